From an optimization exercise on the open Yosys and OpenROAD flow, aimed at small area, a short achievable clock period and few clock cycles per item; shortcuts taken in it are not production practice. At most, simulation tests tie the RTL to the original design; equivalence was not proved. The runs stand in the order in which they began. Some may have run side by side, so a run need not build on the results above it, and the first need not be the original design. The series may have gaps, and a smaller design here may also do less where the tests do not look. The RTL of runs 2 to 4 was laid out without a check of its function.

$ cat flow/constraint.sdc
create_clock -name core_clock -period 8.5 [get_ports {clock}]
set_input_delay 1.7000 -clock core_clock [delete_from_list [all_inputs] [get_ports {clock}]]
set_output_delay 1.7000 -clock core_clock [all_outputs]
set_load 0.01 [all_outputs]
$ cat flow/config.mk
export PLATFORM = sky130hd
export DESIGN_NAME = gemm_array
export DESIGN_NICKNAME = gemm_array
export VERILOG_FILES = /design/flow/design.v
export SDC_FILE = /design/flow/constraint.sdc
export NUM_CORES = 4
export LEC_CHECK = 0
export CAP_MARGIN = 20
export CORE_MARGIN = 2
export CORE_UTILIZATION = 45
export SLEW_MARGIN = 20
$ cat flow/run.sh
#!/bin/bash
# synth_recipe.tcl (not shown) runs the flow's synth.tcl, then flattens the netlist and writes it again
# the make line also repeats each setting of config.mk as NAME=value (left out here)
make -C /OpenROAD-flow-scripts/flow DESIGN_CONFIG=/design/flow/config.mk WORK_HOME=/design/flow/orfs CLKGATE_MAP_FILE= SYNTH_SCRIPT=/design/flow/synth_recipe.tcl finish
$ cat flow/design.v
module delaychain
#(
  parameter C_DATA_WIDTH = 32,
  parameter C_LENGTH = 1
)
(
  input                      clock,
  input  [C_DATA_WIDTH-1: 0] in,
  output [C_DATA_WIDTH-1: 0] out
);
integer i;
reg [C_DATA_WIDTH-1: 0] r_delay [C_LENGTH-1: 0];
generate
if (C_LENGTH == 0)
  assign out = in;
else if (C_LENGTH == 1)
begin
  always @(posedge clock)
    r_delay[0] <= in;
  assign out = r_delay[0];
end
else
begin
  always @(posedge clock)
  begin
    for (i = C_LENGTH-1; i >0; i = i - 1)
      r_delay[i] <= r_delay[i-1];
    r_delay[0] <= in;
  end
  assign out = r_delay[C_LENGTH-1];
end
endgenerate
endmodule
module sdp_ram
#(
  parameter C_DATA_WIDTH = 32,
  parameter C_DEPTH = 4,
  parameter C_IN_DELAY = 0,
  parameter C_OUT_DELAY = 1,
  parameter C_RAM_STYLE = 0
)
(
  input                       clock,
  input [$clog2(C_DEPTH)-1:0] raddr,
  input                       ren,
  output [C_DATA_WIDTH-1: 0]  rdata,
  output                      rdata_vld,
  input [$clog2(C_DEPTH)-1:0] waddr,
  input                       wen,
  input [C_DATA_WIDTH-1: 0]   wdata
);
reg [$clog2(C_DEPTH)-1: 0] r_idx;
wire [C_DATA_WIDTH-1: 0] w_wdata;
wire                     w_wen;
wire [$clog2(C_DEPTH)-1: 0] w_raddr;
wire [$clog2(C_DEPTH)-1: 0] w_waddr;
wire [C_DATA_WIDTH-1: 0] w_rdata;
delaychain
#(
  .C_DATA_WIDTH($clog2(C_DEPTH)),
  .C_LENGTH(C_IN_DELAY)
) waddr_dly (
  .clock(clock),
  .in(waddr),
  .out(w_waddr)
);
delaychain
#(
  .C_DATA_WIDTH(C_DATA_WIDTH),
  .C_LENGTH(C_IN_DELAY)
) wdata_dly (
  .clock(clock),
  .in(wdata),
  .out(w_wdata)
);
delaychain
#(
  .C_DATA_WIDTH(1),
  .C_LENGTH(C_IN_DELAY)
) wen_dly (
  .clock(clock),
  .in(wen),
  .out(w_wen)
);
generate
if (C_RAM_STYLE == 1)
begin : bram_mem
  (* ram_style = "block" *) reg [C_DATA_WIDTH-1: 0] m_ram [C_DEPTH-1:0];
  always @(posedge clock)
  begin
    if (w_wen)
      m_ram[w_waddr] <= w_wdata;
  end
  assign w_rdata = m_ram[w_raddr];
end
else if (C_RAM_STYLE == 2)
begin : dist_mem
  (* ram_style = "distributed" *) reg [C_DATA_WIDTH-1: 0] m_ram [C_DEPTH-1:0];
  always @(posedge clock)
  begin
    if (w_wen)
      m_ram[w_waddr] <= w_wdata;
  end
  assign w_rdata = m_ram[w_raddr];
end
else
begin : auto_mem
  reg [C_DATA_WIDTH-1: 0] m_ram [C_DEPTH-1:0];
  always @(posedge clock)
  begin
    if (w_wen)
      m_ram[w_waddr] <= w_wdata;
  end
  assign w_rdata = m_ram[w_raddr];
end
endgenerate
delaychain
#(
  .C_DATA_WIDTH($clog2(C_DEPTH)),
  .C_LENGTH(C_IN_DELAY)
) raddr_dly (
  .clock(clock),
  .in(raddr),
  .out(w_raddr)
);
delaychain
#(
  .C_DATA_WIDTH(C_DATA_WIDTH),
  .C_LENGTH(C_OUT_DELAY)
) rdata_dly (
  .clock(clock),
  .in(w_rdata),
  .out(rdata)
);
delaychain
#(
  .C_DATA_WIDTH(1),
  .C_LENGTH(C_IN_DELAY+C_OUT_DELAY)
) ren_dly (
  .clock(clock),
  .in(ren),
  .out(rdata_vld)
);
endmodule
module gemm_mac
#(
  parameter C_DATA_WIDTH = 32,
  parameter C_DELAY = 0
)
(
  input clock,
  input [C_DATA_WIDTH-1: 0] A,
  input [C_DATA_WIDTH-1: 0] B,
  input [C_DATA_WIDTH-1: 0] Cin,
  input in_valid,
  output [C_DATA_WIDTH-1: 0] Cout,
  output out_valid
);
reg [C_DATA_WIDTH-1: 0] r_AB;
reg [C_DATA_WIDTH-1: 0] r_Cin;
reg [C_DATA_WIDTH-1: 0] r_Cout;
delaychain
#(
  .C_DATA_WIDTH(1),
  .C_LENGTH(C_DELAY)
) vld_dly (
  .clock(clock),
  .in(in_valid),
  .out(out_valid)
);
generate
if (C_DELAY == 0)
begin
  assign Cout = A*B + Cin;
end
else if (C_DELAY == 1)
begin
  always @(posedge clock)
  begin
    r_AB <= A*B;
    r_Cin <= Cin;
  end
  assign Cout = r_AB + r_Cin;
end
else if (C_DELAY == 2)
begin
  always @(posedge clock)
  begin
    r_AB <= A*B;
    r_Cin <= Cin;
    r_Cout <= r_AB + r_Cin;
  end
  assign Cout = r_Cout;
end
endgenerate
endmodule
module gemm_ctrl_alt
#(
  parameter C_DATA_WIDTH = 32,
  parameter C_DIM = 4,
  parameter C_LAST_PE = 0,
  parameter C_BRAM_DELAY = 1,
  parameter C_MAC_DELAY = 1
)
(
  input                       clock,
  input                       i_reset,
  output                      o_reset,
  input [C_DATA_WIDTH-1: 0]   Ain_data,
  input [C_DATA_WIDTH-1: 0]   Bin_data,
  input                       Ain_valid,
  input                       Bin_valid,
  output [C_DATA_WIDTH-1: 0]  Aout_data,
  output [C_DATA_WIDTH-1: 0]  Bout_data,
  output                      Aout_valid,
  output                      Bout_valid,
  input                       i_rd_output,
  output                      o_rd_output,
  output                      mac_in_valid,
  output [C_DATA_WIDTH-1: 0]  mac_Ain,
  output [C_DATA_WIDTH-1: 0]  mac_Bin,
  output [C_DATA_WIDTH-1: 0]  mac_Cin,
  input [C_DATA_WIDTH-1: 0]   mac_Cout,
  input                       mac_out_valid,
  output [$clog2(C_DIM)-1:0]    ram_raddr,
  output                        ram_ren,
  input  [C_DATA_WIDTH-1: 0]    ram_rdata,
  input                         ram_rdata_vld,
  output [$clog2(C_DIM)-1:0]    ram_waddr,
  output                        ram_wen,
  output [C_DATA_WIDTH-1: 0]    ram_wdata
);
reg [C_DATA_WIDTH-1: 0] r_Ain_data;
reg [C_DATA_WIDTH-1: 0] r_Bin_data;
reg                     r_Ain_valid;
reg                     r_Bin_valid;
reg                     r_reset;
reg                     r_rd_output;
reg                     r_first_valid;
reg                     B_sav_idx;       
reg [C_DATA_WIDTH-1: 0] B_saved [1:0];
reg [$clog2(C_DIM): 0]  r_bvalid_cnt;
reg                     B_wrk_idx;       
reg [$clog2(2*C_DIM*C_DIM + C_DIM): 0] r_valid_cnt;  
reg [$clog2(C_DIM*C_DIM): 0] r_comp_cnt;   
wire [C_DATA_WIDTH-1: 0]  dly_Ain_data;
wire [C_DATA_WIDTH-1: 0]  dly_Bin_data;
wire                      dly_in_valid;
wire [C_DATA_WIDTH-1: 0]  w_mac_out;
wire                      w_mac_out_vld;
localparam WR_RESET = 2'b00,
           WR_COMPUTE = 2'b01,
           WR_CLEAR = 2'b10;
reg [1: 0] c_wr_state;
reg [1: 0] r_wr_state;
reg                       c_wen;
reg [C_DATA_WIDTH-1: 0]   c_wdata;
reg [$clog2(C_DIM)-1: 0]  r_write_addr;
localparam RD_PRELOAD = 2'b00,
           RD_COMPUTE = 2'b01,
           RD_WAIT = 2'b10,
           RD_OUTPUT = 2'b11;
reg [1: 0] c_rd_state;
reg [1: 0] r_rd_state;
reg c_ren;
reg [$clog2(C_DIM)-1: 0]  r_read_addr;
reg [$clog2(C_DIM)-1: 0]  r_rdata_vld;
wire [C_DATA_WIDTH-1: 0]  w_rdata;
assign ram_raddr = r_read_addr;
assign ram_ren = c_ren;
assign w_rdata = ram_rdata;
assign w_rdata_vld = ram_rdata_vld;
assign ram_waddr = r_write_addr;
assign ram_wen = c_wen;
assign ram_wdata = c_wdata;
always @(posedge clock)
begin
  if (r_reset)
    r_write_addr <= 'd0;
  else if (c_wen)
  begin
    if (r_write_addr == C_DIM-1)
      r_write_addr <= 'd0;
    else
      r_write_addr <= r_write_addr + 'd1;
  end
end
always @(*)
begin
  c_wen = 1'b0;
  c_wdata = 'd0;
  case (r_wr_state)
    WR_RESET:
    begin
      c_wen = 1'b1;
      c_wdata = 'd0;
    end
    WR_COMPUTE:
    begin
      c_wen = w_mac_out_vld;
      c_wdata = w_mac_out;
    end
    WR_CLEAR:
    begin
      c_wen = c_ren;
      c_wdata = 'd0;
    end
  endcase
end
always @(posedge clock)
begin
  if (r_reset)  r_wr_state <= WR_RESET;
  else          r_wr_state <= c_wr_state;
end
always @(*)
begin
  c_wr_state = WR_COMPUTE;
  case (r_wr_state)
    WR_RESET:
      c_wr_state = (r_write_addr == C_DIM-1) ? WR_COMPUTE : WR_RESET;
    WR_COMPUTE:
      c_wr_state = (r_comp_cnt == C_DIM*C_DIM-1) ? WR_CLEAR : WR_COMPUTE;
    WR_CLEAR:
      c_wr_state = (r_read_addr == C_DIM-1) ? WR_COMPUTE : WR_CLEAR;
  endcase
end
always @(posedge clock)
begin
  if (r_reset | o_rd_output)
    r_comp_cnt <= 'd0;
  else if (w_mac_out_vld && r_wr_state == WR_COMPUTE)
    r_comp_cnt <= r_comp_cnt + 'd1;
end
always @(posedge clock)
begin
  if (r_reset | o_rd_output)
    r_valid_cnt <= 'd0;
  else if ((r_rd_state != RD_WAIT && r_Ain_valid == 1'b1) || 
           (r_rd_state == RD_WAIT && r_comp_cnt == C_DIM*C_DIM))
    r_valid_cnt <= r_valid_cnt + 'd1;
end
always @(posedge clock)
begin
  if (r_rd_state != RD_OUTPUT)
    r_rdata_vld <= 'd0;
  else if (w_rdata_vld)
    r_rdata_vld <= r_rdata_vld + 'd1;
end
always @(posedge clock)
begin
  if (r_reset | o_rd_output)
  begin
    r_read_addr <= 'd0;
    B_wrk_idx <= 1'b0;
  end
  else if (c_ren)
  begin
    if (r_read_addr == C_DIM-1)
    begin
      r_read_addr <= 'd0;
      B_wrk_idx <= ~B_wrk_idx;
    end
    else
      r_read_addr <= r_read_addr + 'd1;
  end
end
always @(*)
begin
  c_ren = 1'b0;
  case (r_rd_state)
    RD_COMPUTE:
    begin
      c_ren = r_Ain_valid;
    end
    RD_OUTPUT:
      c_ren = 1'b1;
  endcase
end
always @(posedge clock)
begin
  if (r_reset)  r_rd_state <= RD_PRELOAD;
  else          r_rd_state <= c_rd_state;
end
always @(*)
begin
  c_rd_state = RD_PRELOAD;
  case (r_rd_state)
    RD_PRELOAD:
      c_rd_state = (r_valid_cnt == C_DIM-1) ? RD_COMPUTE : RD_PRELOAD;
    RD_COMPUTE:
      c_rd_state = (r_valid_cnt == C_DIM*(C_DIM+1)-1) ? RD_WAIT : RD_COMPUTE;
    RD_WAIT:
      c_rd_state = (r_comp_cnt == C_DIM*C_DIM &&
                    r_rd_output == 1'b1)
                    ? RD_OUTPUT : RD_WAIT;
    RD_OUTPUT:  
      c_rd_state = (r_rdata_vld == C_DIM-1) ? RD_PRELOAD : RD_OUTPUT;
  endcase
end
delaychain
#(
  .C_DATA_WIDTH(C_DATA_WIDTH),
  .C_LENGTH(C_BRAM_DELAY)
) ain_dly (
  .clock(clock),
  .in(r_Ain_data),
  .out(dly_Ain_data)
);
delaychain
#(
  .C_DATA_WIDTH(C_DATA_WIDTH),
  .C_LENGTH(C_BRAM_DELAY)
) bin_dly (
  .clock(clock),
  .in(B_saved[B_wrk_idx]),
  .out(dly_Bin_data)
);
delaychain
#(
  .C_DATA_WIDTH(1),
  .C_LENGTH(C_BRAM_DELAY)
) in_valid_dly (
  .clock(clock),
  .in(r_Ain_valid == 1'b1 & r_rd_state == RD_COMPUTE),
  .out(dly_in_valid)
);
assign mac_in_valid = dly_in_valid;
assign mac_Ain = dly_Ain_data;
assign mac_Bin = dly_Bin_data;
assign mac_Cin = w_rdata;
assign w_mac_out = mac_Cout;
assign w_mac_out_vld = mac_out_valid;
always @(posedge clock)
begin
  r_Ain_data <= Ain_data;
  r_Ain_valid <= Ain_valid;
  r_Bin_data <= Bin_data;
  r_Bin_valid <= Bin_valid;
  r_reset <= i_reset;
  r_rd_output <= i_rd_output;
end
assign o_reset = r_reset;
assign Bout_data = r_Bin_data;
assign o_rd_output = (r_rd_state == RD_OUTPUT &&
                      r_rdata_vld == C_DIM-1) ? 1'b1 : 1'b0;
generate
if (C_LAST_PE == 1)
  assign Aout_valid = (r_rd_state == RD_OUTPUT ? w_rdata_vld | r_Ain_valid
                      : (r_rd_state == RD_WAIT ? r_Ain_valid : 1'b0));
else
  assign Aout_valid = (r_rd_state == RD_OUTPUT ? w_rdata_vld | r_Ain_valid : r_Ain_valid);
endgenerate
assign Aout_data = (r_rd_state == RD_OUTPUT && w_rdata_vld ? 
                    w_rdata : r_Ain_data);
assign Bout_valid = r_Bin_valid & ~r_first_valid;
always @(posedge clock)
begin
  if (r_reset | o_rd_output)
  begin
    r_bvalid_cnt <= 0;
    r_first_valid <= 1'b1;
    B_sav_idx  <= 0;
  end
  else
  begin
    if (r_Bin_valid)
    begin
      if (r_first_valid)
      begin
        r_first_valid <= 1'b0;
      end
      if (r_bvalid_cnt == 'd0)
      begin
        B_saved[B_sav_idx] <= r_Bin_data;
        B_sav_idx <= ~B_sav_idx;
        r_bvalid_cnt <= C_DIM-1;
      end
      else
        r_bvalid_cnt <= r_bvalid_cnt - 'd1;
    end
  end
end
endmodule
module gemm_pe
#(
  parameter C_DATA_WIDTH = 32,
  parameter C_DIM = 4,
  parameter C_LAST_PE = 0,
  parameter C_RAM_IN_DELAY = 1,
  parameter C_RAM_OUT_DELAY = 1,
  parameter C_MAC_DELAY = 1,
  parameter C_RAM_STYLE = 1
)
(
  input                       clock,
  input                       i_reset,
  output                      o_reset,
  input [C_DATA_WIDTH-1: 0]   Ain_data,
  input [C_DATA_WIDTH-1: 0]   Bin_data,
  input                       Ain_valid,
  input                       Bin_valid,
  output [C_DATA_WIDTH-1: 0]  Aout_data,
  output [C_DATA_WIDTH-1: 0]  Bout_data,
  output                      Aout_valid,
  output                      Bout_valid,
  input                       i_rd_output,
  output                      o_rd_output
);
wire                        mac_in_valid;
wire [C_DATA_WIDTH-1: 0]    mac_Ain;
wire [C_DATA_WIDTH-1: 0]    mac_Bin;
wire [C_DATA_WIDTH-1: 0]    mac_Cin;
wire [C_DATA_WIDTH-1: 0]    mac_Cout;
wire                        mac_out_valid;
wire [$clog2(C_DIM)-1:0]    ram_raddr;
wire                        ram_ren;
wire [C_DATA_WIDTH-1: 0]    ram_rdata;
wire                        ram_rdata_vld;
wire [$clog2(C_DIM)-1:0]    ram_waddr;
wire                        ram_wen;
wire [C_DATA_WIDTH-1: 0]    ram_wdata;
gemm_ctrl_alt
#(
  .C_DATA_WIDTH(C_DATA_WIDTH),
  .C_DIM(C_DIM),
  .C_LAST_PE(C_LAST_PE),
  .C_BRAM_DELAY(C_RAM_IN_DELAY+C_RAM_OUT_DELAY),
  .C_MAC_DELAY(C_MAC_DELAY)
) ctrl_i (
  .clock(clock),
  .i_reset(i_reset),
  .o_reset(o_reset),
  .Ain_data(Ain_data),
  .Bin_data(Bin_data),
  .Ain_valid(Ain_valid),
  .Bin_valid(Bin_valid),
  .Aout_data(Aout_data),
  .Bout_data(Bout_data),
  .Aout_valid(Aout_valid),
  .Bout_valid(Bout_valid),
  .i_rd_output(i_rd_output),
  .o_rd_output(o_rd_output),
  .mac_in_valid(mac_in_valid),
  .mac_Ain(mac_Ain),
  .mac_Bin(mac_Bin),
  .mac_Cin(mac_Cin),
  .mac_Cout(mac_Cout),
  .mac_out_valid(mac_out_valid),
  .ram_raddr(ram_raddr),
  .ram_ren(ram_ren),
  .ram_rdata(ram_rdata),
  .ram_rdata_vld(ram_rdata_vld),
  .ram_waddr(ram_waddr),
  .ram_wen(ram_wen),
  .ram_wdata(ram_wdata)
);
gemm_mac
#(
  .C_DATA_WIDTH(C_DATA_WIDTH),
  .C_DELAY(C_MAC_DELAY)
) mac_i
(
  .clock(clock),
  .A(mac_Ain),
  .B(mac_Bin),
  .Cin(mac_Cin),
  .Cout(mac_Cout),
  .in_valid(mac_in_valid),
  .out_valid(mac_out_valid)
);
sdp_ram
#(
  .C_DATA_WIDTH(C_DATA_WIDTH),
  .C_DEPTH(C_DIM),
  .C_IN_DELAY(C_RAM_IN_DELAY),
  .C_OUT_DELAY(C_RAM_OUT_DELAY),
  .C_RAM_STYLE(C_RAM_STYLE)
) ram_i
(
  .clock(clock),
  .raddr(ram_raddr),
  .ren(ram_ren),
  .rdata(ram_rdata),
  .rdata_vld(ram_rdata_vld),
  .waddr(ram_waddr),
  .wen(ram_wen),
  .wdata(ram_wdata)
);
endmodule
module gemm_array
#(
  parameter C_DATA_WIDTH = 32,
  parameter C_DIM = 4,
  parameter C_NUM_PE = 4,
  parameter C_RAM_IN_DELAY = 1,
  parameter C_RAM_OUT_DELAY = 1,
  parameter C_MAC_DELAY = 1,
  parameter C_RAM_STYLE = 1
)
(
  input                       clock,
  input                       i_reset,
  input [C_DATA_WIDTH-1: 0]   Ain_data,
  input [C_DATA_WIDTH-1: 0]   Bin_data,
  input                       Ain_valid,
  input                       Bin_valid,
  output [C_DATA_WIDTH-1: 0]  Aout_data,
  output [C_DATA_WIDTH-1: 0]  Bout_data,
  output                      Aout_valid,
  output                      Bout_valid,
  input                       i_rd_output,
  output                      o_rd_output
);
genvar i;
wire [C_DATA_WIDTH-1: 0] reset [C_NUM_PE: 0];
wire [C_DATA_WIDTH-1: 0] A_data [C_NUM_PE: 0];
wire [C_DATA_WIDTH-1: 0] B_data [C_NUM_PE: 0];
wire [C_DATA_WIDTH-1: 0] A_valid [C_NUM_PE: 0];
wire [C_DATA_WIDTH-1: 0] B_valid [C_NUM_PE: 0];
wire [C_DATA_WIDTH-1: 0] rd_output [C_NUM_PE: 0];
assign reset[0] = i_reset;
assign A_data[0] = Ain_data; 
assign B_data[0] = Bin_data; 
assign A_valid[0] = Ain_valid; 
assign B_valid[0] = Bin_valid; 
assign rd_output[0] = i_rd_output;
assign Aout_data = A_data[C_NUM_PE];
assign Bout_data = B_data[C_NUM_PE];
assign Aout_valid = A_valid[C_NUM_PE];
assign Bout_valid = B_valid[C_NUM_PE];
assign o_rd_output = rd_output[C_NUM_PE];
generate
for (i = 0; i < C_NUM_PE; i = i + 1)
begin : n_1_gemm_pes
  gemm_pe #(
    .C_DATA_WIDTH(C_DATA_WIDTH),
    .C_DIM(C_DIM),
    .C_LAST_PE(i == C_NUM_PE-1 ? 1 : 0),
    .C_RAM_IN_DELAY(C_RAM_IN_DELAY),
    .C_RAM_OUT_DELAY(C_RAM_IN_DELAY),
    .C_MAC_DELAY(C_RAM_IN_DELAY),
    .C_RAM_STYLE(C_RAM_IN_DELAY)
  ) n1pe (
    .clock(clock),
    .i_reset(reset[i]),
    .o_reset(reset[i+1]),
    .Ain_data(A_data[i]),
    .Bin_data(B_data[i]),
    .Ain_valid(A_valid[i]),
    .Bin_valid(B_valid[i]),
    .Aout_data(A_data[i+1]),
    .Bout_data(B_data[i+1]),
    .Aout_valid(A_valid[i+1]),
    .Bout_valid(B_valid[i+1]),
    .i_rd_output(rd_output[i]),
    .o_rd_output(rd_output[i+1])
  );
end
endgenerate
endmodule
==> run summary, run 1 <==
status=complete, no violations; ys flop type=dfxtp_1; Worst R2R Setup Slack=around 1 ns; hold_sp=n_1_gemm_pes[3].n1pe.ctrl_i.bin_dly.r_delay[0][26]; Final period util=88.39%; met3 wire length=17,460 µm; multiplexer area fraction after synthesis=4.622%; core area=287,700 µm²; skew final=0.1209 ns; cells after synthesis=between 10k and 15k; Post-Synth XOR/XNOR Area=3.201%; Final GP Congestion=about 0.9; crit path time final=7.513 ns; maximum clock path buffer count=4; CP max FO=26; dpl ws=0.9607 ns; critical path required time=9.26 ns; Yosys cell types=71; Boundary Pins=136; worst hold endpoint=n_1_gemm_pes[3].n1pe.ctrl_i.bin_dly.r_delay[1][26]; CTS sink count=2,216; Seq/Total Area, Yosys=40.04%; setup ws final=approximately 1 ns; row cnt=197; Via Count=77.45k; post-CTS setup repair buffer count=0; endpoints failing setup=0; Yosys reg bits=approximately 2.2k; wire length on met2=162,000 µm; grt total ovfl=0; gr usage total=around a quarter; cts repair resizes=0; DIE HEIGHT=roughly 540 µm; wire per inst=22.46 µm; Avg Cell Area, Syn=approximately 12 µm²; clk latency of the worst-skew pair=0.94 ns; M1 WL=152,200 µm; Post-Synth Simple-Gate Area=11.13%; DRT antenna net count=0; worst-margin pin slew=1.143 ns; worst min path class=reg2reg; final WL=340,400 µm; Final Core Density=50.01%; crit path DAT=about 8.3 ns; # hold bufs at CTS=0; fraction of layout instances using a drive strength above 1=a little under 9%; CTS clock-pin slew for the worst setup and hold paths=0.06 ns; final HPWL from detailed placement=265,400 µm; nets=13.52k; fmax=133.1 MHz; warnings from Yosys=19; unrepaired setup endpoints after global routing=no; max_slew headroom=23.52%; Final Slew Violations=0; crit path kind=reg2reg; most common cell after layout, fill and taps aside=inv_1; Post-Synthesis Cell Area=about 130,000 µm²; ys async rst share=0%; DR iter-0 viols=~4.9k; Hold Crit Depth=0; H-tree depth=4; First-pass DRT Iterations=5; endpoint of the worst-slack reg-to-reg timing path=n_1_gemm_pes[1].n1pe.mac_i.r_AB[31]; largest net degree at the start of global routing=34; DIE AREA=293,200 µm²; first-pass GRT wire length=approximately 530,000 µm; DR top layer=met5; Syn Nets=13.43k; drt via density=5.112; post-route setup TNS=0 ns; worst reg2reg path depth=22; largest family of logic cells by synthesized area=adder cells; Startpoint Class=flip-flop; vias in the first global route=84.26k; Initial Utilization=a little under half; synth-to-layout area growth=10.68%; Max Cap Violations=0; Die W=541.5 µm; CTS Root Cell=clkbuf_16; initial antenna violation count=35; most frequent cells in the layout=inv_1 (1,662), fa_1 (1,636), dfxtp_1 (1,435), and2_1 (1,176), nand2_1 (1,096); CTS Buf Count=231; adder-cell share of the synthesized area=31.51%; Reg-to-Reg Start=n_1_gemm_pes[1].n1pe.ctrl_i.bin_dly.r_delay[1][6]; CP Capture Type=flip-flop; Post-route DRC=0; Synth Area in Compound Gates=~3.4%; number of enable flip-flop cells after synthesis=768; Port Buf Inserts=135; Final Hold Fails=0; CTS tree=done
## cell usage after synthesis, drive strengths merged, types with 7 or more instances
master | count | area share [%]
xnor2 | 328 | 2.2
o211ai | 21 | 0.12
ha | 656 | 6.3
nand3 | 56 | 0.22
o21bai | 28 | 0.16
o31a | 7 | 0.047
dfxtp | 1448 | 22
a211o | 9 | 0.061
nor3 | 59 | 0.23
buf | 19 | 0.055
nor2b | 27 | 0.13
xor2 | 147 | 0.99
mux2 | 258 | 2.2
a31o | 11 | 0.074
or2 | 17 | 0.082
o31ai | 9 | 0.056
inv | 1662 | 4.8
or3 | 18 | 0.087
edfxtp | 768 | 18
nand2b | 27 | 0.13
mux2i | 22 | 0.17
o21a | 35 | 0.20
fa | 1636 | 25
o21ai | 122 | 0.47
a211oi | 42 | 0.24
clkbuf | 414 | 1.2
a31oi | 34 | 0.17
nor3b | 17 | 0.098
a21oi | 214 | 0.82
and3 | 32 | 0.15
nand4 | 14 | 0.067
and2 | 1176 | 5.7
a21o | 98 | 0.57
a21boi | 11 | 0.064
nor2 | 315 | 0.91
mux4 | 128 | 2.2
nand2 | 1096 | 3.2
nor4 | 10 | 0.048
## state kept, by name (all words and copies together) (netlist names), 12 cells and up
signal / cells
n_1_gemm_pes.n1pe.ctrl_i.bin_dly.r_delay: 256
n_1_gemm_pes.n1pe.ctrl_i.r_valid_cnt: 28
n_1_gemm_pes.n1pe.mac_i.r_Cin: 128
n_1_gemm_pes.n1pe.ctrl_i.r_Ain_data: 128
n_1_gemm_pes.n1pe.ctrl_i.r_comp_cnt: 20
n_1_gemm_pes.n1pe.ctrl_i.r_bvalid_cnt: 12
n_1_gemm_pes.n1pe.ctrl_i.B_saved: 256
n_1_gemm_pes.n1pe.ram_i.bram_mem.m_ram: 512
n_1_gemm_pes.n1pe.mac_i.r_AB: 128
n_1_gemm_pes.n1pe.ram_i.rdata_dly.r_delay: 128
n_1_gemm_pes.n1pe.ram_i.wdata_dly.r_delay: 128
n_1_gemm_pes.n1pe.ctrl_i.r_Bin_data: 128
n_1_gemm_pes.n1pe.ctrl_i.ain_dly.r_delay: 256
## cell families (layout without fill, tap and decap cells)
logic type / Yosys count / count (layout)
AOI/OAI and AO/OA: 695 / 695
and+or+nand+nor: 2888 / 2888
other: 0 / 10
buffers and inverters: 2095 / 2386
xor gates and xnor gates: 475 / 475
adders and majority gates: 2292 / 2292
muxes: 408 / 408
DFF: 2216 / 2216
## worst max-delay path by stage
stage                                                            from                                   to  slack (ns)
CTS                 n_1_gemm_pes[1].n1pe.ctrl_i.bin_dly.r_delay[1][2]  n_1_gemm_pes[1].n1pe.mac_i.r_AB[31]        0.91
global route        n_1_gemm_pes[1].n1pe.ctrl_i.bin_dly.r_delay[1][6]  n_1_gemm_pes[1].n1pe.mac_i.r_AB[31]        0.55
floorplan           n_1_gemm_pes[1].n1pe.ctrl_i.bin_dly.r_delay[1][4]  n_1_gemm_pes[1].n1pe.mac_i.r_AB[31]        1.81
global placement    n_1_gemm_pes[1].n1pe.ctrl_i.bin_dly.r_delay[1][2]  n_1_gemm_pes[1].n1pe.mac_i.r_AB[31]        1.01
detailed placement  n_1_gemm_pes[1].n1pe.ctrl_i.bin_dly.r_delay[1][2]  n_1_gemm_pes[1].n1pe.mac_i.r_AB[31]        0.96
finish              n_1_gemm_pes[1].n1pe.ctrl_i.bin_dly.r_delay[1][6]  n_1_gemm_pes[1].n1pe.mac_i.r_AB[31]        0.99
## stage by stage
stage,hold slack [ns],area (µm²),cells
finish,0.2757,143900,15150
global route,0.2861,143800,15140
CTS,0.2884,143800,15140
detailed placement,0.3121,135700,14700
global placement,0.3101,135700,14700
floorplan,0.3096,130000,11070
## worst max-delay path: stages, from the launching register on
cell	delay, ns
dfxtp_1	0.97
and2_1	0.27
fa_1	0.45
fa_1	0.51
fa_1	0.54
inv_1	0.06
fa_1	0.48
inv_1	0.06
fa_1	0.51
inv_1	0.06
fa_1	0.54
inv_1	0.05
fa_1	0.49
fa_1	0.43
ha_1	0.38
a21o_1	0.19
a221oi_1	0.38
nor2_1	0.10
a21oi_1	0.13
o31ai_1	0.10
o41ai_1	0.44
o21a_1	0.22
xnor2_1	0.06
## routing by layer
| layer | track usage (%) | vias to the layer above |
|---|---|---|
| met3 | 3.139 | 411 |
| met5 | 0 | - |
| met4 | 6.083 | 2 |
| li1 | - | 35000 |
| met1 | 33.15 | 40220 |
| met2 | 39.13 | 1818 |
## final cells by class
type	count	area [µm²]
sequential	2216	52070
clock inverter	148	1743
antenna	10	25.02
fill	25330	143800
inverter	1662	6238
multi-input combinational	6758	70160
tap	3781	4731
clock buffer	289	6391
timing repair buffer	287	2512
Testbench counts, summed over its fixed seeds: cycles 13,056, matrices 256.
Power of run 1 is not shown: the default activity estimate is doubtful for this run.
==> run 2, diff against run 1 <==
==> flow/design.v (replaced) <==
module gemm_mac (
  input             clock,
  input  [10:0]     neg,
  input  [10:0]     m1,
  input  [10:0]     m2,
  input  [10:0]     m3,
  input  [10:0]     m4,
  input  [31:0]     b,
  input  [31:0]     b3,
  input             clr,
  output reg [31:0] r1
);
reg [31:0] r2;
reg [31:0] r3;
wire [31:0] acc = r3;
reg [120:0] cut;
wire pp1;
wire pp2;
wire pp3;
wire pp4;
wire pp5;
wire pp6;
wire pp7;
wire pp8;
wire pp9;
wire pp10;
wire pp11;
wire pp12;
wire pp13;
wire pp14;
wire pp15;
wire pp16;
wire pp17;
wire pp18;
wire pp19;
wire pp20;
wire pp21;
wire pp22;
wire pp23;
wire pp24;
wire pp25;
wire pp26;
wire pp27;
wire pp28;
wire pp29;
wire pp30;
wire pp31;
wire pp32;
wire pp33;
wire pp34;
wire pp35;
wire pp36;
wire pp37;
wire pp38;
wire pp39;
wire pp40;
wire pp41;
wire pp42;
wire pp43;
wire pp44;
wire pp45;
wire pp46;
wire pp47;
wire pp48;
wire pp49;
wire pp50;
wire pp51;
wire pp52;
wire pp53;
wire pp54;
wire pp55;
wire pp56;
wire pp57;
wire pp58;
wire pp59;
wire pp60;
wire pp61;
wire pp62;
wire pp63;
wire pp64;
wire pp65;
wire pp66;
wire pp67;
wire pp68;
wire pp69;
wire pp70;
wire pp71;
wire pp72;
wire pp73;
wire pp74;
wire pp75;
wire pp76;
wire pp77;
wire pp78;
wire pp79;
wire pp80;
wire pp81;
wire pp82;
wire pp83;
wire pp84;
wire pp85;
wire pp86;
wire pp87;
wire pp88;
wire pp89;
wire pp90;
wire pp91;
wire pp92;
wire pp93;
wire pp94;
wire pp95;
wire pp96;
wire pp97;
wire pp98;
wire pp99;
wire pp100;
wire pp101;
wire pp102;
wire pp103;
wire pp104;
wire pp105;
wire pp106;
wire pp107;
wire pp108;
wire pp109;
wire pp110;
wire pp111;
wire pp112;
wire pp113;
wire pp114;
wire pp115;
wire pp116;
wire pp117;
wire pp118;
wire pp119;
wire pp120;
wire pp121;
wire pp122;
wire pp123;
wire pp124;
wire pp125;
wire pp126;
wire pp127;
wire pp128;
wire pp129;
wire pp130;
wire pp131;
wire pp132;
wire pp133;
wire pp134;
wire pp135;
wire pp136;
wire pp137;
wire pp138;
wire pp139;
wire pp140;
wire pp141;
wire pp142;
wire pp143;
wire pp144;
wire pp145;
wire pp146;
wire pp147;
wire pp148;
wire pp149;
wire pp150;
wire pp151;
wire pp152;
wire pp153;
wire pp154;
wire pp155;
wire pp156;
wire pp157;
wire pp158;
wire pp159;
wire pp160;
wire pp161;
wire pp162;
wire pp163;
wire pp164;
wire pp165;
wire pp166;
wire pp167;
wire pp168;
wire pp169;
wire pp170;
wire pp171;
wire pp172;
wire pp173;
wire pp174;
wire pp175;
wire pp176;
wire pp177;
wire pp178;
wire pp179;
wire pp180;
wire pp181;
wire pp182;
wire pp183;
wire pp184;
wire pp185;
wire pp186;
wire pp187;
wire xs188;
wire xc189;
wire xs190;
wire xc191;
wire xs192;
wire xc193;
wire xs194;
wire xc195;
wire xs196;
wire xc197;
wire xs198;
wire xc199;
wire xs200;
wire xc201;
wire xs202;
wire xc203;
wire xs204;
wire xc205;
wire xs206;
wire xc207;
wire xs208;
wire xc209;
wire xs210;
wire xc211;
wire xs212;
wire xc213;
wire xs214;
wire xc215;
wire xs216;
wire xc217;
wire xs218;
wire xc219;
wire xs220;
wire xc221;
wire xs222;
wire xc223;
wire xs224;
wire xc225;
wire xs226;
wire xc227;
wire xs228;
wire xc229;
wire xs230;
wire xc231;
wire xs232;
wire xs233;
wire xs234;
wire xs235;
wire xs236;
wire xc237;
wire xs238;
wire xc239;
wire xs240;
wire xc241;
wire xs242;
wire xc243;
wire xs244;
wire xc245;
wire xs246;
wire xc247;
wire xs248;
wire xc249;
wire xs250;
wire xc251;
wire xs252;
wire xc253;
wire xs254;
wire xc255;
wire xs256;
wire xc257;
wire xs258;
wire xc259;
wire xs260;
wire xc261;
wire xs262;
wire xc263;
wire xs264;
wire xc265;
wire xs266;
wire xc267;
wire xs268;
wire xc269;
wire xs270;
wire xc271;
wire xs272;
wire xc273;
wire xs274;
wire xc275;
wire xs276;
wire xc277;
wire xs278;
wire xc279;
wire xs280;
wire xc281;
wire xs282;
wire xc283;
wire xs284;
wire xc285;
wire xs286;
wire xc287;
wire xs288;
wire xc289;
wire xs290;
wire xc291;
wire xs292;
wire xc293;
wire xs294;
wire xc295;
wire xs296;
wire xc297;
wire xs298;
wire xc299;
wire xs300;
wire xc301;
wire xs302;
wire xc303;
wire xs304;
wire xc305;
wire xs306;
wire xc307;
wire xs308;
wire xc309;
wire xs310;
wire xc311;
wire xs312;
wire xc313;
wire xs314;
wire xc315;
wire xs316;
wire xc317;
wire xs318;
wire xc319;
wire xs320;
wire xc321;
wire xs322;
wire xc323;
wire xs324;
wire xc325;
wire xs326;
wire xc327;
wire xs328;
wire xc329;
wire xs330;
wire xc331;
wire xs332;
wire xs333;
wire xs334;
wire xs335;
wire xc336;
wire xs337;
wire xc338;
wire xs339;
wire xc340;
wire xs341;
wire xc342;
wire xs343;
wire xc344;
wire xs345;
wire xc346;
wire xs347;
wire xc348;
wire xs349;
wire xc350;
wire xs351;
wire xc352;
wire xs353;
wire xc354;
wire xs355;
wire xc356;
wire xs357;
wire xc358;
wire xs359;
wire xc360;
wire xs361;
wire xc362;
wire xs363;
wire xc364;
wire xs365;
wire xc366;
wire xs367;
wire xc368;
wire xs369;
wire xc370;
wire xs371;
wire xc372;
wire xs373;
wire xc374;
wire xs375;
wire xc376;
wire xs377;
wire xc378;
wire xs379;
wire xc380;
wire xs381;
wire xc382;
wire xs383;
wire xc384;
wire xs385;
wire xc386;
wire xs387;
wire xc388;
wire xs389;
wire xc390;
wire xs391;
wire xc392;
wire xs393;
wire xc394;
wire xs395;
wire xc396;
wire xs397;
wire xc398;
wire xs399;
wire xc400;
wire xs401;
wire xc402;
wire xs403;
wire xc404;
wire xs405;
wire xc406;
wire xs407;
wire xc408;
wire xs409;
wire xc410;
wire xs411;
wire xc412;
wire xs413;
wire xc414;
wire xs415;
wire xc416;
wire xs417;
wire xc418;
wire xs419;
wire xc420;
wire xs421;
wire xc422;
wire xs423;
wire xc424;
wire xs425;
wire xc426;
wire xs427;
wire xc428;
wire xs429;
wire xs430;
wire ys431;
wire yc432;
wire ys433;
wire yc434;
wire ys435;
wire yc436;
wire ys437;
wire yc438;
wire ys439;
wire yc440;
wire ys441;
wire yc442;
wire ys443;
wire yc444;
wire ys445;
wire yc446;
wire ys447;
wire yc448;
wire ys449;
wire yc450;
wire ys451;
wire yc452;
wire ys453;
wire yc454;
wire ys455;
wire yc456;
wire ys457;
wire yc458;
wire ys459;
wire yc460;
wire ys461;
wire yc462;
wire ys463;
wire yc464;
wire ys465;
wire yc466;
wire ys467;
wire yc468;
wire ys469;
wire yc470;
wire ys471;
wire yc472;
wire ys473;
wire yc474;
wire ys475;
wire yc476;
wire ys477;
wire yc478;
wire ys479;
wire yc480;
wire ys481;
wire yc482;
wire ys483;
wire yc484;
wire ys485;
wire yc486;
wire ys487;
wire ys488;
wire yc489;
wire ys490;
wire yc491;
wire ys492;
wire yc493;
wire ys494;
wire yc495;
wire ys496;
wire yc497;
wire ys498;
wire yc499;
wire ys500;
wire yc501;
wire ys502;
wire yc503;
wire ys504;
wire yc505;
wire ys506;
wire yc507;
wire ys508;
wire yc509;
wire ys510;
wire yc511;
wire ys512;
wire yc513;
wire ys514;
wire yc515;
wire ys516;
wire yc517;
wire ys518;
wire yc519;
wire ys520;
wire yc521;
wire ys522;
wire yc523;
wire ys524;
wire yc525;
wire ys526;
wire yc527;
wire ys528;
wire yc529;
wire ys530;
wire yc531;
wire ys532;
wire yc533;
wire ys534;
wire yc535;
wire ys536;
wire yc537;
wire ys538;
wire yc539;
wire ys540;
wire yc541;
wire ys542;
wire yc543;
wire ys544;
wire yc545;
wire ys546;
wire yc547;
wire ys548;
wire yc549;
wire ys550;
wire [31:0] opa, opb;
assign pp1 = neg[0] ^ ((m1[0] & b[0]) | (m3[0] & b3[0]));
assign pp2 = neg[0] ^ ((m1[0] & b[1]) | (m3[0] & b3[1]) | (m2[0] & b[0]));
assign pp3 = neg[0] ^ ((m1[0] & b[2]) | (m3[0] & b3[2]) | (m2[0] & b[1]) | (m4[0] & b[0]));
assign pp4 = neg[0] ^ ((m1[0] & b[3]) | (m3[0] & b3[3]) | (m2[0] & b[2]) | (m4[0] & b[1]));
assign pp5 = neg[0] ^ ((m1[0] & b[4]) | (m3[0] & b3[4]) | (m2[0] & b[3]) | (m4[0] & b[2]));
assign pp6 = neg[0] ^ ((m1[0] & b[5]) | (m3[0] & b3[5]) | (m2[0] & b[4]) | (m4[0] & b[3]));
assign pp7 = neg[0] ^ ((m1[0] & b[6]) | (m3[0] & b3[6]) | (m2[0] & b[5]) | (m4[0] & b[4]));
assign pp8 = neg[0] ^ ((m1[0] & b[7]) | (m3[0] & b3[7]) | (m2[0] & b[6]) | (m4[0] & b[5]));
assign pp9 = neg[0] ^ ((m1[0] & b[8]) | (m3[0] & b3[8]) | (m2[0] & b[7]) | (m4[0] & b[6]));
assign pp10 = neg[0] ^ ((m1[0] & b[9]) | (m3[0] & b3[9]) | (m2[0] & b[8]) | (m4[0] & b[7]));
assign pp11 = neg[0] ^ ((m1[0] & b[10]) | (m3[0] & b3[10]) | (m2[0] & b[9]) | (m4[0] & b[8]));
assign pp12 = neg[0] ^ ((m1[0] & b[11]) | (m3[0] & b3[11]) | (m2[0] & b[10]) | (m4[0] & b[9]));
assign pp13 = neg[0] ^ ((m1[0] & b[12]) | (m3[0] & b3[12]) | (m2[0] & b[11]) | (m4[0] & b[10]));
assign pp14 = neg[0] ^ ((m1[0] & b[13]) | (m3[0] & b3[13]) | (m2[0] & b[12]) | (m4[0] & b[11]));
assign pp15 = neg[0] ^ ((m1[0] & b[14]) | (m3[0] & b3[14]) | (m2[0] & b[13]) | (m4[0] & b[12]));
assign pp16 = neg[0] ^ ((m1[0] & b[15]) | (m3[0] & b3[15]) | (m2[0] & b[14]) | (m4[0] & b[13]));
assign pp17 = neg[0] ^ ((m1[0] & b[16]) | (m3[0] & b3[16]) | (m2[0] & b[15]) | (m4[0] & b[14]));
assign pp18 = neg[0] ^ ((m1[0] & b[17]) | (m3[0] & b3[17]) | (m2[0] & b[16]) | (m4[0] & b[15]));
assign pp19 = neg[0] ^ ((m1[0] & b[18]) | (m3[0] & b3[18]) | (m2[0] & b[17]) | (m4[0] & b[16]));
assign pp20 = neg[0] ^ ((m1[0] & b[19]) | (m3[0] & b3[19]) | (m2[0] & b[18]) | (m4[0] & b[17]));
assign pp21 = neg[0] ^ ((m1[0] & b[20]) | (m3[0] & b3[20]) | (m2[0] & b[19]) | (m4[0] & b[18]));
assign pp22 = neg[0] ^ ((m1[0] & b[21]) | (m3[0] & b3[21]) | (m2[0] & b[20]) | (m4[0] & b[19]));
assign pp23 = neg[0] ^ ((m1[0] & b[22]) | (m3[0] & b3[22]) | (m2[0] & b[21]) | (m4[0] & b[20]));
assign pp24 = neg[0] ^ ((m1[0] & b[23]) | (m3[0] & b3[23]) | (m2[0] & b[22]) | (m4[0] & b[21]));
assign pp25 = neg[0] ^ ((m1[0] & b[24]) | (m3[0] & b3[24]) | (m2[0] & b[23]) | (m4[0] & b[22]));
assign pp26 = neg[0] ^ ((m1[0] & b[25]) | (m3[0] & b3[25]) | (m2[0] & b[24]) | (m4[0] & b[23]));
assign pp27 = neg[0] ^ ((m1[0] & b[26]) | (m3[0] & b3[26]) | (m2[0] & b[25]) | (m4[0] & b[24]));
assign pp28 = neg[0] ^ ((m1[0] & b[27]) | (m3[0] & b3[27]) | (m2[0] & b[26]) | (m4[0] & b[25]));
assign pp29 = neg[0] ^ ((m1[0] & b[28]) | (m3[0] & b3[28]) | (m2[0] & b[27]) | (m4[0] & b[26]));
assign pp30 = neg[0] ^ ((m1[0] & b[29]) | (m3[0] & b3[29]) | (m2[0] & b[28]) | (m4[0] & b[27]));
assign pp31 = neg[0] ^ ((m1[0] & b[30]) | (m3[0] & b3[30]) | (m2[0] & b[29]) | (m4[0] & b[28]));
assign pp32 = neg[0] ^ ((m1[0] & b[31]) | (m3[0] & b3[31]) | (m2[0] & b[30]) | (m4[0] & b[29]));
assign pp33 = neg[1] ^ ((m1[1] & b[0]) | (m3[1] & b3[0]));
assign pp34 = neg[1] ^ ((m1[1] & b[1]) | (m3[1] & b3[1]) | (m2[1] & b[0]));
assign pp35 = neg[1] ^ ((m1[1] & b[2]) | (m3[1] & b3[2]) | (m2[1] & b[1]) | (m4[1] & b[0]));
assign pp36 = neg[1] ^ ((m1[1] & b[3]) | (m3[1] & b3[3]) | (m2[1] & b[2]) | (m4[1] & b[1]));
assign pp37 = neg[1] ^ ((m1[1] & b[4]) | (m3[1] & b3[4]) | (m2[1] & b[3]) | (m4[1] & b[2]));
assign pp38 = neg[1] ^ ((m1[1] & b[5]) | (m3[1] & b3[5]) | (m2[1] & b[4]) | (m4[1] & b[3]));
assign pp39 = neg[1] ^ ((m1[1] & b[6]) | (m3[1] & b3[6]) | (m2[1] & b[5]) | (m4[1] & b[4]));
assign pp40 = neg[1] ^ ((m1[1] & b[7]) | (m3[1] & b3[7]) | (m2[1] & b[6]) | (m4[1] & b[5]));
assign pp41 = neg[1] ^ ((m1[1] & b[8]) | (m3[1] & b3[8]) | (m2[1] & b[7]) | (m4[1] & b[6]));
assign pp42 = neg[1] ^ ((m1[1] & b[9]) | (m3[1] & b3[9]) | (m2[1] & b[8]) | (m4[1] & b[7]));
assign pp43 = neg[1] ^ ((m1[1] & b[10]) | (m3[1] & b3[10]) | (m2[1] & b[9]) | (m4[1] & b[8]));
assign pp44 = neg[1] ^ ((m1[1] & b[11]) | (m3[1] & b3[11]) | (m2[1] & b[10]) | (m4[1] & b[9]));
assign pp45 = neg[1] ^ ((m1[1] & b[12]) | (m3[1] & b3[12]) | (m2[1] & b[11]) | (m4[1] & b[10]));
assign pp46 = neg[1] ^ ((m1[1] & b[13]) | (m3[1] & b3[13]) | (m2[1] & b[12]) | (m4[1] & b[11]));
assign pp47 = neg[1] ^ ((m1[1] & b[14]) | (m3[1] & b3[14]) | (m2[1] & b[13]) | (m4[1] & b[12]));
assign pp48 = neg[1] ^ ((m1[1] & b[15]) | (m3[1] & b3[15]) | (m2[1] & b[14]) | (m4[1] & b[13]));
assign pp49 = neg[1] ^ ((m1[1] & b[16]) | (m3[1] & b3[16]) | (m2[1] & b[15]) | (m4[1] & b[14]));
assign pp50 = neg[1] ^ ((m1[1] & b[17]) | (m3[1] & b3[17]) | (m2[1] & b[16]) | (m4[1] & b[15]));
assign pp51 = neg[1] ^ ((m1[1] & b[18]) | (m3[1] & b3[18]) | (m2[1] & b[17]) | (m4[1] & b[16]));
assign pp52 = neg[1] ^ ((m1[1] & b[19]) | (m3[1] & b3[19]) | (m2[1] & b[18]) | (m4[1] & b[17]));
assign pp53 = neg[1] ^ ((m1[1] & b[20]) | (m3[1] & b3[20]) | (m2[1] & b[19]) | (m4[1] & b[18]));
assign pp54 = neg[1] ^ ((m1[1] & b[21]) | (m3[1] & b3[21]) | (m2[1] & b[20]) | (m4[1] & b[19]));
assign pp55 = neg[1] ^ ((m1[1] & b[22]) | (m3[1] & b3[22]) | (m2[1] & b[21]) | (m4[1] & b[20]));
assign pp56 = neg[1] ^ ((m1[1] & b[23]) | (m3[1] & b3[23]) | (m2[1] & b[22]) | (m4[1] & b[21]));
assign pp57 = neg[1] ^ ((m1[1] & b[24]) | (m3[1] & b3[24]) | (m2[1] & b[23]) | (m4[1] & b[22]));
assign pp58 = neg[1] ^ ((m1[1] & b[25]) | (m3[1] & b3[25]) | (m2[1] & b[24]) | (m4[1] & b[23]));
assign pp59 = neg[1] ^ ((m1[1] & b[26]) | (m3[1] & b3[26]) | (m2[1] & b[25]) | (m4[1] & b[24]));
assign pp60 = neg[1] ^ ((m1[1] & b[27]) | (m3[1] & b3[27]) | (m2[1] & b[26]) | (m4[1] & b[25]));
assign pp61 = neg[1] ^ ((m1[1] & b[28]) | (m3[1] & b3[28]) | (m2[1] & b[27]) | (m4[1] & b[26]));
assign pp62 = neg[2] ^ ((m1[2] & b[0]) | (m3[2] & b3[0]));
assign pp63 = neg[2] ^ ((m1[2] & b[1]) | (m3[2] & b3[1]) | (m2[2] & b[0]));
assign pp64 = neg[2] ^ ((m1[2] & b[2]) | (m3[2] & b3[2]) | (m2[2] & b[1]) | (m4[2] & b[0]));
assign pp65 = neg[2] ^ ((m1[2] & b[3]) | (m3[2] & b3[3]) | (m2[2] & b[2]) | (m4[2] & b[1]));
assign pp66 = neg[2] ^ ((m1[2] & b[4]) | (m3[2] & b3[4]) | (m2[2] & b[3]) | (m4[2] & b[2]));
assign pp67 = neg[2] ^ ((m1[2] & b[5]) | (m3[2] & b3[5]) | (m2[2] & b[4]) | (m4[2] & b[3]));
assign pp68 = neg[2] ^ ((m1[2] & b[6]) | (m3[2] & b3[6]) | (m2[2] & b[5]) | (m4[2] & b[4]));
assign pp69 = neg[2] ^ ((m1[2] & b[7]) | (m3[2] & b3[7]) | (m2[2] & b[6]) | (m4[2] & b[5]));
assign pp70 = neg[2] ^ ((m1[2] & b[8]) | (m3[2] & b3[8]) | (m2[2] & b[7]) | (m4[2] & b[6]));
assign pp71 = neg[2] ^ ((m1[2] & b[9]) | (m3[2] & b3[9]) | (m2[2] & b[8]) | (m4[2] & b[7]));
assign pp72 = neg[2] ^ ((m1[2] & b[10]) | (m3[2] & b3[10]) | (m2[2] & b[9]) | (m4[2] & b[8]));
assign pp73 = neg[2] ^ ((m1[2] & b[11]) | (m3[2] & b3[11]) | (m2[2] & b[10]) | (m4[2] & b[9]));
assign pp74 = neg[2] ^ ((m1[2] & b[12]) | (m3[2] & b3[12]) | (m2[2] & b[11]) | (m4[2] & b[10]));
assign pp75 = neg[2] ^ ((m1[2] & b[13]) | (m3[2] & b3[13]) | (m2[2] & b[12]) | (m4[2] & b[11]));
assign pp76 = neg[2] ^ ((m1[2] & b[14]) | (m3[2] & b3[14]) | (m2[2] & b[13]) | (m4[2] & b[12]));
assign pp77 = neg[2] ^ ((m1[2] & b[15]) | (m3[2] & b3[15]) | (m2[2] & b[14]) | (m4[2] & b[13]));
assign pp78 = neg[2] ^ ((m1[2] & b[16]) | (m3[2] & b3[16]) | (m2[2] & b[15]) | (m4[2] & b[14]));
assign pp79 = neg[2] ^ ((m1[2] & b[17]) | (m3[2] & b3[17]) | (m2[2] & b[16]) | (m4[2] & b[15]));
assign pp80 = neg[2] ^ ((m1[2] & b[18]) | (m3[2] & b3[18]) | (m2[2] & b[17]) | (m4[2] & b[16]));
assign pp81 = neg[2] ^ ((m1[2] & b[19]) | (m3[2] & b3[19]) | (m2[2] & b[18]) | (m4[2] & b[17]));
assign pp82 = neg[2] ^ ((m1[2] & b[20]) | (m3[2] & b3[20]) | (m2[2] & b[19]) | (m4[2] & b[18]));
assign pp83 = neg[2] ^ ((m1[2] & b[21]) | (m3[2] & b3[21]) | (m2[2] & b[20]) | (m4[2] & b[19]));
assign pp84 = neg[2] ^ ((m1[2] & b[22]) | (m3[2] & b3[22]) | (m2[2] & b[21]) | (m4[2] & b[20]));
assign pp85 = neg[2] ^ ((m1[2] & b[23]) | (m3[2] & b3[23]) | (m2[2] & b[22]) | (m4[2] & b[21]));
assign pp86 = neg[2] ^ ((m1[2] & b[24]) | (m3[2] & b3[24]) | (m2[2] & b[23]) | (m4[2] & b[22]));
assign pp87 = neg[2] ^ ((m1[2] & b[25]) | (m3[2] & b3[25]) | (m2[2] & b[24]) | (m4[2] & b[23]));
assign pp88 = neg[3] ^ ((m1[3] & b[0]) | (m3[3] & b3[0]));
assign pp89 = neg[3] ^ ((m1[3] & b[1]) | (m3[3] & b3[1]) | (m2[3] & b[0]));
assign pp90 = neg[3] ^ ((m1[3] & b[2]) | (m3[3] & b3[2]) | (m2[3] & b[1]) | (m4[3] & b[0]));
assign pp91 = neg[3] ^ ((m1[3] & b[3]) | (m3[3] & b3[3]) | (m2[3] & b[2]) | (m4[3] & b[1]));
assign pp92 = neg[3] ^ ((m1[3] & b[4]) | (m3[3] & b3[4]) | (m2[3] & b[3]) | (m4[3] & b[2]));
assign pp93 = neg[3] ^ ((m1[3] & b[5]) | (m3[3] & b3[5]) | (m2[3] & b[4]) | (m4[3] & b[3]));
assign pp94 = neg[3] ^ ((m1[3] & b[6]) | (m3[3] & b3[6]) | (m2[3] & b[5]) | (m4[3] & b[4]));
assign pp95 = neg[3] ^ ((m1[3] & b[7]) | (m3[3] & b3[7]) | (m2[3] & b[6]) | (m4[3] & b[5]));
assign pp96 = neg[3] ^ ((m1[3] & b[8]) | (m3[3] & b3[8]) | (m2[3] & b[7]) | (m4[3] & b[6]));
assign pp97 = neg[3] ^ ((m1[3] & b[9]) | (m3[3] & b3[9]) | (m2[3] & b[8]) | (m4[3] & b[7]));
assign pp98 = neg[3] ^ ((m1[3] & b[10]) | (m3[3] & b3[10]) | (m2[3] & b[9]) | (m4[3] & b[8]));
assign pp99 = neg[3] ^ ((m1[3] & b[11]) | (m3[3] & b3[11]) | (m2[3] & b[10]) | (m4[3] & b[9]));
assign pp100 = neg[3] ^ ((m1[3] & b[12]) | (m3[3] & b3[12]) | (m2[3] & b[11]) | (m4[3] & b[10]));
assign pp101 = neg[3] ^ ((m1[3] & b[13]) | (m3[3] & b3[13]) | (m2[3] & b[12]) | (m4[3] & b[11]));
assign pp102 = neg[3] ^ ((m1[3] & b[14]) | (m3[3] & b3[14]) | (m2[3] & b[13]) | (m4[3] & b[12]));
assign pp103 = neg[3] ^ ((m1[3] & b[15]) | (m3[3] & b3[15]) | (m2[3] & b[14]) | (m4[3] & b[13]));
assign pp104 = neg[3] ^ ((m1[3] & b[16]) | (m3[3] & b3[16]) | (m2[3] & b[15]) | (m4[3] & b[14]));
assign pp105 = neg[3] ^ ((m1[3] & b[17]) | (m3[3] & b3[17]) | (m2[3] & b[16]) | (m4[3] & b[15]));
assign pp106 = neg[3] ^ ((m1[3] & b[18]) | (m3[3] & b3[18]) | (m2[3] & b[17]) | (m4[3] & b[16]));
assign pp107 = neg[3] ^ ((m1[3] & b[19]) | (m3[3] & b3[19]) | (m2[3] & b[18]) | (m4[3] & b[17]));
assign pp108 = neg[3] ^ ((m1[3] & b[20]) | (m3[3] & b3[20]) | (m2[3] & b[19]) | (m4[3] & b[18]));
assign pp109 = neg[3] ^ ((m1[3] & b[21]) | (m3[3] & b3[21]) | (m2[3] & b[20]) | (m4[3] & b[19]));
assign pp110 = neg[3] ^ ((m1[3] & b[22]) | (m3[3] & b3[22]) | (m2[3] & b[21]) | (m4[3] & b[20]));
assign pp111 = neg[4] ^ ((m1[4] & b[0]) | (m3[4] & b3[0]));
assign pp112 = neg[4] ^ ((m1[4] & b[1]) | (m3[4] & b3[1]) | (m2[4] & b[0]));
assign pp113 = neg[4] ^ ((m1[4] & b[2]) | (m3[4] & b3[2]) | (m2[4] & b[1]) | (m4[4] & b[0]));
assign pp114 = neg[4] ^ ((m1[4] & b[3]) | (m3[4] & b3[3]) | (m2[4] & b[2]) | (m4[4] & b[1]));
assign pp115 = neg[4] ^ ((m1[4] & b[4]) | (m3[4] & b3[4]) | (m2[4] & b[3]) | (m4[4] & b[2]));
assign pp116 = neg[4] ^ ((m1[4] & b[5]) | (m3[4] & b3[5]) | (m2[4] & b[4]) | (m4[4] & b[3]));
assign pp117 = neg[4] ^ ((m1[4] & b[6]) | (m3[4] & b3[6]) | (m2[4] & b[5]) | (m4[4] & b[4]));
assign pp118 = neg[4] ^ ((m1[4] & b[7]) | (m3[4] & b3[7]) | (m2[4] & b[6]) | (m4[4] & b[5]));
assign pp119 = neg[4] ^ ((m1[4] & b[8]) | (m3[4] & b3[8]) | (m2[4] & b[7]) | (m4[4] & b[6]));
assign pp120 = neg[4] ^ ((m1[4] & b[9]) | (m3[4] & b3[9]) | (m2[4] & b[8]) | (m4[4] & b[7]));
assign pp121 = neg[4] ^ ((m1[4] & b[10]) | (m3[4] & b3[10]) | (m2[4] & b[9]) | (m4[4] & b[8]));
assign pp122 = neg[4] ^ ((m1[4] & b[11]) | (m3[4] & b3[11]) | (m2[4] & b[10]) | (m4[4] & b[9]));
assign pp123 = neg[4] ^ ((m1[4] & b[12]) | (m3[4] & b3[12]) | (m2[4] & b[11]) | (m4[4] & b[10]));
assign pp124 = neg[4] ^ ((m1[4] & b[13]) | (m3[4] & b3[13]) | (m2[4] & b[12]) | (m4[4] & b[11]));
assign pp125 = neg[4] ^ ((m1[4] & b[14]) | (m3[4] & b3[14]) | (m2[4] & b[13]) | (m4[4] & b[12]));
assign pp126 = neg[4] ^ ((m1[4] & b[15]) | (m3[4] & b3[15]) | (m2[4] & b[14]) | (m4[4] & b[13]));
assign pp127 = neg[4] ^ ((m1[4] & b[16]) | (m3[4] & b3[16]) | (m2[4] & b[15]) | (m4[4] & b[14]));
assign pp128 = neg[4] ^ ((m1[4] & b[17]) | (m3[4] & b3[17]) | (m2[4] & b[16]) | (m4[4] & b[15]));
assign pp129 = neg[4] ^ ((m1[4] & b[18]) | (m3[4] & b3[18]) | (m2[4] & b[17]) | (m4[4] & b[16]));
assign pp130 = neg[4] ^ ((m1[4] & b[19]) | (m3[4] & b3[19]) | (m2[4] & b[18]) | (m4[4] & b[17]));
assign pp131 = neg[5] ^ ((m1[5] & b[0]) | (m3[5] & b3[0]));
assign pp132 = neg[5] ^ ((m1[5] & b[1]) | (m3[5] & b3[1]) | (m2[5] & b[0]));
assign pp133 = neg[5] ^ ((m1[5] & b[2]) | (m3[5] & b3[2]) | (m2[5] & b[1]) | (m4[5] & b[0]));
assign pp134 = neg[5] ^ ((m1[5] & b[3]) | (m3[5] & b3[3]) | (m2[5] & b[2]) | (m4[5] & b[1]));
assign pp135 = neg[5] ^ ((m1[5] & b[4]) | (m3[5] & b3[4]) | (m2[5] & b[3]) | (m4[5] & b[2]));
assign pp136 = neg[5] ^ ((m1[5] & b[5]) | (m3[5] & b3[5]) | (m2[5] & b[4]) | (m4[5] & b[3]));
assign pp137 = neg[5] ^ ((m1[5] & b[6]) | (m3[5] & b3[6]) | (m2[5] & b[5]) | (m4[5] & b[4]));
assign pp138 = neg[5] ^ ((m1[5] & b[7]) | (m3[5] & b3[7]) | (m2[5] & b[6]) | (m4[5] & b[5]));
assign pp139 = neg[5] ^ ((m1[5] & b[8]) | (m3[5] & b3[8]) | (m2[5] & b[7]) | (m4[5] & b[6]));
assign pp140 = neg[5] ^ ((m1[5] & b[9]) | (m3[5] & b3[9]) | (m2[5] & b[8]) | (m4[5] & b[7]));
assign pp141 = neg[5] ^ ((m1[5] & b[10]) | (m3[5] & b3[10]) | (m2[5] & b[9]) | (m4[5] & b[8]));
assign pp142 = neg[5] ^ ((m1[5] & b[11]) | (m3[5] & b3[11]) | (m2[5] & b[10]) | (m4[5] & b[9]));
assign pp143 = neg[5] ^ ((m1[5] & b[12]) | (m3[5] & b3[12]) | (m2[5] & b[11]) | (m4[5] & b[10]));
assign pp144 = neg[5] ^ ((m1[5] & b[13]) | (m3[5] & b3[13]) | (m2[5] & b[12]) | (m4[5] & b[11]));
assign pp145 = neg[5] ^ ((m1[5] & b[14]) | (m3[5] & b3[14]) | (m2[5] & b[13]) | (m4[5] & b[12]));
assign pp146 = neg[5] ^ ((m1[5] & b[15]) | (m3[5] & b3[15]) | (m2[5] & b[14]) | (m4[5] & b[13]));
assign pp147 = neg[5] ^ ((m1[5] & b[16]) | (m3[5] & b3[16]) | (m2[5] & b[15]) | (m4[5] & b[14]));
assign pp148 = neg[6] ^ ((m1[6] & b[0]) | (m3[6] & b3[0]));
assign pp149 = neg[6] ^ ((m1[6] & b[1]) | (m3[6] & b3[1]) | (m2[6] & b[0]));
assign pp150 = neg[6] ^ ((m1[6] & b[2]) | (m3[6] & b3[2]) | (m2[6] & b[1]) | (m4[6] & b[0]));
assign pp151 = neg[6] ^ ((m1[6] & b[3]) | (m3[6] & b3[3]) | (m2[6] & b[2]) | (m4[6] & b[1]));
assign pp152 = neg[6] ^ ((m1[6] & b[4]) | (m3[6] & b3[4]) | (m2[6] & b[3]) | (m4[6] & b[2]));
assign pp153 = neg[6] ^ ((m1[6] & b[5]) | (m3[6] & b3[5]) | (m2[6] & b[4]) | (m4[6] & b[3]));
assign pp154 = neg[6] ^ ((m1[6] & b[6]) | (m3[6] & b3[6]) | (m2[6] & b[5]) | (m4[6] & b[4]));
assign pp155 = neg[6] ^ ((m1[6] & b[7]) | (m3[6] & b3[7]) | (m2[6] & b[6]) | (m4[6] & b[5]));
assign pp156 = neg[6] ^ ((m1[6] & b[8]) | (m3[6] & b3[8]) | (m2[6] & b[7]) | (m4[6] & b[6]));
assign pp157 = neg[6] ^ ((m1[6] & b[9]) | (m3[6] & b3[9]) | (m2[6] & b[8]) | (m4[6] & b[7]));
assign pp158 = neg[6] ^ ((m1[6] & b[10]) | (m3[6] & b3[10]) | (m2[6] & b[9]) | (m4[6] & b[8]));
assign pp159 = neg[6] ^ ((m1[6] & b[11]) | (m3[6] & b3[11]) | (m2[6] & b[10]) | (m4[6] & b[9]));
assign pp160 = neg[6] ^ ((m1[6] & b[12]) | (m3[6] & b3[12]) | (m2[6] & b[11]) | (m4[6] & b[10]));
assign pp161 = neg[6] ^ ((m1[6] & b[13]) | (m3[6] & b3[13]) | (m2[6] & b[12]) | (m4[6] & b[11]));
assign pp162 = neg[7] ^ ((m1[7] & b[0]) | (m3[7] & b3[0]));
assign pp163 = neg[7] ^ ((m1[7] & b[1]) | (m3[7] & b3[1]) | (m2[7] & b[0]));
assign pp164 = neg[7] ^ ((m1[7] & b[2]) | (m3[7] & b3[2]) | (m2[7] & b[1]) | (m4[7] & b[0]));
assign pp165 = neg[7] ^ ((m1[7] & b[3]) | (m3[7] & b3[3]) | (m2[7] & b[2]) | (m4[7] & b[1]));
assign pp166 = neg[7] ^ ((m1[7] & b[4]) | (m3[7] & b3[4]) | (m2[7] & b[3]) | (m4[7] & b[2]));
assign pp167 = neg[7] ^ ((m1[7] & b[5]) | (m3[7] & b3[5]) | (m2[7] & b[4]) | (m4[7] & b[3]));
assign pp168 = neg[7] ^ ((m1[7] & b[6]) | (m3[7] & b3[6]) | (m2[7] & b[5]) | (m4[7] & b[4]));
assign pp169 = neg[7] ^ ((m1[7] & b[7]) | (m3[7] & b3[7]) | (m2[7] & b[6]) | (m4[7] & b[5]));
assign pp170 = neg[7] ^ ((m1[7] & b[8]) | (m3[7] & b3[8]) | (m2[7] & b[7]) | (m4[7] & b[6]));
assign pp171 = neg[7] ^ ((m1[7] & b[9]) | (m3[7] & b3[9]) | (m2[7] & b[8]) | (m4[7] & b[7]));
assign pp172 = neg[7] ^ ((m1[7] & b[10]) | (m3[7] & b3[10]) | (m2[7] & b[9]) | (m4[7] & b[8]));
assign pp173 = neg[8] ^ ((m1[8] & b[0]) | (m3[8] & b3[0]));
assign pp174 = neg[8] ^ ((m1[8] & b[1]) | (m3[8] & b3[1]) | (m2[8] & b[0]));
assign pp175 = neg[8] ^ ((m1[8] & b[2]) | (m3[8] & b3[2]) | (m2[8] & b[1]) | (m4[8] & b[0]));
assign pp176 = neg[8] ^ ((m1[8] & b[3]) | (m3[8] & b3[3]) | (m2[8] & b[2]) | (m4[8] & b[1]));
assign pp177 = neg[8] ^ ((m1[8] & b[4]) | (m3[8] & b3[4]) | (m2[8] & b[3]) | (m4[8] & b[2]));
assign pp178 = neg[8] ^ ((m1[8] & b[5]) | (m3[8] & b3[5]) | (m2[8] & b[4]) | (m4[8] & b[3]));
assign pp179 = neg[8] ^ ((m1[8] & b[6]) | (m3[8] & b3[6]) | (m2[8] & b[5]) | (m4[8] & b[4]));
assign pp180 = neg[8] ^ ((m1[8] & b[7]) | (m3[8] & b3[7]) | (m2[8] & b[6]) | (m4[8] & b[5]));
assign pp181 = neg[9] ^ ((m1[9] & b[0]) | (m3[9] & b3[0]));
assign pp182 = neg[9] ^ ((m1[9] & b[1]) | (m3[9] & b3[1]) | (m2[9] & b[0]));
assign pp183 = neg[9] ^ ((m1[9] & b[2]) | (m3[9] & b3[2]) | (m2[9] & b[1]) | (m4[9] & b[0]));
assign pp184 = neg[9] ^ ((m1[9] & b[3]) | (m3[9] & b3[3]) | (m2[9] & b[2]) | (m4[9] & b[1]));
assign pp185 = neg[9] ^ ((m1[9] & b[4]) | (m3[9] & b3[4]) | (m2[9] & b[3]) | (m4[9] & b[2]));
assign pp186 = neg[10] ^ ((m1[10] & b[0]) | (m3[10] & b3[0]));
assign pp187 = neg[10] ^ ((m1[10] & b[1]) | (m3[10] & b3[1]) | (m2[10] & b[0]));
assign xs188 = acc[21] ^ pp22;
assign xc189 = acc[21] & pp22;
assign xs190 = acc[22] ^ pp23;
assign xc191 = acc[22] & pp23;
assign xs192 = acc[23] ^ pp24;
assign xc193 = acc[23] & pp24;
assign xs194 = acc[24] ^ pp25 ^ pp54;
assign xc195 = (acc[24] & pp25) | (acc[24] & pp54) | (pp25 & pp54);
assign xs196 = pp80 ^ pp103;
assign xc197 = pp80 & pp103;
assign xs198 = acc[25] ^ pp26 ^ pp55;
assign xc199 = (acc[25] & pp26) | (acc[25] & pp55) | (pp26 & pp55);
assign xs200 = pp81 ^ pp104;
assign xc201 = pp81 & pp104;
assign xs202 = acc[26] ^ pp27 ^ pp56;
assign xc203 = (acc[26] & pp27) | (acc[26] & pp56) | (pp27 & pp56);
assign xs204 = pp82 ^ pp105;
assign xc205 = pp82 & pp105;
assign xs206 = acc[27] ^ pp28 ^ pp57;
assign xc207 = (acc[27] & pp28) | (acc[27] & pp57) | (pp28 & pp57);
assign xs208 = pp83 ^ pp106 ^ pp126;
assign xc209 = (pp83 & pp106) | (pp83 & pp126) | (pp106 & pp126);
assign xs210 = pp143 ^ pp157;
assign xc211 = pp143 & pp157;
assign xs212 = acc[28] ^ pp29 ^ pp58;
assign xc213 = (acc[28] & pp29) | (acc[28] & pp58) | (pp29 & pp58);
assign xs214 = pp84 ^ pp107 ^ pp127;
assign xc215 = (pp84 & pp107) | (pp84 & pp127) | (pp107 & pp127);
assign xs216 = pp144 ^ pp158;
assign xc217 = pp144 & pp158;
assign xs218 = acc[29] ^ pp30 ^ pp59;
assign xc219 = (acc[29] & pp30) | (acc[29] & pp59) | (pp30 & pp59);
assign xs220 = pp85 ^ pp108 ^ pp128;
assign xc221 = (pp85 & pp108) | (pp85 & pp128) | (pp108 & pp128);
assign xs222 = pp145 ^ pp159;
assign xc223 = pp145 & pp159;
assign xs224 = acc[30] ^ pp31 ^ pp60;
assign xc225 = (acc[30] & pp31) | (acc[30] & pp60) | (pp31 & pp60);
assign xs226 = pp86 ^ pp109 ^ pp129;
assign xc227 = (pp86 & pp109) | (pp86 & pp129) | (pp109 & pp129);
assign xs228 = pp146 ^ pp160 ^ pp171;
assign xc229 = (pp146 & pp160) | (pp146 & pp171) | (pp160 & pp171);
assign xs230 = pp179 ^ pp184;
assign xc231 = pp179 & pp184;
assign xs232 = acc[31] ^ pp32 ^ pp61;
assign xs233 = pp87 ^ pp110 ^ pp130;
assign xs234 = pp147 ^ pp161 ^ pp172;
assign xs235 = pp180 ^ pp185;
assign xs236 = acc[12] ^ pp13;
assign xc237 = acc[12] & pp13;
assign xs238 = acc[13] ^ pp14;
assign xc239 = acc[13] & pp14;
assign xs240 = acc[14] ^ pp15;
assign xc241 = acc[14] & pp15;
assign xs242 = acc[15] ^ pp16 ^ pp45;
assign xc243 = (acc[15] & pp16) | (acc[15] & pp45) | (pp16 & pp45);
assign xs244 = pp71 ^ pp94;
assign xc245 = pp71 & pp94;
assign xs246 = acc[16] ^ pp17 ^ pp46;
assign xc247 = (acc[16] & pp17) | (acc[16] & pp46) | (pp17 & pp46);
assign xs248 = pp72 ^ pp95;
assign xc249 = pp72 & pp95;
assign xs250 = acc[17] ^ pp18 ^ pp47;
assign xc251 = (acc[17] & pp18) | (acc[17] & pp47) | (pp18 & pp47);
assign xs252 = pp73 ^ pp96;
assign xc253 = pp73 & pp96;
assign xs254 = acc[18] ^ pp19 ^ pp48;
assign xc255 = (acc[18] & pp19) | (acc[18] & pp48) | (pp19 & pp48);
assign xs256 = pp74 ^ pp97 ^ pp117;
assign xc257 = (pp74 & pp97) | (pp74 & pp117) | (pp97 & pp117);
assign xs258 = pp134 ^ neg[6];
assign xc259 = pp134 & neg[6];
assign xs260 = acc[19] ^ pp20 ^ pp49;
assign xc261 = (acc[19] & pp20) | (acc[19] & pp49) | (pp20 & pp49);
assign xs262 = pp75 ^ pp98 ^ pp118;
assign xc263 = (pp75 & pp98) | (pp75 & pp118) | (pp98 & pp118);
assign xs264 = pp135 ^ pp149;
assign xc265 = pp135 & pp149;
assign xs266 = acc[20] ^ pp21 ^ pp50;
assign xc267 = (acc[20] & pp21) | (acc[20] & pp50) | (pp21 & pp50);
assign xs268 = pp76 ^ pp99 ^ pp119;
assign xc269 = (pp76 & pp99) | (pp76 & pp119) | (pp99 & pp119);
assign xs270 = pp136 ^ pp150;
assign xc271 = pp136 & pp150;
assign xs272 = pp51 ^ pp77 ^ pp100;
assign xc273 = (pp51 & pp77) | (pp51 & pp100) | (pp77 & pp100);
assign xs274 = pp120 ^ pp137 ^ pp151;
assign xc275 = (pp120 & pp137) | (pp120 & pp151) | (pp137 & pp151);
assign xs276 = neg[7] ^ pp162 ^ xs188;
assign xc277 = (neg[7] & pp162) | (neg[7] & xs188) | (pp162 & xs188);
assign xs278 = pp52 ^ pp78 ^ pp101;
assign xc279 = (pp52 & pp78) | (pp52 & pp101) | (pp78 & pp101);
assign xs280 = pp121 ^ pp138 ^ pp152;
assign xc281 = (pp121 & pp138) | (pp121 & pp152) | (pp138 & pp152);
assign xs282 = pp163 ^ xs190 ^ xc189;
assign xc283 = (pp163 & xs190) | (pp163 & xc189) | (xs190 & xc189);
assign xs284 = pp53 ^ pp79 ^ pp102;
assign xc285 = (pp53 & pp79) | (pp53 & pp102) | (pp79 & pp102);
assign xs286 = pp122 ^ pp139 ^ pp153;
assign xc287 = (pp122 & pp139) | (pp122 & pp153) | (pp139 & pp153);
assign xs288 = pp164 ^ xs192 ^ xc191;
assign xc289 = (pp164 & xs192) | (pp164 & xc191) | (xs192 & xc191);
assign xs290 = pp123 ^ pp140 ^ pp154;
assign xc291 = (pp123 & pp140) | (pp123 & pp154) | (pp140 & pp154);
assign xs292 = pp165 ^ neg[8] ^ pp173;
assign xc293 = (pp165 & neg[8]) | (pp165 & pp173) | (neg[8] & pp173);
assign xs294 = xs194 ^ xs196 ^ xc193;
assign xc295 = (xs194 & xs196) | (xs194 & xc193) | (xs196 & xc193);
assign xs296 = pp124 ^ pp141 ^ pp155;
assign xc297 = (pp124 & pp141) | (pp124 & pp155) | (pp141 & pp155);
assign xs298 = pp166 ^ pp174 ^ xs198;
assign xc299 = (pp166 & pp174) | (pp166 & xs198) | (pp174 & xs198);
assign xs300 = xs200 ^ xc195 ^ xc197;
assign xc301 = (xs200 & xc195) | (xs200 & xc197) | (xc195 & xc197);
assign xs302 = pp125 ^ pp142 ^ pp156;
assign xc303 = (pp125 & pp142) | (pp125 & pp156) | (pp142 & pp156);
assign xs304 = pp167 ^ pp175 ^ xs202;
assign xc305 = (pp167 & pp175) | (pp167 & xs202) | (pp175 & xs202);
assign xs306 = xs204 ^ xc199 ^ xc201;
assign xc307 = (xs204 & xc199) | (xs204 & xc201) | (xc199 & xc201);
assign xs308 = pp168 ^ pp176 ^ neg[9];
assign xc309 = (pp168 & pp176) | (pp168 & neg[9]) | (pp176 & neg[9]);
assign xs310 = pp181 ^ xs206 ^ xs208;
assign xc311 = (pp181 & xs206) | (pp181 & xs208) | (xs206 & xs208);
assign xs312 = xs210 ^ xc203 ^ xc205;
assign xc313 = (xs210 & xc203) | (xs210 & xc205) | (xc203 & xc205);
assign xs314 = pp169 ^ pp177 ^ pp182;
assign xc315 = (pp169 & pp177) | (pp169 & pp182) | (pp177 & pp182);
assign xs316 = xs212 ^ xs214 ^ xs216;
assign xc317 = (xs212 & xs214) | (xs212 & xs216) | (xs214 & xs216);
assign xs318 = xc207 ^ xc209 ^ xc211;
assign xc319 = (xc207 & xc209) | (xc207 & xc211) | (xc209 & xc211);
assign xs320 = pp170 ^ pp178 ^ pp183;
assign xc321 = (pp170 & pp178) | (pp170 & pp183) | (pp178 & pp183);
assign xs322 = xs218 ^ xs220 ^ xs222;
assign xc323 = (xs218 & xs220) | (xs218 & xs222) | (xs220 & xs222);
assign xs324 = xc213 ^ xc215 ^ xc217;
assign xc325 = (xc213 & xc215) | (xc213 & xc217) | (xc215 & xc217);
assign xs326 = neg[10] ^ pp186 ^ xs224;
assign xc327 = (neg[10] & pp186) | (neg[10] & xs224) | (pp186 & xs224);
assign xs328 = xs226 ^ xs228 ^ xs230;
assign xc329 = (xs226 & xs228) | (xs226 & xs230) | (xs228 & xs230);
assign xs330 = xc219 ^ xc221 ^ xc223;
assign xc331 = (xc219 & xc221) | (xc219 & xc223) | (xc221 & xc223);
assign xs332 = pp187 ^ xs232 ^ xs233;
assign xs333 = xs234 ^ xs235 ^ xc225;
assign xs334 = xc227 ^ xc229 ^ xc231;
assign xs335 = acc[6] ^ pp7;
assign xc336 = acc[6] & pp7;
assign xs337 = acc[7] ^ pp8;
assign xc338 = acc[7] & pp8;
assign xs339 = acc[8] ^ pp9;
assign xc340 = acc[8] & pp9;
assign xs341 = acc[9] ^ pp10 ^ pp39;
assign xc342 = (acc[9] & pp10) | (acc[9] & pp39) | (pp10 & pp39);
assign xs343 = pp65 ^ neg[3];
assign xc344 = pp65 & neg[3];
assign xs345 = acc[10] ^ pp11 ^ pp40;
assign xc346 = (acc[10] & pp11) | (acc[10] & pp40) | (pp11 & pp40);
assign xs347 = pp66 ^ pp89;
assign xc348 = pp66 & pp89;
assign xs349 = acc[11] ^ pp12 ^ pp41;
assign xc350 = (acc[11] & pp12) | (acc[11] & pp41) | (pp12 & pp41);
assign xs351 = pp67 ^ pp90;
assign xc352 = pp67 & pp90;
assign xs353 = pp42 ^ pp68 ^ pp91;
assign xc354 = (pp42 & pp68) | (pp42 & pp91) | (pp68 & pp91);
assign xs355 = neg[4] ^ pp111 ^ xs236;
assign xc356 = (neg[4] & pp111) | (neg[4] & xs236) | (pp111 & xs236);
assign xs357 = pp43 ^ pp69 ^ pp92;
assign xc358 = (pp43 & pp69) | (pp43 & pp92) | (pp69 & pp92);
assign xs359 = pp112 ^ xs238 ^ xc237;
assign xc360 = (pp112 & xs238) | (pp112 & xc237) | (xs238 & xc237);
assign xs361 = pp44 ^ pp70 ^ pp93;
assign xc362 = (pp44 & pp70) | (pp44 & pp93) | (pp70 & pp93);
assign xs363 = pp113 ^ xs240 ^ xc239;
assign xc364 = (pp113 & xs240) | (pp113 & xc239) | (xs240 & xc239);
assign xs365 = pp114 ^ neg[5] ^ pp131;
assign xc366 = (pp114 & neg[5]) | (pp114 & pp131) | (neg[5] & pp131);
assign xs367 = xs242 ^ xs244 ^ xc241;
assign xc368 = (xs242 & xs244) | (xs242 & xc241) | (xs244 & xc241);
assign xs369 = pp115 ^ pp132 ^ xs246;
assign xc370 = (pp115 & pp132) | (pp115 & xs246) | (pp132 & xs246);
assign xs371 = xs248 ^ xc243 ^ xc245;
assign xc372 = (xs248 & xc243) | (xs248 & xc245) | (xc243 & xc245);
assign xs373 = pp116 ^ pp133 ^ xs250;
assign xc374 = (pp116 & pp133) | (pp116 & xs250) | (pp133 & xs250);
assign xs375 = xs252 ^ xc247 ^ xc249;
assign xc376 = (xs252 & xc247) | (xs252 & xc249) | (xc247 & xc249);
assign xs377 = pp148 ^ xs254 ^ xs256;
assign xc378 = (pp148 & xs254) | (pp148 & xs256) | (xs254 & xs256);
assign xs379 = xs258 ^ xc251 ^ xc253;
assign xc380 = (xs258 & xc251) | (xs258 & xc253) | (xc251 & xc253);
assign xs381 = xs260 ^ xs262 ^ xs264;
assign xc382 = (xs260 & xs262) | (xs260 & xs264) | (xs262 & xs264);
assign xs383 = xc255 ^ xc257 ^ xc259;
assign xc384 = (xc255 & xc257) | (xc255 & xc259) | (xc257 & xc259);
assign xs385 = xs266 ^ xs268 ^ xs270;
assign xc386 = (xs266 & xs268) | (xs266 & xs270) | (xs268 & xs270);
assign xs387 = xc261 ^ xc263 ^ xc265;
assign xc388 = (xc261 & xc263) | (xc261 & xc265) | (xc263 & xc265);
assign xs389 = xs272 ^ xs274 ^ xs276;
assign xc390 = (xs272 & xs274) | (xs272 & xs276) | (xs274 & xs276);
assign xs391 = xc267 ^ xc269 ^ xc271;
assign xc392 = (xc267 & xc269) | (xc267 & xc271) | (xc269 & xc271);
assign xs393 = xs278 ^ xs280 ^ xs282;
assign xc394 = (xs278 & xs280) | (xs278 & xs282) | (xs280 & xs282);
assign xs395 = xc273 ^ xc275 ^ xc277;
assign xc396 = (xc273 & xc275) | (xc273 & xc277) | (xc275 & xc277);
assign xs397 = xs284 ^ xs286 ^ xs288;
assign xc398 = (xs284 & xs286) | (xs284 & xs288) | (xs286 & xs288);
assign xs399 = xc279 ^ xc281 ^ xc283;
assign xc400 = (xc279 & xc281) | (xc279 & xc283) | (xc281 & xc283);
assign xs401 = xs290 ^ xs292 ^ xs294;
assign xc402 = (xs290 & xs292) | (xs290 & xs294) | (xs292 & xs294);
assign xs403 = xc285 ^ xc287 ^ xc289;
assign xc404 = (xc285 & xc287) | (xc285 & xc289) | (xc287 & xc289);
assign xs405 = xs296 ^ xs298 ^ xs300;
assign xc406 = (xs296 & xs298) | (xs296 & xs300) | (xs298 & xs300);
assign xs407 = xc291 ^ xc293 ^ xc295;
assign xc408 = (xc291 & xc293) | (xc291 & xc295) | (xc293 & xc295);
assign xs409 = xs302 ^ xs304 ^ xs306;
assign xc410 = (xs302 & xs304) | (xs302 & xs306) | (xs304 & xs306);
assign xs411 = xc297 ^ xc299 ^ xc301;
assign xc412 = (xc297 & xc299) | (xc297 & xc301) | (xc299 & xc301);
assign xs413 = xs308 ^ xs310 ^ xs312;
assign xc414 = (xs308 & xs310) | (xs308 & xs312) | (xs310 & xs312);
assign xs415 = xc303 ^ xc305 ^ xc307;
assign xc416 = (xc303 & xc305) | (xc303 & xc307) | (xc305 & xc307);
assign xs417 = xs314 ^ xs316 ^ xs318;
assign xc418 = (xs314 & xs316) | (xs314 & xs318) | (xs316 & xs318);
assign xs419 = xc309 ^ xc311 ^ xc313;
assign xc420 = (xc309 & xc311) | (xc309 & xc313) | (xc311 & xc313);
assign xs421 = xs320 ^ xs322 ^ xs324;
assign xc422 = (xs320 & xs322) | (xs320 & xs324) | (xs322 & xs324);
assign xs423 = xc315 ^ xc317 ^ xc319;
assign xc424 = (xc315 & xc317) | (xc315 & xc319) | (xc317 & xc319);
assign xs425 = xs326 ^ xs328 ^ xs330;
assign xc426 = (xs326 & xs328) | (xs326 & xs330) | (xs328 & xs330);
assign xs427 = xc321 ^ xc323 ^ xc325;
assign xc428 = (xc321 & xc323) | (xc321 & xc325) | (xc323 & xc325);
assign xs429 = xs332 ^ xs333 ^ xs334;
assign xs430 = xc327 ^ xc329 ^ xc331;
assign ys431 = cut[7] ^ cut[8];
assign yc432 = cut[7] & cut[8];
assign ys433 = cut[11] ^ cut[12];
assign yc434 = cut[11] & cut[12];
assign ys435 = cut[14] ^ cut[15];
assign yc436 = cut[14] & cut[15];
assign ys437 = cut[17] ^ cut[18] ^ cut[19];
assign yc438 = (cut[17] & cut[18]) | (cut[17] & cut[19]) | (cut[18] & cut[19]);
assign ys439 = cut[21] ^ cut[22] ^ cut[23];
assign yc440 = (cut[21] & cut[22]) | (cut[21] & cut[23]) | (cut[22] & cut[23]);
assign ys441 = cut[25] ^ cut[26] ^ cut[27];
assign yc442 = (cut[25] & cut[26]) | (cut[25] & cut[27]) | (cut[26] & cut[27]);
assign ys443 = cut[29] ^ cut[30] ^ cut[31];
assign yc444 = (cut[29] & cut[30]) | (cut[29] & cut[31]) | (cut[30] & cut[31]);
assign ys445 = cut[33] ^ cut[34] ^ cut[35];
assign yc446 = (cut[33] & cut[34]) | (cut[33] & cut[35]) | (cut[34] & cut[35]);
assign ys447 = cut[37] ^ cut[38] ^ cut[39];
assign yc448 = (cut[37] & cut[38]) | (cut[37] & cut[39]) | (cut[38] & cut[39]);
assign ys449 = cut[41] ^ cut[42] ^ cut[43];
assign yc450 = (cut[41] & cut[42]) | (cut[41] & cut[43]) | (cut[42] & cut[43]);
assign ys451 = cut[45] ^ cut[46] ^ cut[47];
assign yc452 = (cut[45] & cut[46]) | (cut[45] & cut[47]) | (cut[46] & cut[47]);
assign ys453 = cut[49] ^ cut[50] ^ cut[51];
assign yc454 = (cut[49] & cut[50]) | (cut[49] & cut[51]) | (cut[50] & cut[51]);
assign ys455 = cut[53] ^ cut[54] ^ cut[55];
assign yc456 = (cut[53] & cut[54]) | (cut[53] & cut[55]) | (cut[54] & cut[55]);
assign ys457 = cut[57] ^ cut[58] ^ cut[59];
assign yc458 = (cut[57] & cut[58]) | (cut[57] & cut[59]) | (cut[58] & cut[59]);
assign ys459 = cut[61] ^ cut[62] ^ cut[63];
assign yc460 = (cut[61] & cut[62]) | (cut[61] & cut[63]) | (cut[62] & cut[63]);
assign ys461 = cut[65] ^ cut[66] ^ cut[67];
assign yc462 = (cut[65] & cut[66]) | (cut[65] & cut[67]) | (cut[66] & cut[67]);
assign ys463 = cut[69] ^ cut[70] ^ cut[71];
assign yc464 = (cut[69] & cut[70]) | (cut[69] & cut[71]) | (cut[70] & cut[71]);
assign ys465 = cut[73] ^ cut[74] ^ cut[75];
assign yc466 = (cut[73] & cut[74]) | (cut[73] & cut[75]) | (cut[74] & cut[75]);
assign ys467 = cut[77] ^ cut[78] ^ cut[79];
assign yc468 = (cut[77] & cut[78]) | (cut[77] & cut[79]) | (cut[78] & cut[79]);
assign ys469 = cut[81] ^ cut[82] ^ cut[83];
assign yc470 = (cut[81] & cut[82]) | (cut[81] & cut[83]) | (cut[82] & cut[83]);
assign ys471 = cut[85] ^ cut[86] ^ cut[87];
assign yc472 = (cut[85] & cut[86]) | (cut[85] & cut[87]) | (cut[86] & cut[87]);
assign ys473 = cut[89] ^ cut[90] ^ cut[91];
assign yc474 = (cut[89] & cut[90]) | (cut[89] & cut[91]) | (cut[90] & cut[91]);
assign ys475 = cut[93] ^ cut[94] ^ cut[95];
assign yc476 = (cut[93] & cut[94]) | (cut[93] & cut[95]) | (cut[94] & cut[95]);
assign ys477 = cut[97] ^ cut[98] ^ cut[99];
assign yc478 = (cut[97] & cut[98]) | (cut[97] & cut[99]) | (cut[98] & cut[99]);
assign ys479 = cut[101] ^ cut[102] ^ cut[103];
assign yc480 = (cut[101] & cut[102]) | (cut[101] & cut[103]) | (cut[102] & cut[103]);
assign ys481 = cut[105] ^ cut[106] ^ cut[107];
assign yc482 = (cut[105] & cut[106]) | (cut[105] & cut[107]) | (cut[106] & cut[107]);
assign ys483 = cut[109] ^ cut[110] ^ cut[111];
assign yc484 = (cut[109] & cut[110]) | (cut[109] & cut[111]) | (cut[110] & cut[111]);
assign ys485 = cut[113] ^ cut[114] ^ cut[115];
assign yc486 = (cut[113] & cut[114]) | (cut[113] & cut[115]) | (cut[114] & cut[115]);
assign ys487 = cut[117] ^ cut[118] ^ cut[119];
assign ys488 = cut[0] ^ cut[1];
assign yc489 = cut[0] & cut[1];
assign ys490 = cut[3] ^ cut[4];
assign yc491 = cut[3] & cut[4];
assign ys492 = cut[5] ^ cut[6];
assign yc493 = cut[5] & cut[6];
assign ys494 = cut[9] ^ cut[10] ^ ys431;
assign yc495 = (cut[9] & cut[10]) | (cut[9] & ys431) | (cut[10] & ys431);
assign ys496 = cut[13] ^ ys433 ^ yc432;
assign yc497 = (cut[13] & ys433) | (cut[13] & yc432) | (ys433 & yc432);
assign ys498 = cut[16] ^ ys435 ^ yc434;
assign yc499 = (cut[16] & ys435) | (cut[16] & yc434) | (ys435 & yc434);
assign ys500 = cut[20] ^ ys437 ^ yc436;
assign yc501 = (cut[20] & ys437) | (cut[20] & yc436) | (ys437 & yc436);
assign ys502 = cut[24] ^ ys439 ^ yc438;
assign yc503 = (cut[24] & ys439) | (cut[24] & yc438) | (ys439 & yc438);
assign ys504 = cut[28] ^ ys441 ^ yc440;
assign yc505 = (cut[28] & ys441) | (cut[28] & yc440) | (ys441 & yc440);
assign ys506 = cut[32] ^ ys443 ^ yc442;
assign yc507 = (cut[32] & ys443) | (cut[32] & yc442) | (ys443 & yc442);
assign ys508 = cut[36] ^ ys445 ^ yc444;
assign yc509 = (cut[36] & ys445) | (cut[36] & yc444) | (ys445 & yc444);
assign ys510 = cut[40] ^ ys447 ^ yc446;
assign yc511 = (cut[40] & ys447) | (cut[40] & yc446) | (ys447 & yc446);
assign ys512 = cut[44] ^ ys449 ^ yc448;
assign yc513 = (cut[44] & ys449) | (cut[44] & yc448) | (ys449 & yc448);
assign ys514 = cut[48] ^ ys451 ^ yc450;
assign yc515 = (cut[48] & ys451) | (cut[48] & yc450) | (ys451 & yc450);
assign ys516 = cut[52] ^ ys453 ^ yc452;
assign yc517 = (cut[52] & ys453) | (cut[52] & yc452) | (ys453 & yc452);
assign ys518 = cut[56] ^ ys455 ^ yc454;
assign yc519 = (cut[56] & ys455) | (cut[56] & yc454) | (ys455 & yc454);
assign ys520 = cut[60] ^ ys457 ^ yc456;
assign yc521 = (cut[60] & ys457) | (cut[60] & yc456) | (ys457 & yc456);
assign ys522 = cut[64] ^ ys459 ^ yc458;
assign yc523 = (cut[64] & ys459) | (cut[64] & yc458) | (ys459 & yc458);
assign ys524 = cut[68] ^ ys461 ^ yc460;
assign yc525 = (cut[68] & ys461) | (cut[68] & yc460) | (ys461 & yc460);
assign ys526 = cut[72] ^ ys463 ^ yc462;
assign yc527 = (cut[72] & ys463) | (cut[72] & yc462) | (ys463 & yc462);
assign ys528 = cut[76] ^ ys465 ^ yc464;
assign yc529 = (cut[76] & ys465) | (cut[76] & yc464) | (ys465 & yc464);
assign ys530 = cut[80] ^ ys467 ^ yc466;
assign yc531 = (cut[80] & ys467) | (cut[80] & yc466) | (ys467 & yc466);
assign ys532 = cut[84] ^ ys469 ^ yc468;
assign yc533 = (cut[84] & ys469) | (cut[84] & yc468) | (ys469 & yc468);
assign ys534 = cut[88] ^ ys471 ^ yc470;
assign yc535 = (cut[88] & ys471) | (cut[88] & yc470) | (ys471 & yc470);
assign ys536 = cut[92] ^ ys473 ^ yc472;
assign yc537 = (cut[92] & ys473) | (cut[92] & yc472) | (ys473 & yc472);
assign ys538 = cut[96] ^ ys475 ^ yc474;
assign yc539 = (cut[96] & ys475) | (cut[96] & yc474) | (ys475 & yc474);
assign ys540 = cut[100] ^ ys477 ^ yc476;
assign yc541 = (cut[100] & ys477) | (cut[100] & yc476) | (ys477 & yc476);
assign ys542 = cut[104] ^ ys479 ^ yc478;
assign yc543 = (cut[104] & ys479) | (cut[104] & yc478) | (ys479 & yc478);
assign ys544 = cut[108] ^ ys481 ^ yc480;
assign yc545 = (cut[108] & ys481) | (cut[108] & yc480) | (ys481 & yc480);
assign ys546 = cut[112] ^ ys483 ^ yc482;
assign yc547 = (cut[112] & ys483) | (cut[112] & yc482) | (ys483 & yc482);
assign ys548 = cut[116] ^ ys485 ^ yc484;
assign yc549 = (cut[116] & ys485) | (cut[116] & yc484) | (ys485 & yc484);
assign ys550 = cut[120] ^ ys487 ^ yc486;
assign opa = {ys550, ys548, ys546, ys544, ys542, ys540, ys538, ys536, ys534, ys532, ys530, ys528, ys526, ys524, ys522, ys520, ys518, ys516, ys514, ys512, ys510, ys508, ys506, ys504, ys502, ys500, ys498, ys496, ys494, ys492, ys490, cut[2]};
assign opb = {yc549, yc547, yc545, yc543, yc541, yc539, yc537, yc535, yc533, yc531, yc529, yc527, yc525, yc523, yc521, yc519, yc517, yc515, yc513, yc511, yc509, yc507, yc505, yc503, yc501, yc499, yc497, yc495, yc493, yc491, yc489, ys488};
always @(posedge clock) begin
    cut[0] <= acc[0];
    cut[1] <= neg[0];
    cut[2] <= pp1;
    cut[3] <= acc[1];
    cut[4] <= pp2;
    cut[5] <= acc[2];
    cut[6] <= pp3;
    cut[7] <= acc[3];
    cut[8] <= pp4;
    cut[9] <= neg[1];
    cut[10] <= pp33;
    cut[11] <= acc[4];
    cut[12] <= pp5;
    cut[13] <= pp34;
    cut[14] <= acc[5];
    cut[15] <= pp6;
    cut[16] <= pp35;
    cut[17] <= pp36;
    cut[18] <= neg[2];
    cut[19] <= pp62;
    cut[20] <= xs335;
    cut[21] <= pp37;
    cut[22] <= pp63;
    cut[23] <= xs337;
    cut[24] <= xc336;
    cut[25] <= pp38;
    cut[26] <= pp64;
    cut[27] <= xs339;
    cut[28] <= xc338;
    cut[29] <= pp88;
    cut[30] <= xs341;
    cut[31] <= xs343;
    cut[32] <= xc340;
    cut[33] <= xs345;
    cut[34] <= xs347;
    cut[35] <= xc342;
    cut[36] <= xc344;
    cut[37] <= xs349;
    cut[38] <= xs351;
    cut[39] <= xc346;
    cut[40] <= xc348;
    cut[41] <= xs353;
    cut[42] <= xs355;
    cut[43] <= xc350;
    cut[44] <= xc352;
    cut[45] <= xs357;
    cut[46] <= xs359;
    cut[47] <= xc354;
    cut[48] <= xc356;
    cut[49] <= xs361;
    cut[50] <= xs363;
    cut[51] <= xc358;
    cut[52] <= xc360;
    cut[53] <= xs365;
    cut[54] <= xs367;
    cut[55] <= xc362;
    cut[56] <= xc364;
    cut[57] <= xs369;
    cut[58] <= xs371;
    cut[59] <= xc366;
    cut[60] <= xc368;
    cut[61] <= xs373;
    cut[62] <= xs375;
    cut[63] <= xc370;
    cut[64] <= xc372;
    cut[65] <= xs377;
    cut[66] <= xs379;
    cut[67] <= xc374;
    cut[68] <= xc376;
    cut[69] <= xs381;
    cut[70] <= xs383;
    cut[71] <= xc378;
    cut[72] <= xc380;
    cut[73] <= xs385;
    cut[74] <= xs387;
    cut[75] <= xc382;
    cut[76] <= xc384;
    cut[77] <= xs389;
    cut[78] <= xs391;
    cut[79] <= xc386;
    cut[80] <= xc388;
    cut[81] <= xs393;
    cut[82] <= xs395;
    cut[83] <= xc390;
    cut[84] <= xc392;
    cut[85] <= xs397;
    cut[86] <= xs399;
    cut[87] <= xc394;
    cut[88] <= xc396;
    cut[89] <= xs401;
    cut[90] <= xs403;
    cut[91] <= xc398;
    cut[92] <= xc400;
    cut[93] <= xs405;
    cut[94] <= xs407;
    cut[95] <= xc402;
    cut[96] <= xc404;
    cut[97] <= xs409;
    cut[98] <= xs411;
    cut[99] <= xc406;
    cut[100] <= xc408;
    cut[101] <= xs413;
    cut[102] <= xs415;
    cut[103] <= xc410;
    cut[104] <= xc412;
    cut[105] <= xs417;
    cut[106] <= xs419;
    cut[107] <= xc414;
    cut[108] <= xc416;
    cut[109] <= xs421;
    cut[110] <= xs423;
    cut[111] <= xc418;
    cut[112] <= xc420;
    cut[113] <= xs425;
    cut[114] <= xs427;
    cut[115] <= xc422;
    cut[116] <= xc424;
    cut[117] <= xs429;
    cut[118] <= xs430;
    cut[119] <= xc426;
    cut[120] <= xc428;
    r1 <= opa + opb;
    r2 <= r1;
    r3 <= clr ? 32'd0 : r2;
end
endmodule
module gemm_array
#(
  parameter C_DATA_WIDTH = 32,
  parameter C_DIM = 4,
  parameter C_NUM_PE = 4,
  parameter C_RAM_IN_DELAY = 1,
  parameter C_RAM_OUT_DELAY = 1,
  parameter C_MAC_DELAY = 1,
  parameter C_RAM_STYLE = 1
)
(
  input                       clock,
  input                       i_reset,
  input [C_DATA_WIDTH-1: 0]   Ain_data,
  input [C_DATA_WIDTH-1: 0]   Bin_data,
  input                       Ain_valid,
  input                       Bin_valid,
  output [C_DATA_WIDTH-1: 0]  Aout_data,
  output [C_DATA_WIDTH-1: 0]  Bout_data,
  output                      Aout_valid,
  output                      Bout_valid,
  input                       i_rd_output,
  output                      o_rd_output
);
genvar j;
reg        r_reset;
reg        r_vld;        
reg        r_bvld;       
reg        r_rd;
reg [31:0] b1, b2, b3, b4;    
reg        bp2, bp3, bp4;     
wire [33:0] ax = {Ain_data[31], Ain_data, 1'b0};
reg  [10:0] a_neg, a_m1, a_m2, a_m3, a_m4;
genvar r;
generate
for (r = 0; r < 11; r = r + 1)
begin : aenc
  wire [2:0] y = ax[3*r +: 3] ^ {3{ax[3*r+3]}};
  always @(posedge clock)
  begin
    a_neg[r] <= ax[3*r+3];
    a_m1[r]  <= ~y[2] & (y[1] ^ y[0]);
    a_m2[r]  <= (~y[2] & y[1] & y[0]) | (y[2] & ~y[1] & ~y[0]);
    a_m3[r]  <= y[2] & (y[1] ^ y[0]);
    a_m4[r]  <= y[2] & y[1] & y[0];
  end
end
endgenerate
always @(posedge clock)
begin
  r_reset <= i_reset;
  r_vld   <= Ain_valid;
  r_bvld  <= Bin_valid;
  r_rd    <= i_rd_output;
  b1 <= Bin_data;
  b2 <= b1;
  b3 <= b2;
  b4 <= b3;
end
reg [4:0] tcnt;
always @(posedge clock)
begin
  if (r_reset)
    tcnt <= 5'd0;
  else if (r_vld)
    tcnt <= (tcnt == 5'd19) ? 5'd0 : tcnt + 5'd1;
end
always @(posedge clock)
begin
  if (r_reset)
  begin
    bp2 <= 1'b0;
    bp3 <= 1'b0;
    bp4 <= 1'b0;
  end
  else
  begin
    bp2 <= r_bvld & (tcnt >= 5'd4);
    bp3 <= bp2;
    bp4 <= bp3;
  end
end
assign Bout_data  = b4;
assign Bout_valid = bp4;
wire b_load = r_vld & (tcnt[1:0] == 2'd3);
wire b_zero = r_reset | (r_vld & (tcnt == 5'd19));
wire [31:0] b_tap [0:3];
assign b_tap[0] = b4;
assign b_tap[1] = b3;
assign b_tap[2] = b2;
assign b_tap[3] = b1;
wire acc_clr = r_vld & (tcnt >= 5'd3) & (tcnt <= 5'd6);
wire [31:0] col_r1 [0:3];
generate
for (j = 0; j < 4; j = j + 1)
begin : col
  reg [31:0] bj;
  reg [31:0] b3j;
  always @(posedge clock)
  begin
    if (b_zero)
    begin
      bj  <= 32'd0;
      b3j <= 32'd0;
    end
    else if (b_load)
    begin
      bj  <= b_tap[j];
      b3j <= b_tap[j] + {b_tap[j][30:0], 1'b0};
    end
  end
  gemm_mac mac (
    .clock(clock),
    .neg(a_neg),
    .m1(a_m1),
    .m2(a_m2),
    .m3(a_m3),
    .m4(a_m4),
    .b(bj),
    .b3(b3j),
    .clr(acc_clr),
    .r1(col_r1[j])
  );
end
endgenerate
reg [1:0]  ph;
reg        ready;       
reg        active;      
reg        rd_ok;       
reg [3:0]  on;          
reg [31:0] r_out;
reg        r_out_vld;
reg        r_out_last;
wire deliver = ready & rd_ok & (ph == on[1:0]);
always @(posedge clock)
begin
  ph <= (r_vld && tcnt == 5'd0) ? 2'd3 : ph + 2'd1;
  r_out <= col_r1[on[3:2]];
end
always @(posedge clock)
begin
  if (r_reset)
  begin
    ready <= 1'b0;
    active <= 1'b0;
    rd_ok <= 1'b0;
    on <= 4'd0;
    r_out_vld <= 1'b0;
    r_out_last <= 1'b0;
  end
  else
  begin
    r_out_vld <= deliver;
    r_out_last <= deliver & (on == 4'd15);
    if (deliver)
      on <= on + 4'd1;
    if (deliver && on == 4'd15)
    begin
      ready <= 1'b0;
      active <= 1'b0;
      rd_ok <= 1'b0;
    end
    else
    begin
      if (r_vld && tcnt == 5'd17)
        ready <= 1'b1;
      if (r_vld)
        active <= 1'b1;
      if (r_rd && (active || r_vld))
        rd_ok <= 1'b1;
    end
  end
end
assign Aout_data   = r_out;
assign Aout_valid  = r_out_vld;
assign o_rd_output = r_out_last;
endmodule
--- a/flow/config.mk
+++ b/flow/config.mk
@@ -5,7 +5,9 @@
 export SDC_FILE = /design/flow/constraint.sdc
 export NUM_CORES = 4
 export LEC_CHECK = 0
+export ABC_CLOCK_PERIOD_IN_PS = 2500
 export CAP_MARGIN = 20
 export CORE_MARGIN = 2
-export CORE_UTILIZATION = 45
+export CORE_UTILIZATION = 50
+export SETUP_SLACK_MARGIN = 5
 export SLEW_MARGIN = 20
==> run 2 against run 1 <==
Against the previous run:
- area after synthesis down 37%
- critical endpoint is now col[1].mac.r1[31]
- critical path depth down 7
- die area down 43%
- cell count down 31%
- setup slack better by 3.7 ns
- core utilization up 6.5 points
- critical path type unchanged
==> run summary, run 2 <==
CTS Buf Count=about 150; Via Count=67.90k; wire per inst=30.31 µm; fraction of layout instances using a drive strength above 1=9.621%; ys flop type=dfxtp_1; Final Slew Violations=0; skew final=0.02725 ns; nets=9,131; ys async rst share=0%; Port Buf Inserts=between 100 and 150; Post-synth top cells=dfxtp_1 (1,347), inv_1 (864), xnor2_1 (781); count leader, synth=dfxtp_1; most common cell after layout, fill and taps aside=dfxtp_1; Die W=409.0 µm; Startpoint Class=flip-flop; Post-route DRC=0; DRT antenna net count=0; worst-margin pin slew=approximately 1.2 ns; Avg Cell Area, Syn=9.755 µm²; Seq/Total Area, Yosys=32.89%; worst min path class=reg2reg; Max Cap Violations=0; cells after synthesis=8,406; final HPWL from detailed placement=201,300 µm; status=complete, no violations; Initial Utilization=50.38%; core area=162,800 µm²; drt via density=approximately 6.5; DR iter-0 viols=9,286; vias in the first global route=66.10k; number of flip-flops under the largest register name=475; first-pass GRT wire length=453,900 µm; initial antenna violation count=13; Final period util=44.28%; DIE AREA=roughly 170,000 µm²; share of the synthesized area in the top cell type=about a third; gr usage total=36.61%; First-pass DRT Iterations=8; CP bufs+invs=2; Yosys cell types=72; crit path kind=reg2reg; crit path time final=3.764 ns; Crit path max-delay family=compound AO/OA/AOI/OAI gates; CTS Root Cell=clkbuf_16; CTS tree=done; max incr delay on CP=0.58 ns; CTS clock-pin slew for the worst setup and hold paths=0.06 ns; Post-Synthesis Cell Area=between 80,000 and 90,000 µm²; number of enable flip-flop cells after synthesis=0; Most flops, register=col.mac.cut; endpoints failing setup=0; # hold bufs at CTS=0; clk latency of the worst-skew pair=0.83 ns; CTS sink count=1,347; max_slew headroom=just under 20%; Yosys reg bits=1,347; row cnt=between 100 and 150; CP Cell Sequence=inv_1, fa_1, fa_1, inv_2, ha_4, a21o_1, a41oi_2, o21ai_2, a21oi_2, o31ai_4, a211oi_4, o211ai_2, and3_4, a311o_1, xnor2_1; CP Capture Type=flip-flop; final WL=315,800 µm; unrepaired setup endpoints after global routing=yes; largest net degree at the start of global routing=173; Synth area leaders=dfxtp_1 (33%), fa_1 (14%), xnor2_1 (8.3%), a221oi_1 (7.1%), a22o_1 (7.0%); top cell type by total area after synthesis=dfxtp_1; Syn Nets=9,416; synth-to-layout area growth=12.26%; grt total ovfl=0; warnings from Yosys=2; CP max stage cell=fa_1; crit-path most repeated cell=fa_1; post-route setup TNS=0 ns; Final GP Congestion=0.9731; critical path required time=between 9 and 10 ns; Final Hold Fails=0; CP max FO=2; DIE HEIGHT=409.0 µm; Boundary Pins=136; H-tree depth=4; fmax=265.7 MHz; most frequent cells in the layout=dfxtp_1 (1,257), inv_1 (847), xnor2_1 (779), a221oi_1 (663), a22o_1 (660); maximum clock path buffer count=3; crit path DAT=4.48 ns
## run 2: cell count changes after synthesis, moves of 178 or more
cell	delta
xnor2_1	+453
a21oi_1	+178
and2_1	-1031
a221oi_1	+662
a22o_1	+659
edfxtp_1	-768
inv_1	-798
ha_1	-283
clkbuf_1	+231
mux2_2	-242
nand2_1	-586
fa_1	-1068
## run 2: kinds of logic after synthesis
group	share of synthesized area, %
compound gates	21.49
xor+xnor	11.12
fa+ha+maj	19.56
buf+inv	7.526
flops	32.89
mux	1.209
simple gates	6.210
## run 2: per-stage QoR
stage	hold slack [ns]	area (µm²)	setup slack [ns]	util (%)	instances
6_report	0.3157	92050	4.736	56.55	10420
2_1_floorplan	0.3096	82090	4.911	-	8406
5_1_grt	0.3324	92040	4.600	56.55	10420
3_3_place_gp	0.3118	84310	4.359	51.79	10050
4_1_cts	0.3152	91150	4.757	56.00	10380
3_5_place_dp	0.3121	84310	4.314	51.79	10050
## run 2: timing repair
item                       CTS  global route
resized for setup          249           149
pin swaps                   81            78
buffers inserted            54            36
setup endpoints to repair  257           126
## run 2: cell type report
cell class	instances	area (µm²)
inverter	864	3254
clock buffer	213	4395
clock inverter	62	944.7
timing repair buffer	341	3436
sequential	1347	27160
fill	14260	70720
antenna	3	7.507
tap	2175	2721
multi-input combinational	5415	50130
## run 2: final timing paths
path,startpoint,end,slack (ns),cells after the start
hold reg to reg,col[0].mac.r3[4],col[0].mac.cut[11],0.32,0
setup / recovery,col[1].mac.cut[35],col[1].mac.r1[31],4.74,15
setup reg to reg,col[1].mac.cut[35],col[1].mac.r1[31],4.74,15
hold / removal,col[0].mac.r3[4],col[0].mac.cut[11],0.32,0
## run 2: per-layer routing
layer | part of all wire (%) | global-route usage [%] | vias up
met4 | 7.1 | 20.46 | 8
met1 | 40 | 48.55 | 33200
met2 | 40 | 51.58 | 4824
met3 | 13 | 12.88 | 1195
met5 | 0.047 | 0.5747 | -
li1 | - | - | 28670
Power of run 2 is not shown: the default activity estimate is doubtful for this run.
==> run 3, diff against run 2 <==
--- a/flow/design.v
+++ b/flow/design.v
@@ -8,12 +8,14 @@
   input  [31:0]     b,
   input  [31:0]     b3,
   input             clr,
-  output reg [31:0] r1
+  output [31:0]     sum
 );
+reg [31:0] r1;
 reg [31:0] r2;
-reg [31:0] r3;
-wire [31:0] acc = r3;
-reg [120:0] cut;
+reg [31:0] sa;
+reg [31:0] sb;
+wire [31:0] acc = r2;
+reg [165:0] cut;
 wire pp1;
 wire pp2;
 wire pp3;
@@ -348,102 +350,102 @@
 wire xs332;
 wire xs333;
 wire xs334;
-wire xs335;
-wire xc336;
-wire xs337;
-wire xc338;
-wire xs339;
-wire xc340;
-wire xs341;
-wire xc342;
-wire xs343;
-wire xc344;
-wire xs345;
-wire xc346;
-wire xs347;
-wire xc348;
-wire xs349;
-wire xc350;
-wire xs351;
-wire xc352;
-wire xs353;
-wire xc354;
-wire xs355;
-wire xc356;
-wire xs357;
-wire xc358;
-wire xs359;
-wire xc360;
-wire xs361;
-wire xc362;
-wire xs363;
-wire xc364;
-wire xs365;
-wire xc366;
-wire xs367;
-wire xc368;
-wire xs369;
-wire xc370;
-wire xs371;
-wire xc372;
-wire xs373;
-wire xc374;
-wire xs375;
-wire xc376;
-wire xs377;
-wire xc378;
-wire xs379;
-wire xc380;
-wire xs381;
-wire xc382;
-wire xs383;
-wire xc384;
-wire xs385;
-wire xc386;
-wire xs387;
-wire xc388;
-wire xs389;
-wire xc390;
-wire xs391;
-wire xc392;
-wire xs393;
-wire xc394;
-wire xs395;
-wire xc396;
-wire xs397;
-wire xc398;
-wire xs399;
-wire xc400;
-wire xs401;
-wire xc402;
-wire xs403;
-wire xc404;
-wire xs405;
-wire xc406;
-wire xs407;
-wire xc408;
-wire xs409;
-wire xc410;
-wire xs411;
-wire xc412;
-wire xs413;
-wire xc414;
-wire xs415;
-wire xc416;
-wire xs417;
-wire xc418;
-wire xs419;
-wire xc420;
-wire xs421;
-wire xc422;
-wire xs423;
-wire xc424;
-wire xs425;
-wire xc426;
-wire xs427;
-wire xc428;
-wire xs429;
-wire xs430;
+wire ys335;
+wire yc336;
+wire ys337;
+wire yc338;
+wire ys339;
+wire yc340;
+wire ys341;
+wire yc342;
+wire ys343;
+wire yc344;
+wire ys345;
+wire yc346;
+wire ys347;
+wire yc348;
+wire ys349;
+wire yc350;
+wire ys351;
+wire yc352;
+wire ys353;
+wire yc354;
+wire ys355;
+wire yc356;
+wire ys357;
+wire yc358;
+wire ys359;
+wire yc360;
+wire ys361;
+wire yc362;
+wire ys363;
+wire yc364;
+wire ys365;
+wire yc366;
+wire ys367;
+wire yc368;
+wire ys369;
+wire yc370;
+wire ys371;
+wire yc372;
+wire ys373;
+wire yc374;
+wire ys375;
+wire yc376;
+wire ys377;
+wire yc378;
+wire ys379;
+wire yc380;
+wire ys381;
+wire yc382;
+wire ys383;
+wire yc384;
+wire ys385;
+wire yc386;
+wire ys387;
+wire yc388;
+wire ys389;
+wire yc390;
+wire ys391;
+wire yc392;
+wire ys393;
+wire yc394;
+wire ys395;
+wire yc396;
+wire ys397;
+wire yc398;
+wire ys399;
+wire yc400;
+wire ys401;
+wire yc402;
+wire ys403;
+wire yc404;
+wire ys405;
+wire yc406;
+wire ys407;
+wire yc408;
+wire ys409;
+wire yc410;
+wire ys411;
+wire yc412;
+wire ys413;
+wire yc414;
+wire ys415;
+wire yc416;
+wire ys417;
+wire yc418;
+wire ys419;
+wire yc420;
+wire ys421;
+wire yc422;
+wire ys423;
+wire yc424;
+wire ys425;
+wire yc426;
+wire ys427;
+wire yc428;
+wire ys429;
+wire ys430;
 wire ys431;
 wire yc432;
 wire ys433;
@@ -899,159 +901,159 @@
 assign xs332 = pp187 ^ xs232 ^ xs233;
 assign xs333 = xs234 ^ xs235 ^ xc225;
 assign xs334 = xc227 ^ xc229 ^ xc231;
-assign xs335 = acc[6] ^ pp7;
-assign xc336 = acc[6] & pp7;
-assign xs337 = acc[7] ^ pp8;
-assign xc338 = acc[7] & pp8;
-assign xs339 = acc[8] ^ pp9;
-assign xc340 = acc[8] & pp9;
-assign xs341 = acc[9] ^ pp10 ^ pp39;
-assign xc342 = (acc[9] & pp10) | (acc[9] & pp39) | (pp10 & pp39);
-assign xs343 = pp65 ^ neg[3];
-assign xc344 = pp65 & neg[3];
-assign xs345 = acc[10] ^ pp11 ^ pp40;
-assign xc346 = (acc[10] & pp11) | (acc[10] & pp40) | (pp11 & pp40);
-assign xs347 = pp66 ^ pp89;
-assign xc348 = pp66 & pp89;
-assign xs349 = acc[11] ^ pp12 ^ pp41;
-assign xc350 = (acc[11] & pp12) | (acc[11] & pp41) | (pp12 & pp41);
-assign xs351 = pp67 ^ pp90;
-assign xc352 = pp67 & pp90;
-assign xs353 = pp42 ^ pp68 ^ pp91;
-assign xc354 = (pp42 & pp68) | (pp42 & pp91) | (pp68 & pp91);
-assign xs355 = neg[4] ^ pp111 ^ xs236;
-assign xc356 = (neg[4] & pp111) | (neg[4] & xs236) | (pp111 & xs236);
-assign xs357 = pp43 ^ pp69 ^ pp92;
-assign xc358 = (pp43 & pp69) | (pp43 & pp92) | (pp69 & pp92);
-assign xs359 = pp112 ^ xs238 ^ xc237;
-assign xc360 = (pp112 & xs238) | (pp112 & xc237) | (xs238 & xc237);
-assign xs361 = pp44 ^ pp70 ^ pp93;
-assign xc362 = (pp44 & pp70) | (pp44 & pp93) | (pp70 & pp93);
-assign xs363 = pp113 ^ xs240 ^ xc239;
-assign xc364 = (pp113 & xs240) | (pp113 & xc239) | (xs240 & xc239);
-assign xs365 = pp114 ^ neg[5] ^ pp131;
-assign xc366 = (pp114 & neg[5]) | (pp114 & pp131) | (neg[5] & pp131);
-assign xs367 = xs242 ^ xs244 ^ xc241;
-assign xc368 = (xs242 & xs244) | (xs242 & xc241) | (xs244 & xc241);
-assign xs369 = pp115 ^ pp132 ^ xs246;
-assign xc370 = (pp115 & pp132) | (pp115 & xs246) | (pp132 & xs246);
-assign xs371 = xs248 ^ xc243 ^ xc245;
-assign xc372 = (xs248 & xc243) | (xs248 & xc245) | (xc243 & xc245);
-assign xs373 = pp116 ^ pp133 ^ xs250;
-assign xc374 = (pp116 & pp133) | (pp116 & xs250) | (pp133 & xs250);
-assign xs375 = xs252 ^ xc247 ^ xc249;
-assign xc376 = (xs252 & xc247) | (xs252 & xc249) | (xc247 & xc249);
-assign xs377 = pp148 ^ xs254 ^ xs256;
-assign xc378 = (pp148 & xs254) | (pp148 & xs256) | (xs254 & xs256);
-assign xs379 = xs258 ^ xc251 ^ xc253;
-assign xc380 = (xs258 & xc251) | (xs258 & xc253) | (xc251 & xc253);
-assign xs381 = xs260 ^ xs262 ^ xs264;
-assign xc382 = (xs260 & xs262) | (xs260 & xs264) | (xs262 & xs264);
-assign xs383 = xc255 ^ xc257 ^ xc259;
-assign xc384 = (xc255 & xc257) | (xc255 & xc259) | (xc257 & xc259);
-assign xs385 = xs266 ^ xs268 ^ xs270;
-assign xc386 = (xs266 & xs268) | (xs266 & xs270) | (xs268 & xs270);
-assign xs387 = xc261 ^ xc263 ^ xc265;
-assign xc388 = (xc261 & xc263) | (xc261 & xc265) | (xc263 & xc265);
-assign xs389 = xs272 ^ xs274 ^ xs276;
-assign xc390 = (xs272 & xs274) | (xs272 & xs276) | (xs274 & xs276);
-assign xs391 = xc267 ^ xc269 ^ xc271;
-assign xc392 = (xc267 & xc269) | (xc267 & xc271) | (xc269 & xc271);
-assign xs393 = xs278 ^ xs280 ^ xs282;
-assign xc394 = (xs278 & xs280) | (xs278 & xs282) | (xs280 & xs282);
-assign xs395 = xc273 ^ xc275 ^ xc277;
-assign xc396 = (xc273 & xc275) | (xc273 & xc277) | (xc275 & xc277);
-assign xs397 = xs284 ^ xs286 ^ xs288;
-assign xc398 = (xs284 & xs286) | (xs284 & xs288) | (xs286 & xs288);
-assign xs399 = xc279 ^ xc281 ^ xc283;
-assign xc400 = (xc279 & xc281) | (xc279 & xc283) | (xc281 & xc283);
-assign xs401 = xs290 ^ xs292 ^ xs294;
-assign xc402 = (xs290 & xs292) | (xs290 & xs294) | (xs292 & xs294);
-assign xs403 = xc285 ^ xc287 ^ xc289;
-assign xc404 = (xc285 & xc287) | (xc285 & xc289) | (xc287 & xc289);
-assign xs405 = xs296 ^ xs298 ^ xs300;
-assign xc406 = (xs296 & xs298) | (xs296 & xs300) | (xs298 & xs300);
-assign xs407 = xc291 ^ xc293 ^ xc295;
-assign xc408 = (xc291 & xc293) | (xc291 & xc295) | (xc293 & xc295);
-assign xs409 = xs302 ^ xs304 ^ xs306;
-assign xc410 = (xs302 & xs304) | (xs302 & xs306) | (xs304 & xs306);
-assign xs411 = xc297 ^ xc299 ^ xc301;
-assign xc412 = (xc297 & xc299) | (xc297 & xc301) | (xc299 & xc301);
-assign xs413 = xs308 ^ xs310 ^ xs312;
-assign xc414 = (xs308 & xs310) | (xs308 & xs312) | (xs310 & xs312);
-assign xs415 = xc303 ^ xc305 ^ xc307;
-assign xc416 = (xc303 & xc305) | (xc303 & xc307) | (xc305 & xc307);
-assign xs417 = xs314 ^ xs316 ^ xs318;
-assign xc418 = (xs314 & xs316) | (xs314 & xs318) | (xs316 & xs318);
-assign xs419 = xc309 ^ xc311 ^ xc313;
-assign xc420 = (xc309 & xc311) | (xc309 & xc313) | (xc311 & xc313);
-assign xs421 = xs320 ^ xs322 ^ xs324;
-assign xc422 = (xs320 & xs322) | (xs320 & xs324) | (xs322 & xs324);
-assign xs423 = xc315 ^ xc317 ^ xc319;
-assign xc424 = (xc315 & xc317) | (xc315 & xc319) | (xc317 & xc319);
-assign xs425 = xs326 ^ xs328 ^ xs330;
-assign xc426 = (xs326 & xs328) | (xs326 & xs330) | (xs328 & xs330);
-assign xs427 = xc321 ^ xc323 ^ xc325;
-assign xc428 = (xc321 & xc323) | (xc321 & xc325) | (xc323 & xc325);
-assign xs429 = xs332 ^ xs333 ^ xs334;
-assign xs430 = xc327 ^ xc329 ^ xc331;
+assign ys335 = cut[17] ^ cut[18];
+assign yc336 = cut[17] & cut[18];
+assign ys337 = cut[22] ^ cut[23];
+assign yc338 = cut[22] & cut[23];
+assign ys339 = cut[26] ^ cut[27];
+assign yc340 = cut[26] & cut[27];
+assign ys341 = cut[30] ^ cut[31] ^ cut[32];
+assign yc342 = (cut[30] & cut[31]) | (cut[30] & cut[32]) | (cut[31] & cut[32]);
+assign ys343 = cut[33] ^ cut[34];
+assign yc344 = cut[33] & cut[34];
+assign ys345 = cut[36] ^ cut[37] ^ cut[38];
+assign yc346 = (cut[36] & cut[37]) | (cut[36] & cut[38]) | (cut[37] & cut[38]);
+assign ys347 = cut[39] ^ cut[40];
+assign yc348 = cut[39] & cut[40];
+assign ys349 = cut[41] ^ cut[42] ^ cut[43];
+assign yc350 = (cut[41] & cut[42]) | (cut[41] & cut[43]) | (cut[42] & cut[43]);
+assign ys351 = cut[44] ^ cut[45];
+assign yc352 = cut[44] & cut[45];
+assign ys353 = cut[46] ^ cut[47] ^ cut[48];
+assign yc354 = (cut[46] & cut[47]) | (cut[46] & cut[48]) | (cut[47] & cut[48]);
+assign ys355 = cut[49] ^ cut[50] ^ cut[51];
+assign yc356 = (cut[49] & cut[50]) | (cut[49] & cut[51]) | (cut[50] & cut[51]);
+assign ys357 = cut[52] ^ cut[53] ^ cut[54];
+assign yc358 = (cut[52] & cut[53]) | (cut[52] & cut[54]) | (cut[53] & cut[54]);
+assign ys359 = cut[55] ^ cut[56] ^ cut[57];
+assign yc360 = (cut[55] & cut[56]) | (cut[55] & cut[57]) | (cut[56] & cut[57]);
+assign ys361 = cut[58] ^ cut[59] ^ cut[60];
+assign yc362 = (cut[58] & cut[59]) | (cut[58] & cut[60]) | (cut[59] & cut[60]);
+assign ys363 = cut[61] ^ cut[62] ^ cut[63];
+assign yc364 = (cut[61] & cut[62]) | (cut[61] & cut[63]) | (cut[62] & cut[63]);
+assign ys365 = cut[64] ^ cut[65] ^ cut[66];
+assign yc366 = (cut[64] & cut[65]) | (cut[64] & cut[66]) | (cut[65] & cut[66]);
+assign ys367 = cut[67] ^ cut[68] ^ cut[69];
+assign yc368 = (cut[67] & cut[68]) | (cut[67] & cut[69]) | (cut[68] & cut[69]);
+assign ys369 = cut[70] ^ cut[71] ^ cut[72];
+assign yc370 = (cut[70] & cut[71]) | (cut[70] & cut[72]) | (cut[71] & cut[72]);
+assign ys371 = cut[73] ^ cut[74] ^ cut[75];
+assign yc372 = (cut[73] & cut[74]) | (cut[73] & cut[75]) | (cut[74] & cut[75]);
+assign ys373 = cut[76] ^ cut[77] ^ cut[78];
+assign yc374 = (cut[76] & cut[77]) | (cut[76] & cut[78]) | (cut[77] & cut[78]);
+assign ys375 = cut[79] ^ cut[80] ^ cut[81];
+assign yc376 = (cut[79] & cut[80]) | (cut[79] & cut[81]) | (cut[80] & cut[81]);
+assign ys377 = cut[82] ^ cut[83] ^ cut[84];
+assign yc378 = (cut[82] & cut[83]) | (cut[82] & cut[84]) | (cut[83] & cut[84]);
+assign ys379 = cut[85] ^ cut[86] ^ cut[87];
+assign yc380 = (cut[85] & cut[86]) | (cut[85] & cut[87]) | (cut[86] & cut[87]);
+assign ys381 = cut[88] ^ cut[89] ^ cut[90];
+assign yc382 = (cut[88] & cut[89]) | (cut[88] & cut[90]) | (cut[89] & cut[90]);
+assign ys383 = cut[91] ^ cut[92] ^ cut[93];
+assign yc384 = (cut[91] & cut[92]) | (cut[91] & cut[93]) | (cut[92] & cut[93]);
+assign ys385 = cut[94] ^ cut[95] ^ cut[96];
+assign yc386 = (cut[94] & cut[95]) | (cut[94] & cut[96]) | (cut[95] & cut[96]);
+assign ys387 = cut[97] ^ cut[98] ^ cut[99];
+assign yc388 = (cut[97] & cut[98]) | (cut[97] & cut[99]) | (cut[98] & cut[99]);
+assign ys389 = cut[100] ^ cut[101] ^ cut[102];
+assign yc390 = (cut[100] & cut[101]) | (cut[100] & cut[102]) | (cut[101] & cut[102]);
+assign ys391 = cut[103] ^ cut[104] ^ cut[105];
+assign yc392 = (cut[103] & cut[104]) | (cut[103] & cut[105]) | (cut[104] & cut[105]);
+assign ys393 = cut[106] ^ cut[107] ^ cut[108];
+assign yc394 = (cut[106] & cut[107]) | (cut[106] & cut[108]) | (cut[107] & cut[108]);
+assign ys395 = cut[109] ^ cut[110] ^ cut[111];
+assign yc396 = (cut[109] & cut[110]) | (cut[109] & cut[111]) | (cut[110] & cut[111]);
+assign ys397 = cut[112] ^ cut[113] ^ cut[114];
+assign yc398 = (cut[112] & cut[113]) | (cut[112] & cut[114]) | (cut[113] & cut[114]);
+assign ys399 = cut[115] ^ cut[116] ^ cut[117];
+assign yc400 = (cut[115] & cut[116]) | (cut[115] & cut[117]) | (cut[116] & cut[117]);
+assign ys401 = cut[118] ^ cut[119] ^ cut[120];
+assign yc402 = (cut[118] & cut[119]) | (cut[118] & cut[120]) | (cut[119] & cut[120]);
+assign ys403 = cut[121] ^ cut[122] ^ cut[123];
+assign yc404 = (cut[121] & cut[122]) | (cut[121] & cut[123]) | (cut[122] & cut[123]);
+assign ys405 = cut[124] ^ cut[125] ^ cut[126];
+assign yc406 = (cut[124] & cut[125]) | (cut[124] & cut[126]) | (cut[125] & cut[126]);
+assign ys407 = cut[127] ^ cut[128] ^ cut[129];
+assign yc408 = (cut[127] & cut[128]) | (cut[127] & cut[129]) | (cut[128] & cut[129]);
+assign ys409 = cut[130] ^ cut[131] ^ cut[132];
+assign yc410 = (cut[130] & cut[131]) | (cut[130] & cut[132]) | (cut[131] & cut[132]);
+assign ys411 = cut[133] ^ cut[134] ^ cut[135];
+assign yc412 = (cut[133] & cut[134]) | (cut[133] & cut[135]) | (cut[134] & cut[135]);
+assign ys413 = cut[136] ^ cut[137] ^ cut[138];
+assign yc414 = (cut[136] & cut[137]) | (cut[136] & cut[138]) | (cut[137] & cut[138]);
+assign ys415 = cut[139] ^ cut[140] ^ cut[141];
+assign yc416 = (cut[139] & cut[140]) | (cut[139] & cut[141]) | (cut[140] & cut[141]);
+assign ys417 = cut[142] ^ cut[143] ^ cut[144];
+assign yc418 = (cut[142] & cut[143]) | (cut[142] & cut[144]) | (cut[143] & cut[144]);
+assign ys419 = cut[145] ^ cut[146] ^ cut[147];
+assign yc420 = (cut[145] & cut[146]) | (cut[145] & cut[147]) | (cut[146] & cut[147]);
+assign ys421 = cut[148] ^ cut[149] ^ cut[150];
+assign yc422 = (cut[148] & cut[149]) | (cut[148] & cut[150]) | (cut[149] & cut[150]);
+assign ys423 = cut[151] ^ cut[152] ^ cut[153];
+assign yc424 = (cut[151] & cut[152]) | (cut[151] & cut[153]) | (cut[152] & cut[153]);
+assign ys425 = cut[154] ^ cut[155] ^ cut[156];
+assign yc426 = (cut[154] & cut[155]) | (cut[154] & cut[156]) | (cut[155] & cut[156]);
+assign ys427 = cut[157] ^ cut[158] ^ cut[159];
+assign yc428 = (cut[157] & cut[158]) | (cut[157] & cut[159]) | (cut[158] & cut[159]);
+assign ys429 = cut[160] ^ cut[161] ^ cut[162];
+assign ys430 = cut[163] ^ cut[164] ^ cut[165];
 assign ys431 = cut[7] ^ cut[8];
 assign yc432 = cut[7] & cut[8];
 assign ys433 = cut[11] ^ cut[12];
 assign yc434 = cut[11] & cut[12];
 assign ys435 = cut[14] ^ cut[15];
 assign yc436 = cut[14] & cut[15];
-assign ys437 = cut[17] ^ cut[18] ^ cut[19];
-assign yc438 = (cut[17] & cut[18]) | (cut[17] & cut[19]) | (cut[18] & cut[19]);
-assign ys439 = cut[21] ^ cut[22] ^ cut[23];
-assign yc440 = (cut[21] & cut[22]) | (cut[21] & cut[23]) | (cut[22] & cut[23]);
-assign ys441 = cut[25] ^ cut[26] ^ cut[27];
-assign yc442 = (cut[25] & cut[26]) | (cut[25] & cut[27]) | (cut[26] & cut[27]);
-assign ys443 = cut[29] ^ cut[30] ^ cut[31];
-assign yc444 = (cut[29] & cut[30]) | (cut[29] & cut[31]) | (cut[30] & cut[31]);
-assign ys445 = cut[33] ^ cut[34] ^ cut[35];
-assign yc446 = (cut[33] & cut[34]) | (cut[33] & cut[35]) | (cut[34] & cut[35]);
-assign ys447 = cut[37] ^ cut[38] ^ cut[39];
-assign yc448 = (cut[37] & cut[38]) | (cut[37] & cut[39]) | (cut[38] & cut[39]);
-assign ys449 = cut[41] ^ cut[42] ^ cut[43];
-assign yc450 = (cut[41] & cut[42]) | (cut[41] & cut[43]) | (cut[42] & cut[43]);
-assign ys451 = cut[45] ^ cut[46] ^ cut[47];
-assign yc452 = (cut[45] & cut[46]) | (cut[45] & cut[47]) | (cut[46] & cut[47]);
-assign ys453 = cut[49] ^ cut[50] ^ cut[51];
-assign yc454 = (cut[49] & cut[50]) | (cut[49] & cut[51]) | (cut[50] & cut[51]);
-assign ys455 = cut[53] ^ cut[54] ^ cut[55];
-assign yc456 = (cut[53] & cut[54]) | (cut[53] & cut[55]) | (cut[54] & cut[55]);
-assign ys457 = cut[57] ^ cut[58] ^ cut[59];
-assign yc458 = (cut[57] & cut[58]) | (cut[57] & cut[59]) | (cut[58] & cut[59]);
-assign ys459 = cut[61] ^ cut[62] ^ cut[63];
-assign yc460 = (cut[61] & cut[62]) | (cut[61] & cut[63]) | (cut[62] & cut[63]);
-assign ys461 = cut[65] ^ cut[66] ^ cut[67];
-assign yc462 = (cut[65] & cut[66]) | (cut[65] & cut[67]) | (cut[66] & cut[67]);
-assign ys463 = cut[69] ^ cut[70] ^ cut[71];
-assign yc464 = (cut[69] & cut[70]) | (cut[69] & cut[71]) | (cut[70] & cut[71]);
-assign ys465 = cut[73] ^ cut[74] ^ cut[75];
-assign yc466 = (cut[73] & cut[74]) | (cut[73] & cut[75]) | (cut[74] & cut[75]);
-assign ys467 = cut[77] ^ cut[78] ^ cut[79];
-assign yc468 = (cut[77] & cut[78]) | (cut[77] & cut[79]) | (cut[78] & cut[79]);
-assign ys469 = cut[81] ^ cut[82] ^ cut[83];
-assign yc470 = (cut[81] & cut[82]) | (cut[81] & cut[83]) | (cut[82] & cut[83]);
-assign ys471 = cut[85] ^ cut[86] ^ cut[87];
-assign yc472 = (cut[85] & cut[86]) | (cut[85] & cut[87]) | (cut[86] & cut[87]);
-assign ys473 = cut[89] ^ cut[90] ^ cut[91];
-assign yc474 = (cut[89] & cut[90]) | (cut[89] & cut[91]) | (cut[90] & cut[91]);
-assign ys475 = cut[93] ^ cut[94] ^ cut[95];
-assign yc476 = (cut[93] & cut[94]) | (cut[93] & cut[95]) | (cut[94] & cut[95]);
-assign ys477 = cut[97] ^ cut[98] ^ cut[99];
-assign yc478 = (cut[97] & cut[98]) | (cut[97] & cut[99]) | (cut[98] & cut[99]);
-assign ys479 = cut[101] ^ cut[102] ^ cut[103];
-assign yc480 = (cut[101] & cut[102]) | (cut[101] & cut[103]) | (cut[102] & cut[103]);
-assign ys481 = cut[105] ^ cut[106] ^ cut[107];
-assign yc482 = (cut[105] & cut[106]) | (cut[105] & cut[107]) | (cut[106] & cut[107]);
-assign ys483 = cut[109] ^ cut[110] ^ cut[111];
-assign yc484 = (cut[109] & cut[110]) | (cut[109] & cut[111]) | (cut[110] & cut[111]);
-assign ys485 = cut[113] ^ cut[114] ^ cut[115];
-assign yc486 = (cut[113] & cut[114]) | (cut[113] & cut[115]) | (cut[114] & cut[115]);
-assign ys487 = cut[117] ^ cut[118] ^ cut[119];
+assign ys437 = cut[19] ^ cut[20] ^ cut[21];
+assign yc438 = (cut[19] & cut[20]) | (cut[19] & cut[21]) | (cut[20] & cut[21]);
+assign ys439 = cut[24] ^ cut[25] ^ ys337;
+assign yc440 = (cut[24] & cut[25]) | (cut[24] & ys337) | (cut[25] & ys337);
+assign ys441 = cut[28] ^ cut[29] ^ ys339;
+assign yc442 = (cut[28] & cut[29]) | (cut[28] & ys339) | (cut[29] & ys339);
+assign ys443 = cut[35] ^ ys341 ^ ys343;
+assign yc444 = (cut[35] & ys341) | (cut[35] & ys343) | (ys341 & ys343);
+assign ys445 = ys345 ^ ys347 ^ yc342;
+assign yc446 = (ys345 & ys347) | (ys345 & yc342) | (ys347 & yc342);
+assign ys447 = ys349 ^ ys351 ^ yc346;
+assign yc448 = (ys349 & ys351) | (ys349 & yc346) | (ys351 & yc346);
+assign ys449 = ys353 ^ ys355 ^ yc350;
+assign yc450 = (ys353 & ys355) | (ys353 & yc350) | (ys355 & yc350);
+assign ys451 = ys357 ^ ys359 ^ yc354;
+assign yc452 = (ys357 & ys359) | (ys357 & yc354) | (ys359 & yc354);
+assign ys453 = ys361 ^ ys363 ^ yc358;
+assign yc454 = (ys361 & ys363) | (ys361 & yc358) | (ys363 & yc358);
+assign ys455 = ys365 ^ ys367 ^ yc362;
+assign yc456 = (ys365 & ys367) | (ys365 & yc362) | (ys367 & yc362);
+assign ys457 = ys369 ^ ys371 ^ yc366;
+assign yc458 = (ys369 & ys371) | (ys369 & yc366) | (ys371 & yc366);
+assign ys459 = ys373 ^ ys375 ^ yc370;
+assign yc460 = (ys373 & ys375) | (ys373 & yc370) | (ys375 & yc370);
+assign ys461 = ys377 ^ ys379 ^ yc374;
+assign yc462 = (ys377 & ys379) | (ys377 & yc374) | (ys379 & yc374);
+assign ys463 = ys381 ^ ys383 ^ yc378;
+assign yc464 = (ys381 & ys383) | (ys381 & yc378) | (ys383 & yc378);
+assign ys465 = ys385 ^ ys387 ^ yc382;
+assign yc466 = (ys385 & ys387) | (ys385 & yc382) | (ys387 & yc382);
+assign ys467 = ys389 ^ ys391 ^ yc386;
+assign yc468 = (ys389 & ys391) | (ys389 & yc386) | (ys391 & yc386);
+assign ys469 = ys393 ^ ys395 ^ yc390;
+assign yc470 = (ys393 & ys395) | (ys393 & yc390) | (ys395 & yc390);
+assign ys471 = ys397 ^ ys399 ^ yc394;
+assign yc472 = (ys397 & ys399) | (ys397 & yc394) | (ys399 & yc394);
+assign ys473 = ys401 ^ ys403 ^ yc398;
+assign yc474 = (ys401 & ys403) | (ys401 & yc398) | (ys403 & yc398);
+assign ys475 = ys405 ^ ys407 ^ yc402;
+assign yc476 = (ys405 & ys407) | (ys405 & yc402) | (ys407 & yc402);
+assign ys477 = ys409 ^ ys411 ^ yc406;
+assign yc478 = (ys409 & ys411) | (ys409 & yc406) | (ys411 & yc406);
+assign ys479 = ys413 ^ ys415 ^ yc410;
+assign yc480 = (ys413 & ys415) | (ys413 & yc410) | (ys415 & yc410);
+assign ys481 = ys417 ^ ys419 ^ yc414;
+assign yc482 = (ys417 & ys419) | (ys417 & yc414) | (ys419 & yc414);
+assign ys483 = ys421 ^ ys423 ^ yc418;
+assign yc484 = (ys421 & ys423) | (ys421 & yc418) | (ys423 & yc418);
+assign ys485 = ys425 ^ ys427 ^ yc422;
+assign yc486 = (ys425 & ys427) | (ys425 & yc422) | (ys427 & yc422);
+assign ys487 = ys429 ^ ys430 ^ yc426;
 assign ys488 = cut[0] ^ cut[1];
 assign yc489 = cut[0] & cut[1];
 assign ys490 = cut[3] ^ cut[4];
@@ -1064,59 +1066,60 @@
 assign yc497 = (cut[13] & ys433) | (cut[13] & yc432) | (ys433 & yc432);
 assign ys498 = cut[16] ^ ys435 ^ yc434;
 assign yc499 = (cut[16] & ys435) | (cut[16] & yc434) | (ys435 & yc434);
-assign ys500 = cut[20] ^ ys437 ^ yc436;
-assign yc501 = (cut[20] & ys437) | (cut[20] & yc436) | (ys437 & yc436);
-assign ys502 = cut[24] ^ ys439 ^ yc438;
-assign yc503 = (cut[24] & ys439) | (cut[24] & yc438) | (ys439 & yc438);
-assign ys504 = cut[28] ^ ys441 ^ yc440;
-assign yc505 = (cut[28] & ys441) | (cut[28] & yc440) | (ys441 & yc440);
-assign ys506 = cut[32] ^ ys443 ^ yc442;
-assign yc507 = (cut[32] & ys443) | (cut[32] & yc442) | (ys443 & yc442);
-assign ys508 = cut[36] ^ ys445 ^ yc444;
-assign yc509 = (cut[36] & ys445) | (cut[36] & yc444) | (ys445 & yc444);
-assign ys510 = cut[40] ^ ys447 ^ yc446;
-assign yc511 = (cut[40] & ys447) | (cut[40] & yc446) | (ys447 & yc446);
-assign ys512 = cut[44] ^ ys449 ^ yc448;
-assign yc513 = (cut[44] & ys449) | (cut[44] & yc448) | (ys449 & yc448);
-assign ys514 = cut[48] ^ ys451 ^ yc450;
-assign yc515 = (cut[48] & ys451) | (cut[48] & yc450) | (ys451 & yc450);
-assign ys516 = cut[52] ^ ys453 ^ yc452;
-assign yc517 = (cut[52] & ys453) | (cut[52] & yc452) | (ys453 & yc452);
-assign ys518 = cut[56] ^ ys455 ^ yc454;
-assign yc519 = (cut[56] & ys455) | (cut[56] & yc454) | (ys455 & yc454);
-assign ys520 = cut[60] ^ ys457 ^ yc456;
-assign yc521 = (cut[60] & ys457) | (cut[60] & yc456) | (ys457 & yc456);
-assign ys522 = cut[64] ^ ys459 ^ yc458;
-assign yc523 = (cut[64] & ys459) | (cut[64] & yc458) | (ys459 & yc458);
-assign ys524 = cut[68] ^ ys461 ^ yc460;
-assign yc525 = (cut[68] & ys461) | (cut[68] & yc460) | (ys461 & yc460);
-assign ys526 = cut[72] ^ ys463 ^ yc462;
-assign yc527 = (cut[72] & ys463) | (cut[72] & yc462) | (ys463 & yc462);
-assign ys528 = cut[76] ^ ys465 ^ yc464;
-assign yc529 = (cut[76] & ys465) | (cut[76] & yc464) | (ys465 & yc464);
-assign ys530 = cut[80] ^ ys467 ^ yc466;
-assign yc531 = (cut[80] & ys467) | (cut[80] & yc466) | (ys467 & yc466);
-assign ys532 = cut[84] ^ ys469 ^ yc468;
-assign yc533 = (cut[84] & ys469) | (cut[84] & yc468) | (ys469 & yc468);
-assign ys534 = cut[88] ^ ys471 ^ yc470;
-assign yc535 = (cut[88] & ys471) | (cut[88] & yc470) | (ys471 & yc470);
-assign ys536 = cut[92] ^ ys473 ^ yc472;
-assign yc537 = (cut[92] & ys473) | (cut[92] & yc472) | (ys473 & yc472);
-assign ys538 = cut[96] ^ ys475 ^ yc474;
-assign yc539 = (cut[96] & ys475) | (cut[96] & yc474) | (ys475 & yc474);
-assign ys540 = cut[100] ^ ys477 ^ yc476;
-assign yc541 = (cut[100] & ys477) | (cut[100] & yc476) | (ys477 & yc476);
-assign ys542 = cut[104] ^ ys479 ^ yc478;
-assign yc543 = (cut[104] & ys479) | (cut[104] & yc478) | (ys479 & yc478);
-assign ys544 = cut[108] ^ ys481 ^ yc480;
-assign yc545 = (cut[108] & ys481) | (cut[108] & yc480) | (ys481 & yc480);
-assign ys546 = cut[112] ^ ys483 ^ yc482;
-assign yc547 = (cut[112] & ys483) | (cut[112] & yc482) | (ys483 & yc482);
-assign ys548 = cut[116] ^ ys485 ^ yc484;
-assign yc549 = (cut[116] & ys485) | (cut[116] & yc484) | (ys485 & yc484);
-assign ys550 = cut[120] ^ ys487 ^ yc486;
+assign ys500 = ys335 ^ ys437 ^ yc436;
+assign yc501 = (ys335 & ys437) | (ys335 & yc436) | (ys437 & yc436);
+assign ys502 = yc336 ^ ys439 ^ yc438;
+assign yc503 = (yc336 & ys439) | (yc336 & yc438) | (ys439 & yc438);
+assign ys504 = yc338 ^ ys441 ^ yc440;
+assign yc505 = (yc338 & ys441) | (yc338 & yc440) | (ys441 & yc440);
+assign ys506 = yc340 ^ ys443 ^ yc442;
+assign yc507 = (yc340 & ys443) | (yc340 & yc442) | (ys443 & yc442);
+assign ys508 = yc344 ^ ys445 ^ yc444;
+assign yc509 = (yc344 & ys445) | (yc344 & yc444) | (ys445 & yc444);
+assign ys510 = yc348 ^ ys447 ^ yc446;
+assign yc511 = (yc348 & ys447) | (yc348 & yc446) | (ys447 & yc446);
+assign ys512 = yc352 ^ ys449 ^ yc448;
+assign yc513 = (yc352 & ys449) | (yc352 & yc448) | (ys449 & yc448);
+assign ys514 = yc356 ^ ys451 ^ yc450;
+assign yc515 = (yc356 & ys451) | (yc356 & yc450) | (ys451 & yc450);
+assign ys516 = yc360 ^ ys453 ^ yc452;
+assign yc517 = (yc360 & ys453) | (yc360 & yc452) | (ys453 & yc452);
+assign ys518 = yc364 ^ ys455 ^ yc454;
+assign yc519 = (yc364 & ys455) | (yc364 & yc454) | (ys455 & yc454);
+assign ys520 = yc368 ^ ys457 ^ yc456;
+assign yc521 = (yc368 & ys457) | (yc368 & yc456) | (ys457 & yc456);
+assign ys522 = yc372 ^ ys459 ^ yc458;
+assign yc523 = (yc372 & ys459) | (yc372 & yc458) | (ys459 & yc458);
+assign ys524 = yc376 ^ ys461 ^ yc460;
+assign yc525 = (yc376 & ys461) | (yc376 & yc460) | (ys461 & yc460);
+assign ys526 = yc380 ^ ys463 ^ yc462;
+assign yc527 = (yc380 & ys463) | (yc380 & yc462) | (ys463 & yc462);
+assign ys528 = yc384 ^ ys465 ^ yc464;
+assign yc529 = (yc384 & ys465) | (yc384 & yc464) | (ys465 & yc464);
+assign ys530 = yc388 ^ ys467 ^ yc466;
+assign yc531 = (yc388 & ys467) | (yc388 & yc466) | (ys467 & yc466);
+assign ys532 = yc392 ^ ys469 ^ yc468;
+assign yc533 = (yc392 & ys469) | (yc392 & yc468) | (ys469 & yc468);
+assign ys534 = yc396 ^ ys471 ^ yc470;
+assign yc535 = (yc396 & ys471) | (yc396 & yc470) | (ys471 & yc470);
+assign ys536 = yc400 ^ ys473 ^ yc472;
+assign yc537 = (yc400 & ys473) | (yc400 & yc472) | (ys473 & yc472);
+assign ys538 = yc404 ^ ys475 ^ yc474;
+assign yc539 = (yc404 & ys475) | (yc404 & yc474) | (ys475 & yc474);
+assign ys540 = yc408 ^ ys477 ^ yc476;
+assign yc541 = (yc408 & ys477) | (yc408 & yc476) | (ys477 & yc476);
+assign ys542 = yc412 ^ ys479 ^ yc478;
+assign yc543 = (yc412 & ys479) | (yc412 & yc478) | (ys479 & yc478);
+assign ys544 = yc416 ^ ys481 ^ yc480;
+assign yc545 = (yc416 & ys481) | (yc416 & yc480) | (ys481 & yc480);
+assign ys546 = yc420 ^ ys483 ^ yc482;
+assign yc547 = (yc420 & ys483) | (yc420 & yc482) | (ys483 & yc482);
+assign ys548 = yc424 ^ ys485 ^ yc484;
+assign yc549 = (yc424 & ys485) | (yc424 & yc484) | (ys485 & yc484);
+assign ys550 = yc428 ^ ys487 ^ yc486;
 assign opa = {ys550, ys548, ys546, ys544, ys542, ys540, ys538, ys536, ys534, ys532, ys530, ys528, ys526, ys524, ys522, ys520, ys518, ys516, ys514, ys512, ys510, ys508, ys506, ys504, ys502, ys500, ys498, ys496, ys494, ys492, ys490, cut[2]};
 assign opb = {yc549, yc547, yc545, yc543, yc541, yc539, yc537, yc535, yc533, yc531, yc529, yc527, yc525, yc523, yc521, yc519, yc517, yc515, yc513, yc511, yc509, yc507, yc505, yc503, yc501, yc499, yc497, yc495, yc493, yc491, yc489, ys488};
+assign sum = sa + sb;
 always @(posedge clock) begin
     cut[0] <= acc[0];
     cut[1] <= neg[0];
@@ -1135,113 +1138,159 @@
     cut[14] <= acc[5];
     cut[15] <= pp6;
     cut[16] <= pp35;
-    cut[17] <= pp36;
-    cut[18] <= neg[2];
-    cut[19] <= pp62;
-    cut[20] <= xs335;
-    cut[21] <= pp37;
-    cut[22] <= pp63;
-    cut[23] <= xs337;
-    cut[24] <= xc336;
-    cut[25] <= pp38;
-    cut[26] <= pp64;
-    cut[27] <= xs339;
-    cut[28] <= xc338;
-    cut[29] <= pp88;
-    cut[30] <= xs341;
-    cut[31] <= xs343;
-    cut[32] <= xc340;
-    cut[33] <= xs345;
-    cut[34] <= xs347;
-    cut[35] <= xc342;
-    cut[36] <= xc344;
-    cut[37] <= xs349;
-    cut[38] <= xs351;
-    cut[39] <= xc346;
-    cut[40] <= xc348;
-    cut[41] <= xs353;
-    cut[42] <= xs355;
-    cut[43] <= xc350;
-    cut[44] <= xc352;
-    cut[45] <= xs357;
-    cut[46] <= xs359;
-    cut[47] <= xc354;
-    cut[48] <= xc356;
-    cut[49] <= xs361;
-    cut[50] <= xs363;
-    cut[51] <= xc358;
-    cut[52] <= xc360;
-    cut[53] <= xs365;
-    cut[54] <= xs367;
-    cut[55] <= xc362;
-    cut[56] <= xc364;
-    cut[57] <= xs369;
-    cut[58] <= xs371;
-    cut[59] <= xc366;
-    cut[60] <= xc368;
-    cut[61] <= xs373;
-    cut[62] <= xs375;
-    cut[63] <= xc370;
-    cut[64] <= xc372;
-    cut[65] <= xs377;
-    cut[66] <= xs379;
-    cut[67] <= xc374;
-    cut[68] <= xc376;
-    cut[69] <= xs381;
-    cut[70] <= xs383;
-    cut[71] <= xc378;
-    cut[72] <= xc380;
-    cut[73] <= xs385;
-    cut[74] <= xs387;
-    cut[75] <= xc382;
-    cut[76] <= xc384;
-    cut[77] <= xs389;
-    cut[78] <= xs391;
-    cut[79] <= xc386;
-    cut[80] <= xc388;
-    cut[81] <= xs393;
-    cut[82] <= xs395;
-    cut[83] <= xc390;
-    cut[84] <= xc392;
-    cut[85] <= xs397;
-    cut[86] <= xs399;
-    cut[87] <= xc394;
-    cut[88] <= xc396;
-    cut[89] <= xs401;
-    cut[90] <= xs403;
-    cut[91] <= xc398;
-    cut[92] <= xc400;
-    cut[93] <= xs405;
-    cut[94] <= xs407;
-    cut[95] <= xc402;
-    cut[96] <= xc404;
-    cut[97] <= xs409;
-    cut[98] <= xs411;
-    cut[99] <= xc406;
-    cut[100] <= xc408;
-    cut[101] <= xs413;
-    cut[102] <= xs415;
-    cut[103] <= xc410;
-    cut[104] <= xc412;
-    cut[105] <= xs417;
-    cut[106] <= xs419;
-    cut[107] <= xc414;
-    cut[108] <= xc416;
-    cut[109] <= xs421;
-    cut[110] <= xs423;
-    cut[111] <= xc418;
-    cut[112] <= xc420;
-    cut[113] <= xs425;
-    cut[114] <= xs427;
-    cut[115] <= xc422;
-    cut[116] <= xc424;
-    cut[117] <= xs429;
-    cut[118] <= xs430;
-    cut[119] <= xc426;
-    cut[120] <= xc428;
-    r1 <= opa + opb;
-    r2 <= r1;
-    r3 <= clr ? 32'd0 : r2;
+    cut[17] <= acc[6];
+    cut[18] <= pp7;
+    cut[19] <= pp36;
+    cut[20] <= neg[2];
+    cut[21] <= pp62;
+    cut[22] <= acc[7];
+    cut[23] <= pp8;
+    cut[24] <= pp37;
+    cut[25] <= pp63;
+    cut[26] <= acc[8];
+    cut[27] <= pp9;
+    cut[28] <= pp38;
+    cut[29] <= pp64;
+    cut[30] <= acc[9];
+    cut[31] <= pp10;
+    cut[32] <= pp39;
+    cut[33] <= pp65;
+    cut[34] <= neg[3];
+    cut[35] <= pp88;
+    cut[36] <= acc[10];
+    cut[37] <= pp11;
+    cut[38] <= pp40;
+    cut[39] <= pp66;
+    cut[40] <= pp89;
+    cut[41] <= acc[11];
+    cut[42] <= pp12;
+    cut[43] <= pp41;
+    cut[44] <= pp67;
+    cut[45] <= pp90;
+    cut[46] <= pp42;
+    cut[47] <= pp68;
+    cut[48] <= pp91;
+    cut[49] <= neg[4];
+    cut[50] <= pp111;
+    cut[51] <= xs236;
+    cut[52] <= pp43;
+    cut[53] <= pp69;
+    cut[54] <= pp92;
+    cut[55] <= pp112;
+    cut[56] <= xs238;
+    cut[57] <= xc237;
+    cut[58] <= pp44;
+    cut[59] <= pp70;
+    cut[60] <= pp93;
+    cut[61] <= pp113;
+    cut[62] <= xs240;
+    cut[63] <= xc239;
+    cut[64] <= pp114;
+    cut[65] <= neg[5];
+    cut[66] <= pp131;
+    cut[67] <= xs242;
+    cut[68] <= xs244;
+    cut[69] <= xc241;
+    cut[70] <= pp115;
+    cut[71] <= pp132;
+    cut[72] <= xs246;
+    cut[73] <= xs248;
+    cut[74] <= xc243;
+    cut[75] <= xc245;
+    cut[76] <= pp116;
+    cut[77] <= pp133;
+    cut[78] <= xs250;
+    cut[79] <= xs252;
+    cut[80] <= xc247;
+    cut[81] <= xc249;
+    cut[82] <= pp148;
+    cut[83] <= xs254;
+    cut[84] <= xs256;
+    cut[85] <= xs258;
+    cut[86] <= xc251;
+    cut[87] <= xc253;
+    cut[88] <= xs260;
+    cut[89] <= xs262;
+    cut[90] <= xs264;
+    cut[91] <= xc255;
+    cut[92] <= xc257;
+    cut[93] <= xc259;
+    cut[94] <= xs266;
+    cut[95] <= xs268;
+    cut[96] <= xs270;
+    cut[97] <= xc261;
+    cut[98] <= xc263;
+    cut[99] <= xc265;
+    cut[100] <= xs272;
+    cut[101] <= xs274;
+    cut[102] <= xs276;
+    cut[103] <= xc267;
+    cut[104] <= xc269;
+    cut[105] <= xc271;
+    cut[106] <= xs278;
+    cut[107] <= xs280;
+    cut[108] <= xs282;
+    cut[109] <= xc273;
+    cut[110] <= xc275;
+    cut[111] <= xc277;
+    cut[112] <= xs284;
+    cut[113] <= xs286;
+    cut[114] <= xs288;
+    cut[115] <= xc279;
+    cut[116] <= xc281;
+    cut[117] <= xc283;
+    cut[118] <= xs290;
+    cut[119] <= xs292;
+    cut[120] <= xs294;
+    cut[121] <= xc285;
+    cut[122] <= xc287;
+    cut[123] <= xc289;
+    cut[124] <= xs296;
+    cut[125] <= xs298;
+    cut[126] <= xs300;
+    cut[127] <= xc291;
+    cut[128] <= xc293;
+    cut[129] <= xc295;
+    cut[130] <= xs302;
+    cut[131] <= xs304;
+    cut[132] <= xs306;
+    cut[133] <= xc297;
+    cut[134] <= xc299;
+    cut[135] <= xc301;
+    cut[136] <= xs308;
+    cut[137] <= xs310;
+    cut[138] <= xs312;
+    cut[139] <= xc303;
+    cut[140] <= xc305;
+    cut[141] <= xc307;
+    cut[142] <= xs314;
+    cut[143] <= xs316;
+    cut[144] <= xs318;
+    cut[145] <= xc309;
+    cut[146] <= xc311;
+    cut[147] <= xc313;
+    cut[148] <= xs320;
+    cut[149] <= xs322;
+    cut[150] <= xs324;
+    cut[151] <= xc315;
+    cut[152] <= xc317;
+    cut[153] <= xc319;
+    cut[154] <= xs326;
+    cut[155] <= xs328;
+    cut[156] <= xs330;
+    cut[157] <= xc321;
+    cut[158] <= xc323;
+    cut[159] <= xc325;
+    cut[160] <= xs332;
+    cut[161] <= xs333;
+    cut[162] <= xs334;
+    cut[163] <= xc327;
+    cut[164] <= xc329;
+    cut[165] <= xc331;
+    sa <= opa;
+    sb <= opb;
+    r1 <= sum;
+    r2 <= clr ? 32'd0 : r1;
 end
 endmodule
 module gemm_array
@@ -1336,7 +1385,7 @@
 assign b_tap[2] = b2;
 assign b_tap[3] = b1;
 wire acc_clr = r_vld & (tcnt >= 5'd3) & (tcnt <= 5'd6);
-wire [31:0] col_r1 [0:3];
+wire [31:0] col_sum [0:3];
 generate
 for (j = 0; j < 4; j = j + 1)
 begin : col
@@ -1365,7 +1414,7 @@
     .b(bj),
     .b3(b3j),
     .clr(acc_clr),
-    .r1(col_r1[j])
+    .sum(col_sum[j])
   );
 end
 endgenerate
@@ -1381,7 +1430,7 @@
 always @(posedge clock)
 begin
   ph <= (r_vld && tcnt == 5'd0) ? 2'd3 : ph + 2'd1;
-  r_out <= col_r1[on[3:2]];
+  r_out <= col_sum[on[3:2]];
 end
 always @(posedge clock)
 begin
--- a/flow/config.mk
+++ b/flow/config.mk
@@ -5,7 +5,7 @@
 export SDC_FILE = /design/flow/constraint.sdc
 export NUM_CORES = 4
 export LEC_CHECK = 0
-export ABC_CLOCK_PERIOD_IN_PS = 2500
+export ABC_CLOCK_PERIOD_IN_PS = 2000
 export CAP_MARGIN = 20
 export CORE_MARGIN = 2
 export CORE_UTILIZATION = 50
==> run 3 against run 2 <==
Against the previous run:
- still clean
- synthesized cell count rose by 4.3%
- maximum frequency rose by 5.5%
- sequential share of layout area rose by 4.4 points
- first-iteration DRC count fell by 5.9%
- critical path depth fell by 9
- final area rose by 6.2%
- cell count rose by 4.8%
- via count rose by 2.0%
- core utilization fell by 1.0 points
- count of clock-buffer cells in the layout rose by 38
- global-route usage fell by 3.0 points
- highest routed layer unchanged
==> run summary, run 3 <==
number of enable flip-flop cells after synthesis=0; First-pass DRT Iterations=9; drt via density=6.337; top cell type by total area after synthesis=dfxtp_1; most common cell after layout, fill and taps aside=dfxtp_1; worst reg2reg path depth=6; Yosys cell types=84; endpoint of the worst-slack reg-to-reg timing path=col[3].mac.cut[155]; setup ws final=4.932 ns; Final Hold Fails=0; max_slew headroom=11.78%; largest net degree at the start of global routing=115; gr usage total=33.59%; final WL=309,900 µm; DIE AREA=180,300 µm²; Final Slew Violations=0; crit path DAT=4.30 ns; cells after synthesis=8,766; CTS tree=done; CTS sink count=approximately 1.6k; Hold Crit Depth=0; CP max FO=35; wire per inst=28.36 µm; worst-margin pin slew=between 1 and 1.5 ns; unrepaired setup endpoints after global routing=yes; CP Launch Point=a_m1[5]; Yosys reg bits=1,646; CTS Root Cell=clkbuf_16; DIE HEIGHT=424.6 µm; most frequent cells in the layout=dfxtp_1 (1,551), xnor2_1 (902), inv_1 (790), a22o_1 (663), a221oi_1 (662); Post-Synthesis Cell Area=88,460 µm²; CTS clock-pin slew for the worst setup and hold paths=0.06 ns; worst min path class=reg2reg; DR iter-0 viols=8,737; post-route cell area=97,730 µm²; Reg-to-Reg Start=a_m1[5]; initial antenna violation count=9; Syn Nets=just under 10k; share of the synthesized area in the top cell type=37.25%; warnings from Yosys=2; Post-DP Area=90,790 µm²; CP Capture Type=flip-flop; # hold bufs at CTS=0; Post-synth top cells=dfxtp_1 (1,646), xnor2_1 (905), inv_1 (791); endpoints failing setup=0; count leader, synth=dfxtp_1; Seq/Total Area, Yosys=37.25%; skew final=0.02847 ns; vias in the first global route=67.99k; maximum clock path buffer count=3; hold_sp=col[0].mac.r2[2]; dpl ws=4.582 ns; Die W=424.6 µm; DRT antenna net count=0; core area=between 150,000 and 200,000 µm²; Initial Utilization=between 50% and 60%; H-tree depth=4; Final period util=41.98%; Final GP Congestion=0.9380; Max Cap Violations=0; # fillers=15.48k; clk latency of the worst-skew pair=0.85 ns; final HPWL from detailed placement=204,300 µm; crit path time final=3.568 ns; Worst R2R Setup Slack=4.93 ns; Synth area leaders=dfxtp_1 (37%), fa_1 (13%), xnor2_1 (9.0%), a22o_1 (6.6%), a221oi_1 (6.6%); ys async rst share=0%; Via Count=between 60k and 70k; CTS Buf Count=around 180; status=complete, no violations; ys flop type=dfxtp_1; fraction of layout instances using a drive strength above 1=7.748%; Avg Cell Area, Syn=10.09 µm²; Boundary Pins=136; grt total ovfl=0; nets=around 9.4k; fmax=about 280 MHz; Startpoint Class=flip-flop; row cnt=154; worst hold endpoint=col[0].mac.cut[5]; crit path kind=reg2reg; Post-route DRC=0; Most flops, register=col.mac.cut; first-pass GRT wire length=451,000 µm; number of flip-flops under the largest register name=646; critical path required time=9.23 ns; synth-to-layout area growth=10.48%; Port Buf Inserts=roughly 140; post-route setup TNS=0 ns
[run 3: layout make-up]
cell class,count,area (µm²),area share [%]
Clock buffer,251,5224,5.345
Tap cell,2340,2928,2.996
Antenna cell,2,5.005,0.005121
Timing Repair Buffer,271,2419,2.475
Inverter,792,2973,3.042
Sequential cell,1646,33160,33.92
Multi-Input combinational cell,5536,49910,51.07
Clock inverter,87,1120,1.146
[run 3: critical path: stages, from the launching register on]
cell and delay (ns):
dfxtp_2 1.11, buf_4 0.71, a221oi_1 0.22, xor2_1 0.22
fa_1 0.60, inv_1 0.06, fa_1 0.45
[run 3: how the worst max path moves through the flow]
stage | endpoint | slack, ns
after floorplan | r_out[26] | 5.38
after global placement | r_out[31] | 4.58
after detailed placement | r_out[31] | 4.58
after CTS | r_out[31] | 4.81
after global routing | r_out[26] | 4.90
final | col[3].mac.cut[155] | 4.93
[run 3: routing by layer]
metal  share of wire, %  vias up  global-route usage, %
li1                   -    29810                      -
met1                 41    33870                  45.45
met2                 41     4562                  47.99
met3                 12      981                  10.52
met4                5.9       10                  17.31
met5              0.033        -                 0.1852
[run 3: logic make-up (layout without fill, tap and decap cells)]
group / Yosys count / after routing / share of synthesized area [%]
AND/OR/NAND/NOR: 1181 / 1181 / 6.304
other: 0 / 2 / 0
multiplexers: 47 / 47 / 0.8897
AO/OA/AOI/OAI: 2313 / 2313 / 20.17
adder cells (fa/ha/maj): 949 / 949 / 18.31
buffers and inverters: 1584 / 1401 / 6.724
flip-flops: 1646 / 1646 / 37.25
XOR/XNOR: 1046 / 1046 / 10.36
[run 3: timing repair]
item,in CTS,in global routing
buffers inserted,4,17
resized for setup,110,71
setup endpoints to repair,75,80
pin swaps,8,27
[run 3: stage by stage]
stage	cells	hold slack [ns]	utilization [%]
detailed placement	10560	0.3132	51.61
CTS	10910	0.3256	55.28
floorplan	8766	0.3096	-
finish	10930	0.3217	55.56
global placement	10560	0.3116	51.61
global route	10920	0.3317	55.55
Power of run 3 is not shown: the default activity estimate is doubtful for this run.
==> run 4, diff against run 3 <==
==> flow/flow/run.sh (new file) <==
#!/bin/bash
set -euo pipefail
bash standard.sh SETUP_SLACK_MARGIN=6 finish > make_standard.log 2>&1
==> flow/standard.sh (new file) <==
#!/bin/bash
# synth_recipe.tcl (not shown) runs the flow's synth.tcl, then flattens the netlist and writes it again
# the make line also repeats each setting of config.mk as NAME=value (left out here)
make -C /OpenROAD-flow-scripts/flow DESIGN_CONFIG=/design/flow/config.mk WORK_HOME=/design/flow/orfs CLKGATE_MAP_FILE= SYNTH_SCRIPT=/design/flow/synth_recipe.tcl "${@:-finish}"
--- a/flow/config.mk
+++ b/flow/config.mk
@@ -8,6 +8,5 @@
 export ABC_CLOCK_PERIOD_IN_PS = 2000
 export CAP_MARGIN = 20
 export CORE_MARGIN = 2
-export CORE_UTILIZATION = 50
-export SETUP_SLACK_MARGIN = 5
+export CORE_UTILIZATION = 45
 export SLEW_MARGIN = 20
removed: flow/run.sh
==> run 4 against run 3 <==
Against the previous run:
- synthesized cell count stayed put
- area after synthesis stayed put
- worst hold slack worse by 0.00091 ns
- die area is 11% higher
- largest cell class unchanged
==> run summary, run 4 <==
H-tree depth=4; CTS Buf Count=180; Synth area leaders=dfxtp_1 (37%), fa_1 (13%), xnor2_1 (9.0%), a22o_1 (6.6%), a221oi_1 (6.6%); most common cell after layout, fill and taps aside=dfxtp_1; First-pass DRT Iterations=9; ys async rst share=0%; Final period util=39.31%; final HPWL from detailed placement=~210,000 µm; final WL=346,800 µm; maximum clock path buffer count=3; crit path time final=3.341 ns; critical path required time=9.21 ns; post-route setup TNS=0 ns; number of enable flip-flop cells after synthesis=0; Via Count=around 72k; top cell type by total area after synthesis=dfxtp_1; Post-DP Area=91,660 µm²; row cnt=162; Post-route DRC=0; synth-to-layout area growth=20.27%; wire per inst=29.98 µm; ys flop type=dfxtp_1; Boundary Pins=between 100 and 150; Post-synth top cells=dfxtp_1 (1,646), xnor2_1 (905), inv_1 (791); count leader, synth=dfxtp_1; # hold bufs at CTS=0; core area=195,200 µm²; DIE AREA=200,100 µm²; largest net degree at the start of global routing=between 90 and 100; crit path kind=reg2reg; Port Buf Inserts=135; gr usage total=33.32%; CP max FO=4; grt total ovfl=0; CTS tree=done; Final Hold Fails=0; Avg Cell Area, Syn=~10 µm²; nets=9,803; Most flops, register=col.mac.cut; Initial Utilization=45.32%; Max Cap Violations=0; # fillers=16.68k; Syn Nets=~9.8k; CTS sink count=1,646; crit path DAT=4.05 ns; initial antenna violation count=17; Seq/Total Area, Yosys=37.25%; Final GP Congestion=0.9504; worst-margin pin slew=1.114 ns; max_slew headroom=25.67%; worst min path class=reg2reg; CTS Root Cell=clkbuf_16; Yosys reg bits=about 1.6k; number of flip-flops under the largest register name=646; Post-Synthesis Cell Area=between 80,000 and 90,000 µm²; unrepaired setup endpoints after global routing=yes; Die W=447.4 µm; warnings from Yosys=2; Startpoint Class=flip-flop; DIE HEIGHT=447.4 µm; skew final=0.05408 ns; fmax=299.3 MHz; post-route cell area=106,400 µm²; share of the synthesized area in the top cell type=37.25%; most frequent cells in the layout=dfxtp_1 (1,439), xnor2_1 (860), inv_1 (781), a22o_1 (663), a221oi_1 (599); drt via density=between 6 and 7; first-pass GRT wire length=488,000 µm; cells after synthesis=8,766; vias in the first global route=roughly 71k; CP Capture Type=flip-flop; fraction of layout instances using a drive strength above 1=a little under a fifth; Yosys cell types=84; DR iter-0 viols=10.24k; clk latency of the worst-skew pair=0.88 ns; Final Slew Violations=0; CTS clock-pin slew for the worst setup and hold paths=roughly 0.06 ns; DRT antenna net count=0; endpoints failing setup=0; status=complete, no violations
## run 4: cell counts after synthesis
Identical to the previous run, type by type.
## run 4: cells by family (layout without fill, tap and decap cells)
kind of cell,Yosys count,in the layout,share of synthesized area [%]
DFF,1646,1646,37.25
other,0,4,0
adders and majority gates,949,949,18.31
AOI/OAI and AO/OA,2313,2313,20.17
muxes,47,47,0.8897
and+or+nand+nor,1181,1184,6.304
buffers and inverters,1584,1753,6.724
xor gates and xnor gates,1046,1046,10.36
## run 4: layout make-up
class | count | area [µm²] | share of cell area (%)
Inverter | 792 | 2977 | 2.798
Tap cell | 2624 | 3283 | 3.086
Sequential cell | 1646 | 33480 | 31.46
Multi-Input combinational cell | 5539 | 53230 | 50.03
Clock buffer | 259 | 5295 | 4.977
Timing Repair Buffer | 626 | 7201 | 6.768
Clock inverter | 76 | 924.6 | 0.8690
Antenna cell | 4 | 10.01 | 0.009408
## run 4: repair_timing
| item | CTS | global route |
|---|---|---|
| endpoints found under the setup margin | 768 | 446 |
| resized for setup | 932 | 369 |
| pin swaps | 221 | 254 |
| gates cloned | 9 | 11 |
| buffers inserted | 214 | 149 |
| endpoints found under the hold margin | 0 | 0 |
## run 4: critical path: stages (launching register included)
cell and delay [ns]:
dfxtp_2 0.33, ha_4 0.16, fa_2 0.37, a211oi_4 0.25, o21ai_2 0.12, a211o_1 0.39, o21ai_4 0.20, a21boi_4 0.11
a2111oi_4 0.47, o31ai_2 0.13, xor2_1 0.19, mux4_2 0.48
## run 4: metal layers
| layer | vias to the layer above | global-route usage (%) | routed length (µm) |
|---|---|---|---|
| met5 | - | 0.9524 | 532 |
| met4 | 20 | 20.33 | 27310 |
| met3 | 1397 | 12.46 | 47040 |
| met2 | 5210 | 46.65 | 138300 |
| met1 | 35300 | 43.22 | 133600 |
| li1 | 30500 | - | - |
## run 4: final timing paths
check | startpoint | endpoint | slack, ns | cells after the start
hold / removal | col[0].mac.r2[9] | col[0].mac.cut[30] | 0.32 | 0
setup reg to reg | col[1].mac.sb[0] | r_out[26] | 5.16 | 11
hold reg to reg | col[0].mac.r2[9] | col[0].mac.cut[30] | 0.32 | 0
setup / recovery | col[1].mac.sb[0] | r_out[26] | 5.16 | 11
## run 4: stage by stage
stage | setup WS (ns) | std cells | hold WS (ns) | util (%)
after floorplan | 5.489 | 8766 | 0.3096 | -
after global placement | 4.864 | 10840 | 0.3122 | 46.96
after detailed placement | 4.830 | 10840 | 0.3121 | 46.96
after CTS | 5.210 | 11400 | 0.3217 | 52.80
after global routing | 5.022 | 11560 | 0.3306 | 54.51
final | 5.159 | 11570 | 0.3208 | 54.51
Power of run 4 is not shown: the default activity estimate is doubtful for this run.
==> run 5: too many edits to list; what changed since run 4 <==
flow/design.v: 1472 -> 1894 lines; modules unchanged: 0
  gemm_mac: edited, 1295 -> 1716 lines, shown in part
  gemm_array: edited, 177 -> 178 lines
==> module gemm_mac, changes in run 5, first 125 of 1761 lines <==
@@ -5,17 +5,15 @@
   input  [10:0]     m2,
   input  [10:0]     m3,
   input  [10:0]     m4,
-  input  [31:0]     b,
-  input  [31:0]     b3,
+  input  [31:0]     a,
+  input  [31:0]     a3,
   input             clr,
-  output [31:0]     sum
+  output reg [31:0] r1
 );
-reg [31:0] r1;
 reg [31:0] r2;
-reg [31:0] sa;
-reg [31:0] sb;
-wire [31:0] acc = r2;
-reg [165:0] cut;
+reg [31:0] r3;
+wire [31:0] acc = r3;
+reg [120:0] cut;
 wire pp1;
 wire pp2;
 wire pp3;
@@ -350,102 +348,102 @@
 wire xs332;
 wire xs333;
 wire xs334;
-wire ys335;
-wire yc336;
-wire ys337;
-wire yc338;
-wire ys339;
-wire yc340;
-wire ys341;
-wire yc342;
-wire ys343;
-wire yc344;
-wire ys345;
-wire yc346;
-wire ys347;
-wire yc348;
-wire ys349;
-wire yc350;
-wire ys351;
-wire yc352;
-wire ys353;
-wire yc354;
-wire ys355;
-wire yc356;
-wire ys357;
-wire yc358;
-wire ys359;
-wire yc360;
-wire ys361;
-wire yc362;
-wire ys363;
-wire yc364;
-wire ys365;
-wire yc366;
-wire ys367;
-wire yc368;
-wire ys369;
-wire yc370;
-wire ys371;
-wire yc372;
-wire ys373;
-wire yc374;
-wire ys375;
-wire yc376;
-wire ys377;
-wire yc378;
-wire ys379;
-wire yc380;
-wire ys381;
-wire yc382;
-wire ys383;
-wire yc384;
-wire ys385;
-wire yc386;
-wire ys387;
-wire yc388;
-wire ys389;
-wire yc390;
-wire ys391;
-wire yc392;
-wire ys393;
-wire yc394;
-wire ys395;
-wire yc396;
-wire ys397;
-wire yc398;
-wire ys399;
-wire yc400;
-wire ys401;
-wire yc402;
-wire ys403;
-wire yc404;
-wire ys405;
-wire yc406;
-wire ys407;
-wire yc408;
-wire ys409;
-wire yc410;
-wire ys411;
-wire yc412;
-wire ys413;
-wire yc414;
-wire ys415;
-wire yc416;
-wire ys417;
-wire yc418;
-wire ys419;
-wire yc420;
-wire ys421;
-wire yc422;
-wire ys423;
-wire yc424;
-wire ys425;
-wire yc426;
-wire ys427;
-wire yc428;
-wire ys429;
-wire ys430;
+wire xs335;
==> module gemm_array, changes in run 5 <==
@@ -29,23 +29,13 @@
 reg        r_rd;
 reg [31:0] b1, b2, b3, b4;    
 reg        bp2, bp3, bp4;     
-wire [33:0] ax = {Ain_data[31], Ain_data, 1'b0};
-reg  [10:0] a_neg, a_m1, a_m2, a_m3, a_m4;
-genvar r;
-generate
-for (r = 0; r < 11; r = r + 1)
-begin : aenc
-  wire [2:0] y = ax[3*r +: 3] ^ {3{ax[3*r+3]}};
-  always @(posedge clock)
-  begin
-    a_neg[r] <= ax[3*r+3];
-    a_m1[r]  <= ~y[2] & (y[1] ^ y[0]);
-    a_m2[r]  <= (~y[2] & y[1] & y[0]) | (y[2] & ~y[1] & ~y[0]);
-    a_m3[r]  <= y[2] & (y[1] ^ y[0]);
-    a_m4[r]  <= y[2] & y[1] & y[0];
-  end
+reg [31:0] r_a;
+reg [31:0] r_a3;
+always @(posedge clock)
+begin
+  r_a  <= Ain_data;
+  r_a3 <= Ain_data + {Ain_data[30:0], 1'b0};
 end
-endgenerate
 always @(posedge clock)
 begin
   r_reset <= i_reset;
@@ -90,36 +80,47 @@
 assign b_tap[2] = b2;
 assign b_tap[3] = b1;
 wire acc_clr = r_vld & (tcnt >= 5'd3) & (tcnt <= 5'd6);
-wire [31:0] col_sum [0:3];
+wire [31:0] col_r1 [0:3];
 generate
 for (j = 0; j < 4; j = j + 1)
 begin : col
-  reg [31:0] bj;
-  reg [31:0] b3j;
-  always @(posedge clock)
-  begin
-    if (b_zero)
+  wire [33:0] bx = {b_tap[j][31], b_tap[j], 1'b0};
+  reg  [10:0] d_neg, d_m1, d_m2, d_m3, d_m4;
+  genvar r;
+  for (r = 0; r < 11; r = r + 1)
+  begin : benc
+    wire [2:0] y = bx[3*r +: 3] ^ {3{bx[3*r+3]}};
+    always @(posedge clock)
     begin
-      bj  <= 32'd0;
-      b3j <= 32'd0;
-    end
-    else if (b_load)
-    begin
-      bj  <= b_tap[j];
-      b3j <= b_tap[j] + {b_tap[j][30:0], 1'b0};
+      if (b_zero)
+      begin
+        d_neg[r] <= 1'b0;
+        d_m1[r]  <= 1'b0;
+        d_m2[r]  <= 1'b0;
+        d_m3[r]  <= 1'b0;
+        d_m4[r]  <= 1'b0;
+      end
+      else if (b_load)
+      begin
+        d_neg[r] <= bx[3*r+3];
+        d_m1[r]  <= ~y[2] & (y[1] ^ y[0]);
+        d_m2[r]  <= (~y[2] & y[1] & y[0]) | (y[2] & ~y[1] & ~y[0]);
+        d_m3[r]  <= y[2] & (y[1] ^ y[0]);
+        d_m4[r]  <= y[2] & y[1] & y[0];
+      end
     end
   end
   gemm_mac mac (
     .clock(clock),
-    .neg(a_neg),
-    .m1(a_m1),
-    .m2(a_m2),
-    .m3(a_m3),
-    .m4(a_m4),
-    .b(bj),
-    .b3(b3j),
+    .neg(d_neg),
+    .m1(d_m1),
+    .m2(d_m2),
+    .m3(d_m3),
+    .m4(d_m4),
+    .a(r_a),
+    .a3(r_a3),
     .clr(acc_clr),
-    .sum(col_sum[j])
+    .r1(col_r1[j])
   );
 end
 endgenerate
@@ -135,7 +136,7 @@
 always @(posedge clock)
 begin
   ph <= (r_vld && tcnt == 5'd0) ? 2'd3 : ph + 2'd1;
-  r_out <= col_sum[on[3:2]];
+  r_out <= col_r1[on[3:2]];
 end
 always @(posedge clock)
 begin
==> flow/flow/run.sh (replaced) <==
#!/bin/bash
set -euo pipefail
bash standard.sh SETUP_SLACK_MARGIN=5.6 finish > make_standard.log 2>&1
--- a/flow/config.mk
+++ b/flow/config.mk
@@ -5,7 +5,6 @@
 export SDC_FILE = /design/flow/constraint.sdc
 export NUM_CORES = 4
 export LEC_CHECK = 0
-export ABC_CLOCK_PERIOD_IN_PS = 2000
 export CAP_MARGIN = 20
 export CORE_MARGIN = 2
 export CORE_UTILIZATION = 45
==> run 5 against run 4 <==
Against the previous run:
- critical path type unchanged
- sequential share of layout area down 2.1 points
- worst hold slack better by 0.0059 ns
- global-route usage up 0.46 points
- routed wire length down 8.4%
- synthesized cell count down 15%
- still clean
- core utilization down 0.52 points
- cell count down 16%
- clock skew up 0.020 ns
- area after synthesis down 13%
==> run summary, run 5 <==
nets=8,267; Initial Utilization=between 40% and 50%; CP Cell Sequence=fa_1, fa_1, ha_4, a21o_1, a211o_1, a31oi_4, o31a_1, o31a_1, o221a_4, o21ai_4, or4_1, nand4_1; ys async rst share=0%; skew final=0.07382 ns; max incr delay on CP=0.57 ns; drt via density=6.655; Worst R2R Setup Slack=4.78 ns; Most flops, register=col.mac.cut; # hold bufs at CTS=0; Die W=418.2 µm; Final GP Congestion=0.9590; Post-Synthesis Cell Area=77,190 µm²; number of flip-flops under the largest register name=484; Post-synth top cells=dfxtp_1 (1,326), xnor2_1 (793), clkbuf_1 (676); CTS Root Cell=clkbuf_16; Crit path max-delay family=compound AO/OA/AOI/OAI gates; critical path required time=9.29 ns; Final Slew Violations=0; count leader, synth=dfxtp_1; status=complete, no violations; hold_sp=col[1].mac.r3[2]; fraction of layout instances using a drive strength above 1=19.87%; first-pass GRT wire length=433,900 µm; Yosys reg bits=about 1.3k; CP max stage cell=fa_1; vias in the first global route=61.53k; cells after synthesis=7,472; final HPWL from detailed placement=179,100 µm; synth-to-layout area growth=19.59%; CP bufs+invs=0; CP max FO=5; CP Launch Point=col[1].mac.cut[25]; wire per inst=32.69 µm; Port Buf Inserts=between 100 and 150; unrepaired setup endpoints after global routing=yes; DRT antenna net count=0; CTS tree=done; most frequent cells in the layout=dfxtp_1 (1,114), xnor2_1 (771), a22o_1 (658), fa_1 (538), a221oi_1 (524); share of the synthesized area in the top cell type=34.39%; Boundary Pins=136; CTS clock-pin slew for the worst setup and hold paths=0.06 ns; warnings from Yosys=2; clk latency of the worst-skew pair=0.86 ns; final WL=317,500 µm; Yosys cell types=slightly below 80; First-pass DRT Iterations=11; worst min path class=reg2reg; Final period util=a little over two fifths; number of enable flip-flop cells after synthesis=0; Via Count=around 65k; Post-route DRC=0; Crit. path cell count=12; crit path kind=reg2reg; DIE AREA=174,900 µm²; most common cell after layout, fill and taps aside=dfxtp_1; H-tree depth=4; Seq/Total Area, Yosys=about a third; post-route setup TNS=0 ns; Final Hold Fails=0; max_slew headroom=21.43%; initial antenna violation count=9; Avg Cell Area, Syn=10.33 µm²; Startpoint Class=flip-flop; Syn Nets=~8.4k; Reg-to-Reg Start=col[1].mac.cut[25]; endpoints failing setup=0; CTS sink count=1,326; DR iter-0 viols=9,176; row cnt=152; endpoint of the worst-slack reg-to-reg timing path=col[1].mac.r1[29]; crit path DAT=4.51 ns; CP Capture Type=flip-flop; ys flop type=dfxtp_1; worst reg2reg path depth=12; largest net degree at the start of global routing=220; top cell type by total area after synthesis=dfxtp_1; fmax=268.9 MHz; core area=171,000 µm²; Synth area leaders=dfxtp_1 (34%), fa_1 (15%), xnor2_1 (9.0%), a221oi_1 (7.5%), a22o_1 (7.5%); DIE HEIGHT=418.2 µm; worst setup path endpoint=col[1].mac.r1[29]; gr usage total=33.77%; Max Cap Violations=0; worst-margin pin slew=1.166 ns; maximum clock path buffer count=3; CTS Buf Count=149; grt total ovfl=0; crit path time final=3.718 ns
## run 5: changes by cell type in the layout (fill, tap and decap cells not counted), sizes merged, moves of 43 or more
cell    change
nand2     -327
inv       -497
a21oi     -155
o21ai      -54
nor2      +150
xnor2     -112
a21o       -58
nor3      +130
clkbuf     -43
xor2      +125
buf        -84
ha         -87
dfxtp     -320
## run 5: how the worst min path moves through the flow
stage / to / depth (start not counted)
2_1_floorplan: col[0].mac.cut[0] / 0
3_3_place_gp: col[1].mac.cut[11] / 0
3_5_place_dp: col[0].mac.cut[14] / 0
4_1_cts: col[1].mac.cut[7] / 0
5_1_grt: col[1].mac.cut[5] / 0
6_report: col[1].mac.cut[5] / 0
## run 5: layout make-up
class	instances	area, µm²
antenna	21	52.55
fill	14590	78660
tap	2233	2794
clock inverter	61	878.3
multi-input combinational	5034	49830
timing repair buffer	543	6369
inverter	293	1107
clock buffer	203	4223
sequential	1326	27060
## run 5: logic make-up after synthesis
logic type / share of synthesized area, %
muxes: 1.298
xor gates and xnor gates: 12.02
and+or+nand+nor: 7.095
buffers and inverters: 5.422
adders and majority gates: 19.29
AOI/OAI and AO/OA: 20.49
DFF: 34.39
## run 5: what timing repair did
action	CTS	global route
resized for setup	920	379
pin swaps	172	204
buffers inserted	152	108
setup endpoints to repair	672	384
gates cloned	15	26
## run 5: layer usage
metal / track usage, % / part of all wire [%] / vias to the layer above
met1: 42.81 / 37 / 31750
met3: 12.13 / 13 / 1386
met2: 47.01 / 40 / 4918
met4: 24.74 / 9.9 / 18
met5: 0.6669 / 0.12 / -
li1: - / - / 26580
## run 5: worst register-to-register path: stages (launching register included)
cell	delay [ns]
dfxtp_1	0.32
fa_1	0.57
fa_1	0.46
ha_4	0.25
a21o_1	0.20
a211o_1	0.34
a31oi_4	0.20
o31a_1	0.25
o31a_1	0.21
o221a_4	0.25
o21ai_4	0.09
or4_1	0.43
nand4_1	0.09
## run 5: stage by stage
step	cell area, µm²	utilization [%]	instances	worst slack, ns	hold slack [ns]
6_report	92310	53.99	9714	4.782	0.3266
5_1_grt	92300	53.98	9708	4.689	0.3326
4_1_cts	89160	52.15	9558	4.831	0.3258
3_5_place_dp	80060	46.82	9127	3.713	0.3147
3_3_place_gp	80050	46.82	9127	3.763	0.3129
2_1_floorplan	78090	-	7472	4.811	0.3096
Testbench counts for the RTL of run 5, summed over its fixed seeds: cycles 8,960, matrices 256.
Power of run 5 is not shown: the default activity estimate is doubtful for this run.
==> run 6, diff against run 5 <==
==> flow/run.sh (new file) <==
#!/bin/bash
# synth_recipe.tcl (not shown) runs the flow's synth.tcl, then flattens the netlist and writes it again
# the make line also repeats each setting of config.mk as NAME=value (left out here)
make -C /OpenROAD-flow-scripts/flow DESIGN_CONFIG=/design/flow/config.mk WORK_HOME=/design/flow/orfs CLKGATE_MAP_FILE= SYNTH_SCRIPT=/design/flow/synth_recipe.tcl finish
--- a/flow/config.mk
+++ b/flow/config.mk
@@ -8,4 +8,5 @@
 export CAP_MARGIN = 20
 export CORE_MARGIN = 2
 export CORE_UTILIZATION = 45
+export SETUP_SLACK_MARGIN = 5
 export SLEW_MARGIN = 20
removed: flow/flow/run.sh
removed: flow/standard.sh
==> run 6 against run 5 <==
Against the previous run:
- global-route usage decreased by 2.7 points
- final area decreased by 6.1%
- die area unchanged
- critical path type unchanged
==> run summary, run 6 <==
worst hold endpoint=col[2].mac.cut[14]; hold_sp=col[2].mac.r3[5]; Final Slew Violations=0; nets=8,039; First-pass DRT Iterations=7; synth-to-layout area growth=12.27%; final std cells w/o fill=9,482; Synth area leaders=dfxtp_1 (34%), fa_1 (15%), xnor2_1 (9.0%), a221oi_1 (7.5%), a22o_1 (7.5%); grt total ovfl=0; Syn Nets=8,392; worst reg2reg path depth=12; # fillers=15.17k; core area=171,000 µm²; number of enable flip-flop cells after synthesis=0; CTS tree=done; worst-margin pin slew=about 1.3 ns; DR iter-0 viols=7,706; Port Buf Inserts=135; drt via density=between 6 and 7; Seq/Total Area, Yosys=34.39%; fmax=271.8 MHz; share of the synthesized area in the top cell type=34.39%; vias in the first global route=60.36k; CP Capture Type=flip-flop; maximum clock path buffer count=3; Final period util=43.29%; largest net degree at the start of global routing=207; Initial Utilization=45.15%; crit path DAT=4.45 ns; Final GP Congestion=0.9299; Final Hold Fails=0; crit path time final=about 3.7 ns; Yosys reg bits=1,326; crit path kind=reg2reg; Hold Crit Depth=0; Avg Cell Area, Syn=10.33 µm²; gr usage total=a little under a third; Post-route DRC=0; Post-Synthesis Cell Area=between 70,000 and 80,000 µm²; initial antenna violation count=15; status=complete, no violations; Max Cap Violations=0; Reg-to-Reg Start=col[1].mac.cut[27]; Via Count=about 60k; Die W=roughly 420 µm; endpoints failing setup=0; DIE AREA=between 150,000 and 200,000 µm²; CP max FO=6; worst min path class=reg2reg; most frequent cells in the layout=dfxtp_1 (1,229), xnor2_1 (792), a22o_1 (660), a221oi_1 (660), fa_1 (563); final WL=279,800 µm; Post-synth top cells=dfxtp_1 (1,326), xnor2_1 (793), clkbuf_1 (676); Startpoint Class=flip-flop; skew final=0.05180 ns; post-route setup TNS=0 ns; Most flops, register=col.mac.cut; Boundary Pins=136; # hold bufs at CTS=0; cells after synthesis=7,472; max_slew headroom=14.85%; critical path required time=9.27 ns; Yosys cell types=approximately 80; CTS clock-pin slew for the worst setup and hold paths=0.06 ns; count leader, synth=dfxtp_1; ys async rst share=0%; Hold WS=around 0.33 ns; Placed Instances=9,130; clk latency of the worst-skew pair=between 0.8 and 0.9 ns; endpoint of the worst-slack reg-to-reg timing path=col[1].mac.r1[29]; row cnt=152; number of flip-flops under the largest register name=a little under 500; DRT antenna net count=0; wire per inst=29.51 µm; CTS Buf Count=151; first-pass GRT wire length=a little over 400,000 µm; final HPWL from detailed placement=approximately 180,000 µm; H-tree depth=4; warnings from Yosys=2; DIE HEIGHT=418.2 µm; CTS sink count=~1.3k; CTS Root Cell=clkbuf_16; Worst R2R Setup Slack=4.82 ns; most common cell after layout, fill and taps aside=dfxtp_1; unrepaired setup endpoints after global routing=yes; ys flop type=dfxtp_1; fraction of layout instances using a drive strength above 1=10.62%; top cell type by total area after synthesis=dfxtp_1
run 6: changes by cell type in the layout (fill, tap and decap cells not counted), sizes merged, moves of 5 or more:
cell | previous run | this run
buf | 456 | 181
clkdlybuf4s50 | 45 | 96
dlygate4sd2 | 3 | 29
clkbuf | 227 | 208
diode | 21 | 11
bufbuf | 8 | 0
clkdlybuf4s15 | 5 | 0
dlymetal6s2s | 2 | 7
run 6: how the worst max path moves through the flow:
stage | start | slack (ns) | endpoint | cells past startpoint
floorplan | Ain_data[0] | 4.81 | r_a3[23] | 12
global placement | Ain_data[1] | 3.86 | r_a3[17] | 13
detailed placement | Ain_data[1] | 3.83 | r_a3[17] | 13
CTS | col[1].mac.cut[19] | 4.74 | col[1].mac.r1[31] | 14
global route | col[1].mac.cut[27] | 4.71 | col[1].mac.r1[29] | 12
finish | col[1].mac.cut[27] | 4.82 | col[1].mac.r1[29] | 12
run 6: metal layers:
layer  global-route usage [%]  routed length (µm)
met1                    41.00              110800
met2                    44.04              114900
met3                    9.548               33900
met4                    19.86               20210
met5                        0                  55
run 6: final cells by class:
cell class	instances	area [µm²]	area share, %
inverter	293	1100	1.269
clock buffer	205	4345	5.014
tap	2233	2794	3.224
multi-input combinational	5031	47720	55.07
clock inverter	67	924.6	1.067
timing repair buffer	316	2974	3.432
sequential	1326	26770	30.90
antenna	11	27.53	0.03176
run 6: timing repair:
item,in CTS,in global routing
pin swaps,100,67
endpoints found under the setup margin,149,169
buffers inserted,44,25
resized for setup,234,97
run 6: metrics by stage:
step                util (%)  area (µm²)  setup WS (ns)
floorplan                  -       77390          4.811
finish                 50.69       86660          4.820
detailed placement     46.47       79460          3.830
global route           50.67       86630          4.705
CTS                    50.28       85970          4.735
global placement       46.47       79450          3.857
run 6: cell families after synthesis:
group / after synthesis / share of synthesized area (%)
AO/OA/AOI/OAI: 1980 / 20.49
flip-flops: 1326 / 34.39
buffers and inverters: 1115 / 5.422
AND/OR/NAND/NOR: 1083 / 7.095
XOR/XNOR: 1059 / 12.02
adder cells (fa/ha/maj): 851 / 19.29
multiplexers: 58 / 1.298
run 6: worst max-delay path, cell delays in order (launching register included):
cell     delay (ns)
dfxtp_1        0.31
fa_1           0.55
fa_1           0.46
ha_4           0.29
a21o_1         0.21
a211o_1        0.33
a31oi_4        0.18
o31a_1         0.21
o31a_1         0.22
o221a_4        0.24
o21ai_4        0.10
or4_1          0.42
nand4_1        0.11
Power of run 6 is not shown: the default activity estimate is doubtful for this run.
==> run 7: too many edits to list; what changed since run 6 <==
flow/design.v: 1894 -> 2004 lines; modules unchanged: 0
  gemm_mac: edited, 1716 -> 1809 lines, shown in part
  gemm_array: edited, 178 -> 195 lines
==> module gemm_mac, changes in run 7, first 121 of 1458 lines <==
@@ -5,15 +5,17 @@
   input  [10:0]     m2,
   input  [10:0]     m3,
   input  [10:0]     m4,
-  input  [31:0]     a,
-  input  [31:0]     a3,
+  input  [31:0]     b,
+  input  [31:0]     b3,
   input             clr,
-  output reg [31:0] r1
+  output [31:0]     sum
 );
+reg [31:0] r1;
 reg [31:0] r2;
-reg [31:0] r3;
-wire [31:0] acc = r3;
+wire [31:0] acc = r2;
 reg [120:0] cut;
+reg [31:0] kx;
+reg [30:0] kg;
 wire pp1;
 wire pp2;
 wire pp3;
@@ -564,412 +566,442 @@
 wire ys548;
 wire yc549;
 wire ys550;
-wire kg1_1;
-wire kg1_2;
-wire kp1_2;
-wire kg1_3;
-wire kp1_3;
-wire kg1_4;
-wire kp1_4;
-wire kg1_5;
-wire kp1_5;
-wire kg1_6;
-wire kp1_6;
-wire kg1_7;
-wire kp1_7;
-wire kg1_8;
-wire kp1_8;
-wire kg1_9;
-wire kp1_9;
-wire kg1_10;
-wire kp1_10;
-wire kg1_11;
-wire kp1_11;
-wire kg1_12;
-wire kp1_12;
-wire kg1_13;
-wire kp1_13;
-wire kg1_14;
-wire kp1_14;
-wire kg1_15;
-wire kp1_15;
-wire kg1_16;
-wire kp1_16;
-wire kg1_17;
-wire kp1_17;
-wire kg1_18;
-wire kp1_18;
-wire kg1_19;
-wire kp1_19;
-wire kg1_20;
-wire kp1_20;
-wire kg1_21;
-wire kp1_21;
-wire kg1_22;
-wire kp1_22;
-wire kg1_23;
-wire kp1_23;
-wire kg1_24;
-wire kp1_24;
-wire kg1_25;
-wire kp1_25;
-wire kg1_26;
-wire kp1_26;
-wire kg1_27;
-wire kp1_27;
-wire kg1_28;
-wire kp1_28;
-wire kg1_29;
-wire kp1_29;
-wire kg1_30;
-wire kp1_30;
-wire kg2_2;
-wire kg2_3;
-wire kg2_4;
-wire kp2_4;
-wire kg2_5;
-wire kp2_5;
-wire kg2_6;
-wire kp2_6;
-wire kg2_7;
-wire kp2_7;
-wire kg2_8;
-wire kp2_8;
-wire kg2_9;
-wire kp2_9;
-wire kg2_10;
-wire kp2_10;
-wire kg2_11;
-wire kp2_11;
-wire kg2_12;
-wire kp2_12;
-wire kg2_13;
-wire kp2_13;
-wire kg2_14;
-wire kp2_14;
-wire kg2_15;
-wire kp2_15;
-wire kg2_16;
-wire kp2_16;
-wire kg2_17;
-wire kp2_17;
-wire kg2_18;
-wire kp2_18;
-wire kg2_19;
-wire kp2_19;
-wire kg2_20;
==> module gemm_array as of run 7 <==
module gemm_array
#(
  parameter C_DATA_WIDTH = 32,
  parameter C_DIM = 4,
  parameter C_NUM_PE = 4,
  parameter C_RAM_IN_DELAY = 1,
  parameter C_RAM_OUT_DELAY = 1,
  parameter C_MAC_DELAY = 1,
  parameter C_RAM_STYLE = 1
)
(
  input                       clock,
  input                       i_reset,
  input [C_DATA_WIDTH-1: 0]   Ain_data,
  input [C_DATA_WIDTH-1: 0]   Bin_data,
  input                       Ain_valid,
  input                       Bin_valid,
  output [C_DATA_WIDTH-1: 0]  Aout_data,
  output [C_DATA_WIDTH-1: 0]  Bout_data,
  output                      Aout_valid,
  output                      Bout_valid,
  input                       i_rd_output,
  output                      o_rd_output
);
genvar j;
reg        r_reset;
reg        r_vld;        
reg        r_bvld;       
reg        r_rd;
reg [31:0] b1, b2, b3, b4;    
reg        bp2, bp3, bp4;     
wire [33:0] ax = {Ain_data[31], Ain_data, 1'b0};
reg  [10:0] a_neg, a_m1, a_m2, a_m3, a_m4;
reg  [4:0] icnt;
wire       a_use = Ain_valid & (icnt >= 5'd4);
always @(posedge clock)
begin
  if (r_reset)
    icnt <= 5'd0;
  else if (Ain_valid)
    icnt <= (icnt == 5'd19) ? 5'd0 : icnt + 5'd1;
end
genvar r;
generate
for (r = 0; r < 11; r = r + 1)
begin : aenc
  wire [2:0] y = ax[3*r +: 3] ^ {3{ax[3*r+3]}};
  always @(posedge clock)
  begin
    a_neg[r] <= a_use & ax[3*r+3];
    a_m1[r]  <= a_use & ~y[2] & (y[1] ^ y[0]);
    a_m2[r]  <= a_use & ((~y[2] & y[1] & y[0]) | (y[2] & ~y[1] & ~y[0]));
    a_m3[r]  <= a_use & y[2] & (y[1] ^ y[0]);
    a_m4[r]  <= a_use & y[2] & y[1] & y[0];
  end
end
endgenerate
always @(posedge clock)
begin
  r_reset <= i_reset;
  r_vld   <= Ain_valid;
  r_bvld  <= Bin_valid;
  r_rd    <= i_rd_output;
  b1 <= Bin_data;
  b2 <= b1;
  b3 <= b2;
  b4 <= b3;
end
reg [4:0] tcnt;
always @(posedge clock)
begin
  if (r_reset)
    tcnt <= 5'd0;
  else if (r_vld)
    tcnt <= (tcnt == 5'd19) ? 5'd0 : tcnt + 5'd1;
end
always @(posedge clock)
begin
  if (r_reset)
  begin
    bp2 <= 1'b0;
    bp3 <= 1'b0;
    bp4 <= 1'b0;
  end
  else
  begin
    bp2 <= r_bvld & (tcnt >= 5'd4);
    bp3 <= bp2;
    bp4 <= bp3;
  end
end
assign Bout_data  = b4;
assign Bout_valid = bp4;
reg  [16:0] t1;
reg  [31:0] y2, y3, y4;
wire [31:0] y1 = {b1[31:16] + {b1[30:16], b1[15]} + {15'd0, t1[16]}, t1[15:0]};
always @(posedge clock)
begin
  t1 <= {1'b0, Bin_data[15:0]} + {1'b0, Bin_data[14:0], 1'b0};
  y2 <= y1;
  y3 <= y2;
  y4 <= y3;
end
wire b_load = r_vld & (tcnt[1:0] == 2'd3);
wire [31:0] b_tap [0:3];
assign b_tap[0] = b4;
assign b_tap[1] = b3;
assign b_tap[2] = b2;
assign b_tap[3] = b1;
wire [31:0] y_tap [0:3];
assign y_tap[0] = y4;
assign y_tap[1] = y3;
assign y_tap[2] = y2;
assign y_tap[3] = y1;
wire acc_clr = r_vld & (tcnt >= 5'd3) & (tcnt <= 5'd6);
wire [31:0] col_sum [0:3];
generate
for (j = 0; j < 4; j = j + 1)
begin : col
  reg [31:0] bj;
  reg [31:0] b3j;
  always @(posedge clock)
  begin
    if (b_load)
    begin
      bj  <= b_tap[j];
      b3j <= y_tap[j];
    end
  end
  gemm_mac mac (
    .clock(clock),
    .neg(a_neg),
    .m1(a_m1),
    .m2(a_m2),
    .m3(a_m3),
    .m4(a_m4),
    .b(bj),
    .b3(b3j),
    .clr(acc_clr),
    .sum(col_sum[j])
  );
end
endgenerate
reg [1:0]  ph;
reg        ready;       
reg        active;      
reg        rd_ok;       
reg [3:0]  on;          
reg [31:0] r_out;
reg        r_out_vld;
reg        r_out_last;
wire deliver = ready & rd_ok & (ph == on[1:0]);
always @(posedge clock)
begin
  ph <= (r_vld && tcnt == 5'd0) ? 2'd3 : ph + 2'd1;
  r_out <= col_sum[on[3:2]];
end
always @(posedge clock)
begin
  if (r_reset)
  begin
    ready <= 1'b0;
    active <= 1'b0;
    rd_ok <= 1'b0;
    on <= 4'd0;
    r_out_vld <= 1'b0;
    r_out_last <= 1'b0;
  end
  else
  begin
    r_out_vld <= deliver;
    r_out_last <= deliver & (on == 4'd15);
    if (deliver)
      on <= on + 4'd1;
    if (deliver && on == 4'd15)
    begin
      ready <= 1'b0;
      active <= 1'b0;
      rd_ok <= 1'b0;
    end
    else
    begin
      if (r_vld && tcnt == 5'd17)
        ready <= 1'b1;
      if (r_vld)
        active <= 1'b1;
      if (r_rd && (active || r_vld))
        rd_ok <= 1'b1;
    end
  end
end
assign Aout_data   = r_out;
assign Aout_valid  = r_out_vld;
assign o_rd_output = r_out_last;
endmodule
removed: flow/run.sh
==> flow/flow/run.sh (new file) <==
#!/bin/bash
set -euo pipefail
bash standard.sh SETUP_SLACK_MARGIN=5.6 finish > make_standard.log 2>&1
==> flow/standard.sh (new file) <==
#!/bin/bash
# synth_recipe.tcl (not shown) runs the flow's synth.tcl, then flattens the netlist and writes it again
# the make line also repeats each setting of config.mk as NAME=value (left out here)
make -C /OpenROAD-flow-scripts/flow DESIGN_CONFIG=/design/flow/config.mk WORK_HOME=/design/flow/orfs CLKGATE_MAP_FILE= SYNTH_SCRIPT=/design/flow/synth_recipe.tcl "${@:-finish}"
--- a/flow/config.mk
+++ b/flow/config.mk
@@ -7,6 +7,7 @@
 export LEC_CHECK = 0
 export CAP_MARGIN = 20
 export CORE_MARGIN = 2
-export CORE_UTILIZATION = 45
-export SETUP_SLACK_MARGIN = 5
+export CORE_UTILIZATION = 40
+export CTS_CLUSTER_DIAMETER = 60
+export CTS_CLUSTER_SIZE = 30
 export SLEW_MARGIN = 20
==> run 7 against run 6 <==
Against the previous run:
- non-clock buffer count is 433 higher
- core utilization is 0.98 points lower
- maximum frequency is 17% higher
- synthesized cell count is 7.1% lower
- routed wire length is 20% higher
- via count is 3.5% higher
- critical endpoint is now col[1].mac.cut[113]
- worst hold slack hardly changed
- area after synthesis is 4.6% higher
- die area is 17% higher
- still clean on timing, DRC and antenna
==> run summary, run 7 <==
first-pass GRT wire length=roughly 460,000 µm; H-tree depth=4; Seq/Total Area, Yosys=42.43%; Startpoint Class=flip-flop; CP max FO=36; synth-to-layout area growth=23.21%; top cell type by total area after synthesis=dfxtp_1; ys flop type=dfxtp_1; clk latency of the worst-skew pair=0.87 ns; CP Capture Type=flip-flop; gr usage total=31.79%; CTS Buf Count=130; Post-synth top cells=dfxtp_1 (1,333), xnor2_1 (719), a221oi_1 (666); Most flops, register=col.mac.cut; final WL=335,900 µm; Final GP Congestion=1.015; # fillers=~17k; # hold bufs at CTS=0; worst-margin pin slew=1.235 ns; Final Slew Violations=0; Final Hold Fails=0; Yosys reg bits=between 1.5k and 2k; grt total ovfl=0; critical path required time=9.31 ns; max_slew headroom=17.09%; DR iter-0 viols=9,449; DIE HEIGHT=around 450 µm; DRT antenna net count=0; fmax=approximately 320 MHz; initial antenna violation count=46; CTS sink count=1,585; fraction of layout instances using a drive strength above 1=a little under a quarter; Port Buf Inserts=135; crit path DAT=3.96 ns; post-route setup TNS=0 ns; CTS tree=done; number of flip-flops under the largest register name=roughly 480; share of the synthesized area in the top cell type=33.06%; Post-Synthesis Cell Area=80,720 µm²; crit path time final=between 3 and 4 ns; drt via density=6.422; Avg Cell Area, Syn=11.62 µm²; Synth area leaders=dfxtp_1 (33%), fa_1 (14%), edfxtp_1 (9.4%), xnor2_1 (7.8%), a221oi_1 (7.2%); CTS Root Cell=clkbuf_16; vias in the first global route=62.40k; Final period util=37.10%; maximum clock path buffer count=3; largest net degree at the start of global routing=130; Die W=approximately 450 µm; First-pass DRT Iterations=14; warnings from Yosys=2; nets=8,065; count leader, synth=dfxtp_1; most common cell after layout, fill and taps aside=dfxtp_1; core area=~200,000 µm²; Post-route DRC=0; skew final=around 0.054 ns; Boundary Pins=136; Syn Nets=7,865; endpoints failing setup=0; DIE AREA=205,400 µm²; status=complete, no violations; number of enable flip-flop cells after synthesis=252; wire per inst=approximately 34 µm; most frequent cells in the layout=dfxtp_1 (1,207), a22o_1 (660), xnor2_1 (659), fa_1 (482), a221oi_1 (470); worst min path class=reg2reg; Max Cap Violations=0; Via Count=63.90k; unrepaired setup endpoints after global routing=yes; row cnt=approximately 160; Initial Utilization=~40%; ys async rst share=0%; CTS clock-pin slew for the worst setup and hold paths=0.09 ns; cells after synthesis=roughly 6.9k; crit path kind=reg2reg; Yosys cell types=85; final HPWL from detailed placement=between 150,000 and 200,000 µm
[run 7: cell count changes after synthesis, moves of 38 or more]
cell,previous run,this run
a211oi_1,53,15
a21oi_1,257,142
clkbuf_1,676,553
edfxtp_1,0,252
inv_1,293,423
nand2_1,229,81
nor2_1,316,105
nor3_1,169,25
xnor2_1,793,719
[run 7: critical path: stages, from the launching register on]
cell,delay [ns]
dfxtp_1,0.31
buf_6,0.20
a22o_1,0.30
a221oi_2,0.20
xor2_1,0.27
fa_2,0.61
fa_1,0.59
inv_1,0.07
fa_2,0.51
[run 7: cell families (layout without fill, tap and decap cells)]
group | count (synthesis) | count (layout) | share of synthesized area, %
xor gates and xnor gates | 977 | 977 | 10.60
adders and majority gates | 851 | 851 | 18.43
other | 0 | 41 | 0
DFF | 1585 | 1585 | 42.43
and+or+nand+nor | 523 | 525 | 3.578
AOI/OAI and AO/OA | 1847 | 1847 | 18.70
muxes | 54 | 54 | 1.099
buffers and inverters | 1108 | 1414 | 5.157
[run 7: stage by stage]
stage                     area, µm²  setup WS (ns)  util [%]  hold WS (ns)  std cells
after floorplan               81790          3.744         -        0.3096       6945
after global placement        84540          3.883     42.25        0.3105       9189
after detailed placement      84540          4.056     42.26        0.3121       9189
after CTS                     96910          5.343     48.44        0.3270       9819
after global routing          99370          5.278     49.67        0.3311       9915
final                         99450          5.347     49.71        0.3256       9950
[run 7: final cells by class]
type | instances | area [µm²] | share of cell area [%]
Timing Repair Buffer | 749 | 9010 | 9.059
Tap cell | 2656 | 3323 | 3.341
Multi-Input combinational cell | 4254 | 45920 | 46.17
Antenna cell | 41 | 102.6 | 0.1032
Sequential cell | 1585 | 34570 | 34.76
Clock buffer | 139 | 3368 | 3.387
Clock inverter | 101 | 1555 | 1.564
Inverter | 425 | 1600 | 1.609
[run 7: per-layer routing]
layer	global-route usage, %	wire length [µm]	vias up
li1	-	-	25470
met1	38.62	120900	31450
met2	45.34	136400	5234
met3	13.01	47780	1725
met4	22.63	30230	24
met5	0.5830	634	-
[run 7: timing repair]
action	4_1_cts	5_1_grt
cloned	42	9
resized for setup	983	348
setup endpoints to repair	433	467
setup buffers	348	80
pin swaps	208	221
[run 7: worst paths after layout]
kind | from | endpoint | slack (ns) | cells past startpoint
worst max-delay path | a_m4[7] | col[1].mac.cut[113] | 5.35 | 8
worst max register to register | a_m4[7] | col[1].mac.cut[113] | 5.35 | 8
worst min-delay path | col[3].mac.r2[2] | col[3].mac.cut[5] | 0.33 | 0
worst min register to register | col[3].mac.r2[2] | col[3].mac.cut[5] | 0.33 | 0
Testbench counts for the RTL of run 7, summed over its fixed seeds: cycles 8,960, matrices 256.
Power of run 7 is not shown: the default activity estimate is doubtful for this run.
==> run 8, diff against run 7 <==
--- a/flow/design.v
+++ b/flow/design.v
@@ -13,7 +13,7 @@
 reg [31:0] r1;
 reg [31:0] r2;
 wire [31:0] acc = r2;
-reg [120:0] cut;
+reg [86:0] cut;
 reg [31:0] kx;
 reg [30:0] kg;
 wire pp1;
@@ -248,9 +248,9 @@
 wire xs230;
 wire xc231;
 wire xs232;
-wire xs233;
+wire xc233;
 wire xs234;
-wire xs235;
+wire xc235;
 wire xs236;
 wire xc237;
 wire xs238;
@@ -328,9 +328,9 @@
 wire xs310;
 wire xc311;
 wire xs312;
-wire xc313;
+wire xs313;
 wire xs314;
-wire xc315;
+wire xs315;
 wire xs316;
 wire xc317;
 wire xs318;
@@ -348,136 +348,136 @@
 wire xs330;
 wire xc331;
 wire xs332;
-wire xs333;
+wire xc333;
 wire xs334;
-wire xs335;
-wire xc336;
-wire xs337;
-wire xc338;
-wire xs339;
-wire xc340;
-wire xs341;
-wire xc342;
-wire xs343;
-wire xc344;
-wire xs345;
-wire xc346;
-wire xs347;
-wire xc348;
-wire xs349;
-wire xc350;
-wire xs351;
-wire xc352;
-wire xs353;
-wire xc354;
-wire xs355;
-wire xc356;
-wire xs357;
-wire xc358;
-wire xs359;
-wire xc360;
-wire xs361;
-wire xc362;
-wire xs363;
-wire xc364;
-wire xs365;
-wire xc366;
-wire xs367;
-wire xc368;
-wire xs369;
-wire xc370;
-wire xs371;
-wire xc372;
-wire xs373;
-wire xc374;
-wire xs375;
-wire xc376;
-wire xs377;
-wire xc378;
-wire xs379;
-wire xc380;
-wire xs381;
-wire xc382;
-wire xs383;
-wire xc384;
-wire xs385;
-wire xc386;
-wire xs387;
-wire xc388;
-wire xs389;
-wire xc390;
-wire xs391;
-wire xc392;
-wire xs393;
-wire xc394;
-wire xs395;
-wire xc396;
+wire xc335;
+wire xs336;
+wire xc337;
+wire xs338;
+wire xc339;
+wire xs340;
+wire xc341;
+wire xs342;
+wire xc343;
+wire xs344;
+wire xc345;
+wire xs346;
+wire xc347;
+wire xs348;
+wire xc349;
+wire xs350;
+wire xc351;
+wire xs352;
+wire xc353;
+wire xs354;
+wire xc355;
+wire xs356;
+wire xc357;
+wire xs358;
+wire xc359;
+wire xs360;
+wire xc361;
+wire xs362;
+wire xc363;
+wire xs364;
+wire xc365;
+wire xs366;
+wire xc367;
+wire xs368;
+wire xc369;
+wire xs370;
+wire xc371;
+wire xs372;
+wire xc373;
+wire xs374;
+wire xc375;
+wire xs376;
+wire xc377;
+wire xs378;
+wire xc379;
+wire xs380;
+wire xc381;
+wire xs382;
+wire xc383;
+wire xs384;
+wire xc385;
+wire xs386;
+wire xc387;
+wire xs388;
+wire xc389;
+wire xs390;
+wire xc391;
+wire xs392;
+wire xc393;
+wire xs394;
+wire xc395;
+wire xs396;
 wire xs397;
-wire xc398;
-wire xs399;
-wire xc400;
-wire xs401;
-wire xc402;
-wire xs403;
-wire xc404;
-wire xs405;
-wire xc406;
-wire xs407;
-wire xc408;
-wire xs409;
-wire xc410;
-wire xs411;
-wire xc412;
-wire xs413;
-wire xc414;
-wire xs415;
-wire xc416;
-wire xs417;
-wire xc418;
-wire xs419;
-wire xc420;
-wire xs421;
-wire xc422;
-wire xs423;
-wire xc424;
-wire xs425;
-wire xc426;
-wire xs427;
-wire xc428;
-wire xs429;
+wire xs398;
+wire xc399;
+wire xs400;
+wire xc401;
+wire xs402;
+wire xc403;
+wire xs404;
+wire xc405;
+wire xs406;
+wire xc407;
+wire xs408;
+wire xc409;
+wire xs410;
+wire xc411;
+wire xs412;
+wire xc413;
+wire xs414;
+wire xc415;
+wire xs416;
+wire xc417;
+wire xs418;
+wire xc419;
+wire xs420;
+wire xc421;
+wire xs422;
+wire xc423;
+wire xs424;
+wire xc425;
+wire xs426;
+wire xc427;
+wire xs428;
+wire xc429;
 wire xs430;
-wire ys431;
-wire yc432;
-wire ys433;
-wire yc434;
-wire ys435;
-wire yc436;
-wire ys437;
-wire yc438;
-wire ys439;
-wire yc440;
-wire ys441;
-wire yc442;
-wire ys443;
-wire yc444;
-wire ys445;
-wire yc446;
-wire ys447;
-wire yc448;
-wire ys449;
-wire yc450;
-wire ys451;
-wire yc452;
-wire ys453;
-wire yc454;
-wire ys455;
-wire yc456;
-wire ys457;
-wire yc458;
-wire ys459;
-wire yc460;
-wire ys461;
-wire yc462;
+wire xc431;
+wire xs432;
+wire xc433;
+wire xs434;
+wire xc435;
+wire xs436;
+wire xc437;
+wire xs438;
+wire xc439;
+wire xs440;
+wire xc441;
+wire xs442;
+wire xc443;
+wire xs444;
+wire xc445;
+wire xs446;
+wire xc447;
+wire xs448;
+wire xs449;
+wire ys450;
+wire yc451;
+wire ys452;
+wire yc453;
+wire ys454;
+wire yc455;
+wire ys456;
+wire yc457;
+wire ys458;
+wire yc459;
+wire ys460;
+wire yc461;
+wire ys462;
 wire ys463;
 wire yc464;
 wire ys465;
@@ -503,12 +503,12 @@
 wire ys485;
 wire yc486;
 wire ys487;
-wire ys488;
-wire yc489;
-wire ys490;
-wire yc491;
-wire ys492;
-wire yc493;
+wire yc488;
+wire ys489;
+wire yc490;
+wire ys491;
+wire yc492;
+wire ys493;
 wire ys494;
 wire yc495;
 wire ys496;
@@ -1002,371 +1002,371 @@
 assign pp185 = neg[9] ^ ((m1[9] & b[4]) | (m3[9] & b3[4]) | (m2[9] & b[3]) | (m4[9] & b[2]));
 assign pp186 = neg[10] ^ ((m1[10] & b[0]) | (m3[10] & b3[0]));
 assign pp187 = neg[10] ^ ((m1[10] & b[1]) | (m3[10] & b3[1]) | (m2[10] & b[0]));
-assign xs188 = acc[21] ^ pp22;
-assign xc189 = acc[21] & pp22;
-assign xs190 = acc[22] ^ pp23;
-assign xc191 = acc[22] & pp23;
-assign xs192 = acc[23] ^ pp24;
-assign xc193 = acc[23] & pp24;
-assign xs194 = acc[24] ^ pp25 ^ pp54;
-assign xc195 = (acc[24] & pp25) | (acc[24] & pp54) | (pp25 & pp54);
-assign xs196 = pp80 ^ pp103;
-assign xc197 = pp80 & pp103;
-assign xs198 = acc[25] ^ pp26 ^ pp55;
-assign xc199 = (acc[25] & pp26) | (acc[25] & pp55) | (pp26 & pp55);
-assign xs200 = pp81 ^ pp104;
-assign xc201 = pp81 & pp104;
-assign xs202 = acc[26] ^ pp27 ^ pp56;
-assign xc203 = (acc[26] & pp27) | (acc[26] & pp56) | (pp27 & pp56);
-assign xs204 = pp82 ^ pp105;
-assign xc205 = pp82 & pp105;
-assign xs206 = acc[27] ^ pp28 ^ pp57;
-assign xc207 = (acc[27] & pp28) | (acc[27] & pp57) | (pp28 & pp57);
-assign xs208 = pp83 ^ pp106 ^ pp126;
-assign xc209 = (pp83 & pp106) | (pp83 & pp126) | (pp106 & pp126);
-assign xs210 = pp143 ^ pp157;
-assign xc211 = pp143 & pp157;
-assign xs212 = acc[28] ^ pp29 ^ pp58;
-assign xc213 = (acc[28] & pp29) | (acc[28] & pp58) | (pp29 & pp58);
-assign xs214 = pp84 ^ pp107 ^ pp127;
-assign xc215 = (pp84 & pp107) | (pp84 & pp127) | (pp107 & pp127);
-assign xs216 = pp144 ^ pp158;
-assign xc217 = pp144 & pp158;
-assign xs218 = acc[29] ^ pp30 ^ pp59;
-assign xc219 = (acc[29] & pp30) | (acc[29] & pp59) | (pp30 & pp59);
-assign xs220 = pp85 ^ pp108 ^ pp128;
-assign xc221 = (pp85 & pp108) | (pp85 & pp128) | (pp108 & pp128);
-assign xs222 = pp145 ^ pp159;
-assign xc223 = pp145 & pp159;
-assign xs224 = acc[30] ^ pp31 ^ pp60;
-assign xc225 = (acc[30] & pp31) | (acc[30] & pp60) | (pp31 & pp60);
-assign xs226 = pp86 ^ pp109 ^ pp129;
-assign xc227 = (pp86 & pp109) | (pp86 & pp129) | (pp109 & pp129);
-assign xs228 = pp146 ^ pp160 ^ pp171;
-assign xc229 = (pp146 & pp160) | (pp146 & pp171) | (pp160 & pp171);
-assign xs230 = pp179 ^ pp184;
-assign xc231 = pp179 & pp184;
-assign xs232 = acc[31] ^ pp32 ^ pp61;
-assign xs233 = pp87 ^ pp110 ^ pp130;
-assign xs234 = pp147 ^ pp161 ^ pp172;
-assign xs235 = pp180 ^ pp185;
-assign xs236 = acc[12] ^ pp13;
-assign xc237 = acc[12] & pp13;
-assign xs238 = acc[13] ^ pp14;
-assign xc239 = acc[13] & pp14;
-assign xs240 = acc[14] ^ pp15;
-assign xc241 = acc[14] & pp15;
-assign xs242 = acc[15] ^ pp16 ^ pp45;
-assign xc243 = (acc[15] & pp16) | (acc[15] & pp45) | (pp16 & pp45);
-assign xs244 = pp71 ^ pp94;
-assign xc245 = pp71 & pp94;
-assign xs246 = acc[16] ^ pp17 ^ pp46;
-assign xc247 = (acc[16] & pp17) | (acc[16] & pp46) | (pp17 & pp46);
-assign xs248 = pp72 ^ pp95;
-assign xc249 = pp72 & pp95;
-assign xs250 = acc[17] ^ pp18 ^ pp47;
-assign xc251 = (acc[17] & pp18) | (acc[17] & pp47) | (pp18 & pp47);
-assign xs252 = pp73 ^ pp96;
-assign xc253 = pp73 & pp96;
-assign xs254 = acc[18] ^ pp19 ^ pp48;
-assign xc255 = (acc[18] & pp19) | (acc[18] & pp48) | (pp19 & pp48);
-assign xs256 = pp74 ^ pp97 ^ pp117;
-assign xc257 = (pp74 & pp97) | (pp74 & pp117) | (pp97 & pp117);
-assign xs258 = pp134 ^ neg[6];
-assign xc259 = pp134 & neg[6];
-assign xs260 = acc[19] ^ pp20 ^ pp49;
-assign xc261 = (acc[19] & pp20) | (acc[19] & pp49) | (pp20 & pp49);
-assign xs262 = pp75 ^ pp98 ^ pp118;
-assign xc263 = (pp75 & pp98) | (pp75 & pp118) | (pp98 & pp118);
-assign xs264 = pp135 ^ pp149;
-assign xc265 = pp135 & pp149;
-assign xs266 = acc[20] ^ pp21 ^ pp50;
-assign xc267 = (acc[20] & pp21) | (acc[20] & pp50) | (pp21 & pp50);
-assign xs268 = pp76 ^ pp99 ^ pp119;
-assign xc269 = (pp76 & pp99) | (pp76 & pp119) | (pp99 & pp119);
-assign xs270 = pp136 ^ pp150;
-assign xc271 = pp136 & pp150;
-assign xs272 = pp51 ^ pp77 ^ pp100;
-assign xc273 = (pp51 & pp77) | (pp51 & pp100) | (pp77 & pp100);
-assign xs274 = pp120 ^ pp137 ^ pp151;
-assign xc275 = (pp120 & pp137) | (pp120 & pp151) | (pp137 & pp151);
-assign xs276 = neg[7] ^ pp162 ^ xs188;
-assign xc277 = (neg[7] & pp162) | (neg[7] & xs188) | (pp162 & xs188);
-assign xs278 = pp52 ^ pp78 ^ pp101;
-assign xc279 = (pp52 & pp78) | (pp52 & pp101) | (pp78 & pp101);
-assign xs280 = pp121 ^ pp138 ^ pp152;
-assign xc281 = (pp121 & pp138) | (pp121 & pp152) | (pp138 & pp152);
-assign xs282 = pp163 ^ xs190 ^ xc189;
-assign xc283 = (pp163 & xs190) | (pp163 & xc189) | (xs190 & xc189);
-assign xs284 = pp53 ^ pp79 ^ pp102;
-assign xc285 = (pp53 & pp79) | (pp53 & pp102) | (pp79 & pp102);
-assign xs286 = pp122 ^ pp139 ^ pp153;
-assign xc287 = (pp122 & pp139) | (pp122 & pp153) | (pp139 & pp153);
-assign xs288 = pp164 ^ xs192 ^ xc191;
-assign xc289 = (pp164 & xs192) | (pp164 & xc191) | (xs192 & xc191);
-assign xs290 = pp123 ^ pp140 ^ pp154;
-assign xc291 = (pp123 & pp140) | (pp123 & pp154) | (pp140 & pp154);
-assign xs292 = pp165 ^ neg[8] ^ pp173;
-assign xc293 = (pp165 & neg[8]) | (pp165 & pp173) | (neg[8] & pp173);
-assign xs294 = xs194 ^ xs196 ^ xc193;
-assign xc295 = (xs194 & xs196) | (xs194 & xc193) | (xs196 & xc193);
-assign xs296 = pp124 ^ pp141 ^ pp155;
-assign xc297 = (pp124 & pp141) | (pp124 & pp155) | (pp141 & pp155);
-assign xs298 = pp166 ^ pp174 ^ xs198;
-assign xc299 = (pp166 & pp174) | (pp166 & xs198) | (pp174 & xs198);
-assign xs300 = xs200 ^ xc195 ^ xc197;
-assign xc301 = (xs200 & xc195) | (xs200 & xc197) | (xc195 & xc197);
-assign xs302 = pp125 ^ pp142 ^ pp156;
-assign xc303 = (pp125 & pp142) | (pp125 & pp156) | (pp142 & pp156);
-assign xs304 = pp167 ^ pp175 ^ xs202;
-assign xc305 = (pp167 & pp175) | (pp167 & xs202) | (pp175 & xs202);
-assign xs306 = xs204 ^ xc199 ^ xc201;
-assign xc307 = (xs204 & xc199) | (xs204 & xc201) | (xc199 & xc201);
-assign xs308 = pp168 ^ pp176 ^ neg[9];
-assign xc309 = (pp168 & pp176) | (pp168 & neg[9]) | (pp176 & neg[9]);
-assign xs310 = pp181 ^ xs206 ^ xs208;
-assign xc311 = (pp181 & xs206) | (pp181 & xs208) | (xs206 & xs208);
-assign xs312 = xs210 ^ xc203 ^ xc205;
-assign xc313 = (xs210 & xc203) | (xs210 & xc205) | (xc203 & xc205);
-assign xs314 = pp169 ^ pp177 ^ pp182;
-assign xc315 = (pp169 & pp177) | (pp169 & pp182) | (pp177 & pp182);
-assign xs316 = xs212 ^ xs214 ^ xs216;
-assign xc317 = (xs212 & xs214) | (xs212 & xs216) | (xs214 & xs216);
-assign xs318 = xc207 ^ xc209 ^ xc211;
-assign xc319 = (xc207 & xc209) | (xc207 & xc211) | (xc209 & xc211);
-assign xs320 = pp170 ^ pp178 ^ pp183;
-assign xc321 = (pp170 & pp178) | (pp170 & pp183) | (pp178 & pp183);
-assign xs322 = xs218 ^ xs220 ^ xs222;
-assign xc323 = (xs218 & xs220) | (xs218 & xs222) | (xs220 & xs222);
-assign xs324 = xc213 ^ xc215 ^ xc217;
-assign xc325 = (xc213 & xc215) | (xc213 & xc217) | (xc215 & xc217);
-assign xs326 = neg[10] ^ pp186 ^ xs224;
-assign xc327 = (neg[10] & pp186) | (neg[10] & xs224) | (pp186 & xs224);
-assign xs328 = xs226 ^ xs228 ^ xs230;
-assign xc329 = (xs226 & xs228) | (xs226 & xs230) | (xs228 & xs230);
-assign xs330 = xc219 ^ xc221 ^ xc223;
-assign xc331 = (xc219 & xc221) | (xc219 & xc223) | (xc221 & xc223);
-assign xs332 = pp187 ^ xs232 ^ xs233;
-assign xs333 = xs234 ^ xs235 ^ xc225;
-assign xs334 = xc227 ^ xc229 ^ xc231;
-assign xs335 = acc[6] ^ pp7;
-assign xc336 = acc[6] & pp7;
-assign xs337 = acc[7] ^ pp8;
-assign xc338 = acc[7] & pp8;
-assign xs339 = acc[8] ^ pp9;
-assign xc340 = acc[8] & pp9;
-assign xs341 = acc[9] ^ pp10 ^ pp39;
-assign xc342 = (acc[9] & pp10) | (acc[9] & pp39) | (pp10 & pp39);
-assign xs343 = pp65 ^ neg[3];
-assign xc344 = pp65 & neg[3];
-assign xs345 = acc[10] ^ pp11 ^ pp40;
-assign xc346 = (acc[10] & pp11) | (acc[10] & pp40) | (pp11 & pp40);
-assign xs347 = pp66 ^ pp89;
-assign xc348 = pp66 & pp89;
-assign xs349 = acc[11] ^ pp12 ^ pp41;
-assign xc350 = (acc[11] & pp12) | (acc[11] & pp41) | (pp12 & pp41);
-assign xs351 = pp67 ^ pp90;
-assign xc352 = pp67 & pp90;
-assign xs353 = pp42 ^ pp68 ^ pp91;
-assign xc354 = (pp42 & pp68) | (pp42 & pp91) | (pp68 & pp91);
-assign xs355 = neg[4] ^ pp111 ^ xs236;
-assign xc356 = (neg[4] & pp111) | (neg[4] & xs236) | (pp111 & xs236);
-assign xs357 = pp43 ^ pp69 ^ pp92;
-assign xc358 = (pp43 & pp69) | (pp43 & pp92) | (pp69 & pp92);
-assign xs359 = pp112 ^ xs238 ^ xc237;
-assign xc360 = (pp112 & xs238) | (pp112 & xc237) | (xs238 & xc237);
-assign xs361 = pp44 ^ pp70 ^ pp93;
-assign xc362 = (pp44 & pp70) | (pp44 & pp93) | (pp70 & pp93);
-assign xs363 = pp113 ^ xs240 ^ xc239;
-assign xc364 = (pp113 & xs240) | (pp113 & xc239) | (xs240 & xc239);
-assign xs365 = pp114 ^ neg[5] ^ pp131;
-assign xc366 = (pp114 & neg[5]) | (pp114 & pp131) | (neg[5] & pp131);
-assign xs367 = xs242 ^ xs244 ^ xc241;
-assign xc368 = (xs242 & xs244) | (xs242 & xc241) | (xs244 & xc241);
-assign xs369 = pp115 ^ pp132 ^ xs246;
-assign xc370 = (pp115 & pp132) | (pp115 & xs246) | (pp132 & xs246);
-assign xs371 = xs248 ^ xc243 ^ xc245;
-assign xc372 = (xs248 & xc243) | (xs248 & xc245) | (xc243 & xc245);
-assign xs373 = pp116 ^ pp133 ^ xs250;
-assign xc374 = (pp116 & pp133) | (pp116 & xs250) | (pp133 & xs250);
-assign xs375 = xs252 ^ xc247 ^ xc249;
-assign xc376 = (xs252 & xc247) | (xs252 & xc249) | (xc247 & xc249);
-assign xs377 = pp148 ^ xs254 ^ xs256;
-assign xc378 = (pp148 & xs254) | (pp148 & xs256) | (xs254 & xs256);
-assign xs379 = xs258 ^ xc251 ^ xc253;
-assign xc380 = (xs258 & xc251) | (xs258 & xc253) | (xc251 & xc253);
-assign xs381 = xs260 ^ xs262 ^ xs264;
-assign xc382 = (xs260 & xs262) | (xs260 & xs264) | (xs262 & xs264);
-assign xs383 = xc255 ^ xc257 ^ xc259;
-assign xc384 = (xc255 & xc257) | (xc255 & xc259) | (xc257 & xc259);
-assign xs385 = xs266 ^ xs268 ^ xs270;
-assign xc386 = (xs266 & xs268) | (xs266 & xs270) | (xs268 & xs270);
-assign xs387 = xc261 ^ xc263 ^ xc265;
-assign xc388 = (xc261 & xc263) | (xc261 & xc265) | (xc263 & xc265);
-assign xs389 = xs272 ^ xs274 ^ xs276;
-assign xc390 = (xs272 & xs274) | (xs272 & xs276) | (xs274 & xs276);
-assign xs391 = xc267 ^ xc269 ^ xc271;
-assign xc392 = (xc267 & xc269) | (xc267 & xc271) | (xc269 & xc271);
-assign xs393 = xs278 ^ xs280 ^ xs282;
-assign xc394 = (xs278 & xs280) | (xs278 & xs282) | (xs280 & xs282);
-assign xs395 = xc273 ^ xc275 ^ xc277;
-assign xc396 = (xc273 & xc275) | (xc273 & xc277) | (xc275 & xc277);
-assign xs397 = xs284 ^ xs286 ^ xs288;
-assign xc398 = (xs284 & xs286) | (xs284 & xs288) | (xs286 & xs288);
-assign xs399 = xc279 ^ xc281 ^ xc283;
-assign xc400 = (xc279 & xc281) | (xc279 & xc283) | (xc281 & xc283);
-assign xs401 = xs290 ^ xs292 ^ xs294;
-assign xc402 = (xs290 & xs292) | (xs290 & xs294) | (xs292 & xs294);
-assign xs403 = xc285 ^ xc287 ^ xc289;
-assign xc404 = (xc285 & xc287) | (xc285 & xc289) | (xc287 & xc289);
-assign xs405 = xs296 ^ xs298 ^ xs300;
-assign xc406 = (xs296 & xs298) | (xs296 & xs300) | (xs298 & xs300);
-assign xs407 = xc291 ^ xc293 ^ xc295;
-assign xc408 = (xc291 & xc293) | (xc291 & xc295) | (xc293 & xc295);
-assign xs409 = xs302 ^ xs304 ^ xs306;
-assign xc410 = (xs302 & xs304) | (xs302 & xs306) | (xs304 & xs306);
-assign xs411 = xc297 ^ xc299 ^ xc301;
-assign xc412 = (xc297 & xc299) | (xc297 & xc301) | (xc299 & xc301);
-assign xs413 = xs308 ^ xs310 ^ xs312;
-assign xc414 = (xs308 & xs310) | (xs308 & xs312) | (xs310 & xs312);
-assign xs415 = xc303 ^ xc305 ^ xc307;
-assign xc416 = (xc303 & xc305) | (xc303 & xc307) | (xc305 & xc307);
-assign xs417 = xs314 ^ xs316 ^ xs318;
-assign xc418 = (xs314 & xs316) | (xs314 & xs318) | (xs316 & xs318);
-assign xs419 = xc309 ^ xc311 ^ xc313;
-assign xc420 = (xc309 & xc311) | (xc309 & xc313) | (xc311 & xc313);
-assign xs421 = xs320 ^ xs322 ^ xs324;
-assign xc422 = (xs320 & xs322) | (xs320 & xs324) | (xs322 & xs324);
-assign xs423 = xc315 ^ xc317 ^ xc319;
-assign xc424 = (xc315 & xc317) | (xc315 & xc319) | (xc317 & xc319);
-assign xs425 = xs326 ^ xs328 ^ xs330;
-assign xc426 = (xs326 & xs328) | (xs326 & xs330) | (xs328 & xs330);
-assign xs427 = xc321 ^ xc323 ^ xc325;
-assign xc428 = (xc321 & xc323) | (xc321 & xc325) | (xc323 & xc325);
-assign xs429 = xs332 ^ xs333 ^ xs334;
-assign xs430 = xc327 ^ xc329 ^ xc331;
-assign ys431 = cut[7] ^ cut[8];
-assign yc432 = cut[7] & cut[8];
-assign ys433 = cut[11] ^ cut[12];
-assign yc434 = cut[11] & cut[12];
-assign ys435 = cut[14] ^ cut[15];
-assign yc436 = cut[14] & cut[15];
-assign ys437 = cut[17] ^ cut[18] ^ cut[19];
-assign yc438 = (cut[17] & cut[18]) | (cut[17] & cut[19]) | (cut[18] & cut[19]);
-assign ys439 = cut[21] ^ cut[22] ^ cut[23];
-assign yc440 = (cut[21] & cut[22]) | (cut[21] & cut[23]) | (cut[22] & cut[23]);
-assign ys441 = cut[25] ^ cut[26] ^ cut[27];
-assign yc442 = (cut[25] & cut[26]) | (cut[25] & cut[27]) | (cut[26] & cut[27]);
-assign ys443 = cut[29] ^ cut[30] ^ cut[31];
-assign yc444 = (cut[29] & cut[30]) | (cut[29] & cut[31]) | (cut[30] & cut[31]);
-assign ys445 = cut[33] ^ cut[34] ^ cut[35];
-assign yc446 = (cut[33] & cut[34]) | (cut[33] & cut[35]) | (cut[34] & cut[35]);
-assign ys447 = cut[37] ^ cut[38] ^ cut[39];
-assign yc448 = (cut[37] & cut[38]) | (cut[37] & cut[39]) | (cut[38] & cut[39]);
-assign ys449 = cut[41] ^ cut[42] ^ cut[43];
-assign yc450 = (cut[41] & cut[42]) | (cut[41] & cut[43]) | (cut[42] & cut[43]);
-assign ys451 = cut[45] ^ cut[46] ^ cut[47];
-assign yc452 = (cut[45] & cut[46]) | (cut[45] & cut[47]) | (cut[46] & cut[47]);
-assign ys453 = cut[49] ^ cut[50] ^ cut[51];
-assign yc454 = (cut[49] & cut[50]) | (cut[49] & cut[51]) | (cut[50] & cut[51]);
-assign ys455 = cut[53] ^ cut[54] ^ cut[55];
-assign yc456 = (cut[53] & cut[54]) | (cut[53] & cut[55]) | (cut[54] & cut[55]);
-assign ys457 = cut[57] ^ cut[58] ^ cut[59];
-assign yc458 = (cut[57] & cut[58]) | (cut[57] & cut[59]) | (cut[58] & cut[59]);
-assign ys459 = cut[61] ^ cut[62] ^ cut[63];
-assign yc460 = (cut[61] & cut[62]) | (cut[61] & cut[63]) | (cut[62] & cut[63]);
-assign ys461 = cut[65] ^ cut[66] ^ cut[67];
-assign yc462 = (cut[65] & cut[66]) | (cut[65] & cut[67]) | (cut[66] & cut[67]);
-assign ys463 = cut[69] ^ cut[70] ^ cut[71];
-assign yc464 = (cut[69] & cut[70]) | (cut[69] & cut[71]) | (cut[70] & cut[71]);
-assign ys465 = cut[73] ^ cut[74] ^ cut[75];
-assign yc466 = (cut[73] & cut[74]) | (cut[73] & cut[75]) | (cut[74] & cut[75]);
-assign ys467 = cut[77] ^ cut[78] ^ cut[79];
-assign yc468 = (cut[77] & cut[78]) | (cut[77] & cut[79]) | (cut[78] & cut[79]);
-assign ys469 = cut[81] ^ cut[82] ^ cut[83];
-assign yc470 = (cut[81] & cut[82]) | (cut[81] & cut[83]) | (cut[82] & cut[83]);
-assign ys471 = cut[85] ^ cut[86] ^ cut[87];
-assign yc472 = (cut[85] & cut[86]) | (cut[85] & cut[87]) | (cut[86] & cut[87]);
-assign ys473 = cut[89] ^ cut[90] ^ cut[91];
-assign yc474 = (cut[89] & cut[90]) | (cut[89] & cut[91]) | (cut[90] & cut[91]);
-assign ys475 = cut[93] ^ cut[94] ^ cut[95];
-assign yc476 = (cut[93] & cut[94]) | (cut[93] & cut[95]) | (cut[94] & cut[95]);
-assign ys477 = cut[97] ^ cut[98] ^ cut[99];
-assign yc478 = (cut[97] & cut[98]) | (cut[97] & cut[99]) | (cut[98] & cut[99]);
-assign ys479 = cut[101] ^ cut[102] ^ cut[103];
-assign yc480 = (cut[101] & cut[102]) | (cut[101] & cut[103]) | (cut[102] & cut[103]);
-assign ys481 = cut[105] ^ cut[106] ^ cut[107];
-assign yc482 = (cut[105] & cut[106]) | (cut[105] & cut[107]) | (cut[106] & cut[107]);
-assign ys483 = cut[109] ^ cut[110] ^ cut[111];
-assign yc484 = (cut[109] & cut[110]) | (cut[109] & cut[111]) | (cut[110] & cut[111]);
-assign ys485 = cut[113] ^ cut[114] ^ cut[115];
-assign yc486 = (cut[113] & cut[114]) | (cut[113] & cut[115]) | (cut[114] & cut[115]);
-assign ys487 = cut[117] ^ cut[118] ^ cut[119];
-assign ys488 = cut[0] ^ cut[1];
-assign yc489 = cut[0] & cut[1];
-assign ys490 = cut[3] ^ cut[4];
-assign yc491 = cut[3] & cut[4];
-assign ys492 = cut[5] ^ cut[6];
-assign yc493 = cut[5] & cut[6];
-assign ys494 = cut[9] ^ cut[10] ^ ys431;
-assign yc495 = (cut[9] & cut[10]) | (cut[9] & ys431) | (cut[10] & ys431);
-assign ys496 = cut[13] ^ ys433 ^ yc432;
-assign yc497 = (cut[13] & ys433) | (cut[13] & yc432) | (ys433 & yc432);
-assign ys498 = cut[16] ^ ys435 ^ yc434;
-assign yc499 = (cut[16] & ys435) | (cut[16] & yc434) | (ys435 & yc434);
-assign ys500 = cut[20] ^ ys437 ^ yc436;
-assign yc501 = (cut[20] & ys437) | (cut[20] & yc436) | (ys437 & yc436);
-assign ys502 = cut[24] ^ ys439 ^ yc438;
-assign yc503 = (cut[24] & ys439) | (cut[24] & yc438) | (ys439 & yc438);
-assign ys504 = cut[28] ^ ys441 ^ yc440;
-assign yc505 = (cut[28] & ys441) | (cut[28] & yc440) | (ys441 & yc440);
-assign ys506 = cut[32] ^ ys443 ^ yc442;
-assign yc507 = (cut[32] & ys443) | (cut[32] & yc442) | (ys443 & yc442);
-assign ys508 = cut[36] ^ ys445 ^ yc444;
-assign yc509 = (cut[36] & ys445) | (cut[36] & yc444) | (ys445 & yc444);
-assign ys510 = cut[40] ^ ys447 ^ yc446;
-assign yc511 = (cut[40] & ys447) | (cut[40] & yc446) | (ys447 & yc446);
-assign ys512 = cut[44] ^ ys449 ^ yc448;
-assign yc513 = (cut[44] & ys449) | (cut[44] & yc448) | (ys449 & yc448);
-assign ys514 = cut[48] ^ ys451 ^ yc450;
-assign yc515 = (cut[48] & ys451) | (cut[48] & yc450) | (ys451 & yc450);
-assign ys516 = cut[52] ^ ys453 ^ yc452;
-assign yc517 = (cut[52] & ys453) | (cut[52] & yc452) | (ys453 & yc452);
-assign ys518 = cut[56] ^ ys455 ^ yc454;
-assign yc519 = (cut[56] & ys455) | (cut[56] & yc454) | (ys455 & yc454);
-assign ys520 = cut[60] ^ ys457 ^ yc456;
-assign yc521 = (cut[60] & ys457) | (cut[60] & yc456) | (ys457 & yc456);
-assign ys522 = cut[64] ^ ys459 ^ yc458;
-assign yc523 = (cut[64] & ys459) | (cut[64] & yc458) | (ys459 & yc458);
-assign ys524 = cut[68] ^ ys461 ^ yc460;
-assign yc525 = (cut[68] & ys461) | (cut[68] & yc460) | (ys461 & yc460);
-assign ys526 = cut[72] ^ ys463 ^ yc462;
-assign yc527 = (cut[72] & ys463) | (cut[72] & yc462) | (ys463 & yc462);
-assign ys528 = cut[76] ^ ys465 ^ yc464;
-assign yc529 = (cut[76] & ys465) | (cut[76] & yc464) | (ys465 & yc464);
-assign ys530 = cut[80] ^ ys467 ^ yc466;
-assign yc531 = (cut[80] & ys467) | (cut[80] & yc466) | (ys467 & yc466);
-assign ys532 = cut[84] ^ ys469 ^ yc468;
-assign yc533 = (cut[84] & ys469) | (cut[84] & yc468) | (ys469 & yc468);
-assign ys534 = cut[88] ^ ys471 ^ yc470;
-assign yc535 = (cut[88] & ys471) | (cut[88] & yc470) | (ys471 & yc470);
-assign ys536 = cut[92] ^ ys473 ^ yc472;
-assign yc537 = (cut[92] & ys473) | (cut[92] & yc472) | (ys473 & yc472);
-assign ys538 = cut[96] ^ ys475 ^ yc474;
-assign yc539 = (cut[96] & ys475) | (cut[96] & yc474) | (ys475 & yc474);
-assign ys540 = cut[100] ^ ys477 ^ yc476;
-assign yc541 = (cut[100] & ys477) | (cut[100] & yc476) | (ys477 & yc476);
-assign ys542 = cut[104] ^ ys479 ^ yc478;
-assign yc543 = (cut[104] & ys479) | (cut[104] & yc478) | (ys479 & yc478);
-assign ys544 = cut[108] ^ ys481 ^ yc480;
-assign yc545 = (cut[108] & ys481) | (cut[108] & yc480) | (ys481 & yc480);
-assign ys546 = cut[112] ^ ys483 ^ yc482;
-assign yc547 = (cut[112] & ys483) | (cut[112] & yc482) | (ys483 & yc482);
-assign ys548 = cut[116] ^ ys485 ^ yc484;
-assign yc549 = (cut[116] & ys485) | (cut[116] & yc484) | (ys485 & yc484);
-assign ys550 = cut[120] ^ ys487 ^ yc486;
-assign opa = {ys550, ys548, ys546, ys544, ys542, ys540, ys538, ys536, ys534, ys532, ys530, ys528, ys526, ys524, ys522, ys520, ys518, ys516, ys514, ys512, ys510, ys508, ys506, ys504, ys502, ys500, ys498, ys496, ys494, ys492, ys490, cut[2]};
-assign opb = {yc549, yc547, yc545, yc543, yc541, yc539, yc537, yc535, yc533, yc531, yc529, yc527, yc525, yc523, yc521, yc519, yc517, yc515, yc513, yc511, yc509, yc507, yc505, yc503, yc501, yc499, yc497, yc495, yc493, yc491, yc489, ys488};
+assign xs188 = acc[0] ^ neg[0] ^ pp1;
+assign xc189 = (acc[0] & neg[0]) | (acc[0] & pp1) | (neg[0] & pp1);
+assign xs190 = acc[3] ^ pp4 ^ neg[1];
+assign xc191 = (acc[3] & pp4) | (acc[3] & neg[1]) | (pp4 & neg[1]);
+assign xs192 = acc[4] ^ pp5 ^ pp34;
+assign xc193 = (acc[4] & pp5) | (acc[4] & pp34) | (pp5 & pp34);
+assign xs194 = acc[5] ^ pp6 ^ pp35;
+assign xc195 = (acc[5] & pp6) | (acc[5] & pp35) | (pp6 & pp35);
+assign xs196 = acc[6] ^ pp7 ^ pp36;
+assign xc197 = (acc[6] & pp7) | (acc[6] & pp36) | (pp7 & pp36);
+assign xs198 = acc[7] ^ pp8 ^ pp37;
+assign xc199 = (acc[7] & pp8) | (acc[7] & pp37) | (pp8 & pp37);
+assign xs200 = acc[8] ^ pp9 ^ pp38;
+assign xc201 = (acc[8] & pp9) | (acc[8] & pp38) | (pp9 & pp38);
+assign xs202 = acc[9] ^ pp10 ^ pp39;
+assign xc203 = (acc[9] & pp10) | (acc[9] & pp39) | (pp10 & pp39);
+assign xs204 = pp65 ^ neg[3] ^ pp88;
+assign xc205 = (pp65 & neg[3]) | (pp65 & pp88) | (neg[3] & pp88);
+assign xs206 = acc[10] ^ pp11 ^ pp40;
+assign xc207 = (acc[10] & pp11) | (acc[10] & pp40) | (pp11 & pp40);
+assign xs208 = acc[11] ^ pp12 ^ pp41;
+assign xc209 = (acc[11] & pp12) | (acc[11] & pp41) | (pp12 & pp41);
+assign xs210 = acc[12] ^ pp13 ^ pp42;
+assign xc211 = (acc[12] & pp13) | (acc[12] & pp42) | (pp13 & pp42);
+assign xs212 = pp68 ^ pp91 ^ neg[4];
+assign xc213 = (pp68 & pp91) | (pp68 & neg[4]) | (pp91 & neg[4]);
+assign xs214 = acc[13] ^ pp14 ^ pp43;
+assign xc215 = (acc[13] & pp14) | (acc[13] & pp43) | (pp14 & pp43);
+assign xs216 = pp69 ^ pp92 ^ pp112;
+assign xc217 = (pp69 & pp92) | (pp69 & pp112) | (pp92 & pp112);
+assign xs218 = acc[14] ^ pp15 ^ pp44;
+assign xc219 = (acc[14] & pp15) | (acc[14] & pp44) | (pp15 & pp44);
+assign xs220 = pp70 ^ pp93 ^ pp113;
+assign xc221 = (pp70 & pp93) | (pp70 & pp113) | (pp93 & pp113);
+assign xs222 = acc[15] ^ pp16 ^ pp45;
+assign xc223 = (acc[15] & pp16) | (acc[15] & pp45) | (pp16 & pp45);
+assign xs224 = pp71 ^ pp94 ^ pp114;
+assign xc225 = (pp71 & pp94) | (pp71 & pp114) | (pp94 & pp114);
+assign xs226 = acc[16] ^ pp17 ^ pp46;
+assign xc227 = (acc[16] & pp17) | (acc[16] & pp46) | (pp17 & pp46);
+assign xs228 = pp72 ^ pp95 ^ pp115;
+assign xc229 = (pp72 & pp95) | (pp72 & pp115) | (pp95 & pp115);
+assign xs230 = acc[17] ^ pp18 ^ pp47;
+assign xc231 = (acc[17] & pp18) | (acc[17] & pp47) | (pp18 & pp47);
+assign xs232 = pp73 ^ pp96 ^ pp116;
+assign xc233 = (pp73 & pp96) | (pp73 & pp116) | (pp96 & pp116);
+assign xs234 = acc[18] ^ pp19 ^ pp48;
+assign xc235 = (acc[18] & pp19) | (acc[18] & pp48) | (pp19 & pp48);
+assign xs236 = pp74 ^ pp97 ^ pp117;
+assign xc237 = (pp74 & pp97) | (pp74 & pp117) | (pp97 & pp117);
+assign xs238 = pp134 ^ neg[6] ^ pp148;
+assign xc239 = (pp134 & neg[6]) | (pp134 & pp148) | (neg[6] & pp148);
+assign xs240 = acc[19] ^ pp20 ^ pp49;
+assign xc241 = (acc[19] & pp20) | (acc[19] & pp49) | (pp20 & pp49);
+assign xs242 = pp75 ^ pp98 ^ pp118;
+assign xc243 = (pp75 & pp98) | (pp75 & pp118) | (pp98 & pp118);
+assign xs244 = acc[20] ^ pp21 ^ pp50;
+assign xc245 = (acc[20] & pp21) | (acc[20] & pp50) | (pp21 & pp50);
+assign xs246 = pp76 ^ pp99 ^ pp119;
+assign xc247 = (pp76 & pp99) | (pp76 & pp119) | (pp99 & pp119);
+assign xs248 = acc[21] ^ pp22 ^ pp51;
+assign xc249 = (acc[21] & pp22) | (acc[21] & pp51) | (pp22 & pp51);
+assign xs250 = pp77 ^ pp100 ^ pp120;
+assign xc251 = (pp77 & pp100) | (pp77 & pp120) | (pp100 & pp120);
+assign xs252 = pp137 ^ pp151 ^ neg[7];
+assign xc253 = (pp137 & pp151) | (pp137 & neg[7]) | (pp151 & neg[7]);
+assign xs254 = acc[22] ^ pp23 ^ pp52;
+assign xc255 = (acc[22] & pp23) | (acc[22] & pp52) | (pp23 & pp52);
+assign xs256 = pp78 ^ pp101 ^ pp121;
+assign xc257 = (pp78 & pp101) | (pp78 & pp121) | (pp101 & pp121);
+assign xs258 = pp138 ^ pp152 ^ pp163;
+assign xc259 = (pp138 & pp152) | (pp138 & pp163) | (pp152 & pp163);
+assign xs260 = acc[23] ^ pp24 ^ pp53;
+assign xc261 = (acc[23] & pp24) | (acc[23] & pp53) | (pp24 & pp53);
+assign xs262 = pp79 ^ pp102 ^ pp122;
+assign xc263 = (pp79 & pp102) | (pp79 & pp122) | (pp102 & pp122);
+assign xs264 = pp139 ^ pp153 ^ pp164;
+assign xc265 = (pp139 & pp153) | (pp139 & pp164) | (pp153 & pp164);
+assign xs266 = acc[24] ^ pp25 ^ pp54;
+assign xc267 = (acc[24] & pp25) | (acc[24] & pp54) | (pp25 & pp54);
+assign xs268 = pp80 ^ pp103 ^ pp123;
+assign xc269 = (pp80 & pp103) | (pp80 & pp123) | (pp103 & pp123);
+assign xs270 = pp140 ^ pp154 ^ pp165;
+assign xc271 = (pp140 & pp154) | (pp140 & pp165) | (pp154 & pp165);
+assign xs272 = acc[25] ^ pp26 ^ pp55;
+assign xc273 = (acc[25] & pp26) | (acc[25] & pp55) | (pp26 & pp55);
+assign xs274 = pp81 ^ pp104 ^ pp124;
+assign xc275 = (pp81 & pp104) | (pp81 & pp124) | (pp104 & pp124);
+assign xs276 = pp141 ^ pp155 ^ pp166;
+assign xc277 = (pp141 & pp155) | (pp141 & pp166) | (pp155 & pp166);
+assign xs278 = acc[26] ^ pp27 ^ pp56;
+assign xc279 = (acc[26] & pp27) | (acc[26] & pp56) | (pp27 & pp56);
+assign xs280 = pp82 ^ pp105 ^ pp125;
+assign xc281 = (pp82 & pp105) | (pp82 & pp125) | (pp105 & pp125);
+assign xs282 = pp142 ^ pp156 ^ pp167;
+assign xc283 = (pp142 & pp156) | (pp142 & pp167) | (pp156 & pp167);
+assign xs284 = acc[27] ^ pp28 ^ pp57;
+assign xc285 = (acc[27] & pp28) | (acc[27] & pp57) | (pp28 & pp57);
+assign xs286 = pp83 ^ pp106 ^ pp126;
+assign xc287 = (pp83 & pp106) | (pp83 & pp126) | (pp106 & pp126);
+assign xs288 = pp143 ^ pp157 ^ pp168;
+assign xc289 = (pp143 & pp157) | (pp143 & pp168) | (pp157 & pp168);
+assign xs290 = pp176 ^ neg[9] ^ pp181;
+assign xc291 = (pp176 & neg[9]) | (pp176 & pp181) | (neg[9] & pp181);
+assign xs292 = acc[28] ^ pp29 ^ pp58;
+assign xc293 = (acc[28] & pp29) | (acc[28] & pp58) | (pp29 & pp58);
+assign xs294 = pp84 ^ pp107 ^ pp127;
+assign xc295 = (pp84 & pp107) | (pp84 & pp127) | (pp107 & pp127);
+assign xs296 = pp144 ^ pp158 ^ pp169;
+assign xc297 = (pp144 & pp158) | (pp144 & pp169) | (pp158 & pp169);
+assign xs298 = acc[29] ^ pp30 ^ pp59;
+assign xc299 = (acc[29] & pp30) | (acc[29] & pp59) | (pp30 & pp59);
+assign xs300 = pp85 ^ pp108 ^ pp128;
+assign xc301 = (pp85 & pp108) | (pp85 & pp128) | (pp108 & pp128);
+assign xs302 = pp145 ^ pp159 ^ pp170;
+assign xc303 = (pp145 & pp159) | (pp145 & pp170) | (pp159 & pp170);
+assign xs304 = acc[30] ^ pp31 ^ pp60;
+assign xc305 = (acc[30] & pp31) | (acc[30] & pp60) | (pp31 & pp60);
+assign xs306 = pp86 ^ pp109 ^ pp129;
+assign xc307 = (pp86 & pp109) | (pp86 & pp129) | (pp109 & pp129);
+assign xs308 = pp146 ^ pp160 ^ pp171;
+assign xc309 = (pp146 & pp160) | (pp146 & pp171) | (pp160 & pp171);
+assign xs310 = pp179 ^ pp184 ^ neg[10];
+assign xc311 = (pp179 & pp184) | (pp179 & neg[10]) | (pp184 & neg[10]);
+assign xs312 = acc[31] ^ pp32 ^ pp61;
+assign xs313 = pp87 ^ pp110 ^ pp130;
+assign xs314 = pp147 ^ pp161 ^ pp172;
+assign xs315 = pp180 ^ pp185 ^ pp187;
+assign xs316 = acc[1] ^ pp2 ^ xc189;
+assign xc317 = (acc[1] & pp2) | (acc[1] & xc189) | (pp2 & xc189);
+assign xs318 = neg[2] ^ pp62 ^ xs196;
+assign xc319 = (neg[2] & pp62) | (neg[2] & xs196) | (pp62 & xs196);
+assign xs320 = pp63 ^ xs198 ^ xc197;
+assign xc321 = (pp63 & xs198) | (pp63 & xc197) | (xs198 & xc197);
+assign xs322 = pp64 ^ xs200 ^ xc199;
+assign xc323 = (pp64 & xs200) | (pp64 & xc199) | (xs200 & xc199);
+assign xs324 = xs202 ^ xs204 ^ xc201;
+assign xc325 = (xs202 & xs204) | (xs202 & xc201) | (xs204 & xc201);
+assign xs326 = pp66 ^ pp89 ^ xs206;
+assign xc327 = (pp66 & pp89) | (pp66 & xs206) | (pp89 & xs206);
+assign xs328 = pp67 ^ pp90 ^ xs208;
+assign xc329 = (pp67 & pp90) | (pp67 & xs208) | (pp90 & xs208);
+assign xs330 = pp111 ^ xs210 ^ xs212;
+assign xc331 = (pp111 & xs210) | (pp111 & xs212) | (xs210 & xs212);
+assign xs332 = xs214 ^ xs216 ^ xc211;
+assign xc333 = (xs214 & xs216) | (xs214 & xc211) | (xs216 & xc211);
+assign xs334 = xs218 ^ xs220 ^ xc215;
+assign xc335 = (xs218 & xs220) | (xs218 & xc215) | (xs220 & xc215);
+assign xs336 = neg[5] ^ pp131 ^ xs222;
+assign xc337 = (neg[5] & pp131) | (neg[5] & xs222) | (pp131 & xs222);
+assign xs338 = xs224 ^ xc219 ^ xc221;
+assign xc339 = (xs224 & xc219) | (xs224 & xc221) | (xc219 & xc221);
+assign xs340 = pp132 ^ xs226 ^ xs228;
+assign xc341 = (pp132 & xs226) | (pp132 & xs228) | (xs226 & xs228);
+assign xs342 = pp133 ^ xs230 ^ xs232;
+assign xc343 = (pp133 & xs230) | (pp133 & xs232) | (xs230 & xs232);
+assign xs344 = xs234 ^ xs236 ^ xs238;
+assign xc345 = (xs234 & xs236) | (xs234 & xs238) | (xs236 & xs238);
+assign xs346 = pp135 ^ pp149 ^ xs240;
+assign xc347 = (pp135 & pp149) | (pp135 & xs240) | (pp149 & xs240);
+assign xs348 = xs242 ^ xc235 ^ xc237;
+assign xc349 = (xs242 & xc235) | (xs242 & xc237) | (xc235 & xc237);
+assign xs350 = pp136 ^ pp150 ^ xs244;
+assign xc351 = (pp136 & pp150) | (pp136 & xs244) | (pp150 & xs244);
+assign xs352 = xs246 ^ xc241 ^ xc243;
+assign xc353 = (xs246 & xc241) | (xs246 & xc243) | (xc241 & xc243);
+assign xs354 = pp162 ^ xs248 ^ xs250;
+assign xc355 = (pp162 & xs248) | (pp162 & xs250) | (xs248 & xs250);
+assign xs356 = xs252 ^ xc245 ^ xc247;
+assign xc357 = (xs252 & xc245) | (xs252 & xc247) | (xc245 & xc247);
+assign xs358 = xs254 ^ xs256 ^ xs258;
+assign xc359 = (xs254 & xs256) | (xs254 & xs258) | (xs256 & xs258);
+assign xs360 = xc249 ^ xc251 ^ xc253;
+assign xc361 = (xc249 & xc251) | (xc249 & xc253) | (xc251 & xc253);
+assign xs362 = xs260 ^ xs262 ^ xs264;
+assign xc363 = (xs260 & xs262) | (xs260 & xs264) | (xs262 & xs264);
+assign xs364 = xc255 ^ xc257 ^ xc259;
+assign xc365 = (xc255 & xc257) | (xc255 & xc259) | (xc257 & xc259);
+assign xs366 = neg[8] ^ pp173 ^ xs266;
+assign xc367 = (neg[8] & pp173) | (neg[8] & xs266) | (pp173 & xs266);
+assign xs368 = xs268 ^ xs270 ^ xc261;
+assign xc369 = (xs268 & xs270) | (xs268 & xc261) | (xs270 & xc261);
+assign xs370 = pp174 ^ xs272 ^ xs274;
+assign xc371 = (pp174 & xs272) | (pp174 & xs274) | (xs272 & xs274);
+assign xs372 = xs276 ^ xc267 ^ xc269;
+assign xc373 = (xs276 & xc267) | (xs276 & xc269) | (xc267 & xc269);
+assign xs374 = pp175 ^ xs278 ^ xs280;
+assign xc375 = (pp175 & xs278) | (pp175 & xs280) | (xs278 & xs280);
+assign xs376 = xs282 ^ xc273 ^ xc275;
+assign xc377 = (xs282 & xc273) | (xs282 & xc275) | (xc273 & xc275);
+assign xs378 = xs284 ^ xs286 ^ xs288;
+assign xc379 = (xs284 & xs286) | (xs284 & xs288) | (xs286 & xs288);
+assign xs380 = xs290 ^ xc279 ^ xc281;
+assign xc381 = (xs290 & xc279) | (xs290 & xc281) | (xc279 & xc281);
+assign xs382 = pp177 ^ pp182 ^ xs292;
+assign xc383 = (pp177 & pp182) | (pp177 & xs292) | (pp182 & xs292);
+assign xs384 = xs294 ^ xs296 ^ xc285;
+assign xc385 = (xs294 & xs296) | (xs294 & xc285) | (xs296 & xc285);
+assign xs386 = xc287 ^ xc289 ^ xc291;
+assign xc387 = (xc287 & xc289) | (xc287 & xc291) | (xc289 & xc291);
+assign xs388 = pp178 ^ pp183 ^ xs298;
+assign xc389 = (pp178 & pp183) | (pp178 & xs298) | (pp183 & xs298);
+assign xs390 = xs300 ^ xs302 ^ xc293;
+assign xc391 = (xs300 & xs302) | (xs300 & xc293) | (xs302 & xc293);
+assign xs392 = pp186 ^ xs304 ^ xs306;
+assign xc393 = (pp186 & xs304) | (pp186 & xs306) | (xs304 & xs306);
+assign xs394 = xs308 ^ xs310 ^ xc299;
+assign xc395 = (xs308 & xs310) | (xs308 & xc299) | (xs310 & xc299);
+assign xs396 = xs312 ^ xs313 ^ xs314;
+assign xs397 = xs315 ^ xc305 ^ xc307;
+assign xs398 = acc[2] ^ pp3 ^ xc317;
+assign xc399 = (acc[2] & pp3) | (acc[2] & xc317) | (pp3 & xc317);
+assign xs400 = xc203 ^ xc205 ^ xs326;
+assign xc401 = (xc203 & xc205) | (xc203 & xs326) | (xc205 & xs326);
+assign xs402 = xc207 ^ xs328 ^ xc327;
+assign xc403 = (xc207 & xs328) | (xc207 & xc327) | (xs328 & xc327);
+assign xs404 = xc209 ^ xs330 ^ xc329;
+assign xc405 = (xc209 & xs330) | (xc209 & xc329) | (xs330 & xc329);
+assign xs406 = xc213 ^ xs332 ^ xc331;
+assign xc407 = (xc213 & xs332) | (xc213 & xc331) | (xs332 & xc331);
+assign xs408 = xc217 ^ xs334 ^ xc333;
+assign xc409 = (xc217 & xs334) | (xc217 & xc333) | (xs334 & xc333);
+assign xs410 = xs336 ^ xs338 ^ xc335;
+assign xc411 = (xs336 & xs338) | (xs336 & xc335) | (xs338 & xc335);
+assign xs412 = xc223 ^ xc225 ^ xs340;
+assign xc413 = (xc223 & xc225) | (xc223 & xs340) | (xc225 & xs340);
+assign xs414 = xc227 ^ xc229 ^ xs342;
+assign xc415 = (xc227 & xc229) | (xc227 & xs342) | (xc229 & xs342);
+assign xs416 = xc231 ^ xc233 ^ xs344;
+assign xc417 = (xc231 & xc233) | (xc231 & xs344) | (xc233 & xs344);
+assign xs418 = xc239 ^ xs346 ^ xs348;
+assign xc419 = (xc239 & xs346) | (xc239 & xs348) | (xs346 & xs348);
+assign xs420 = xs350 ^ xs352 ^ xc347;
+assign xc421 = (xs350 & xs352) | (xs350 & xc347) | (xs352 & xc347);
+assign xs422 = xs354 ^ xs356 ^ xc351;
+assign xc423 = (xs354 & xs356) | (xs354 & xc351) | (xs356 & xc351);
+assign xs424 = xs358 ^ xs360 ^ xc355;
+assign xc425 = (xs358 & xs360) | (xs358 & xc355) | (xs360 & xc355);
+assign xs426 = xs362 ^ xs364 ^ xc359;
+assign xc427 = (xs362 & xs364) | (xs362 & xc359) | (xs364 & xc359);
+assign xs428 = xc263 ^ xc265 ^ xs366;
+assign xc429 = (xc263 & xc265) | (xc263 & xs366) | (xc265 & xs366);
+assign xs430 = xs368 ^ xc363 ^ xc365;
+assign xc431 = (xs368 & xc363) | (xs368 & xc365) | (xc363 & xc365);
+assign xs432 = xc271 ^ xs370 ^ xs372;
+assign xc433 = (xc271 & xs370) | (xc271 & xs372) | (xs370 & xs372);
+assign xs434 = xc277 ^ xs374 ^ xs376;
+assign xc435 = (xc277 & xs374) | (xc277 & xs376) | (xs374 & xs376);
+assign xs436 = xc283 ^ xs378 ^ xs380;
+assign xc437 = (xc283 & xs378) | (xc283 & xs380) | (xs378 & xs380);
+assign xs438 = xs382 ^ xs384 ^ xs386;
+assign xc439 = (xs382 & xs384) | (xs382 & xs386) | (xs384 & xs386);
+assign xs440 = xc295 ^ xc297 ^ xs388;
+assign xc441 = (xc295 & xc297) | (xc295 & xs388) | (xc297 & xs388);
+assign xs442 = xs390 ^ xc383 ^ xc385;
+assign xc443 = (xs390 & xc383) | (xs390 & xc385) | (xc383 & xc385);
+assign xs444 = xc301 ^ xc303 ^ xs392;
+assign xc445 = (xc301 & xc303) | (xc301 & xs392) | (xc303 & xs392);
+assign xs446 = xs394 ^ xc389 ^ xc391;
+assign xc447 = (xs394 & xc389) | (xs394 & xc391) | (xc389 & xc391);
+assign xs448 = xc309 ^ xc311 ^ xs396;
+assign xs449 = xs397 ^ xc393 ^ xc395;
+assign ys450 = cut[58] ^ cut[59];
+assign yc451 = cut[58] & cut[59];
+assign ys452 = cut[63] ^ cut[64];
+assign yc453 = cut[63] & cut[64];
+assign ys454 = cut[67] ^ cut[68];
+assign yc455 = cut[67] & cut[68];
+assign ys456 = cut[71] ^ cut[72];
+assign yc457 = cut[71] & cut[72];
+assign ys458 = cut[75] ^ cut[76];
+assign yc459 = cut[75] & cut[76];
+assign ys460 = cut[79] ^ cut[80];
+assign yc461 = cut[79] & cut[80];
+assign ys462 = cut[83] ^ cut[84];
+assign ys463 = cut[30] ^ cut[31];
+assign yc464 = cut[30] & cut[31];
+assign ys465 = cut[34] ^ cut[35];
+assign yc466 = cut[34] & cut[35];
+assign ys467 = cut[37] ^ cut[38];
+assign yc468 = cut[37] & cut[38];
+assign ys469 = cut[40] ^ cut[41];
+assign yc470 = cut[40] & cut[41];
+assign ys471 = cut[43] ^ cut[44];
+assign yc472 = cut[43] & cut[44];
+assign ys473 = cut[46] ^ cut[47];
+assign yc474 = cut[46] & cut[47];
+assign ys475 = cut[49] ^ cut[50];
+assign yc476 = cut[49] & cut[50];
+assign ys477 = cut[52] ^ cut[53];
+assign yc478 = cut[52] & cut[53];
+assign ys479 = cut[55] ^ cut[56];
+assign yc480 = cut[55] & cut[56];
+assign ys481 = cut[60] ^ cut[61] ^ cut[62];
+assign yc482 = (cut[60] & cut[61]) | (cut[60] & cut[62]) | (cut[61] & cut[62]);
+assign ys483 = cut[65] ^ cut[66] ^ ys452;
+assign yc484 = (cut[65] & cut[66]) | (cut[65] & ys452) | (cut[66] & ys452);
+assign ys485 = cut[69] ^ cut[70] ^ ys454;
+assign yc486 = (cut[69] & cut[70]) | (cut[69] & ys454) | (cut[70] & ys454);
+assign ys487 = cut[73] ^ cut[74] ^ ys456;
+assign yc488 = (cut[73] & cut[74]) | (cut[73] & ys456) | (cut[74] & ys456);
+assign ys489 = cut[77] ^ cut[78] ^ ys458;
+assign yc490 = (cut[77] & cut[78]) | (cut[77] & ys458) | (cut[78] & ys458);
+assign ys491 = cut[81] ^ cut[82] ^ ys460;
+assign yc492 = (cut[81] & cut[82]) | (cut[81] & ys460) | (cut[82] & ys460);
+assign ys493 = cut[85] ^ cut[86] ^ ys462;
+assign ys494 = cut[3] ^ cut[4];
+assign yc495 = cut[3] & cut[4];
+assign ys496 = cut[6] ^ cut[7];
+assign yc497 = cut[6] & cut[7];
+assign ys498 = cut[8] ^ cut[9];
+assign yc499 = cut[8] & cut[9];
+assign ys500 = cut[10] ^ cut[11];
+assign yc501 = cut[10] & cut[11];
+assign ys502 = cut[12] ^ cut[13];
+assign yc503 = cut[12] & cut[13];
+assign ys504 = cut[14] ^ cut[15];
+assign yc505 = cut[14] & cut[15];
+assign ys506 = cut[16] ^ cut[17];
+assign yc507 = cut[16] & cut[17];
+assign ys508 = cut[18] ^ cut[19];
+assign yc509 = cut[18] & cut[19];
+assign ys510 = cut[20] ^ cut[21];
+assign yc511 = cut[20] & cut[21];
+assign ys512 = cut[22] ^ cut[23];
+assign yc513 = cut[22] & cut[23];
+assign ys514 = cut[24] ^ cut[25];
+assign yc515 = cut[24] & cut[25];
+assign ys516 = cut[26] ^ cut[27];
+assign yc517 = cut[26] & cut[27];
+assign ys518 = cut[28] ^ cut[29];
+assign yc519 = cut[28] & cut[29];
+assign ys520 = cut[32] ^ cut[33] ^ ys463;
+assign yc521 = (cut[32] & cut[33]) | (cut[32] & ys463) | (cut[33] & ys463);
+assign ys522 = cut[36] ^ ys465 ^ yc464;
+assign yc523 = (cut[36] & ys465) | (cut[36] & yc464) | (ys465 & yc464);
+assign ys524 = cut[39] ^ ys467 ^ yc466;
+assign yc525 = (cut[39] & ys467) | (cut[39] & yc466) | (ys467 & yc466);
+assign ys526 = cut[42] ^ ys469 ^ yc468;
+assign yc527 = (cut[42] & ys469) | (cut[42] & yc468) | (ys469 & yc468);
+assign ys528 = cut[45] ^ ys471 ^ yc470;
+assign yc529 = (cut[45] & ys471) | (cut[45] & yc470) | (ys471 & yc470);
+assign ys530 = cut[48] ^ ys473 ^ yc472;
+assign yc531 = (cut[48] & ys473) | (cut[48] & yc472) | (ys473 & yc472);
+assign ys532 = cut[51] ^ ys475 ^ yc474;
+assign yc533 = (cut[51] & ys475) | (cut[51] & yc474) | (ys475 & yc474);
+assign ys534 = cut[54] ^ ys477 ^ yc476;
+assign yc535 = (cut[54] & ys477) | (cut[54] & yc476) | (ys477 & yc476);
+assign ys536 = cut[57] ^ ys479 ^ yc478;
+assign yc537 = (cut[57] & ys479) | (cut[57] & yc478) | (ys479 & yc478);
+assign ys538 = ys450 ^ ys481 ^ yc480;
+assign yc539 = (ys450 & ys481) | (ys450 & yc480) | (ys481 & yc480);
+assign ys540 = yc451 ^ ys483 ^ yc482;
+assign yc541 = (yc451 & ys483) | (yc451 & yc482) | (ys483 & yc482);
+assign ys542 = yc453 ^ ys485 ^ yc484;
+assign yc543 = (yc453 & ys485) | (yc453 & yc484) | (ys485 & yc484);
+assign ys544 = yc455 ^ ys487 ^ yc486;
+assign yc545 = (yc455 & ys487) | (yc455 & yc486) | (ys487 & yc486);
+assign ys546 = yc457 ^ ys489 ^ yc488;
+assign yc547 = (yc457 & ys489) | (yc457 & yc488) | (ys489 & yc488);
+assign ys548 = yc459 ^ ys491 ^ yc490;
+assign yc549 = (yc459 & ys491) | (yc459 & yc490) | (ys491 & yc490);
+assign ys550 = yc461 ^ ys493 ^ yc492;
+assign opa = {ys550, ys548, ys546, ys544, ys542, ys540, ys538, ys536, ys534, ys532, ys530, ys528, ys526, ys524, ys522, ys520, ys518, ys516, ys514, ys512, ys510, ys508, ys506, ys504, ys502, ys500, ys498, ys496, cut[5], cut[2], cut[1], cut[0]};
+assign opb = {yc549, yc547, yc545, yc543, yc541, yc539, yc537, yc535, yc533, yc531, yc529, yc527, yc525, yc523, yc521, yc519, yc517, yc515, yc513, yc511, yc509, yc507, yc505, yc503, yc501, yc499, yc497, yc495, ys494, 1'b0, 1'b0, 1'b0};
 assign p0 = opa ^ opb;
 assign g0 = opa & opb;
 assign g1_1 = kg[1] | (kx[1] & kg[0]);
@@ -1650,127 +1650,93 @@
 assign sum[30] = kx[30] ^ g5_29;
 assign sum[31] = kx[31] ^ g5_30;
 always @(posedge clock) begin
-    cut[0] <= acc[0];
-    cut[1] <= neg[0];
-    cut[2] <= pp1;
-    cut[3] <= acc[1];
-    cut[4] <= pp2;
-    cut[5] <= acc[2];
-    cut[6] <= pp3;
-    cut[7] <= acc[3];
-    cut[8] <= pp4;
-    cut[9] <= neg[1];
-    cut[10] <= pp33;
-    cut[11] <= acc[4];
-    cut[12] <= pp5;
-    cut[13] <= pp34;
-    cut[14] <= acc[5];
-    cut[15] <= pp6;
-    cut[16] <= pp35;
-    cut[17] <= pp36;
-    cut[18] <= neg[2];
-    cut[19] <= pp62;
-    cut[20] <= xs335;
-    cut[21] <= pp37;
-    cut[22] <= pp63;
-    cut[23] <= xs337;
-    cut[24] <= xc336;
-    cut[25] <= pp38;
-    cut[26] <= pp64;
-    cut[27] <= xs339;
-    cut[28] <= xc338;
-    cut[29] <= pp88;
-    cut[30] <= xs341;
-    cut[31] <= xs343;
-    cut[32] <= xc340;
-    cut[33] <= xs345;
-    cut[34] <= xs347;
-    cut[35] <= xc342;
-    cut[36] <= xc344;
-    cut[37] <= xs349;
-    cut[38] <= xs351;
-    cut[39] <= xc346;
-    cut[40] <= xc348;
-    cut[41] <= xs353;
-    cut[42] <= xs355;
-    cut[43] <= xc350;
-    cut[44] <= xc352;
-    cut[45] <= xs357;
-    cut[46] <= xs359;
-    cut[47] <= xc354;
-    cut[48] <= xc356;
-    cut[49] <= xs361;
-    cut[50] <= xs363;
-    cut[51] <= xc358;
-    cut[52] <= xc360;
-    cut[53] <= xs365;
-    cut[54] <= xs367;
-    cut[55] <= xc362;
-    cut[56] <= xc364;
-    cut[57] <= xs369;
-    cut[58] <= xs371;
-    cut[59] <= xc366;
-    cut[60] <= xc368;
-    cut[61] <= xs373;
-    cut[62] <= xs375;
-    cut[63] <= xc370;
-    cut[64] <= xc372;
-    cut[65] <= xs377;
-    cut[66] <= xs379;
-    cut[67] <= xc374;
-    cut[68] <= xc376;
-    cut[69] <= xs381;
-    cut[70] <= xs383;
-    cut[71] <= xc378;
-    cut[72] <= xc380;
-    cut[73] <= xs385;
-    cut[74] <= xs387;
-    cut[75] <= xc382;
-    cut[76] <= xc384;
-    cut[77] <= xs389;
-    cut[78] <= xs391;
-    cut[79] <= xc386;
-    cut[80] <= xc388;
-    cut[81] <= xs393;
-    cut[82] <= xs395;
-    cut[83] <= xc390;
-    cut[84] <= xc392;
-    cut[85] <= xs397;
-    cut[86] <= xs399;
-    cut[87] <= xc394;
-    cut[88] <= xc396;
-    cut[89] <= xs401;
-    cut[90] <= xs403;
-    cut[91] <= xc398;
-    cut[92] <= xc400;
-    cut[93] <= xs405;
-    cut[94] <= xs407;
-    cut[95] <= xc402;
-    cut[96] <= xc404;
-    cut[97] <= xs409;
-    cut[98] <= xs411;
-    cut[99] <= xc406;
-    cut[100] <= xc408;
-    cut[101] <= xs413;
-    cut[102] <= xs415;
-    cut[103] <= xc410;
-    cut[104] <= xc412;
-    cut[105] <= xs417;
-    cut[106] <= xs419;
-    cut[107] <= xc414;
-    cut[108] <= xc416;
-    cut[109] <= xs421;
-    cut[110] <= xs423;
-    cut[111] <= xc418;
-    cut[112] <= xc420;
-    cut[113] <= xs425;
-    cut[114] <= xs427;
-    cut[115] <= xc422;
-    cut[116] <= xc424;
-    cut[117] <= xs429;
-    cut[118] <= xs430;
-    cut[119] <= xc426;
-    cut[120] <= xc428;
+    cut[0] <= xs188;
+    cut[1] <= xs316;
+    cut[2] <= xs398;
+    cut[3] <= pp33;
+    cut[4] <= xs190;
+    cut[5] <= xc399;
+    cut[6] <= xs192;
+    cut[7] <= xc191;
+    cut[8] <= xs194;
+    cut[9] <= xc193;
+    cut[10] <= xc195;
+    cut[11] <= xs318;
+    cut[12] <= xs320;
+    cut[13] <= xc319;
+    cut[14] <= xs322;
+    cut[15] <= xc321;
+    cut[16] <= xs324;
+    cut[17] <= xc323;
+    cut[18] <= xc325;
+    cut[19] <= xs400;
+    cut[20] <= xs402;
+    cut[21] <= xc401;
+    cut[22] <= xs404;
+    cut[23] <= xc403;
+    cut[24] <= xs406;
+    cut[25] <= xc405;
+    cut[26] <= xs408;
+    cut[27] <= xc407;
+    cut[28] <= xs410;
+    cut[29] <= xc409;
+    cut[30] <= xc337;
+    cut[31] <= xc339;
+    cut[32] <= xs412;
+    cut[33] <= xc411;
+    cut[34] <= xc341;
+    cut[35] <= xs414;
+    cut[36] <= xc413;
+    cut[37] <= xc343;
+    cut[38] <= xs416;
+    cut[39] <= xc415;
+    cut[40] <= xc345;
+    cut[41] <= xs418;
+    cut[42] <= xc417;
+    cut[43] <= xc349;
+    cut[44] <= xs420;
+    cut[45] <= xc419;
+    cut[46] <= xc353;
+    cut[47] <= xs422;
+    cut[48] <= xc421;
+    cut[49] <= xc357;
+    cut[50] <= xs424;
+    cut[51] <= xc423;
+    cut[52] <= xc361;
+    cut[53] <= xs426;
+    cut[54] <= xc425;
+    cut[55] <= xs428;
+    cut[56] <= xs430;
+    cut[57] <= xc427;
+    cut[58] <= xc367;
+    cut[59] <= xc369;
+    cut[60] <= xs432;
+    cut[61] <= xc429;
+    cut[62] <= xc431;
+    cut[63] <= xc371;
+    cut[64] <= xc373;
+    cut[65] <= xs434;
+    cut[66] <= xc433;
+    cut[67] <= xc375;
+    cut[68] <= xc377;
+    cut[69] <= xs436;
+    cut[70] <= xc435;
+    cut[71] <= xc379;
+    cut[72] <= xc381;
+    cut[73] <= xs438;
+    cut[74] <= xc437;
+    cut[75] <= xc387;
+    cut[76] <= xs440;
+    cut[77] <= xs442;
+    cut[78] <= xc439;
+    cut[79] <= xs444;
+    cut[80] <= xs446;
+    cut[81] <= xc441;
+    cut[82] <= xc443;
+    cut[83] <= xs448;
+    cut[84] <= xs449;
+    cut[85] <= xc445;
+    cut[86] <= xc447;
     kx <= p0;
     kg[0] <= g0[0];
     kg[1] <= g0[1];
@@ -1840,15 +1806,6 @@
 reg        bp2, bp3, bp4;     
 wire [33:0] ax = {Ain_data[31], Ain_data, 1'b0};
 reg  [10:0] a_neg, a_m1, a_m2, a_m3, a_m4;
-reg  [4:0] icnt;
-wire       a_use = Ain_valid & (icnt >= 5'd4);
-always @(posedge clock)
-begin
-  if (r_reset)
-    icnt <= 5'd0;
-  else if (Ain_valid)
-    icnt <= (icnt == 5'd19) ? 5'd0 : icnt + 5'd1;
-end
 genvar r;
 generate
 for (r = 0; r < 11; r = r + 1)
@@ -1856,11 +1813,11 @@
   wire [2:0] y = ax[3*r +: 3] ^ {3{ax[3*r+3]}};
   always @(posedge clock)
   begin
-    a_neg[r] <= a_use & ax[3*r+3];
-    a_m1[r]  <= a_use & ~y[2] & (y[1] ^ y[0]);
-    a_m2[r]  <= a_use & ((~y[2] & y[1] & y[0]) | (y[2] & ~y[1] & ~y[0]));
-    a_m3[r]  <= a_use & y[2] & (y[1] ^ y[0]);
-    a_m4[r]  <= a_use & y[2] & y[1] & y[0];
+    a_neg[r] <= ax[3*r+3];
+    a_m1[r]  <= ~y[2] & (y[1] ^ y[0]);
+    a_m2[r]  <= (~y[2] & y[1] & y[0]) | (y[2] & ~y[1] & ~y[0]);
+    a_m3[r]  <= y[2] & (y[1] ^ y[0]);
+    a_m4[r]  <= y[2] & y[1] & y[0];
   end
 end
 endgenerate
@@ -1900,17 +1857,18 @@
 end
 assign Bout_data  = b4;
 assign Bout_valid = bp4;
-reg  [16:0] t1;
+reg  [8:0]  t1;
 reg  [31:0] y2, y3, y4;
-wire [31:0] y1 = {b1[31:16] + {b1[30:16], b1[15]} + {15'd0, t1[16]}, t1[15:0]};
+wire [31:0] y1 = {b1[31:8] + {b1[30:8], b1[7]} + {23'd0, t1[8]}, t1[7:0]};
 always @(posedge clock)
 begin
-  t1 <= {1'b0, Bin_data[15:0]} + {1'b0, Bin_data[14:0], 1'b0};
+  t1 <= {1'b0, Bin_data[7:0]} + {1'b0, Bin_data[6:0], 1'b0};
   y2 <= y1;
   y3 <= y2;
   y4 <= y3;
 end
 wire b_load = r_vld & (tcnt[1:0] == 2'd3);
+wire b_zero = r_reset | (r_vld & (tcnt == 5'd19));
 wire [31:0] b_tap [0:3];
 assign b_tap[0] = b4;
 assign b_tap[1] = b3;
@@ -1930,7 +1888,12 @@
   reg [31:0] b3j;
   always @(posedge clock)
   begin
-    if (b_load)
+    if (b_zero)
+    begin
+      bj  <= 32'd0;
+      b3j <= 32'd0;
+    end
+    else if (b_load)
     begin
       bj  <= b_tap[j];
       b3j <= y_tap[j];
==> run 8 against run 7 <==
Against the previous run:
- die area is 1.9% lower
- first-iteration DRC count is 9.5% higher
- critical path depth is 1 lower
- global-route usage is 0.35 points higher
- register-to-register slack worse by 0.15 ns
- sequential share of layout area is 4.9 points lower
- setup slack worse by 0.15 ns
- non-clock buffer count is 218 lower
- routed wire length is 4.0% higher
- synthesized cell count is 14% higher
- worst hold slack better by 0.0087 ns
==> run summary, run 8 <==
status=complete, no violations; crit path kind=reg2reg; final HPWL from detailed placement=roughly 200,000 µm; nets=approximately 8.6k; vias in the first global route=63.94k; Worst R2R Setup Slack=~5.2 ns; CTS clock-pin slew for the worst setup and hold paths=about 0.090 ns; Final GP Congestion=0.9212; CP Cell Sequence=buf_16, a221oi_2, xor2_1, fa_1, fa_1, inv_2, fa_2; final std cells w/o fill=10.52k; max_slew headroom=21.37%; Yosys reg bits=~1.4k; final WL=~350,000 µm; Avg Cell Area, Syn=10.04 µm²; Yosys cell types=79; CTS Root Cell=clkbuf_16; initial antenna violation count=26; Seq/Total Area, Yosys=36.22%; Most flops, register=col.mac.cut; # hold bufs at CTS=0; Via Count=67.80k; Post-Synthesis Cell Area=79,210 µm²; First-pass DRT Iterations=10; share of the synthesized area in the top cell type=36.22%; Post-DP Area=83,710 µm²; Port Buf Inserts=135; ys async rst share=0%; Placed Instances=around 10k; crit path DAT=4.05 ns; unrepaired setup endpoints after global routing=yes; CTS tree=done; post-route setup TNS=0 ns; fmax=303.1 MHz; drt via density=6.445; Syn Nets=8,787; Final Slew Violations=0; CTS Buf Count=117; critical path required time=9.25 ns; DIE AREA=201,600 µm²; warnings from Yosys=2; CP max FO=49; Initial Utilization=40.21%; crit-path most repeated cell=fa_1; Hold WS=0.3344 ns; CTS sink count=~1.4k; Final Hold Fails=0; Die W=449.0 µm; Post-route DRC=0; most frequent cells in the layout=dfxtp_1 (1,246), a22o_1 (649), inv_1 (635), nand2_1 (593), xnor2_1 (503); post-route cell area=97,230 µm²; cells after synthesis=7,889; DR iter-0 viols=10.34k; skew final=0.06343 ns; number of enable flip-flop cells after synthesis=0; most common cell after layout, fill and taps aside=dfxtp_1; gr usage total=32.14%; CP max stage cell=a221oi_2; clk latency of the worst-skew pair=0.85 ns; first-pass GRT wire length=approximately 470,000 µm; number of flip-flops under the largest register name=348; maximum clock path buffer count=3; Startpoint Class=flip-flop; Post-synth top cells=dfxtp_1 (1,433), inv_1 (735), a221oi_1 (663); DRT antenna net count=0; grt total ovfl=0; Max Cap Violations=0; largest net degree at the start of global routing=204; Final period util=38.82%; max incr delay on CP=0.53 ns; ys flop type=dfxtp_1; synth-to-layout area growth=22.75%; crit path time final=3.299 ns; Boundary Pins=between 100 and 150; top cell type by total area after synthesis=dfxtp_1; core area=between 150,000 and 200,000 µm²; worst min path class=reg2reg; worst-margin pin slew=1.179 ns; count leader, synth=dfxtp_1; row cnt=163; CP Capture Type=flip-flop; Synth area leaders=dfxtp_1 (36%), fa_1 (14%), a221oi_1 (7.3%), a22o_1 (7.3%), xnor2_1 (6.3%); endpoints failing setup=0; wire per inst=33.22 µm; DIE HEIGHT=449.0 µm; fraction of layout instances using a drive strength above 1=a little under a quarter; H-tree depth=3
run 8: layout make-up:
cell class / count / area [µm²]
Antenna cell: 28 / 70.07
Clock buffer: 130 / 3080
Clock inverter: 93 / 1438
Fill cell: 17680 / 99780
Inverter: 737 / 2774
Multi-Input combinational cell: 4929 / 49820
Sequential cell: 1433 / 29080
Tap cell: 2640 / 3303
Timing Repair Buffer: 531 / 7670
run 8: routing by layer:
layer / global-route usage [%] / up-vias / wire, µm
li1: - / 27170 / -
met1: 39.59 / 33030 / 125400
met2: 43.93 / 5709 / 135700
met3: 13.07 / 1862 / 50670
met4: 25.53 / 39 / 36690
met5: 1.184 / - / 963
run 8: worst max-delay path, delay by kind of cell (launching register included):
kind,cells,cell delay [ns]
flip-flops,1,0.41
buffers and inverters,2,0.28
adder cells (fa/ha/maj),3,1.53
XOR/XNOR,1,0.24
AO/OA/AOI/OAI,1,0.53
run 8: cell families after synthesis:
kind of cell | Yosys count | share of synthesized area, %
compound gates | 2020 | 20.11
buf+inv | 1527 | 7.246
flops | 1433 | 36.22
simple gates | 1051 | 6.039
xor+xnor | 961 | 10.63
fa+ha+maj | 829 | 18.47
mux | 68 | 1.297
run 8: per-stage QoR:
step,setup WS (ns),utilization (%)
final,5.201,49.35
after global routing,5.240,49.32
after CTS,5.364,47.81
after detailed placement,4.200,42.49
after global placement,4.229,42.48
after floorplan,5.556,-
run 8: path summary, 6_finish.rpt:
| kind | to | cells past startpoint | start |
|---|---|---|---|
| max | col[3].mac.cut[41] | 7 | a_m1[0] |
| min | col[3].mac.kx[1] | 0 | col[3].mac.cut[1] |
| max reg2reg | col[3].mac.cut[41] | 7 | a_m1[0] |
| min reg2reg | col[3].mac.kx[1] | 0 | col[3].mac.cut[1] |
run 8: timing repair:
item / CTS / global route
pin swaps: 283 / 345
buffers inserted: 154 / 47
resized for setup: 1050 / 410
endpoints found under the setup margin: 671 / 399
cloned: 40 / 27
Testbench counts for the RTL of run 8, summed over its fixed seeds: cycles 8,960, matrices 256.
Power of run 8 is not shown: the default activity estimate is doubtful for this run.
==> run 9, diff against run 8 <==
==> flow/run.sh (new file) <==
#!/bin/bash
# synth_recipe.tcl (not shown) runs the flow's synth.tcl, then flattens the netlist and writes it again
# the make line also repeats each setting of config.mk as NAME=value (left out here)
make -C /OpenROAD-flow-scripts/flow DESIGN_CONFIG=/design/flow/config.mk WORK_HOME=/design/flow/orfs CLKGATE_MAP_FILE= SYNTH_SCRIPT=/design/flow/synth_recipe.tcl finish
--- a/flow/config.mk
+++ b/flow/config.mk
@@ -10,4 +10,5 @@
 export CORE_UTILIZATION = 40
 export CTS_CLUSTER_DIAMETER = 60
 export CTS_CLUSTER_SIZE = 30
+export SETUP_SLACK_MARGIN = 5
 export SLEW_MARGIN = 20
removed: flow/flow/run.sh
removed: flow/standard.sh
==> run 9 against run 8 <==
Against the previous run:
- routed wire length down 11%
- sequential share of layout area rose by 2.9 points
- area after synthesis unchanged
- first-iteration DRC count fell by 8.0%
- core utilization decreased by 4.7 points
- sequential cell count unchanged
- highest routed layer unchanged
- still clean on timing, DRC and antenna
==> run summary, run 9 <==
DIE HEIGHT=449.0 µm; vias in the first global route=63.10k; # hold bufs at CTS=0; clk latency of the worst-skew pair=between 0.8 and 0.9 ns; Die W=roughly 450 µm; synth-to-layout area growth=11.18%; CP Cell Sequence=a22o_1, a221oi_1, xnor2_1, fa_1, inv_1, fa_1, inv_1, fa_1; DIE AREA=just over 200,000 µm²; gr usage total=29.62%; Final period util=between 40% and 50%; Via Count=about 64k; # fillers=18.64k; Synth area leaders=dfxtp_1 (36%), fa_1 (14%), a221oi_1 (7.3%), a22o_1 (7.3%), xnor2_1 (6.3%); First-pass DRT Iterations=13; DRT antenna net count=0; H-tree depth=3; CTS tree=done; CP max FO=19; nets=roughly 8.4k; critical path required time=between 9 and 10 ns; top cell type by total area after synthesis=dfxtp_1; number of enable flip-flop cells after synthesis=0; crit-path most repeated cell=fa_1; worst-margin pin slew=between 1 and 1.5 ns; CP Capture Type=flip-flop; Boundary Pins=136; final HPWL from detailed placement=about 200,000 µm; Startpoint Class=flip-flop; Yosys reg bits=1,433; cells after synthesis=7,889; DR iter-0 viols=roughly 9.5k; CP max stage cell=dfxtp_1; Seq/Total Area, Yosys=36.22%; Worst R2R Setup Slack=4.95 ns; row cnt=163; crit path DAT=approximately 4.2 ns; skew final=0.05139 ns; drt via density=6.253; Crit path max-delay family=adder cells; count leader, synth=dfxtp_1; most frequent cells in the layout=dfxtp_1 (1,366), inv_1 (734), a22o_1 (661), a221oi_1 (642), nand2_1 (594); CTS Root Cell=clkbuf_16; Syn Nets=8,787; Initial Utilization=about two fifths; crit path kind=reg2reg; status=complete, no violations; wire per inst=30.36 µm; Reg area=28,850 µm²; most common cell after layout, fill and taps aside=dfxtp_1; ys async rst share=0%; max incr delay on CP=1.08 ns; Avg Cell Area, Syn=10.04 µm²; ys flop type=dfxtp_1; maximum clock path buffer count=3; first-pass GRT wire length=441,200 µm; post-route setup TNS=0 ns; max_slew headroom=17.11%; warnings from Yosys=2; CTS clock-pin slew for the worst setup and hold paths=0.10 ns; Post-route DRC=0; crit path time final=around 3.6 ns; Post-Synthesis Cell Area=between 70,000 and 80,000 µm²; area occupied by multi-input gates=around 45,000 µm²; fmax=281.7 MHz; number of flip-flops under the largest register name=348; Yosys cell types=79; CTS sink count=about 1.4k; Final GP Congestion=0.9444; Max Cap Violations=0; largest net degree at the start of global routing=between 90 and 100; Final Hold Fails=0; endpoints failing setup=0; Final Slew Violations=0; CTS Buf Count=approximately 110; core area=197,000 µm²; initial antenna violation count=12; Most flops, register=col.mac.cut; share of the synthesized area in the top cell type=36.22%; Post-synth top cells=dfxtp_1 (1,433), inv_1 (735), a221oi_1 (663); Port Buf Inserts=about 140; worst min path class=reg2reg; CP bufs+invs=2; unrepaired setup endpoints after global routing=yes; final WL=312,000 µm; fraction of layout instances using a drive strength above 1=7.762%; grt total ovfl=0; Hold WS=0.3350 ns
[run 9: cell counts after synthesis]
No cell type changed its count.
[run 9: final timing paths]
| kind | startpoint | endpoint | cells past startpoint |
|---|---|---|---|
| setup / recovery | col[0].bj[14] | col[0].mac.cut[32] | 8 |
| hold reg to reg | col[1].mac.cut[2] | col[1].mac.kx[2] | 0 |
| setup reg to reg | col[0].bj[14] | col[0].mac.cut[32] | 8 |
| hold / removal | col[1].mac.cut[2] | col[1].mac.kx[2] | 0 |
[run 9: per-layer routing]
metal  global-route usage [%]  share of wire, %  up-vias  routed length, µm
li1                         -                 -    26580                  -
met1                    36.95                37    31360             115900
met2                    41.91                40     4980             125000
met3                    10.40                13     1333              41360
met4                    22.17               9.5       10              29610
met5                   0.1657             0.034        -                105
[run 9: cells by family (layout without fill, tap and decap cells)]
logic type,after synthesis,in the layout,synth area share (%)
buffers and inverters,1527,1263,7.246
XOR/XNOR,961,961,10.63
AO/OA/AOI/OAI,2020,2021,20.11
adder cells (fa/ha/maj),829,829,18.47
AND/OR/NAND/NOR,1051,1052,6.039
other,0,9,0
flip-flops,1433,1433,36.22
multiplexers,68,68,1.297
[run 9: timing repair]
item / 4_1_cts / 5_1_grt
buffers inserted: 21 / 23
pin swaps: 2 / 2
resized for setup: 107 / 66
cloned: 3 / 0
endpoints found under the setup margin: 380 / 169
[run 9: final cells by class]
type	instances	share of cell area, %
multi-input cells	4931	51.24
flip-flops and latches	1433	32.77
repair buffers	311	3.856
well taps	2640	3.751
clock buffers	120	3.347
inverters	737	3.144
clock inverters	95	1.868
diodes	9	0.02557
[run 9: worst register-to-register path, stage by stage, from the launching register on]
cell,delay (ns)
dfxtp_1,1.08
a22o_1,0.28
a221oi_1,0.07
xnor2_1,0.52
fa_1,0.49
inv_1,0.09
fa_1,0.41
inv_1,0.07
fa_1,0.41
[run 9: metrics by stage]
step	cells	util [%]	cell area, µm²	worst slack, ns
global placement	10010	41.64	82030	4.307
detailed placement	10010	41.64	82040	4.266
CTS	10240	44.36	87400	4.965
finish	10280	44.70	88060	4.950
floorplan	7889	-	79210	5.182
global route	10270	44.69	88040	4.965
Power of run 9 is not shown: the default activity estimate is doubtful for this run.
==> run 10, diff against run 9 <==
--- a/flow/design.v
+++ b/flow/design.v
@@ -13,9 +13,9 @@
 reg [31:0] r1;
 reg [31:0] r2;
 wire [31:0] acc = r2;
-reg [86:0] cut;
-reg [31:0] kx;
-reg [30:0] kg;
+reg [115:0] cut;
+reg [31:0] sa;
+reg [31:0] sb;
 wire pp1;
 wire pp2;
 wire pp3;
@@ -413,71 +413,71 @@
 wire xc395;
 wire xs396;
 wire xs397;
-wire xs398;
-wire xc399;
-wire xs400;
-wire xc401;
-wire xs402;
-wire xc403;
-wire xs404;
-wire xc405;
-wire xs406;
-wire xc407;
-wire xs408;
-wire xc409;
-wire xs410;
-wire xc411;
-wire xs412;
-wire xc413;
-wire xs414;
-wire xc415;
-wire xs416;
-wire xc417;
-wire xs418;
-wire xc419;
-wire xs420;
-wire xc421;
-wire xs422;
-wire xc423;
-wire xs424;
-wire xc425;
-wire xs426;
-wire xc427;
-wire xs428;
-wire xc429;
-wire xs430;
-wire xc431;
-wire xs432;
-wire xc433;
-wire xs434;
-wire xc435;
-wire xs436;
-wire xc437;
-wire xs438;
-wire xc439;
-wire xs440;
-wire xc441;
-wire xs442;
-wire xc443;
-wire xs444;
-wire xc445;
-wire xs446;
-wire xc447;
-wire xs448;
-wire xs449;
-wire ys450;
-wire yc451;
-wire ys452;
-wire yc453;
-wire ys454;
-wire yc455;
-wire ys456;
-wire yc457;
-wire ys458;
-wire yc459;
-wire ys460;
-wire yc461;
-wire ys462;
+wire ys398;
+wire yc399;
+wire ys400;
+wire yc401;
+wire ys402;
+wire yc403;
+wire ys404;
+wire yc405;
+wire ys406;
+wire yc407;
+wire ys408;
+wire yc409;
+wire ys410;
+wire yc411;
+wire ys412;
+wire yc413;
+wire ys414;
+wire yc415;
+wire ys416;
+wire ys417;
+wire ys418;
+wire yc419;
+wire ys420;
+wire yc421;
+wire ys422;
+wire yc423;
+wire ys424;
+wire yc425;
+wire ys426;
+wire yc427;
+wire ys428;
+wire yc429;
+wire ys430;
+wire yc431;
+wire ys432;
+wire yc433;
+wire ys434;
+wire yc435;
+wire ys436;
+wire yc437;
+wire ys438;
+wire yc439;
+wire ys440;
+wire yc441;
+wire ys442;
+wire yc443;
+wire ys444;
+wire yc445;
+wire ys446;
+wire yc447;
+wire ys448;
+wire ys449;
+wire yc450;
+wire ys451;
+wire yc452;
+wire ys453;
+wire yc454;
+wire ys455;
+wire yc456;
+wire ys457;
+wire yc458;
+wire ys459;
+wire yc460;
+wire ys461;
+wire yc462;
 wire ys463;
 wire yc464;
 wire ys465;
@@ -507,8 +507,8 @@
 wire ys489;
 wire yc490;
 wire ys491;
-wire yc492;
-wire ys493;
+wire ys492;
+wire yc493;
 wire ys494;
 wire yc495;
 wire ys496;
@@ -1212,225 +1212,225 @@
 assign xc395 = (xs308 & xs310) | (xs308 & xc299) | (xs310 & xc299);
 assign xs396 = xs312 ^ xs313 ^ xs314;
 assign xs397 = xs315 ^ xc305 ^ xc307;
-assign xs398 = acc[2] ^ pp3 ^ xc317;
-assign xc399 = (acc[2] & pp3) | (acc[2] & xc317) | (pp3 & xc317);
-assign xs400 = xc203 ^ xc205 ^ xs326;
-assign xc401 = (xc203 & xc205) | (xc203 & xs326) | (xc205 & xs326);
-assign xs402 = xc207 ^ xs328 ^ xc327;
-assign xc403 = (xc207 & xs328) | (xc207 & xc327) | (xs328 & xc327);
-assign xs404 = xc209 ^ xs330 ^ xc329;
-assign xc405 = (xc209 & xs330) | (xc209 & xc329) | (xs330 & xc329);
-assign xs406 = xc213 ^ xs332 ^ xc331;
-assign xc407 = (xc213 & xs332) | (xc213 & xc331) | (xs332 & xc331);
-assign xs408 = xc217 ^ xs334 ^ xc333;
-assign xc409 = (xc217 & xs334) | (xc217 & xc333) | (xs334 & xc333);
-assign xs410 = xs336 ^ xs338 ^ xc335;
-assign xc411 = (xs336 & xs338) | (xs336 & xc335) | (xs338 & xc335);
-assign xs412 = xc223 ^ xc225 ^ xs340;
-assign xc413 = (xc223 & xc225) | (xc223 & xs340) | (xc225 & xs340);
-assign xs414 = xc227 ^ xc229 ^ xs342;
-assign xc415 = (xc227 & xc229) | (xc227 & xs342) | (xc229 & xs342);
-assign xs416 = xc231 ^ xc233 ^ xs344;
-assign xc417 = (xc231 & xc233) | (xc231 & xs344) | (xc233 & xs344);
-assign xs418 = xc239 ^ xs346 ^ xs348;
-assign xc419 = (xc239 & xs346) | (xc239 & xs348) | (xs346 & xs348);
-assign xs420 = xs350 ^ xs352 ^ xc347;
-assign xc421 = (xs350 & xs352) | (xs350 & xc347) | (xs352 & xc347);
-assign xs422 = xs354 ^ xs356 ^ xc351;
-assign xc423 = (xs354 & xs356) | (xs354 & xc351) | (xs356 & xc351);
-assign xs424 = xs358 ^ xs360 ^ xc355;
-assign xc425 = (xs358 & xs360) | (xs358 & xc355) | (xs360 & xc355);
-assign xs426 = xs362 ^ xs364 ^ xc359;
-assign xc427 = (xs362 & xs364) | (xs362 & xc359) | (xs364 & xc359);
-assign xs428 = xc263 ^ xc265 ^ xs366;
-assign xc429 = (xc263 & xc265) | (xc263 & xs366) | (xc265 & xs366);
-assign xs430 = xs368 ^ xc363 ^ xc365;
-assign xc431 = (xs368 & xc363) | (xs368 & xc365) | (xc363 & xc365);
-assign xs432 = xc271 ^ xs370 ^ xs372;
-assign xc433 = (xc271 & xs370) | (xc271 & xs372) | (xs370 & xs372);
-assign xs434 = xc277 ^ xs374 ^ xs376;
-assign xc435 = (xc277 & xs374) | (xc277 & xs376) | (xs374 & xs376);
-assign xs436 = xc283 ^ xs378 ^ xs380;
-assign xc437 = (xc283 & xs378) | (xc283 & xs380) | (xs378 & xs380);
-assign xs438 = xs382 ^ xs384 ^ xs386;
-assign xc439 = (xs382 & xs384) | (xs382 & xs386) | (xs384 & xs386);
-assign xs440 = xc295 ^ xc297 ^ xs388;
-assign xc441 = (xc295 & xc297) | (xc295 & xs388) | (xc297 & xs388);
-assign xs442 = xs390 ^ xc383 ^ xc385;
-assign xc443 = (xs390 & xc383) | (xs390 & xc385) | (xc383 & xc385);
-assign xs444 = xc301 ^ xc303 ^ xs392;
-assign xc445 = (xc301 & xc303) | (xc301 & xs392) | (xc303 & xs392);
-assign xs446 = xs394 ^ xc389 ^ xc391;
-assign xc447 = (xs394 & xc389) | (xs394 & xc391) | (xc389 & xc391);
-assign xs448 = xc309 ^ xc311 ^ xs396;
-assign xs449 = xs397 ^ xc393 ^ xc395;
-assign ys450 = cut[58] ^ cut[59];
-assign yc451 = cut[58] & cut[59];
-assign ys452 = cut[63] ^ cut[64];
-assign yc453 = cut[63] & cut[64];
-assign ys454 = cut[67] ^ cut[68];
-assign yc455 = cut[67] & cut[68];
-assign ys456 = cut[71] ^ cut[72];
-assign yc457 = cut[71] & cut[72];
-assign ys458 = cut[75] ^ cut[76];
-assign yc459 = cut[75] & cut[76];
-assign ys460 = cut[79] ^ cut[80];
-assign yc461 = cut[79] & cut[80];
-assign ys462 = cut[83] ^ cut[84];
-assign ys463 = cut[30] ^ cut[31];
-assign yc464 = cut[30] & cut[31];
-assign ys465 = cut[34] ^ cut[35];
-assign yc466 = cut[34] & cut[35];
-assign ys467 = cut[37] ^ cut[38];
-assign yc468 = cut[37] & cut[38];
-assign ys469 = cut[40] ^ cut[41];
-assign yc470 = cut[40] & cut[41];
-assign ys471 = cut[43] ^ cut[44];
-assign yc472 = cut[43] & cut[44];
-assign ys473 = cut[46] ^ cut[47];
-assign yc474 = cut[46] & cut[47];
-assign ys475 = cut[49] ^ cut[50];
-assign yc476 = cut[49] & cut[50];
-assign ys477 = cut[52] ^ cut[53];
-assign yc478 = cut[52] & cut[53];
-assign ys479 = cut[55] ^ cut[56];
-assign yc480 = cut[55] & cut[56];
-assign ys481 = cut[60] ^ cut[61] ^ cut[62];
-assign yc482 = (cut[60] & cut[61]) | (cut[60] & cut[62]) | (cut[61] & cut[62]);
-assign ys483 = cut[65] ^ cut[66] ^ ys452;
-assign yc484 = (cut[65] & cut[66]) | (cut[65] & ys452) | (cut[66] & ys452);
-assign ys485 = cut[69] ^ cut[70] ^ ys454;
-assign yc486 = (cut[69] & cut[70]) | (cut[69] & ys454) | (cut[70] & ys454);
-assign ys487 = cut[73] ^ cut[74] ^ ys456;
-assign yc488 = (cut[73] & cut[74]) | (cut[73] & ys456) | (cut[74] & ys456);
-assign ys489 = cut[77] ^ cut[78] ^ ys458;
-assign yc490 = (cut[77] & cut[78]) | (cut[77] & ys458) | (cut[78] & ys458);
-assign ys491 = cut[81] ^ cut[82] ^ ys460;
-assign yc492 = (cut[81] & cut[82]) | (cut[81] & ys460) | (cut[82] & ys460);
-assign ys493 = cut[85] ^ cut[86] ^ ys462;
-assign ys494 = cut[3] ^ cut[4];
-assign yc495 = cut[3] & cut[4];
-assign ys496 = cut[6] ^ cut[7];
-assign yc497 = cut[6] & cut[7];
-assign ys498 = cut[8] ^ cut[9];
-assign yc499 = cut[8] & cut[9];
-assign ys500 = cut[10] ^ cut[11];
-assign yc501 = cut[10] & cut[11];
-assign ys502 = cut[12] ^ cut[13];
-assign yc503 = cut[12] & cut[13];
-assign ys504 = cut[14] ^ cut[15];
-assign yc505 = cut[14] & cut[15];
-assign ys506 = cut[16] ^ cut[17];
-assign yc507 = cut[16] & cut[17];
-assign ys508 = cut[18] ^ cut[19];
-assign yc509 = cut[18] & cut[19];
-assign ys510 = cut[20] ^ cut[21];
-assign yc511 = cut[20] & cut[21];
-assign ys512 = cut[22] ^ cut[23];
-assign yc513 = cut[22] & cut[23];
-assign ys514 = cut[24] ^ cut[25];
-assign yc515 = cut[24] & cut[25];
-assign ys516 = cut[26] ^ cut[27];
-assign yc517 = cut[26] & cut[27];
-assign ys518 = cut[28] ^ cut[29];
-assign yc519 = cut[28] & cut[29];
-assign ys520 = cut[32] ^ cut[33] ^ ys463;
-assign yc521 = (cut[32] & cut[33]) | (cut[32] & ys463) | (cut[33] & ys463);
-assign ys522 = cut[36] ^ ys465 ^ yc464;
-assign yc523 = (cut[36] & ys465) | (cut[36] & yc464) | (ys465 & yc464);
-assign ys524 = cut[39] ^ ys467 ^ yc466;
-assign yc525 = (cut[39] & ys467) | (cut[39] & yc466) | (ys467 & yc466);
-assign ys526 = cut[42] ^ ys469 ^ yc468;
-assign yc527 = (cut[42] & ys469) | (cut[42] & yc468) | (ys469 & yc468);
-assign ys528 = cut[45] ^ ys471 ^ yc470;
-assign yc529 = (cut[45] & ys471) | (cut[45] & yc470) | (ys471 & yc470);
-assign ys530 = cut[48] ^ ys473 ^ yc472;
-assign yc531 = (cut[48] & ys473) | (cut[48] & yc472) | (ys473 & yc472);
-assign ys532 = cut[51] ^ ys475 ^ yc474;
-assign yc533 = (cut[51] & ys475) | (cut[51] & yc474) | (ys475 & yc474);
-assign ys534 = cut[54] ^ ys477 ^ yc476;
-assign yc535 = (cut[54] & ys477) | (cut[54] & yc476) | (ys477 & yc476);
-assign ys536 = cut[57] ^ ys479 ^ yc478;
-assign yc537 = (cut[57] & ys479) | (cut[57] & yc478) | (ys479 & yc478);
-assign ys538 = ys450 ^ ys481 ^ yc480;
-assign yc539 = (ys450 & ys481) | (ys450 & yc480) | (ys481 & yc480);
-assign ys540 = yc451 ^ ys483 ^ yc482;
-assign yc541 = (yc451 & ys483) | (yc451 & yc482) | (ys483 & yc482);
-assign ys542 = yc453 ^ ys485 ^ yc484;
-assign yc543 = (yc453 & ys485) | (yc453 & yc484) | (ys485 & yc484);
-assign ys544 = yc455 ^ ys487 ^ yc486;
-assign yc545 = (yc455 & ys487) | (yc455 & yc486) | (ys487 & yc486);
-assign ys546 = yc457 ^ ys489 ^ yc488;
-assign yc547 = (yc457 & ys489) | (yc457 & yc488) | (ys489 & yc488);
-assign ys548 = yc459 ^ ys491 ^ yc490;
-assign yc549 = (yc459 & ys491) | (yc459 & yc490) | (ys491 & yc490);
-assign ys550 = yc461 ^ ys493 ^ yc492;
-assign opa = {ys550, ys548, ys546, ys544, ys542, ys540, ys538, ys536, ys534, ys532, ys530, ys528, ys526, ys524, ys522, ys520, ys518, ys516, ys514, ys512, ys510, ys508, ys506, ys504, ys502, ys500, ys498, ys496, cut[5], cut[2], cut[1], cut[0]};
-assign opb = {yc549, yc547, yc545, yc543, yc541, yc539, yc537, yc535, yc533, yc531, yc529, yc527, yc525, yc523, yc521, yc519, yc517, yc515, yc513, yc511, yc509, yc507, yc505, yc503, yc501, yc499, yc497, yc495, ys494, 1'b0, 1'b0, 1'b0};
-assign p0 = opa ^ opb;
-assign g0 = opa & opb;
-assign g1_1 = kg[1] | (kx[1] & kg[0]);
-assign p1_1 = kx[1] & kx[0];
-assign g1_2 = kg[2] | (kx[2] & kg[1]);
-assign p1_2 = kx[2] & kx[1];
-assign g1_3 = kg[3] | (kx[3] & kg[2]);
-assign p1_3 = kx[3] & kx[2];
-assign g1_4 = kg[4] | (kx[4] & kg[3]);
-assign p1_4 = kx[4] & kx[3];
-assign g1_5 = kg[5] | (kx[5] & kg[4]);
-assign p1_5 = kx[5] & kx[4];
-assign g1_6 = kg[6] | (kx[6] & kg[5]);
-assign p1_6 = kx[6] & kx[5];
-assign g1_7 = kg[7] | (kx[7] & kg[6]);
-assign p1_7 = kx[7] & kx[6];
-assign g1_8 = kg[8] | (kx[8] & kg[7]);
-assign p1_8 = kx[8] & kx[7];
-assign g1_9 = kg[9] | (kx[9] & kg[8]);
-assign p1_9 = kx[9] & kx[8];
-assign g1_10 = kg[10] | (kx[10] & kg[9]);
-assign p1_10 = kx[10] & kx[9];
-assign g1_11 = kg[11] | (kx[11] & kg[10]);
-assign p1_11 = kx[11] & kx[10];
-assign g1_12 = kg[12] | (kx[12] & kg[11]);
-assign p1_12 = kx[12] & kx[11];
-assign g1_13 = kg[13] | (kx[13] & kg[12]);
-assign p1_13 = kx[13] & kx[12];
-assign g1_14 = kg[14] | (kx[14] & kg[13]);
-assign p1_14 = kx[14] & kx[13];
-assign g1_15 = kg[15] | (kx[15] & kg[14]);
-assign p1_15 = kx[15] & kx[14];
-assign g1_16 = kg[16] | (kx[16] & kg[15]);
-assign p1_16 = kx[16] & kx[15];
-assign g1_17 = kg[17] | (kx[17] & kg[16]);
-assign p1_17 = kx[17] & kx[16];
-assign g1_18 = kg[18] | (kx[18] & kg[17]);
-assign p1_18 = kx[18] & kx[17];
-assign g1_19 = kg[19] | (kx[19] & kg[18]);
-assign p1_19 = kx[19] & kx[18];
-assign g1_20 = kg[20] | (kx[20] & kg[19]);
-assign p1_20 = kx[20] & kx[19];
-assign g1_21 = kg[21] | (kx[21] & kg[20]);
-assign p1_21 = kx[21] & kx[20];
-assign g1_22 = kg[22] | (kx[22] & kg[21]);
-assign p1_22 = kx[22] & kx[21];
-assign g1_23 = kg[23] | (kx[23] & kg[22]);
-assign p1_23 = kx[23] & kx[22];
-assign g1_24 = kg[24] | (kx[24] & kg[23]);
-assign p1_24 = kx[24] & kx[23];
-assign g1_25 = kg[25] | (kx[25] & kg[24]);
-assign p1_25 = kx[25] & kx[24];
-assign g1_26 = kg[26] | (kx[26] & kg[25]);
-assign p1_26 = kx[26] & kx[25];
-assign g1_27 = kg[27] | (kx[27] & kg[26]);
-assign p1_27 = kx[27] & kx[26];
-assign g1_28 = kg[28] | (kx[28] & kg[27]);
-assign p1_28 = kx[28] & kx[27];
-assign g1_29 = kg[29] | (kx[29] & kg[28]);
-assign p1_29 = kx[29] & kx[28];
-assign g1_30 = kg[30] | (kx[30] & kg[29]);
-assign p1_30 = kx[30] & kx[29];
-assign g2_2 = g1_2 | (p1_2 & kg[0]);
-assign p2_2 = p1_2 & kx[0];
+assign ys398 = cut[71] ^ cut[72];
+assign yc399 = cut[71] & cut[72];
+assign ys400 = cut[77] ^ cut[78];
+assign yc401 = cut[77] & cut[78];
+assign ys402 = cut[82] ^ cut[83];
+assign yc403 = cut[82] & cut[83];
+assign ys404 = cut[87] ^ cut[88];
+assign yc405 = cut[87] & cut[88];
+assign ys406 = cut[92] ^ cut[93];
+assign yc407 = cut[92] & cut[93];
+assign ys408 = cut[97] ^ cut[98] ^ cut[99];
+assign yc409 = (cut[97] & cut[98]) | (cut[97] & cut[99]) | (cut[98] & cut[99]);
+assign ys410 = cut[100] ^ cut[101];
+assign yc411 = cut[100] & cut[101];
+assign ys412 = cut[104] ^ cut[105] ^ cut[106];
+assign yc413 = (cut[104] & cut[105]) | (cut[104] & cut[106]) | (cut[105] & cut[106]);
+assign ys414 = cut[107] ^ cut[108];
+assign yc415 = cut[107] & cut[108];
+assign ys416 = cut[110] ^ cut[111] ^ cut[112];
+assign ys417 = cut[113] ^ cut[114];
+assign ys418 = cut[38] ^ cut[39];
+assign yc419 = cut[38] & cut[39];
+assign ys420 = cut[43] ^ cut[44];
+assign yc421 = cut[43] & cut[44];
+assign ys422 = cut[47] ^ cut[48];
+assign yc423 = cut[47] & cut[48];
+assign ys424 = cut[51] ^ cut[52];
+assign yc425 = cut[51] & cut[52];
+assign ys426 = cut[55] ^ cut[56];
+assign yc427 = cut[55] & cut[56];
+assign ys428 = cut[59] ^ cut[60];
+assign yc429 = cut[59] & cut[60];
+assign ys430 = cut[63] ^ cut[64];
+assign yc431 = cut[63] & cut[64];
+assign ys432 = cut[67] ^ cut[68];
+assign yc433 = cut[67] & cut[68];
+assign ys434 = cut[73] ^ cut[74] ^ cut[75];
+assign yc435 = (cut[73] & cut[74]) | (cut[73] & cut[75]) | (cut[74] & cut[75]);
+assign ys436 = cut[79] ^ cut[80] ^ cut[81];
+assign yc437 = (cut[79] & cut[80]) | (cut[79] & cut[81]) | (cut[80] & cut[81]);
+assign ys438 = cut[84] ^ cut[85] ^ cut[86];
+assign yc439 = (cut[84] & cut[85]) | (cut[84] & cut[86]) | (cut[85] & cut[86]);
+assign ys440 = cut[89] ^ cut[90] ^ cut[91];
+assign yc441 = (cut[89] & cut[90]) | (cut[89] & cut[91]) | (cut[90] & cut[91]);
+assign ys442 = cut[94] ^ cut[95] ^ cut[96];
+assign yc443 = (cut[94] & cut[95]) | (cut[94] & cut[96]) | (cut[95] & cut[96]);
+assign ys444 = cut[102] ^ cut[103] ^ ys408;
+assign yc445 = (cut[102] & cut[103]) | (cut[102] & ys408) | (cut[103] & ys408);
+assign ys446 = cut[109] ^ ys412 ^ ys414;
+assign yc447 = (cut[109] & ys412) | (cut[109] & ys414) | (ys412 & ys414);
+assign ys448 = cut[115] ^ ys416 ^ ys417;
+assign ys449 = cut[19] ^ cut[20];
+assign yc450 = cut[19] & cut[20];
+assign ys451 = cut[23] ^ cut[24];
+assign yc452 = cut[23] & cut[24];
+assign ys453 = cut[26] ^ cut[27];
+assign yc454 = cut[26] & cut[27];
+assign ys455 = cut[29] ^ cut[30];
+assign yc456 = cut[29] & cut[30];
+assign ys457 = cut[32] ^ cut[33];
+assign yc458 = cut[32] & cut[33];
+assign ys459 = cut[35] ^ cut[36];
+assign yc460 = cut[35] & cut[36];
+assign ys461 = cut[40] ^ cut[41] ^ cut[42];
+assign yc462 = (cut[40] & cut[41]) | (cut[40] & cut[42]) | (cut[41] & cut[42]);
+assign ys463 = cut[45] ^ cut[46] ^ ys420;
+assign yc464 = (cut[45] & cut[46]) | (cut[45] & ys420) | (cut[46] & ys420);
+assign ys465 = cut[49] ^ cut[50] ^ ys422;
+assign yc466 = (cut[49] & cut[50]) | (cut[49] & ys422) | (cut[50] & ys422);
+assign ys467 = cut[53] ^ cut[54] ^ ys424;
+assign yc468 = (cut[53] & cut[54]) | (cut[53] & ys424) | (cut[54] & ys424);
+assign ys469 = cut[57] ^ cut[58] ^ ys426;
+assign yc470 = (cut[57] & cut[58]) | (cut[57] & ys426) | (cut[58] & ys426);
+assign ys471 = cut[61] ^ cut[62] ^ ys428;
+assign yc472 = (cut[61] & cut[62]) | (cut[61] & ys428) | (cut[62] & ys428);
+assign ys473 = cut[65] ^ cut[66] ^ ys430;
+assign yc474 = (cut[65] & cut[66]) | (cut[65] & ys430) | (cut[66] & ys430);
+assign ys475 = cut[69] ^ cut[70] ^ ys432;
+assign yc476 = (cut[69] & cut[70]) | (cut[69] & ys432) | (cut[70] & ys432);
+assign ys477 = cut[76] ^ ys398 ^ ys434;
+assign yc478 = (cut[76] & ys398) | (cut[76] & ys434) | (ys398 & ys434);
+assign ys479 = ys400 ^ yc399 ^ ys436;
+assign yc480 = (ys400 & yc399) | (ys400 & ys436) | (yc399 & ys436);
+assign ys481 = ys402 ^ yc401 ^ ys438;
+assign yc482 = (ys402 & yc401) | (ys402 & ys438) | (yc401 & ys438);
+assign ys483 = ys404 ^ yc403 ^ ys440;
+assign yc484 = (ys404 & yc403) | (ys404 & ys440) | (yc403 & ys440);
+assign ys485 = ys406 ^ yc405 ^ ys442;
+assign yc486 = (ys406 & yc405) | (ys406 & ys442) | (yc405 & ys442);
+assign ys487 = ys410 ^ yc407 ^ ys444;
+assign yc488 = (ys410 & yc407) | (ys410 & ys444) | (yc407 & ys444);
+assign ys489 = yc409 ^ yc411 ^ ys446;
+assign yc490 = (yc409 & yc411) | (yc409 & ys446) | (yc411 & ys446);
+assign ys491 = yc413 ^ yc415 ^ ys448;
+assign ys492 = cut[2] ^ cut[3];
+assign yc493 = cut[2] & cut[3];
+assign ys494 = cut[5] ^ cut[6];
+assign yc495 = cut[5] & cut[6];
+assign ys496 = cut[7] ^ cut[8];
+assign yc497 = cut[7] & cut[8];
+assign ys498 = cut[9] ^ cut[10];
+assign yc499 = cut[9] & cut[10];
+assign ys500 = cut[11] ^ cut[12];
+assign yc501 = cut[11] & cut[12];
+assign ys502 = cut[13] ^ cut[14];
+assign yc503 = cut[13] & cut[14];
+assign ys504 = cut[15] ^ cut[16];
+assign yc505 = cut[15] & cut[16];
+assign ys506 = cut[17] ^ cut[18];
+assign yc507 = cut[17] & cut[18];
+assign ys508 = cut[21] ^ cut[22] ^ ys449;
+assign yc509 = (cut[21] & cut[22]) | (cut[21] & ys449) | (cut[22] & ys449);
+assign ys510 = cut[25] ^ ys451 ^ yc450;
+assign yc511 = (cut[25] & ys451) | (cut[25] & yc450) | (ys451 & yc450);
+assign ys512 = cut[28] ^ ys453 ^ yc452;
+assign yc513 = (cut[28] & ys453) | (cut[28] & yc452) | (ys453 & yc452);
+assign ys514 = cut[31] ^ ys455 ^ yc454;
+assign yc515 = (cut[31] & ys455) | (cut[31] & yc454) | (ys455 & yc454);
+assign ys516 = cut[34] ^ ys457 ^ yc456;
+assign yc517 = (cut[34] & ys457) | (cut[34] & yc456) | (ys457 & yc456);
+assign ys518 = cut[37] ^ ys459 ^ yc458;
+assign yc519 = (cut[37] & ys459) | (cut[37] & yc458) | (ys459 & yc458);
+assign ys520 = ys418 ^ ys461 ^ yc460;
+assign yc521 = (ys418 & ys461) | (ys418 & yc460) | (ys461 & yc460);
+assign ys522 = yc419 ^ ys463 ^ yc462;
+assign yc523 = (yc419 & ys463) | (yc419 & yc462) | (ys463 & yc462);
+assign ys524 = yc421 ^ ys465 ^ yc464;
+assign yc525 = (yc421 & ys465) | (yc421 & yc464) | (ys465 & yc464);
+assign ys526 = yc423 ^ ys467 ^ yc466;
+assign yc527 = (yc423 & ys467) | (yc423 & yc466) | (ys467 & yc466);
+assign ys528 = yc425 ^ ys469 ^ yc468;
+assign yc529 = (yc425 & ys469) | (yc425 & yc468) | (ys469 & yc468);
+assign ys530 = yc427 ^ ys471 ^ yc470;
+assign yc531 = (yc427 & ys471) | (yc427 & yc470) | (ys471 & yc470);
+assign ys532 = yc429 ^ ys473 ^ yc472;
+assign yc533 = (yc429 & ys473) | (yc429 & yc472) | (ys473 & yc472);
+assign ys534 = yc431 ^ ys475 ^ yc474;
+assign yc535 = (yc431 & ys475) | (yc431 & yc474) | (ys475 & yc474);
+assign ys536 = yc433 ^ ys477 ^ yc476;
+assign yc537 = (yc433 & ys477) | (yc433 & yc476) | (ys477 & yc476);
+assign ys538 = yc435 ^ ys479 ^ yc478;
+assign yc539 = (yc435 & ys479) | (yc435 & yc478) | (ys479 & yc478);
+assign ys540 = yc437 ^ ys481 ^ yc480;
+assign yc541 = (yc437 & ys481) | (yc437 & yc480) | (ys481 & yc480);
+assign ys542 = yc439 ^ ys483 ^ yc482;
+assign yc543 = (yc439 & ys483) | (yc439 & yc482) | (ys483 & yc482);
+assign ys544 = yc441 ^ ys485 ^ yc484;
+assign yc545 = (yc441 & ys485) | (yc441 & yc484) | (ys485 & yc484);
+assign ys546 = yc443 ^ ys487 ^ yc486;
+assign yc547 = (yc443 & ys487) | (yc443 & yc486) | (ys487 & yc486);
+assign ys548 = yc445 ^ ys489 ^ yc488;
+assign yc549 = (yc445 & ys489) | (yc445 & yc488) | (ys489 & yc488);
+assign ys550 = yc447 ^ ys491 ^ yc490;
+assign opa = {ys550, ys548, ys546, ys544, ys542, ys540, ys538, ys536, ys534, ys532, ys530, ys528, ys526, ys524, ys522, ys520, ys518, ys516, ys514, ys512, ys510, ys508, ys506, ys504, ys502, ys500, ys498, ys496, ys494, cut[4], cut[1], cut[0]};
+assign opb = {yc549, yc547, yc545, yc543, yc541, yc539, yc537, yc535, yc533, yc531, yc529, yc527, yc525, yc523, yc521, yc519, yc517, yc515, yc513, yc511, yc509, yc507, yc505, yc503, yc501, yc499, yc497, yc495, yc493, ys492, 1'b0, 1'b0};
+assign p0 = sa ^ sb;
+assign g0 = sa & sb;
+assign g1_1 = g0[1] | (p0[1] & g0[0]);
+assign p1_1 = p0[1] & p0[0];
+assign g1_2 = g0[2] | (p0[2] & g0[1]);
+assign p1_2 = p0[2] & p0[1];
+assign g1_3 = g0[3] | (p0[3] & g0[2]);
+assign p1_3 = p0[3] & p0[2];
+assign g1_4 = g0[4] | (p0[4] & g0[3]);
+assign p1_4 = p0[4] & p0[3];
+assign g1_5 = g0[5] | (p0[5] & g0[4]);
+assign p1_5 = p0[5] & p0[4];
+assign g1_6 = g0[6] | (p0[6] & g0[5]);
+assign p1_6 = p0[6] & p0[5];
+assign g1_7 = g0[7] | (p0[7] & g0[6]);
+assign p1_7 = p0[7] & p0[6];
+assign g1_8 = g0[8] | (p0[8] & g0[7]);
+assign p1_8 = p0[8] & p0[7];
+assign g1_9 = g0[9] | (p0[9] & g0[8]);
+assign p1_9 = p0[9] & p0[8];
+assign g1_10 = g0[10] | (p0[10] & g0[9]);
+assign p1_10 = p0[10] & p0[9];
+assign g1_11 = g0[11] | (p0[11] & g0[10]);
+assign p1_11 = p0[11] & p0[10];
+assign g1_12 = g0[12] | (p0[12] & g0[11]);
+assign p1_12 = p0[12] & p0[11];
+assign g1_13 = g0[13] | (p0[13] & g0[12]);
+assign p1_13 = p0[13] & p0[12];
+assign g1_14 = g0[14] | (p0[14] & g0[13]);
+assign p1_14 = p0[14] & p0[13];
+assign g1_15 = g0[15] | (p0[15] & g0[14]);
+assign p1_15 = p0[15] & p0[14];
+assign g1_16 = g0[16] | (p0[16] & g0[15]);
+assign p1_16 = p0[16] & p0[15];
+assign g1_17 = g0[17] | (p0[17] & g0[16]);
+assign p1_17 = p0[17] & p0[16];
+assign g1_18 = g0[18] | (p0[18] & g0[17]);
+assign p1_18 = p0[18] & p0[17];
+assign g1_19 = g0[19] | (p0[19] & g0[18]);
+assign p1_19 = p0[19] & p0[18];
+assign g1_20 = g0[20] | (p0[20] & g0[19]);
+assign p1_20 = p0[20] & p0[19];
+assign g1_21 = g0[21] | (p0[21] & g0[20]);
+assign p1_21 = p0[21] & p0[20];
+assign g1_22 = g0[22] | (p0[22] & g0[21]);
+assign p1_22 = p0[22] & p0[21];
+assign g1_23 = g0[23] | (p0[23] & g0[22]);
+assign p1_23 = p0[23] & p0[22];
+assign g1_24 = g0[24] | (p0[24] & g0[23]);
+assign p1_24 = p0[24] & p0[23];
+assign g1_25 = g0[25] | (p0[25] & g0[24]);
+assign p1_25 = p0[25] & p0[24];
+assign g1_26 = g0[26] | (p0[26] & g0[25]);
+assign p1_26 = p0[26] & p0[25];
+assign g1_27 = g0[27] | (p0[27] & g0[26]);
+assign p1_27 = p0[27] & p0[26];
+assign g1_28 = g0[28] | (p0[28] & g0[27]);
+assign p1_28 = p0[28] & p0[27];
+assign g1_29 = g0[29] | (p0[29] & g0[28]);
+assign p1_29 = p0[29] & p0[28];
+assign g1_30 = g0[30] | (p0[30] & g0[29]);
+assign p1_30 = p0[30] & p0[29];
+assign g2_2 = g1_2 | (p1_2 & g0[0]);
+assign p2_2 = p1_2 & p0[0];
 assign g2_3 = g1_3 | (p1_3 & g1_1);
 assign p2_3 = p1_3 & p1_1;
 assign g2_4 = g1_4 | (p1_4 & g1_2);
@@ -1487,8 +1487,8 @@
 assign p2_29 = p1_29 & p1_27;
 assign g2_30 = g1_30 | (p1_30 & g1_28);
 assign p2_30 = p1_30 & p1_28;
-assign g3_4 = g2_4 | (p2_4 & kg[0]);
-assign p3_4 = p2_4 & kx[0];
+assign g3_4 = g2_4 | (p2_4 & g0[0]);
+assign p3_4 = p2_4 & p0[0];
 assign g3_5 = g2_5 | (p2_5 & g1_1);
 assign p3_5 = p2_5 & p1_1;
 assign g3_6 = g2_6 | (p2_6 & g2_2);
@@ -1541,8 +1541,8 @@
 assign p3_29 = p2_29 & p2_25;
 assign g3_30 = g2_30 | (p2_30 & g2_26);
 assign p3_30 = p2_30 & p2_26;
-assign g4_8 = g3_8 | (p3_8 & kg[0]);
-assign p4_8 = p3_8 & kx[0];
+assign g4_8 = g3_8 | (p3_8 & g0[0]);
+assign p4_8 = p3_8 & p0[0];
 assign g4_9 = g3_9 | (p3_9 & g1_1);
 assign p4_9 = p3_9 & p1_1;
 assign g4_10 = g3_10 | (p3_10 & g2_2);
@@ -1587,8 +1587,8 @@
 assign p4_29 = p3_29 & p3_21;
 assign g4_30 = g3_30 | (p3_30 & g3_22);
 assign p4_30 = p3_30 & p3_22;
-assign g5_16 = g4_16 | (p4_16 & kg[0]);
-assign p5_16 = p4_16 & kx[0];
+assign g5_16 = g4_16 | (p4_16 & g0[0]);
+assign p5_16 = p4_16 & p0[0];
 assign g5_17 = g4_17 | (p4_17 & g1_1);
 assign p5_17 = p4_17 & p1_1;
 assign g5_18 = g4_18 | (p4_18 & g2_2);
@@ -1617,158 +1617,157 @@
 assign p5_29 = p4_29 & p4_13;
 assign g5_30 = g4_30 | (p4_30 & g4_14);
 assign p5_30 = p4_30 & p4_14;
-assign sum[0] = kx[0];
-assign sum[1] = kx[1] ^ kg[0];
-assign sum[2] = kx[2] ^ g1_1;
-assign sum[3] = kx[3] ^ g2_2;
-assign sum[4] = kx[4] ^ g2_3;
-assign sum[5] = kx[5] ^ g3_4;
-assign sum[6] = kx[6] ^ g3_5;
-assign sum[7] = kx[7] ^ g3_6;
-assign sum[8] = kx[8] ^ g3_7;
-assign sum[9] = kx[9] ^ g4_8;
-assign sum[10] = kx[10] ^ g4_9;
-assign sum[11] = kx[11] ^ g4_10;
-assign sum[12] = kx[12] ^ g4_11;
-assign sum[13] = kx[13] ^ g4_12;
-assign sum[14] = kx[14] ^ g4_13;
-assign sum[15] = kx[15] ^ g4_14;
-assign sum[16] = kx[16] ^ g4_15;
-assign sum[17] = kx[17] ^ g5_16;
-assign sum[18] = kx[18] ^ g5_17;
-assign sum[19] = kx[19] ^ g5_18;
-assign sum[20] = kx[20] ^ g5_19;
-assign sum[21] = kx[21] ^ g5_20;
-assign sum[22] = kx[22] ^ g5_21;
-assign sum[23] = kx[23] ^ g5_22;
-assign sum[24] = kx[24] ^ g5_23;
-assign sum[25] = kx[25] ^ g5_24;
-assign sum[26] = kx[26] ^ g5_25;
-assign sum[27] = kx[27] ^ g5_26;
-assign sum[28] = kx[28] ^ g5_27;
-assign sum[29] = kx[29] ^ g5_28;
-assign sum[30] = kx[30] ^ g5_29;
-assign sum[31] = kx[31] ^ g5_30;
+assign sum[0] = p0[0];
+assign sum[1] = p0[1] ^ g0[0];
+assign sum[2] = p0[2] ^ g1_1;
+assign sum[3] = p0[3] ^ g2_2;
+assign sum[4] = p0[4] ^ g2_3;
+assign sum[5] = p0[5] ^ g3_4;
+assign sum[6] = p0[6] ^ g3_5;
+assign sum[7] = p0[7] ^ g3_6;
+assign sum[8] = p0[8] ^ g3_7;
+assign sum[9] = p0[9] ^ g4_8;
+assign sum[10] = p0[10] ^ g4_9;
+assign sum[11] = p0[11] ^ g4_10;
+assign sum[12] = p0[12] ^ g4_11;
+assign sum[13] = p0[13] ^ g4_12;
+assign sum[14] = p0[14] ^ g4_13;
+assign sum[15] = p0[15] ^ g4_14;
+assign sum[16] = p0[16] ^ g4_15;
+assign sum[17] = p0[17] ^ g5_16;
+assign sum[18] = p0[18] ^ g5_17;
+assign sum[19] = p0[19] ^ g5_18;
+assign sum[20] = p0[20] ^ g5_19;
+assign sum[21] = p0[21] ^ g5_20;
+assign sum[22] = p0[22] ^ g5_21;
+assign sum[23] = p0[23] ^ g5_22;
+assign sum[24] = p0[24] ^ g5_23;
+assign sum[25] = p0[25] ^ g5_24;
+assign sum[26] = p0[26] ^ g5_25;
+assign sum[27] = p0[27] ^ g5_26;
+assign sum[28] = p0[28] ^ g5_27;
+assign sum[29] = p0[29] ^ g5_28;
+assign sum[30] = p0[30] ^ g5_29;
+assign sum[31] = p0[31] ^ g5_30;
 always @(posedge clock) begin
     cut[0] <= xs188;
     cut[1] <= xs316;
-    cut[2] <= xs398;
-    cut[3] <= pp33;
-    cut[4] <= xs190;
-    cut[5] <= xc399;
-    cut[6] <= xs192;
-    cut[7] <= xc191;
-    cut[8] <= xs194;
-    cut[9] <= xc193;
-    cut[10] <= xc195;
-    cut[11] <= xs318;
-    cut[12] <= xs320;
-    cut[13] <= xc319;
-    cut[14] <= xs322;
-    cut[15] <= xc321;
-    cut[16] <= xs324;
-    cut[17] <= xc323;
-    cut[18] <= xc325;
-    cut[19] <= xs400;
-    cut[20] <= xs402;
-    cut[21] <= xc401;
-    cut[22] <= xs404;
-    cut[23] <= xc403;
-    cut[24] <= xs406;
-    cut[25] <= xc405;
-    cut[26] <= xs408;
-    cut[27] <= xc407;
-    cut[28] <= xs410;
-    cut[29] <= xc409;
-    cut[30] <= xc337;
-    cut[31] <= xc339;
-    cut[32] <= xs412;
-    cut[33] <= xc411;
-    cut[34] <= xc341;
-    cut[35] <= xs414;
-    cut[36] <= xc413;
-    cut[37] <= xc343;
-    cut[38] <= xs416;
-    cut[39] <= xc415;
-    cut[40] <= xc345;
-    cut[41] <= xs418;
-    cut[42] <= xc417;
-    cut[43] <= xc349;
-    cut[44] <= xs420;
-    cut[45] <= xc419;
-    cut[46] <= xc353;
-    cut[47] <= xs422;
-    cut[48] <= xc421;
-    cut[49] <= xc357;
-    cut[50] <= xs424;
-    cut[51] <= xc423;
-    cut[52] <= xc361;
-    cut[53] <= xs426;
-    cut[54] <= xc425;
-    cut[55] <= xs428;
-    cut[56] <= xs430;
-    cut[57] <= xc427;
-    cut[58] <= xc367;
-    cut[59] <= xc369;
-    cut[60] <= xs432;
-    cut[61] <= xc429;
-    cut[62] <= xc431;
-    cut[63] <= xc371;
-    cut[64] <= xc373;
-    cut[65] <= xs434;
-    cut[66] <= xc433;
-    cut[67] <= xc375;
-    cut[68] <= xc377;
-    cut[69] <= xs436;
-    cut[70] <= xc435;
-    cut[71] <= xc379;
-    cut[72] <= xc381;
-    cut[73] <= xs438;
-    cut[74] <= xc437;
-    cut[75] <= xc387;
-    cut[76] <= xs440;
-    cut[77] <= xs442;
-    cut[78] <= xc439;
-    cut[79] <= xs444;
-    cut[80] <= xs446;
-    cut[81] <= xc441;
-    cut[82] <= xc443;
-    cut[83] <= xs448;
-    cut[84] <= xs449;
-    cut[85] <= xc445;
-    cut[86] <= xc447;
-    kx <= p0;
-    kg[0] <= g0[0];
-    kg[1] <= g0[1];
-    kg[2] <= g0[2];
-    kg[3] <= g0[3];
-    kg[4] <= g0[4];
-    kg[5] <= g0[5];
-    kg[6] <= g0[6];
-    kg[7] <= g0[7];
-    kg[8] <= g0[8];
-    kg[9] <= g0[9];
-    kg[10] <= g0[10];
-    kg[11] <= g0[11];
-    kg[12] <= g0[12];
-    kg[13] <= g0[13];
-    kg[14] <= g0[14];
-    kg[15] <= g0[15];
-    kg[16] <= g0[16];
-    kg[17] <= g0[17];
-    kg[18] <= g0[18];
-    kg[19] <= g0[19];
-    kg[20] <= g0[20];
-    kg[21] <= g0[21];
-    kg[22] <= g0[22];
-    kg[23] <= g0[23];
-    kg[24] <= g0[24];
-    kg[25] <= g0[25];
-    kg[26] <= g0[26];
-    kg[27] <= g0[27];
-    kg[28] <= g0[28];
-    kg[29] <= g0[29];
-    kg[30] <= g0[30];
+    cut[2] <= acc[2];
+    cut[3] <= pp3;
+    cut[4] <= xc317;
+    cut[5] <= pp33;
+    cut[6] <= xs190;
+    cut[7] <= xs192;
+    cut[8] <= xc191;
+    cut[9] <= xs194;
+    cut[10] <= xc193;
+    cut[11] <= xc195;
+    cut[12] <= xs318;
+    cut[13] <= xs320;
+    cut[14] <= xc319;
+    cut[15] <= xs322;
+    cut[16] <= xc321;
+    cut[17] <= xs324;
+    cut[18] <= xc323;
+    cut[19] <= xc203;
+    cut[20] <= xc205;
+    cut[21] <= xs326;
+    cut[22] <= xc325;
+    cut[23] <= xc207;
+    cut[24] <= xs328;
+    cut[25] <= xc327;
+    cut[26] <= xc209;
+    cut[27] <= xs330;
+    cut[28] <= xc329;
+    cut[29] <= xc213;
+    cut[30] <= xs332;
+    cut[31] <= xc331;
+    cut[32] <= xc217;
+    cut[33] <= xs334;
+    cut[34] <= xc333;
+    cut[35] <= xs336;
+    cut[36] <= xs338;
+    cut[37] <= xc335;
+    cut[38] <= xc223;
+    cut[39] <= xc225;
+    cut[40] <= xs340;
+    cut[41] <= xc337;
+    cut[42] <= xc339;
+    cut[43] <= xc227;
+    cut[44] <= xc229;
+    cut[45] <= xs342;
+    cut[46] <= xc341;
+    cut[47] <= xc231;
+    cut[48] <= xc233;
+    cut[49] <= xs344;
+    cut[50] <= xc343;
+    cut[51] <= xc239;
+    cut[52] <= xs346;
+    cut[53] <= xs348;
+    cut[54] <= xc345;
+    cut[55] <= xs350;
+    cut[56] <= xs352;
+    cut[57] <= xc347;
+    cut[58] <= xc349;
+    cut[59] <= xs354;
+    cut[60] <= xs356;
+    cut[61] <= xc351;
+    cut[62] <= xc353;
+    cut[63] <= xs358;
+    cut[64] <= xs360;
+    cut[65] <= xc355;
+    cut[66] <= xc357;
+    cut[67] <= xs362;
+    cut[68] <= xs364;
+    cut[69] <= xc359;
+    cut[70] <= xc361;
+    cut[71] <= xc263;
+    cut[72] <= xc265;
+    cut[73] <= xs366;
+    cut[74] <= xs368;
+    cut[75] <= xc363;
+    cut[76] <= xc365;
+    cut[77] <= xc271;
+    cut[78] <= xs370;
+    cut[79] <= xs372;
+    cut[80] <= xc367;
+    cut[81] <= xc369;
+    cut[82] <= xc277;
+    cut[83] <= xs374;
+    cut[84] <= xs376;
+    cut[85] <= xc371;
+    cut[86] <= xc373;
+    cut[87] <= xc283;
+    cut[88] <= xs378;
+    cut[89] <= xs380;
+    cut[90] <= xc375;
+    cut[91] <= xc377;
+    cut[92] <= xs382;
+    cut[93] <= xs384;
+    cut[94] <= xs386;
+    cut[95] <= xc379;
+    cut[96] <= xc381;
+    cut[97] <= xc295;
+    cut[98] <= xc297;
+    cut[99] <= xs388;
+    cut[100] <= xs390;
+    cut[101] <= xc383;
+    cut[102] <= xc385;
+    cut[103] <= xc387;
+    cut[104] <= xc301;
+    cut[105] <= xc303;
+    cut[106] <= xs392;
+    cut[107] <= xs394;
+    cut[108] <= xc389;
+    cut[109] <= xc391;
+    cut[110] <= xc309;
+    cut[111] <= xc311;
+    cut[112] <= xs396;
+    cut[113] <= xs397;
+    cut[114] <= xc393;
+    cut[115] <= xc395;
+    sa <= opa;
+    sb <= opb;
     r1 <= sum;
     r2 <= clr ? 32'd0 : r1;
 end
==> flow/flow/run.sh (new file) <==
#!/bin/bash
set -euo pipefail
bash standard.sh SETUP_SLACK_MARGIN=5.45 finish > make_standard.log 2>&1
==> flow/standard.sh (new file) <==
#!/bin/bash
# synth_recipe.tcl (not shown) runs the flow's synth.tcl, then flattens the netlist and writes it again
# the make line also repeats each setting of config.mk as NAME=value (left out here)
make -C /OpenROAD-flow-scripts/flow DESIGN_CONFIG=/design/flow/config.mk WORK_HOME=/design/flow/orfs CLKGATE_MAP_FILE= SYNTH_SCRIPT=/design/flow/synth_recipe.tcl "${@:-finish}"
--- a/flow/config.mk
+++ b/flow/config.mk
@@ -5,10 +5,10 @@
 export SDC_FILE = /design/flow/constraint.sdc
 export NUM_CORES = 4
 export LEC_CHECK = 0
+export ABC_AREA = 1
 export CAP_MARGIN = 20
 export CORE_MARGIN = 2
 export CORE_UTILIZATION = 40
 export CTS_CLUSTER_DIAMETER = 60
 export CTS_CLUSTER_SIZE = 30
-export SETUP_SLACK_MARGIN = 5
 export SLEW_MARGIN = 20
removed: flow/run.sh
==> run 10 against run 9 <==
Against the previous run:
- still clean
- first-iteration DRC count up 22%
- worst hold slack worse by 0.011 ns
- cell count up 22%
- core utilization up 0.35 points
- register-to-register slack better by 0.40 ns
- via count up 17%
- critical path depth unchanged
- sequential cell count up 124
- non-clock buffer count up 29
- critical endpoint is now col[3].mac.cut[55]
==> run summary, run 10 <==
warnings from Yosys=2; Seq/Total Area, Yosys=36.38%; gr usage total=between 30% and 40%; fraction of layout instances using a drive strength above 1=8.787%; skew final=0.05850 ns; Startpoint Class=flip-flop; Synth area leaders=dfxtp_1 (36%), fa_1 (13%), xor2_1 (8.1%), nand2_1 (7.0%), inv_1 (6.3%); CTS clock-pin slew for the worst setup and hold paths=~0.1 ns; Final period util=37.06%; grt met3 use=about 14%; Final GP Congestion=1.039; drt via density=6.006; top cell type by total area after synthesis=dfxtp_1; area occupied by multi-input gates=between 40,000 and 50,000 µm²; dpl ws=between 4 and 5 ns; initial antenna violation count=27; crit path kind=reg2reg; Hold WS=about 0.32 ns; Via Count=75.34k; worst-margin pin slew=1.225 ns; grt total ovfl=0; # fillers=between 20k and 25k; Top Usage Layer GRT=met2; Syn Nets=10.66k; CTS Root Cell=clkbuf_16; Avg Cell Area, Syn=8.784 µm²; Yosys reg bits=~1.6k; nets=between 10k and 15k; maximum clock path buffer count=3; CP Capture Type=flip-flop; grt met2 use=48.45%; max incr delay on CP=0.60 ns; DRT antenna net count=0; Crit path max-delay family=adder cells; wire per inst=31.80 µm; count leader, synth=nand2_1; most frequent cells in the layout=nand2_1 (1,602), dfxtp_1 (1,458), inv_1 (1,417), xor2_1 (791), o22ai_1 (686); most common cell after layout, fill and taps aside=nand2_1; number of enable flip-flop cells after synthesis=0; CP bufs+invs=3; unrepaired setup endpoints after global routing=yes; status=complete, no violations; crit path DAT=3.84 ns; Post-route DRC=0; ys async rst share=0%; share of the synthesized area in the top cell type=36.38%; post-route cell area=95,720 µm²; CP Cell Sequence=clkbuf_8, clkinv_16, buf_16, o22ai_1, a221oi_2, xor2_1, fa_1, fa_1; row cnt=approximately 170; critical path required time=just over 9 ns; Post-Synthesis Cell Area=85,680 µm²; Yosys cell types=52; CP max FO=28; Post-DP Area=around 90,000 µm²; clk latency of the worst-skew pair=0.86 ns; setup ws final=5.350 ns; grt met1 use=between 40% and 50%; CTS sink count=1,557; Final Slew Violations=0; CTS Buf Count=around 130; CTS tree=done; final HPWL from detailed placement=~280,000 µm; final WL=398,900 µm; Port Buf Inserts=135; endpoints failing setup=0; Reg area=31,420 µm²; post-route setup TNS=0 ns; H-tree depth=4; number of flip-flops under the largest register name=464; cells after synthesis=9,754; CP max stage cell=fa_1; Max Cap Violations=0; fmax=317.4 MHz; Final Hold Fails=0; Most flops, register=col.mac.cut; vias in the first global route=72.02k; Boundary Pins=136; core area=roughly 210,000 µm²; crit path time final=3.150 ns; DIE HEIGHT=~470 µm; ys flop type=dfxtp_1; synth-to-layout area growth=11.73%; max_slew headroom=between 10% and 20%; worst min path class=reg2reg; Die W=466.8 µm; DR iter-0 viols=11.60k; DIE AREA=217,900 µm²; Post-synth top cells=nand2_1 (1,604), dfxtp_1 (1,557), inv_1 (1,436); crit-path most repeated cell=fa_1; Initial Utilization=40.32%; largest net degree at the start of global routing=~130; first-pass GRT wire length=547,000 µm; First-pass DRT Iterations=13
-- run 10: cell types whose count changed after synthesis, moves of 124 or more --
cell,previous run,this run
clkbuf_1,639,232
inv_1,735,1436
a22o_1,661,0
a221oi_1,663,535
xor2_1,387,796
nand3_1,35,217
nand2_1,595,1604
nor2_1,117,438
dfxtp_1,1433,1557
o22ai_1,3,686
xnor2_1,574,82
buf_2,2,286
-- run 10: worst register-to-register path: stages (launching register included) --
cell       delay [ns]
dfxtp_1          0.31
clkbuf_8         0.26
clkinv_16        0.19
buf_16           0.31
o22ai_1          0.15
a221oi_2         0.55
xor2_1           0.21
fa_1             0.60
fa_1             0.42
-- run 10: layer usage --
metal  up-vias  share of wire, %
met5         -              0.21
met4        26               9.0
met3      1712                14
met2      5887                39
met1     35980                38
li1      31740                 -
-- run 10: path summary, 6_finish.rpt --
kind,from,end,slack (ns),cells after the start
max,a_m3[0],col[3].mac.cut[55],5.35,8
min,col[3].mac.cut[0],col[3].mac.sa[0],0.32,0
max reg2reg,a_m3[0],col[3].mac.cut[55],5.35,8
min reg2reg,col[3].mac.cut[0],col[3].mac.sa[0],0.32,0
-- run 10: logic make-up (layout without fill, tap and decap cells) --
kind of cell / count (synthesis) / in the layout / synth area share [%]
flip-flops: 1557 / 1557 / 36.38
adder cells (fa/ha/maj): 833 / 833 / 17.13
buffers and inverters: 2160 / 2113 / 10.30
multiplexers: 5 / 5 / 0.06133
XOR/XNOR: 881 / 881 / 9.059
other: 0 / 15 / 0
AND/OR/NAND/NOR: 2452 / 2453 / 11.61
AO/OA/AOI/OAI: 1866 / 1866 / 15.46
-- run 10: area by class of cell --
type | instances | area share [%]
repair buffers | 340 | 3.727
diodes | 15 | 0.03921
flip-flops and latches | 1557 | 32.82
clock buffers | 145 | 3.710
inverters | 1526 | 6.300
clock inverters | 96 | 1.571
well taps | 2821 | 3.687
repair inverters | 6 | 0.05490
multi-input cells | 6038 | 48.09
-- run 10: stage by stage --
stage | std cells | utilization, %
3_5_place_dp | 12200 | 41.67
3_3_place_gp | 12200 | 41.67
5_1_grt | 12530 | 45.03
4_1_cts | 12490 | 44.64
6_report | 12540 | 45.04
2_1_floorplan | 9754 | -
-- run 10: what timing repair did --
item	CTS	global route
resized for setup	547	102
gates cloned	8	3
pin swaps	1	4
hold endpoints to repair	0	0
hold buffers	0	0
endpoints found under the setup margin	709	438
buffers inserted	39	33
Testbench counts for the RTL of run 10, summed over its fixed seeds: cycles 8,960, matrices 256.
Power of run 10 is not shown: the default activity estimate is doubtful for this run.
==> run 11, diff against run 10 <==
==> flow/flow/run.sh (replaced) <==
#!/bin/bash
set -euo pipefail
bash standard.sh SETUP_SLACK_MARGIN=5.45 "BUFFER_PORTS_ARGS=-buffer_cell sky130_fd_sc_hd__buf_4" finish > make_standard.log 2>&1
==> run 11 against run 10 <==
Against the previous run:
- count of clock-buffer cells in the layout grew 5
- cell count is essentially flat
- maximum frequency decreased by 0.99%
- worst hold slack improved by 0.0071 ns
- critical endpoint is now col[2].mac.cut[113]
- non-clock buffer count rose by 1
- routed wire length up 1.6%
- global-route usage grew 0.52 points
- first-iteration DRC count is 4.0% higher
==> run summary, run 11 <==
status=complete, no violations; CP max FO=65; CTS Root Cell=clkbuf_16; DIE HEIGHT=466.8 µm; max_slew headroom=18.12%; row cnt=169; H-tree depth=4; drt via density=6.020; skew final=roughly 0.063 ns; Post-synth top cells=nand2_1 (1,604), dfxtp_1 (1,557), inv_1 (1,436); wire per inst=32.29 µm; maximum clock path buffer count=3; First-pass DRT Iterations=12; Syn Nets=around 11k; most frequent cells in the layout=nand2_1 (1,602), dfxtp_1 (1,475), inv_1 (1,425), xor2_1 (784), o22ai_1 (686); critical path required time=9.28 ns; CP Capture Type=flip-flop; Port Buf Inserts=135; synth-to-layout area growth=11.88%; CTS Buf Count=138; Synth area leaders=dfxtp_1 (36%), fa_1 (13%), xor2_1 (8.1%), nand2_1 (7.0%), inv_1 (6.3%); DIE AREA=217,900 µm²; number of flip-flops under the largest register name=between 400 and 500; CTS clock-pin slew for the worst setup and hold paths=0.08 ns; crit path time final=~3.2 ns; Initial Utilization=40.32%; Post-route DRC=0; most common cell after layout, fill and taps aside=nand2_1; largest net degree at the start of global routing=131; Final GP Congestion=1.018; Seq/Total Area, Yosys=36.38%; # hold bufs at CTS=0; nets=roughly 11k; CP Launch Point=a_m4[1]; warnings from Yosys=2; Yosys reg bits=between 1.5k and 2k; initial antenna violation count=24; clk latency of the worst-skew pair=0.87 ns; fmax=314.3 MHz; Final Slew Violations=0; Final period util=37.43%; top cell type by total area after synthesis=dfxtp_1; Final Hold Fails=0; DR iter-0 viols=~12k; core area=212,500 µm²; unrepaired setup endpoints after global routing=yes; Via Count=75.55k; CTS sink count=1,557; Boundary Pins=136; post-route setup TNS=0 ns; number of enable flip-flop cells after synthesis=0; CTS tree=done; ys async rst share=0%; Die W=466.8 µm; worst min path class=reg2reg; Most flops, register=col.mac.cut; final WL=405,300 µm; final HPWL from detailed placement=between 200,000 and 300,000 µm; Post-Synthesis Cell Area=85,680 µm²; endpoints failing setup=0; hold_sp=col[2].mac.cut[1]; crit path kind=reg2reg; cells after synthesis=9,754; Startpoint Class=flip-flop; grt total ovfl=0; Avg Cell Area, Syn=around 8.8 µm²; count leader, synth=nand2_1; vias in the first global route=72.27k; DRT antenna net count=0; ys flop type=dfxtp_1; crit path DAT=3.96 ns; Max Cap Violations=0; first-pass GRT wire length=553,500 µm; Yosys cell types=52; fraction of layout instances using a drive strength above 1=under 10%; Reg-to-Reg Start=a_m4[1]; gr usage total=35.88%; share of the synthesized area in the top cell type=between 30 and 40%; worst-margin pin slew=1.224 ns
run 11: cell counts after synthesis:
No cell type changed its count.
run 11: logic make-up after synthesis:
group	share of synthesized area [%]
fa+ha+maj	17.13
simple gates	11.61
compound gates	15.46
buf+inv	10.30
xor+xnor	9.059
flops	36.38
mux	0.06133
run 11: what timing repair did:
action | 4_1_cts | 5_1_grt
hold endpoints to repair | 0 | 0
pin swaps | 0 | 1
setup buffers | 30 | 20
gates resized for setup | 259 | 114
endpoints found under the setup margin | 663 | 374
gates cloned | 6 | 6
run 11: final timing paths:
kind	to	slack [ns]	depth (start not counted)
min reg2reg	col[2].mac.sa[1]	0.33	0
max	col[2].mac.cut[113]	5.32	8
min	col[2].mac.sa[1]	0.33	0
max reg2reg	col[2].mac.cut[113]	5.32	8
run 11: layer usage:
layer	up-vias	GRT usage (%)	routed length, µm
met4	24	23.46	35480
met3	1689	13.94	55830
met1	36130	46.49	156700
met5	-	1.801	776
met2	5978	49.01	156500
li1	31730	-	-
run 11: area by class of cell:
class                           instances  area (µm²)
Clock inverter                        103        1594
Inverter                             1526        5962
Fill cell                           20790      116700
Sequential cell                      1557       31380
Clock buffer                          150        3676
Multi-Input combinational cell       6037       46090
Antenna cell                           11       27.53
Tap cell                             2821        3530
Timing Repair inverter                  4       35.03
Timing Repair Buffer                  341        3557
run 11: stage by stage:
stage / hold slack [ns] / setup WS, ns / util, % / area [µm²] / cells
finish: 0.3309 / 5.318 / 45.11 / 95860 / 12550
global route: 0.3350 / 5.377 / 45.09 / 95830 / 12540
CTS: 0.3333 / 5.373 / 44.73 / 95060 / 12510
detailed placement: 0.3121 / 4.398 / 41.60 / 88390 / 12220
global placement: 0.3101 / 4.418 / 41.59 / 88380 / 12220
floorplan: 0.3096 / 5.501 / - / 85680 / 9754
run 11: critical path, stage by stage (launching register included):
cell	delay, ns
dfxtp_4	0.71
buf_12	0.33
a221oi_1	0.24
xor2_1	0.22
fa_1	0.46
xor2_1	0.23
xor2_1	0.20
xor2_1	0.19
xnor2_1	0.14
Power of run 11 is not shown: the default activity estimate is doubtful for this run.
==> run 12, diff against run 11 <==
==> flow/flow/run.sh (replaced) <==
#!/bin/bash
set -euo pipefail
bash standard.sh SETUP_SLACK_MARGIN=5.45 finish > make_standard.log 2>&1
--- a/flow/config.mk
+++ b/flow/config.mk
@@ -8,7 +8,7 @@
 export ABC_AREA = 1
 export CAP_MARGIN = 20
 export CORE_MARGIN = 2
-export CORE_UTILIZATION = 40
+export CORE_UTILIZATION = 50
 export CTS_CLUSTER_DIAMETER = 60
 export CTS_CLUSTER_SIZE = 30
 export SLEW_MARGIN = 20
==> run 12 against run 11 <==
Against the previous run:
- area after synthesis unchanged
- count of clock-buffer cells in the layout down 24
- sequential cell count is the same
- still clean on timing, DRC and antenna
- sequential share of layout area is 0.70 points higher
- global-route usage rose by 5.2 points
- die area decreased by 20%
- maximum frequency shrank 0.74%
- non-clock buffer count fell by 23
- cell count is 5.3% lower
- critical path depth shrank 4
==> run summary, run 12 <==
grt total ovfl=0; final WL=370,800 µm; count leader, synth=nand2_1; nets=between 10k and 15k; Syn Nets=10.66k; CP max FO=11; gr usage total=41.12%; row cnt=151; Avg Cell Area, Syn=a little under 9 µm²; Boundary Pins=136; Via Count=74.08k; clk latency of the worst-skew pair=roughly 0.84 ns; CTS Buf Count=~110; Max Cap Violations=0; worst reg2reg path depth=4; share of the synthesized area in the top cell type=36.38%; final HPWL from detailed placement=~260,000 µm; ys async rst share=0%; First-pass DRT Iterations=17; cells after synthesis=9,754; Seq/Total Area, Yosys=36.38%; worst-margin pin slew=approximately 1.3 ns; CTS sink count=1,557; H-tree depth=3; max_slew headroom=between 15 and 20%; warnings from Yosys=2; initial antenna violation count=14; largest net degree at the start of global routing=160; CTS clock-pin slew for the worst setup and hold paths=0.11 ns; Yosys cell types=52; Final GP Congestion=1.014; drt via density=6.234; skew final=0.08285 ns; wire per inst=between 30 and 40 µm; Synth area leaders=dfxtp_1 (36%), fa_1 (13%), xor2_1 (8.1%), nand2_1 (7.0%), inv_1 (6.3%); top cell type by total area after synthesis=dfxtp_1; DRT antenna net count=0; unrepaired setup endpoints after global routing=yes; most frequent cells in the layout=nand2_1 (1,602), dfxtp_1 (1,475), inv_1 (1,426), xor2_1 (791), o22ai_1 (685); crit path DAT=3.86 ns; Most flops, register=col.mac.cut; DR iter-0 viols=11.97k; fmax=312.0 MHz; Final Hold Fails=0; Startpoint Class=flip-flop; crit path kind=reg2reg; Post-route DRC=0; ys flop type=dfxtp_1; number of flip-flops under the largest register name=between 400 and 500; Final period util=37.71%; critical path required time=9.16 ns; crit path time final=3.205 ns; CTS tree=done; DIE AREA=between 150,000 and 200,000 µm²; DIE HEIGHT=418.0 µm; status=complete, no violations; endpoints failing setup=0; CP Capture Type=flip-flop; # hold bufs at CTS=0; Die W=418.0 µm; post-route setup TNS=0 ns; fraction of layout instances using a drive strength above 1=between 7 and 8%; CTS Root Cell=clkbuf_16; worst min path class=reg2reg; Initial Utilization=between 50% and 60%; first-pass GRT wire length=511,700 µm; Port Buf Inserts=135; synth-to-layout area growth=9.450%; Yosys reg bits=1,557; Hold Crit Depth=0; Final Slew Violations=0; Post-Synthesis Cell Area=85,680 µm²; maximum clock path buffer count=3; number of enable flip-flop cells after synthesis=0; core area=between 150,000 and 200,000 µm²; vias in the first global route=between 60k and 70k; Post-synth top cells=nand2_1 (1,604), dfxtp_1 (1,557), inv_1 (1,436); most common cell after layout, fill and taps aside=nand2_1
[run 12: metrics by stage]
step                      setup slack (ns)  util [%]  cells  hold WS, ns  cell area, µm²
after floorplan                      5.501         -   9754       0.3096           85680
after global placement               4.150     51.74  11610       0.3116           87880
after detailed placement             4.235     51.75  11610       0.3121           87890
after CTS                            5.433     54.91  11860       0.3353           93270
after global routing                 5.403     55.20  11880       0.3394           93750
final                                5.295     55.21  11880       0.3320           93770
[run 12: worst paths after layout]
path                                        start                 end  slack (ns)
worst min register to register  col[3].mac.cut[4]    col[3].mac.sa[2]        0.33
worst max-delay path                col[3].b3j[1]  col[3].mac.cut[21]        5.29
worst min-delay path            col[3].mac.cut[4]    col[3].mac.sa[2]        0.33
worst max register to register      col[3].b3j[1]  col[3].mac.cut[21]        5.29
[run 12: worst max-delay path, cell delays in order, from the launching register on]
cell	delay, ns
dfxtp_1	1.16
nand2_1	0.59
o221ai_1	0.24
xor2_1	0.50
fa_1	0.52
[run 12: area by class of cell]
type / instances / area [µm²]
Timing Repair inverter: 3 / 21.27
Clock buffer: 126 / 3003
Tap cell: 2218 / 2775
Antenna cell: 8 / 20.02
Multi-Input combinational cell: 6037 / 45940
Fill cell: 15560 / 76080
Timing Repair Buffer: 318 / 3178
Inverter: 1526 / 5961
Clock inverter: 90 / 1520
Sequential cell: 1557 / 31360
[run 12: metal layers]
metal  up-vias  wire length, µm  share of wire (%)  global-route usage [%]
met4        21            30880                8.3                   25.95
met2      5682           138200                 37                   54.41
li1      31610                -                  -                       -
met5         -              415               0.11                  0.1667
met3      1557            52910                 14                   16.22
met1     35210           148400                 40                   55.33
[run 12: cell families after synthesis]
logic type / count (synthesis) / share of synthesized area (%)
and+or+nand+nor: 2452 / 11.61
buffers and inverters: 2160 / 10.30
AOI/OAI and AO/OA: 1866 / 15.46
DFF: 1557 / 36.38
xor gates and xnor gates: 881 / 9.059
adders and majority gates: 833 / 17.13
muxes: 5 / 0.06133
[run 12: timing repair]
action,4_1_cts,5_1_grt
setup endpoints to repair,687,376
setup buffers,32,11
hold endpoints to repair,0,0
pin swaps,0,0
gates resized for setup,463,91
gates cloned,6,3
Power of run 12 is not shown: the default activity estimate is doubtful for this run.
==> run 13, diff against run 12 <==
==> flow/flow/run.sh (replaced) <==
#!/bin/bash
set -euo pipefail
bash standard.sh SETUP_SLACK_MARGIN=5.3 finish > make_standard.log 2>&1
--- a/flow/config.mk
+++ b/flow/config.mk
@@ -8,7 +8,7 @@
 export ABC_AREA = 1
 export CAP_MARGIN = 20
 export CORE_MARGIN = 2
-export CORE_UTILIZATION = 50
+export CORE_UTILIZATION = 40
 export CTS_CLUSTER_DIAMETER = 60
 export CTS_CLUSTER_SIZE = 30
 export SLEW_MARGIN = 20
==> run 13 against run 12 <==
Against the previous run:
- still clean
- sequential share of layout area is 0.38 points lower
- final area is 1.2% higher
- die area is 25% higher
- clock skew is 0.028 ns lower
- maximum frequency is 4.2% lower
- global-route usage is 6.1 points lower
- sequential cell count stayed put
- non-clock buffer count is 6 lower
- via count is 0.59% higher
==> run summary, run 13 <==
Synth area leaders=dfxtp_1 (36%), fa_1 (13%), xor2_1 (8.1%), nand2_1 (7.0%), inv_1 (6.3%); grt total ovfl=0; fraction of layout instances using a drive strength above 1=under 10%; top cell type by total area after synthesis=dfxtp_1; Final Core Density=44.64%; dpl ws=around 4.3 ns; drt via density=5.957; First-pass DRT Iterations=10; Final Hold Fails=0; Seq/Total Area, Yosys=a little over a third; max_slew headroom=19.46%; Avg Cell Area, Syn=a little under 9 µm²; endpoints failing setup=0; multiplexer area fraction after synthesis=less than 1%; core area=212,500 µm²; CP Launch Point=a_neg[2]; count leader, synth=nand2_1; DIE HEIGHT=466.8 µm; Top Usage Layer GRT=met2; Most flops, register=col.mac.cut; Synth Area in Compound Gates=15.46%; post-route setup TNS=0 ns; CTS sink count=1,557; Yosys reg bits=1,557; clk latency of the worst-skew pair=0.86 ns; crit path DAT=between 4 and 5 ns; CTS Buf Count=around 130; vias in the first global route=71.80k; CP max stage cell=dfxtp_4; Port Buf Inserts=about 140; Boundary Pins=136; DR iter-0 viols=about 11k; warnings from Yosys=2; cells after synthesis=9,754; setup ws final=5.153 ns; crit-path most repeated cell=fa_1; Final GP Congestion=1.039; wire per inst=31.24 µm; Syn Nets=approximately 11k; Reg-to-Reg Start=a_neg[2]; CP Cell Sequence=inv_4, buf_8, xor2_1, fa_1, fa_1; worst reg2reg path depth=5; # hold bufs at CTS=0; Yosys cell types=52; Crit path max-delay family=adder cells; maximum clock path buffer count=3; grt met3 use=approximately 14%; max incr delay on CP=0.89 ns; nets=10.47k; CTS tree=done; Placed Instances=12.20k; worst-margin pin slew=approximately 1.2 ns; status=complete, no violations; initial antenna violation count=25; skew final=0.05440 ns; CP bufs+invs=2; endpoint of the worst-slack reg-to-reg timing path=col[2].mac.cut[33]; # fillers=20.87k; Post-synth top cells=nand2_1 (1,604), dfxtp_1 (1,557), inv_1 (1,436); final std cells w/o fill=roughly 13k; CTS Root Cell=clkbuf_16; synth-to-layout area growth=10.71%; most common cell after layout, fill and taps aside=nand2_1; share of the synthesized area in the top cell type=a little over a third; Initial Utilization=40.32%; DIE AREA=217,900 µm²; CP max FO=36; final WL=390,800 µm; gr usage total=35.04%; CTS clock-pin slew for the worst setup and hold paths=roughly 0.1 ns; largest net degree at the start of global routing=127; adder-cell share of the synthesized area=17.13%; final HPWL from detailed placement=between 200,000 and 300,000 µm; row cnt=~170; number of enable flip-flop cells after synthesis=0; Post-Synth Simple-Gate Area=11.61%; ys async rst share=0%; critical path required time=9.20 ns; Max Cap Violations=0; Post-route DRC=0; most frequent cells in the layout=nand2_1 (1,602), dfxtp_1 (1,493), inv_1 (1,424), xor2_1 (796), o22ai_1 (686); largest family of logic cells by synthesized area=adder cells; ys flop type=dfxtp_1; first-pass GRT wire length=542,900 µm; Final Slew Violations=0; H-tree depth=4; DRT antenna net count=0; worst min path class=reg2reg; unrepaired setup endpoints after global routing=yes; CP Capture Type=flip-flop; crit path kind=reg2reg; Worst R2R Setup Slack=5.15 ns; Die W=466.8 µm; grt met1 use=45.11%; number of flip-flops under the largest register name=around 460; fmax=298.7 MHz; Post-Synth XOR/XNOR Area=9.059%; worst setup path endpoint=col[2].mac.cut[33]; Final period util=between 30% and 40%; grt met2 use=47.73%; Post-Synthesis Cell Area=85,680 µm²; Via Count=74.52k; crit path time final=between 3 and 4 ns; Crit. path cell count=5; Startpoint Class=flip-flop
[run 13: cell counts after synthesis]
No cell type changed its count.
[run 13: timing repair]
item                                   4_1_cts  5_1_grt
endpoints found under the hold margin        0        0
resized for setup                          319       78
buffers inserted                            27       20
gates cloned                                 3        0
setup endpoints to repair                  684      329
[run 13: layout make-up]
class	count	area [µm²]	area share (%)
clock inverters	96	1504	1.586
diodes	15	37.54	0.03957
inverters	1526	5951	6.274
clock buffers	145	3551	3.744
well taps	2821	3530	3.721
repair buffers	312	3053	3.219
multi-input cells	6037	45870	48.35
flip-flops and latches	1557	31360	33.06
repair inverters	1	8.758	0.009233
[run 13: how the worst min path moves through the flow]
stage,startpoint,end,slack [ns],cells after the start
after floorplan,col[0].mac.r2[2],col[0].mac.cut[2],0.31,0
after global placement,col[3].mac.cut[1],col[3].mac.sa[1],0.31,0
after detailed placement,col[0].mac.r2[2],col[0].mac.cut[2],0.31,0
after CTS,col[3].mac.cut[0],col[3].mac.sa[0],0.32,0
after global routing,col[3].mac.cut[0],col[3].mac.sa[0],0.33,0
final,col[3].mac.cut[0],col[3].mac.sa[0],0.32,0
[run 13: metal layers]
metal,up-vias,part of all wire [%]
met5,-,0.15
met4,18,8.9
met3,1617,13
met2,5553,39
met1,35660,39
li1,31680,-
[run 13: stage by stage]
stage / hold WS, ns / cell area, µm²
CTS: 0.3186 / 94310
finish: 0.3197 / 94850
floorplan: 0.3096 / 85680
global route: 0.3259 / 94820
global placement: 0.3102 / 88560
detailed placement: 0.3121 / 88560
[run 13: cell families (layout without fill, tap and decap cells)]
| kind of cell | after synthesis | in the layout |
|---|---|---|
| and+or+nand+nor | 2452 | 2452 |
| other | 0 | 15 |
| buffers and inverters | 2160 | 2080 |
| adders and majority gates | 833 | 833 |
| xor gates and xnor gates | 881 | 881 |
| AOI/OAI and AO/OA | 1866 | 1866 |
| muxes | 5 | 5 |
| DFF | 1557 | 1557 |
Power of run 13 is not shown: the default activity estimate is doubtful for this run.

## static timing again, ports no longer ideal
How much do the figures lean on ideal ports? The routed layouts below were timed once more, with nothing changed but the port constraints.
Step 1: set_driving_cell puts a clkbuf_16 on clock and a buf_2 on each other input, an assumption about the parent block.
Step 2, shift: input delay + t, output delay - t, t = (earliest + latest rising clock arrival at the registers) / 2. This alone moves slack from input paths to output paths.
Three values: ideal ports, drivers, drivers and shift; two values: the first two.
run | shift t [ns] | setup slack, ns | worst hold slack (ns) | latest minus earliest clock arrival (ns) | worst data-port slew with drivers (ns)
run 1 | 0.980 | 0.987 / 0.987 / 0.987 | 0.276 / 0.276 / 0.276 | 0.125 / 0.124 | 0.06
run 2 | 0.891 | 4.736 / 4.736 / 4.736 | 0.316 / 0.316 / 0.316 | 0.029 / 0.029 | 0.04
run 3 | 0.930 | 4.932 / 4.932 / 4.932 | 0.322 / 0.322 / 0.322 | 0.031 / 0.032 | 0.06
run 4 | 0.939 | 5.159 / 5.159 / 5.159 | 0.321 / 0.321 / 0.321 | 0.058 / 0.058 | 0.05
run 5 | 0.911 | 4.782 / 4.782 / 4.471 | 0.327 / 0.327 / 0.327 | 0.076 / 0.076 | 0.06
run 6 | 0.905 | 4.820 / 4.820 / 4.248 | 0.326 / 0.326 / 0.326 | 0.057 / 0.057 | 0.06
run 7 | 0.932 | 5.347 / 5.293 / 4.698 | 0.326 / 0.326 / 0.326 | 0.055 / 0.055 | 0.24
run 8 | 0.908 | 5.201 / 5.201 / 4.826 | 0.334 / 0.334 / 0.334 | 0.071 / 0.070 | 0.06
run 9 | 0.901 | 4.950 / 4.942 / 4.847 | 0.335 / 0.335 / 0.335 | 0.056 / 0.057 | 0.08
run 10 | 0.928 | 5.350 / 5.303 / 4.812 | 0.324 / 0.324 / 0.324 | 0.060 / 0.060 | 0.05
run 11 | 0.935 | 5.318 / 5.299 / 5.133 | 0.331 / 0.331 / 0.331 | 0.069 / 0.069 | 0.07
run 12 | 0.897 | 5.295 / 5.295 / 4.780 | 0.332 / 0.332 / 0.332 | 0.084 / 0.085 | 0.04
run 13 | 0.930 | 5.153 / 5.153 / 4.613 | 0.320 / 0.320 / 0.320 | 0.063 / 0.063 | 0.05
After both steps every run listed still meets setup and hold. The setup slack of run 7, which loses most, moves by -0.054 ns with the drivers and by -0.649 ns with both steps.
